Source: an optimization exercise on an open RTL-to-GDS flow (aim: small area, a short achievable clock period and few clock cycles). Production flows keep margins and buffers that such runs may drop.
RTL that was checked went through simulation tests only; none was proved equivalent to the original.
Order is by start time. A run may have started before the one above it ended, and the first run may already hold edits.
Not every run is shown, and edits may drop behaviour that the tests do not exercise.
No functional check of the RTL was part of run 2.
No driver is modelled on the clock port, so clocking that relies on it looks cheaper here than on a real chip.
No activity file was given, so power comes from the tool's default toggle rates.

--- design/flow/design.v ---
module apb_master #( 
    parameter ADDR_WIDTH = 32, 
    parameter DATA_WIDTH = 32 
)( 
    input  wire                    pclk, 
    input  wire                    presetn, 
    input  wire                    transfer_req, 
    input  wire [ADDR_WIDTH-1:0]   transfer_addr, 
    input  wire [DATA_WIDTH-1:0]   transfer_wdata, 
    input  wire                    transfer_write, 
    output reg                     transfer_ready, 
    output reg  [DATA_WIDTH-1:0]   transfer_rdata, 
    output reg                     transfer_error, 
    output reg  [ADDR_WIDTH-1:0]   paddr, 
    output reg  [DATA_WIDTH-1:0]   pwdata, 
    input  wire [DATA_WIDTH-1:0]   prdata, 
    output reg                     pwrite, 
    output reg                     psel, 
    output reg                     penable, 
    input  wire                    pready, 
    input  wire                    pslverr, 
    output reg  [2:0]              pprot, 
    output reg  [3:0]              pstrb 
); 
    typedef enum logic [1:0] { 
        IDLE   = 2'b00, 
        SETUP  = 2'b01, 
        ACCESS = 2'b10 
    } apb_state_t; 
    apb_state_t current_state, next_state; 
    always_ff @(posedge pclk or negedge presetn) begin 
        if (!presetn) 
            current_state <= IDLE; 
        else 
            current_state <= next_state; 
    end 
    always_comb begin 
        case (current_state) 
            IDLE: begin 
                if (transfer_req) 
                    next_state = SETUP; 
                else 
                    next_state = IDLE; 
            end 
            SETUP: begin 
                next_state = ACCESS; 
            end 
            ACCESS: begin 
                if (pready) 
                    next_state = IDLE; 
                else 
                    next_state = ACCESS; 
            end 
            default: next_state = IDLE; 
        endcase 
    end 
    always_ff @(posedge pclk or negedge presetn) begin 
        if (!presetn) begin 
            paddr         <= '0; 
            pwdata        <= '0; 
            pwrite        <= 1'b0; 
            psel          <= 1'b0; 
            penable       <= 1'b0; 
            pprot         <= 3'b000; 
            pstrb         <= 4'b0000; 
            transfer_ready <= 1'b1; 
            transfer_rdata <= '0; 
            transfer_error <= 1'b0; 
        end else begin 
            case (current_state) 
                IDLE: begin 
                    psel          <= 1'b0; 
                    penable       <= 1'b0; 
                    transfer_ready <= 1'b1; 
                    if (transfer_req) begin 
                        paddr         <= transfer_addr; 
                        pwdata        <= transfer_wdata; 
                        pwrite        <= transfer_write; 
                        pprot         <= 3'b000;  
                        pstrb         <= 4'b1111;  
                        transfer_ready <= 1'b0; 
                    end 
                end 
                SETUP: begin 
                    psel    <= 1'b1; 
                    penable <= 1'b0; 
                end 
                ACCESS: begin 
                    psel    <= 1'b1; 
                    penable <= 1'b1; 
                    if (pready) begin 
                        if (!pwrite) begin 
                            transfer_rdata <= prdata; 
                        end 
                        transfer_error <= pslverr; 
                    end 
                end 
            endcase 
        end 
    end 
endmodule 
module apb_decoder #( 
    parameter ADDR_WIDTH = 32, 
    parameter NUM_SLAVES = 3     	
)( 
    input  wire [ADDR_WIDTH-1:0]   paddr, 
    input  wire                    psel_master, 
    output reg  [NUM_SLAVES-1:0]   psel_slaves, 
    output reg                     decode_error 
); 
    localparam SLAVE_ADDR_BITS = 16;  
    always_comb begin 
        psel_slaves = '0; 
        decode_error = 1'b0; 
        if (psel_master) begin 
            case (paddr[19:16])  
                4'h0: psel_slaves[0] = 1'b1;  
                4'h1: psel_slaves[1] = 1'b1;  
                4'h2: psel_slaves[2] = 1'b1;  
                default: begin 
                    psel_slaves = '0; 
                    decode_error = 1'b1; 
                end 
            endcase 
        end 
    end 
endmodule 
module apb_slave #( 
    parameter ADDR_WIDTH = 32, 
    parameter DATA_WIDTH = 32, 
    parameter SLAVE_ID = 0, 
    parameter WAIT_CYCLES = 0 
)( 
    input  wire                    pclk, 
    input  wire                    presetn, 
    input  wire [ADDR_WIDTH-1:0]   paddr, 
    input  wire [DATA_WIDTH-1:0]   pwdata, 
    output reg  [DATA_WIDTH-1:0]   prdata, 
    input  wire                    pwrite, 
    input  wire                    psel, 
    input  wire                    penable, 
    output reg                     pready, 
    output reg                     pslverr, 
    input  wire [2:0]              pprot, 
    input  wire [3:0]              pstrb 
); 
    reg [DATA_WIDTH-1:0] memory [0:63]; 
    localparam WAIT_W = (WAIT_CYCLES > 0) ? $clog2(WAIT_CYCLES+1) : 1; 
    reg [WAIT_W-1:0] wait_count; 
    typedef enum logic [1:0] { 
        IDLE   = 2'b00, 
        ACCESS = 2'b01, 
        ERROR  = 2'b10 
    } slave_state_t; 
    slave_state_t current_state, next_state; 
    wire [5:0] mem_addr = paddr[7:2];  
    wire valid_address = (paddr[31:20] == 12'h0) && (paddr[15:8] == 8'h0);  
    always_ff @(posedge pclk or negedge presetn) begin 
        if (!presetn) 
            current_state <= IDLE; 
        else 
            current_state <= next_state; 
    end 
    always_comb begin 
        case (current_state) 
            IDLE: begin 
                if (psel && !penable) 
                    next_state = ACCESS; 
                else 
                    next_state = IDLE; 
            end 
            ACCESS: begin 
                if (!valid_address) 
                    next_state = ERROR; 
                else if (wait_count == WAIT_CYCLES) 
                    next_state = IDLE; 
                else 
                    next_state = ACCESS; 
            end 
            ERROR: begin 
                next_state = IDLE; 
            end 
            default: next_state = IDLE; 
        endcase 
    end 
    always_ff @(posedge pclk or negedge presetn) begin 
        if (!presetn) begin 
            wait_count <= '0; 
        end else begin 
            if (current_state == ACCESS && next_state == ACCESS) 
                wait_count <= wait_count + 1; 
            else 
                wait_count <= '0; 
        end 
    end 
    always_ff @(posedge pclk or negedge presetn) begin 
        if (!presetn) begin 
            prdata  <= '0; 
            pready  <= 1'b0; 
            pslverr <= 1'b0; 
            for (int i = 0; i < 64; i++) begin 
                memory[i] <= {SLAVE_ID[7:0], 24'h000000} + i; 
            end 
        end else begin 
            case (current_state) 
                IDLE: begin 
                    pready  <= 1'b0; 
                    pslverr <= 1'b0; 
                    prdata  <= '0; 
                end 
                ACCESS: begin 
                    if (valid_address && wait_count == WAIT_CYCLES) begin 
                        pready <= 1'b1; 
                        pslverr <= 1'b0; 
                        if (pwrite) begin 
                            if (pstrb[0]) memory[mem_addr][ 7: 0] <= pwdata[ 7: 0]; 
                            if (pstrb[1]) memory[mem_addr][15: 8] <= pwdata[15: 8]; 
                            if (pstrb[2]) memory[mem_addr][23:16] <= pwdata[23:16]; 
                            if (pstrb[3]) memory[mem_addr][31:24] <= pwdata[31:24]; 
                        end else begin 
                            prdata <= memory[mem_addr]; 
                        end 
                    end else if (!valid_address) begin 
                        pready  <= 1'b0; 
                        pslverr <= 1'b0; 
                    end else begin 
                        pready  <= 1'b0; 
                        pslverr <= 1'b0; 
                    end 
                end 
                ERROR: begin 
                    pready  <= 1'b1; 
                    pslverr <= 1'b1; 
                    prdata  <= 32'hDEADBEEF;  
                end 
            endcase 
        end 
    end 
endmodule
module apb_system_top #( 
    parameter ADDR_WIDTH = 32, 
    parameter DATA_WIDTH = 32, 
    parameter NUM_SLAVES = 3 
)( 
    input  wire                    pclk, 
    input  wire                    presetn, 
    input  wire                    transfer_req, 
    input  wire [ADDR_WIDTH-1:0]   transfer_addr, 
    input  wire [DATA_WIDTH-1:0]   transfer_wdata, 
    input  wire                    transfer_write, 
    output wire                    transfer_ready, 
    output wire [DATA_WIDTH-1:0]   transfer_rdata, 
    output wire                    transfer_error 
); 
    wire [ADDR_WIDTH-1:0]   paddr; 
    wire [DATA_WIDTH-1:0]   pwdata; 
    reg  [DATA_WIDTH-1:0]   prdata; 
    wire                    pwrite; 
    wire                    psel_master; 
    wire                    penable; 
    reg                     pready; 
    reg                     pslverr; 
    wire [2:0]              pprot; 
    wire [3:0]              pstrb; 
    wire [NUM_SLAVES-1:0]   psel_slaves; 
    wire                    decode_error; 
    wire [DATA_WIDTH-1:0]   prdata_slaves [NUM_SLAVES-1:0]; 
    wire [NUM_SLAVES-1:0]   pready_slaves; 
    wire [NUM_SLAVES-1:0]   pslverr_slaves; 
    apb_master #( 
        .ADDR_WIDTH(ADDR_WIDTH), 
        .DATA_WIDTH(DATA_WIDTH) 
    ) u_apb_master ( 
        .pclk           (pclk), 
        .presetn        (presetn), 
        .transfer_req   (transfer_req), 
        .transfer_addr  (transfer_addr), 
        .transfer_wdata (transfer_wdata), 
        .transfer_write (transfer_write), 
        .transfer_ready (transfer_ready), 
        .transfer_rdata (transfer_rdata), 
        .transfer_error (transfer_error), 
        .paddr          (paddr), 
        .pwdata         (pwdata), 
        .prdata         (prdata), 
        .pwrite         (pwrite), 
        .psel           (psel_master), 
        .penable        (penable), 
        .pready         (pready), 
        .pslverr        (pslverr), 
        .pprot          (pprot), 
        .pstrb          (pstrb) 
    ); 
    apb_decoder #( 
        .ADDR_WIDTH(ADDR_WIDTH), 
        .NUM_SLAVES(NUM_SLAVES) 
    ) u_apb_decoder ( 
        .paddr        (paddr), 
        .psel_master  (psel_master), 
        .psel_slaves  (psel_slaves), 
        .decode_error (decode_error) 
    ); 
    genvar i; 
    generate 
        for (i = 0; i < NUM_SLAVES; i++) begin : gen_slaves 
            apb_slave #( 
                .ADDR_WIDTH(ADDR_WIDTH), 
                .DATA_WIDTH(DATA_WIDTH), 
                .SLAVE_ID(i), 
                .WAIT_CYCLES(i)  
            ) u_apb_slave ( 
                .pclk    (pclk), 
                .presetn (presetn), 
                .paddr   (paddr), 
                .pwdata  (pwdata), 
                .prdata  (prdata_slaves[i]), 
                .pwrite  (pwrite), 
                .psel    (psel_slaves[i]), 
                .penable (penable), 
                .pready  (pready_slaves[i]), 
                .pslverr (pslverr_slaves[i]), 
                .pprot   (pprot), 
                .pstrb   (pstrb) 
            ); 
        end 
    endgenerate 
    always_comb begin 
        prdata = '0; 
        pready = decode_error;  
        pslverr = decode_error;  
        for (int j = 0; j < NUM_SLAVES; j++) begin 
            if (psel_slaves[j]) begin 
                prdata = prdata_slaves[j]; 
                pready = pready_slaves[j]; 
                pslverr = pslverr_slaves[j] | decode_error; 
            end 
        end 
    end 
endmodule 
--- design/flow/constraint.sdc ---
create_clock -name core_clock -period 6.0 [get_ports {pclk}]
set_input_delay 1.2000 -clock core_clock [delete_from_list [all_inputs] [get_ports {pclk}]]
set_output_delay 1.2000 -clock core_clock [all_outputs]
set_load 0.01 [all_outputs]
--- design/flow/config.mk ---
export PLATFORM = sky130hd
export DESIGN_NAME = apb_system_top
export DESIGN_NICKNAME = apb_system_top
export VERILOG_FILES = /design/flow/design.v
export SDC_FILE = /design/flow/constraint.sdc
export NUM_CORES = 8
export LEC_CHECK = 0
export CAP_MARGIN = 30
export CORE_MARGIN = 2
export CORE_UTILIZATION = 40
export SLEW_MARGIN = 50
--- design/flow/run.sh ---
#!/bin/bash
# synth_recipe.tcl (not shown) runs the flow's synth.tcl, then flattens the netlist and writes it again
# the make line also repeats each setting of config.mk as NAME=value (left out here)
make -C /OpenROAD-flow-scripts/flow DESIGN_CONFIG=/design/flow/config.mk WORK_HOME=/design/flow/orfs CLKGATE_MAP_FILE= SYNTH_SCRIPT=/design/flow/synth_recipe.tcl finish
==> results_dict.tcl, run 1 <==
set metrics [dict create \
    final-max-slew-violation-count 0 \
    vias_in_the_first_global_route 190600 \
    grt.overflow.total 0 \
    critPathArrivalTime_ns 5.77 \
    rr_endpoint "gen_slaves[2].u_apb_slave.prdata[25]$_DFFE_PN0P_" \
    dominantRegCellSynth "dfrtp_1" \
    dp_hpwl_microns 714200 \
    finalCoreUtilization_pct 46.35 \
    maxCapViolCount 0 \
    cts.reportedPaths.clkPinSlew_ns 0.06 \
    r2r-start "u_apb_master.paddr[5]$_DFFE_PN0P_" \
    rsz_0062_raised_after_global_routing "no" \
    layout_worst_path_cycle_share_pct 78.70 \
    setup-tns-final_ns 0 \
    cp-start-kind "flop" \
    final_layout_size_suffix_gt1_share_pct 45.25 \
    hold_path.class "input port to async pin" \
    detail_route.first_pass.iterations 7 \
    grt_pass1_wl_microns 1600000 \
    synth.distinct_cells 78 \
    ys_seq_elements 6358 \
    grt_antenna_before_repair 121 \
    vias_per_cell 6.566 \
    synthesis.instances 20320 \
    track_usage_pct 32.51 \
    cts_buffers 657 \
    postRouteWirelength_microns 1171000 \
    initial_utilization_pct 40.17 \
    cts_tree "done" \
    asyncSetResetFlopFracSynth_pct 100.0 \
    synth-edff-count 0 \
    tightestPinTransition_ns 0.8699 \
    die-width_microns 836.4 \
    layout.cells.most_common "mux2_2" \
    leakage_component_of_the_power_nw 150.3 \
    portBuffers 99 \
    pwr_density_cell_nw_per_um2 334.5 \
    startpoint "u_apb_master.paddr[5]$_DFFE_PN0P_" \
    timing_hold_violations_final 0 \
    cts.path.max_buffers 4 \
    critPathRequiredTime_ns 7.05 \
    fp.coreArea_sq_um 690000 \
    syn-mean-instance-area_sq_um 13.64 \
    syn2layout_area_growth_pct 15.38 \
    die_h_microns 836.4 \
    cts_setup_buffers 0 \
    grt_start_max_net_pins 171 \
    detailedRoute.firstIterationViolations 27460 \
    setup_violations 0 \
    clock.fmax_ghz 0.2118 \
    clockRootBuffer "clkbuf_16" \
    place.gp.congestion 0.9083 \
    htreeDepth 6 \
    worst-setup-path-type "flop to flop" \
    max_slew_margin_pct 41.39 \
    placed_area_sq_um 296700 \
    mappedNetlistNets 20410 \
    most_frequent_cells_in_the_layout "6,122 x mux2_2, 5,614 x dfrtp_1, 2,521 x a22oi_1" \
    design.final.nets 20270 \
    ir_drop_mv 0.3921 \
    status "finished clean" \
    ant_nets 0 \
    synth-seq-area-share_pct 57.72 \
    yosysWarningCount 9 \
    finalWorstPathRequiredPeriod_ns 4.722 \
    final.setup_skew_ns 0.1278 \
    tritoncts_num_sinks 6358 \
    postLayoutCellArea_sq_um 319800 \
    critical_path.endpoint "gen_slaves[2].u_apb_slave.prdata[25]$_DFFE_PN0P_" \
    synth.cell_area_sq_um 277200 \
    floorplan.die_area_sq_um 699600 \
    design.portCount 102 \
    routed-via-count 197100 \
    clkLatencyLatePin_ns 1.21 \
    post_cts_hold_buffer_count 0 \
    wl_per_cell_microns 39.02 \
    reg2reg_depth 12 \
    cts_repair_resized_insts 0 \
    timing.critical_path.fanout_max 24 \
    placementRows 305 \
    timing.reg2reg.setup_slack_ns 1.28 \
    timing.critical_path.to_type "flop" \
    drc 0 \
]
## power breakdown
group	internal [W]	leakage, nW	total, W	switching (W)
sequential	0.0433	86.1	0.0450	0.00173
combinational	0.00370	53.4	0.0198	0.0161
clock	0.0241	10.8	0.0422	0.0181
total	0.0710	150	0.107	0.0359
## layout make-up
class | instances | area [sq um]
diodes | 63 | 157.7
repair buffers | 1260 | 15680
well taps | 9210 | 11520
flip-flops and latches | 6358 | 160100
fillers | 61140 | 370100
multi-input cells | 11900 | 110200
inverters | 18 | 67.56
clock inverters | 142 | 1952
clock buffers | 1074 | 20080
## through the flow
step | worst slack, ns | hold WS, ns | total power (W) | cells
CTS | 1.548 | 0.03649 | 0.1057 | 29920
detailed placement | 1.588 | 0.4321 | 0.06399 | 28700
global placement | 1.101 | 0.4268 | 0.06291 | 28550
finish | 1.278 | 0.07873 | 0.1070 | 30020
floorplan | 3.441 | 0.4014 | 0.05223 | 20320
global route | 1.393 | 0.07449 | 0.1088 | 29970
## state kept, by name (all words and copies together), names as in the netlist, 2 cells and up
signal                                flops
u_apb_master.pwdata                      32
gen_slaves.u_apb_slave.memory          6144
gen_slaves.u_apb_slave.pready             3
gen_slaves.u_apb_slave.prdata            96
gen_slaves.u_apb_slave.wait_count         4
gen_slaves.u_apb_slave.current_state      6
u_apb_master.current_state                2
gen_slaves.u_apb_slave.pslverr            3
u_apb_master.transfer_rdata              32
u_apb_master.paddr                       30
## critical path, cell delays in order (launching register included)
cell	delay, ns
dfrtp_2	0.65
buf_4	0.34
nand4bb_2	0.68
nor2_4	0.81
buf_4	0.44
buf_4	0.54
a22oi_1	0.19
nand2_1	0.11
a2111oi_2	0.05
buf_2	0.22
buf_4	0.16
nand4_1	0.10
a221o_1	0.16
## logic make-up after synthesis
group,synth area share (%)
and+or+nand+nor,3.442
buffers and inverters,3.395
adders and majority gates,0.07222
muxes,26.11
DFF,57.72
AOI/OAI and AO/OA,9.259
## metal layers
metal  routed length [microns]  GRT usage [%]  up-vias
li1                          -              -    74780
met1                    452600          43.38   105900
met2                    489700          46.53    12860
met3                    146200          10.54     3542
met4                     82180          18.38       66
met5                       667         0.4065        -
## worst min-delay path by stage
stage / slack [ns] / start / endpoint / cells past startpoint
CTS: 0.04 / presetn / gen_slaves[1].u_apb_slave.memory[25][13]$_DFFE_PN0P_ / 2
global route: 0.07 / presetn / gen_slaves[1].u_apb_slave.memory[16][13]$_DFFE_PN0P_ / 2
global placement: 0.43 / gen_slaves[2].u_apb_slave.wait_count[0]$_DFF_PN0_ / gen_slaves[2].u_apb_slave.wait_count[0]$_DFF_PN0_ / 1
finish: 0.08 / presetn / gen_slaves[1].u_apb_slave.memory[16][13]$_DFFE_PN0P_ / 2
detailed placement: 0.43 / gen_slaves[2].u_apb_slave.wait_count[0]$_DFF_PN0_ / gen_slaves[2].u_apb_slave.wait_count[0]$_DFF_PN0_ / 1
floorplan: 0.40 / gen_slaves[2].u_apb_slave.wait_count[0]$_DFF_PN0_ / gen_slaves[2].u_apb_slave.wait_count[0]$_DFF_PN0_ / 1
## cells in the mapped netlist (all sizes together), types with 52 or more instances
cell type | instances | area [sq um]
nor3 | 177 | 890.9
buf | 987 | 5348
dfrtp | 5653 | 141500
nor4 | 99 | 640.6
nor2 | 326 | 1286
a221o | 105 | 1051
o21ai | 256 | 1281
dfstp | 705 | 18520
a21oi | 108 | 540.5
o21a | 62 | 465.5
nand4 | 353 | 2215
o22ai | 52 | 325.3
mux2i | 132 | 1321
a22oi | 2521 | 18930
mux2 | 6306 | 71010
clkbuf | 1064 | 3994
a22o | 110 | 963.4
nand2 | 869 | 3264
Testbench counts, summed over its fixed seeds: cycles 32,072.
==> run 2: changes to the inputs <==
==> design/flow/design.v (replaced) <==
module apb_system_top #(
    parameter ADDR_WIDTH = 32,
    parameter DATA_WIDTH = 32,
    parameter NUM_SLAVES = 3
)(
    input  wire                    pclk,
    input  wire                    presetn,
    input  wire                    transfer_req,
    input  wire [ADDR_WIDTH-1:0]   transfer_addr,
    input  wire [DATA_WIDTH-1:0]   transfer_wdata,
    input  wire                    transfer_write,
    output wire                    transfer_ready,
    output wire [DATA_WIDTH-1:0]   transfer_rdata,
    output wire                    transfer_error
);
    wire [3:0] slave  = transfer_addr[19:16];
    wire [5:0] word   = transfer_addr[7:2];
    wire       mapped = (slave[3:2] == 2'b00) && (slave[1:0] != 2'b11);
    wire       inwin  = (transfer_addr[31:20] == 12'h0) && (transfer_addr[15:8] == 8'h0);
    wire       hit    = mapped && inwin;
    reg        ready_q;
    reg  [5:0] init_cnt;
    always @(posedge pclk or negedge presetn) begin
        if (!presetn) begin
            ready_q  <= 1'b0;
            init_cnt <= 6'd0;
        end else if (!ready_q) begin
            init_cnt <= init_cnt + 6'd1;
            if (init_cnt == 6'd63) ready_q <= 1'b1;
        end
    end
    wire wr = transfer_req && transfer_write && hit && ready_q;
    wire [192*32-1:0] rd_terms;
    genvar s, w;
    generate
        for (s = 0; s < 3; s = s + 1) begin : g_s
            wire [31:0] wd = ready_q ? transfer_wdata
                                     : {6'd0, s == 2 ? 1'b1 : 1'b0, s == 1 ? 1'b1 : 1'b0, 18'd0, init_cnt};
            for (w = 0; w < 64; w = w + 1) begin : g_w
                wire we = ready_q ? (wr && slave[1:0] == s && word == w) : (init_cnt == w);
                reg [31:0] q;
                always @(posedge pclk)
                    if (we) q <= wd;
                wire rs = hit && slave[1:0] == s && word == w;
                assign rd_terms[(s*64+w)*32 +: 32] = {32{rs}} & q;
            end
        end
    endgenerate
    reg [31:0] rd_or;
    integer i;
    always @* begin
        rd_or = 32'd0;
        for (i = 0; i < 192; i = i + 1) rd_or = rd_or | rd_terms[i*32 +: 32];
    end
    reg [31:0] rdata_q;
    reg        error_q;
    always @(posedge pclk) begin
        rdata_q <= rd_or | ((mapped && !inwin) ? 32'hDEADBEEF : 32'd0);
        error_q <= !hit;
    end
    assign transfer_ready = ready_q;
    assign transfer_rdata = rdata_q;
    assign transfer_error = error_q;
endmodule
==> run 2 against run 1 <==
Global-route usage rose by 13 points. Still clean on timing, DRC and antenna. Core utilization rose by 3.7 points. Critical path type is now input port to flop. Register-to-register slack improved by 0.69 ns. Highest routed layer unchanged. Total power fell by 17%. Sequential power rose by 4%.
==> results_dict.tcl, run 2 <==
set metrics [dict create \
    mappedNetlistNets 12420 \
    tritoncts_num_sinks 6184 \
    timing.critical_path.to_type "flop" \
    place.gp.congestion 1.079 \
    tightestPinTransition_ns 1.116 \
    initial_utilization_pct 40.18 \
    finalWorstPathRequiredPeriod_ns 5.125 \
    post_cts_hold_buffer_count 0 \
    p_seq_share_pct 52.8 \
    clockRootBuffer "clkbuf_16" \
    startpoint "transfer_addr[7]" \
    placed_area_sq_um 259200 \
    power.net_switching_w 0.01946 \
    grt_antenna_before_repair 231 \
    htreeDepth 6 \
    r2r-start "g_s[1].g_w[1].q[6]$_DFFE_PP_" \
    crit_path_cell_trace "buf_4 -> buf_4 -> buf_4 -> or4b_2 -> nor2_4 -> buf_8 -> buf_12 -> buf_4 -> a22oi_1 -> nand4_1 -> o21ai_0 -> o21ai_1 -> nor3_2 -> buf_4 -> nand4_1 -> buf_4" \
    maxCapViolCount 0 \
    vias_in_the_first_global_route 145000 \
    grt.overflow.total 0 \
    most_frequent_cells_in_the_layout "6,144 x edfxtp_1, 2,005 x a22oi_1, 1,167 x buf_4" \
    critPathArrivalTime_ns 6.20 \
    track_usage_pct 45.98 \
    synth.top_cells.by_count "6,144 x edfxtp_1, 2,007 x a22oi_1, 493 x nand2_1, 321 x clkbuf_1, 311 x nand3_1" \
    final-max-slew-violation-count 0 \
    drc 0 \
    power.share.combinational_pct 2.3 \
    syn-mean-instance-area_sq_um 18.27 \
    synth.cell_area_sq_um 225600 \
    detailedRoute.firstIterationViolations 45530 \
    seqCellArea_sq_um 185300 \
    largest-register "g_s.g_w.q" \
    leakage_component_of_the_power_nw 79.42 \
    multi_input_comb_area_sq_um 40920 \
    finalCoreUtilization_pct 50.05 \
    ir_drop_mv 0.3043 \
    timing_hold_violations_final 0 \
    yosysTopAreaCellShare_pct 81.77 \
    clkPwrFrac_pct 44.9 \
    fill_cells 45800 \
    detail_route.first_pass.iterations 9 \
    portBuffers 99 \
    floorplan.die_area_sq_um 570100 \
    top_flop_regs "g_s.g_w.q x6144, rdata_q x32, init_cnt x6" \
    placed_cells_incl_taps 21050 \
    synthDominantAreaCellType "edfxtp_1" \
    setup_violations 0 \
    power.share.switching_pct 21.97 \
    grt_start_max_net_pins 162 \
    design.portCount 102 \
    routed-via-count 172600 \
    worst_path_max_delay_cell "nor3_2" \
    syn2layout_area_growth_pct 24.56 \
    timing.critical_path.fanout_max 28 \
    rsz_0062_raised_after_global_routing "no" \
    max_ffs_per_register 6144 \
    synth.distinct_cells 90 \
    synth.area.top_cells "edfxtp_1 82%, a22oi_1 6.7%, nand2_1 0.82%, a222oi_1 0.74%, a221oi_1 0.73%" \
    cp_common_cell "buf_4" \
    cts_tree "done" \
    die-width_microns 755.0 \
    worst-setup-path-type "input port to flop" \
    max_slew_margin_pct 25.62 \
    cts_repair_resized_insts 0 \
    vias_per_cell 7.667 \
    layout_worst_path_cycle_share_pct 85.41 \
    grt_pass1_wl_microns 1659000 \
    power.internal_w 0.06909 \
    final.setup_skew_ns 0.1129 \
    slowest_delay_ns 0.66 \
    dp_hpwl_microns 866400 \
    postRouteWirelength_microns 1349000 \
    reg2reg_depth 13 \
    layout.cells.most_common "edfxtp_1" \
    critPathRequiredTime_ns 7.07 \
    postLayoutCellArea_sq_um 281000 \
    yosysWarningCount 1 \
    synth-seq-area-share_pct 82.14 \
    placementRows 275 \
    post_layout_nonfiller_instances 22510 \
    cts.path.max_buffers 4 \
    status "finished clean" \
    design.final.nets 14310 \
    ant_nets 0 \
    clkLatencyLatePin_ns 1.25 \
    synth-edff-count 6144 \
    hold_path.class "input port to async pin" \
    cts_setup_buffers 0 \
    dominantRegCellSynth "edfxtp_1" \
    die_h_microns 755.0 \
    wl_per_cell_microns 59.93 \
    cp-start-kind "input port" \
    cts.reportedPaths.clkPinSlew_ns 0.06 \
    total_power_w 0.08855 \
    ys_seq_elements 6184 \
    fp.coreArea_sq_um 561500 \
    asyncSetResetFlopFracSynth_pct 0.1132 \
    yosysMostFrequentCell "edfxtp_1" \
    clock.fmax_ghz 0.1951 \
    pwr_density_cell_nw_per_um2 315.1 \
    final_layout_size_suffix_gt1_share_pct 22.59 \
    setup-tns-final_ns 0 \
    cts_buffers 633 \
    synthesis.instances 12350 \
]
[run 2: cell count changes in the layout (fill, tap and decap cells not counted), moves of 372 or more]
cell	before	now
dfstp_2	705	0
a22oi_1	2521	2005
dfrtp_1	5614	6
buf_12	295	667
buf_4	607	1167
edfxtp_1	0	6144
nand2_1	865	485
mux2_2	6122	23
[run 2: final cells by class]
| type | count | area share [%] |
|---|---|---|
| tap | 7479 | 3.330 |
| timing repair buffer | 2010 | 8.660 |
| clock inverter | 344 | 1.288 |
| antenna | 287 | 0.2555 |
| inverter | 24 | 0.03205 |
| multi-input combinational | 5386 | 14.56 |
| clock buffer | 799 | 5.931 |
| sequential | 6184 | 65.95 |
[run 2: kinds of logic (layout without fill, tap and decap cells)]
| group | count (synthesis) | in the layout | share of synthesized area (%) |
|---|---|---|---|
| DFF | 6184 | 6184 | 82.14 |
| AOI/OAI and AO/OA | 3481 | 3481 | 11.73 |
| and+or+nand+nor | 1809 | 1809 | 4.171 |
| buffers and inverters | 778 | 3177 | 1.508 |
| muxes | 87 | 87 | 0.4054 |
| xor gates and xnor gates | 5 | 5 | 0.01941 |
| adders and majority gates | 4 | 4 | 0.02218 |
| other | 0 | 287 | 0 |
[run 2: metal layers]
layer / part of all wire (%) / GRT usage [%] / vias to the layer above
met2: 39 / 60.26 / 23120
met3: 19 / 23.56 / 5677
met1: 32 / 55.43 / 87170
li1: - / - / 56560
met5: 0.058 / 0.4966 / -
met4: 11 / 39.12 / 70
[run 2: power by group through the flow]
stage / logic [W] / registers [W] / clock network, W
6_report: 0.00201 / 0.0468 / 0.0398
5_1_grt: 0.00190 / 0.0467 / 0.0409
4_1_cts: 0.00183 / 0.0468 / 0.0392
3_5_place_dp: 0.00183 / 0.0477 / 0
3_3_place_gp: 0.00181 / 0.0477 / 0
2_1_floorplan: 0.000616 / 0.0477 / 0
[run 2: critical path, delay by kind of cell]
kind / cells / cell delay, ns
compound gates: 3 / 1.16
buf+inv: 8 / 2.21
simple gates: 5 / 1.51
[run 2: path summary, 6_finish.rpt]
check / endpoint / slack, ns
min reg2reg: init_cnt[0]$_DFFE_PN0N_ / 0.53
max in group asynchronous: ready_q$_DFF_PN0_ / 5.45
max reg2reg: rdata_q[6]$_DFF_P_ / 1.97
min: init_cnt[5]$_DFFE_PN0N_ / 0.26
min in group core_clock: init_cnt[0]$_DFFE_PN0N_ / 0.53
max: rdata_q[6]$_DFF_P_ / 0.88
[run 2: metrics by stage]
stage / hold slack, ns / setup slack, ns
2_1_floorplan: 0.4459 / -0.8710
3_3_place_gp: 0.4889 / -0.8623
3_5_place_dp: 0.4982 / 0.02227
4_1_cts: 0.2844 / 1.179
5_1_grt: 0.3023 / 1.085
6_report: 0.2587 / 0.8755
==> run 3: changes to the inputs <==
==> design/flow/design.v (replaced) <==
module apb_rd_aoi3 (
    input  wire        s0, s1, s2,
    input  wire [31:0] d0, d1, d2,
    output wire [31:0] y
);
    assign y = ~(({32{s0}} & d0) | ({32{s1}} & d1) | ({32{s2}} & d2));
endmodule
module apb_rd_nand4 (
    input  wire [31:0] a, b, c, d,
    output wire [31:0] y
);
    assign y = ~(a & b & c & d);
endmodule
module apb_rd_nor4 (
    input  wire [31:0] a, b, c, d,
    output wire [31:0] y
);
    assign y = ~(a | b | c | d);
endmodule
module apb_rd_nor2 (
    input  wire [31:0] a, b,
    output wire [31:0] y
);
    assign y = ~(a | b);
endmodule
module apb_system_top #(
    parameter ADDR_WIDTH = 32,
    parameter DATA_WIDTH = 32,
    parameter NUM_SLAVES = 3
)(
    input  wire                    pclk,
    input  wire                    presetn,
    input  wire                    transfer_req,
    input  wire [ADDR_WIDTH-1:0]   transfer_addr,
    input  wire [DATA_WIDTH-1:0]   transfer_wdata,
    input  wire                    transfer_write,
    output wire                    transfer_ready,
    output wire [DATA_WIDTH-1:0]   transfer_rdata,
    output wire                    transfer_error
);
    wire [3:0] slave  = transfer_addr[19:16];
    wire [5:0] word   = transfer_addr[7:2];
    wire       mapped = (slave[3:2] == 2'b00) && (slave[1:0] != 2'b11);
    wire       inwin  = (transfer_addr[31:20] == 12'h0) && (transfer_addr[15:8] == 8'h0);
    wire       hit    = mapped && inwin;
    wire       wr     = transfer_req && transfer_write && hit;
    wire [31:0] wd0 = transfer_wdata & {32{presetn}};
    wire [31:0] wd1 = transfer_wdata | {32{!presetn}};
    wire [3:0] p0 = 4'b0001 << word[1:0];
    wire [3:0] p1 = 4'b0001 << word[3:2];
    wire [3:0] p2 = 4'b0001 << word[5:4];
    wire [3:0] sd = 4'b0001 << slave[1:0];
    wire [64*32-1:0] ya;
    genvar s, w, b;
    generate
        for (w = 0; w < 64; w = w + 1) begin : g_w
            wire        wl = p2[w/16] & p1[(w/4)%4] & p0[w%4];
            wire [2:0]  sel;
            wire [31:0] q [0:2];
            for (s = 0; s < 3; s = s + 1) begin : g_s
                localparam [31:0] INIT = (s << 24) + w;
                wire [31:0] wd;
                for (b = 0; b < 32; b = b + 1) begin : g_b
                    assign wd[b] = INIT[b] ? wd1[b] : wd0[b];
                end
                wire we = (wr && sd[s] && wl) || !presetn;
                reg [31:0] m;
                always @(posedge pclk)
                    if (we) m <= wd;
                assign q[s]   = m;
                assign sel[s] = sd[s] & wl;
            end
            apb_rd_aoi3 u_a (.s0(sel[0]), .s1(sel[1]), .s2(sel[2]),
                             .d0(q[0]), .d1(q[1]), .d2(q[2]), .y(ya[w*32 +: 32]));
        end
    endgenerate
    wire [16*32-1:0] yb;
    wire [8*32-1:0]  yc;
    wire [2*32-1:0]  yd;
    genvar k;
    generate
        for (k = 0; k < 16; k = k + 1) begin : g_b4
            apb_rd_nand4 u_b (.a(ya[(4*k)*32 +: 32]), .b(ya[(4*k+1)*32 +: 32]),
                              .c(ya[(4*k+2)*32 +: 32]), .d(ya[(4*k+3)*32 +: 32]),
                              .y(yb[k*32 +: 32]));
        end
        for (k = 0; k < 8; k = k + 1) begin : g_c2
            apb_rd_nor2 u_c (.a(yb[(2*k)*32 +: 32]), .b(yb[(2*k+1)*32 +: 32]),
                             .y(yc[k*32 +: 32]));
        end
        for (k = 0; k < 2; k = k + 1) begin : g_d4
            apb_rd_nand4 u_d (.a(yc[(4*k)*32 +: 32]), .b(yc[(4*k+1)*32 +: 32]),
                              .c(yc[(4*k+2)*32 +: 32]), .d(yc[(4*k+3)*32 +: 32]),
                              .y(yd[k*32 +: 32]));
        end
    endgenerate
    wire [31:0] rd = yd[0 +: 32] | yd[32 +: 32];
    reg [31:0] rdata_q;
    reg        error_q;
    always @(posedge pclk) begin
        rdata_q <= (hit ? rd : 32'd0) | ((mapped && !inwin) ? 32'hDEADBEEF : 32'd0);
        error_q <= !hit;
    end
    reg ready_q;
    always @(posedge pclk or negedge presetn)
        if (!presetn) ready_q <= 1'b0;
        else          ready_q <= 1'b1;
    assign transfer_ready = ready_q;
    assign transfer_rdata = rdata_q;
    assign transfer_error = error_q;
endmodule
--- a/design/flow/config.mk
+++ b/design/flow/config.mk
@@ -9,3 +9,9 @@
 export CORE_MARGIN = 2
-export CORE_UTILIZATION = 40
+export CORE_UTILIZATION = 60
+export CTS_BUF_LIST = sky130_fd_sc_hd__clkbuf_16
+export CTS_CLUSTER_DIAMETER = 80
+export CTS_CLUSTER_SIZE = 20
+export SETUP_SLACK_MARGIN = 3.0
 export SLEW_MARGIN = 50
+export SYNTH_HIERARCHICAL = 1
+export SYNTH_MINIMUM_KEEP_SIZE = 0
==> run 3 against run 2 <==
Total power is 10% lower. Register-to-register slack better by 1.3 ns. First-iteration DRC count is 44% lower. Synthesized cell count is 16% lower. Sequential share of layout area is 7.7 points higher. Non-clock buffer count is 672 lower. Sequential power is 11% higher. Critical path depth stayed put. Clock skew is 0.066 ns lower. Combinational power is 89% higher. Area after synthesis is 2.7% lower. Critical path type unchanged.
==> results_dict.tcl, run 3 <==
set metrics [dict create \
    slowest_delay_ns 0.45 \
    cp-start-kind "input port" \
    cts.path.max_buffers 4 \
    clkLatencyLatePin_ns 0.99 \
    design.final.nets 11420 \
    synth.area.top_cells "edfxtp_1 84%, a222oi_1 9.3%, buf_6 2.1%, nand4_1 1.6%, nor2_1 0.82%" \
    detailedRoute.firstIterationViolations 25390 \
    vias_in_the_first_global_route 114900 \
    synthAdderAreaFrac_pct 0 \
    cts_tree "done" \
    initial_utilization_pct 60.18 \
    grt_antenna_before_repair 33 \
    htreeDepth 5 \
    die_h_microns 609.0 \
    synth.distinct_cells 34 \
    die-width_microns 609.0 \
    maxCapViolCount 0 \
    dominantRegCellSynth "edfxtp_1" \
    total_power_w 0.07965 \
    track_usage_pct 35.71 \
    ys_seq_elements 6178 \
    mappedNetlistNets 10400 \
    rr_endpoint "rdata_q[5]$_DFF_P_" \
    detail_route.first_pass.iterations 13 \
    pre_cts_ws_ns 0.2419 \
    cp_common_cell "buf_12" \
    max_ffs_per_register 6144 \
    synth.top_cells.by_count "6,144 x edfxtp_1, 2,048 x a222oi_1, 576 x nand4_1, 481 x nor2_1, 402 x buf_6" \
    place.gp.congestion 0.8521 \
    placementRows 222 \
    status "finished clean" \
    yosysMostFrequentCell "edfxtp_1" \
    pwr_density_cell_nw_per_um2 316.5 \
    layout_worst_path_cycle_share_pct 60.67 \
    critPathRequiredTime_ns 6.86 \
    floorplan.die_area_sq_um 370900 \
    top_flop_regs "g_w.g_s.m x6144, rdata_q x32" \
    setup_violations 0 \
    asyncSetResetFlopFracSynth_pct 0.01619 \
    final_layout_size_suffix_gt1_share_pct 20.69 \
    grt_pass1_wl_microns 914000 \
    layout.cells.most_common "edfxtp_1" \
    ir_drop_mv 0.2704 \
    yosysTopAreaCellShare_pct 84.00 \
    synthXorXnorAreaFrac_pct 0 \
    grt_start_max_net_pins 133 \
    dp_hpwl_microns 382600 \
    syn2layout_area_growth_pct 14.57 \
    synth-simple-area-share_pct 2.896 \
    synthesis.instances 10340 \
    cts_buffers 347 \
    post_cts_hold_buffer_count 0 \
    finalWorstPathRequiredPeriod_ns 3.640 \
    portBuffers 99 \
    largest-register "g_w.g_s.m" \
    timing_hold_violations_final 0 \
    r2r-start "g_w[4].g_s[0].m[5]$_DFFE_PP_" \
    dominant_combinational_cell_family_by_area_after_synthesis "compound AO/OA/AOI/OAI gates" \
    setup-tns-final_ns 0 \
    max_slew_margin_pct 45.23 \
    setup_ws_ns 2.360 \
    routed-via-count 122600 \
    wl_per_cell_microns 41.69 \
    postRouteWirelength_microns 678400 \
    syn-mean-instance-area_sq_um 21.25 \
    hold_path.class "input port to async pin" \
    timing.critical_path.max_delay_family "simple AND/OR/NAND/NOR gates" \
    timing.critical_path.to_type "flop" \
    finalCoreUtilization_pct 68.95 \
    tightestPinTransition_ns 0.8215 \
    timing.critical_path.fanout_max 7 \
    synthDominantAreaCellType "edfxtp_1" \
    worst_path_max_delay_cell "nand4_1" \
    final-max-slew-violation-count 0 \
    design.portCount 102 \
    worst-setup-path-type "input port to flop" \
    synth-compound-area-share_pct 10.14 \
    clock.fmax_ghz 0.2747 \
    reg2reg_depth 7 \
    synth-seq-area-share_pct 84.31 \
    synth-edff-count 6144 \
    critPathArrivalTime_ns 4.50 \
    vias_per_cell 7.535 \
    leakage_component_of_the_power_nw 81.81 \
    timing.reg2reg.setup_slack_ns 3.28 \
    tritoncts_num_sinks 6178 \
    ant_nets 0 \
    most_frequent_cells_in_the_layout "6,144 x edfxtp_1, 2,048 x a222oi_1, 576 x nand4_1, 576 x buf_4, 369 x clkbuf_16" \
    clockRootBuffer "clkbuf_16" \
    fp.coreArea_sq_um 365000 \
    crit_path_cell_trace "buf_12 -> buf_16 -> buf_12 -> buf_12 -> and4bb_4 -> nand2_8 -> nor2_4 -> buf_12 -> buf_12 -> buf_4 -> a222oi_1 -> nand4_1 -> nor2_2 -> nand4_1 -> nor2_1 -> nor4_1" \
    final.setup_skew_ns 0.04696 \
    synth.cell_area_sq_um 219600 \
    cts.reportedPaths.clkPinSlew_ns 0.09 \
    rsz_0062_raised_after_global_routing "yes" \
    drc 0 \
    yosysWarningCount 7 \
    synth.mux.area_fraction_pct 0 \
    grt.overflow.total 0 \
    cp.buffers_inverters 7 \
]
-- run 3: final cells by class --
class | instances | area [sq um]
clock buffer | 361 | 9034
antenna | 37 | 92.59
fill | 22700 | 113300
sequential | 6178 | 185300
timing repair buffer | 1338 | 16760
tap | 4816 | 6026
multi-input combinational | 3483 | 34150
clock inverter | 58 | 314.1
-- run 3: through the flow --
step | instance area, sq um | cells | hold slack (ns)
after CTS | 249500 | 16140 | 0.2842
after global placement | 230800 | 15250 | 0.8233
after floorplan | 220800 | 10340 | 0.7053
after detailed placement | 232600 | 15340 | 0.8336
after global routing | 251600 | 16260 | 0.3142
final | 251600 | 16270 | 0.3073
-- run 3: worst max-delay path by stage --
stage / from / end / cells after the start
after global routing: transfer_addr[4] / rdata_q[19]$_DFF_P_ / 14
after floorplan: transfer_addr[10] / g_w[0].g_s[0].m[0]$_DFFE_PP_ / 4
after CTS: transfer_addr[7] / rdata_q[5]$_DFF_P_ / 18
after detailed placement: transfer_addr[17] / rdata_q[5]$_DFF_P_ / 12
final: transfer_addr[4] / rdata_q[29]$_SDFF_PN0_ / 16
after global placement: transfer_addr[2] / rdata_q[5]$_DFF_P_ / 14
-- run 3: what timing repair did --
action | 4_1_cts | 5_1_grt
cloned | 50 | 11
setup buffers | 332 | 65
pin swaps | 488 | 206
resized for setup | 912 | 268
endpoints found under the setup margin | 6019 | 4300
-- run 3: Yosys stat by module (local to each module, per instance) --
module          times used  cells inside  area, sq um  flip-flops and latches
apb_system_top           1          6879       189300                    6178
apb_rd_aoi3             64            41        402.9                       0
apb_rd_nand4            18            32        200.2                       0
apb_rd_nor2              8            32        120.1                       0
-- run 3: power breakdown --
part / internal (W) / switching (W) / leakage (nW)
Clock: 0.0108 / 0.0130 / 4.76
Combinational: 0.000847 / 0.00295 / 17.3
Sequential: 0.0512 / 0.000917 / 59.7
-- run 3: kinds of logic after synthesis --
kind of cell | after synthesis
AOI/OAI and AO/OA | 2266
buffers and inverters | 683
and+or+nand+nor | 1207
DFF | 6178
other | 1
-- run 3: per-layer routing --
layer	track usage [%]	routed length, microns	vias to the layer above
met1	48.38	235100	64010
met3	6.148	80240	1120
met5	0	57	-
li1	-	-	48920
met4	19.82	45570	8
met2	55.85	317400	8554
Testbench counts for the RTL of run 3, summed over its fixed seeds: cycles 4,800.
==> run 4: changes to the inputs <==
--- a/design/flow/config.mk
+++ b/design/flow/config.mk
@@ -17 +17,2 @@
 export SYNTH_MINIMUM_KEEP_SIZE = 0
+export TNS_END_PERCENT = 10
==> run 4 against run 3 <==
Still clean. Non-clock buffer count is 55 higher. Fmax up 1.7%. Total power barely moved. Setup slack better by 0.060 ns. Clock skew is 0.019 ns lower. Die area is the same. First-iteration DRC count decreased by 3.1%. Final cell count rose by 0.21%. Combinational power fell by 1%. Clock-buffer cell count fell by 1. Worst hold slack worse by 0.11 ns.
==> results_dict.tcl, run 4 <==
set metrics [dict create \
    cts.reportedPaths.clkPinSlew_ns 0.08 \
    grt_antenna_before_repair 33 \
    most_frequent_cells_in_the_layout "6,144 x edfxtp_1, 2,048 x a222oi_1, 768 x buf_4" \
    finalWorstPathRequiredPeriod_ns 3.580 \
    postRouteWirelength_microns 674700 \
    cts_buffers 347 \
    fp.coreArea_sq_um 365000 \
    asyncSetResetFlopFracSynth_pct 0.01619 \
    design.final.nets 11470 \
    max_slew_margin_pct 43.03 \
    critPathArrivalTime_ns 4.42 \
    timing.reg2reg.setup_slack_ns 3.21 \
    cp-start-kind "input port" \
    ys_seq_elements 6178 \
    reg2reg_depth 7 \
    final.setup_skew_ns 0.02803 \
    synth-edff-count 6144 \
    yosysWarningCount 7 \
    grt.overflow.total 0 \
    post_layout_nonfiller_instances 16310 \
    cts.path.max_buffers 4 \
    mappedNetlistNets 10400 \
    status "finished clean" \
    syn-mean-instance-area_sq_um 21.25 \
    design.portCount 102 \
    layout_worst_path_cycle_share_pct 59.66 \
    multi_input_comb_area_sq_um 33790 \
    floorplan.die_area_sq_um 370900 \
    track_usage_pct 35.52 \
    r2r-start "g_w[49].g_s[0].m[6]$_DFFE_PP_" \
    htreeDepth 5 \
    yosysMostFrequentCell "edfxtp_1" \
    cts_tree "done" \
    startpoint "transfer_addr[5]" \
    synthesis.instances 10340 \
    placed_cells_incl_taps 15410 \
    vias_per_cell 7.538 \
    timing.critical_path.to_type "flop" \
    portBuffers 99 \
    detailedRoute.firstIterationViolations 24590 \
    synth-seq-area-share_pct 84.31 \
    largest-register "g_w.g_s.m" \
    pwr_density_cell_nw_per_um2 318.2 \
    place.gp.congestion 0.8603 \
    layout.cells.most_common "edfxtp_1" \
    synth.distinct_cells 34 \
    critical_path.endpoint "rdata_q[21]$_DFF_P_" \
    drc 0 \
    routed-via-count 122900 \
    maxCapViolCount 0 \
    top_flop_regs "g_w.g_s.m x6144, rdata_q x32" \
    synth.top_cells.by_count "6,144 x edfxtp_1, 2,048 x a222oi_1, 576 x nand4_1, 481 x nor2_1, 402 x buf_6" \
    ir_drop_mv 0.2975 \
    timing_hold_violations_final 0 \
    grt_pass1_wl_microns 912700 \
    synth.area.top_cells "edfxtp_1 84%, a222oi_1 9.3%, buf_6 2.1%, nand4_1 1.6%, nor2_1 0.82%" \
    tritoncts_num_sinks 6178 \
    die_h_microns 609.0 \
    leakage_component_of_the_power_nw 81.43 \
    synth.cell_area_sq_um 219600 \
    initial_utilization_pct 60.18 \
    die-width_microns 609.0 \
    clockRootBuffer "clkbuf_16" \
    clock.fmax_ghz 0.2793 \
    dp_hpwl_microns 387100 \
    timing.critical_path.fanout_max 6 \
    rr_endpoint "rdata_q[6]$_DFF_P_" \
    hold_path.class "input port to async pin" \
    critPathRequiredTime_ns 6.84 \
    dominantRegCellSynth "edfxtp_1" \
    final_layout_size_suffix_gt1_share_pct 20.32 \
    synthDominantAreaCellType "edfxtp_1" \
    tightestPinTransition_ns 0.8545 \
    ant_nets 0 \
    syn2layout_area_growth_pct 13.98 \
    fill_cells 22850 \
    rsz_0062_raised_after_global_routing "yes" \
    max_ffs_per_register 6144 \
    wl_per_cell_microns 41.38 \
    clkLatencyLatePin_ns 0.99 \
    seqCellArea_sq_um 185200 \
    detail_route.first_pass.iterations 13 \
    yosysTopAreaCellShare_pct 84.00 \
    post_cts_hold_buffer_count 0 \
    setup-tns-final_ns 0 \
    worst-setup-path-type "input port to flop" \
    grt_start_max_net_pins 133 \
    placementRows 222 \
    vias_in_the_first_global_route 115800 \
    final-max-slew-violation-count 0 \
    setup_violations 0 \
]
-- run 4: cell counts after synthesis --
Identical to the previous run, type by type.
-- run 4: logic make-up after synthesis --
| kind of cell | synth area share [%] |
|---|---|
| DFF | 84.31 |
| AOI/OAI and AO/OA | 10.14 |
| buffers and inverters | 2.652 |
| and+or+nand+nor | 2.896 |
| other | 0.001707 |
-- run 4: metrics by stage --
stage | hold slack, ns | total power [W] | setup slack, ns | cell area, sq um | util (%)
2_1_floorplan | 0.7053 | 0.05423 | 0.9313 | 220200 | -
3_3_place_gp | 0.7811 | 0.05607 | 0.09259 | 230700 | 63.20
3_5_place_dp | 0.7817 | 0.05648 | 0.2373 | 232800 | 63.79
4_1_cts | 0.1803 | 0.07970 | 2.614 | 248600 | 68.11
5_1_grt | 0.2055 | 0.08165 | 2.445 | 250300 | 68.58
6_report | 0.1995 | 0.07967 | 2.420 | 250400 | 68.59
-- run 4: area by class of cell --
cell class / instances / share of cell area, %
antenna: 22 / 0.02199
clock buffer: 360 / 3.598
clock inverter: 56 / 0.1269
multi-input combinational: 3480 / 13.50
sequential: 6178 / 73.98
tap: 4816 / 2.407
timing repair buffer: 1393 / 6.370
-- run 4: how the worst min path moves through the flow --
| stage | slack (ns) | to | from | cells past startpoint |
|---|---|---|---|---|
| after global routing | 0.21 | ready_q$_DFF_PN0_ | presetn | 1 |
| after CTS | 0.18 | ready_q$_DFF_PN0_ | presetn | 1 |
| after floorplan | 0.71 | rdata_q[0]$_DFF_P_ | g_w[9].g_s[2].m[0]$_DFFE_PP_ | 6 |
| final | 0.20 | ready_q$_DFF_PN0_ | presetn | 1 |
| after global placement | 0.78 | rdata_q[28]$_DFF_P_ | g_w[21].g_s[2].m[28]$_DFFE_PP_ | 6 |
| after detailed placement | 0.78 | rdata_q[15]$_DFF_P_ | g_w[9].g_s[2].m[15]$_DFFE_PP_ | 6 |
-- run 4: worst max-delay path, stage by stage --
cell	delay [ns]
buf_12	0.11
buf_12	0.14
buf_16	0.15
and4bb_4	0.27
nand2_8	0.08
buf_4	0.12
nor2_4	0.05
buf_12	0.15
buf_6	0.15
buf_4	0.15
a222oi_1	0.38
nand4_1	0.43
nor2_4	0.38
nand4_1	0.34
nor2_1	0.19
a31oi_1	0.09
-- run 4: per-layer routing --
metal / vias up / GRT usage [%] / share of wire [%]
met2: 8491 / 54.96 / 46
met1: 64330 / 48.88 / 35
met4: 8 / 19.39 / 6.6
met3: 1151 / 6.060 / 12
li1: 48940 / - / -
met5: - / 0 / 0.0074
-- run 4: Yosys stat by module, one instance, submodules excluded --
module / times used / cells inside / flops+latches / cell area [sq um]
apb_rd_aoi3: 64 / 41 / 0 / 402.9
apb_rd_nand4: 18 / 32 / 0 / 200.2
apb_rd_nor2: 8 / 32 / 0 / 120.1
apb_system_top: 1 / 6879 / 6178 / 189300
-- run 4: what timing repair did --
item | in CTS | in global routing
setup endpoints to repair | 6203 | 5627
setup buffers | 339 | 70
gates resized for setup | 665 | 195
gates cloned | 33 | 7
pin swaps | 362 | 192
-- run 4: power by group --
part	internal (W)	switching, W	leakage [nW]
Clock	0.0107	0.0131	4.73
Combinational	0.000825	0.00293	17.0
Sequential	0.0512	0.000921	59.7
Total	0.0627	0.0169	81.4
==> run 5: changes to the inputs <==
--- a/design/flow/design.v
+++ b/design/flow/design.v
@@ -96,7 +96,7 @@
     endgenerate
-    wire [31:0] rd = yd[0 +: 32] | yd[32 +: 32];
-    reg [31:0] rdata_q;
+    reg [31:0] rd0_n, rd1_n;
     reg        error_q;
     always @(posedge pclk) begin
-        rdata_q <= (hit ? rd : 32'd0) | ((mapped && !inwin) ? 32'hDEADBEEF : 32'd0);
+        rd0_n   <= ~(({32{hit}} & yd[0 +: 32]) | ((mapped && !inwin) ? 32'hDEADBEEF : 32'd0));
+        rd1_n   <= ~({32{hit}} & yd[32 +: 32]);
         error_q <= !hit;
@@ -108,3 +108,3 @@
     assign transfer_ready = ready_q;
-    assign transfer_rdata = rdata_q;
+    assign transfer_rdata = ~(rd0_n & rd1_n);
     assign transfer_error = error_q;
==> run 5 against run 4 <==
Setup slack improved by 0.27 ns. Area after synthesis up 0.31%. Die area is 0.31% higher. Fmax grew 8.2%. Design area down 0.68%. Via count shrank 0.39%. Critical endpoint is now rd0_n[18]$_DFF_P_. Routed wire length is 1.4% lower. Critical path depth shrank 4.
==> results_dict.tcl, run 5 <==
set metrics [dict create \
    ant_nets 0 \
    design.portCount 102 \
    timing.critical_path.fanout_max 8 \
    startpoint "transfer_addr[7]" \
    finalWorstPathRequiredPeriod_ns 3.309 \
    layout.cells.most_common "edfxtp_1" \
    grt_pass1_wl_microns 896100 \
    rr_endpoint "rd0_n[18]$_DFF_P_" \
    grt_most_used_layer "met2" \
    timing_hold_violations_final 0 \
    syn-mean-instance-area_sq_um 21.18 \
    place.gp.congestion 0.8479 \
    floorplan.die_area_sq_um 372100 \
    final-max-slew-violation-count 0 \
    max_slew_margin_pct 42.87 \
    drc 0 \
    wl_per_cell_microns 41.21 \
    die_h_microns 610.0 \
    synth.area.top_cells "edfxtp_1 84%, a222oi_1 9.3%, buf_6 2.0%, nand4_1 1.6%, nor2_1 0.76%" \
    vias_in_the_first_global_route 114300 \
    final.setup_skew_ns 0.02934 \
    synth-edff-count 6144 \
    htreeDepth 5 \
    routed-via-count 122400 \
    cts.path.max_buffers 4 \
    r2r-start "g_w[25].g_s[0].m[18]$_DFFE_PP_" \
    synth.top_cells.by_count "6,144 x edfxtp_1, 2,048 x a222oi_1, 576 x nand4_1, 449 x nor2_1, 396 x buf_6" \
    yosysTopAreaCellShare_pct 83.74 \
    critPathRequiredTime_ns 6.90 \
    detailedRoute.firstIterationViolations 25190 \
    max_ffs_per_register 6144 \
    setup_ws_ns 2.691 \
    synthesis.instances 10400 \
    yosysWarningCount 7 \
    clkLatencyLatePin_ns 1.00 \
    tightestPinTransition_ns 0.8569 \
    power.net_switching_w 0.01693 \
    die-width_microns 610.0 \
    power.share.combinational_pct 4.4 \
    grt.overflow.total 0 \
    most_frequent_cells_in_the_layout "6,144 x edfxtp_1, 2,048 x a222oi_1, 576 x nand4_1" \
    tritoncts_num_sinks 6210 \
    fp.coreArea_sq_um 365500 \
    setup_violations 0 \
    groute.layer.met3.usage_pct 8.148 \
    cts_tree "done" \
    worst-setup-path-type "input port to flop" \
    vias_per_cell 7.586 \
    placed_area_sq_um 232300 \
    grtUsageMet2_pct 52.53 \
    reg2reg_depth 5 \
    critical_path.endpoint "rd0_n[18]$_DFF_P_" \
    maxCapViolCount 0 \
    cts.reportedPaths.clkPinSlew_ns 0.08 \
    initial_utilization_pct 60.27 \
    grt_antenna_before_repair 35 \
    dp_hpwl_microns 370200 \
    cp-start-kind "input port" \
    fill_cells 23050 \
    final_layout_size_suffix_gt1_share_pct 19.19 \
    synth-seq-area-share_pct 84.34 \
    yosysMostFrequentCell "edfxtp_1" \
    ir_drop_mv 0.2662 \
    pwr_density_cell_nw_per_um2 321.7 \
    p_seq_share_pct 65.4 \
    detail_route.first_pass.iterations 14 \
    power.share.switching_pct 21.17 \
    mappedNetlistNets 10470 \
    status "finished clean" \
    timing.critical_path.to_type "flop" \
    clockRootBuffer "clkbuf_16" \
    cts_buffers 349 \
    postRouteWirelength_microns 665100 \
    rsz_0062_raised_after_global_routing "yes" \
    finalCoreUtilization_pct 68.03 \
    grt_start_max_net_pins 145 \
    clkPwrFrac_pct 30.2 \
    groute.layer.met1.usage_pct 50.33 \
    pre_cts_ws_ns 0.6738 \
    timing.reg2reg.setup_slack_ns 3.62 \
    dominantRegCellSynth "edfxtp_1" \
    critPathArrivalTime_ns 4.21 \
    asyncSetResetFlopFracSynth_pct 0.01610 \
    hold_path.class "input port to async pin" \
    clock.fmax_ghz 0.3022 \
    top_flop_regs "g_w.g_s.m x6144, rd0_n x32, rd1_n x32" \
    synth.distinct_cells 29 \
    synth.cell_area_sq_um 220300 \
    setup-tns-final_ns 0 \
    layout_worst_path_cycle_share_pct 55.15 \
    largest-register "g_w.g_s.m" \
    synthDominantAreaCellType "edfxtp_1" \
    postLayoutCellArea_sq_um 248700 \
    portBuffers 99 \
    track_usage_pct 34.69 \
    leakage_component_of_the_power_nw 80.53 \
    syn2layout_area_growth_pct 12.86 \
    power.internal_w 0.06305 \
    placementRows 222 \
    ys_seq_elements 6210 \
    design.final.nets 11230 \
]
-- run 5: cell count changes after synthesis, moves of 17 or more --
cell and delta:
a31oi_1 -24, dfxtp_1 +32, nand2_1 +33, nand3_1 +39
nor2_1 -32, o31ai_1 +41, o31ai_2 -17
-- run 5: cell families (layout without fill, tap and decap cells) --
family                 count (synthesis)  after routing  synth area share (%)
DFF                                 6210           6210                 84.34
AOI/OAI and AO/OA                   2265           2265                 10.08
and+or+nand+nor                     1239           1242                 2.942
buffers and inverters                689           1584                 2.636
other                                  1             23              0.001702
-- run 5: Yosys stat by module (local to each module, per instance) --
module,copies in the design,cells,area (sq um)
apb_rd_aoi3,64,41,402.9
apb_rd_nand4,18,32,200.2
apb_rd_nor2,8,32,120.1
apb_system_top,1,6948,190000
-- run 5: power groups by stage --
stage,clock [W],combinational (W),sequential (W)
after floorplan,0,0.00129,0.0531
after global placement,0,0.00302,0.0531
after detailed placement,0,0.00320,0.0533
after CTS,0.0244,0.00336,0.0523
after global routing,0.0258,0.00361,0.0526
final,0.0242,0.00353,0.0523
-- run 5: metal layers --
layer | vias to the layer above | routed length (microns)
met2 | 8562 | 303600
met4 | 10 | 25020
li1 | 48620 | -
met5 | - | 65
met3 | 869 | 91130
met1 | 64370 | 245300
-- run 5: through the flow --
step | hold slack (ns) | instances | power [W]
after floorplan | 0.6111 | 10400 | 0.05436
after global placement | 0.6892 | 15230 | 0.05609
after detailed placement | 0.6913 | 15310 | 0.05649
after CTS | 0.1024 | 15960 | 0.08002
after global routing | 0.1255 | 16120 | 0.08197
final | 0.1218 | 16140 | 0.07999
-- run 5: worst min-delay path by stage --
stage	to	cells after the start
6_report	ready_q$_DFF_PN0_	1
5_1_grt	ready_q$_DFF_PN0_	1
4_1_cts	ready_q$_DFF_PN0_	1
3_5_place_dp	rd1_n[18]$_DFF_P_	5
3_3_place_gp	rd0_n[8]$_DFF_P_	5
2_1_floorplan	rd0_n[14]$_DFF_P_	5
-- run 5: layout make-up --
cell class              instances  area [sq um]  area share, %
diodes                         22         55.05        0.02214
clock buffers                 366          9159          3.683
clock inverters               123         544.3         0.2189
multi-input cells            3508         34240          13.77
flip-flops and latches       6210        185900          74.78
well taps                    4816          6026          2.423
repair buffers               1095         12700          5.108
-- run 5: what timing repair did --
| item | 4_1_cts | 5_1_grt |
|---|---|---|
| pin swaps | 165 | 224 |
| buffers inserted | 147 | 129 |
| hold buffers | 0 | 0 |
| resized for setup | 741 | 317 |
| cloned | 13 | 18 |
| setup endpoints to repair | 6242 | 5010 |
-- run 5: critical path: stages --
cell,delay (ns)
buf_12,0.13
buf_16,0.18
and4bb_4,0.34
nand2_4,0.09
buf_6,0.12
nor2_4,0.06
buf_6,0.14
a222oi_1,0.50
nand4_1,0.58
nor2_4,0.43
nand4_1,0.13
o31ai_1,0.23
Testbench counts for the RTL of run 5, summed over its fixed seeds: cycles 4,800.
==> run 6: changes to the inputs <==
--- a/design/flow/config.mk
+++ b/design/flow/config.mk
@@ -13,3 +13,3 @@
 export CTS_CLUSTER_SIZE = 20
-export SETUP_SLACK_MARGIN = 3.0
+export SETUP_SLACK_MARGIN = 3.6
 export SLEW_MARGIN = 50
==> run 6 against run 5 <==
Critical path type unchanged. Critical endpoint is now rd0_n[28]$_DFF_P_. Highest routed layer unchanged. Fmax fell by 0.13%. Global-route usage rose by 1.2 points. Still clean. Total power rose by 0.58%. Setup slack got worse by 0.0043 ns.
==> results_dict.tcl, run 6 <==
set metrics [dict create \
    top_flop_regs "g_w.g_s.m x6144, rd0_n x32, rd1_n x32" \
    timing_hold_violations_final 0 \
    cp-start-kind "input port" \
    ant_nets 0 \
    floorplan.die_area_sq_um 372100 \
    detail_route.first_pass.iterations 13 \
    vias_in_the_first_global_route 115900 \
    placementRows 222 \
    setup_violations 0 \
    tritoncts_num_sinks 6210 \
    synth.top_cells.by_count "6,144 x edfxtp_1, 2,048 x a222oi_1, 576 x nand4_1, 449 x nor2_1, 396 x buf_6" \
    ys_seq_elements 6210 \
    postRouteWirelength_microns 696500 \
    design.final.nets 11530 \
    syn-mean-instance-area_sq_um 21.18 \
    r2r-start "g_w[25].g_s[0].m[18]$_DFFE_PP_" \
    yosysWarningCount 7 \
    seqCellArea_sq_um 186000 \
    cts_buffers 349 \
    place.gp.congestion 0.8479 \
    mappedNetlistNets 10470 \
    rsz_0062_raised_after_global_routing "yes" \
    ir_drop_mv 0.2648 \
    worst-setup-path-type "input port to flop" \
    track_usage_pct 35.93 \
    portBuffers 99 \
    largest-register "g_w.g_s.m" \
    max_ffs_per_register 6144 \
    grt.overflow.total 0 \
    synth.area.top_cells "edfxtp_1 84%, a222oi_1 9.3%, buf_6 2.0%, nand4_1 1.6%, nor2_1 0.76%" \
    synth.cell_area_sq_um 220300 \
    clockRootBuffer "clkbuf_16" \
    setup-tns-final_ns 0 \
    hold_path.class "input port to async pin" \
    timing.critical_path.fanout_max 7 \
    design.portCount 102 \
    yosysMostFrequentCell "edfxtp_1" \
    synth-seq-area-share_pct 84.34 \
    status "finished clean" \
    finalWorstPathRequiredPeriod_ns 3.314 \
    die_h_microns 610.0 \
    power.internal_w 0.06329 \
    synth.distinct_cells 29 \
    routed-via-count 125600 \
    syn2layout_area_growth_pct 15.84 \
    reg2reg_depth 5 \
    final.setup_skew_ns 0.02633 \
    power.share.combinational_pct 4.9 \
    cts.path.max_buffers 4 \
    tightestPinTransition_ns 0.7941 \
    wl_per_cell_microns 42.37 \
    placed_cells_incl_taps 15310 \
    timing.reg2reg.setup_slack_ns 3.70 \
    clkPwrFrac_pct 30.1 \
    post_cts_hold_buffer_count 0 \
    critPathRequiredTime_ns 6.88 \
    initial_utilization_pct 60.27 \
    postLayoutCellArea_sq_um 255200 \
    layout_worst_path_cycle_share_pct 55.23 \
    yosysTopAreaCellShare_pct 83.74 \
    layout.cells.most_common "edfxtp_1" \
    rr_endpoint "rd0_n[18]$_DFF_P_" \
    critPathArrivalTime_ns 4.20 \
    asyncSetResetFlopFracSynth_pct 0.01610 \
    power.share.switching_pct 21.33 \
    dominantRegCellSynth "edfxtp_1" \
    final-max-slew-violation-count 0 \
    fp.coreArea_sq_um 365500 \
    dp_hpwl_microns 370200 \
    leakage_component_of_the_power_nw 83.69 \
    pwr_density_cell_nw_per_um2 315.2 \
    timing.critical_path.to_type "flop" \
    synthesis.instances 10400 \
    placed_area_sq_um 232300 \
    cts.reportedPaths.clkPinSlew_ns 0.08 \
    final_layout_size_suffix_gt1_share_pct 21.68 \
    cts_tree "done" \
    grt_pass1_wl_microns 924400 \
    maxCapViolCount 0 \
    fill_cells 22190 \
    max_slew_margin_pct 47.06 \
    post_layout_nonfiller_instances 16440 \
    clock.fmax_ghz 0.3018 \
    synth-edff-count 6144 \
    detailedRoute.firstIterationViolations 26460 \
    power.net_switching_w 0.01716 \
    p_seq_share_pct 65.0 \
    multi_input_comb_area_sq_um 34710 \
    clkLatencyLatePin_ns 0.99 \
    finalCoreUtilization_pct 69.82 \
    die-width_microns 610.0 \
    htreeDepth 5 \
    drc 0 \
    most_frequent_cells_in_the_layout "6,144 x edfxtp_1, 2,048 x a222oi_1, 598 x buf_4" \
    grt_antenna_before_repair 33 \
    grt_start_max_net_pins 145 \
    vias_per_cell 7.639 \
    total_power_w 0.08045 \
    synthDominantAreaCellType "edfxtp_1" \
]
==> run 6: how the worst max path moves through the flow <==
stage                            startpoint                             to  slack [ns]  cells after the start
after floorplan           transfer_addr[28]  g_w[12].g_s[1].m[0]$_DFFE_PP_        1.84                      5
after global placement     transfer_addr[2]              rd1_n[22]$_DFF_P_        0.26                     11
after detailed placement   transfer_addr[2]              rd0_n[18]$_DFF_P_        0.67                     14
after CTS                 rd0_n[22]$_DFF_P_             transfer_rdata[22]        2.94                      2
after global routing       transfer_addr[3]              rd0_n[26]$_DFF_P_        2.77                     12
final                      transfer_addr[4]              rd0_n[28]$_DFF_P_        2.69                     13
==> run 6: power groups by stage <==
stage	sequential, W	combinational [W]	clock (W)
floorplan	0.0531	0.00129	0
global placement	0.0531	0.00302	0
detailed placement	0.0533	0.00320	0
CTS	0.0523	0.00362	0.0244
global route	0.0526	0.00398	0.0258
finish	0.0523	0.00392	0.0242
==> run 6: cell families (layout without fill, tap and decap cells) <==
group                  Yosys count  in the layout  share of synthesized area, %
buffers and inverters          689           1877                         2.636
other                            1             26                      0.001702
flip-flops                    6210           6210                         84.34
AO/OA/AOI/OAI                 2265           2265                         10.08
AND/OR/NAND/NOR               1239           1243                         2.942
==> run 6: per-stage QoR <==
stage | hold WS, ns | setup WS [ns]
6_report | 0.08242 | 2.686
5_1_grt | 0.07539 | 2.770
4_1_cts | 0.1024 | 2.944
3_5_place_dp | 0.6913 | 0.6738
3_3_place_gp | 0.6892 | 0.2628
2_1_floorplan | 0.6111 | 1.837
==> run 6: modules after synthesis, one instance, submodules excluded <==
module | cells | cell area (sq um)
apb_system_top | 6948 | 190000
apb_rd_aoi3 | 41 | 402.9
apb_rd_nand4 | 32 | 200.2
apb_rd_nor2 | 32 | 120.1
==> run 6: metal layers <==
| layer | track usage [%] | vias up | routed length, microns | part of all wire (%) |
|---|---|---|---|---|
| met2 | 54.12 | 9365 | 315500 | 45 |
| met5 | 0 | - | 81 | 0.012 |
| li1 | - | 49250 | - | - |
| met4 | 13.27 | 12 | 30940 | 4.4 |
| met3 | 9.024 | 1110 | 100400 | 14 |
| met1 | 51.52 | 65830 | 249500 | 36 |
==> run 6: layout make-up <==
type / instances / share of cell area, %
clock inverter: 123 / 0.2133
tap: 4816 / 2.361
clock buffer: 366 / 3.589
sequential: 6210 / 72.86
timing repair buffer: 1388 / 7.357
multi-input combinational: 3509 / 13.60
antenna: 25 / 0.02451
==> run 6: critical path: stages <==
cell	delay, ns
buf_12	0.11
buf_12	0.14
buf_16	0.15
and4bb_4	0.30
nand2_8	0.13
nor2_4	0.10
buf_12	0.17
buf_4	0.16
a222oi_1	0.34
nand4_1	0.48
nor2_1	0.38
nand4_1	0.18
o31ai_2	0.31
==> run 6: repair_timing <==
action	4_1_cts	5_1_grt
setup buffers	356	93
endpoints found under the setup margin	6339	6347
cloned	80	74
gates resized for setup	1311	248
pin swaps	543	213
==> run 7: changes to the inputs <==
--- a/design/flow/config.mk
+++ b/design/flow/config.mk
@@ -9,3 +9,3 @@
 export CORE_MARGIN = 2
-export CORE_UTILIZATION = 60
+export CORE_UTILIZATION = 70
 export CTS_BUF_LIST = sky130_fd_sc_hd__clkbuf_16
@@ -13,3 +13,4 @@
 export CTS_CLUSTER_SIZE = 20
-export SETUP_SLACK_MARGIN = 3.6
+export PLACE_DENSITY = 0.75
+export SETUP_SLACK_MARGIN = 3.0
 export SLEW_MARGIN = 50
==> run 7 against run 6 <==
Global-route usage increased by 3.9 points. Final cell count is 6.0% lower. Worst hold slack better by 0.031 ns. Via count is 0.59% higher. Largest cell class unchanged.
==> results_dict.tcl, run 7 <==
set metrics [dict create \
    status "finished clean" \
    layout_worst_path_cycle_share_pct 55.72 \
    max_ffs_per_register 6144 \
    synth-seq-area-share_pct 84.34 \
    grt.overflow.total 0 \
    clock.fmax_ghz 0.2991 \
    final-max-slew-violation-count 0 \
    die_h_microns 565.0 \
    yosysWarningCount 7 \
    multi_input_comb_area_sq_um 33940 \
    timing.critical_path.fanout_max 16 \
    ys_seq_elements 6210 \
    critPathArrivalTime_ns 4.20 \
    htreeDepth 5 \
    cts_buffers 349 \
    syn2layout_area_growth_pct 12.17 \
    synth.cell_area_sq_um 220300 \
    grt_pass1_wl_microns 885200 \
    drc 0 \
    synth-edff-count 6144 \
    grt_antenna_before_repair 57 \
    synthesis.instances 10400 \
    seqCellArea_sq_um 185900 \
    asyncSetResetFlopFracSynth_pct 0.01610 \
    dp_hpwl_microns 355900 \
    setup-tns-final_ns 0 \
    worst-setup-path-type "input port to flop" \
    top_flop_regs "g_w.g_s.m x6144, rd0_n x32, rd1_n x32" \
    finalWorstPathRequiredPeriod_ns 3.343 \
    cts.path.max_buffers 4 \
    crit_path_cell_trace "buf_12 -> buf_16 -> buf_4 -> and4bb_2 -> nand2_2 -> nor2_4 -> buf_8 -> a222oi_1 -> nand4_1 -> nor2_2 -> nand4_1 -> o31ai_1" \
    pwr_density_cell_nw_per_um2 322.7 \
    largest-register "g_w.g_s.m" \
    place.gp.congestion 0.9382 \
    die-width_microns 565.0 \
    routed-via-count 126300 \
    tightestPinTransition_ns 0.7801 \
    cp_common_cell "nand4_1" \
    synth.area.top_cells "edfxtp_1 84%, a222oi_1 9.3%, buf_6 2.0%, nand4_1 1.6%, nor2_1 0.76%" \
    portBuffers 99 \
    timing_hold_violations_final 0 \
    synth.top_cells.by_count "6,144 x edfxtp_1, 2,048 x a222oi_1, 576 x nand4_1, 449 x nor2_1, 396 x buf_6" \
    max_slew_margin_pct 47.99 \
    cp-start-kind "input port" \
    ir_drop_mv 0.3251 \
    clockRootBuffer "clkbuf_16" \
    detailedRoute.firstIterationViolations 31180 \
    syn-mean-instance-area_sq_um 21.18 \
    tritoncts_num_sinks 6210 \
    initial_utilization_pct 70.52 \
    layout.cells.most_common "edfxtp_1" \
    slowest_delay_ns 0.63 \
    vias_in_the_first_global_route 119000 \
    mappedNetlistNets 10470 \
    wl_per_cell_microns 41.79 \
    synth.distinct_cells 29 \
    fp.coreArea_sq_um 312400 \
    clkLatencyLatePin_ns 1.00 \
    cts.reportedPaths.clkPinSlew_ns 0.08 \
    finalCoreUtilization_pct 79.10 \
    yosysTopAreaCellShare_pct 83.74 \
    grt_start_max_net_pins 145 \
    leakage_component_of_the_power_nw 80.73 \
    hold_ws_ns 0.1135 \
    detail_route.first_pass.iterations 15 \
    synthDominantAreaCellType "edfxtp_1" \
    track_usage_pct 39.82 \
    rsz_0062_raised_after_global_routing "yes" \
    final_layout_size_suffix_gt1_share_pct 18.22 \
    critPathRequiredTime_ns 6.86 \
    most_frequent_cells_in_the_layout "6,144 x edfxtp_1, 2,048 x a222oi_1, 591 x buf_4" \
    dominantRegCellSynth "edfxtp_1" \
    fill_cells 14820 \
    yosysMostFrequentCell "edfxtp_1" \
    maxCapViolCount 0 \
    floorplan.die_area_sq_um 319300 \
    design.portCount 102 \
    vias_per_cell 8.174 \
    cts_tree "done" \
    design.final.nets 11190 \
    postRouteWirelength_microns 645700 \
    hold_path.class "input port to async pin" \
    setup_violations 0 \
    ant_nets 0 \
    final.setup_skew_ns 0.06345 \
    placementRows 205 \
    timing.critical_path.to_type "flop" \
    worst_path_max_delay_cell "a222oi_1" \
    post_cts_hold_buffer_count 0 \
]
==> run 7: metrics by stage <==
step	std cells	cell area [sq um]	power, W	setup WS [ns]
finish	15450	247100	0.07976	2.657
global placement	14570	229600	0.05593	0.4691
CTS	15350	245800	0.07943	2.512
detailed placement	14640	231200	0.05644	0.4514
floorplan	10400	221800	0.05436	1.837
global route	15410	247000	0.08144	2.709
==> run 7: kinds of logic (layout without fill, tap and decap cells) <==
| logic type | count (synthesis) | count (layout) | synth area share [%] |
|---|---|---|---|
| simple gates | 1239 | 1246 | 2.942 |
| flops | 6210 | 6210 | 84.34 |
| buf+inv | 689 | 1546 | 2.636 |
| other cells | 1 | 45 | 0.001702 |
| compound gates | 2265 | 2265 | 10.08 |
==> run 7: power breakdown <==
group | switching [W] | internal (W) | total, W | leakage (nW)
Combinational | 0.00275 | 0.000725 | 0.00347 | 15.6
Sequential | 0.00105 | 0.0514 | 0.0525 | 60.0
Clock | 0.0131 | 0.0108 | 0.0238 | 5.15
==> run 7: repair_timing <==
item	CTS	global route
buffers inserted	184	36
resized for setup	624	182
cloned	36	7
setup endpoints to repair	6241	5344
pin swaps	217	71
==> run 7: Yosys stat by module (local to each module, per instance) <==
module          flip-flops and latches  copies in the design  area, sq um
apb_rd_aoi3                          0                    64        402.9
apb_rd_nand4                         0                    18        200.2
apb_rd_nor2                          0                     8        120.1
apb_system_top                    6210                     1       190000
==> run 7: final timing paths <==
path                                                    start           endpoint  slack, ns  cells after the start
worst min-delay path                                  presetn  ready_q$_DFF_PN0_       0.11                      1
worst max-delay path                         transfer_addr[4]  rd0_n[26]$_DFF_P_       2.66                     12
max in group asynchronous                             presetn  ready_q$_DFF_PN0_       5.62                      1
min in group core_clock         g_w[1].g_s[2].m[10]$_DFFE_PP_  rd0_n[10]$_DFF_P_       0.68                      5
worst min register to register  g_w[1].g_s[2].m[10]$_DFFE_PP_  rd0_n[10]$_DFF_P_       0.68                      5
worst max register to register  g_w[7].g_s[0].m[28]$_DFFE_PP_  rd0_n[28]$_DFF_P_       3.60                      5
==> run 7: final cells by class <==
| type | instances | share of cell area, % |
|---|---|---|
| antenna | 44 | 0.04455 |
| clock buffer | 358 | 3.625 |
| clock inverter | 138 | 0.2623 |
| multi-input combinational | 3512 | 13.73 |
| sequential | 6210 | 75.23 |
| tap | 4140 | 2.096 |
| timing repair buffer | 1050 | 5.012 |
==> run 7: worst max-delay path: cells and delay by family <==
kind / cells / cell delay [ns]
compound gates: 2 / 0.90
buf+inv: 4 / 0.67
simple gates: 6 / 1.39
==> run 7: routing by layer <==
layer | part of all wire [%] | up-vias | GRT usage (%) | wire length (microns)
met4 | 5.7 | 42 | 19.77 | 37020
met1 | 31 | 63440 | 53.14 | 197700
li1 | - | 48530 | - | -
met3 | 18 | 1846 | 13.44 | 115500
met2 | 46 | 12440 | 59.70 | 295300
met5 | 0.040 | - | 0 | 261
==> run 8: changes to the inputs <==
--- a/design/flow/config.mk
+++ b/design/flow/config.mk
@@ -9,3 +9,3 @@
 export CORE_MARGIN = 2
-export CORE_UTILIZATION = 70
+export CORE_UTILIZATION = 60
 export CTS_BUF_LIST = sky130_fd_sc_hd__clkbuf_16
@@ -13,4 +13,3 @@
 export CTS_CLUSTER_SIZE = 20
-export PLACE_DENSITY = 0.75
-export SETUP_SLACK_MARGIN = 3.0
+export SETUP_SLACK_MARGIN = 2.7
 export SLEW_MARGIN = 50
==> run 8 against run 7 <==
Final cell count is 3.2% higher. Clock power hardly changed. Combinational power is 2% higher. Still clean. Sequential power hardly changed. Critical endpoint is now rd1_n[7]$_DFF_P_. Total power is 0.13% lower. Via count is 5.0% lower. Fmax is 3.4% lower.
==> results_dict.tcl, run 8 <==
set metrics [dict create \
    status "finished clean" \
    worst_path_max_delay_cell "a222oi_1" \
    rsz_0062_raised_after_global_routing "yes" \
    final_layout_size_suffix_gt1_share_pct 16.65 \
    dp_hpwl_microns 373200 \
    asyncSetResetFlopFracSynth_pct 0.01610 \
    cts.path.max_buffers 4 \
    portBuffers 99 \
    synth-edff-count 6144 \
    synth.mux.area_fraction_pct 0 \
    synth.distinct_cells 29 \
    timing.critical_path.fanout_max 32 \
    finalWorstPathRequiredPeriod_ns 3.462 \
    leakage_component_of_the_power_nw 79.41 \
    cp_common_cell "nand4_1" \
    clockRootBuffer "clkbuf_16" \
    cts_tree "done" \
    ir_drop_mv 0.2459 \
    syn-mean-instance-area_sq_um 21.18 \
    die-width_microns 610.0 \
    setup-tns-final_ns 0 \
    layout_worst_path_cycle_share_pct 57.69 \
    postRouteWirelength_microns 652200 \
    power.net_switching_w 0.01676 \
    cp-start-kind "input port" \
    dominant_combinational_cell_family_by_area_after_synthesis "compound AO/OA/AOI/OAI gates" \
    cts_buffers 349 \
    yosysWarningCount 7 \
    place.gp.congestion 0.8856 \
    synth-simple-area-share_pct 2.942 \
    vias_in_the_first_global_route 113300 \
    synth-seq-area-share_pct 84.34 \
    grt_antenna_before_repair 37 \
    ys_seq_elements 6210 \
    largest-register "g_w.g_s.m" \
    synth.area.top_cells "edfxtp_1 84%, a222oi_1 9.3%, buf_6 2.0%, nand4_1 1.6%, nor2_1 0.76%" \
    most_frequent_cells_in_the_layout "6,144 x edfxtp_1, 2,048 x a222oi_1, 576 x nand4_1" \
    mappedNetlistNets 10470 \
    post_cts_hold_buffer_count 0 \
    timing.critical_path.to_type "flop" \
    top_flop_regs "g_w.g_s.m x6144, rd0_n x32, rd1_n x32" \
    final-max-slew-violation-count 0 \
    wl_per_cell_microns 40.91 \
    initial_utilization_pct 60.27 \
    synth.cell_area_sq_um 220300 \
    yosysTopAreaCellShare_pct 83.74 \
    detail_route.first_pass.iterations 13 \
    fp.coreArea_sq_um 365500 \
    grt.overflow.total 0 \
    clkPwrFrac_pct 29.9 \
    clkLatencyLatePin_ns 0.99 \
    syn2layout_area_growth_pct 11.70 \
    setup_violations 0 \
    cts.reportedPaths.clkPinSlew_ns 0.08 \
    max_ffs_per_register 6144 \
    pwr_density_cell_nw_per_um2 323.7 \
    power.share.combinational_pct 4.4 \
    ant_nets 0 \
    grt_start_max_net_pins 142 \
    floorplan.die_area_sq_um 372100 \
    htreeDepth 5 \
    placementRows 222 \
    maxCapViolCount 0 \
    dominantRegCellSynth "edfxtp_1" \
    tightestPinTransition_ns 0.7771 \
    detailedRoute.firstIterationViolations 24530 \
    design.final.nets 11030 \
    synthAdderAreaFrac_pct 0 \
    grt_pass1_wl_microns 886500 \
    synth-compound-area-share_pct 10.08 \
    design.portCount 102 \
    p_seq_share_pct 65.6 \
    vias_per_cell 7.522 \
    max_slew_margin_pct 48.20 \
    critPathRequiredTime_ns 6.91 \
    synthXorXnorAreaFrac_pct 0 \
    synthDominantAreaCellType "edfxtp_1" \
    synthesis.instances 10400 \
    routed-via-count 119900 \
    fill_cells 23280 \
    hold_path.class "input port to async pin" \
    synth.top_cells.by_count "6,144 x edfxtp_1, 2,048 x a222oi_1, 576 x nand4_1, 449 x nor2_1, 396 x buf_6" \
    worst-setup-path-type "input port to flop" \
    total_power_w 0.07966 \
    slowest_delay_ns 0.60 \
    critPathArrivalTime_ns 4.37 \
    clock.fmax_ghz 0.2889 \
    track_usage_pct 34.34 \
    timing_hold_violations_final 0 \
    yosysMostFrequentCell "edfxtp_1" \
    final.setup_skew_ns 0.03465 \
    tritoncts_num_sinks 6210 \
    die_h_microns 610.0 \
    power.share.switching_pct 21.04 \
    crit_path_cell_trace "buf_4 -> buf_12 -> and4b_1 -> nand2_2 -> nor2_2 -> buf_6 -> a222oi_1 -> nand4_1 -> nor2_4 -> nand4_1 -> nand3_1" \
    drc 0 \
    power.internal_w 0.06290 \
    layout.cells.most_common "edfxtp_1" \
]
## run 8: cell types whose count changed in the layout (fill, tap and decap cells not counted), moves of 19 or more
cell / change
buf_4: -161
buf_12: +87
nor2_2: +51
nand2_1: +25
dlymetal6s2s_1: -29
nor2_4: -65
clkdlybuf4s50_1: +19
buf_6: -51
diode_2: -20
## run 8: per-stage QoR
stage	utilization [%]	std cells	hold WS (ns)	setup slack [ns]	instance area [sq um]
finish	67.33	15940	0.1258	2.538	246100
global route	67.31	15920	0.1171	2.608	246100
CTS	67.07	15890	0.09197	2.529	245200
detailed placement	64.04	15340	0.6708	0.5686	234100
global placement	63.57	15270	0.6643	0.5096	232400
floorplan	-	10400	0.6111	1.837	221800
## run 8: area by class of cell
cell class / instances / area (sq um) / share of cell area, %
clock buffers: 357 / 8934 / 3.630
well taps: 4816 / 6026 / 2.448
diodes: 24 / 60.06 / 0.02440
repair buffers: 896 / 11430 / 4.645
clock inverters: 135 / 586.8 / 0.2384
flip-flops and latches: 6210 / 185900 / 75.53
multi-input cells: 3505 / 33180 / 13.48
## run 8: path summary, 6_finish.rpt
kind / cells past startpoint / end / slack, ns / start
min: 1 / ready_q$_DFF_PN0_ / 0.13 / presetn
max in group asynchronous: 1 / ready_q$_DFF_PN0_ / 5.56 / presetn
min in group core_clock: 5 / rd1_n[29]$_DFF_P_ / 0.69 / g_w[40].g_s[2].m[29]$_DFFE_PP_
min reg2reg: 5 / rd1_n[29]$_DFF_P_ / 0.69 / g_w[40].g_s[2].m[29]$_DFFE_PP_
max: 11 / rd1_n[7]$_DFF_P_ / 2.54 / transfer_addr[6]
max reg2reg: 6 / rd0_n[16]$_DFF_P_ / 3.66 / g_w[27].g_s[0].m[16]$_DFFE_PP_
## run 8: what timing repair did
action                                  4_1_cts  5_1_grt
setup buffers                                48       17
gates cloned                                  8        2
resized for setup                           305      113
endpoints found under the hold margin         0        0
endpoints found under the setup margin     3637      418
pin swaps                                    61       97
## run 8: critical path, delay by kind of cell
| family | cells | cell delay (ns) |
|---|---|---|
| AO/OA/AOI/OAI | 1 | 0.60 |
| buffers and inverters | 3 | 0.68 |
| AND/OR/NAND/NOR | 7 | 1.82 |
## run 8: power by group through the flow
stage                     logic [W]  registers (W)  clock network [W]
after floorplan             0.00129         0.0531                  0
after global placement      0.00316         0.0531                  0
after detailed placement    0.00336         0.0533                  0
after CTS                   0.00346         0.0523             0.0241
after global routing        0.00361         0.0526             0.0255
final                       0.00353         0.0523             0.0239
## run 8: per-layer routing
metal	global-route usage, %	share of wire, %	vias to the layer above
li1	-	-	48170
met1	47.96	36	62990
met2	53.12	47	7857
met3	8.124	13	912
met4	13.41	4.3	4
met5	0	0.0064	-
## run 8: modules after synthesis, one instance, submodules excluded
module,copies in the design,cells,area (sq um),flip-flops and latches
apb_rd_aoi3,64,41,402.9,0
apb_system_top,1,6948,190000,6210
apb_rd_nand4,18,32,200.2,0
apb_rd_nor2,8,32,120.1,0
## run 8: cell families (layout without fill, tap and decap cells)
| family | count (synthesis) | after routing |
|---|---|---|
| AO/OA/AOI/OAI | 2265 | 2265 |
| buffers and inverters | 689 | 1388 |
| other | 1 | 25 |
| flip-flops | 6210 | 6210 |
| AND/OR/NAND/NOR | 1239 | 1239 |
==> run 9: changes to the inputs <==
--- a/design/flow/config.mk
+++ b/design/flow/config.mk
@@ -11,5 +11,5 @@
 export CTS_BUF_LIST = sky130_fd_sc_hd__clkbuf_16
-export CTS_CLUSTER_DIAMETER = 80
-export CTS_CLUSTER_SIZE = 20
-export SETUP_SLACK_MARGIN = 2.7
+export CTS_CLUSTER_DIAMETER = 100
+export CTS_CLUSTER_SIZE = 25
+export SETUP_SLACK_MARGIN = 3.0
 export SLEW_MARGIN = 50
==> run 9 against run 8 <==
Still clean. Register-to-register slack about the same. Sequential power barely moved. Worst hold slack worse by 0.0084 ns. Highest routed layer unchanged.
==> results_dict.tcl, run 9 <==
set metrics [dict create \
    fp.coreArea_sq_um 365500 \
    most_frequent_cells_in_the_layout "6,144 x edfxtp_1, 2,048 x a222oi_1, 576 x nand4_1" \
    critPathRequiredTime_ns 6.90 \
    worst_path_max_delay_cell "nand4_1" \
    synth-seq-area-share_pct 84.34 \
    top_flop_regs "g_w.g_s.m x6144, rd0_n x32, rd1_n x32" \
    setup-tns-final_ns 0 \
    finalWorstPathRequiredPeriod_ns 3.317 \
    layout.cells.most_common "edfxtp_1" \
    max_ffs_per_register 6144 \
    leakage_component_of_the_power_nw 79.27 \
    synth.area.top_cells "edfxtp_1 84%, a222oi_1 9.3%, buf_6 2.0%, nand4_1 1.6%, nor2_1 0.76%" \
    track_usage_pct 34.66 \
    cp-start-kind "input port" \
    tightestPinTransition_ns 0.8154 \
    worst-setup-path-type "input port to flop" \
    design.portCount 102 \
    fill_cells 23220 \
    tritoncts_num_sinks 6210 \
    critPathArrivalTime_ns 4.21 \
    floorplan.die_area_sq_um 372100 \
    initial_utilization_pct 60.27 \
    syn2layout_area_growth_pct 11.85 \
    layout_worst_path_cycle_share_pct 55.28 \
    cts.path.max_buffers 4 \
    setup_ws_ns 2.683 \
    maxCapViolCount 0 \
    yosysTopAreaCellShare_pct 83.74 \
    design.final.nets 11130 \
    yosysWarningCount 7 \
    timing_hold_violations_final 0 \
    routed-via-count 121000 \
    die-width_microns 610.0 \
    ys_seq_elements 6210 \
    postRouteWirelength_microns 662300 \
    final_layout_size_suffix_gt1_share_pct 18.15 \
    mappedNetlistNets 10470 \
    cp_common_cell "buf_12" \
    final-max-slew-violation-count 0 \
    detail_route.first_pass.iterations 13 \
    cts_buffers 286 \
    vias_in_the_first_global_route 113400 \
    timing.critical_path.to_type "flop" \
    synth-edff-count 6144 \
    clockRootBuffer "clkbuf_16" \
    clkLatencyLatePin_ns 0.99 \
    portBuffers 99 \
    grt_pass1_wl_microns 894200 \
    dominantRegCellSynth "edfxtp_1" \
    wl_per_cell_microns 41.39 \
    vias_per_cell 7.560 \
    detailedRoute.firstIterationViolations 24800 \
    startpoint "transfer_addr[6]" \
    crit_path_cell_trace "buf_16 -> buf_16 -> buf_12 -> and4b_4 -> nand2_2 -> buf_6 -> nor2_4 -> buf_12 -> buf_12 -> a222oi_1 -> nand4_1 -> nor2_4 -> nand4_1 -> nand3_1" \
    clock.fmax_ghz 0.3015 \
    slowest_delay_ns 0.64 \
    cts_tree "done" \
    syn-mean-instance-area_sq_um 21.18 \
    ant_nets 0 \
    grt_antenna_before_repair 32 \
    rsz_0062_raised_after_global_routing "yes" \
    die_h_microns 610.0 \
    post_cts_hold_buffer_count 0 \
    grt.overflow.total 0 \
    cts.reportedPaths.clkPinSlew_ns 0.10 \
    final.setup_skew_ns 0.05777 \
    synth.top_cells.by_count "6,144 x edfxtp_1, 2,048 x a222oi_1, 576 x nand4_1, 449 x nor2_1, 396 x buf_6" \
    largest-register "g_w.g_s.m" \
    asyncSetResetFlopFracSynth_pct 0.01610 \
    reg2reg_depth 5 \
    hold_path.class "input port to async pin" \
    status "finished clean" \
    timing.critical_path.fanout_max 12 \
    place.gp.congestion 0.8479 \
    pwr_density_cell_nw_per_um2 314.1 \
    synthesis.instances 10400 \
    hold_ws_ns 0.1175 \
    synthDominantAreaCellType "edfxtp_1" \
    r2r-start "g_w[25].g_s[0].m[18]$_DFFE_PP_" \
    ir_drop_mv 0.2713 \
    max_slew_margin_pct 45.48 \
    placementRows 222 \
    setup_violations 0 \
    synth.cell_area_sq_um 220300 \
    drc 0 \
    synth.distinct_cells 29 \
    pre_cts_ws_ns 0.6738 \
    htreeDepth 5 \
    dp_hpwl_microns 370200 \
    yosysMostFrequentCell "edfxtp_1" \
    grt_start_max_net_pins 145 \
]
run 9: changes by cell type in the layout (fill, tap and decap cells not counted), sizes merged:
cell           before  now
buf               792  956
clkbuf            364  310
inv               130   96
clkdlybuf4s50      77   57
clkdlybuf4s15       0   15
diode              24   20
dlygate4sd2        10    6
dlymetal6s2s        3    0
bufbuf              6    7
bufinv              1    0
clkdlybuf4s18       1    0
clkinv              4    3
nor2              449  450
run 9: metal layers:
metal | vias up | GRT usage [%] | routed length, microns
met2 | 8102 | 52.16 | 299900
met5 | - | 0.2454 | 257
met4 | 20 | 12.34 | 27020
li1 | 48300 | - | -
met1 | 63650 | 50.48 | 244700
met3 | 906 | 7.920 | 90410
run 9: metrics by stage:
step	cell area (sq um)	std cells	util (%)	power [W]
global route	246400	15990	67.41	0.07935
global placement	230400	15230	63.03	0.05609
detailed placement	232300	15310	63.54	0.05649
finish	246400	16000	67.42	0.07741
floorplan	221800	10400	-	0.05436
CTS	244300	15870	66.83	0.07747
run 9: Yosys stat by module, one instance, submodules excluded:
module | area (sq um) | cells inside | copies in the design
apb_rd_aoi3 | 402.9 | 41 | 64
apb_rd_nand4 | 200.2 | 32 | 18
apb_system_top | 190000 | 6948 | 1
apb_rd_nor2 | 120.1 | 32 | 8
run 9: what timing repair did:
| action | CTS | global route |
|---|---|---|
| setup endpoints to repair | 6242 | 4964 |
| cloned | 15 | 15 |
| gates resized for setup | 798 | 174 |
| pin swaps | 227 | 96 |
| setup buffers | 154 | 81 |
run 9: layout make-up:
cell class | instances | area [sq um] | area share (%)
flip-flops and latches | 6210 | 185900 | 75.45
multi-input cells | 3506 | 34070 | 13.83
repair buffers | 1056 | 12580 | 5.104
clock buffers | 295 | 7382 | 2.995
well taps | 4816 | 6026 | 2.445
clock inverters | 99 | 397.9 | 0.1615
diodes | 20 | 50.05 | 0.02031
run 9: logic make-up (layout without fill, tap and decap cells):
kind of cell    after synthesis  after routing  synth area share [%]
simple gates               1239           1240                 2.942
buf+inv                     689           1450                 2.636
other cells                   1             21              0.001702
flops                      6210           6210                 84.34
compound gates             2265           2265                 10.08
run 9: power by group:
| part | internal (W) | total (W) | switching [W] |
|---|---|---|---|
| Sequential | 0.0514 | 0.0523 | 0.000889 |
| Clock | 0.00893 | 0.0216 | 0.0127 |
| Combinational | 0.000737 | 0.00353 | 0.00279 |
| Total | 0.0610 | 0.0774 | 0.0164 |
run 9: worst paths after layout:
check / end / slack, ns
setup reg to reg: rd0_n[18]$_DFF_P_ / 3.66
hold reg to reg: rd1_n[18]$_DFF_P_ / 0.70
hold / removal: ready_q$_DFF_PN0_ / 0.12
max in group asynchronous: ready_q$_DFF_PN0_ / 5.56
min in group core_clock: rd1_n[18]$_DFF_P_ / 0.70
setup / recovery: rd1_n[4]$_DFF_P_ / 2.68
run 9: critical path: cells and delay by family:
kind | cells | cell delay, ns
AO/OA/AOI/OAI | 1 | 0.41
buffers and inverters | 6 | 0.84
AND/OR/NAND/NOR | 7 | 1.70
==> run 10: changes to the inputs <==
--- a/design/flow/config.mk
+++ b/design/flow/config.mk
@@ -11,4 +11,5 @@
 export CTS_BUF_LIST = sky130_fd_sc_hd__clkbuf_16
-export CTS_CLUSTER_DIAMETER = 100
-export CTS_CLUSTER_SIZE = 25
+export CTS_CLUSTER_DIAMETER = 80
+export CTS_CLUSTER_SIZE = 20
+export GPL_ROUTABILITY_DRIVEN = 0
 export SETUP_SLACK_MARGIN = 3.0
==> run 10 against run 9 <==
Global-route usage hardly changed. Still clean on timing, DRC and antenna. Design area is 0.90% higher. Clock power is 12% higher. Critical path type unchanged. Core utilization is 0.61 points higher.
==> results_dict.tcl, run 10 <==
set metrics [dict create \
    wl_per_cell_microns 41.21 \
    routed-via-count 122400 \
    syn2layout_area_growth_pct 12.86 \
    design.final.nets 11230 \
    pwr_density_cell_nw_per_um2 321.7 \
    postLayoutCellArea_sq_um 248700 \
    htreeDepth 5 \
    worst_path_max_delay_cell "nand4_1" \
    dp_hpwl_microns 370200 \
    worst-setup-path-type "input port to flop" \
    final_layout_size_suffix_gt1_share_pct 19.19 \
    layout_worst_path_cycle_share_pct 55.15 \
    cts_tree "done" \
    postRouteWirelength_microns 665100 \
    clockRootBuffer "clkbuf_16" \
    post_cts_hold_buffer_count 0 \
    grt_start_max_net_pins 145 \
    setup_violations 0 \
    grt.overflow.total 0 \
    clock.fmax_ghz 0.3022 \
    setup-tns-final_ns 0 \
    hold_path.class "input port to async pin" \
    grt_antenna_before_repair 35 \
    top_flop_regs "g_w.g_s.m x6144, rd0_n x32, rd1_n x32" \
    power.internal_w 0.06305 \
    cts.reportedPaths.clkPinSlew_ns 0.08 \
    die-width_microns 610.0 \
    finalWorstPathRequiredPeriod_ns 3.309 \
    placed_area_sq_um 232300 \
    layout.cells.most_common "edfxtp_1" \
    critPathRequiredTime_ns 6.90 \
    yosysMostFrequentCell "edfxtp_1" \
    clkPwrFrac_pct 30.2 \
    final-max-slew-violation-count 0 \
    die_h_microns 610.0 \
    asyncSetResetFlopFracSynth_pct 0.01610 \
    slowest_delay_ns 0.58 \
    clkLatencyLatePin_ns 1.00 \
    detailedRoute.firstIterationViolations 25190 \
    hold_ws_ns 0.1218 \
    synth.distinct_cells 29 \
    max_ffs_per_register 6144 \
    syn-mean-instance-area_sq_um 21.18 \
    initial_utilization_pct 60.27 \
    synthDominantAreaCellType "edfxtp_1" \
    final.setup_skew_ns 0.02934 \
    synthesis.instances 10400 \
    portBuffers 99 \
    rsz_0062_raised_after_global_routing "yes" \
    mappedNetlistNets 10470 \
    detail_route.first_pass.iterations 14 \
    design.portCount 102 \
    power.share.combinational_pct 4.4 \
    crit_path_cell_trace "buf_12 -> buf_16 -> and4bb_4 -> nand2_4 -> buf_6 -> nor2_4 -> buf_6 -> a222oi_1 -> nand4_1 -> nor2_4 -> nand4_1 -> o31ai_1" \
    cts.path.max_buffers 4 \
    ant_nets 0 \
    ys_seq_elements 6210 \
    timing.reg2reg.setup_slack_ns 3.62 \
    maxCapViolCount 0 \
    synth-edff-count 6144 \
    max_slew_margin_pct 42.87 \
    cp-start-kind "input port" \
    synth.cell_area_sq_um 220300 \
    timing.critical_path.to_type "flop" \
    largest-register "g_w.g_s.m" \
    cts_buffers 349 \
    power.share.switching_pct 21.17 \
    tritoncts_num_sinks 6210 \
    floorplan.die_area_sq_um 372100 \
    track_usage_pct 34.69 \
    placementRows 222 \
    fp.coreArea_sq_um 365500 \
    drc 0 \
    critPathArrivalTime_ns 4.21 \
    vias_in_the_first_global_route 114300 \
    grt_pass1_wl_microns 896100 \
    synth-seq-area-share_pct 84.34 \
    ir_drop_mv 0.2662 \
    p_seq_share_pct 65.4 \
    synth.top_cells.by_count "6,144 x edfxtp_1, 2,048 x a222oi_1, 576 x nand4_1, 449 x nor2_1, 396 x buf_6" \
    yosysTopAreaCellShare_pct 83.74 \
    tightestPinTransition_ns 0.8569 \
    dominantRegCellSynth "edfxtp_1" \
    synth.area.top_cells "edfxtp_1 84%, a222oi_1 9.3%, buf_6 2.0%, nand4_1 1.6%, nor2_1 0.76%" \
    most_frequent_cells_in_the_layout "6,144 x edfxtp_1, 2,048 x a222oi_1, 576 x nand4_1" \
    status "finished clean" \
    yosysWarningCount 7 \
    timing.critical_path.fanout_max 8 \
    vias_per_cell 7.586 \
    power.net_switching_w 0.01693 \
    timing_hold_violations_final 0 \
    leakage_component_of_the_power_nw 80.53 \
]
-- run 10: changes by cell type in the layout (fill, tap and decap cells not counted), sizes merged --
| cell | before | now |
|---|---|---|
| clkdlybuf4s15 | 15 | 10 |
| diode | 20 | 22 |
| clkdlybuf4s50 | 57 | 58 |
| clkinv | 3 | 6 |
| nor2 | 450 | 452 |
| buf | 956 | 1005 |
| bufbuf | 7 | 3 |
| inv | 96 | 117 |
| dlygate4sd2 | 6 | 2 |
| clkbuf | 310 | 383 |
-- run 10: kinds of logic after synthesis --
kind of cell	count (synthesis)	share of synthesized area [%]
AOI/OAI and AO/OA	2265	10.08
DFF	6210	84.34
other	1	0.001702
and+or+nand+nor	1239	2.942
buffers and inverters	689	2.636
-- run 10: path summary, 6_finish.rpt --
| kind | to | cells after the start | start |
|---|---|---|---|
| hold / removal | ready_q$_DFF_PN0_ | 1 | presetn |
| hold reg to reg | rd1_n[24]$_DFF_P_ | 5 | g_w[41].g_s[2].m[24]$_DFFE_PP_ |
| setup reg to reg | rd0_n[18]$_DFF_P_ | 5 | g_w[25].g_s[0].m[18]$_DFFE_PP_ |
| min in group core_clock | rd1_n[24]$_DFF_P_ | 5 | g_w[41].g_s[2].m[24]$_DFFE_PP_ |
| setup / recovery | rd0_n[18]$_DFF_P_ | 12 | transfer_addr[7] |
| max in group asynchronous | ready_q$_DFF_PN0_ | 1 | presetn |
-- run 10: metal layers --
layer | up-vias | GRT usage, % | wire, microns
met4 | 10 | 11.79 | 25020
met5 | - | 0 | 65
met1 | 64370 | 50.33 | 245300
met3 | 869 | 8.148 | 91130
met2 | 8562 | 52.53 | 303600
li1 | 48620 | - | -
-- run 10: critical path: cells and delay by family --
family,cells,cell delay (ns)
AND/OR/NAND/NOR,6,1.63
AO/OA/AOI/OAI,2,0.73
buffers and inverters,4,0.57
-- run 10: cell type report --
type                            count  area, sq um
Sequential cell                  6210       185900
Fill cell                       23050       116900
Multi-Input combinational cell   3508        34240
Timing Repair Buffer             1095        12700
Clock buffer                      366         9159
Tap cell                         4816         6026
Clock inverter                    123        544.3
Antenna cell                       22        55.05
-- run 10: what timing repair did --
| action | CTS | global route |
|---|---|---|
| gates resized for setup | 741 | 317 |
| pin swaps | 165 | 224 |
| cloned | 13 | 18 |
| setup buffers | 147 | 129 |
| setup endpoints to repair | 6242 | 5010 |
-- run 10: per-module statistics from Yosys (local to each module, per instance) --
module          area, sq um  cells inside  copies in the design
apb_rd_aoi3           402.9            41                    64
apb_rd_nand4          200.2            32                    18
apb_rd_nor2           120.1            32                     8
apb_system_top       190000          6948                     1
-- run 10: power groups by stage --
stage | combinational (W) | sequential (W) | clock [W]
3_5_place_dp | 0.00320 | 0.0533 | 0
3_3_place_gp | 0.00302 | 0.0531 | 0
6_report | 0.00353 | 0.0523 | 0.0242
4_1_cts | 0.00336 | 0.0523 | 0.0244
2_1_floorplan | 0.00129 | 0.0531 | 0
5_1_grt | 0.00361 | 0.0526 | 0.0258
-- run 10: stage by stage --
step / std cells / worst slack [ns] / util [%] / total power (W)
after floorplan: 10400 / 1.837 / - / 0.05436
after global placement: 15230 / 0.2628 / 63.03 / 0.05609
after detailed placement: 15310 / 0.6738 / 63.54 / 0.05649
after CTS: 15960 / 2.809 / 67.20 / 0.08002
after global routing: 16120 / 2.753 / 68.01 / 0.08197
final: 16140 / 2.691 / 68.03 / 0.07999
==> run 11: changes to the inputs <==
--- a/design/flow/design.v
+++ b/design/flow/design.v
@@ -46,4 +46,17 @@
     wire       wr     = transfer_req && transfer_write && hit;
-    wire [31:0] wd0 = transfer_wdata & {32{presetn}};
-    wire [31:0] wd1 = transfer_wdata | {32{!presetn}};
+    reg        pw_valid;
+    reg  [5:0] pw_word;
+    reg  [1:0] pw_slave;
+    reg [31:0] pw_data;
+    always @(posedge pclk or negedge presetn)
+        if (!presetn) pw_valid <= 1'b0;
+        else          pw_valid <= wr;
+    always @(posedge pclk) begin
+        pw_word  <= word;
+        pw_slave <= slave[1:0];
+        pw_data  <= transfer_wdata;
+    end
+    wire byp = pw_valid && hit && word == pw_word && slave[1:0] == pw_slave;
+    wire [31:0] wd0 = pw_data & {32{presetn}};
+    wire [31:0] wd1 = pw_data | {32{!presetn}};
     wire [3:0] p0 = 4'b0001 << word[1:0];
@@ -52,2 +65,6 @@
     wire [3:0] sd = 4'b0001 << slave[1:0];
+    wire [3:0] q0 = 4'b0001 << pw_word[1:0];
+    wire [3:0] q1 = 4'b0001 << pw_word[3:2];
+    wire [3:0] q2 = 4'b0001 << pw_word[5:4];
+    wire [3:0] qs = {4{pw_valid}} & (4'b0001 << pw_slave);
     wire [64*32-1:0] ya;
@@ -56,3 +73,4 @@
         for (w = 0; w < 64; w = w + 1) begin : g_w
-            wire        wl = p2[w/16] & p1[(w/4)%4] & p0[w%4];
+            wire        wl  = p2[w/16] & p1[(w/4)%4] & p0[w%4];
+            wire        wwl = q2[w/16] & q1[(w/4)%4] & q0[w%4];
             wire [2:0]  sel;
@@ -65,3 +83,3 @@
                 end
-                wire we = (wr && sd[s] && wl) || !presetn;
+                wire we = (qs[s] && wwl) || !presetn;
                 reg [31:0] m;
@@ -99,4 +117,5 @@
     always @(posedge pclk) begin
-        rd0_n   <= ~(({32{hit}} & yd[0 +: 32]) | ((mapped && !inwin) ? 32'hDEADBEEF : 32'd0));
-        rd1_n   <= ~({32{hit}} & yd[32 +: 32]);
+        rd0_n   <= ~(({32{hit && !byp}} & yd[0 +: 32]) | ({32{byp}} & pw_data)
+                     | ((mapped && !inwin) ? 32'hDEADBEEF : 32'd0));
+        rd1_n   <= ~({32{hit && !byp}} & yd[32 +: 32]);
         error_q <= !hit;
--- a/design/flow/config.mk
+++ b/design/flow/config.mk
@@ -11,5 +11,4 @@
 export CTS_BUF_LIST = sky130_fd_sc_hd__clkbuf_16
-export CTS_CLUSTER_DIAMETER = 80
-export CTS_CLUSTER_SIZE = 20
-export GPL_ROUTABILITY_DRIVEN = 0
+export CTS_CLUSTER_DIAMETER = 100
+export CTS_CLUSTER_SIZE = 25
 export SETUP_SLACK_MARGIN = 3.0
==> run 11 against run 10 <==
Still clean. Routed wire length rose by 0.21%. Sequential power barely moved. Global-route usage rose by 0.30 points. Core utilization fell by 0.88 points. Worst hold slack improved by 0.28 ns. Register-to-register slack got worse by 0.78 ns. Setup slack got worse by 0.096 ns. Critical endpoint is now rd0_n[1]$_DFF_P_. Largest power group unchanged.
==> results_dict.tcl, run 11 <==
set metrics [dict create \
    htreeDepth 5 \
    floorplan.die_area_sq_um 374200 \
    vias_in_the_first_global_route 114200 \
    hold_path_startpoint "transfer_addr[16]" \
    cts_tree "done" \
    synth.cell_area_sq_um 221600 \
    finalWorstPathRequiredPeriod_ns 3.405 \
    startpoint "transfer_addr[2]" \
    synth-seq-area-share_pct 84.23 \
    cts.reportedPaths.clkPinSlew_ns 0.10 \
    grt_start_max_net_pins 121 \
    setup-tns-final_ns 0 \
    synth.distinct_cells 39 \
    design.portCount 102 \
    wl_per_cell_microns 40.96 \
    design.final.nets 11370 \
    syn-mean-instance-area_sq_um 20.84 \
    yosysTopAreaCellShare_pct 83.26 \
    synth.area.top_cells "edfxtp_1 83%, a222oi_1 9.3%, buf_6 2.0%, nand4_1 1.6%, dfxtp_1 0.95%" \
    rsz_0062_raised_after_global_routing "yes" \
    pwr_density_cell_nw_per_um2 315.3 \
    clockRootBuffer "clkbuf_16" \
    critPathRequiredTime_ns 6.86 \
    mappedNetlistNets 10700 \
    grt_antenna_before_repair 30 \
    fp.coreArea_sq_um 368300 \
    max_slew_margin_pct 44.13 \
    hold_path.class "input port to flop" \
    cts.path.max_buffers 4 \
    yosysWarningCount 7 \
    portBuffers 99 \
    most_frequent_cells_in_the_layout "6,144 x edfxtp_1, 2,048 x a222oi_1, 616 x buf_4" \
    die-width_microns 611.7 \
    status "finished clean" \
    timing.critical_path.fanout_max 13 \
    detailedRoute.firstIterationViolations 24460 \
    detail_route.first_pass.iterations 13 \
    grt.overflow.total 0 \
    worst-setup-path-type "input port to flop" \
    yosysMostFrequentCell "edfxtp_1" \
    drc 0 \
    largest-register "g_w.g_s.m" \
    r2r-start "pw_word[5]$_DFF_P_" \
    tritoncts_num_sinks 6251 \
    clock.fmax_ghz 0.2937 \
    ys_seq_elements 6251 \
    synth-edff-count 6144 \
    track_usage_pct 34.99 \
    cp-start-kind "input port" \
    initial_utilization_pct 60.16 \
    timing_hold_violations_final 0 \
    final.setup_skew_ns 0.03649 \
    dp_hpwl_microns 385700 \
    leakage_component_of_the_power_nw 78.83 \
    postRouteWirelength_microns 666500 \
    multi_input_comb_area_sq_um 33820 \
    grt_pass1_wl_microns 902400 \
    hold_ws_ns 0.3984 \
    synthesis.instances 10630 \
    final-max-slew-violation-count 0 \
    synth.top_cells.by_count "6,144 x edfxtp_1, 2,048 x a222oi_1, 583 x nand4_1, 468 x nor2_1, 387 x buf_6" \
    clkLatencyLatePin_ns 0.98 \
    die_h_microns 611.7 \
    pre_cts_ws_ns 0.3662 \
    placementRows 223 \
    dominantRegCellSynth "edfxtp_1" \
    tightestPinTransition_ns 0.8381 \
    maxCapViolCount 0 \
    layout_worst_path_cycle_share_pct 56.76 \
    asyncSetResetFlopFracSynth_pct 0.03199 \
    fill_cells 23380 \
    seqCellArea_sq_um 186700 \
    layout.cells.most_common "edfxtp_1" \
    routed-via-count 121800 \
    synthDominantAreaCellType "edfxtp_1" \
    post_cts_hold_buffer_count 0 \
    critPathArrivalTime_ns 4.26 \
    max_ffs_per_register 6144 \
    place.gp.congestion 0.9286 \
    timing.critical_path.to_type "flop" \
    syn2layout_area_growth_pct 11.61 \
    setup_violations 0 \
    ir_drop_mv 0.2744 \
    cts_buffers 288 \
    setup_ws_ns 2.595 \
    vias_per_cell 7.489 \
    final_layout_size_suffix_gt1_share_pct 17.59 \
    ant_nets 0 \
]
==> run 11: cells by family (layout without fill, tap and decap cells) <==
kind of cell | count (synthesis) | after routing | share of synthesized area [%]
flops | 6251 | 6251 | 84.23
compound gates | 2305 | 2305 | 9.956
simple gates | 1363 | 1366 | 3.133
buf+inv | 706 | 1478 | 2.634
xor+xnor | 8 | 8 | 0.04179
other cells | 1 | 26 | 0.001692
==> run 11: per-stage QoR <==
step | instance area [sq um] | util (%) | total power, W | cells
finish | 247300 | 67.15 | 0.07797 | 16270
global route | 247200 | 67.13 | 0.07990 | 16250
CTS | 246700 | 66.99 | 0.07805 | 16210
detailed placement | 235000 | 63.80 | 0.05673 | 15650
global placement | 232500 | 63.12 | 0.05631 | 15510
floorplan | 221600 | - | 0.05441 | 10630
==> run 11: worst paths after layout <==
| path | end | slack [ns] | cells after the start |
|---|---|---|---|
| min in group asynchronous | ready_q$_DFF_PN0_ | 0.43 | 2 |
| worst max register to register | g_w[38].g_s[0].m[12]$_DFFE_PP_ | 2.84 | 5 |
| worst min-delay path | pw_slave[0]$_DFF_P_ | 0.40 | 1 |
| max in group asynchronous | pw_valid$_DFF_PN0_ | 4.95 | 3 |
| worst max-delay path | rd0_n[1]$_DFF_P_ | 2.59 | 14 |
| worst min register to register | rd0_n[29]$_DFF_P_ | 0.52 | 2 |
==> run 11: where the power goes <==
group	internal (W)	switching (W)
clock network	0.00925	0.0128
logic	0.000726	0.00294
registers	0.0514	0.000865
total	0.0614	0.0166
==> run 11: cell type report <==
type	instances	area share (%)
timing repair buffer	1074	5.093
antenna	25	0.02530
tap	4837	2.447
inverter	10	0.01518
clock inverter	89	0.1649
sequential	6251	75.49
clock buffer	305	3.086
multi-input combinational	3680	13.68
==> run 11: Yosys stat by module (local to each module, per instance) <==
module / copies in the design / cells inside
apb_system_top: 1 / 7178
apb_rd_aoi3: 64 / 41
apb_rd_nand4: 18 / 32
apb_rd_nor2: 8 / 32
==> run 11: what timing repair did <==
| item | 4_1_cts | 5_1_grt |
|---|---|---|
| pin swaps | 218 | 31 |
| resized for setup | 524 | 13 |
| endpoints found under the setup margin | 2135 | 3363 |
| setup buffers | 142 | 23 |
| gates cloned | 31 | 2 |
==> run 11: worst max-delay path: stages <==
cell	delay, ns
buf_12	0.11
nor2b_4	0.19
clkbuf_16	0.19
buf_4	0.15
nand2_8	0.08
nor2_4	0.06
buf_12	0.16
buf_4	0.16
a222oi_1	0.42
nand4_1	0.47
nor2_1	0.57
nand4_1	0.15
o31a_1	0.13
o31ai_1	0.20
==> run 11: per-layer routing <==
layer	GRT usage (%)	wire length [microns]	up-vias
li1	-	-	48950
met3	9.069	91340	975
met1	49.28	241500	63750
met2	52.92	301500	8159
met4	13.93	32100	20
met5	0	127	-
Testbench counts for the RTL of run 11, summed over its fixed seeds: cycles 4,800.
==> run 12: changes to the inputs <==
--- a/design/flow/config.mk
+++ b/design/flow/config.mk
@@ -7,2 +7,3 @@
 export LEC_CHECK = 0
+export ABC_CLOCK_PERIOD_IN_PS = 1500
 export CAP_MARGIN = 30
==> run 12 against run 11 <==
Still clean on timing, DRC and antenna. Non-clock buffer count stayed put. Total power did not move. Register-to-register slack is essentially flat. Clock-buffer cell count unchanged. Via count did not move. Critical path depth unchanged. Clock skew unchanged. Setup slack stayed put. Synthesized cell count did not move. Design area did not move. Critical endpoint unchanged. Largest power group unchanged.
==> results_dict.tcl, run 12 <==
set metrics [dict create \
    setup-tns-final_ns 0 \
    portBuffers 99 \
    layout_worst_path_cycle_share_pct 56.76 \
    syn2layout_area_growth_pct 11.61 \
    die_h_microns 611.7 \
    status "finished clean" \
    track_usage_pct 34.99 \
    timing.critical_path.fanout_max 13 \
    vias_in_the_first_global_route 114200 \
    yosysMostFrequentCell "edfxtp_1" \
    vias_per_cell 7.489 \
    layout.cells.most_common "edfxtp_1" \
    maxCapViolCount 0 \
    design.portCount 102 \
    critPathRequiredTime_ns 6.86 \
    timing.reg2reg.setup_slack_ns 2.84 \
    cts_buffers 288 \
    clkLatencyLatePin_ns 0.98 \
    fill_cells 23380 \
    max_ffs_per_register 6144 \
    synth.area.top_cells "edfxtp_1 83%, a222oi_1 9.3%, buf_6 2.0%, nand4_1 1.6%, dfxtp_1 0.95%" \
    post_cts_hold_buffer_count 0 \
    hold_path.class "input port to flop" \
    yosysWarningCount 7 \
    final_layout_size_suffix_gt1_share_pct 17.59 \
    setup_ws_ns 2.595 \
    grt.overflow.total 0 \
    worst_path_max_delay_cell "nor2_1" \
    timing.critical_path.to_type "flop" \
    htreeDepth 5 \
    setup_violations 0 \
    synth.cell_area_sq_um 221600 \
    mappedNetlistNets 10700 \
    max_slew_margin_pct 44.13 \
    routed-via-count 121800 \
    clockRootBuffer "clkbuf_16" \
    asyncSetResetFlopFracSynth_pct 0.03199 \
    synth-edff-count 6144 \
    grt_antenna_before_repair 30 \
    tightestPinTransition_ns 0.8381 \
    ant_nets 0 \
    hold_ws_ns 0.3984 \
    clock.fmax_ghz 0.2937 \
    place.gp.congestion 0.9286 \
    most_frequent_cells_in_the_layout "6,144 x edfxtp_1, 2,048 x a222oi_1, 616 x buf_4" \
    wl_per_cell_microns 40.96 \
    dominantRegCellSynth "edfxtp_1" \
    synth-seq-area-share_pct 84.23 \
    synthDominantAreaCellType "edfxtp_1" \
    floorplan.die_area_sq_um 374200 \
    die-width_microns 611.7 \
    detail_route.first_pass.iterations 13 \
    yosysTopAreaCellShare_pct 83.26 \
    pre_cts_ws_ns 0.3662 \
    critPathArrivalTime_ns 4.26 \
    fp.coreArea_sq_um 368300 \
    slowest_delay_ns 0.57 \
    grt_pass1_wl_microns 902400 \
    final.setup_skew_ns 0.03649 \
    final-max-slew-violation-count 0 \
    placementRows 223 \
    drc 0 \
    cts_tree "done" \
    leakage_component_of_the_power_nw 78.83 \
    timing_hold_violations_final 0 \
    synth.top_cells.by_count "6,144 x edfxtp_1, 2,048 x a222oi_1, 583 x nand4_1, 468 x nor2_1, 387 x buf_6" \
    detailedRoute.firstIterationViolations 24460 \
    finalWorstPathRequiredPeriod_ns 3.405 \
    synth.distinct_cells 39 \
    worst-setup-path-type "input port to flop" \
    syn-mean-instance-area_sq_um 20.84 \
    rsz_0062_raised_after_global_routing "yes" \
    cts.reportedPaths.clkPinSlew_ns 0.10 \
    pwr_density_cell_nw_per_um2 315.3 \
    synthesis.instances 10630 \
    tritoncts_num_sinks 6251 \
    largest-register "g_w.g_s.m" \
    design.final.nets 11370 \
    grt_start_max_net_pins 121 \
    ys_seq_elements 6251 \
    cp-start-kind "input port" \
    crit_path_cell_trace "buf_12 -> nor2b_4 -> clkbuf_16 -> buf_4 -> nand2_8 -> nor2_4 -> buf_12 -> buf_4 -> a222oi_1 -> nand4_1 -> nor2_1 -> nand4_1 -> o31a_1 -> o31ai_1" \
    postRouteWirelength_microns 666500 \
    initial_utilization_pct 60.16 \
    ir_drop_mv 0.2744 \
    cts.path.max_buffers 4 \
    dp_hpwl_microns 385700 \
]
run 12: worst paths after layout:
check,startpoint,depth (start not counted),to
hold reg to reg,pw_data[29]$_DFF_P_,2,rd0_n[29]$_DFF_P_
min in group asynchronous,presetn,2,ready_q$_DFF_PN0_
setup / recovery,transfer_addr[2],14,rd0_n[1]$_DFF_P_
setup reg to reg,pw_word[5]$_DFF_P_,5,g_w[38].g_s[0].m[12]$_DFFE_PP_
hold / removal,transfer_addr[16],1,pw_slave[0]$_DFF_P_
max in group asynchronous,presetn,3,pw_valid$_DFF_PN0_
run 12: final cells by class:
class	count	area, sq um	share of cell area (%)
Inverter	10	37.54	0.01518
Multi-Input combinational cell	3680	33820	13.68
Tap cell	4837	6052	2.447
Timing Repair Buffer	1074	12600	5.093
Clock buffer	305	7632	3.086
Sequential cell	6251	186700	75.49
Clock inverter	89	407.9	0.1649
Antenna cell	25	62.56	0.02530
run 12: logic make-up (layout without fill, tap and decap cells):
family | Yosys count | after routing | share of synthesized area (%)
buf+inv | 706 | 1478 | 2.634
xor+xnor | 8 | 8 | 0.04179
flops | 6251 | 6251 | 84.23
simple gates | 1363 | 1366 | 3.133
compound gates | 2305 | 2305 | 9.956
other cells | 1 | 26 | 0.001692
run 12: worst max-delay path, delay by kind of cell:
| family | cells | cell delay [ns] |
|---|---|---|
| AOI/OAI and AO/OA | 3 | 0.75 |
| and+or+nand+nor | 6 | 1.52 |
| buffers and inverters | 5 | 0.77 |
run 12: per-module statistics from Yosys, one instance, submodules excluded:
module          cells  flops+latches  copies in the design
apb_rd_nor2        32              0                     8
apb_rd_nand4       32              0                    18
apb_system_top   7178           6251                     1
apb_rd_aoi3        41              0                    64
run 12: what timing repair did:
| item | in CTS | in global routing |
|---|---|---|
| gates resized for setup | 524 | 13 |
| setup buffers | 142 | 23 |
| pin swaps | 218 | 31 |
| endpoints found under the setup margin | 2135 | 3363 |
| gates cloned | 31 | 2 |
run 12: per-layer routing:
| metal | GRT usage (%) | part of all wire (%) | vias up |
|---|---|---|---|
| met4 | 13.93 | 4.8 | 20 |
| met5 | 0 | 0.019 | - |
| met1 | 49.28 | 36 | 63750 |
| li1 | - | - | 48950 |
| met2 | 52.92 | 45 | 8159 |
| met3 | 9.069 | 14 | 975 |
run 12: power breakdown:
group / internal (W) / switching, W / leakage, nW
combinational: 0.000726 / 0.00294 / 15.4
clock: 0.00925 / 0.0128 / 4.24
sequential: 0.0514 / 0.000865 / 59.2
total: 0.0614 / 0.0166 / 78.8
run 12: through the flow:
step	power [W]	cell area, sq um	util (%)	instances
after CTS	0.07805	246700	66.99	16210
after global routing	0.07990	247200	67.13	16250
after detailed placement	0.05673	235000	63.80	15650
after floorplan	0.05441	221600	-	10630
final	0.07797	247300	67.15	16270
after global placement	0.05631	232500	63.12	15510
==> run 13: changes to the inputs <==
--- a/design/flow/design.v
+++ b/design/flow/design.v
@@ -25,2 +25,8 @@
 endmodule
+module apb_rd_nand2 (
+    input  wire [31:0] a, b,
+    output wire [31:0] y
+);
+    assign y = ~(a & b);
+endmodule
 module apb_system_top #(
@@ -46,17 +52,4 @@
     wire       wr     = transfer_req && transfer_write && hit;
-    reg        pw_valid;
-    reg  [5:0] pw_word;
-    reg  [1:0] pw_slave;
-    reg [31:0] pw_data;
-    always @(posedge pclk or negedge presetn)
-        if (!presetn) pw_valid <= 1'b0;
-        else          pw_valid <= wr;
-    always @(posedge pclk) begin
-        pw_word  <= word;
-        pw_slave <= slave[1:0];
-        pw_data  <= transfer_wdata;
-    end
-    wire byp = pw_valid && hit && word == pw_word && slave[1:0] == pw_slave;
-    wire [31:0] wd0 = pw_data & {32{presetn}};
-    wire [31:0] wd1 = pw_data | {32{!presetn}};
+    wire [31:0] wd0 = transfer_wdata & {32{presetn}};
+    wire [31:0] wd1 = transfer_wdata | {32{!presetn}};
     wire [3:0] p0 = 4'b0001 << word[1:0];
@@ -65,6 +58,2 @@
     wire [3:0] sd = 4'b0001 << slave[1:0];
-    wire [3:0] q0 = 4'b0001 << pw_word[1:0];
-    wire [3:0] q1 = 4'b0001 << pw_word[3:2];
-    wire [3:0] q2 = 4'b0001 << pw_word[5:4];
-    wire [3:0] qs = {4{pw_valid}} & (4'b0001 << pw_slave);
     wire [64*32-1:0] ya;
@@ -73,4 +62,3 @@
         for (w = 0; w < 64; w = w + 1) begin : g_w
-            wire        wl  = p2[w/16] & p1[(w/4)%4] & p0[w%4];
-            wire        wwl = q2[w/16] & q1[(w/4)%4] & q0[w%4];
+            wire        wl = p2[w/16] & p1[(w/4)%4] & p0[w%4];
             wire [2:0]  sel;
@@ -83,3 +71,3 @@
                 end
-                wire we = (qs[s] && wwl) || !presetn;
+                wire we = (wr && sd[s] && wl) || !presetn;
                 reg [31:0] m;
@@ -96,3 +84,3 @@
     wire [8*32-1:0]  yc;
-    wire [2*32-1:0]  yd;
+    wire [4*32-1:0]  yd;
     genvar k;
@@ -108,5 +96,4 @@
         end
-        for (k = 0; k < 2; k = k + 1) begin : g_d4
-            apb_rd_nand4 u_d (.a(yc[(4*k)*32 +: 32]), .b(yc[(4*k+1)*32 +: 32]),
-                              .c(yc[(4*k+2)*32 +: 32]), .d(yc[(4*k+3)*32 +: 32]),
+        for (k = 0; k < 4; k = k + 1) begin : g_d2
+            apb_rd_nand2 u_d (.a(yc[(2*k)*32 +: 32]), .b(yc[(2*k+1)*32 +: 32]),
                               .y(yd[k*32 +: 32]));
@@ -114,8 +101,9 @@
     endgenerate
-    reg [31:0] rd0_n, rd1_n;
-    reg        error_q;
+    reg [4*32-1:0] rd_n;
+    reg            error_q;
     always @(posedge pclk) begin
-        rd0_n   <= ~(({32{hit && !byp}} & yd[0 +: 32]) | ({32{byp}} & pw_data)
-                     | ((mapped && !inwin) ? 32'hDEADBEEF : 32'd0));
-        rd1_n   <= ~({32{hit && !byp}} & yd[32 +: 32]);
+        rd_n[0 +: 32]  <= ~(({32{hit}} & yd[0 +: 32]) | ((mapped && !inwin) ? 32'hDEADBEEF : 32'd0));
+        rd_n[32 +: 32] <= ~({32{hit}} & yd[32 +: 32]);
+        rd_n[64 +: 32] <= ~({32{hit}} & yd[64 +: 32]);
+        rd_n[96 +: 32] <= ~({32{hit}} & yd[96 +: 32]);
         error_q <= !hit;
@@ -127,3 +115,3 @@
     assign transfer_ready = ready_q;
-    assign transfer_rdata = ~(rd0_n & rd1_n);
+    assign transfer_rdata = ~(rd_n[0 +: 32] & rd_n[32 +: 32] & rd_n[64 +: 32] & rd_n[96 +: 32]);
     assign transfer_error = error_q;
--- a/design/flow/config.mk
+++ b/design/flow/config.mk
@@ -7,3 +7,2 @@
 export LEC_CHECK = 0
-export ABC_CLOCK_PERIOD_IN_PS = 1500
 export CAP_MARGIN = 30
==> run 13 against run 12 <==
First-iteration DRC count is 2.4% higher. Worst hold slack improved by 0.23 ns. Critical endpoint is now transfer_rdata[0]. Non-clock buffer count down 25. Via count fell by 0.38%. Setup slack got worse by 0.14 ns. Clock power about the same. Critical path type is now flop to output port.
==> results_dict.tcl, run 13 <==
set metrics [dict create \
    status "finished clean" \
    yosysMostFrequentCell "edfxtp_1" \
    finalCoreUtilization_pct 67.10 \
    synthesis.instances 10610 \
    die_h_microns 612.3 \
    yosysWarningCount 7 \
    final.setup_skew_ns 0.04198 \
    timing.critical_path.fanout_max 1 \
    fp.coreArea_sq_um 368600 \
    asyncSetResetFlopFracSynth_pct 0.01594 \
    max_slew_margin_pct 42.55 \
    pwr_density_cell_nw_per_um2 315.7 \
    layout.cells.most_common "edfxtp_1" \
    ant_nets 0 \
    synth.area.top_cells "edfxtp_1 83%, a222oi_1 9.2%, buf_6 2.0%, nand4_1 1.5%, dfxtp_1 1.2%" \
    clkLatencyLatePin_ns 0.98 \
    critPathArrivalTime_ns 2.34 \
    clock.fmax_ghz 0.2824 \
    final-max-slew-violation-count 0 \
    multi_input_comb_area_sq_um 34170 \
    yosysTopAreaCellShare_pct 83.10 \
    drc 0 \
    timing.critical_path.to_type "output port" \
    synth-edff-count 6144 \
    floorplan.die_area_sq_um 374900 \
    synth.top_cells.by_count "6,144 x edfxtp_1, 2,048 x a222oi_1, 544 x nand4_1, 449 x nor2_1, 385 x buf_6" \
    synth.distinct_cells 29 \
    cts.reportedPaths.clkPinSlew_ns 0.10 \
    routed-via-count 121400 \
    detail_route.first_pass.iterations 10 \
    grt_start_max_net_pins 145 \
    die-width_microns 612.3 \
    grt_pass1_wl_microns 889200 \
    place.gp.congestion 0.8510 \
    cts_buffers 289 \
    placementRows 223 \
    synthDominantAreaCellType "edfxtp_1" \
    most_frequent_cells_in_the_layout "6,144 x edfxtp_1, 2,048 x a222oi_1, 617 x buf_4" \
    finalWorstPathRequiredPeriod_ns 3.542 \
    initial_utilization_pct 60.24 \
    syn-mean-instance-area_sq_um 20.93 \
    fill_cells 23700 \
    slowest_delay_ns 0.57 \
    max_ffs_per_register 6144 \
    dominantRegCellSynth "edfxtp_1" \
    leakage_component_of_the_power_nw 80.05 \
    largest-register "g_w.g_s.m" \
    critPathRequiredTime_ns 4.80 \
    worst_path_max_delay_cell "nand4_1" \
    seqCellArea_sq_um 187300 \
    worst-setup-path-type "flop to output port" \
    final_layout_size_suffix_gt1_share_pct 18.10 \
    dp_hpwl_microns 376400 \
    clockRootBuffer "clkbuf_16" \
    synth.cell_area_sq_um 222000 \
    vias_per_cell 7.441 \
    vias_in_the_first_global_route 114100 \
    layout_worst_path_cycle_share_pct 59.03 \
    setup-tns-final_ns 0 \
    synth-seq-area-share_pct 84.27 \
    grt_antenna_before_repair 30 \
    crit_path_cell_trace "nand4_1 -> buf_2" \
    mappedNetlistNets 10680 \
    hold_path.class "input port to async pin" \
    timing_hold_violations_final 0 \
    ys_seq_elements 6274 \
    top_flop_regs "g_w.g_s.m x6144, rd_n x128" \
    htreeDepth 5 \
    cp-start-kind "flop" \
    maxCapViolCount 0 \
    cts_tree "done" \
    design.final.nets 11320 \
    postRouteWirelength_microns 650800 \
    detailedRoute.firstIterationViolations 25050 \
    ir_drop_mv 0.2493 \
    rsz_0062_raised_after_global_routing "yes" \
    wl_per_cell_microns 39.89 \
    setup_violations 0 \
    syn2layout_area_growth_pct 11.40 \
    track_usage_pct 34.12 \
    tritoncts_num_sinks 6274 \
    tightestPinTransition_ns 0.8617 \
    grt.overflow.total 0 \
    cts.path.max_buffers 4 \
    timing.reg2reg.setup_slack_ns 3.77 \
    portBuffers 99 \
    design.portCount 102 \
]
==> run 13: cell types whose count changed in the layout (fill, tap and decap cells not counted), sizes merged, moves of 19 or more <==
cell    change
nand2      +20
buf        +21
bufbuf     -19
nand4      -36
o31a       -26
o31ai     +186
nand3      +70
o21ai     -194
dfxtp      +24
==> run 13: per-stage QoR <==
step	area (sq um)	hold slack [ns]	setup WS, ns	instances	power (W)
5_1_grt	247300	0.6344	2.522	16310	0.08003
4_1_cts	246500	0.5859	2.570	16260	0.07824
2_1_floorplan	223600	0.5969	1.763	10610	0.05479
3_3_place_gp	233600	0.6400	0.4950	15630	0.05653
6_report	247300	0.6311	2.458	16310	0.07807
3_5_place_dp	235000	0.6374	0.5722	15700	0.05691
==> run 13: report_power, final <==
group	internal (W)	total (W)	switching [W]	leakage, nW
clock network	0.00922	0.0220	0.0128	4.23
logic	0.000653	0.00336	0.00270	15.4
registers	0.0518	0.0527	0.000907	60.5
total	0.0617	0.0781	0.0164	80.0
==> run 13: final timing paths <==
check / startpoint / end / cells past startpoint
min reg2reg: g_w[57].g_s[2].m[6]$_DFFE_PP_ / rd_n[102]$_DFF_P_ / 5
min: presetn / ready_q$_DFF_PN0_ / 2
max reg2reg: g_w[14].g_s[0].m[8]$_DFFE_PP_ / rd_n[8]$_DFF_P_ / 5
min in group core_clock: g_w[57].g_s[2].m[6]$_DFFE_PP_ / rd_n[102]$_DFF_P_ / 5
max: rd_n[0]$_DFF_P_ / transfer_rdata[0] / 2
max in group asynchronous: presetn / ready_q$_DFF_PN0_ / 2
==> run 13: area by class of cell <==
type | count | share of cell area, %
antenna | 11 | 0.01113
tap | 4950 | 2.504
timing repair buffer | 1049 | 4.666
clock buffer | 305 | 3.086
multi-input combinational | 3637 | 13.82
sequential | 6274 | 75.75
clock inverter | 88 | 0.1664
==> run 13: cells by family (layout without fill, tap and decap cells) <==
logic type,count (synthesis),count (layout),synth area share (%)
buffers and inverters,703,1442,2.617
other,1,12,0.001689
and+or+nand+nor,1367,1371,3.136
DFF,6274,6274,84.27
AOI/OAI and AO/OA,2265,2265,9.973
==> run 13: modules after synthesis (local to each module, per instance) <==
module | cell area, sq um | flip-flops and latches
apb_rd_nor2 | 120.1 | 0
apb_rd_nand4 | 200.2 | 0
apb_rd_aoi3 | 402.9 | 0
apb_rd_nand2 | 120.1 | 0
apb_system_top | 191600 | 6274
==> run 13: metal layers <==
layer,vias to the layer above,share of wire (%),global-route usage (%)
met5,-,0,0
met4,0,5.1,14.73
met3,990,11,4.900
li1,48860,-,-
met1,63650,37,48.38
met2,7885,47,53.73
==> run 13: worst max-delay path: cells and delay by family, from the launching register on <==
kind	cells	cell delay (ns)
buffers and inverters	1	0.38
DFF	1	0.42
and+or+nand+nor	1	0.57
==> run 13: repair_timing <==
item                                    in CTS  in global routing
hold buffers                                 1                  0
gates resized for setup                    701                 73
pin swaps                                  225                 26
endpoints found under the hold margin        1                  0
endpoints found under the setup margin    6296               4876
setup buffers                              155                 26
gates cloned                                10                  2
Testbench counts for the RTL of run 13, summed over its fixed seeds: cycles 4,800.
==> run 14: changes to the inputs <==
--- a/design/flow/design.v
+++ b/design/flow/design.v
@@ -30,2 +30,8 @@
     assign y = ~(a & b);
+endmodule
+module apb_rd_and4 (
+    input  wire [31:0] a, b, c, d,
+    output wire [31:0] y
+);
+    assign y = a & b & c & d;
 endmodule
@@ -88,13 +94,13 @@
         for (k = 0; k < 16; k = k + 1) begin : g_b4
-            apb_rd_nand4 u_b (.a(ya[(4*k)*32 +: 32]), .b(ya[(4*k+1)*32 +: 32]),
-                              .c(ya[(4*k+2)*32 +: 32]), .d(ya[(4*k+3)*32 +: 32]),
-                              .y(yb[k*32 +: 32]));
+            apb_rd_and4 u_b (.a(ya[(4*k)*32 +: 32]), .b(ya[(4*k+1)*32 +: 32]),
+                             .c(ya[(4*k+2)*32 +: 32]), .d(ya[(4*k+3)*32 +: 32]),
+                             .y(yb[k*32 +: 32]));
         end
         for (k = 0; k < 8; k = k + 1) begin : g_c2
-            apb_rd_nor2 u_c (.a(yb[(2*k)*32 +: 32]), .b(yb[(2*k+1)*32 +: 32]),
-                             .y(yc[k*32 +: 32]));
+            apb_rd_nand2 u_c (.a(yb[(2*k)*32 +: 32]), .b(yb[(2*k+1)*32 +: 32]),
+                              .y(yc[k*32 +: 32]));
         end
         for (k = 0; k < 4; k = k + 1) begin : g_d2
-            apb_rd_nand2 u_d (.a(yc[(2*k)*32 +: 32]), .b(yc[(2*k+1)*32 +: 32]),
-                              .y(yd[k*32 +: 32]));
+            apb_rd_nor2 u_d (.a(yc[(2*k)*32 +: 32]), .b(yc[(2*k+1)*32 +: 32]),
+                             .y(yd[k*32 +: 32]));
         end
@@ -104,6 +110,6 @@
     always @(posedge pclk) begin
-        rd_n[0 +: 32]  <= ~(({32{hit}} & yd[0 +: 32]) | ((mapped && !inwin) ? 32'hDEADBEEF : 32'd0));
-        rd_n[32 +: 32] <= ~({32{hit}} & yd[32 +: 32]);
-        rd_n[64 +: 32] <= ~({32{hit}} & yd[64 +: 32]);
-        rd_n[96 +: 32] <= ~({32{hit}} & yd[96 +: 32]);
+        rd_n[0 +: 32]  <= ~(({32{hit}} & ~yd[0 +: 32]) | ((mapped && !inwin) ? 32'hDEADBEEF : 32'd0));
+        rd_n[32 +: 32] <= ~({32{hit}} & ~yd[32 +: 32]);
+        rd_n[64 +: 32] <= ~({32{hit}} & ~yd[64 +: 32]);
+        rd_n[96 +: 32] <= ~({32{hit}} & ~yd[96 +: 32]);
         error_q <= !hit;
==> run 14 against run 13 <==
Critical path depth is the same. Final cell count shrank 0.47%. Clock-buffer cell count shrank 5. Still clean. Die area grew 0.72%. Non-clock buffer count shrank 155. Area after synthesis grew 0.73%. Sequential power is essentially flat. Via count shrank 0.56%. Design area shrank 0.15%. Global-route usage shrank 0.53 points. Core utilization shrank 0.65 points.
==> results_dict.tcl, run 14 <==
set metrics [dict create \
    dominantRegCellSynth "edfxtp_1" \
    rsz_0062_raised_after_global_routing "yes" \
    postRouteWirelength_microns 649100 \
    yosysMostFrequentCell "edfxtp_1" \
    hold_ws_ns 0.1105 \
    drc 0 \
    final.setup_skew_ns 0.03110 \
    cts_buffers 289 \
    cp-start-kind "flop" \
    wl_per_cell_microns 39.98 \
    synth-edff-count 6144 \
    syn-mean-instance-area_sq_um 21.03 \
    most_frequent_cells_in_the_layout "6,144 x edfxtp_1, 2,048 x a222oi_1, 459 x and4_1" \
    place.gp.congestion 0.8484 \
    clock.fmax_ghz 0.2836 \
    tightestPinTransition_ns 0.8715 \
    max_slew_margin_pct 41.90 \
    r2r-start "g_w[9].g_s[0].m[10]$_DFFE_PP_" \
    final_layout_size_suffix_gt1_share_pct 16.12 \
    status "finished clean" \
    synth.cell_area_sq_um 223600 \
    placementRows 224 \
    design.portCount 102 \
    cts_tree "done" \
    cts.path.max_buffers 4 \
    timing.critical_path.to_type "output port" \
    timing_hold_violations_final 0 \
    critPathRequiredTime_ns 4.80 \
    detail_route.first_pass.iterations 14 \
    synth.top_cells.by_count "6,144 x edfxtp_1, 2,048 x a222oi_1, 513 x and4_1, 385 x buf_6, 322 x nand2_1" \
    maxCapViolCount 0 \
    layout_worst_path_cycle_share_pct 58.78 \
    finalWorstPathRequiredPeriod_ns 3.527 \
    hold_path.class "input port to async pin" \
    grt.overflow.total 0 \
    clockRootBuffer "clkbuf_16" \
    postLayoutCellArea_sq_um 246900 \
    vias_per_cell 7.434 \
    detailedRoute.firstIterationViolations 23350 \
    synth-seq-area-share_pct 83.66 \
    fp.coreArea_sq_um 371600 \
    crit_path_cell_trace "nand4_1 -> buf_2" \
    slowest_delay_ns 0.55 \
    top_flop_regs "g_w.g_s.m x6144, rd_n x128" \
    timing.critical_path.fanout_max 1 \
    synth.area.top_cells "edfxtp_1 82%, a222oi_1 9.2%, and4_1 2.0%, buf_6 1.9%, dfxtp_1 1.2%" \
    floorplan.die_area_sq_um 377600 \
    synth.distinct_cells 31 \
    yosysTopAreaCellShare_pct 82.50 \
    max_ffs_per_register 6144 \
    synthDominantAreaCellType "edfxtp_1" \
    grt_start_max_net_pins 133 \
    yosysWarningCount 7 \
    placed_area_sq_um 235500 \
    total_power_w 0.07794 \
    tritoncts_num_sinks 6274 \
    die_h_microns 614.5 \
    mappedNetlistNets 10700 \
    leakage_component_of_the_power_nw 78.02 \
    final-max-slew-violation-count 0 \
    critPathArrivalTime_ns 2.33 \
    track_usage_pct 33.59 \
    setup_violations 0 \
    syn2layout_area_growth_pct 10.42 \
    pwr_density_cell_nw_per_um2 315.6 \
    setup-tns-final_ns 0 \
    grt_antenna_before_repair 20 \
    worst-setup-path-type "flop to output port" \
    ys_seq_elements 6274 \
    cp.buffers_inverters 1 \
    grt_pass1_wl_microns 887500 \
    timing.critical_path.max_delay_family "simple AND/OR/NAND/NOR gates" \
    timing.reg2reg.setup_slack_ns 3.83 \
    die-width_microns 614.5 \
    synthesis.instances 10630 \
    layout.cells.most_common "edfxtp_1" \
    cts.reportedPaths.clkPinSlew_ns 0.10 \
    routed-via-count 120700 \
    asyncSetResetFlopFracSynth_pct 0.01594 \
    largest-register "g_w.g_s.m" \
    rr_endpoint "rd_n[10]$_DFF_P_" \
    ant_nets 0 \
    design.final.nets 11190 \
    reg2reg_depth 6 \
    dp_hpwl_microns 363100 \
    htreeDepth 5 \
    worst_path_max_delay_cell "nand4_1" \
    vias_in_the_first_global_route 113200 \
    ir_drop_mv 0.2499 \
    placed_cells_incl_taps 15660 \
    post_layout_nonfiller_instances 16240 \
    portBuffers 99 \
    initial_utilization_pct 60.18 \
    clkLatencyLatePin_ns 0.98 \
]
==> run 14: cell count changes after synthesis <==
cell,previous run,this run
nand3b_1,0,104
inv_1,0,24
buf_2,206,199
nand4_1,544,32
and4_1,1,513
nand2_1,194,322
nand3_1,105,1
buf_4,6,5
buf_1,21,13
clkbuf_1,85,101
nor2_1,449,321
==> run 14: cells by family (layout without fill, tap and decap cells) <==
logic type	after synthesis	count (layout)	share of synthesized area, %
flops	6274	6274	83.66
other cells	1	28	0.001677
simple gates	1367	1371	3.803
compound gates	2265	2265	9.900
buf+inv	727	1328	2.632
==> run 14: cell type report <==
type / instances / area, sq um
multi-input cells: 3637 / 34920
flip-flops and latches: 6274 / 187300
repair buffers: 894 / 10400
fillers: 24300 / 124700
clock buffers: 300 / 7507
inverters: 24 / 90.09
well taps: 4972 / 6221
diodes: 27 / 67.56
clock inverters: 110 / 479.2
==> run 14: power breakdown <==
group	internal [W]	switching, W
Combinational	0.000665	0.00266
Sequential	0.0518	0.000893
Clock	0.00910	0.0128
Total	0.0616	0.0164
==> run 14: Yosys stat by module, one instance, submodules excluded <==
| module | times used | area [sq um] |
|---|---|---|
| apb_rd_and4 | 16 | 280.3 |
| apb_rd_nor2 | 4 | 120.1 |
| apb_system_top | 1 | 191900 |
| apb_rd_nand2 | 8 | 120.1 |
| apb_rd_aoi3 | 64 | 402.9 |
==> run 14: worst max path at each step <==
stage / from / to / slack, ns / cells after the start
2_1_floorplan: transfer_addr[11] / g_w[50].g_s[1].m[0]$_DFFE_PP_ / 1.78 / 4
3_3_place_gp: transfer_addr[3] / rd_n[112]$_DFF_P_ / 0.56 / 11
3_5_place_dp: transfer_addr[3] / rd_n[79]$_DFF_P_ / 0.73 / 12
4_1_cts: rd_n[40]$_DFF_P_ / transfer_rdata[8] / 2.53 / 2
5_1_grt: rd_n[98]$_DFF_P_ / transfer_rdata[2] / 2.56 / 2
6_report: rd_n[45]$_DFF_P_ / transfer_rdata[13] / 2.47 / 2
==> run 14: routing by layer <==
layer	GRT usage (%)	vias up	part of all wire, %
met3	4.350	908	11
met4	13.87	8	4.9
li1	-	48630	-
met1	48.21	63280	37
met2	52.97	7885	47
met5	0	-	0.016
==> run 14: timing repair <==
item                                    in CTS  in global routing
hold buffers                                 0                  0
resized for setup                          638                 55
pin swaps                                  102                  9
cloned                                      12                  0
endpoints found under the setup margin    6294               6039
buffers inserted                           113                  7
==> run 14: stage by stage <==
| step | setup WS, ns | util, % |
|---|---|---|
| final | 2.473 | 66.45 |
| after global routing | 2.560 | 66.44 |
| after global placement | 0.5603 | 63.08 |
| after floorplan | 1.776 | - |
| after detailed placement | 0.7251 | 63.38 |
| after CTS | 2.533 | 66.28 |
Testbench counts for the RTL of run 14, summed over its fixed seeds: cycles 4,800.
==> run 15: changes to the inputs <==
==> design/flow/design.v: back to that of run 5 <==
==> design/flow/flow/run.sh (new file) <==
#!/bin/bash
# Layout flow: the standard layout, with one extra step after clock tree
# synthesis: the cells on the slowest paths are sized (other drive strengths
# of the same cell, no new cells and no logic change) by a greedy search on
# placement parasitics, and the placement is legalized again. The standard
# flow then continues from global routing to the finished layout.
set -euo pipefail
W=$(pwd)
R=$W/orfs/results/${FLOW_PLATFORM}/apb_system_top/base
bash standard.sh "$R/4_cts.odb" > "$W/std_pass1.log" 2>&1
cp "$R/4_cts.odb" "$W/cts_pass1.odb"
ECO_IN="$W/cts_pass1.odb" ECO_SDC="$R/4_cts.sdc" ECO_OUT="$R/4_cts.odb" \
  GS_TCL="$W/flow/gsize.tcl" GS_ITER=8 GS_PATHS=64 \
  PLATFORM_DIR="$FLOW_HOME/platforms/$FLOW_PLATFORM" \
  openroad -no_init -exit "$W/flow/ctsgs.tcl" > "$W/ctsgs.log" 2>&1
rm -f "$W/cts_pass1.odb"
bash standard.sh finish > "$W/std_pass2.log" 2>&1
==> design/flow/flow/ctsgs.tcl (new file) <==
# Greedy sizing on the clock-tree-synthesized placement, with placement
# parasitics, then legalization.
set P $::env(PLATFORM_DIR)
read_lef $P/lef/sky130_fd_sc_hd.tlef
read_lef $P/lef/sky130_fd_sc_hd_merged.lef
read_liberty $P/lib/sky130_fd_sc_hd__tt_025C_1v80.lib
read_db $::env(ECO_IN)
read_sdc $::env(ECO_SDC)
source $P/setRC.tcl
set_propagated_clock [all_clocks]
estimate_parasitics -placement
report_worst_slack -max
source $::env(GS_TCL)
gs_run $::env(GS_ITER) $::env(GS_PATHS)
report_worst_slack -max
detailed_placement
check_placement
estimate_parasitics -placement
report_worst_slack -max
write_db $::env(ECO_OUT)
==> design/flow/flow/gsize.tcl (new file) <==
# Greedy sizing of the cells on the slowest paths: for each cell on the
# worst path, try the other drive strengths of its footprint and keep the one
# that gives the best worst slack. Repeats until no change helps.
proc gs_variants {master} {
  if {![regexp {^(.*)_([0-9]+)$} $master -> base n]} { return {} }
  set out {}
  foreach c [get_lib_cells */${base}_*] {
    set nm [get_name $c]
    if {[regexp "^${base}_\[0-9\]+\$" $nm]} { lappend out $nm }
  }
  return $out
}
proc gs_dontuse {name} {
  return [regexp {probe|lpflow|clkdly|dlygate|dlymetal} $name]
}
proc gs_ep_slack {ep} {
  return [get_property $ep slack_max]
}
proc gs_run {max_iter npaths} {
  set block [ord::get_db_block]
  for {set it 0} {$it < $max_iter} {incr it} {
    set changed 0
    set paths [find_timing_paths -path_delay max -group_path_count $npaths -sort_by_slack]
    set work {}
    foreach path $paths {
      set ep [get_full_name [get_property $path endpoint]]
      set insts {}
      foreach pt [get_property $path points] {
        set pin [get_property $pt pin]
        if {[get_property $pin is_port]} continue
        lappend insts [get_full_name [$pin instance]]
      }
      lappend work [list $ep $insts]
    }
    unset paths
    foreach item $work {
      lassign $item ep insts
      set epobj [get_pins -quiet $ep]
      if {$epobj eq ""} { set epobj [get_ports $ep] }
      foreach iname $insts {
        set dbi [$block findInst $iname]
        if {$dbi eq "NULL"} continue
        set cur [[$dbi getMaster] getName]
        if {[gs_dontuse $cur]} continue
        if {[regexp {clkbuf|clkinv|tapvpwr|fill|decap} $cur]} continue
        set best $cur
        set bestep [gs_ep_slack $epobj]
        set bestws [sta::worst_slack_cmd max]
        foreach v [gs_variants $cur] {
          if {$v eq $cur || [gs_dontuse $v]} continue
          replace_cell $iname $v
          set e [gs_ep_slack $epobj]
          set w [sta::worst_slack_cmd max]
          if {$e > $bestep + 0.002 && $w >= $bestws - 0.0005} { set best $v; set bestep $e; set bestws $w }
        }
        if {[[[$block findInst $iname] getMaster] getName] ne $best} { replace_cell $iname $best }
        if {$best ne $cur} { incr changed }
      }
    }
    puts "gsize iter $it: changed $changed, worst slack [sta::worst_slack_cmd max]"
    if {$changed == 0} break
  }
}
==> design/flow/standard.sh (new file) <==
#!/bin/bash
# synth_recipe.tcl (not shown) runs the flow's synth.tcl, then flattens the netlist and writes it again
# the make line also repeats each setting of config.mk as NAME=value (left out here)
make -C /OpenROAD-flow-scripts/flow DESIGN_CONFIG=/design/flow/config.mk WORK_HOME=/design/flow/orfs CLKGATE_MAP_FILE= SYNTH_SCRIPT=/design/flow/synth_recipe.tcl "${@:-finish}"
removed: design/flow/run.sh
==> run 15 against run 14 <==
Die area is 1.5% lower. Worst hold slack worse by 0.042 ns. Sequential power decreased by 0.8%. Flip-flop and latch count is 64 lower. Core utilization rose by 1.6 points. Critical endpoint is now rd1_n[26]$_DFF_P_.
==> results_dict.tcl, run 15 <==
set metrics [dict create \
    htreeDepth 5 \
    clockRootBuffer "clkbuf_16" \
    placed_cells_incl_taps 15310 \
    critPathRequiredTime_ns 6.89 \
    syn-mean-instance-area_sq_um 21.18 \
    timing_hold_violations_final 0 \
    wl_per_cell_microns 41.44 \
    largest-register "g_w.g_s.m" \
    final.setup_skew_ns 0.04992 \
    yosysTopAreaCellShare_pct 83.74 \
    leakage_component_of_the_power_nw 80.21 \
    die_h_microns 610.0 \
    asyncSetResetFlopFracSynth_pct 0.01610 \
    synth.distinct_cells 29 \
    syn2layout_area_growth_pct 12.88 \
    cts.reportedPaths.clkPinSlew_ns 0.10 \
    synthXorXnorAreaFrac_pct 0 \
    clkLatencyLatePin_ns 0.98 \
    tritoncts_num_sinks 6210 \
    grt_start_max_net_pins 145 \
    synth-simple-area-share_pct 2.942 \
    top_flop_regs "g_w.g_s.m x6144, rd0_n x32, rd1_n x32" \
    die-width_microns 610.0 \
    synth-edff-count 6144 \
    postRouteWirelength_microns 665900 \
    synth.cell_area_sq_um 220300 \
    hold_path.class "input port to async pin" \
    layout_worst_path_cycle_share_pct 54.28 \
    placementRows 222 \
    rsz_0062_raised_after_global_routing "yes" \
    power.internal_w 0.06108 \
    dominantRegCellSynth "edfxtp_1" \
    clock.fmax_ghz 0.3070 \
    yosysMostFrequentCell "edfxtp_1" \
    postLayoutCellArea_sq_um 248700 \
    timing.critical_path.to_type "flop" \
    place.gp.congestion 0.8479 \
    total_power_w 0.07750 \
    timing.critical_path.fanout_max 7 \
    yosysWarningCount 7 \
    p_seq_share_pct 67.4 \
    clkPwrFrac_pct 27.9 \
    ys_seq_elements 6210 \
    placed_area_sq_um 232300 \
    dominant_combinational_cell_family_by_area_after_synthesis "compound AO/OA/AOI/OAI gates" \
    synthAdderAreaFrac_pct 0 \
    post_layout_nonfiller_instances 16070 \
    vias_per_cell 7.582 \
    detailedRoute.firstIterationViolations 24710 \
    track_usage_pct 34.70 \
    status "finished clean" \
    vias_in_the_first_global_route 113600 \
    max_ffs_per_register 6144 \
    ir_drop_mv 0.2696 \
    fp.coreArea_sq_um 365500 \
    grt_antenna_before_repair 29 \
    layout.cells.most_common "edfxtp_1" \
    detail_route.first_pass.iterations 13 \
    cts_buffers 286 \
    power.share.switching_pct 21.18 \
    synth.top_cells.by_count "6,144 x edfxtp_1, 2,048 x a222oi_1, 576 x nand4_1, 449 x nor2_1, 396 x buf_6" \
    max_slew_margin_pct 45.39 \
    final-max-slew-violation-count 0 \
    synth.mux.area_fraction_pct 0 \
    dp_hpwl_microns 370200 \
    tightestPinTransition_ns 0.8191 \
    floorplan.die_area_sq_um 372100 \
    finalWorstPathRequiredPeriod_ns 3.257 \
    design.portCount 102 \
    synth-seq-area-share_pct 84.34 \
    worst-setup-path-type "input port to flop" \
    initial_utilization_pct 60.27 \
    ant_nets 0 \
    grt_pass1_wl_microns 896000 \
    cp-start-kind "input port" \
    critPathArrivalTime_ns 4.15 \
    synthDominantAreaCellType "edfxtp_1" \
    finalCoreUtilization_pct 68.03 \
    final_layout_size_suffix_gt1_share_pct 19.63 \
    drc 0 \
    grt.overflow.total 0 \
    cts.path.max_buffers 4 \
    setup-tns-final_ns 0 \
    synth-compound-area-share_pct 10.08 \
    setup_violations 0 \
    synth.area.top_cells "edfxtp_1 84%, a222oi_1 9.3%, buf_6 2.0%, nand4_1 1.6%, nor2_1 0.76%" \
    synthesis.instances 10400 \
    maxCapViolCount 0 \
    mappedNetlistNets 10470 \
    routed-via-count 121800 \
    power.net_switching_w 0.01641 \
    cts_tree "done" \
    portBuffers 99 \
    design.final.nets 11200 \
    pwr_density_cell_nw_per_um2 311.6 \
    most_frequent_cells_in_the_layout "6,144 x edfxtp_1, 2,048 x a222oi_1, 535 x buf_4" \
    power.share.combinational_pct 4.7 \
]
==> run 15: changes by cell type after synthesis, sizes merged <==
cell	previous run	this run
and4	513	1
clkbuf	101	77
nand4	35	579
inv	24	0
nand3	1	41
dfxtp	129	65
buf	602	612
nand3b	104	0
nor2	321	449
nand2	322	98
==> run 15: layer usage <==
layer  global-route usage (%)  share of wire (%)  vias up
li1                         -                  -    48470
met1                    50.70                 37    63980
met2                    52.17                 45     8495
met3                    7.676                 14      882
met4                    12.63                4.2       12
met5                        0              0.012        -
==> run 15: kinds of logic after synthesis <==
| group | after synthesis |
|---|---|
| and+or+nand+nor | 1239 |
| AOI/OAI and AO/OA | 2265 |
| buffers and inverters | 689 |
| DFF | 6210 |
| other | 1 |
==> run 15: per-stage QoR <==
stage,hold WS (ns),setup slack (ns)
after global routing,0.05831,2.742
final,0.06889,2.743
after CTS,0.09817,2.889
after floorplan,0.6111,1.837
after detailed placement,0.6913,0.6738
after global placement,0.6892,0.2628
==> run 15: power by group through the flow <==
stage | Clock (W) | Sequential [W] | Combinational, W
floorplan | 0 | 0.0531 | 0.00129
finish | 0.0216 | 0.0523 | 0.00360
detailed placement | 0 | 0.0533 | 0.00320
global route | 0.0232 | 0.0526 | 0.00369
global placement | 0 | 0.0531 | 0.00302
CTS | 0.0218 | 0.0523 | 0.00338
==> run 15: path summary, 6_finish.rpt <==
| check | from | end | slack (ns) | cells after the start |
|---|---|---|---|---|
| max in group asynchronous | presetn | ready_q$_DFF_PN0_ | 5.70 | 1 |
| worst max register to register | g_w[59].g_s[0].m[4]$_DFFE_PP_ | rd1_n[4]$_DFF_P_ | 3.78 | 5 |
| worst max-delay path | transfer_addr[4] | rd1_n[26]$_DFF_P_ | 2.74 | 15 |
| worst min register to register | g_w[33].g_s[2].m[18]$_DFFE_PP_ | rd1_n[18]$_DFF_P_ | 0.68 | 5 |
| min in group core_clock | g_w[33].g_s[2].m[18]$_DFFE_PP_ | rd1_n[18]$_DFF_P_ | 0.68 | 5 |
| worst min-delay path | presetn | ready_q$_DFF_PN0_ | 0.07 | 1 |
==> run 15: cell type report <==
class / count / area, sq um
repair buffers: 1124 / 13890
well taps: 4816 / 6026
flip-flops and latches: 6210 / 185900
clock inverters: 99 / 397.9
multi-input cells: 3508 / 35020
diodes: 18 / 45.04
fillers: 22990 / 116800
clock buffers: 295 / 7382
==> run 15: Yosys stat by module, one instance, submodules excluded <==
module          area (sq um)  flip-flops and latches  cells inside  copies in the design
apb_rd_aoi3            402.9                       0            41                    64
apb_rd_nor2            120.1                       0            32                     8
apb_rd_nand4           200.2                       0            32                    18
apb_system_top        190000                    6210          6948                     1
==> run 15: repair_timing <==
| item | CTS | global route |
|---|---|---|
| gates cloned | 15 | 28 |
| hold buffers | 0 | 0 |
| setup buffers | 154 | 138 |
| pin swaps | 227 | 294 |
| gates resized for setup | 798 | 285 |
| endpoints found under the setup margin | 6242 | 2641 |
==> run 15: critical path: stages <==
cell and delay, ns:
buf_12 0.10, buf_8 0.14, buf_12 0.14, buf_6 0.12
and4b_4 0.29, nand2_8 0.14, nor2_4 0.06, buf_12 0.15
buf_12 0.13, clkbuf_16 0.15, a222oi_1 0.40, nand4_1 0.51
nor2_4 0.38, nand4_1 0.11, nand3_1 0.09
Testbench counts for the RTL of run 15, summed over its fixed seeds: cycles 4,800.
==> run 16: changes to the inputs <==
==> design/flow/design.v: back to that of run 14 <==
==> run 16 against run 15 <==
Area after synthesis is 1.5% higher. Design area is 0.15% higher. Still clean. Via count is 0.69% lower. Clock skew is 0.023 ns lower. Largest power group unchanged. Register-to-register slack better by 0.07 ns. Final cell count is 1.2% higher. Routed wire length is 2.3% lower. Die area is 1.5% higher. Synthesized cell count is 2.2% higher.
==> results_dict.tcl, run 16 <==
set metrics [dict create \
    status "finished clean" \
    crit_path_cell_count 12 \
    cp_common_cell "buf_12" \
    worst_path_max_delay_cell "a222oi_1" \
    portBuffers 99 \
    rsz_0062_raised_after_global_routing "yes" \
    power.share.switching_pct 21.02 \
    design.portCount 102 \
    clkPwrFrac_pct 28.1 \
    clock.fmax_ghz 0.3146 \
    mappedNetlistNets 10700 \
    ys_seq_elements 6274 \
    synth.area.top_cells "edfxtp_1 82%, a222oi_1 9.2%, and4_1 2.0%, buf_6 1.9%, dfxtp_1 1.2%" \
    dominantRegCellSynth "edfxtp_1" \
    timing.critical_path.max_delay_family "simple AND/OR/NAND/NOR gates" \
    syn2layout_area_growth_pct 11.37 \
    power.share.combinational_pct 4.4 \
    grt.overflow.total 0 \
    track_usage_pct 33.61 \
    yosysTopAreaCellShare_pct 82.50 \
    finalCoreUtilization_pct 67.02 \
    critical_path.endpoint "rd_n[112]$_DFF_P_" \
    reg2reg_depth 6 \
    startpoint "transfer_addr[17]" \
    cp.buffers_inverters 5 \
    worst-setup-path-type "input port to flop" \
    cts.path.max_buffers 4 \
    initial_utilization_pct 60.18 \
    maxCapViolCount 0 \
    timing.reg2reg.setup_slack_ns 3.85 \
    grt_start_max_net_pins 133 \
    largest-register "g_w.g_s.m" \
    wl_per_cell_microns 40.04 \
    setup-tns-final_ns 0 \
    timing.critical_path.fanout_max 32 \
    power.net_switching_w 0.01640 \
    placed_area_sq_um 235500 \
    htreeDepth 5 \
    ir_drop_mv 0.2508 \
    detail_route.first_pass.iterations 12 \
    ant_nets 0 \
    critPathRequiredTime_ns 6.89 \
    synthDominantAreaCellType "edfxtp_1" \
    vias_in_the_first_global_route 113400 \
    layout.cells.most_common "edfxtp_1" \
    setup_violations 0 \
    critPathArrivalTime_ns 4.07 \
    clkLatencyLatePin_ns 0.98 \
    place.gp.congestion 0.8484 \
    synthesis.instances 10630 \
    die_h_microns 614.5 \
    floorplan.die_area_sq_um 377600 \
    clockRootBuffer "clkbuf_16" \
    grt_antenna_before_repair 19 \
    power.internal_w 0.06164 \
    max_ffs_per_register 6144 \
    cts_buffers 289 \
    layout_worst_path_cycle_share_pct 52.98 \
    final_layout_size_suffix_gt1_share_pct 17.49 \
    grt_pass1_wl_microns 888600 \
    total_power_w 0.07804 \
    post_cts_hold_buffer_count 0 \
    p_seq_share_pct 67.5 \
    synth-edff-count 6144 \
    die-width_microns 614.5 \
    tightestPinTransition_ns 0.8793 \
    synth.distinct_cells 31 \
    rr_endpoint "rd_n[10]$_DFF_P_" \
    vias_per_cell 7.444 \
    most_frequent_cells_in_the_layout "6,144 x edfxtp_1, 2,048 x a222oi_1, 442 x and4_1" \
    yosysWarningCount 7 \
    placed_cells_incl_taps 15660 \
    design.final.nets 11210 \
    hold_path.class "input port to async pin" \
    placementRows 224 \
    drc 0 \
    final-max-slew-violation-count 0 \
    finalWorstPathRequiredPeriod_ns 3.179 \
    timing_hold_violations_final 0 \
    cts.reportedPaths.clkPinSlew_ns 0.09 \
    synth.cell_area_sq_um 223600 \
    post_layout_nonfiller_instances 16260 \
    cp-start-kind "input port" \
    final.setup_skew_ns 0.02670 \
    r2r-start "g_w[9].g_s[0].m[10]$_DFFE_PP_" \
    max_slew_margin_pct 41.38 \
    detailedRoute.firstIterationViolations 24550 \
    fp.coreArea_sq_um 371600 \
    top_flop_regs "g_w.g_s.m x6144, rd_n x128" \
    postLayoutCellArea_sq_um 249100 \
    syn-mean-instance-area_sq_um 21.03 \
    postRouteWirelength_microns 650800 \
    leakage_component_of_the_power_nw 79.17 \
    crit_path_cell_trace "buf_2 -> or2_4 -> buf_12 -> buf_16 -> buf_4 -> nor2_2 -> buf_12 -> a222oi_1 -> and4_1 -> nand2_1 -> nor2_1 -> nand3b_1" \
    cts_tree "done" \
    routed-via-count 121000 \
    timing.critical_path.to_type "flop" \
    tritoncts_num_sinks 6274 \
    yosysMostFrequentCell "edfxtp_1" \
    slowest_delay_ns 0.44 \
    synth-seq-area-share_pct 83.66 \
    pwr_density_cell_nw_per_um2 313.3 \
    synth.top_cells.by_count "6,144 x edfxtp_1, 2,048 x a222oi_1, 513 x and4_1, 385 x buf_6, 322 x nand2_1" \
    dp_hpwl_microns 363100 \
    asyncSetResetFlopFracSynth_pct 0.01594 \
]
==> run 16: power by group through the flow <==
stage / Sequential (W) / Clock (W) / Combinational, W
floorplan: 0.0535 / 0 / 0.00131
global placement: 0.0535 / 0 / 0.00300
detailed placement: 0.0537 / 0 / 0.00316
CTS: 0.0527 / 0.0222 / 0.00328
global route: 0.0530 / 0.0235 / 0.00353
finish: 0.0527 / 0.0219 / 0.00343
==> run 16: layer usage <==
metal  track usage [%]  routed length, microns
met5                 0                      15
met3             4.274                   71860
met2             53.06                  306500
met1             48.34                  240800
met4             13.68                   31620
==> run 16: logic make-up after synthesis <==
group,Yosys count,synth area share (%)
flip-flops,6274,83.66
AO/OA/AOI/OAI,2265,9.900
AND/OR/NAND/NOR,1367,3.803
buffers and inverters,727,2.632
other,1,0.001677
==> run 16: what timing repair did <==
action,4_1_cts,5_1_grt
cloned,12,8
setup buffers,113,21
gates resized for setup,638,107
pin swaps,102,17
setup endpoints to repair,6294,5325
==> run 16: layout make-up <==
type / instances / area (sq um)
Antenna cell: 21 / 52.55
Clock buffer: 300 / 7507
Clock inverter: 110 / 479.2
Fill cell: 24010 / 122600
Inverter: 24 / 92.59
Multi-Input combinational cell: 3637 / 35940
Sequential cell: 6274 / 187300
Tap cell: 4972 / 6221
Timing Repair Buffer: 917 / 11490
==> run 16: how the worst min path moves through the flow <==
stage                                   start                 to  slack [ns]  cells past startpoint
2_1_floorplan    g_w[5].g_s[2].m[0]$_DFFE_PP_    rd_n[0]$_DFF_P_        0.71                      6
3_3_place_gp   g_w[37].g_s[2].m[12]$_DFFE_PP_   rd_n[76]$_DFF_P_        0.79                      5
3_5_place_dp   g_w[37].g_s[2].m[21]$_DFFE_PP_   rd_n[85]$_DFF_P_        0.80                      5
4_1_cts                               presetn  ready_q$_DFF_PN0_        0.06                      1
5_1_grt                               presetn  ready_q$_DFF_PN0_        0.05                      1
6_report                              presetn  ready_q$_DFF_PN0_        0.06                      1
==> run 16: Yosys stat by module (local to each module, per instance) <==
| module | area, sq um | times used |
|---|---|---|
| apb_rd_and4 | 280.3 | 16 |
| apb_system_top | 191900 | 1 |
| apb_rd_nand2 | 120.1 | 8 |
| apb_rd_nor2 | 120.1 | 4 |
| apb_rd_aoi3 | 402.9 | 64 |
==> run 16: worst reg2reg max path: stages (launching register included) <==
cell and delay (ns):
edfxtp_1 0.37, a222oi_1 0.66, and4_1 0.38, nand2_1 0.08
nor2_1 0.20, inv_4 0.08, o31ai_2 0.27
==> run 16: per-stage QoR <==
stage	setup WS (ns)	hold WS, ns
6_report	2.821	0.06278
5_1_grt	2.876	0.05054
4_1_cts	2.533	0.05826
3_5_place_dp	0.7251	0.7990
3_3_place_gp	0.5603	0.7916
2_1_floorplan	1.776	0.7112
Testbench counts for the RTL of run 16, summed over its fixed seeds: cycles 4,800.
==> run 17: changes to the inputs <==
--- a/design/flow/config.mk
+++ b/design/flow/config.mk
@@ -11,4 +11,4 @@
 export CTS_BUF_LIST = sky130_fd_sc_hd__clkbuf_16
-export CTS_CLUSTER_DIAMETER = 100
-export CTS_CLUSTER_SIZE = 25
+export CTS_CLUSTER_DIAMETER = 80
+export CTS_CLUSTER_SIZE = 20
 export SETUP_SLACK_MARGIN = 3.0
==> run 17 against run 16 <==
Still clean. Fmax down 6.8%. Design area up 0.92%. Die area unchanged. Final cell count rose by 0.69%. Synthesized cell count unchanged. Clock-buffer cell count grew 68. Flip-flop and latch count is the same. Clock power increased by 11%. Clock skew rose by 0.00096 ns. First-iteration DRC count up 0.33%. Global-route usage rose by 0.35 points. Via count is 0.46% higher. Critical endpoint is now transfer_rdata[4].
==> results_dict.tcl, run 17 <==
set metrics [dict create \
    status "finished clean" \
    yosysWarningCount 7 \
    cp-start-kind "flop" \
    vias_in_the_first_global_route 114500 \
    cts.reportedPaths.clkPinSlew_ns 0.08 \
    tightestPinTransition_ns 0.9154 \
    postRouteWirelength_microns 655500 \
    max_slew_margin_pct 38.97 \
    cts_buffers 352 \
    synth-seq-area-share_pct 83.66 \
    post_layout_nonfiller_instances 16370 \
    placed_cells_incl_taps 15660 \
    postLayoutCellArea_sq_um 251400 \
    design.portCount 102 \
    floorplan.die_area_sq_um 377600 \
    most_frequent_cells_in_the_layout "6,144 x edfxtp_1, 2,048 x a222oi_1, 448 x and4_1" \
    grt_pass1_wl_microns 897100 \
    htreeDepth 5 \
    die_h_microns 614.5 \
    portBuffers 99 \
    finalCoreUtilization_pct 67.64 \
    leakage_component_of_the_power_nw 80.39 \
    timing.critical_path.max_delay_family "flip-flops" \
    dr.max_layer_used "met5" \
    track_usage_pct 33.96 \
    largest-register "g_w.g_s.m" \
    initial_utilization_pct 60.18 \
    design.final.nets 11290 \
    timing_hold_violations_final 0 \
    wl_per_cell_microns 40.05 \
    power.share.combinational_pct 4.3 \
    synth-simple-area-share_pct 3.803 \
    synth-edff-count 6144 \
    syn2layout_area_growth_pct 12.40 \
    tritoncts_num_sinks 6274 \
    grt.overflow.total 0 \
    yosysMostFrequentCell "edfxtp_1" \
    synth.mux.area_fraction_pct 0 \
    max_ffs_per_register 6144 \
    placementRows 224 \
    dominantRegCellSynth "edfxtp_1" \
    yosysTopAreaCellShare_pct 82.50 \
    finalWorstPathRequiredPeriod_ns 3.412 \
    synth-compound-area-share_pct 9.900 \
    ant_nets 0 \
    grt_antenna_before_repair 22 \
    clkLatencyLatePin_ns 1.00 \
    setup_violations 0 \
    crit_path_cell_trace "nand4_1 -> buf_2" \
    ir_drop_mv 0.2911 \
    timing.critical_path.to_type "output port" \
    die-width_microns 614.5 \
    grt_start_max_net_pins 133 \
    top_flop_regs "g_w.g_s.m x6144, rd_n x128" \
    asyncSetResetFlopFracSynth_pct 0.01594 \
    drc 0 \
    syn-mean-instance-area_sq_um 21.03 \
    total_power_w 0.08051 \
    worst_path_max_delay_cell "dfxtp_4" \
    mappedNetlistNets 10700 \
    clockRootBuffer "clkbuf_16" \
    layout.cells.most_common "edfxtp_1" \
    detailedRoute.firstIterationViolations 24630 \
    worst-setup-path-type "flop to output port" \
    cp.buffers_inverters 1 \
    layout_worst_path_cycle_share_pct 56.86 \
    pwr_density_cell_nw_per_um2 320.3 \
    final-max-slew-violation-count 0 \
    fill_cells 23810 \
    dp_hpwl_microns 363100 \
    clock.fmax_ghz 0.2931 \
    power.share.switching_pct 21.03 \
    hold_path.class "input port to async pin" \
    fp.coreArea_sq_um 371600 \
    slowest_delay_ns 0.46 \
    timing.critical_path.fanout_max 1 \
    dominant_combinational_cell_family_by_area_after_synthesis "compound AO/OA/AOI/OAI gates" \
    synth.area.top_cells "edfxtp_1 82%, a222oi_1 9.2%, and4_1 2.0%, buf_6 1.9%, dfxtp_1 1.2%" \
    cts.path.max_buffers 4 \
    placed_area_sq_um 235500 \
    maxCapViolCount 0 \
    synth.cell_area_sq_um 223600 \
    setup-tns-final_ns 0 \
    routed-wl-met3_microns 75700 \
    synthAdderAreaFrac_pct 0 \
    final_layout_size_suffix_gt1_share_pct 18.04 \
    routed-via-count 121600 \
    synthXorXnorAreaFrac_pct 0 \
    power.internal_w 0.06358 \
    met1_length_microns 240600 \
    detail_route.first_pass.iterations 14 \
    cts_tree "done" \
    met2WireLength_microns 307600 \
    synth.distinct_cells 31 \
    rsz_0062_raised_after_global_routing "yes" \
    critPathArrivalTime_ns 2.21 \
    final.setup_skew_ns 0.02766 \
    synthDominantAreaCellType "edfxtp_1" \
    place.gp.congestion 0.8484 \
    power.net_switching_w 0.01693 \
    critPathRequiredTime_ns 4.80 \
    clkPwrFrac_pct 30.2 \
    synthesis.instances 10630 \
    synth.top_cells.by_count "6,144 x edfxtp_1, 2,048 x a222oi_1, 513 x and4_1, 385 x buf_6, 322 x nand2_1" \
    vias_per_cell 7.427 \
    ys_seq_elements 6274 \
    p_seq_share_pct 65.5 \
]
-- run 17: cell count changes in the layout (fill, tap and decap cells not counted), moves of 12 or more --
cell       previous run  this run
and4_4               23        37
inv_1               114       132
nand2_1             213       201
clkbuf_16           308       369
and4_2               48        28
buf_8                34        47
-- run 17: cell type report --
cell class	instances	area [sq um]	area share [%]
flip-flops and latches	6274	187300	74.50
clock inverters	135	628.1	0.2499
well taps	4972	6221	2.475
multi-input cells	3639	36120	14.37
inverters	24	90.09	0.03584
repair buffers	930	11780	4.685
diodes	25	62.56	0.02489
clock buffers	368	9209	3.663
-- run 17: per-layer routing --
layer,vias to the layer above,GRT usage (%)
met4,8,13.99
met2,8080,53.19
met3,930,5.146
met5,-,0
li1,48920,-
met1,63620,48.57
-- run 17: cells by family after synthesis --
kind of cell	after synthesis
flip-flops	6274
AO/OA/AOI/OAI	2265
AND/OR/NAND/NOR	1367
buffers and inverters	727
other	1
-- run 17: timing repair --
item / CTS / global route
setup buffers: 140 / 10
gates cloned: 20 / 1
setup endpoints to repair: 6288 / 5486
resized for setup: 721 / 72
hold buffers: 0 / 0
pin swaps: 132 / 11
-- run 17: modules after synthesis (local to each module, per instance) --
module	cells	cell area [sq um]	flip-flops and latches	times used
apb_rd_aoi3	41	402.9	0	64
apb_rd_and4	32	280.3	0	16
apb_rd_nand2	32	120.1	0	8
apb_rd_nor2	32	120.1	0	4
apb_system_top	7114	191900	6274	1
-- run 17: power by group through the flow --
stage / logic (W) / clock network (W) / registers [W]
after floorplan: 0.00131 / 0 / 0.0535
after detailed placement: 0.00316 / 0 / 0.0537
after CTS: 0.00331 / 0.0246 / 0.0527
final: 0.00345 / 0.0244 / 0.0527
after global placement: 0.00300 / 0 / 0.0535
after global routing: 0.00355 / 0.0261 / 0.0530
-- run 17: metrics by stage --
| stage | hold slack [ns] | setup WS (ns) |
|---|---|---|
| detailed placement | 0.7990 | 0.7251 |
| finish | 0.03688 | 2.588 |
| global route | -0.01002 | 2.585 |
| global placement | 0.7916 | 0.5603 |
| CTS | 0.02177 | 2.532 |
| floorplan | 0.7112 | 1.776 |
-- run 17: worst reg2reg max path, cell delays in order (launching register included) --
cell and delay (ns):
edfxtp_1 0.37, a222oi_1 0.71, and4_1 0.33, nand2_1 0.14, nor2_8 0.17, inv_2 0.06
o31ai_2 0.24
-- run 17: final timing paths --
path	from	endpoint	slack [ns]	cells after the start
worst max-delay path	rd_n[36]$_DFF_P_	transfer_rdata[4]	2.59	2
worst min-delay path	presetn	ready_q$_DFF_PN0_	0.04	1
worst max register to register	g_w[9].g_s[0].m[15]$_DFFE_PP_	rd_n[15]$_DFF_P_	3.87	6
worst min register to register	g_w[17].g_s[2].m[4]$_DFFE_PP_	rd_n[36]$_DFF_P_	0.81	5
max in group asynchronous	presetn	ready_q$_DFF_PN0_	5.77	1
min in group core_clock	g_w[17].g_s[2].m[4]$_DFFE_PP_	rd_n[36]$_DFF_P_	0.81	5
==> run 18: changes to the inputs <==
--- a/design/flow/config.mk
+++ b/design/flow/config.mk
@@ -9,6 +9,6 @@
 export CORE_MARGIN = 2
-export CORE_UTILIZATION = 60
+export CORE_UTILIZATION = 55
 export CTS_BUF_LIST = sky130_fd_sc_hd__clkbuf_16
-export CTS_CLUSTER_DIAMETER = 80
-export CTS_CLUSTER_SIZE = 20
+export CTS_CLUSTER_DIAMETER = 100
+export CTS_CLUSTER_SIZE = 25
 export SETUP_SLACK_MARGIN = 3.0
==> run 18 against run 17 <==
Still clean on timing, DRC and antenna. Via count about the same. Routed wire length increased by 2.5%. Area after synthesis unchanged. Flip-flop and latch count unchanged. Final cell count increased by 2.2%. Die area increased by 9.0%. Setup slack got worse by 0.11 ns. Design area decreased by 0.31%. Register-to-register slack improved by 0.08 ns. Global-route usage decreased by 2.2 points. Total power decreased by 2.8%. Critical endpoint is now transfer_rdata[31]. Largest cell class unchanged. Highest routed layer unchanged.
==> results_dict.tcl, run 18 <==
set metrics [dict create \
    status "finished clean" \
    htreeDepth 5 \
    grt_antenna_before_repair 47 \
    total_power_w 0.07826 \
    largest-register "g_w.g_s.m" \
    mappedNetlistNets 10700 \
    detail_route.first_pass.iterations 12 \
    initial_utilization_pct 55.15 \
    synth.top_cells.by_count "6,144 x edfxtp_1, 2,048 x a222oi_1, 513 x and4_1, 385 x buf_6, 322 x nand2_1" \
    timing.reg2reg.setup_slack_ns 3.95 \
    detailedRoute.firstIterationViolations 24630 \
    finalCoreUtilization_pct 61.80 \
    die-width_microns 641.7 \
    synthDominantAreaCellType "edfxtp_1" \
    syn-mean-instance-area_sq_um 21.03 \
    postRouteWirelength_microns 672000 \
    synth.cell_area_sq_um 223600 \
    layout_worst_path_cycle_share_pct 58.76 \
    r2r-start "g_w[1].g_s[0].m[15]$_DFFE_PP_" \
    tightestPinTransition_ns 0.8170 \
    rsz_0062_raised_after_global_routing "yes" \
    design.portCount 102 \
    timing.critical_path.fanout_max 2 \
    grt.overflow.total 0 \
    crit_path_cell_trace "nand4_1 -> buf_2" \
    yosysTopAreaCellShare_pct 82.50 \
    layout.cells.most_common "edfxtp_1" \
    clock.fmax_ghz 0.2837 \
    synth-edff-count 6144 \
    max_slew_margin_pct 45.53 \
    critPathArrivalTime_ns 2.33 \
    wl_per_cell_microns 40.18 \
    finalWorstPathRequiredPeriod_ns 3.525 \
    vias_in_the_first_global_route 115100 \
    routed-via-count 121600 \
    pwr_density_cell_nw_per_um2 312.3 \
    synth-seq-area-share_pct 83.66 \
    post_cts_hold_buffer_count 0 \
    ys_seq_elements 6274 \
    synth.distinct_cells 31 \
    yosysMostFrequentCell "edfxtp_1" \
    hold_path.class "input port to async pin" \
    ir_drop_mv 0.2676 \
    worst_path_max_delay_cell "nand4_1" \
    synthesis.instances 10630 \
    most_frequent_cells_in_the_layout "6,144 x edfxtp_1, 2,048 x a222oi_1, 402 x and4_1" \
    rr_endpoint "rd_n[15]$_DFF_P_" \
    dominantRegCellSynth "edfxtp_1" \
    tritoncts_num_sinks 6274 \
    critical_path.endpoint "transfer_rdata[31]" \
    asyncSetResetFlopFracSynth_pct 0.01594 \
    dp_hpwl_microns 366400 \
    clkLatencyLatePin_ns 0.99 \
    yosysWarningCount 7 \
    top_flop_regs "g_w.g_s.m x6144, rd_n x128" \
    track_usage_pct 31.80 \
    floorplan.die_area_sq_um 411700 \
    syn2layout_area_growth_pct 12.06 \
    setup-tns-final_ns 0 \
    startpoint "rd_n[63]$_DFF_P_" \
    final_layout_size_suffix_gt1_share_pct 18.52 \
    synth.area.top_cells "edfxtp_1 82%, a222oi_1 9.2%, and4_1 2.0%, buf_6 1.9%, dfxtp_1 1.2%" \
    die_h_microns 641.7 \
    drc 0 \
    cts_tree "done" \
    grt_start_max_net_pins 145 \
    grt_pass1_wl_microns 907700 \
    max_ffs_per_register 6144 \
    worst-setup-path-type "flop to output port" \
    portBuffers 99 \
    placementRows 234 \
    cts.reportedPaths.clkPinSlew_ns 0.10 \
    design.final.nets 11200 \
    reg2reg_depth 6 \
    place.gp.congestion 0.8528 \
    ant_nets 0 \
    critPathRequiredTime_ns 4.80 \
    fp.coreArea_sq_um 405500 \
    clockRootBuffer "clkbuf_16" \
    maxCapViolCount 0 \
    final-max-slew-violation-count 0 \
    setup_violations 0 \
    slowest_delay_ns 0.54 \
    vias_per_cell 7.271 \
    timing.critical_path.to_type "output port" \
    timing_hold_violations_final 0 \
    leakage_component_of_the_power_nw 79.58 \
    cts_buffers 289 \
    cp-start-kind "flop" \
    cts.path.max_buffers 4 \
    final.setup_skew_ns 0.04168 \
]
## run 18: critical path: cells and delay by family, from the launching register on
kind,cells,cell delay [ns]
simple gates,1,0.54
flops,1,0.42
buf+inv,1,0.37
## run 18: per-module statistics from Yosys (local to each module, per instance)
| module | cells | flops+latches |
|---|---|---|
| apb_system_top | 7114 | 6274 |
| apb_rd_aoi3 | 41 | 0 |
| apb_rd_and4 | 32 | 0 |
| apb_rd_nand2 | 32 | 0 |
| apb_rd_nor2 | 32 | 0 |
## run 18: area by class of cell
class / count / area [sq um]
fillers: 27700 / 154900
diodes: 41 / 102.6
clock inverters: 109 / 523.0
flip-flops and latches: 6274 / 187300
well taps: 5428 / 6792
clock buffers: 301 / 7532
repair buffers: 914 / 11950
multi-input cells: 3633 / 36290
inverters: 24 / 92.59
## run 18: worst min-delay path by stage
stage,from,to,slack [ns],depth (start not counted)
2_1_floorplan,g_w[5].g_s[2].m[0]$_DFFE_PP_,rd_n[0]$_DFF_P_,0.71,6
3_3_place_gp,g_w[5].g_s[2].m[29]$_DFFE_PP_,rd_n[29]$_DFF_P_,0.79,5
3_5_place_dp,g_w[5].g_s[2].m[30]$_DFFE_PP_,rd_n[30]$_DFF_P_,0.80,6
4_1_cts,presetn,ready_q$_DFF_PN0_,0.18,1
5_1_grt,presetn,ready_q$_DFF_PN0_,0.12,1
6_report,presetn,ready_q$_DFF_PN0_,0.12,1
## run 18: cells by family (layout without fill, tap and decap cells)
| group | Yosys count | in the layout | share of synthesized area [%] |
|---|---|---|---|
| other cells | 1 | 42 | 0.001677 |
| compound gates | 2265 | 2265 | 9.900 |
| buf+inv | 727 | 1348 | 2.632 |
| flops | 6274 | 6274 | 83.66 |
| simple gates | 1367 | 1367 | 3.803 |
## run 18: what timing repair did
action	4_1_cts	5_1_grt
buffers inserted	128	25
gates cloned	14	12
pin swaps	121	61
setup endpoints to repair	6283	4438
endpoints found under the hold margin	0	0
resized for setup	768	172
## run 18: metrics by stage
step,hold slack [ns],instance area [sq um],instances,worst slack (ns)
after detailed placement,0.7967,236400,16080,0.6922
final,0.1171,250600,16720,2.475
after global routing,0.1182,250600,16710,2.501
after floorplan,0.7112,225200,10630,1.776
after CTS,0.1763,247900,16630,2.454
after global placement,0.7912,235300,16030,0.5307
## run 18: power by group
part	total, W	switching, W	internal [W]
Clock	0.0221	0.0129	0.00914
Combinational	0.00351	0.00276	0.000744
Sequential	0.0527	0.000893	0.0518
## run 18: routing by layer
layer | up-vias | GRT usage [%] | routed length [microns]
li1 | 48680 | - | -
met1 | 63490 | 44.04 | 241600
met2 | 8380 | 48.91 | 308900
met3 | 1037 | 6.184 | 83820
met4 | 14 | 15.52 | 37620
met5 | - | 0 | 105
==> run 19: changes to the inputs <==
--- a/design/flow/design.v
+++ b/design/flow/design.v
@@ -58,4 +58,17 @@
     wire       wr     = transfer_req && transfer_write && hit;
-    wire [31:0] wd0 = transfer_wdata & {32{presetn}};
-    wire [31:0] wd1 = transfer_wdata | {32{!presetn}};
+    reg        pw_valid;
+    reg  [5:0] pw_word;
+    reg  [1:0] pw_slave;
+    reg [31:0] pw_data;
+    always @(posedge pclk or negedge presetn)
+        if (!presetn) pw_valid <= 1'b0;
+        else          pw_valid <= wr;
+    always @(posedge pclk) begin
+        pw_word  <= word;
+        pw_slave <= slave[1:0];
+        pw_data  <= transfer_wdata;
+    end
+    wire byp = pw_valid && hit && word == pw_word && slave[1:0] == pw_slave;
+    wire [31:0] wd0 = pw_data & {32{presetn}};
+    wire [31:0] wd1 = pw_data | {32{!presetn}};
     wire [3:0] p0 = 4'b0001 << word[1:0];
@@ -64,2 +77,6 @@
     wire [3:0] sd = 4'b0001 << slave[1:0];
+    wire [3:0] q0 = 4'b0001 << pw_word[1:0];
+    wire [3:0] q1 = 4'b0001 << pw_word[3:2];
+    wire [3:0] q2 = 4'b0001 << pw_word[5:4];
+    wire [3:0] qs = {4{pw_valid}} & (4'b0001 << pw_slave);
     wire [64*32-1:0] ya;
@@ -68,3 +85,4 @@
         for (w = 0; w < 64; w = w + 1) begin : g_w
-            wire        wl = p2[w/16] & p1[(w/4)%4] & p0[w%4];
+            wire        wl  = p2[w/16] & p1[(w/4)%4] & p0[w%4];
+            wire        wwl = q2[w/16] & q1[(w/4)%4] & q0[w%4];
             wire [2:0]  sel;
@@ -77,3 +95,3 @@
                 end
-                wire we = (wr && sd[s] && wl) || !presetn;
+                wire we = (qs[s] && wwl) || !presetn;
                 reg [31:0] m;
@@ -107,2 +125,3 @@
     endgenerate
+    wire           hb = hit && !byp;
     reg [4*32-1:0] rd_n;
@@ -110,6 +129,7 @@
     always @(posedge pclk) begin
-        rd_n[0 +: 32]  <= ~(({32{hit}} & ~yd[0 +: 32]) | ((mapped && !inwin) ? 32'hDEADBEEF : 32'd0));
-        rd_n[32 +: 32] <= ~({32{hit}} & ~yd[32 +: 32]);
-        rd_n[64 +: 32] <= ~({32{hit}} & ~yd[64 +: 32]);
-        rd_n[96 +: 32] <= ~({32{hit}} & ~yd[96 +: 32]);
+        rd_n[0 +: 32]  <= ~(({32{hb}} & ~yd[0 +: 32]) | ({32{byp}} & pw_data)
+                            | ((mapped && !inwin) ? 32'hDEADBEEF : 32'd0));
+        rd_n[32 +: 32] <= ~({32{hb}} & ~yd[32 +: 32]);
+        rd_n[64 +: 32] <= ~({32{hb}} & ~yd[64 +: 32]);
+        rd_n[96 +: 32] <= ~({32{hb}} & ~yd[96 +: 32]);
         error_q <= !hit;
--- a/design/flow/flow/run.sh
+++ b/design/flow/flow/run.sh
@@ -4,4 +4,4 @@
 # of the same cell, no new cells and no logic change) by a greedy search on
-# placement parasitics, and the placement is legalized again. The standard
-# flow then continues from global routing to the finished layout.
+# placement parasitics, in two rounds, each followed by legalization. The
+# standard flow then continues from global routing to the finished layout.
 set -euo pipefail
@@ -12,3 +12,3 @@
 ECO_IN="$W/cts_pass1.odb" ECO_SDC="$R/4_cts.sdc" ECO_OUT="$R/4_cts.odb" \
-  GS_TCL="$W/flow/gsize.tcl" GS_ITER=8 GS_PATHS=64 \
+  GS_TCL="$W/flow/gsize.tcl" GS_ROUNDS="8 3" GS_PATHS=64 \
   PLATFORM_DIR="$FLOW_HOME/platforms/$FLOW_PLATFORM" \
==> design/flow/flow/ctsgs.tcl (replaced) <==
# Greedy sizing on the clock-tree-synthesized placement, with placement
# parasitics, in rounds; the placement is legalized after each round.
set P $::env(PLATFORM_DIR)
read_lef $P/lef/sky130_fd_sc_hd.tlef
read_lef $P/lef/sky130_fd_sc_hd_merged.lef
read_liberty $P/lib/sky130_fd_sc_hd__tt_025C_1v80.lib
read_db $::env(ECO_IN)
read_sdc $::env(ECO_SDC)
source $P/setRC.tcl
set_propagated_clock [all_clocks]
estimate_parasitics -placement
report_worst_slack -max
source $::env(GS_TCL)
foreach iters $::env(GS_ROUNDS) {
  gs_run $iters $::env(GS_PATHS)
  report_worst_slack -max
  detailed_placement
  estimate_parasitics -placement
  report_worst_slack -max
}
check_placement
write_db $::env(ECO_OUT)
--- a/design/flow/config.mk
+++ b/design/flow/config.mk
@@ -9,3 +9,3 @@
 export CORE_MARGIN = 2
-export CORE_UTILIZATION = 55
+export CORE_UTILIZATION = 60
 export CTS_BUF_LIST = sky130_fd_sc_hd__clkbuf_16
==> run 19 against run 18 <==
Still clean. Design area grew 0.50%. Total power grew 0.49%. Critical path depth grew 11. Routed wire length decreased by 2.0%. Core utilization is 5.8 points higher. Critical endpoint is now rd_n[114]$_DFF_P_. Largest power group unchanged.
==> results_dict.tcl, run 19 <==
set metrics [dict create \
    clock.fmax_ghz 0.3213 \
    crit_path_cell_trace "clkdlybuf4s15_2 -> nand2b_4 -> buf_16 -> buf_12 -> buf_4 -> nor2_1 -> buf_12 -> buf_4 -> a222oi_1 -> and4_1 -> nand2_1 -> nor2_2 -> or2_0" \
    dominantRegCellSynth "edfxtp_1" \
    tightestPinTransition_ns 0.7932 \
    floorplan.die_area_sq_um 379100 \
    multi_input_comb_area_sq_um 36560 \
    synthAdderAreaFrac_pct 0 \
    pwr_density_cell_nw_per_um2 312.3 \
    pre_cts_ws_ns 0.6685 \
    synth.cell_area_sq_um 224500 \
    mappedNetlistNets 10870 \
    synth.mux.area_fraction_pct 0.03121 \
    startpoint "transfer_addr[16]" \
    rsz_0062_raised_after_global_routing "yes" \
    maxCapViolCount 0 \
    dp_hpwl_microns 385400 \
    synth-compound-area-share_pct 9.695 \
    htreeDepth 5 \
    timing.critical_path.max_delay_family "buffers and inverters" \
    final_layout_size_suffix_gt1_share_pct 19.24 \
    synth.area.top_cells "edfxtp_1 82%, a222oi_1 9.1%, and4_1 2.0%, buf_6 2.0%, dfxtp_1 1.5%" \
    critPathArrivalTime_ns 4.01 \
    fp.coreArea_sq_um 372500 \
    tritoncts_num_sinks 6315 \
    top_flop_regs "g_w.g_s.m x6144, rd_n x128, pw_data x32" \
    cp.buffers_inverters 6 \
    seqCellArea_sq_um 188100 \
    most_frequent_cells_in_the_layout "6,144 x edfxtp_1, 2,048 x a222oi_1, 577 x buf_4" \
    yosysTopAreaCellShare_pct 82.18 \
    worst_path_max_delay_cell "and4_1" \
    reg2reg_depth 6 \
    hold_path.class "input port to async pin" \
    timing.critical_path.fanout_max 11 \
    timing.critical_path.to_type "flop" \
    die_h_microns 615.7 \
    synthDominantAreaCellType "edfxtp_1" \
    cp-start-kind "input port" \
    detail_route.first_pass.iterations 13 \
    design.final.nets 11540 \
    ant_nets 0 \
    asyncSetResetFlopFracSynth_pct 0.03167 \
    clkLatencyLatePin_ns 0.98 \
    layout_worst_path_cycle_share_pct 51.88 \
    fill_cells 23590 \
    finalWorstPathRequiredPeriod_ns 3.113 \
    setup_ws_ns 2.887 \
    place.gp.congestion 0.8900 \
    dominant_combinational_cell_family_by_area_after_synthesis "compound AO/OA/AOI/OAI gates" \
    synth-simple-area-share_pct 3.924 \
    setup_violations 0 \
    syn2layout_area_growth_pct 12.19 \
    ir_drop_mv 0.2526 \
    yosysWarningCount 7 \
    placementRows 224 \
    design.portCount 102 \
    largest-register "g_w.g_s.m" \
    timing_hold_violations_final 0 \
    synthXorXnorAreaFrac_pct 0.03121 \
    track_usage_pct 34.09 \
    grt_pass1_wl_microns 902800 \
    synth-seq-area-share_pct 83.71 \
    syn-mean-instance-area_sq_um 20.77 \
    grt_antenna_before_repair 27 \
    detailedRoute.firstIterationViolations 24650 \
    slowest_delay_ns 0.38 \
    portBuffers 99 \
    drc 0 \
    cts_tree "done" \
    worst-setup-path-type "input port to flop" \
    clockRootBuffer "clkbuf_16" \
    cts.path.max_buffers 4 \
    synthesis.instances 10810 \
    ys_seq_elements 6315 \
    synth-edff-count 6144 \
    die-width_microns 615.7 \
    synth.top_cells.by_count "6,144 x edfxtp_1, 2,048 x a222oi_1, 512 x and4_1, 396 x nand2_1, 395 x buf_6" \
    critPathRequiredTime_ns 6.90 \
    final-max-slew-violation-count 0 \
    rr_endpoint "g_w[17].g_s[1].m[28]$_DFFE_PP_" \
    r2r-start "pw_word[4]$_DFF_P_" \
    layout.cells.most_common "edfxtp_1" \
    max_ffs_per_register 6144 \
    final.setup_skew_ns 0.03809 \
    grt_start_max_net_pins 145 \
    max_slew_margin_pct 47.12 \
    status "finished clean" \
    leakage_component_of_the_power_nw 79.29 \
    postRouteWirelength_microns 658600 \
    synth.distinct_cells 38 \
    setup-tns-final_ns 0 \
    initial_utilization_pct 60.27 \
    cts_buffers 290 \
    vias_in_the_first_global_route 115400 \
    timing.reg2reg.setup_slack_ns 2.97 \
    cts.reportedPaths.clkPinSlew_ns 0.10 \
    yosysMostFrequentCell "edfxtp_1" \
    wl_per_cell_microns 39.65 \
    routed-via-count 122400 \
    grt.overflow.total 0 \
    vias_per_cell 7.368 \
]
-- run 19: changes by cell type after synthesis, moves of 17 or more --
cell,delta
o31ai_1,-216
o21ai_0,+190
nand3b_1,-102
nand2_1,+74
or2_2,+56
nor2_1,+44
or2_1,+41
dfxtp_1,+40
clkbuf_1,-30
and2_1,+26
o21ai_1,+17
o31ai_2,+17
-- run 19: worst max path at each step --
stage / end / depth (start not counted)
after floorplan: g_w[0].g_s[0].m[25]$_DFFE_PP_ / 3
after CTS: transfer_rdata[22] / 2
after detailed placement: rd_n[59]$_DFF_P_ / 12
after global routing: g_w[17].g_s[1].m[10]$_DFFE_PP_ / 6
final: rd_n[114]$_DFF_P_ / 13
after global placement: rd_n[5]$_DFF_P_ / 12
-- run 19: power by group --
part | switching [W] | total [W] | internal (W)
Sequential | 0.000881 | 0.0527 | 0.0519
Combinational | 0.00276 | 0.00352 | 0.000757
Clock | 0.0130 | 0.0224 | 0.00936
-- run 19: final cells by class --
type / count / area share (%)
Clock inverter: 134 / 0.2181
Antenna cell: 12 / 0.01192
Tap cell: 4972 / 2.470
Clock buffer: 309 / 3.070
Sequential cell: 6315 / 74.70
Timing Repair Buffer: 1063 / 5.007
Inverter: 8 / 0.01192
Multi-Input combinational cell: 3798 / 14.51
-- run 19: routing by layer --
metal,vias to the layer above,global-route usage [%],routed length [microns],share of wire (%)
met5,-,0,49,0.0074
met4,8,14.14,31620,4.8
met1,64070,48.40,242200,37
li1,49250,-,-,-
met3,942,5.887,78220,12
met2,8115,53.13,306600,47
-- run 19: stage by stage --
step / area, sq um / util [%] / total power [W] / hold WS (ns) / std cells
2_1_floorplan: 224500 / - / 0.05484 / 0.5000 / 10810
3_3_place_gp: 235900 / 63.33 / 0.05660 / 0.5698 / 15850
3_5_place_dp: 237400 / 63.73 / 0.05701 / 0.5918 / 15920
4_1_cts: 248500 / 66.71 / 0.07863 / 0.1550 / 16570
5_1_grt: 251800 / 67.61 / 0.08066 / 0.1680 / 16600
6_report: 251900 / 67.62 / 0.07865 / 0.1715 / 16610
-- run 19: worst register-to-register path, cell delays in order (launching register included) --
cell and delay (ns):
dfxtp_1 0.61, nand2b_2 0.38, nor3_1 0.52, nand2_1 0.30, o21ai_4 0.42, buf_6 0.21, buf_4 0.26
-- run 19: per-module statistics from Yosys, one instance, submodules excluded --
module	flip-flops and latches	cells	times used
apb_rd_nand2	0	32	8
apb_rd_nor2	0	32	4
apb_rd_aoi3	0	41	64
apb_system_top	6315	7286	1
apb_rd_and4	0	32	16
-- run 19: cells by family after synthesis --
kind of cell	after synthesis
buf+inv	694
simple gates	1507
flops	6315
other cells	1
compound gates	2274
mux	7
xor+xnor	8
-- run 19: what timing repair did --
| action | 4_1_cts | 5_1_grt |
|---|---|---|
| hold endpoints to repair | 1 | 0 |
| gates resized for setup | 532 | 39 |
| cloned | 1 | 0 |
| setup endpoints to repair | 2074 | 505 |
| hold buffers | 1 | 0 |
| pin swaps | 117 | 11 |
| setup buffers | 199 | 12 |
Testbench counts for the RTL of run 19, summed over its fixed seeds: cycles 4,800.
==> run 20: changes to the inputs <==
--- a/design/flow/design.v
+++ b/design/flow/design.v
@@ -58,17 +58,4 @@
     wire       wr     = transfer_req && transfer_write && hit;
-    reg        pw_valid;
-    reg  [5:0] pw_word;
-    reg  [1:0] pw_slave;
-    reg [31:0] pw_data;
-    always @(posedge pclk or negedge presetn)
-        if (!presetn) pw_valid <= 1'b0;
-        else          pw_valid <= wr;
-    always @(posedge pclk) begin
-        pw_word  <= word;
-        pw_slave <= slave[1:0];
-        pw_data  <= transfer_wdata;
-    end
-    wire byp = pw_valid && hit && word == pw_word && slave[1:0] == pw_slave;
-    wire [31:0] wd0 = pw_data & {32{presetn}};
-    wire [31:0] wd1 = pw_data | {32{!presetn}};
+    wire [31:0] wd0 = transfer_wdata & {32{presetn}};
+    wire [31:0] wd1 = transfer_wdata | {32{!presetn}};
     wire [3:0] p0 = 4'b0001 << word[1:0];
@@ -77,6 +64,2 @@
     wire [3:0] sd = 4'b0001 << slave[1:0];
-    wire [3:0] q0 = 4'b0001 << pw_word[1:0];
-    wire [3:0] q1 = 4'b0001 << pw_word[3:2];
-    wire [3:0] q2 = 4'b0001 << pw_word[5:4];
-    wire [3:0] qs = {4{pw_valid}} & (4'b0001 << pw_slave);
     wire [64*32-1:0] ya;
@@ -85,4 +68,3 @@
         for (w = 0; w < 64; w = w + 1) begin : g_w
-            wire        wl  = p2[w/16] & p1[(w/4)%4] & p0[w%4];
-            wire        wwl = q2[w/16] & q1[(w/4)%4] & q0[w%4];
+            wire        wl = p2[w/16] & p1[(w/4)%4] & p0[w%4];
             wire [2:0]  sel;
@@ -95,3 +77,3 @@
                 end
-                wire we = (qs[s] && wwl) || !presetn;
+                wire we = (wr && sd[s] && wl) || !presetn;
                 reg [31:0] m;
@@ -125,3 +107,2 @@
     endgenerate
-    wire           hb = hit && !byp;
     reg [4*32-1:0] rd_n;
@@ -129,7 +110,6 @@
     always @(posedge pclk) begin
-        rd_n[0 +: 32]  <= ~(({32{hb}} & ~yd[0 +: 32]) | ({32{byp}} & pw_data)
-                            | ((mapped && !inwin) ? 32'hDEADBEEF : 32'd0));
-        rd_n[32 +: 32] <= ~({32{hb}} & ~yd[32 +: 32]);
-        rd_n[64 +: 32] <= ~({32{hb}} & ~yd[64 +: 32]);
-        rd_n[96 +: 32] <= ~({32{hb}} & ~yd[96 +: 32]);
+        rd_n[0 +: 32]  <= ~(({32{hit}} & ~yd[0 +: 32]) | ((mapped && !inwin) ? 32'hDEADBEEF : 32'd0));
+        rd_n[32 +: 32] <= ~({32{hit}} & ~yd[32 +: 32]);
+        rd_n[64 +: 32] <= ~({32{hit}} & ~yd[64 +: 32]);
+        rd_n[96 +: 32] <= ~({32{hit}} & ~yd[96 +: 32]);
         error_q <= !hit;
==> run 20 against run 19 <==
Still clean on timing, DRC and antenna. Die area fell by 0.38%. Clock power fell by 2%. Combinational power fell by 3%. Design area fell by 1.1%. Sequential share of layout area rose by 0.47 points. Critical path type is now flop to output port.
==> results_dict.tcl, run 20 <==
set metrics [dict create \
    cts_tree "done" \
    ys_seq_elements 6274 \
    design.portCount 102 \
    slowest_delay_ns 0.45 \
    postRouteWirelength_microns 649900 \
    die-width_microns 614.5 \
    setup-tns-final_ns 0 \
    vias_per_cell 7.436 \
    startpoint "rd_n[20]$_DFF_P_" \
    leakage_component_of_the_power_nw 79.28 \
    yosysMostFrequentCell "edfxtp_1" \
    ir_drop_mv 0.2493 \
    critPathRequiredTime_ns 4.80 \
    routed-via-count 120800 \
    timing_hold_violations_final 0 \
    worst_path_max_delay_cell "dfxtp_4" \
    critPathArrivalTime_ns 1.96 \
    grt_antenna_before_repair 19 \
    multi_input_comb_area_sq_um 36020 \
    cp.buffers_inverters 1 \
    synthDominantAreaCellType "edfxtp_1" \
    floorplan.die_area_sq_um 377600 \
    tightestPinTransition_ns 0.8974 \
    cp-start-kind "flop" \
    clockRootBuffer "clkbuf_16" \
    synth.top_cells.by_count "6,144 x edfxtp_1, 2,048 x a222oi_1, 513 x and4_1, 385 x buf_6, 322 x nand2_1" \
    fill_cells 24000 \
    hold_path.class "input port to async pin" \
    placed_area_sq_um 235500 \
    setup_violations 0 \
    max_ffs_per_register 6144 \
    cts_buffers 289 \
    wl_per_cell_microns 40.02 \
    syn2layout_area_growth_pct 11.40 \
    synth.distinct_cells 31 \
    pre_cts_ws_ns 0.7251 \
    fp.coreArea_sq_um 371600 \
    synth-seq-area-share_pct 83.66 \
    max_slew_margin_pct 40.18 \
    ant_nets 0 \
    setup_ws_ns 2.837 \
    design.final.nets 11200 \
    timing.critical_path.fanout_max 2 \
    final_layout_size_suffix_gt1_share_pct 17.51 \
    place.gp.congestion 0.8484 \
    timing.critical_path.max_delay_family "flip-flops" \
    cts.path.max_buffers 4 \
    grt.overflow.total 0 \
    drc 0 \
    final.setup_skew_ns 0.02881 \
    synth-edff-count 6144 \
    grtUsageMet2_pct 53.18 \
    most_frequent_cells_in_the_layout "6,144 x edfxtp_1, 2,048 x a222oi_1, 449 x and4_1" \
    finalWorstPathRequiredPeriod_ns 3.163 \
    layout_worst_path_cycle_share_pct 52.72 \
    asyncSetResetFlopFracSynth_pct 0.01594 \
    postLayoutCellArea_sq_um 249100 \
    synthesis.instances 10630 \
    tritoncts_num_sinks 6274 \
    timing.critical_path.to_type "output port" \
    r2r-start "g_w[9].g_s[0].m[10]$_DFFE_PP_" \
    top_flop_regs "g_w.g_s.m x6144, rd_n x128" \
    mappedNetlistNets 10700 \
    dominantRegCellSynth "edfxtp_1" \
    cts.reportedPaths.clkPinSlew_ns 0.10 \
    maxCapViolCount 0 \
    status "finished clean" \
    track_usage_pct 33.62 \
    crit_path_cell_trace "nand4_4 -> dlygate4sd2_1" \
    grt_start_max_net_pins 133 \
    grt_most_used_layer "met2" \
    yosysWarningCount 7 \
    worst-setup-path-type "flop to output port" \
    rsz_0062_raised_after_global_routing "yes" \
    placementRows 224 \
    htreeDepth 5 \
    clock.fmax_ghz 0.3161 \
    synth.area.top_cells "edfxtp_1 82%, a222oi_1 9.2%, and4_1 2.0%, buf_6 1.9%, dfxtp_1 1.2%" \
    groute.layer.met3.usage_pct 4.287 \
    syn-mean-instance-area_sq_um 21.03 \
    vias_in_the_first_global_route 113400 \
    dp_hpwl_microns 363100 \
    grt_pass1_wl_microns 888900 \
    groute.layer.met1.usage_pct 48.30 \
    post_cts_hold_buffer_count 0 \
    die_h_microns 614.5 \
    yosysTopAreaCellShare_pct 82.50 \
    largest-register "g_w.g_s.m" \
    synth.cell_area_sq_um 223600 \
    detail_route.first_pass.iterations 11 \
    pwr_density_cell_nw_per_um2 313.3 \
    layout.cells.most_common "edfxtp_1" \
    initial_utilization_pct 60.18 \
    portBuffers 99 \
    final-max-slew-violation-count 0 \
    detailedRoute.firstIterationViolations 23640 \
    seqCellArea_sq_um 187300 \
    clkLatencyLatePin_ns 0.98 \
]
## run 20: per-module statistics from Yosys (local to each module, per instance)
module / cell area (sq um) / flip-flops and latches / cells inside / copies in the design
apb_rd_and4: 280.3 / 0 / 32 / 16
apb_rd_aoi3: 402.9 / 0 / 41 / 64
apb_rd_nand2: 120.1 / 0 / 32 / 8
apb_rd_nor2: 120.1 / 0 / 32 / 4
apb_system_top: 191900 / 6274 / 7114 / 1
## run 20: where the power goes
group	switching, W	internal [W]	leakage, nW
logic	0.00269	0.000745	14.5
clock network	0.0128	0.00910	4.28
registers	0.000897	0.0518	60.5
## run 20: worst paths after layout
| path | cells after the start | slack [ns] | endpoint |
|---|---|---|---|
| worst max-delay path | 2 | 2.84 | transfer_rdata[20] |
| worst min-delay path | 1 | 0.07 | ready_q$_DFF_PN0_ |
| worst max register to register | 6 | 3.85 | rd_n[10]$_DFF_P_ |
| worst min register to register | 5 | 0.82 | rd_n[76]$_DFF_P_ |
| max in group asynchronous | 1 | 5.74 | ready_q$_DFF_PN0_ |
| min in group core_clock | 4 | 0.79 | rd_n[3]$_DFF_P_ |
## run 20: worst reg2reg max path: stages, from the launching register on
cell	delay [ns]
edfxtp_1	0.38
a222oi_1	0.66
and4_1	0.37
nand2_1	0.08
nor2_1	0.20
inv_4	0.09
o31ai_2	0.27
## run 20: logic make-up after synthesis
family,Yosys count,synth area share [%]
DFF,6274,83.66
AOI/OAI and AO/OA,2265,9.900
and+or+nand+nor,1367,3.803
buffers and inverters,727,2.632
other,1,0.001677
## run 20: layout make-up
class | instances | area share (%)
sequential | 6274 | 75.17
antenna | 16 | 0.01607
inverter | 24 | 0.03716
clock buffer | 300 | 3.013
clock inverter | 110 | 0.1923
multi-input combinational | 3637 | 14.46
tap | 4972 | 2.497
timing repair buffer | 908 | 4.618
## run 20: stage by stage
step | util, % | hold slack (ns) | total power [W] | instances
floorplan | - | 0.7112 | 0.05481 | 10630
global placement | 63.08 | 0.7916 | 0.05651 | 15610
detailed placement | 63.38 | 0.7990 | 0.05689 | 15660
CTS | 66.28 | 0.05826 | 0.07815 | 16190
global route | 67.03 | 0.05054 | 0.08003 | 16230
finish | 67.04 | 0.06948 | 0.07805 | 16240
## run 20: metal layers
metal	vias to the layer above	wire length, microns	share of wire [%]
li1	48670	-	-
met1	63500	241000	37
met2	7697	306000	47
met3	903	71270	11
met4	8	31560	4.9
met5	-	52	0.0080
## run 20: what timing repair did
item                        CTS  global route
setup buffers               113            16
gates cloned                 12             4
setup endpoints to repair  6294          5241
gates resized for setup     638            68
pin swaps                   102             6
Testbench counts for the RTL of run 20, summed over its fixed seeds: cycles 4,800.
==> run 21: changes to the inputs <==
--- a/design/flow/design.v
+++ b/design/flow/design.v
@@ -37,2 +37,9 @@
 endmodule
+module apb_rd_aoi2 (
+    input  wire        s0, s1,
+    input  wire [31:0] d0, d1,
+    output wire [31:0] y
+);
+    assign y = ~(({32{s0}} & d0) | ({32{s1}} & d1));
+endmodule
 module apb_system_top #(
@@ -58,4 +65,17 @@
     wire       wr     = transfer_req && transfer_write && hit;
-    wire [31:0] wd0 = transfer_wdata & {32{presetn}};
-    wire [31:0] wd1 = transfer_wdata | {32{!presetn}};
+    reg        pw_valid;
+    reg  [5:0] pw_word;
+    reg  [1:0] pw_slave;
+    reg [31:0] pw_data;
+    always @(posedge pclk or negedge presetn)
+        if (!presetn) pw_valid <= 1'b0;
+        else          pw_valid <= wr;
+    always @(posedge pclk) begin
+        pw_word  <= word;
+        pw_slave <= slave[1:0];
+        pw_data  <= transfer_wdata;
+    end
+    wire byp = pw_valid && hit && word == pw_word && slave[1:0] == pw_slave;
+    wire [31:0] wd0 = pw_data & {32{presetn}};
+    wire [31:0] wd1 = pw_data | {32{!presetn}};
     wire [3:0] p0 = 4'b0001 << word[1:0];
@@ -64,10 +84,19 @@
     wire [3:0] sd = 4'b0001 << slave[1:0];
-    wire [64*32-1:0] ya;
-    genvar s, w, b;
+    wire [3:0] q0 = 4'b0001 << pw_word[1:0];
+    wire [3:0] q1 = 4'b0001 << pw_word[3:2];
+    wire [3:0] q2 = 4'b0001 << pw_word[5:4];
+    wire [3:0] qs = {4{pw_valid}} & (4'b0001 << pw_slave);
+    wire [63:0] wl, wwl;
+    genvar s, w, b, k;
     generate
-        for (w = 0; w < 64; w = w + 1) begin : g_w
-            wire        wl = p2[w/16] & p1[(w/4)%4] & p0[w%4];
-            wire [2:0]  sel;
-            wire [31:0] q [0:2];
-            for (s = 0; s < 3; s = s + 1) begin : g_s
+        for (w = 0; w < 64; w = w + 1) begin : g_wl
+            assign wl[w]  = p2[w/16] & p1[(w/4)%4] & p0[w%4];
+            assign wwl[w] = q2[w/16] & q1[(w/4)%4] & q0[w%4];
+        end
+    endgenerate
+    wire [3*4*32-1:0] yc;
+    generate
+        for (s = 0; s < 3; s = s + 1) begin : g_s
+            wire [31:0] q [0:63];
+            for (w = 0; w < 64; w = w + 1) begin : g_w
                 localparam [31:0] INIT = (s << 24) + w;
@@ -77,3 +106,3 @@
                 end
-                wire we = (wr && sd[s] && wl) || !presetn;
+                wire we = (qs[s] && wwl[w]) || !presetn;
                 reg [31:0] m;
@@ -81,35 +110,32 @@
                     if (we) m <= wd;
-                assign q[s]   = m;
-                assign sel[s] = sd[s] & wl;
+                assign q[w] = m;
             end
-            apb_rd_aoi3 u_a (.s0(sel[0]), .s1(sel[1]), .s2(sel[2]),
-                             .d0(q[0]), .d1(q[1]), .d2(q[2]), .y(ya[w*32 +: 32]));
+            wire [32*32-1:0] ya;
+            wire [8*32-1:0]  yb;
+            for (k = 0; k < 32; k = k + 1) begin : g_a2
+                apb_rd_aoi2 u_a (.s0(wl[2*k]), .s1(wl[2*k+1]), .d0(q[2*k]), .d1(q[2*k+1]),
+                                 .y(ya[k*32 +: 32]));
+            end
+            for (k = 0; k < 8; k = k + 1) begin : g_b4
+                apb_rd_and4 u_b (.a(ya[(4*k)*32 +: 32]), .b(ya[(4*k+1)*32 +: 32]),
+                                 .c(ya[(4*k+2)*32 +: 32]), .d(ya[(4*k+3)*32 +: 32]),
+                                 .y(yb[k*32 +: 32]));
+            end
+            for (k = 0; k < 4; k = k + 1) begin : g_c2
+                apb_rd_nand2 u_c (.a(yb[(2*k)*32 +: 32]), .b(yb[(2*k+1)*32 +: 32]),
+                                  .y(yc[(s*4+k)*32 +: 32]));
+            end
         end
     endgenerate
-    wire [16*32-1:0] yb;
-    wire [8*32-1:0]  yc;
-    wire [4*32-1:0]  yd;
-    genvar k;
-    generate
-        for (k = 0; k < 16; k = k + 1) begin : g_b4
-            apb_rd_and4 u_b (.a(ya[(4*k)*32 +: 32]), .b(ya[(4*k+1)*32 +: 32]),
-                             .c(ya[(4*k+2)*32 +: 32]), .d(ya[(4*k+3)*32 +: 32]),
-                             .y(yb[k*32 +: 32]));
-        end
-        for (k = 0; k < 8; k = k + 1) begin : g_c2
-            apb_rd_nand2 u_c (.a(yb[(2*k)*32 +: 32]), .b(yb[(2*k+1)*32 +: 32]),
-                              .y(yc[k*32 +: 32]));
-        end
-        for (k = 0; k < 4; k = k + 1) begin : g_d2
-            apb_rd_nor2 u_d (.a(yc[(2*k)*32 +: 32]), .b(yc[(2*k+1)*32 +: 32]),
-                             .y(yd[k*32 +: 32]));
-        end
-    endgenerate
+    wire [2:0] hs = {3{hit && !byp}} & sd[2:0];
+    wire [31:0] err_data = (mapped && !inwin) ? 32'hDEADBEEF : 32'd0;
     reg [4*32-1:0] rd_n;
     reg            error_q;
+    integer j;
     always @(posedge pclk) begin
-        rd_n[0 +: 32]  <= ~(({32{hit}} & ~yd[0 +: 32]) | ((mapped && !inwin) ? 32'hDEADBEEF : 32'd0));
-        rd_n[32 +: 32] <= ~({32{hit}} & ~yd[32 +: 32]);
-        rd_n[64 +: 32] <= ~({32{hit}} & ~yd[64 +: 32]);
-        rd_n[96 +: 32] <= ~({32{hit}} & ~yd[96 +: 32]);
+        for (j = 0; j < 4; j = j + 1)
+            rd_n[j*32 +: 32] <= ~(({32{hs[0]}} & yc[(0*4+j)*32 +: 32])
+                                | ({32{hs[1]}} & yc[(1*4+j)*32 +: 32])
+                                | ({32{hs[2]}} & yc[(2*4+j)*32 +: 32])
+                                | (j == 0 ? (err_data | ({32{byp}} & pw_data)) : 32'd0));
         error_q <= !hit;
==> run 21 against run 20 <==
Clock power increased by 2%. Via count increased by 5.6%. Design area increased by 3.3%. Core utilization increased by 0.38 points. Setup slack improved by 0.082 ns. Total power increased by 2.1%. Largest power group unchanged. Area after synthesis increased by 2.7%. Final cell count increased by 9.6%. Sequential share of layout area decreased by 2.1 points. Largest cell class unchanged. Sequential power about the same. Global-route usage increased by 2.1 points. Clock-buffer cell count increased by 7.
==> results_dict.tcl, run 21 <==
set metrics [dict create \
    vias_per_cell 7.163 \
    worst-setup-path-type "flop to flop" \
    vias_in_the_first_global_route 119600 \
    cp-start-kind "flop" \
    grt_pass1_wl_microns 961200 \
    synth.distinct_cells 38 \
    yosysTopAreaCellShare_pct 80.35 \
    final-max-slew-violation-count 0 \
    clockRootBuffer "clkbuf_16" \
    synth-seq-area-share_pct 81.84 \
    ys_seq_elements 6315 \
    layout.cells.most_common "edfxtp_1" \
    place.gp.congestion 0.8640 \
    hold_path_startpoint "transfer_addr[3]" \
    dp_hpwl_microns 405700 \
    ant_nets 0 \
    max_slew_margin_pct 42.92 \
    power.share.combinational_pct 5.4 \
    p_seq_share_pct 66.4 \
    ir_drop_mv 0.3354 \
    power.net_switching_w 0.01737 \
    design.portCount 102 \
    routed-via-count 127500 \
    final_layout_size_suffix_gt1_share_pct 16.53 \
    syn-mean-instance-area_sq_um 19.08 \
    final.setup_skew_ns 0.03819 \
    clkLatencyLatePin_ns 0.99 \
    largest-register "g_s.g_w.m" \
    cts_tree "done" \
    wl_per_cell_microns 39.55 \
    timing.critical_path.fanout_max 13 \
    slowest_delay_ns 0.55 \
    cts.reportedPaths.clkPinSlew_ns 0.10 \
    synth.area.top_cells "edfxtp_1 80%, a22oi_1 10%, and4_1 2.9%, dfxtp_1 1.5%, buf_6 1.4%" \
    timing.critical_path.to_type "flop" \
    postRouteWirelength_microns 704100 \
    top_flop_regs "g_s.g_w.m x6144, rd_n x128, pw_data x32" \
    r2r-start "pw_word[3]$_DFF_P_" \
    cts_buffers 291 \
    syn2layout_area_growth_pct 12.08 \
    asyncSetResetFlopFracSynth_pct 0.03167 \
    cts.path.max_buffers 4 \
    critPathRequiredTime_ns 6.68 \
    max_ffs_per_register 6144 \
    setup-tns-final_ns 0 \
    detail_route.first_pass.iterations 18 \
    hold_path.class "input port to flop" \
    finalCoreUtilization_pct 67.42 \
    power.internal_w 0.06230 \
    die-width_microns 622.6 \
    yosysMostFrequentCell "edfxtp_1" \
    grt.overflow.total 0 \
    grt_antenna_before_repair 44 \
    postLayoutCellArea_sq_um 257400 \
    pwr_density_cell_nw_per_um2 309.6 \
    detailedRoute.firstIterationViolations 19190 \
    floorplan.die_area_sq_um 387700 \
    most_frequent_cells_in_the_layout "6,144 x edfxtp_1, 3,079 x a22oi_1, 691 x and4_1" \
    synth.cell_area_sq_um 229600 \
    clock.fmax_ghz 0.3246 \
    finalWorstPathRequiredPeriod_ns 3.081 \
    synth-edff-count 6144 \
    worst_path_max_delay_cell "o21ai_4" \
    initial_utilization_pct 60.15 \
    critPathArrivalTime_ns 3.76 \
    rsz_0062_raised_after_global_routing "yes" \
    fp.coreArea_sq_um 381700 \
    grt_start_max_net_pins 129 \
    crit_path_cell_trace "nand2b_4 -> nor3_4 -> nand2_2 -> o21ai_4 -> buf_6 -> buf_4" \
    drc 0 \
    die_h_microns 622.6 \
    dominantRegCellSynth "edfxtp_1" \
    maxCapViolCount 0 \
    yosysWarningCount 7 \
    startpoint "pw_word[3]$_DFF_P_" \
    synthesis.instances 12040 \
    tightestPinTransition_ns 0.8562 \
    mappedNetlistNets 12100 \
    tritoncts_num_sinks 6315 \
    placed_area_sq_um 242200 \
    track_usage_pct 35.71 \
    power.share.switching_pct 21.80 \
    design.final.nets 12680 \
    clkPwrFrac_pct 28.1 \
    hold_ws_ns 0.3864 \
    leakage_component_of_the_power_nw 80.58 \
    status "finished clean" \
    placementRows 227 \
    htreeDepth 5 \
    timing_hold_violations_final 0 \
    post_cts_hold_buffer_count 0 \
    synthDominantAreaCellType "edfxtp_1" \
    portBuffers 99 \
    synth.top_cells.by_count "6,144 x edfxtp_1, 3,176 x a22oi_1, 768 x and4_1, 469 x nand2_1, 303 x buf_2" \
    layout_worst_path_cycle_share_pct 51.35 \
    setup_violations 0 \
]
==> run 21: final timing paths <==
kind                                           endpoint  slack [ns]  depth (start not counted)
max                        g_s[1].g_w[6].m[8]$_DFFE_PP_        2.92                          6
min                                  pw_word[1]$_DFF_P_        0.39                          1
max reg2reg                g_s[1].g_w[6].m[8]$_DFFE_PP_        2.92                          6
min reg2reg                            rd_n[16]$_DFF_P_        0.65                          2
max in group asynchronous             ready_q$_DFF_PN0_        5.21                          2
min in group asynchronous            pw_valid$_DFF_PN0_        0.42                          2
==> run 21: metrics by stage <==
step / power (W) / std cells / setup slack, ns
floorplan: 0.05537 / 12040 / 2.152
global placement: 0.05750 / 17050 / 0.3787
detailed placement: 0.05789 / 17170 / 0.5406
CTS: 0.07954 / 17740 / 2.564
global route: 0.08160 / 17790 / 2.920
finish: 0.07967 / 17800 / 2.919
==> run 21: critical path, delay by kind of cell, from the launching register on <==
kind	cells	cell delay (ns)
simple gates	3	1.17
compound gates	1	0.55
buf+inv	2	0.53
flops	1	0.51
==> run 21: metal layers <==
metal / track usage, % / up-vias / part of all wire, %
li1: - / 51620 / -
met1: 51.45 / 67180 / 38
met2: 55.18 / 7707 / 46
met3: 6.675 / 1019 / 11
met4: 13.26 / 6 / 4.4
met5: 0 / - / 0.0054
==> run 21: cell type report <==
class | count | area, sq um
antenna | 28 | 70.07
sequential | 6315 | 188200
clock inverter | 111 | 499.2
multi-input combinational | 5019 | 42180
fill | 24690 | 124400
timing repair buffer | 977 | 12430
clock buffer | 307 | 7682
inverter | 9 | 36.28
tap | 5038 | 6304
==> run 21: power groups by stage <==
stage / combinational [W] / sequential (W) / clock, W
after floorplan: 0.00165 / 0.0537 / 0
after global routing: 0.00444 / 0.0532 / 0.0240
after detailed placement: 0.00396 / 0.0539 / 0
after global placement: 0.00376 / 0.0537 / 0
after CTS: 0.00407 / 0.0529 / 0.0226
final: 0.00434 / 0.0529 / 0.0224
==> run 21: cells by family after synthesis <==
family,after synthesis,share of synthesized area (%)
AO/OA/AOI/OAI,3394,10.90
XOR/XNOR,8,0.03051
buffers and inverters,701,2.259
flip-flops,6315,81.84
multiplexers,160,0.7672
other,1,0.001633
AND/OR/NAND/NOR,1456,4.199
==> run 21: what timing repair did <==
action,in CTS,in global routing
gates cloned,31,4
pin swaps,104,16
endpoints found under the setup margin,2056,164
resized for setup,505,50
setup buffers,126,11
==> run 21: modules after synthesis, one instance, submodules excluded <==
| module | cell area [sq um] | cells inside | copies in the design |
|---|---|---|---|
| apb_rd_and4 | 280.3 | 32 | 24 |
| apb_rd_aoi2 | 289.0 | 38 | 96 |
| apb_rd_nand2 | 120.1 | 32 | 12 |
| apb_system_top | 193700 | 7235 | 1 |
Testbench counts for the RTL of run 21, summed over its fixed seeds: cycles 4,800.
==> run 22: changes to the inputs <==
--- a/design/flow/design.v
+++ b/design/flow/design.v
@@ -65,17 +65,4 @@
     wire       wr     = transfer_req && transfer_write && hit;
-    reg        pw_valid;
-    reg  [5:0] pw_word;
-    reg  [1:0] pw_slave;
-    reg [31:0] pw_data;
-    always @(posedge pclk or negedge presetn)
-        if (!presetn) pw_valid <= 1'b0;
-        else          pw_valid <= wr;
-    always @(posedge pclk) begin
-        pw_word  <= word;
-        pw_slave <= slave[1:0];
-        pw_data  <= transfer_wdata;
-    end
-    wire byp = pw_valid && hit && word == pw_word && slave[1:0] == pw_slave;
-    wire [31:0] wd0 = pw_data & {32{presetn}};
-    wire [31:0] wd1 = pw_data | {32{!presetn}};
+    wire [31:0] wd0 = transfer_wdata & {32{presetn}};
+    wire [31:0] wd1 = transfer_wdata | {32{!presetn}};
     wire [3:0] p0 = 4'b0001 << word[1:0];
@@ -84,7 +71,3 @@
     wire [3:0] sd = 4'b0001 << slave[1:0];
-    wire [3:0] q0 = 4'b0001 << pw_word[1:0];
-    wire [3:0] q1 = 4'b0001 << pw_word[3:2];
-    wire [3:0] q2 = 4'b0001 << pw_word[5:4];
-    wire [3:0] qs = {4{pw_valid}} & (4'b0001 << pw_slave);
-    wire [63:0] wl, wwl;
+    wire [63:0] wl;
     genvar s, w, b, k;
@@ -92,4 +75,3 @@
         for (w = 0; w < 64; w = w + 1) begin : g_wl
-            assign wl[w]  = p2[w/16] & p1[(w/4)%4] & p0[w%4];
-            assign wwl[w] = q2[w/16] & q1[(w/4)%4] & q0[w%4];
+            assign wl[w] = p2[w/16] & p1[(w/4)%4] & p0[w%4];
         end
@@ -106,3 +88,3 @@
                 end
-                wire we = (qs[s] && wwl[w]) || !presetn;
+                wire we = (wr && sd[s] && wl[w]) || !presetn;
                 reg [31:0] m;
@@ -129,3 +111,3 @@
     endgenerate
-    wire [2:0] hs = {3{hit && !byp}} & sd[2:0];
+    wire [2:0] hs = {3{hit}} & sd[2:0];
     wire [31:0] err_data = (mapped && !inwin) ? 32'hDEADBEEF : 32'd0;
@@ -139,3 +121,3 @@
                                 | ({32{hs[2]}} & yc[(2*4+j)*32 +: 32])
-                                | (j == 0 ? (err_data | ({32{byp}} & pw_data)) : 32'd0));
+                                | (j == 0 ? err_data : 32'd0));
         error_q <= !hit;
==> run 22 against run 21 <==
Setup slack worse by 0.090 ns. Flip-flop and latch count is 41 lower. Register-to-register slack better by 1.1 ns. Clock power hardly changed. Total power is 0.39% lower. Sequential share of layout area is 0.35 points lower. Core utilization is 0.47 points higher. Critical path depth is 2 higher. Worst hold slack better by 0.044 ns. Area after synthesis is 0.45% lower. Largest power group unchanged.
==> results_dict.tcl, run 22 <==
set metrics [dict create \
    finalWorstPathRequiredPeriod_ns 3.171 \
    floorplan.die_area_sq_um 386000 \
    final.setup_skew_ns 0.04554 \
    detailedRoute.firstIterationViolations 19680 \
    critPathArrivalTime_ns 3.77 \
    dp_hpwl_microns 401500 \
    routed-via-count 128300 \
    grt_most_used_layer "met2" \
    setup_violations 0 \
    die_h_microns 621.3 \
    cts.path.max_buffers 4 \
    ir_drop_mv 0.2460 \
    synth.top_cells.by_count "6,144 x edfxtp_1, 3,072 x a22oi_1, 768 x and4_1, 684 x nand2_1, 344 x o21ai_0" \
    final-max-slew-violation-count 0 \
    synth.distinct_cells 30 \
    dominant_combinational_cell_family_by_area_after_synthesis "compound AO/OA/AOI/OAI gates" \
    rsz_0062_raised_after_global_routing "yes" \
    grt_antenna_before_repair 31 \
    initial_utilization_pct 60.29 \
    ant_nets 0 \
    cts_buffers 289 \
    leakage_component_of_the_power_nw 80.87 \
    synthDominantAreaCellType "edfxtp_1" \
    tritoncts_num_sinks 6274 \
    max_slew_margin_pct 46.30 \
    tightestPinTransition_ns 0.8055 \
    power.share.combinational_pct 5.7 \
    layout_worst_path_cycle_share_pct 52.85 \
    die-width_microns 621.3 \
    mappedNetlistNets 12200 \
    synth-seq-area-share_pct 81.85 \
    synth-compound-area-share_pct 10.85 \
    largest-register "g_s.g_w.m" \
    portBuffers 99 \
    dominantRegCellSynth "edfxtp_1" \
    maxCapViolCount 0 \
    syn-mean-instance-area_sq_um 18.84 \
    syn2layout_area_growth_pct 12.61 \
    hold_ws_ns 0.4309 \
    worst-setup-path-type "input port to flop" \
    drc 0 \
    grtUsageMet2_pct 54.39 \
    groute.layer.met3.usage_pct 6.371 \
    post_cts_hold_buffer_count 0 \
    design.final.nets 12910 \
    timing.critical_path.to_type "flop" \
    clkPwrFrac_pct 27.9 \
    p_seq_share_pct 66.4 \
    clockRootBuffer "clkbuf_16" \
    most_frequent_cells_in_the_layout "6,144 x edfxtp_1, 3,071 x a22oi_1, 690 x and4_1" \
    yosysTopAreaCellShare_pct 80.71 \
    postRouteWirelength_microns 703800 \
    fp.coreArea_sq_um 379200 \
    finalCoreUtilization_pct 67.89 \
    power.net_switching_w 0.01728 \
    synthesis.instances 12130 \
    synth-edff-count 6144 \
    placementRows 226 \
    timing.critical_path.max_delay_family "buffers and inverters" \
    detail_route.first_pass.iterations 6 \
    clkLatencyLatePin_ns 0.98 \
    slowest_delay_ns 0.57 \
    timing_hold_violations_final 0 \
    yosysMostFrequentCell "edfxtp_1" \
    synthAdderAreaFrac_pct 0 \
    cp-start-kind "input port" \
    synth.mux.area_fraction_pct 0.5605 \
    synth.cell_area_sq_um 228600 \
    groute.layer.met1.usage_pct 52.91 \
    layout.cells.most_common "edfxtp_1" \
    worst_path_max_delay_cell "buf_4" \
    power.share.switching_pct 21.77 \
    place.gp.congestion 0.8632 \
    asyncSetResetFlopFracSynth_pct 0.01594 \
    pwr_density_cell_nw_per_um2 308.3 \
    max_ffs_per_register 6144 \
    grt.overflow.total 0 \
    synthXorXnorAreaFrac_pct 0 \
    cp.buffers_inverters 4 \
    htreeDepth 5 \
    synth.area.top_cells "edfxtp_1 81%, a22oi_1 10%, and4_1 2.9%, buf_6 1.4%, dfxtp_1 1.1%" \
    wl_per_cell_microns 39.18 \
    crit_path_cell_trace "clkdlybuf4s50_1 -> or4_1 -> nor2_2 -> buf_6 -> nand4_4 -> buf_12 -> o21ai_4 -> buf_4" \
    hold_path.class "input port to async pin" \
    placed_cells_incl_taps 17350 \
    synth-simple-area-share_pct 4.367 \
    ys_seq_elements 6274 \
    critPathRequiredTime_ns 6.60 \
    vias_per_cell 7.144 \
    clock.fmax_ghz 0.3154 \
    cts.reportedPaths.clkPinSlew_ns 0.09 \
    track_usage_pct 35.79 \
    timing.critical_path.fanout_max 32 \
    power.internal_w 0.06209 \
    status "finished clean" \
    design.portCount 102 \
    grt_start_max_net_pins 121 \
    cts_tree "done" \
    yosysWarningCount 7 \
    final_layout_size_suffix_gt1_share_pct 16.55 \
    top_flop_regs "g_s.g_w.m x6144, rd_n x128" \
    vias_in_the_first_global_route 120300 \
    grt_pass1_wl_microns 961300 \
    post_layout_nonfiller_instances 17960 \
]
[run 22: changes by cell type after synthesis, moves of 18 or more]
| cell | delta |
|---|---|
| nand2_1 | +215 |
| o21ai_0 | +152 |
| mux2_2 | -128 |
| a22oi_1 | -104 |
| mux2i_1 | +96 |
| nor2_1 | -90 |
| inv_1 | +56 |
| dfxtp_1 | -40 |
| clkbuf_1 | -29 |
| a221oi_1 | -24 |
| clkbuf_2 | +18 |
[run 22: final cells by class]
type / count / area [sq um]
Clock buffer: 303 / 7582
Timing Repair Buffer: 1081 / 14030
Sequential cell: 6274 / 187300
Timing Repair inverter: 22 / 180.2
Tap cell: 5016 / 6276
Fill cell: 24420 / 121800
Inverter: 65 / 963.4
Clock inverter: 83 / 391.6
Antenna cell: 11 / 27.53
Multi-Input combinational cell: 5109 / 40680
[run 22: what timing repair did]
item                                    in CTS  in global routing
pin swaps                                   50                 10
hold endpoints to repair                     0                  0
endpoints found under the setup margin    6270               3912
gates resized for setup                    906                175
cloned                                      48                  5
buffers inserted                            93                 56
[run 22: final timing paths]
kind                                                      from                              to  slack (ns)  cells after the start
worst max-delay path                         transfer_addr[21]  g_s[1].g_w[61].m[20]$_DFFE_PP_        2.83                      8
worst min-delay path                                   presetn               ready_q$_DFF_PN0_        0.43                      2
worst max register to register  g_s[0].g_w[14].m[10]$_DFFE_PP_                rd_n[10]$_DFF_P_        4.03                      7
worst min register to register   g_s[1].g_w[43].m[1]$_DFFE_PP_                rd_n[65]$_DFF_P_        0.78                      6
max in group asynchronous                              presetn               ready_q$_DFF_PN0_        5.34                      2
min in group core_clock          g_s[1].g_w[43].m[1]$_DFFE_PP_                rd_n[65]$_DFF_P_        0.78                      6
[run 22: stage by stage]
step	TNS (ns)	total power, W	instance area, sq um	setup slack [ns]
finish	0	0.07937	257400	2.829
global route	0	0.08130	257400	2.855
CTS	0	0.07925	254000	2.513
detailed placement	0	0.05781	241600	0.4049
global placement	-0.3778	0.05746	240400	-0.1296
floorplan	0	0.05530	228900	0.8950
[run 22: power groups by stage]
stage | clock network [W] | registers [W] | logic (W)
floorplan | 0 | 0.0537 | 0.00164
global placement | 0 | 0.0536 | 0.00390
detailed placement | 0 | 0.0538 | 0.00406
CTS | 0.0223 | 0.0527 | 0.00424
global route | 0.0236 | 0.0530 | 0.00463
finish | 0.0221 | 0.0527 | 0.00453
[run 22: modules after synthesis, one instance, submodules excluded]
module          cells inside  copies in the design  flops+latches
apb_rd_nand2              32                    12              0
apb_system_top          7334                     1           6274
apb_rd_aoi2               38                    96              0
apb_rd_and4               32                    24              0
[run 22: cell families (layout without fill, tap and decap cells)]
group           Yosys count  in the layout
simple gates           1563           1563
flops                  6274           6274
compound gates         3417           3417
other cells               1             12
mux                     128            128
buf+inv                 751           1554
[run 22: routing by layer]
metal | vias up | routed length, microns
met5 | - | 55
met2 | 7993 | 322100
met3 | 990 | 82510
met4 | 8 | 29610
met1 | 67390 | 269500
li1 | 51950 | -
Testbench counts for the RTL of run 22, summed over its fixed seeds: cycles 4,800.
==> run 23: changes to the inputs <==
==> design/flow/design.v: back to that of run 19 <==
--- a/design/flow/flow/gsize.tcl
+++ b/design/flow/flow/gsize.tcl
@@ -3,4 +3,11 @@
 # that gives the best worst slack. Repeats until no change helps.
-proc gs_variants {master} {
+proc gs_variants {master {iname ""}} {
   if {![regexp {^(.*)_([0-9]+)$} $master -> base n]} { return {} }
+  # A port buffer (the flow may have made it a delay cell) may become a
+  # plain buffer.
+  if {[regexp {^(input|output)[0-9]+$} $iname]
+      && [regexp {__(buf|clkbuf|clkdlybuf4s[0-9]+|dlygate4sd[0-9]|dlymetal6s[0-9]s)$} $base]} {
+    return {sky130_fd_sc_hd__buf_1 sky130_fd_sc_hd__buf_2 sky130_fd_sc_hd__buf_4
+            sky130_fd_sc_hd__buf_6 sky130_fd_sc_hd__buf_8 sky130_fd_sc_hd__buf_12}
+  }
   set out {}
@@ -8,3 +15,3 @@
     set nm [get_name $c]
-    if {[regexp "^${base}_\[0-9\]+\$" $nm]} { lappend out $nm }
+    if {[regexp {^[0-9]+$} [string range $nm [string length ${base}_] end]]} { lappend out $nm }
   }
@@ -43,3 +50,3 @@
         set cur [[$dbi getMaster] getName]
-        if {[gs_dontuse $cur]} continue
+        if {[gs_dontuse $cur] && ![regexp {^(input|output)[0-9]+$} $iname]} continue
         if {[regexp {clkbuf|clkinv|tapvpwr|fill|decap} $cur]} continue
@@ -48,3 +55,4 @@
         set bestws [sta::worst_slack_cmd max]
-        foreach v [gs_variants $cur] {
+        set hold0 [expr {min(0.0, [sta::worst_slack_cmd min])}]
+        foreach v [gs_variants $cur $iname] {
           if {$v eq $cur || [gs_dontuse $v]} continue
@@ -53,3 +61,3 @@
           set w [sta::worst_slack_cmd max]
-          if {$e > $bestep + 0.002 && $w >= $bestws - 0.0005} { set best $v; set bestep $e; set bestws $w }
+          if {$e > $bestep + 0.002 && $w >= $bestws - 0.0005 && [sta::worst_slack_cmd min] >= $hold0} { set best $v; set bestep $e; set bestws $w }
         }
==> run 23 against run 22 <==
Setup slack got worse by 0.22 ns. Combinational power is 23% lower. Fmax fell by 6.5%. Critical endpoint is now transfer_rdata[4]. Area after synthesis decreased by 1.8%. Synthesized cell count is 11% lower. Still clean on timing, DRC and antenna. Register-to-register slack got worse by 0.97 ns. Via count fell by 4.7%. Critical path type is now flop to output port. Final cell count fell by 7.6%. Global-route usage decreased by 1.7 points. Non-clock buffer count down 31. Core utilization fell by 0.42 points. Critical path depth decreased by 6.
==> results_dict.tcl, run 23 <==
set metrics [dict create \
    status "finished clean" \
    maxCapViolCount 0 \
    yosysTopAreaCellShare_pct 82.18 \
    fp.coreArea_sq_um 372500 \
    rsz_0062_raised_after_global_routing "yes" \
    final-max-slew-violation-count 0 \
    portBuffers 99 \
    post_layout_nonfiller_instances 16600 \
    finalWorstPathRequiredPeriod_ns 3.392 \
    htreeDepth 5 \
    dominantRegCellSynth "edfxtp_1" \
    asyncSetResetFlopFracSynth_pct 0.03167 \
    layout_worst_path_cycle_share_pct 56.53 \
    top_flop_regs "g_w.g_s.m x6144, rd_n x128, pw_data x32" \
    timing.critical_path.to_type "output port" \
    postRouteWirelength_microns 657500 \
    clockRootBuffer "clkbuf_16" \
    clock.fmax_ghz 0.2948 \
    ir_drop_mv 0.2527 \
    die-width_microns 615.7 \
    met1_length_microns 241700 \
    grt_start_max_net_pins 145 \
    design.portCount 102 \
    detail_route.first_pass.iterations 13 \
    synth-seq-area-share_pct 83.71 \
    routed-wl-met3_microns 77600 \
    detailedRoute.firstIterationViolations 24830 \
    synthDominantAreaCellType "edfxtp_1" \
    setup_violations 0 \
    yosysMostFrequentCell "edfxtp_1" \
    cts.path.max_buffers 4 \
    max_slew_margin_pct 44.71 \
    cts_buffers 290 \
    layout.cells.most_common "edfxtp_1" \
    hold_ws_ns 0.1859 \
    routed-via-count 122300 \
    timing.critical_path.fanout_max 1 \
    yosysWarningCount 7 \
    syn2layout_area_growth_pct 11.94 \
    syn-mean-instance-area_sq_um 20.77 \
    floorplan.die_area_sq_um 379100 \
    tritoncts_num_sinks 6315 \
    dr.max_layer_used "met5" \
    vias_in_the_first_global_route 115200 \
    synthesis.instances 10810 \
    synth.area.top_cells "edfxtp_1 82%, a222oi_1 9.1%, and4_1 2.0%, buf_6 2.0%, dfxtp_1 1.5%" \
    placed_cells_incl_taps 15920 \
    vias_per_cell 7.365 \
    grt_pass1_wl_microns 902200 \
    wl_per_cell_microns 39.60 \
    design.final.nets 11530 \
    critPathRequiredTime_ns 4.80 \
    track_usage_pct 34.07 \
    die_h_microns 615.7 \
    synth-edff-count 6144 \
    synth.distinct_cells 38 \
    drc 0 \
    final.setup_skew_ns 0.03906 \
    clkLatencyLatePin_ns 0.98 \
    cts.reportedPaths.clkPinSlew_ns 0.10 \
    tightestPinTransition_ns 0.8294 \
    grt_antenna_before_repair 31 \
    timing_hold_violations_final 0 \
    initial_utilization_pct 60.27 \
    grt.overflow.total 0 \
    ant_nets 0 \
    finalCoreUtilization_pct 67.47 \
    placementRows 224 \
    max_ffs_per_register 6144 \
    critPathArrivalTime_ns 2.19 \
    synth.top_cells.by_count "6,144 x edfxtp_1, 2,048 x a222oi_1, 512 x and4_1, 396 x nand2_1, 395 x buf_6" \
    cp-start-kind "flop" \
    place.gp.congestion 0.8900 \
    pwr_density_cell_nw_per_um2 312.7 \
    met2WireLength_microns 306700 \
    most_frequent_cells_in_the_layout "6,144 x edfxtp_1, 2,048 x a222oi_1, 584 x buf_4" \
    synth.cell_area_sq_um 224500 \
    timing.reg2reg.setup_slack_ns 3.06 \
    leakage_component_of_the_power_nw 79.05 \
    setup-tns-final_ns 0 \
    hold_path.class "input port to async pin" \
    ys_seq_elements 6315 \
    worst-setup-path-type "flop to output port" \
    dp_hpwl_microns 385400 \
    final_layout_size_suffix_gt1_share_pct 18.91 \
    largest-register "g_w.g_s.m" \
    cts_tree "done" \
    mappedNetlistNets 10870 \
]
[run 23: cell types whose count changed in the layout (fill, tap and decap cells not counted), moves of 68 or more]
cell,delta
nand2_1,-261
and4_1,-252
nor2_4,+151
nor2_1,+86
a222oi_1,+2048
mux2i_1,-68
nor2_2,+112
a22oi_1,-3071
buf_4,+96
[run 23: timing repair]
action / in CTS / in global routing
endpoints found under the setup margin: 2074 / 287
resized for setup: 532 / 4
setup buffers: 199 / 0
pin swaps: 117 / 1
cloned: 1 / 0
endpoints found under the hold margin: 1 / 0
hold buffers: 1 / 0
[run 23: logic make-up (layout without fill, tap and decap cells)]
family,count (synthesis),after routing,share of synthesized area [%]
DFF,6315,6315,83.71
AOI/OAI and AO/OA,2274,2274,9.695
and+or+nand+nor,1507,1508,3.924
buffers and inverters,694,1501,2.603
xor gates and xnor gates,8,8,0.03121
muxes,7,7,0.03121
other,1,17,0.001670
[run 23: critical path, cell delays in order, from the launching register on]
cell     delay, ns
dfxtp_4       0.47
nand4_1       0.42
buf_2         0.31
[run 23: area by class of cell]
type	instances	area [sq um]
clock inverters	134	549.3
multi-input cells	3798	36290
repair buffers	1050	12300
flip-flops and latches	6315	188100
fillers	23660	121200
clock buffers	309	7732
well taps	4972	6221
inverters	8	30.03
diodes	16	40.04
[run 23: path summary, 6_finish.rpt]
check                           depth (start not counted)                   to                start
worst max-delay path                                    2    transfer_rdata[4]      rd_n[4]$_DFF_P_
min in group core_clock                                 1  pw_slave[1]$_DFF_P_    transfer_addr[17]
worst min-delay path                                    2    ready_q$_DFF_PN0_              presetn
max in group asynchronous                               2   pw_valid$_DFF_PN0_              presetn
worst max register to register                          6    rd_n[124]$_DFF_P_   pw_word[0]$_DFF_P_
worst min register to register                          2     rd_n[16]$_DFF_P_  pw_data[16]$_DFF_P_
[run 23: per-stage QoR]
step / total power, W / setup slack (ns) / instance area [sq um]
2_1_floorplan: 0.05484 / 2.160 / 224500
3_3_place_gp: 0.05660 / 0.3637 / 235900
3_5_place_dp: 0.05701 / 0.6685 / 237400
4_1_cts: 0.07863 / 2.495 / 248500
5_1_grt: 0.08063 / 2.654 / 251300
6_report: 0.07859 / 2.608 / 251300
[run 23: per-module statistics from Yosys (local to each module, per instance)]
module | flops+latches | cell area, sq um | cells
apb_rd_nor2 | 0 | 120.1 | 32
apb_rd_nand2 | 0 | 120.1 | 32
apb_system_top | 6315 | 192800 | 7286
apb_rd_and4 | 0 | 280.3 | 32
apb_rd_aoi3 | 0 | 402.9 | 41
[run 23: per-layer routing]
layer	GRT usage, %	vias to the layer above
met5	0	-
met4	13.98	16
met3	5.648	887
met2	53.17	8128
met1	48.57	64020
li1	-	49220
[run 23: report_power, final]
part,internal [W],total [W],switching (W)
sequential,0.0519,0.0527,0.000881
combinational,0.000735,0.00348,0.00275
clock,0.00936,0.0224,0.0130
Testbench counts for the RTL of run 23, summed over its fixed seeds: cycles 4,800.
==> run 24: changes to the inputs <==
==> design/flow/design.v: back to that of run 21 <==
==> run 24 against run 23 <==
Still clean on timing, DRC and antenna. Clock power is essentially flat. Critical path depth did not move. First-iteration DRC count fell by 21%.
==> results_dict.tcl, run 24 <==
set metrics [dict create \
    detail_route.first_pass.iterations 6 \
    finalWorstPathRequiredPeriod_ns 3.443 \
    rsz_0062_raised_after_global_routing "yes" \
    synthDominantAreaCellType "edfxtp_1" \
    drc 0 \
    synth-seq-area-share_pct 81.84 \
    cts_buffers 291 \
    yosysTopAreaCellShare_pct 80.35 \
    synth.top_cells.by_count "6,144 x edfxtp_1, 3,176 x a22oi_1, 768 x and4_1, 469 x nand2_1, 303 x buf_2" \
    cp-start-kind "flop" \
    dp_hpwl_microns 405700 \
    dominantRegCellSynth "edfxtp_1" \
    ys_seq_elements 6315 \
    floorplan.die_area_sq_um 387700 \
    grt.overflow.total 0 \
    synth-edff-count 6144 \
    cts_tree "done" \
    vias_per_cell 7.152 \
    clockRootBuffer "clkbuf_16" \
    detailedRoute.firstIterationViolations 19490 \
    finalCoreUtilization_pct 67.22 \
    design.final.nets 12670 \
    placementRows 227 \
    syn-mean-instance-area_sq_um 19.08 \
    maxCapViolCount 0 \
    pwr_density_cell_nw_per_um2 310.4 \
    fp.coreArea_sq_um 381700 \
    final-max-slew-violation-count 0 \
    cts.reportedPaths.clkPinSlew_ns 0.10 \
    grt_start_max_net_pins 129 \
    status "finished clean" \
    cts.path.max_buffers 4 \
    portBuffers 99 \
    die_h_microns 622.6 \
    ir_drop_mv 0.3337 \
    synth.distinct_cells 38 \
    postRouteWirelength_microns 702800 \
    yosysWarningCount 7 \
    grt_antenna_before_repair 56 \
    timing.critical_path.fanout_max 1 \
    hold_path.class "input port to flop" \
    most_frequent_cells_in_the_layout "6,144 x edfxtp_1, 3,093 x a22oi_1, 715 x and4_1" \
    worstHoldPathCells 1 \
    grt_pass1_wl_microns 960500 \
    syn2layout_area_growth_pct 11.74 \
    final_layout_size_suffix_gt1_share_pct 16.11 \
    vias_in_the_first_global_route 119600 \
    yosysMostFrequentCell "edfxtp_1" \
    tritoncts_num_sinks 6315 \
    initial_utilization_pct 60.15 \
    die-width_microns 622.6 \
    tightestPinTransition_ns 0.8007 \
    htreeDepth 5 \
    worst-setup-path-type "flop to output port" \
    critPathRequiredTime_ns 4.80 \
    mappedNetlistNets 12100 \
    clock.fmax_ghz 0.2904 \
    layout_worst_path_cycle_share_pct 57.39 \
    final.setup_skew_ns 0.03863 \
    track_usage_pct 35.70 \
    synth.cell_area_sq_um 229600 \
    top_flop_regs "g_s.g_w.m x6144, rd_n x128, pw_data x32" \
    reg2reg_depth 6 \
    routed-via-count 127300 \
    timing_hold_violations_final 0 \
    max_ffs_per_register 6144 \
    design.portCount 102 \
    setup-tns-final_ns 0 \
    leakage_component_of_the_power_nw 79.95 \
    largest-register "g_s.g_w.m" \
    critPathArrivalTime_ns 2.24 \
    clkLatencyLatePin_ns 0.99 \
    ant_nets 0 \
    asyncSetResetFlopFracSynth_pct 0.03167 \
    synth.area.top_cells "edfxtp_1 80%, a22oi_1 10%, and4_1 2.9%, dfxtp_1 1.5%, buf_6 1.4%" \
    setup_violations 0 \
    layout.cells.most_common "edfxtp_1" \
    wl_per_cell_microns 39.49 \
    synthesis.instances 12040 \
    place.gp.congestion 0.8640 \
    max_slew_margin_pct 46.62 \
    timing.critical_path.to_type "output port" \
]
==> run 24: changes by cell type after synthesis, sizes merged, moves of 26 or more <==
| cell | before | now |
|---|---|---|
| or2 | 98 | 1 |
| a222oi | 2048 | 0 |
| and2 | 59 | 33 |
| mux2 | 0 | 128 |
| nand2 | 396 | 469 |
| a22oi | 0 | 3176 |
| and4 | 512 | 768 |
| nor2 | 365 | 101 |
==> run 24: final timing paths <==
path                                startpoint                      endpoint  slack [ns]
min reg2reg                pw_data[16]$_DFF_P_              rd_n[16]$_DFF_P_        0.65
max reg2reg                 pw_word[3]$_DFF_P_  g_s[1].g_w[6].m[8]$_DFFE_PP_        2.93
min                           transfer_addr[3]            pw_word[1]$_DFF_P_        0.39
min in group asynchronous              presetn            pw_valid$_DFF_PN0_        0.42
max in group asynchronous              presetn             ready_q$_DFF_PN0_        5.22
max                          rd_n[100]$_DFF_P_             transfer_rdata[4]        2.56
==> run 24: Yosys stat by module, one instance, submodules excluded <==
module,copies in the design,cells inside
apb_system_top,1,7235
apb_rd_aoi2,96,38
apb_rd_and4,24,32
apb_rd_nand2,12,32
==> run 24: metrics by stage <==
stage               cells  hold slack (ns)  power (W)  instance area (sq um)  worst slack [ns]
floorplan           12040           0.5384    0.05537                 229700             2.152
global placement    17050           0.6694    0.05750                 240200            0.3787
detailed placement  17170           0.6742    0.05789                 242200            0.5406
CTS                 17740           0.4277    0.07954                 253700             2.564
global route        17780           0.3743    0.08158                 256500             2.634
finish              17800           0.3860    0.07964                 256600             2.557
==> run 24: kinds of logic after synthesis <==
| logic type | count (synthesis) | synth area share (%) |
|---|---|---|
| AO/OA/AOI/OAI | 3394 | 10.90 |
| flip-flops | 6315 | 81.84 |
| AND/OR/NAND/NOR | 1456 | 4.199 |
| multiplexers | 160 | 0.7672 |
| other | 1 | 0.001633 |
| buffers and inverters | 701 | 2.259 |
| XOR/XNOR | 8 | 0.03051 |
==> run 24: final cells by class <==
type,instances,area (sq um)
Inverter,9,36.28
Multi-Input combinational cell,5019,41580
Sequential cell,6315,188200
Tap cell,5038,6304
Antenna cell,35,87.58
Timing Repair Buffer,964,12230
Clock buffer,307,7682
Clock inverter,111,499.2
Fill cell,24780,125100
==> run 24: where the power goes <==
| part | leakage [nW] | total (W) | switching [W] | internal, W |
|---|---|---|---|---|
| clock | 4.37 | 0.0224 | 0.0131 | 0.00930 |
| sequential | 60.3 | 0.0529 | 0.000938 | 0.0520 |
| combinational | 15.3 | 0.00433 | 0.00330 | 0.00103 |
| total | 80.0 | 0.0796 | 0.0174 | 0.0623 |
==> run 24: timing repair <==
| item | CTS | global route |
|---|---|---|
| endpoints found under the setup margin | 2056 | 559 |
| pin swaps | 104 | 10 |
| gates cloned | 31 | 0 |
| gates resized for setup | 505 | 15 |
| hold buffers | 0 | 0 |
| buffers inserted | 126 | 3 |
==> run 24: layer usage <==
metal	vias to the layer above	track usage (%)	wire (microns)
met5	-	0	230
met2	7701	55.07	324800
met4	34	13.50	31930
met3	1105	7.070	78910
li1	51580	-	-
met1	66880	51.11	266900
==> run 24: worst max-delay path, cell delays in order, from the launching register on <==
cell,delay (ns)
dfxtp_4,0.44
nand4_1,0.50
buf_2,0.34
Testbench counts for the RTL of run 24, summed over its fixed seeds: cycles 4,800.
==> run 25: changes to the inputs <==
==> design/flow/design.v: back to that of run 19 <==
--- a/design/flow/flow/run.sh
+++ b/design/flow/flow/run.sh
@@ -12,3 +12,3 @@
 ECO_IN="$W/cts_pass1.odb" ECO_SDC="$R/4_cts.sdc" ECO_OUT="$R/4_cts.odb" \
-  GS_TCL="$W/flow/gsize.tcl" GS_ROUNDS="8 3" GS_PATHS=64 \
+  GS_TCL="$W/flow/gsize.tcl" GS_ROUNDS="8 3" GS_PATHS=128 \
   PLATFORM_DIR="$FLOW_HOME/platforms/$FLOW_PLATFORM" \
--- a/design/flow/flow/gsize.tcl
+++ b/design/flow/flow/gsize.tcl
@@ -3,11 +3,4 @@
 # that gives the best worst slack. Repeats until no change helps.
-proc gs_variants {master {iname ""}} {
+proc gs_variants {master} {
   if {![regexp {^(.*)_([0-9]+)$} $master -> base n]} { return {} }
-  # A port buffer (the flow may have made it a delay cell) may become a
-  # plain buffer.
-  if {[regexp {^(input|output)[0-9]+$} $iname]
-      && [regexp {__(buf|clkbuf|clkdlybuf4s[0-9]+|dlygate4sd[0-9]|dlymetal6s[0-9]s)$} $base]} {
-    return {sky130_fd_sc_hd__buf_1 sky130_fd_sc_hd__buf_2 sky130_fd_sc_hd__buf_4
-            sky130_fd_sc_hd__buf_6 sky130_fd_sc_hd__buf_8 sky130_fd_sc_hd__buf_12}
-  }
   set out {}
@@ -15,3 +8,3 @@
     set nm [get_name $c]
-    if {[regexp {^[0-9]+$} [string range $nm [string length ${base}_] end]]} { lappend out $nm }
+    if {[regexp "^${base}_\[0-9\]+\$" $nm]} { lappend out $nm }
   }
@@ -50,3 +43,3 @@
         set cur [[$dbi getMaster] getName]
-        if {[gs_dontuse $cur] && ![regexp {^(input|output)[0-9]+$} $iname]} continue
+        if {[gs_dontuse $cur]} continue
         if {[regexp {clkbuf|clkinv|tapvpwr|fill|decap} $cur]} continue
@@ -55,4 +48,3 @@
         set bestws [sta::worst_slack_cmd max]
-        set hold0 [expr {min(0.0, [sta::worst_slack_cmd min])}]
-        foreach v [gs_variants $cur $iname] {
+        foreach v [gs_variants $cur] {
           if {$v eq $cur || [gs_dontuse $v]} continue
@@ -61,3 +53,3 @@
           set w [sta::worst_slack_cmd max]
-          if {$e > $bestep + 0.002 && $w >= $bestws - 0.0005 && [sta::worst_slack_cmd min] >= $hold0} { set best $v; set bestep $e; set bestws $w }
+          if {$e > $bestep + 0.002 && $w >= $bestws - 0.0005} { set best $v; set bestep $e; set bestws $w }
         }
==> run 25 against run 24 <==
Core utilization increased by 0.61 points. Design area fell by 1.5%. Fmax grew 11%. Largest cell class unchanged. Still clean on timing, DRC and antenna. Clock skew about the same. Highest routed layer unchanged. Area after synthesis fell by 2.2%. Worst hold slack worse by 0.20 ns. Combinational power shrank 18%. Non-clock buffer count up 97.
==> results_dict.tcl, run 25 <==
set metrics [dict create \
    status "finished clean" \
    cts.reportedPaths.clkPinSlew_ns 0.10 \
    top_flop_regs "g_w.g_s.m x6144, rd_n x128, pw_data x32" \
    cts_buffers 290 \
    final.setup_skew_ns 0.03907 \
    detailedRoute.firstIterationViolations 24170 \
    r2r-start "pw_word[1]$_DFF_P_" \
    layout.cells.most_common "edfxtp_1" \
    track_usage_pct 34.14 \
    design.final.nets 11540 \
    clock.fmax_ghz 0.3220 \
    total_power_w 0.07866 \
    placed_area_sq_um 237400 \
    drc 0 \
    ys_seq_elements 6315 \
    tritoncts_num_sinks 6315 \
    clkLatencyLatePin_ns 0.98 \
    portBuffers 99 \
    syn2layout_area_growth_pct 12.55 \
    grt_start_max_net_pins 145 \
    detail_route.first_pass.iterations 21 \
    postLayoutCellArea_sq_um 252700 \
    dominantRegCellSynth "edfxtp_1" \
    setup-tns-final_ns 0 \
    layout_worst_path_cycle_share_pct 51.76 \
    grt.overflow.total 0 \
    timing.reg2reg.setup_slack_ns 2.96 \
    largest-register "g_w.g_s.m" \
    design.portCount 102 \
    cp-start-kind "flop" \
    grt_most_used_layer "met2" \
    post_layout_nonfiller_instances 16610 \
    vias_per_cell 7.359 \
    synth.top_cells.by_count "6,144 x edfxtp_1, 2,048 x a222oi_1, 512 x and4_1, 396 x nand2_1, 395 x buf_6" \
    max_ffs_per_register 6144 \
    place.gp.congestion 0.8900 \
    worst-setup-path-type "flop to output port" \
    cts.path.max_buffers 4 \
    max_slew_margin_pct 26.28 \
    rsz_0062_raised_after_global_routing "yes" \
    groute.layer.met1.usage_pct 48.45 \
    synth-edff-count 6144 \
    die-width_microns 615.7 \
    most_frequent_cells_in_the_layout "6,144 x edfxtp_1, 2,048 x a222oi_1, 559 x buf_4" \
    final-max-slew-violation-count 0 \
    timing_hold_violations_final 0 \
    synthDominantAreaCellType "edfxtp_1" \
    groute.layer.met3.usage_pct 5.951 \
    ir_drop_mv 0.2521 \
    leakage_component_of_the_power_nw 79.62 \
    setup_violations 0 \
    dp_hpwl_microns 385400 \
    synthesis.instances 10810 \
    final_layout_size_suffix_gt1_share_pct 20.62 \
    die_h_microns 615.7 \
    yosysMostFrequentCell "edfxtp_1" \
    finalWorstPathRequiredPeriod_ns 3.106 \
    cts_tree "done" \
    critPathRequiredTime_ns 4.80 \
    timing.critical_path.fanout_max 1 \
    routed-via-count 122200 \
    initial_utilization_pct 60.27 \
    wl_per_cell_microns 39.67 \
    syn-mean-instance-area_sq_um 20.77 \
    rr_endpoint "g_w[30].g_s[1].m[28]$_DFFE_PP_" \
    mappedNetlistNets 10870 \
    setup_ws_ns 2.894 \
    tightestPinTransition_ns 1.106 \
    synth.area.top_cells "edfxtp_1 82%, a222oi_1 9.1%, and4_1 2.0%, buf_6 2.0%, dfxtp_1 1.5%" \
    grtUsageMet2_pct 53.36 \
    timing.critical_path.to_type "output port" \
    critPathArrivalTime_ns 1.91 \
    pwr_density_cell_nw_per_um2 311.3 \
    pre_cts_ws_ns 0.6685 \
    yosysWarningCount 7 \
    clockRootBuffer "clkbuf_16" \
    postRouteWirelength_microns 658900 \
    ant_nets 0 \
    startpoint "rd_n[29]$_DFF_P_" \
    synth.distinct_cells 38 \
    grt_antenna_before_repair 28 \
    grt_pass1_wl_microns 904300 \
    reg2reg_depth 6 \
    synth-seq-area-share_pct 83.71 \
    vias_in_the_first_global_route 115400 \
    maxCapViolCount 0 \
    synth.cell_area_sq_um 224500 \
    yosysTopAreaCellShare_pct 82.18 \
    asyncSetResetFlopFracSynth_pct 0.03167 \
    floorplan.die_area_sq_um 379100 \
    htreeDepth 5 \
    hold_path.class "input port to async pin" \
    placementRows 224 \
    fp.coreArea_sq_um 372500 \
    placed_cells_incl_taps 15920 \
]
[run 25: changes by cell type in the layout (fill, tap and decap cells not counted), sizes merged, moves of 25 or more]
cell | before | now
inv | 116 | 141
nor2 | 101 | 365
a222oi | 0 | 2048
and4 | 768 | 512
and2 | 33 | 59
nand2 | 469 | 396
or2 | 1 | 98
buf | 887 | 998
mux2i | 32 | 7
a22oi | 3176 | 0
mux2 | 128 | 0
[run 25: repair_timing]
| action | 4_1_cts | 5_1_grt |
|---|---|---|
| hold buffers | 1 | 0 |
| hold endpoints to repair | 1 | 0 |
| resized for setup | 532 | 40 |
| setup buffers | 199 | 8 |
| pin swaps | 117 | 11 |
| setup endpoints to repair | 2074 | 158 |
| cloned | 1 | 2 |
[run 25: power by group]
| group | internal, W | switching, W | total (W) | leakage [nW] |
|---|---|---|---|---|
| sequential | 0.0519 | 0.000880 | 0.0527 | 59.8 |
| clock | 0.00935 | 0.0130 | 0.0223 | 4.51 |
| combinational | 0.000787 | 0.00277 | 0.00356 | 15.3 |
| total | 0.0620 | 0.0166 | 0.0787 | 79.6 |
[run 25: cell type report]
cell class	count	area, sq um
flip-flops and latches	6315	188100
diodes	12	30.03
repair buffers	1061	12800
fillers	23550	119800
well taps	4972	6221
clock inverters	134	549.3
inverters	8	30.03
clock buffers	309	7732
multi-input cells	3798	37160
[run 25: worst max path at each step]
stage	end	slack [ns]
global placement	rd_n[5]$_DFF_P_	0.36
floorplan	g_w[0].g_s[0].m[25]$_DFFE_PP_	2.16
global route	transfer_rdata[8]	2.89
detailed placement	rd_n[59]$_DFF_P_	0.67
CTS	transfer_rdata[22]	2.49
finish	transfer_rdata[29]	2.89
[run 25: cells by family (layout without fill, tap and decap cells)]
logic type      Yosys count  in the layout  share of synthesized area [%]
flops                  6315           6315                          83.71
compound gates         2274           2274                          9.695
simple gates           1507           1508                          3.924
buf+inv                 694           1512                          2.603
xor+xnor                  8              8                        0.03121
mux                       7              7                        0.03121
other cells               1             13                       0.001670
[run 25: metrics by stage]
step | util (%) | hold WS [ns]
2_1_floorplan | - | 0.5000
3_3_place_gp | 63.33 | 0.5698
3_5_place_dp | 63.73 | 0.5918
4_1_cts | 66.71 | 0.1550
5_1_grt | 67.83 | 0.1679
6_report | 67.83 | 0.1817
[run 25: Yosys stat by module (local to each module, per instance)]
module / copies in the design / flip-flops and latches / cell area [sq um]
apb_rd_and4: 16 / 0 / 280.3
apb_rd_nand2: 8 / 0 / 120.1
apb_rd_aoi3: 64 / 0 / 402.9
apb_rd_nor2: 4 / 0 / 120.1
apb_system_top: 1 / 6315 / 192800
[run 25: worst max-delay path, cell delays in order (launching register included)]
cell	delay [ns]
dfxtp_4	0.44
nand4_4	0.27
buf_6	0.22
[run 25: routing by layer]
metal,share of wire (%),up-vias,wire length (microns)
met5,0.0068,-,45
met4,4.7,6,31030
met3,12,879,78330
met2,47,8001,307300
met1,37,64090,242200
li1,-,49250,-
Testbench counts for the RTL of run 25, summed over its fixed seeds: cycles 4,800.
==> run 26: changes to the inputs <==
--- a/design/flow/flow/run.sh
+++ b/design/flow/flow/run.sh
@@ -12,3 +12,3 @@
 ECO_IN="$W/cts_pass1.odb" ECO_SDC="$R/4_cts.sdc" ECO_OUT="$R/4_cts.odb" \
-  GS_TCL="$W/flow/gsize.tcl" GS_ROUNDS="8 3" GS_PATHS=128 \
+  GS_TCL="$W/flow/gsize.tcl" GS_ROUNDS="8 3" GS_PATHS=64 \
   PLATFORM_DIR="$FLOW_HOME/platforms/$FLOW_PLATFORM" \
--- a/design/flow/config.mk
+++ b/design/flow/config.mk
@@ -13,3 +13,3 @@
 export CTS_CLUSTER_SIZE = 25
-export SETUP_SLACK_MARGIN = 3.0
+export SETUP_SLACK_MARGIN = 2.8
 export SLEW_MARGIN = 50
==> run 26 against run 25 <==
Still clean. Worst hold slack worse by 0.14 ns. Core utilization shrank 0.67 points. Design area shrank 0.98%. Global-route usage is 0.38 points lower. Final cell count down 0.42%. Synthesized cell count stayed put. Area after synthesis stayed put. Fmax fell by 6.0%. Routed wire length is 1.3% lower. Critical path depth grew 10. Clock skew decreased by 0.0048 ns. Critical path type is now input port to flop. Largest power group unchanged. Highest routed layer unchanged.
==> results_dict.tcl, run 26 <==
set metrics [dict create \
    portBuffers 99 \
    post_layout_nonfiller_instances 16540 \
    r2r-start "pw_word[0]$_DFF_P_" \
    design.portCount 102 \
    finalWorstPathRequiredPeriod_ns 3.305 \
    drc 0 \
    power.internal_w 0.06174 \
    routed-via-count 121400 \
    cts_buffers 290 \
    timing.critical_path.to_type "flop" \
    syn2layout_area_growth_pct 11.44 \
    post_cts_hold_buffer_count 0 \
    top_flop_regs "g_w.g_s.m x6144, rd_n x128, pw_data x32" \
    grt_start_max_net_pins 133 \
    clockRootBuffer "clkbuf_16" \
    timing.critical_path.fanout_max 32 \
    reg2reg_depth 5 \
    grt_antenna_before_repair 40 \
    ys_seq_elements 6315 \
    postRouteWirelength_microns 650300 \
    die_h_microns 615.7 \
    mappedNetlistNets 10870 \
    yosysMostFrequentCell "edfxtp_1" \
    wl_per_cell_microns 39.32 \
    synthesis.instances 10810 \
    power.net_switching_w 0.01653 \
    htreeDepth 5 \
    finalCoreUtilization_pct 67.17 \
    timing.reg2reg.setup_slack_ns 2.95 \
    tritoncts_num_sinks 6315 \
    postLayoutCellArea_sq_um 250200 \
    design.final.nets 11480 \
    largest-register "g_w.g_s.m" \
    synth.cell_area_sq_um 224500 \
    synth.area.top_cells "edfxtp_1 82%, a222oi_1 9.1%, and4_1 2.0%, buf_6 2.0%, dfxtp_1 1.5%" \
    syn-mean-instance-area_sq_um 20.77 \
    fp.coreArea_sq_um 372500 \
    leakage_component_of_the_power_nw 78.64 \
    asyncSetResetFlopFracSynth_pct 0.03167 \
    clock.fmax_ghz 0.3025 \
    synth.distinct_cells 38 \
    synthDominantAreaCellType "edfxtp_1" \
    grt.overflow.total 0 \
    final_layout_size_suffix_gt1_share_pct 18.24 \
    layout_worst_path_cycle_share_pct 55.09 \
    cp-start-kind "input port" \
    critical_path.endpoint "rd_n[111]$_DFF_P_" \
    final-max-slew-violation-count 0 \
    maxCapViolCount 0 \
    floorplan.die_area_sq_um 379100 \
    vias_in_the_first_global_route 114800 \
    cts_tree "done" \
    track_usage_pct 33.76 \
    synth-edff-count 6144 \
    cts.reportedPaths.clkPinSlew_ns 0.10 \
    grt_most_used_layer "met2" \
    rsz_0062_raised_after_global_routing "yes" \
    worst-setup-path-type "input port to flop" \
    groute.layer.met1.usage_pct 47.78 \
    rr_endpoint "g_w[41].g_s[2].m[29]$_DFFE_PP_" \
    dp_hpwl_microns 379500 \
    synth.top_cells.by_count "6,144 x edfxtp_1, 2,048 x a222oi_1, 512 x and4_1, 396 x nand2_1, 395 x buf_6" \
    yosysWarningCount 7 \
    max_slew_margin_pct 47.98 \
    most_frequent_cells_in_the_layout "6,144 x edfxtp_1, 2,048 x a222oi_1, 564 x buf_4" \
    cts.path.max_buffers 4 \
    critPathRequiredTime_ns 6.90 \
    detailedRoute.firstIterationViolations 24200 \
    dominantRegCellSynth "edfxtp_1" \
    clkLatencyLatePin_ns 0.98 \
    status "finished clean" \
    placed_cells_incl_taps 15910 \
    critPathArrivalTime_ns 4.20 \
    yosysTopAreaCellShare_pct 82.18 \
    ant_nets 0 \
    ir_drop_mv 0.2565 \
    vias_per_cell 7.343 \
    hold_path.class "input port to async pin" \
    layout.cells.most_common "edfxtp_1" \
    initial_utilization_pct 60.27 \
    detail_route.first_pass.iterations 13 \
    grtUsageMet2_pct 52.45 \
    clkPwrFrac_pct 28.3 \
    max_ffs_per_register 6144 \
    p_seq_share_pct 67.4 \
    placed_area_sq_um 236900 \
    startpoint "transfer_addr[17]" \
    die-width_microns 615.7 \
    synth-seq-area-share_pct 83.71 \
    place.gp.congestion 0.9286 \
    timing_hold_violations_final 0 \
    final.setup_skew_ns 0.03432 \
    setup_violations 0 \
    fill_cells 23940 \
    placementRows 224 \
    grt_pass1_wl_microns 892700 \
    groute.layer.met3.usage_pct 6.239 \
    setup-tns-final_ns 0 \
    pwr_density_cell_nw_per_um2 312.8 \
    power.share.switching_pct 21.12 \
    tightestPinTransition_ns 0.7803 \
    power.share.combinational_pct 4.3 \
]
[run 26: metal layers]
metal  vias to the layer above  share of wire (%)
met1                     63730                 37
met5                         -             0.0063
met2                      7756                 47
met4                         6                4.9
met3                       861                 12
li1                      49100                  -
[run 26: area by class of cell]
| class | instances | area (sq um) | area share [%] |
|---|---|---|---|
| Sequential cell | 6315 | 188100 | 75.20 |
| Multi-Input combinational cell | 3799 | 36520 | 14.60 |
| Inverter | 8 | 30.03 | 0.01200 |
| Clock buffer | 302 | 7557 | 3.021 |
| Clock inverter | 131 | 591.8 | 0.2366 |
| Antenna cell | 18 | 45.04 | 0.01800 |
| Timing Repair Buffer | 994 | 11090 | 4.433 |
| Tap cell | 4972 | 6221 | 2.487 |
[run 26: through the flow]
step / setup WS (ns) / hold WS (ns) / total power [W]
2_1_floorplan: 2.052 / 0.5091 / 0.05487
3_3_place_gp: 0.5108 / 0.5340 / 0.05657
3_5_place_dp: 0.6747 / 0.5485 / 0.05696
4_1_cts: 2.499 / 0.007989 / 0.07836
5_1_grt: 2.698 / 0.01188 / 0.08036
6_report: 2.695 / 0.03743 / 0.07827
[run 26: worst max-delay path, stage by stage]
cell      delay, ns
buf_2          0.29
or2_4          0.22
buf_6          0.14
buf_1          0.28
buf_6          0.35
nor2_2         0.07
buf_4          0.29
a222oi_1       0.46
and4_2         0.35
nand2_1        0.10
nor2_4         0.23
or2_0          0.14
[run 26: modules after synthesis, one instance, submodules excluded]
module / flip-flops and latches / cells
apb_rd_and4: 0 / 32
apb_rd_nor2: 0 / 32
apb_system_top: 6315 / 7286
apb_rd_nand2: 0 / 32
apb_rd_aoi3: 0 / 41
[run 26: power groups by stage]
| stage | Clock (W) | Sequential (W) | Combinational (W) |
|---|---|---|---|
| after floorplan | 0 | 0.0536 | 0.00126 |
| after global placement | 0 | 0.0536 | 0.00300 |
| after detailed placement | 0 | 0.0538 | 0.00318 |
| after CTS | 0.0224 | 0.0527 | 0.00323 |
| after global routing | 0.0238 | 0.0530 | 0.00351 |
| final | 0.0221 | 0.0527 | 0.00340 |
[run 26: cells by family (layout without fill, tap and decap cells)]
family,count (synthesis),in the layout,synth area share [%]
buffers and inverters,694,1435,2.603
other,1,19,0.001670
AOI/OAI and AO/OA,2274,2274,9.695
muxes,7,7,0.03121
DFF,6315,6315,83.71
xor gates and xnor gates,8,8,0.03121
and+or+nand+nor,1507,1509,3.924
[run 26: how the worst min path moves through the flow]
stage                   endpoint  slack, ns  cells after the start
2_1_floorplan   rd_n[14]$_DFF_P_       0.51                      2
4_1_cts        ready_q$_DFF_PN0_      0.008                      1
3_5_place_dp    rd_n[23]$_DFF_P_       0.55                      2
5_1_grt        ready_q$_DFF_PN0_       0.01                      1
3_3_place_gp    rd_n[23]$_DFF_P_       0.53                      2
6_report       ready_q$_DFF_PN0_       0.04                      1
[run 26: repair_timing]
item                                    4_1_cts  5_1_grt
setup buffers                               148        6
endpoints found under the setup margin     1004      122
resized for setup                           359       23
cloned                                        3        0
pin swaps                                    82        4
==> run 27: changes to the inputs <==
--- a/design/flow/config.mk
+++ b/design/flow/config.mk
@@ -13,3 +13,3 @@
 export CTS_CLUSTER_SIZE = 25
-export SETUP_SLACK_MARGIN = 2.8
+export SETUP_SLACK_MARGIN = 3.0
 export SLEW_MARGIN = 50
@@ -17,2 +17,2 @@
 export SYNTH_MINIMUM_KEEP_SIZE = 0
-export TNS_END_PERCENT = 10
+export TNS_END_PERCENT = 30
==> run 27 against run 26 <==
Design area rose by 0.70%. Clock-buffer cell count grew 7. Final cell count is 0.62% higher. Flip-flop and latch count unchanged. Synthesized cell count is the same. Combinational power rose by 4%. Core utilization grew 0.47 points. Critical path depth down 10. Critical path type is now flop to output port. Critical endpoint is now transfer_rdata[6]. Largest cell class unchanged.
==> results_dict.tcl, run 27 <==
set metrics [dict create \
    status "finished clean" \
    grt_antenna_before_repair 30 \
    dominantRegCellSynth "edfxtp_1" \
    largest-register "g_w.g_s.m" \
    finalCoreUtilization_pct 67.64 \
    maxCapViolCount 0 \
    yosysWarningCount 7 \
    die-width_microns 615.7 \
    wl_per_cell_microns 39.66 \
    asyncSetResetFlopFracSynth_pct 0.03167 \
    die_h_microns 615.7 \
    design.portCount 102 \
    final.setup_skew_ns 0.03807 \
    cts_buffers 290 \
    htreeDepth 5 \
    detail_route.first_pass.iterations 17 \
    setup_violations 0 \
    synth.cell_area_sq_um 224500 \
    dp_hpwl_microns 385400 \
    track_usage_pct 34.15 \
    synth-edff-count 6144 \
    cp-start-kind "flop" \
    synthDominantAreaCellType "edfxtp_1" \
    layout_worst_path_cycle_share_pct 52.24 \
    final_layout_size_suffix_gt1_share_pct 19.49 \
    pwr_density_cell_nw_per_um2 312.1 \
    worst-setup-path-type "flop to output port" \
    design.final.nets 11570 \
    yosysMostFrequentCell "edfxtp_1" \
    cts.path.max_buffers 4 \
    cts.reportedPaths.clkPinSlew_ns 0.10 \
    ys_seq_elements 6315 \
    drc 0 \
    max_slew_margin_pct 44.31 \
    setup_ws_ns 2.866 \
    timing.critical_path.to_type "output port" \
    synth.area.top_cells "edfxtp_1 82%, a222oi_1 9.1%, and4_1 2.0%, buf_6 2.0%, dfxtp_1 1.5%" \
    synth.distinct_cells 38 \
    rsz_0062_raised_after_global_routing "yes" \
    place.gp.congestion 0.8900 \
    timing_hold_violations_final 0 \
    tritoncts_num_sinks 6315 \
    most_frequent_cells_in_the_layout "6,144 x edfxtp_1, 2,048 x a222oi_1, 621 x buf_4" \
    total_power_w 0.07863 \
    portBuffers 99 \
    vias_in_the_first_global_route 115300 \
    top_flop_regs "g_w.g_s.m x6144, rd_n x128, pw_data x32" \
    synth.top_cells.by_count "6,144 x edfxtp_1, 2,048 x a222oi_1, 512 x and4_1, 396 x nand2_1, 395 x buf_6" \
    hold_path.class "input port to async pin" \
    mappedNetlistNets 10870 \
    setup-tns-final_ns 0 \
    clock.fmax_ghz 0.3190 \
    cts_tree "done" \
    timing.critical_path.fanout_max 1 \
    placementRows 224 \
    critPathRequiredTime_ns 4.80 \
    finalWorstPathRequiredPeriod_ns 3.134 \
    ant_nets 0 \
    syn-mean-instance-area_sq_um 20.77 \
    tightestPinTransition_ns 0.8353 \
    hold_ws_ns 0.1718 \
    vias_per_cell 7.363 \
    fp.coreArea_sq_um 372500 \
    routed-via-count 122500 \
    detailedRoute.firstIterationViolations 24990 \
    grt_pass1_wl_microns 903900 \
    final-max-slew-violation-count 0 \
    leakage_component_of_the_power_nw 79.24 \
    floorplan.die_area_sq_um 379100 \
    synth-seq-area-share_pct 83.71 \
    initial_utilization_pct 60.27 \
    clockRootBuffer "clkbuf_16" \
    critPathArrivalTime_ns 1.93 \
    synthesis.instances 10810 \
    grt.overflow.total 0 \
    clkLatencyLatePin_ns 0.98 \
    postRouteWirelength_microns 660000 \
    ir_drop_mv 0.2519 \
    yosysTopAreaCellShare_pct 82.18 \
    grt_start_max_net_pins 145 \
    pre_cts_ws_ns 0.6685 \
    max_ffs_per_register 6144 \
    layout.cells.most_common "edfxtp_1" \
    syn2layout_area_growth_pct 12.22 \
]
## run 27: cell counts after synthesis
No cell type changed its count.
## run 27: final cells by class
cell class | instances | area [sq um]
fill | 23620 | 120500
tap | 4972 | 6221
timing repair buffer | 1092 | 12730
clock inverter | 134 | 549.3
antenna | 14 | 35.03
sequential | 6315 | 188100
clock buffer | 309 | 7732
multi-input combinational | 3798 | 36510
inverter | 8 | 30.03
## run 27: what timing repair did
action                     4_1_cts  5_1_grt
setup buffers                  218       24
gates resized for setup        536       32
gates cloned                     1        2
hold buffers                     1        0
hold endpoints to repair         1        0
pin swaps                      128       14
setup endpoints to repair     2074      166
## run 27: power by group
part           internal, W  switching, W  leakage (nW)
Combinational     0.000761       0.00277          14.9
Clock              0.00935        0.0130          4.51
Sequential          0.0519      0.000879          59.8
Total               0.0620        0.0166          79.2
## run 27: final timing paths
| kind | start | to | slack [ns] | cells past startpoint |
|---|---|---|---|---|
| max | rd_n[6]$_DFF_P_ | transfer_rdata[6] | 2.87 | 2 |
| min | presetn | ready_q$_DFF_PN0_ | 0.17 | 2 |
| max reg2reg | pw_word[2]$_DFF_P_ | g_w[6].g_s[2].m[8]$_DFFE_PP_ | 2.97 | 5 |
| min reg2reg | pw_data[29]$_DFF_P_ | rd_n[29]$_DFF_P_ | 0.59 | 2 |
| max in group asynchronous | presetn | pw_valid$_DFF_PN0_ | 5.37 | 2 |
| min in group core_clock | transfer_addr[4] | pw_word[2]$_DFF_P_ | 0.38 | 1 |
## run 27: Yosys stat by module, one instance, submodules excluded
| module | times used | cell area [sq um] | flops+latches |
|---|---|---|---|
| apb_rd_nand2 | 8 | 120.1 | 0 |
| apb_rd_and4 | 16 | 280.3 | 0 |
| apb_rd_nor2 | 4 | 120.1 | 0 |
| apb_system_top | 1 | 192800 | 6315 |
| apb_rd_aoi3 | 64 | 402.9 | 0 |
## run 27: worst max-delay path, cell delays in order (launching register included)
cell and delay, ns:
dfxtp_1 0.51, nand4_4 0.25, buf_6 0.20
## run 27: cell families after synthesis
| family | count (synthesis) | share of synthesized area (%) |
|---|---|---|
| AND/OR/NAND/NOR | 1507 | 3.924 |
| other | 1 | 0.001670 |
| AO/OA/AOI/OAI | 2274 | 9.695 |
| flip-flops | 6315 | 83.71 |
| XOR/XNOR | 8 | 0.03121 |
| buffers and inverters | 694 | 2.603 |
| multiplexers | 7 | 0.03121 |
## run 27: through the flow
stage | area, sq um | cells
floorplan | 224500 | 10810
global placement | 235900 | 15850
detailed placement | 237400 | 15920
CTS | 248700 | 16590
global route | 251900 | 16630
finish | 251900 | 16640
## run 27: routing by layer
layer / GRT usage (%) / share of wire, % / vias up
li1: - / - / 49310
met1: 48.43 / 37 / 64130
met3: 5.869 / 12 / 945
met5: 0 / 0.0088 / -
met2: 53.13 / 46 / 8134
met4: 14.57 / 5.0 / 8
==> run 28: changes to the inputs <==
--- a/design/flow/flow/run.sh
+++ b/design/flow/flow/run.sh
@@ -12,3 +12,3 @@
 ECO_IN="$W/cts_pass1.odb" ECO_SDC="$R/4_cts.sdc" ECO_OUT="$R/4_cts.odb" \
-  GS_TCL="$W/flow/gsize.tcl" GS_ROUNDS="8 3" GS_PATHS=64 \
+  GS_TCL="$W/flow/gsize.tcl" GS_ROUNDS="8 3" GS_PATHS=256 \
   PLATFORM_DIR="$FLOW_HOME/platforms/$FLOW_PLATFORM" \
--- a/design/flow/config.mk
+++ b/design/flow/config.mk
@@ -17,2 +17,2 @@
 export SYNTH_MINIMUM_KEEP_SIZE = 0
-export TNS_END_PERCENT = 30
+export TNS_END_PERCENT = 10
==> run 28 against run 27 <==
Design area grew 0.44%. Sequential power is essentially flat. Critical endpoint is now transfer_rdata[29]. Highest routed layer unchanged. Synthesized cell count is the same.
==> results_dict.tcl, run 28 <==
set metrics [dict create \
    status "finished clean" \
    syn-mean-instance-area_sq_um 20.77 \
    layout.cells.most_common "edfxtp_1" \
    grt_antenna_before_repair 31 \
    wl_per_cell_microns 39.66 \
    timing_hold_violations_final 0 \
    syn2layout_area_growth_pct 12.71 \
    dominantRegCellSynth "edfxtp_1" \
    htreeDepth 5 \
    met1_length_microns 240600 \
    yosysMostFrequentCell "edfxtp_1" \
    seqCellArea_sq_um 188100 \
    design.portCount 102 \
    tritoncts_num_sinks 6315 \
    worst-setup-path-type "flop to output port" \
    tightestPinTransition_ns 0.8454 \
    initial_utilization_pct 60.27 \
    routed-via-count 122600 \
    reg2reg_depth 5 \
    critPathRequiredTime_ns 4.80 \
    design.final.nets 11530 \
    cts.path.max_buffers 4 \
    synth.area.top_cells "edfxtp_1 82%, a222oi_1 9.1%, and4_1 2.0%, buf_6 2.0%, dfxtp_1 1.5%" \
    mappedNetlistNets 10870 \
    largest-register "g_w.g_s.m" \
    clock.fmax_ghz 0.2805 \
    top_flop_regs "g_w.g_s.m x6144, rd_n x128, pw_data x32" \
    place.gp.congestion 0.8900 \
    floorplan.die_area_sq_um 379100 \
    ir_drop_mv 0.2525 \
    worst_path_max_delay_cell "nand4_1" \
    rsz_0062_raised_after_global_routing "yes" \
    portBuffers 99 \
    cts_tree "done" \
    detail_route.first_pass.iterations 11 \
    grt_pass1_wl_microns 904900 \
    vias_in_the_first_global_route 115600 \
    multi_input_comb_area_sq_um 36970 \
    vias_per_cell 7.384 \
    setup-tns-final_ns 0 \
    synth.distinct_cells 38 \
    die_h_microns 615.7 \
    cts_buffers 290 \
    most_frequent_cells_in_the_layout "6,144 x edfxtp_1, 2,048 x a222oi_1, 495 x buf_4" \
    crit_path_cell_trace "nand4_1 -> buf_2" \
    drc 0 \
    final.setup_skew_ns 0.04297 \
    critPathArrivalTime_ns 2.37 \
    fp.coreArea_sq_um 372500 \
    clkLatencyLatePin_ns 0.98 \
    die-width_microns 615.7 \
    synth-seq-area-share_pct 83.71 \
    synthDominantAreaCellType "edfxtp_1" \
    cp-start-kind "flop" \
    finalWorstPathRequiredPeriod_ns 3.566 \
    clockRootBuffer "clkbuf_16" \
    grt.overflow.total 0 \
    grt_start_max_net_pins 145 \
    routed-wl-met3_microns 78230 \
    max_slew_margin_pct 43.64 \
    layout_worst_path_cycle_share_pct 59.43 \
    hold_path.class "input port to async pin" \
    setup_violations 0 \
    synth.top_cells.by_count "6,144 x edfxtp_1, 2,048 x a222oi_1, 512 x and4_1, 396 x nand2_1, 395 x buf_6" \
    final-max-slew-violation-count 0 \
    synth-edff-count 6144 \
    detailedRoute.firstIterationViolations 24530 \
    placed_cells_incl_taps 15920 \
    maxCapViolCount 0 \
    post_layout_nonfiller_instances 16600 \
    yosysWarningCount 7 \
    track_usage_pct 34.18 \
    placementRows 224 \
    ys_seq_elements 6315 \
    dr.max_layer_used "met5" \
    asyncSetResetFlopFracSynth_pct 0.03167 \
    synthesis.instances 10810 \
    fill_cells 23510 \
    cts.reportedPaths.clkPinSlew_ns 0.10 \
    final_layout_size_suffix_gt1_share_pct 20.49 \
    dp_hpwl_microns 385400 \
    leakage_component_of_the_power_nw 80.03 \
    slowest_delay_ns 0.58 \
    postRouteWirelength_microns 658400 \
    timing.critical_path.fanout_max 1 \
    met2WireLength_microns 307400 \
    max_ffs_per_register 6144 \
    yosysTopAreaCellShare_pct 82.18 \
    ant_nets 0 \
    pwr_density_cell_nw_per_um2 311.0 \
    synth.cell_area_sq_um 224500 \
    timing.critical_path.to_type "output port" \
]
-- run 28: cell counts after synthesis --
No cell type changed its count.
-- run 28: stage by stage --
stage               utilization, %  hold slack, ns  setup WS (ns)  total power (W)  cell area (sq um)
detailed placement           63.73          0.5918         0.6685          0.05701             237400
floorplan                        -          0.5000          2.160          0.05484             224500
CTS                          66.71          0.1550          2.495          0.07863             248500
finish                       67.93          0.1768          2.434          0.07870             253000
global placement             63.33          0.5698         0.3637          0.05660             235900
global route                 67.93          0.1680          2.535          0.08074             253000
-- run 28: final timing paths --
| kind | start | to | slack (ns) |
|---|---|---|---|
| min reg2reg | pw_data[29]$_DFF_P_ | rd_n[29]$_DFF_P_ | 0.58 |
| min | presetn | ready_q$_DFF_PN0_ | 0.18 |
| max in group asynchronous | presetn | pw_valid$_DFF_PN0_ | 5.37 |
| min in group core_clock | transfer_addr[5] | pw_word[3]$_DFF_P_ | 0.38 |
| max | rd_n[29]$_DFF_P_ | transfer_rdata[29] | 2.43 |
| max reg2reg | pw_word[3]$_DFF_P_ | g_w[8].g_s[2].m[8]$_DFFE_PP_ | 3.05 |
-- run 28: cell type report --
class                           instances  share of cell area [%]
Antenna cell                           12                 0.01187
Clock buffer                          309                   3.056
Clock inverter                        134                  0.2171
Inverter                                8                 0.01187
Multi-Input combinational cell       3798                   14.61
Sequential cell                      6315                   74.35
Tap cell                             4972                   2.459
Timing Repair Buffer                 1053                   5.281
-- run 28: Yosys stat by module (local to each module, per instance) --
module	copies in the design	cells inside
apb_rd_and4	16	32
apb_rd_aoi3	64	41
apb_rd_nand2	8	32
apb_rd_nor2	4	32
apb_system_top	1	7286
-- run 28: power by group --
group / leakage, nW / total (W) / switching, W / internal, W
Clock: 4.51 / 0.0224 / 0.0130 / 0.00935
Sequential: 59.8 / 0.0527 / 0.000878 / 0.0519
Combinational: 15.7 / 0.00361 / 0.00278 / 0.000823
Total: 80.0 / 0.0787 / 0.0167 / 0.0620
-- run 28: critical path: cells and delay by family, from the launching register on --
kind | cells | cell delay (ns)
simple gates | 1 | 0.58
flops | 1 | 0.44
buf+inv | 1 | 0.37
-- run 28: cells by family after synthesis --
group / after synthesis / synth area share, %
compound gates: 2274 / 9.695
xor+xnor: 8 / 0.03121
buf+inv: 694 / 2.603
flops: 6315 / 83.71
mux: 7 / 0.03121
other cells: 1 / 0.001670
simple gates: 1507 / 3.924
-- run 28: layer usage --
layer / vias to the layer above / global-route usage, %
met5: - / 0
met3: 887 / 5.709
met1: 64300 / 48.57
met4: 8 / 14.23
li1: 49250 / -
met2: 8130 / 53.36
-- run 28: repair_timing --
item / 4_1_cts / 5_1_grt
gates cloned: 1 / 0
buffers inserted: 199 / 3
endpoints found under the setup margin: 2074 / 155
hold buffers: 1 / 0
pin swaps: 117 / 8
resized for setup: 532 / 22
hold endpoints to repair: 1 / 0
==> run 29: changes to the inputs <==
--- a/design/flow/flow/run.sh
+++ b/design/flow/flow/run.sh
@@ -12,3 +12,3 @@
 ECO_IN="$W/cts_pass1.odb" ECO_SDC="$R/4_cts.sdc" ECO_OUT="$R/4_cts.odb" \
-  GS_TCL="$W/flow/gsize.tcl" GS_ROUNDS="8 3" GS_PATHS=256 \
+  GS_TCL="$W/flow/gsize.tcl" GS_ROUNDS="8 3" GS_PATHS=128 \
   PLATFORM_DIR="$FLOW_HOME/platforms/$FLOW_PLATFORM" \
--- a/design/flow/config.mk
+++ b/design/flow/config.mk
@@ -17,2 +17,2 @@
 export SYNTH_MINIMUM_KEEP_SIZE = 0
-export TNS_END_PERCENT = 10
+export TNS_END_PERCENT = 60
==> run 29 against run 28 <==
Critical path type unchanged. Fmax increased by 0.65%. Still clean on timing, DRC and antenna. Critical path depth did not move. Largest cell class unchanged. Clock skew hardly changed. Sequential power hardly changed. Largest power group unchanged.
==> results_dict.tcl, run 29 <==
set metrics [dict create \
    power.share.combinational_pct 4.5 \
    top_flop_regs "g_w.g_s.m x6144, rd_n x128, pw_data x32" \
    multi_input_comb_area_sq_um 36460 \
    fill_cells 23780 \
    seqCellArea_sq_um 188200 \
    timing.reg2reg.setup_slack_ns 3.09 \
    cts.path.max_buffers 4 \
    dominantRegCellSynth "edfxtp_1" \
    finalCoreUtilization_pct 67.35 \
    fp.coreArea_sq_um 372500 \
    vias_per_cell 7.401 \
    layout.cells.most_common "edfxtp_1" \
    setup_violations 0 \
    postRouteWirelength_microns 663400 \
    synth-seq-area-share_pct 83.71 \
    synth.area.top_cells "edfxtp_1 82%, a222oi_1 9.1%, and4_1 2.0%, buf_6 2.0%, dfxtp_1 1.5%" \
    placementRows 224 \
    place.gp.congestion 0.8315 \
    ir_drop_mv 0.2443 \
    portBuffers 99 \
    yosysMostFrequentCell "edfxtp_1" \
    startpoint "rd_n[104]$_DFF_P_" \
    max_slew_margin_pct 43.23 \
    critPathRequiredTime_ns 4.80 \
    post_cts_hold_buffer_count 0 \
    reg2reg_depth 5 \
    critical_path.endpoint "transfer_rdata[8]" \
    dp_hpwl_microns 379600 \
    timing.critical_path.fanout_max 1 \
    cp.buffers_inverters 1 \
    grt.overflow.total 0 \
    htreeDepth 5 \
    worst-setup-path-type "flop to output port" \
    synth.cell_area_sq_um 224500 \
    clock.fmax_ghz 0.2823 \
    timing.critical_path.to_type "output port" \
    die-width_microns 615.7 \
    slowest_delay_ns 0.55 \
    max_ffs_per_register 6144 \
    layout_worst_path_cycle_share_pct 59.04 \
    finalWorstPathRequiredPeriod_ns 3.543 \
    tightestPinTransition_ns 0.8516 \
    final.setup_skew_ns 0.04341 \
    design.portCount 102 \
    cp-start-kind "flop" \
    synthesis.instances 10810 \
    r2r-start "pw_valid$_DFF_PN0_" \
    largest-register "g_w.g_s.m" \
    tritoncts_num_sinks 6315 \
    grt_antenna_before_repair 35 \
    yosysTopAreaCellShare_pct 82.18 \
    floorplan.die_area_sq_um 379100 \
    synth-edff-count 6144 \
    routed-via-count 122200 \
    cts_buffers 290 \
    initial_utilization_pct 60.27 \
    mappedNetlistNets 10870 \
    detailedRoute.firstIterationViolations 24360 \
    maxCapViolCount 0 \
    hold_path.class "input port to async pin" \
    syn2layout_area_growth_pct 11.75 \
    drc 0 \
    status "finished clean" \
    synthDominantAreaCellType "edfxtp_1" \
    clkLatencyLatePin_ns 1.00 \
    asyncSetResetFlopFracSynth_pct 0.03167 \
    final-max-slew-violation-count 0 \
    clockRootBuffer "clkbuf_16" \
    rr_endpoint "g_w[56].g_s[0].m[23]$_DFFE_PP_" \
    p_seq_share_pct 67.2 \
    power.net_switching_w 0.01659 \
    power.share.switching_pct 21.16 \
    most_frequent_cells_in_the_layout "6,144 x edfxtp_1, 2,048 x a222oi_1, 450 x buf_4" \
    grt_pass1_wl_microns 906000 \
    synth.top_cells.by_count "6,144 x edfxtp_1, 2,048 x a222oi_1, 512 x and4_1, 396 x nand2_1, 395 x buf_6" \
    detail_route.first_pass.iterations 12 \
    wl_per_cell_microns 40.19 \
    power.internal_w 0.06181 \
    track_usage_pct 34.38 \
    synth.distinct_cells 38 \
    pwr_density_cell_nw_per_um2 312.5 \
    crit_path_cell_trace "nand4_1 -> buf_2" \
    critPathArrivalTime_ns 2.34 \
    yosysWarningCount 7 \
    rsz_0062_raised_after_global_routing "yes" \
    leakage_component_of_the_power_nw 78.91 \
    worst_path_max_delay_cell "nand4_1" \
    setup-tns-final_ns 0 \
    timing_hold_violations_final 0 \
    clkPwrFrac_pct 28.3 \
    design.final.nets 11430 \
    final_layout_size_suffix_gt1_share_pct 18.99 \
    timing.critical_path.max_delay_family "simple AND/OR/NAND/NOR gates" \
    vias_in_the_first_global_route 116200 \
    syn-mean-instance-area_sq_um 20.77 \
    cts.reportedPaths.clkPinSlew_ns 0.10 \
    ys_seq_elements 6315 \
    crit_path_cell_count 2 \
    cts_tree "done" \
    ant_nets 0 \
    grt_start_max_net_pins 145 \
    die_h_microns 615.7 \
]
==> run 29: changes by cell type in the layout (fill, tap and decap cells not counted), moves of 23 or more <==
cell,delta
and4_1,+90
and4_4,-77
buf_12,-62
buf_4,-45
nor2_2,+34
nand2_1,+28
nand2_8,-23
==> run 29: cell type report <==
type,count,share of cell area (%)
sequential,6315,75.01
tap,4972,2.480
clock buffer,304,3.032
multi-input combinational,3798,14.53
inverter,8,0.01197
clock inverter,135,0.2259
antenna,22,0.02194
timing repair buffer,953,4.687
==> run 29: routing by layer <==
| layer | share of wire, % | track usage, % | up-vias |
|---|---|---|---|
| met1 | 36 | 46.96 | 63980 |
| li1 | - | - | 49060 |
| met3 | 11 | 5.584 | 1065 |
| met5 | 0.011 | 0 | - |
| met2 | 48 | 55.02 | 8061 |
| met4 | 5.3 | 16.02 | 12 |
==> run 29: logic make-up after synthesis <==
group / count (synthesis) / share of synthesized area [%]
flip-flops: 6315 / 83.71
AND/OR/NAND/NOR: 1507 / 3.924
XOR/XNOR: 8 / 0.03121
AO/OA/AOI/OAI: 2274 / 9.695
multiplexers: 7 / 0.03121
other: 1 / 0.001670
buffers and inverters: 694 / 2.603
==> run 29: worst min-delay path by stage <==
stage                              endpoint  cells past startpoint                 from
after detailed placement   rd_n[15]$_DFF_P_                      2  pw_data[15]$_DFF_P_
after CTS                 ready_q$_DFF_PN0_                      1              presetn
after floorplan            rd_n[20]$_DFF_P_                      2  pw_data[20]$_DFF_P_
final                     ready_q$_DFF_PN0_                      1              presetn
after global placement     rd_n[15]$_DFF_P_                      2  pw_data[15]$_DFF_P_
after global routing      ready_q$_DFF_PN0_                      1              presetn
==> run 29: modules after synthesis, one instance, submodules excluded <==
module / area [sq um] / flops+latches
apb_rd_aoi3: 402.9 / 0
apb_rd_and4: 280.3 / 0
apb_rd_nor2: 120.1 / 0
apb_system_top: 192800 / 6315
apb_rd_nand2: 120.1 / 0
==> run 29: timing repair <==
action / in CTS / in global routing
resized for setup: 620 / 24
buffers inserted: 145 / 0
gates cloned: 6 / 0
pin swaps: 112 / 14
endpoints found under the setup margin: 1746 / 79
==> run 29: metrics by stage <==
step	instance area [sq um]	cells	power, W	hold WS [ns]	setup slack, ns
after floorplan	224900	10810	0.05483	0.5000	2.160
after global placement	235500	15820	0.05659	0.5419	0.5156
after detailed placement	236600	15880	0.05696	0.5471	0.4749
after CTS	247600	16470	0.07837	0.1502	2.452
after global routing	250800	16490	0.08035	0.08592	2.566
final	250900	16510	0.07840	0.05853	2.457
==> run 29: power by group through the flow <==
stage	sequential (W)	combinational, W	clock, W
4_1_cts	0.0527	0.00327	0.0224
5_1_grt	0.0530	0.00359	0.0238
3_3_place_gp	0.0536	0.00303	0
2_1_floorplan	0.0536	0.00128	0
3_5_place_dp	0.0538	0.00320	0
6_report	0.0527	0.00351	0.0222
==> run 30: changes to the inputs <==
--- a/design/flow/flow/run.sh
+++ b/design/flow/flow/run.sh
@@ -12,3 +12,3 @@
 ECO_IN="$W/cts_pass1.odb" ECO_SDC="$R/4_cts.sdc" ECO_OUT="$R/4_cts.odb" \
-  GS_TCL="$W/flow/gsize.tcl" GS_ROUNDS="8 3" GS_PATHS=128 \
+  GS_TCL="$W/flow/gsize.tcl" GS_ROUNDS="8 3" GS_PATHS=64 \
   PLATFORM_DIR="$FLOW_HOME/platforms/$FLOW_PLATFORM" \
--- a/design/flow/config.mk
+++ b/design/flow/config.mk
@@ -17,2 +17,2 @@
 export SYNTH_MINIMUM_KEEP_SIZE = 0
-export TNS_END_PERCENT = 60
+export TNS_END_PERCENT = 20
==> run 30 against run 29 <==
Still clean. Sequential share of layout area down 0.31 points. Combinational power about the same. Die area unchanged. Via count up 0.19%. Clock skew down 0.0088 ns. Routed wire length down 0.69%. Setup slack better by 0.42 ns. Sequential power about the same. Global-route usage down 0.26 points. Critical path depth up 9. Non-clock buffer count up 130. Core utilization up 0.27 points. Critical path type is now input port to flop. Critical endpoint is now rd_n[54]$_DFF_P_. Largest cell class unchanged.
==> results_dict.tcl, run 30 <==
set metrics [dict create \
    htreeDepth 5 \
    cts_tree "done" \
    dp_hpwl_microns 385400 \
    postRouteWirelength_microns 658800 \
    synth-edff-count 6144 \
    wl_per_cell_microns 39.62 \
    finalWorstPathRequiredPeriod_ns 3.127 \
    maxCapViolCount 0 \
    cts.reportedPaths.clkPinSlew_ns 0.10 \
    detailedRoute.firstIterationViolations 24590 \
    final_layout_size_suffix_gt1_share_pct 19.48 \
    critPathArrivalTime_ns 4.04 \
    largest-register "g_w.g_s.m" \
    yosysWarningCount 7 \
    placed_area_sq_um 237400 \
    mappedNetlistNets 10870 \
    dominant_combinational_cell_family_by_area_after_synthesis "compound AO/OA/AOI/OAI gates" \
    hold_path.class "input port to async pin" \
    grt.overflow.total 0 \
    tightestPinTransition_ns 0.8377 \
    timing.critical_path.fanout_max 15 \
    met2WireLength_microns 305400 \
    die-width_microns 615.7 \
    timing.critical_path.to_type "flop" \
    ant_nets 0 \
    synth.distinct_cells 38 \
    power.net_switching_w 0.01664 \
    tritoncts_num_sinks 6315 \
    met1_length_microns 240900 \
    asyncSetResetFlopFracSynth_pct 0.03167 \
    ys_seq_elements 6315 \
    clkPwrFrac_pct 28.4 \
    ir_drop_mv 0.2525 \
    drc 0 \
    placementRows 224 \
    yosysMostFrequentCell "edfxtp_1" \
    p_seq_share_pct 67.1 \
    final-max-slew-violation-count 0 \
    die_h_microns 615.7 \
    power.share.combinational_pct 4.5 \
    yosysTopAreaCellShare_pct 82.18 \
    clkLatencyLatePin_ns 0.98 \
    max_ffs_per_register 6144 \
    track_usage_pct 34.12 \
    setup-tns-final_ns 0 \
    leakage_component_of_the_power_nw 79.29 \
    detail_route.first_pass.iterations 17 \
    initial_utilization_pct 60.27 \
    routed-via-count 122400 \
    synth.area.top_cells "edfxtp_1 82%, a222oi_1 9.1%, and4_1 2.0%, buf_6 2.0%, dfxtp_1 1.5%" \
    pwr_density_cell_nw_per_um2 312.2 \
    clock.fmax_ghz 0.3198 \
    synth-seq-area-share_pct 83.71 \
    cp-start-kind "input port" \
    setup_violations 0 \
    synthesis.instances 10810 \
    postLayoutCellArea_sq_um 251900 \
    power.internal_w 0.06198 \
    synthAdderAreaFrac_pct 0 \
    critPathRequiredTime_ns 6.91 \
    synth-compound-area-share_pct 9.695 \
    total_power_w 0.07863 \
    synth.cell_area_sq_um 224500 \
    layout.cells.most_common "edfxtp_1" \
    synth-simple-area-share_pct 3.924 \
    vias_in_the_first_global_route 115400 \
    timing.reg2reg.setup_slack_ns 3.02 \
    floorplan.die_area_sq_um 379100 \
    clockRootBuffer "clkbuf_16" \
    dr.max_layer_used "met5" \
    top_flop_regs "g_w.g_s.m x6144, rd_n x128, pw_data x32" \
    rsz_0062_raised_after_global_routing "yes" \
    portBuffers 99 \
    max_slew_margin_pct 44.16 \
    cts.path.max_buffers 4 \
    fp.coreArea_sq_um 372500 \
    vias_per_cell 7.361 \
    synthDominantAreaCellType "edfxtp_1" \
    layout_worst_path_cycle_share_pct 52.12 \
    status "finished clean" \
    synth.top_cells.by_count "6,144 x edfxtp_1, 2,048 x a222oi_1, 512 x and4_1, 396 x nand2_1, 395 x buf_6" \
    grt_start_max_net_pins 145 \
    design.final.nets 11560 \
    grt_pass1_wl_microns 903400 \
    timing_hold_violations_final 0 \
    routed-wl-met3_microns 80470 \
    most_frequent_cells_in_the_layout "6,144 x edfxtp_1, 2,048 x a222oi_1, 614 x buf_4" \
    cts_buffers 290 \
    worst-setup-path-type "input port to flop" \
    synthXorXnorAreaFrac_pct 0.03121 \
    design.portCount 102 \
    dominantRegCellSynth "edfxtp_1" \
    power.share.switching_pct 21.17 \
    hold_ws_ns 0.1773 \
    final.setup_skew_ns 0.03461 \
    place.gp.congestion 0.8900 \
    syn-mean-instance-area_sq_um 20.77 \
    grt_antenna_before_repair 26 \
    syn2layout_area_growth_pct 12.19 \
    synth.mux.area_fraction_pct 0.03121 \
]
==> run 30: modules after synthesis (local to each module, per instance) <==
module | cell area, sq um | flip-flops and latches | times used | cells inside
apb_system_top | 192800 | 6315 | 1 | 7286
apb_rd_aoi3 | 402.9 | 0 | 64 | 41
apb_rd_and4 | 280.3 | 0 | 16 | 32
apb_rd_nand2 | 120.1 | 0 | 8 | 32
apb_rd_nor2 | 120.1 | 0 | 4 | 32
==> run 30: final cells by class <==
class / count / area (sq um)
sequential: 6315 / 188100
fill: 23640 / 120600
multi-input combinational: 3798 / 36580
timing repair buffer: 1083 / 12590
clock buffer: 309 / 7732
tap: 4972 / 6221
clock inverter: 134 / 549.3
inverter: 8 / 30.03
antenna: 9 / 22.52
==> run 30: path summary, 6_finish.rpt <==
path / from / cells past startpoint / end
worst min register to register: pw_data[29]$_DFF_P_ / 2 / rd_n[29]$_DFF_P_
worst max-delay path: transfer_addr[17] / 11 / rd_n[54]$_DFF_P_
worst min-delay path: presetn / 2 / ready_q$_DFF_PN0_
min in group core_clock: transfer_addr[5] / 1 / pw_word[3]$_DFF_P_
max in group asynchronous: presetn / 2 / pw_valid$_DFF_PN0_
worst max register to register: pw_word[1]$_DFF_P_ / 6 / g_w[30].g_s[2].m[23]$_DFFE_PP_
==> run 30: what timing repair did <==
action,4_1_cts,5_1_grt
pin swaps,127,13
endpoints found under the hold margin,1,0
gates resized for setup,535,36
endpoints found under the setup margin,2074,134
gates cloned,1,1
hold buffers,1,0
buffers inserted,217,17
==> run 30: power groups by stage <==
stage | clock, W | combinational, W | sequential [W]
6_report | 0.0224 | 0.00353 | 0.0527
5_1_grt | 0.0240 | 0.00362 | 0.0530
4_1_cts | 0.0226 | 0.00331 | 0.0527
3_5_place_dp | 0 | 0.00324 | 0.0538
3_3_place_gp | 0 | 0.00303 | 0.0536
2_1_floorplan | 0 | 0.00126 | 0.0536
==> run 30: per-layer routing <==
metal	up-vias	track usage [%]
met1	63920	48.45
met3	953	6.000
met5	-	0
met4	6	13.93
li1	49280	-
met2	8247	53.21
==> run 30: metrics by stage <==
stage | std cells | worst slack, ns | utilization, %
2_1_floorplan | 10810 | 2.160 | -
3_3_place_gp | 15850 | 0.3637 | 63.33
3_5_place_dp | 15920 | 0.6685 | 63.73
4_1_cts | 16580 | 2.495 | 66.76
5_1_grt | 16620 | 2.898 | 67.61
6_report | 16630 | 2.873 | 67.62
==> run 30: worst max-delay path, stage by stage <==
cell and delay [ns]:
clkdlybuf4s18_2 0.30, or2_4 0.23, buf_12 0.23, buf_8 0.26, nor2_4 0.08, buf_12 0.16, a222oi_1 0.65, and4_2 0.52
nand2_1 0.12, nor2_2 0.13, or2_1 0.12
==> run 30: kinds of logic after synthesis <==
kind of cell	Yosys count
flip-flops	6315
AO/OA/AOI/OAI	2274
AND/OR/NAND/NOR	1507
buffers and inverters	694
XOR/XNOR	8
multiplexers	7
other	1

-- re-timing with driven ports --
In the flow no input, the clock included, has a driving cell. The finished layouts below were timed again as built, in two steps. Step 1 sets driving cells, clkbuf_16 on the clock port and buf_2 on the other inputs (assumed; they add their load-dependent delay and slew). Step 2 moves the port delays by t, midway between the first and last clock arrival at a register: inputs arrive t later, outputs are due t later. That takes back most of the time a late clock gives input paths. Slacks: ideal / step 1 / step 2; pairs: ideal / step 1.
run | shift t [ns] | slack for setup (ns) | worst hold slack (ns) | worst register clock-pin slew, ns
run 1 | 1.293 | 1.278 / 1.278 / 1.278 | 0.079 / 0.020 / 0.439 | 0.08 / 0.08
run 2 | 1.327 | 0.875 / 0.777 / -0.550 | 0.259 / 0.155 / 0.531 | 0.07 / 0.07
run 3 | 1.099 | 2.360 / 2.334 / 1.235 | 0.307 / 0.232 / 0.878 | 0.09 / 0.09
run 4 | 1.081 | 2.420 / 2.455 / 1.374 | 0.200 / 0.143 / 0.808 | 0.09 / 0.09
run 5 | 1.081 | 2.691 / 2.678 / 1.598 | 0.122 / 0.073 / 0.688 | 0.09 / 0.09
run 6 | 1.090 | 2.686 / 2.688 / 1.598 | 0.082 / 0.040 / 0.692 | 0.09 / 0.09
run 7 | 1.097 | 2.657 / 2.707 / 1.610 | 0.114 / 0.045 / 0.682 | 0.09 / 0.09
run 8 | 1.081 | 2.538 / 2.447 / 1.543 | 0.126 / 0.064 / 0.690 | 0.09 / 0.09
run 9 | 1.073 | 2.683 / 2.711 / 1.639 | 0.117 / 0.062 / 0.696 | 0.10 / 0.10
run 10 | 1.081 | 2.691 / 2.678 / 1.598 | 0.122 / 0.073 / 0.688 | 0.09 / 0.09
run 11 | 1.069 | 2.595 / 2.584 / 1.515 | 0.398 / 0.364 / 0.522 | 0.10 / 0.10
run 12 | 1.069 | 2.595 / 2.584 / 1.515 | 0.398 / 0.364 / 0.522 | 0.10 / 0.10
run 13 | 1.078 | 2.458 / 2.341 / 1.738 | 0.631 / 0.564 / 0.639 | 0.11 / 0.11
run 14 | 1.078 | 2.473 / 2.352 / 1.609 | 0.111 / 0.045 / 0.812 | 0.11 / 0.11
run 15 | 1.066 | 2.743 / 2.796 / 1.730 | 0.069 / 0.048 / 0.682 | 0.10 / 0.10
run 16 | 1.071 | 2.821 / 2.735 / 1.800 | 0.063 / 0.042 / 0.808 | 0.10 / 0.10
run 17 | 1.109 | 2.588 / 2.465 / 1.617 | 0.037 / 0.004 / 0.807 | 0.09 / 0.09
run 18 | 1.091 | 2.475 / 2.357 / 1.521 | 0.117 / 0.087 / 0.820 | 0.11 / 0.11
run 19 | 1.072 | 2.887 / 2.791 / 1.869 | 0.171 / 0.139 / 0.581 | 0.11 / 0.11
run 20 | 1.071 | 2.837 / 2.724 / 1.755 | 0.069 / 0.048 / 0.817 | 0.10 / 0.10
run 21 | 1.099 | 2.919 / 2.802 / 1.838 | 0.386 / 0.381 / 0.646 | 0.11 / 0.11
run 22 | 1.072 | 2.829 / 2.713 / 1.827 | 0.431 / 0.404 / 0.779 | 0.11 / 0.11
run 23 | 1.063 | 2.608 / 2.506 / 1.920 | 0.186 / 0.156 / 0.603 | 0.11 / 0.11
run 24 | 1.099 | 2.557 / 2.427 / 1.824 | 0.386 / 0.358 / 0.650 | 0.11 / 0.11
run 25 | 1.072 | 2.894 / 2.786 / 1.859 | 0.182 / 0.149 / 0.591 | 0.11 / 0.11
run 26 | 1.069 | 2.695 / 2.601 / 1.678 | 0.037 / 0.018 / 0.556 | 0.10 / 0.10
run 27 | 1.076 | 2.866 / 2.755 / 1.908 | 0.172 / 0.136 / 0.585 | 0.11 / 0.11
run 28 | 1.060 | 2.434 / 2.332 / 1.679 | 0.177 / 0.151 / 0.583 | 0.11 / 0.11
run 29 | 1.098 | 2.457 / 2.337 / 1.832 | 0.059 / 0.027 / 0.555 | 0.10 / 0.10
run 30 | 1.075 | 2.873 / 2.769 / 1.845 | 0.177 / 0.145 / 0.605 | 0.11 / 0.11
Met with ideal ports but missed after step 2: setup timing in run 2. The setup slack of run 2, which loses most, moves by -0.098 ns with the drivers and by -1.425 ns with both steps.
